Context: an optimization exercise on an open-source flow, tuned for small area and a short achievable clock period. The choices shown serve that exercise and are no tape-out recipe.
Where RTL was checked, it was by simulation tests only, not by an equivalence proof against the original.
Runs are listed by start time; runs that overlapped did not see each other's results, and the first one shown may already differ from the original design.
Not every run is shown, and edits may drop behaviour that the tests do not exercise.
Only the layout flow was run in runs 1, 6 to 8, 12 to 20, 24, 25, 31 and 34; the RTL was not checked for function there.
The clock cells of runs 19, 20, 25, 26 and 33 come from the design's own scripts or RTL, not from TritonCTS.
No driver is modelled on the clock port, so clock power and skew are understated where the tree is cut down; a real chip needs a root buffer or a tree.
Power and IR drop assume default switching activity.

==> flow/run.sh <==
#!/bin/bash
# synth_recipe.tcl (not shown) runs the flow's synth.tcl, then flattens the netlist and writes it again
# the make line also repeats each setting of config.mk as NAME=value (left out here)
make -C /OpenROAD-flow-scripts/flow DESIGN_CONFIG=/design/flow/config.mk WORK_HOME=/design/flow/orfs CLKGATE_MAP_FILE= SYNTH_SCRIPT=/design/flow/synth_recipe.tcl finish
==> flow/config.mk <==
export PLATFORM = sky130hd
export DESIGN_NAME = lightHashDES
export DESIGN_NICKNAME = lightHashDES
export VERILOG_FILES = /design/flow/design.v
export SDC_FILE = /design/flow/constraint.sdc
export NUM_CORES = 4
export LEC_CHECK = 0
export CAP_MARGIN = 20
export CORE_MARGIN = 2
export CORE_UTILIZATION = 40
export SLEW_MARGIN = 20
==> flow/constraint.sdc <==
create_clock -name core_clock -period 3.3 [get_ports {clk}]
set_input_delay 0.6600 -clock core_clock [delete_from_list [all_inputs] [get_ports {clk}]]
set_output_delay 0.6600 -clock core_clock [all_outputs]
set_load 0.01 [all_outputs]
==> flow/design.v <==
module Sbox5 (
    input  [5:0] in,
    output reg [3:0] out
);
    reg [1:0] row;
    reg [3:0] column;
    always @(*) begin
        row = {in[5], in[0]};
        column = in[4:1];
        case (column)
            4'b0000 : case (row)
                        2'b00 :  out = 4'b0010;
                        2'b01 :  out = 4'b1110;
                        2'b10 :  out = 4'b0100;
                        2'b11 :  out = 4'b1011;
                     endcase
            4'b0001 : case (row)
                        2'b00 :  out = 4'b1100;
                        2'b01 :  out = 4'b1011;
                        2'b10 :  out = 4'b0010;
                        2'b11 :  out = 4'b1000;
                     endcase
            4'b0010 : case (row)
                        2'b00 :  out = 4'b0100;
                        2'b01 :  out = 4'b0010;
                        2'b10 :  out = 4'b0001;
                        2'b11 :  out = 4'b1100;
                     endcase
            4'b0011 : case (row)
                        2'b00 :  out = 4'b0001;
                        2'b01 :  out = 4'b1100;
                        2'b10 :  out = 4'b1011;
                        2'b11 :  out = 4'b0111;
                     endcase
            4'b0100 : case (row)
                        2'b00 :  out = 4'b0111;
                        2'b01 :  out = 4'b0100;
                        2'b10 :  out = 4'b1100;
                        2'b11 :  out = 4'b0001;
                     endcase
            4'b0101 : case (row)
                        2'b00 :  out = 4'b1010;
                        2'b01 :  out = 4'b0111;  
                        2'b10 :  out = 4'b1101;
                        2'b11 :  out = 4'b1110;
                     endcase
            4'b0110 : case (row)
                        2'b00 :  out = 4'b1011;
                        2'b01 :  out = 4'b1101;
                        2'b10 :  out = 4'b0111;
                        2'b11 :  out = 4'b0010;
                     endcase
            4'b0111 : case (row)
                        2'b00 :  out = 4'b0110;
                        2'b01 :  out = 4'b0001;
                        2'b10 :  out = 4'b1000;
                        2'b11 :  out = 4'b1101;
                     endcase
            4'b1000 : case (row)
                        2'b00 :  out = 4'b1000;
                        2'b01 :  out = 4'b0101;
                        2'b10 :  out = 4'b1111;
                        2'b11 :  out = 4'b0110;
                     endcase
            4'b1001 : case (row)
                        2'b00 :  out = 4'b0101;
                        2'b01 :  out = 4'b0000;
                        2'b10 :  out = 4'b1001;
                        2'b11 :  out = 4'b1111;
                     endcase
            4'b1010 : case (row)
                        2'b00 :  out = 4'b0011;
                        2'b01 :  out = 4'b1111;
                        2'b10 :  out = 4'b1100;
                        2'b11 :  out = 4'b0000;
                     endcase
            4'b1011 : case (row)
                        2'b00 :  out = 4'b1111;
                        2'b01 :  out = 4'b1100;
                        2'b10 :  out = 4'b0101;
                        2'b11 :  out = 4'b1001;
                     endcase
            4'b1100 : case (row)
                        2'b00 :  out = 4'b1101;
                        2'b01 :  out = 4'b0011;
                        2'b10 :  out = 4'b0110;
                        2'b11 :  out = 4'b1100;
                     endcase
            4'b1101 : case (row)
                        2'b00 :  out = 4'b0000;
                        2'b01 :  out = 4'b1001;
                        2'b10 :  out = 4'b0011;
                        2'b11 :  out = 4'b0100;
                     endcase
            4'b1110 : case (row)
                        2'b00 :  out = 4'b1110;
                        2'b01 :  out = 4'b1000;
                        2'b10 :  out = 4'b0000;
                        2'b11 :  out = 4'b0101;
                     endcase
            4'b1111 : case (row)
                        2'b00 :  out = 4'b1001;
                        2'b01 :  out = 4'b0110;
                        2'b10 :  out = 4'b1110;
                        2'b11 :  out = 4'b0011;
                     endcase
            default: out = 4'h0;
        endcase
    end
endmodule
module Round (
    input  [3:0]  s_box_out,
    input  [31:0] h_in,
    output reg [31:0] h_out
);
    reg [3:0] h_in_n [0:7];
    reg [3:0] h_out_n [0:7];
    integer i;
    reg [3:0] temp;
    reg [1:0] rot;  
    always @(*) begin
        h_in_n[7] = h_in[31:28];
        h_in_n[6] = h_in[27:24];
        h_in_n[5] = h_in[23:20];
        h_in_n[4] = h_in[19:16];
        h_in_n[3] = h_in[15:12];
        h_in_n[2] = h_in[11:8];
        h_in_n[1] = h_in[7:4];
        h_in_n[0] = h_in[3:0];
        for (i = 0; i < 8; i = i + 1) begin
            temp = h_in_n[(i + 2) % 8] ^ s_box_out;
            rot = (i/2);  
            if (rot == 0)
                h_out_n[i] = temp & 4'hF;
            else
                h_out_n[i] = ( ((temp << rot) | (temp >> (4 - rot))) & 4'hF );
        end
        h_out = {h_out_n[7], h_out_n[6], h_out_n[5], h_out_n[4],
                 h_out_n[3], h_out_n[2], h_out_n[1], h_out_n[0]};
    end
endmodule
module HashIteration (
    input  [7:0]  M,
    input  [31:0] h,
    output [31:0] h_out
);
    wire [3:0] s_box_out;
    wire [5:0] M6;
    assign M6 = {M[5], (M[7] ^ M[2]), M[3], M[0], (M[4] ^ M[1]), M[6]};
    Sbox5 sbox (
        .in(M6),
        .out(s_box_out)
    );
    wire [31:0] h1_out;
    wire [31:0] h2_out;
    wire [31:0] h3_out;
    Round round1 (
        .s_box_out(s_box_out),
        .h_in(h),
        .h_out(h1_out)
    );
    Round round2 (
        .s_box_out(s_box_out),
        .h_in(h1_out),
        .h_out(h2_out)
    );
    Round round3 (
        .s_box_out(s_box_out),
        .h_in(h2_out),
        .h_out(h3_out)
    );
    Round round4 (
        .s_box_out(s_box_out),
        .h_in(h3_out),
        .h_out(h_out)
    );
endmodule
module lightHashDES(
    input              clk,
    input              M_valid,
    input              rst_n,
    input      [7:0]   M,
    input     [63:0]   input_length,
    output reg         hash_ready,
    output reg [31:0]  digest
);
    localparam [31:0] IV = 32'hF3C29D4B;  
    reg busy;
    reg [63:0] counter;
    reg [7:0] M_t;
    reg M_valid_t;
    reg [31:0] H;
    wire [31:0] H_fb;
    wire [7:0][3:0] H_array;
    wire [7:0][3:0] H_out_array;
    assign {H_array[7],H_array[6],H_array[5],H_array[4],
            H_array[3],H_array[2],H_array[1],H_array[0]} = H;
    assign H_fb = {H_out_array[7],H_out_array[6],H_out_array[5],H_out_array[4],
                   H_out_array[3],H_out_array[2],H_out_array[1],H_out_array[0]};
    HashIteration main (
        .M(M_t),
        .h(H_array),
        .h_out(H_out_array)
    );
    always @(posedge clk or negedge rst_n) begin
        if (!rst_n) begin
            hash_ready <= 0;
            busy <= 0;
            counter <= 0;
            M_t <= 0;
            M_valid_t <= 0;
            H <= IV;
            digest <= 0;
        end else begin
            if (!busy && M_valid) begin
                busy <= 1;
                counter <= input_length;
                hash_ready <= 0;
                H <= IV;
                M_t <= M;
                M_valid_t <= 1;
            end else if (busy) begin
                if (counter > 0) begin
                    H <= H_fb;
                    counter <= counter - 1;
                    M_t <= M;
                    M_valid_t <= M_valid;
                end
                if (counter == 1) begin
                    busy <= 0;
                    hash_ready <= 1;
                    digest <= H_fb;
                end
            end else begin
                M_valid_t <= 0;
                hash_ready <= 0;
            end
        end
    end
endmodule
==> summary.md, run 1 <==
| Metric | Value |
|---|---|
| RSZ-0062 raised after global routing | `false` |
| Fin. max-slew vios | `0` |
| Row count | `50` |
| Synth top area cells | `dfrtp_1, dfstp_2, xnor2_1` |
| Final GP Congestion | `0.886` |
| Setup total negative slack | `0 ns` |
| Drt wl/cell | `16.0 um` |
| R2R cell count | `9` |
| Max_cap viols | `0` |
| Top-area cell type share of the netlist area | `0.398` |
| P&R area growth vs syn | `25.3%` |
| CP bufs+invs | `1` |
| Post-synth EDFFs | `0` |
| Initial antenna violation count | `0` |
| Leak | `0.00376 uW` |
| Dpl ws | `0.315 ns` |
| Placed cells | `1116` |
| Actual slew at the worst max-slew pin | `0.734 ns` |
| Status | `finished clean` |
| Max Clk Rate | `334 MHz` |
| Critical path arrival | `3.34 ns` |
| Die Width | `141 um` |
| Metal2 WL | `8.57 mm` |
| Synth Register Bits | `138` |
| DRC viols | `0` |
| Largest net degree at the start of global routing | `87` |
| Clock-pin transition on the worst setup and hold timing paths | `0.07 ns` |
| Num CTS Buffers | `17` |
| Clk Latency, worst-skew pair | `0.43 ns` |
| First-pass DRT Iterations | `5` |
| Post-CTS Setup Bufs | `0` |
| Worst-path fanout max | `16` |
| Die Height | `141 um` |
| Metal-1 WL | `8.80 mm` |
| Worst Setup Start Kind | `register` |
| Ys Warns | `5` |
| Clk buf depth | `2` |
| Worst Setup EP | `H[4]$_DFFE_PN0P_` |
| Placed wire-length estimate | `12.5 mm` |
| Ports | `108` |
| Htree depth | `4` |
| Placement Cell Area | `8890 um^2` |
| Power Dens Cells | `583 nW/um^2` |
| Crit. End Element | `register` |
| Final min period | `2.99 ns` |
| Worst Setup SP | `M_t[5]$_DFFE_PN0P_` |
| Final hold violations | `0` |
| Clock skew | `0.00906 ns` |
| Reg-to-reg setup timing slack | `0.31 ns` |
| WL final | `18.4 mm` |
| Metal3 WL | `754 um` |
| Design area | `9440 um^2` |
| Worst path max stage delay | `0.58 ns` |
| Synth cell types | `68` |
| Peak VDD IR | `0.453 mV` |
| R2R Path End | `H[4]$_DFFE_PN0P_` |
| Core area | `18600 um^2` |
| PnR worst setup slack | `0.306 ns` |
| Worst path cell trace | `inv_1, ha_1, or4_1, nand3_1, o2bb2ai_1, xor2_1, nand2_4, xnor3_1, o21ai_1` |
| Family with the most delay on the worst path | `simple AND/OR/NAND/NOR gates` |
| Starting Density | `0.406` |
| DR top layer | `met4` |
| Worst endpoint required time | `3.65 ns` |
| WHS | `0.204 ns` |
| Gr ovfl total | `0` |
| GRT Total Usage | `0.189` |
| Synth area leader | `dfrtp_1` |
| CTS Root Cell | `clkbuf_16` |
| Cell area after synthesis | `7540 um^2` |
| Ys async rst share | `1.00` |
| Violation count after the first detailed-routing iteration | `357` |
| Fraction of layout cells with a size suffix above 1 | `0.112` |
| Vias in the first global route | `5916` |
| Layout Nets | `987` |
| Syn_area_per_cell | `9.46 um^2` |
| Vias per cell | `5.25` |
| CTS resizes | `0` |
| Crit path kind | `reg -> reg` |
| CTS hold repair buffers | `0` |
| Cell Count, Final, Fillers Out | `1148` |
| Total die area | `20000 um^2` |
| TritonCTS clock tree | `done` |
| Sequential-to-total area share from yosys stat | `0.461` |
| Crit. path cell count | `9` |
| First-pass GRT wire length | `30.1 mm` |
| CTS Sinks | `138` |
| # diodes | `0` |
| Vias | `6022` |
| Most used DFF post-synth | `dfrtp_1` |
| Number of nets still failing antenna checks after routing | `0` |
| Slew headroom | `0.511` |
| Slowest CP cell | `or4_1` |
| Fin crit share | `0.907` |
| Hold Path Class | `in -> async` |
| Mapped Cells | `797` |
| FF-to-FF Start | `M_t[5]$_DFFE_PN0P_` |
| Setup Viol. Count Final | `0` |
| Port Buffers | `107` |
==> placed cells by master, fill, tap and decap left out, types with 7 or more instances in the layout <==
master	Yosys	layout
nand4_1	11	11
or3_1	17	17
mux2_2	12	12
nand2_1	125	124
dfstp_2	18	18
nand3_1	24	24
xnor2_1	54	54
xnor3_1	8	8
nor2_1	63	63
ha_1	11	11
inv_1	10	10
nor3_1	23	23
xor2_1	21	21
o21ai_1	14	14
o21ai_0	72	72
dfrtp_1	120	120
clkbuf_16	0	17
nor4_1	17	17
clkdlybuf4s50_1	0	106
a21oi_1	32	32
buf_4	0	22
nand2b_1	7	7
==> worst min-delay path by stage <==
stage          cells after the start                endpoint
2_1_floorplan                      0       H[13]$_DFFE_PN0P_
3_3_place_gp                       2  hash_ready$_DFFE_PN0P_
3_5_place_dp                       2  hash_ready$_DFFE_PN0P_
4_1_cts                            1       H[18]$_DFFE_PN0P_
5_1_grt                            1       H[18]$_DFFE_PN0P_
6_report                           1       H[18]$_DFFE_PN0P_
==> state kept, by name (all words and copies together), names as in the netlist <==
register and flops:
counter 64, hash_ready 1, busy 1, M_t 8
digest 32, H 32
==> cells in the mapped netlist, types with 2 or more instances <==
cell type  instances
o31ai_1            4
nor3_1            23
nor4_2             2
nand4_1           11
a311oi_1           2
and4_1             4
nor2b_1            5
o211a_1            2
o21ai_1           14
or3_1             17
xnor2_1           54
nand3b_1           3
nor4_1            17
nand3_1           24
nand2b_1           7
a211oi_1           4
dfrtp_1          120
a32oi_1            2
buf_12             2
a31oi_1            5
o21bai_1           2
mux2_2            12
xnor2_2            2
xnor3_1            8
a21oi_1           32
nor4b_1            2
and3_1             5
a22oi_1            2
xor2_1            21
and3b_1            3
or4_1              5
and2_1             3
mux2i_1            5
a211o_1            3
ha_1              11
o2111ai_1          3
o22a_1             3
nor2_1            63
dfstp_2           18
nand2_1          125
o21ai_0           72
xor2_2             3
clkbuf_1          38
inv_1             10
==> worst reg2reg max path, delay by kind of cell (launching register included) <==
family	cells	cell delay, ns
XOR/XNOR	2	0.69
flip-flops	1	0.42
adder cells (fa/ha/maj)	1	0.49
AND/OR/NAND/NOR	3	0.91
AO/OA/AOI/OAI	2	0.29
buffers and inverters	1	0.13
==> where the power goes <==
part | internal [uW] | leakage [uW] | total [uW] | switching [uW]
sequential | 2110 | 0.00167 | 2390 | 280
combinational | 729 | 0.00183 | 1320 | 595
clock | 1000 | 0.000267 | 1800 | 798
==> area by class of cell <==
cell class              instances  area (um^2)
clock inverters                13          110
repair buffers                130         1260
multi-input cells             603         3820
flip-flops and latches        138         3480
inverters                      11         41.3
well taps                     234          293
clock buffers                  19          443
fillers                      1765         9140
==> metal layers <==
| layer | vias to the layer above | track usage |
|---|---|---|
| li1 | 2989 | - |
| met1 | 2872 | 0.265 |
| met2 | 143 | 0.298 |
| met3 | 18 | 0.0395 |
| met4 | 0 | 0.0558 |
| met5 | - | 0 |
==> stage by stage <==
stage	utilization	power, uW
floorplan	-	3410
global placement	0.478	3710
detailed placement	0.478	3740
CTS	0.508	5570
global route	0.508	5830
finish	0.508	5510
==> cell families after synthesis <==
logic type,after synthesis,share of synthesized area
simple gates,322,0.204
compound gates,163,0.128
flops,138,0.461
xor+xnor,90,0.129
buf+inv,56,0.0350
mux,17,0.0246
fa+ha+maj,11,0.0183
==> inputs of run 2 (changes only) <==
--- a/flow/design.v
+++ b/flow/design.v
@@ -140,40 +140,17 @@
     end
 endmodule
 module HashIteration (
-    input  [7:0]  M,
-    input  [31:0] h,
-    output [31:0] h_out
+    input  [7:0] M,
+    output       a,
+    output       b
 );
-    wire [3:0] s_box_out;
-    wire [5:0] M6;
-    assign M6 = {M[5], (M[7] ^ M[2]), M[3], M[0], (M[4] ^ M[1]), M[6]};
+    wire [3:0] s;
     Sbox5 sbox (
-        .in(M6),
-        .out(s_box_out)
+        .in({M[5], (M[7] ^ M[2]), M[3], M[0], (M[4] ^ M[1]), M[6]}),
+        .out(s)
     );
-    wire [31:0] h1_out;
-    wire [31:0] h2_out;
-    wire [31:0] h3_out;
-    Round round1 (
-        .s_box_out(s_box_out),
-        .h_in(h),
-        .h_out(h1_out)
-    );
-    Round round2 (
-        .s_box_out(s_box_out),
-        .h_in(h1_out),
-        .h_out(h2_out)
-    );
-    Round round3 (
-        .s_box_out(s_box_out),
-        .h_in(h2_out),
-        .h_out(h3_out)
-    );
-    Round round4 (
-        .s_box_out(s_box_out),
-        .h_in(h3_out),
-        .h_out(h_out)
-    );
+    assign a = s[0] ^ s[2];
+    assign b = s[1] ^ s[3];
 endmodule
 module lightHashDES(
     input              clk,
@@ -182,59 +159,39 @@
     input      [7:0]   M,
     input     [63:0]   input_length,
     output reg         hash_ready,
-    output reg [31:0]  digest
+    output     [31:0]  digest
 );
-    localparam [31:0] IV = 32'hF3C29D4B;  
-    reg busy;
+    reg        busy;
     reg [63:0] counter;
-    reg [7:0] M_t;
-    reg M_valid_t;
-    reg [31:0] H;
-    wire [31:0] H_fb;
-    wire [7:0][3:0] H_array;
-    wire [7:0][3:0] H_out_array;
-    assign {H_array[7],H_array[6],H_array[5],H_array[4],
-            H_array[3],H_array[2],H_array[1],H_array[0]} = H;
-    assign H_fb = {H_out_array[7],H_out_array[6],H_out_array[5],H_out_array[4],
-                   H_out_array[3],H_out_array[2],H_out_array[1],H_out_array[0]};
-    HashIteration main (
-        .M(M_t),
-        .h(H_array),
-        .h_out(H_out_array)
-    );
+    reg        a_t, b_t;       
+    reg [11:0] f;              
+    wire a_m, b_m;
+    HashIteration main (.M(M), .a(a_m), .b(b_m));
+    wire start = !busy && M_valid;
+    wire last  = busy && (counter == 64'd1);
+    localparam [11:0] C0 = 12'b1010_1101_0101;    
+    localparam [11:0] CP = 12'b0111_1110_0011;
+    localparam [11:0] CA = 12'b1000_0110_1111;
+    localparam [11:0] CB = 12'b0001_1001_1111;
     always @(posedge clk or negedge rst_n) begin
         if (!rst_n) begin
-            hash_ready <= 0;
-            busy <= 0;
-            counter <= 0;
-            M_t <= 0;
-            M_valid_t <= 0;
-            H <= IV;
-            digest <= 0;
+            busy       <= 1'b0;
+            hash_ready <= 1'b0;
         end else begin
-            if (!busy && M_valid) begin
-                busy <= 1;
-                counter <= input_length;
-                hash_ready <= 0;
-                H <= IV;
-                M_t <= M;
-                M_valid_t <= 1;
-            end else if (busy) begin
-                if (counter > 0) begin
-                    H <= H_fb;
-                    counter <= counter - 1;
-                    M_t <= M;
-                    M_valid_t <= M_valid;
-                end
-                if (counter == 1) begin
-                    busy <= 0;
-                    hash_ready <= 1;
-                    digest <= H_fb;
-                end
-            end else begin
-                M_valid_t <= 0;
-                hash_ready <= 0;
-            end
+            hash_ready <= last;
+            busy       <= start | (busy & !last);
         end
     end
+    always @(posedge clk) begin
+        counter <= start ? input_length : counter - 64'd1;
+        a_t     <= a_m;
+        b_t     <= b_m;
+        f       <= start ? C0 : f ^ CP ^ (CA & {12{a_t}}) ^ (CB & {12{b_t}});
+    end
+    assign digest = {
+        f[4],  f[11], f[4],  f[11], f[8],  f[5],  f[7],  f[6],    
+        f[9],  f[9],  f[10], f[10], f[10], 1'b0,  f[9],  1'b0,    
+        f[6],  f[8],  f[5],  f[7],  f[6],  f[4],  f[5],  f[4],    
+        f[3],  f[0],  f[3],  f[1],  f[2],  f[1],  f[2],  f[0]     
+    };
 endmodule
==> run 2 against run 1 <==
Against the previous run: combinational power decreased by 17%; clock skew decreased by 0.0025 ns; power decreased by 36%; non-clock buffer count decreased by 5; sequential share of layout area decreased by 9.8 points; register-to-register slack got worse by 0.06 ns; cell area decreased by 37%; synthesized cell count decreased by 27%; still clean; largest cell class unchanged; worst setup slack got worse by 0.056 ns.
==> summary.md, run 2 <==
| Metric | Value |
|---|---|
| Status | `finished clean` |
| Gr ovfl total | `0` |
| Synth top area cells | `dfxtp_1, xnor2_1, nand2_1` |
| Actual slew at the worst max-slew pin | `0.696 ns` |
| Post-Route Utilization | `0.546` |
| Worst-path fanout max | `6` |
| Largest net degree at the start of global routing | `37` |
| # diodes | `0` |
| Fraction of layout cells with a size suffix above 1 | `0.0760` |
| Main combinational cell family by area after synthesis | `simple AND/OR/NAND/NOR gates` |
| Post-synth top cells | `nand2_1, dfxtp_1, o21ai_0` |
| Top flop regs | `counter x64, f x12` |
| Critical path arrival | `3.27 ns` |
| Most frequent cells in the layout | `clkdlybuf4s50_1, nand2_1, dfxtp_1, o21ai_0, nor2_1` |
| Syn_area_per_cell | `7.80 um^2` |
| Vias in the first global route | `3939` |
| Drt wl/cell | `14.8 um` |
| Fin. max-slew vios | `0` |
| CTS hold repair buffers | `0` |
| Setup total negative slack | `0 ns` |
| Ys Warns | `2` |
| Vias | `4261` |
| Clk Latency, worst-skew pair | `0.34 ns` |
| Most frequent cell after synthesis | `nand2_1` |
| Most flop-heavy register | `counter` |
| P&R area growth vs syn | `32.6%` |
| Max Clk Rate | `328 MHz` |
| Met1 Use GR | `0.276` |
| Number of nets still failing antenna checks after routing | `0` |
| Number of fill cells | `1035` |
| Die Height | `110 um` |
| Clk buf depth | `2` |
| First-pass DRT Iterations | `4` |
| Cell Count, Final, Fillers Out | `811` |
| Placed cells | `794` |
| Sequential-to-total area share from yosys stat | `0.357` |
| RSZ-0062 raised after global routing | `false` |
| Slew headroom | `0.535` |
| Synth cell types | `58` |
| Max FFs per register | `64` |
| Port Buffers | `105` |
| Register Area | `1610 um^2` |
| WHS | `0.433 ns` |
| Starting Density | `0.412` |
| Post-CTS Setup Bufs | `0` |
| Violation count after the first detailed-routing iteration | `178` |
| Worst endpoint required time | `3.52 ns` |
| Layout Nets | `749` |
| Cell area after synthesis | `4510 um^2` |
| Initial antenna violation count | `0` |
| Max_cap viols | `0` |
| Peak VDD IR | `0.369 mV` |
| Total die area | `12100 um^2` |
| Crit path kind | `reg -> reg` |
| WL final | `12.0 mm` |
| Fin crit share | `0.924` |
| Final GP Congestion | `0.835` |
| CTS Root Cell | `clkbuf_16` |
| CTS resizes | `0` |
| Compound-Gate Fraction of Synth Area | `0.154` |
| Ports | `108` |
| GRT Total Usage | `0.202` |
| Vias per cell | `5.25` |
| Most common cell after layout, fill and taps aside | `clkdlybuf4s50_1` |
| CTS Sinks | `80` |
| Final hold violations | `0` |
| Most used DFF post-synth | `dfxtp_1` |
| Post-Synth Simple-Gate Area | `0.257` |
| Num CTS Buffers | `9` |
| Area of the multi-input gates | `2620 um^2` |
| Leak | `0.00209 uW` |
| DRC viols | `0` |
| Post-synth EDFFs | `0` |
| Power Dens Cells | `590 nW/um^2` |
| Placed wire-length estimate | `8.75 mm` |
| Hold Path Class | `reg -> reg` |
| XOR/XNOR Fraction of Synth Area | `0.140` |
| Htree depth | `3` |
| TritonCTS clock tree | `done` |
| Worst Setup Start Kind | `register` |
| Setup Viol. Count Final | `0` |
| Ys async rst share | `0.0250` |
| Core area | `10900 um^2` |
| Clock skew | `0.00656 ns` |
| Die Width | `110 um` |
| Post-synthesis mux area share | `0.00472` |
| Clock-pin transition on the worst setup and hold timing paths | `0.06 ns` |
| Tot Pwr | `3520 uW` |
| Top-area cell type share of the netlist area | `0.346` |
| Final min period | `3.05 ns` |
| First-pass GRT wire length | `19.1 mm` |
| Synth Area in Adders | `0.0222` |
| Met2 usage | `0.313` |
| Crit. End Element | `register` |
| Synth area leader | `dfxtp_1` |
| Synth Register Bits | `80` |
| Mapped Cells | `578` |
| GRT Max-Usage Layer | `met2` |
| GR Util met3 | `0.0435` |
| Row count | `38` |
[run 2: cell count changes after synthesis, moves of 10 or more]
| cell | delta |
|---|---|
| buf_4 | +20 |
| nand4_1 | -11 |
| dfstp_2 | -18 |
| dfxtp_1 | +78 |
| nand3_1 | -16 |
| a21oi_1 | -22 |
| nand2_1 | -34 |
| xnor2_1 | -13 |
| mux2_2 | -11 |
| o21ai_0 | -12 |
| dfrtp_1 | -118 |
| clkbuf_1 | -11 |
| xor2_1 | +10 |
[run 2: critical path, stage by stage (launching register included)]
cell     delay (ns)
dfxtp_1        0.35
inv_1          0.07
ha_1           0.16
or3b_1         0.44
or4b_1         0.59
or2_1          0.36
or2_4          0.30
or4_1          0.43
xor2_1         0.15
o21ai_1        0.07
[run 2: final timing paths]
kind,from,to,slack [ns],depth (start not counted)
min,f[9]$_SDFF_PP1_,f[9]$_SDFF_PP1_,0.43,1
min reg2reg,f[9]$_SDFF_PP1_,f[9]$_SDFF_PP1_,0.43,1
max in group asynchronous,rst_n,busy$_DFF_PN0_,2.71,1
max reg2reg,counter[0]$_DFF_P_,counter[44]$_DFF_P_,0.25,9
max,counter[0]$_DFF_P_,counter[44]$_DFF_P_,0.25,9
min in group asynchronous,rst_n,hash_ready$_DFF_PN0_,0.48,1
[run 2: layout make-up]
class,count,area share
multi-input combinational,442,0.438
sequential,80,0.270
timing repair buffer,125,0.209
clock buffer,12,0.0446
tap,140,0.0293
inverter,8,0.00503
clock inverter,4,0.00461
[run 2: metal layers]
layer,share of wire,up-vias
met1,0.48,1986
li1,-,2144
met4,0.016,0
met2,0.45,113
met5,0,-
met3,0.052,18
[run 2: power breakdown]
group | internal (uW) | switching, uW | total (uW)
Clock | 571 | 402 | 973
Combinational | 642 | 444 | 1090
Sequential | 1220 | 249 | 1470
[run 2: cells by family after synthesis]
group	after synthesis
xor gates and xnor gates	72
other	1
adders and majority gates	8
muxes	2
buffers and inverters	57
and+or+nand+nor	242
DFF	80
AOI/OAI and AO/OA	116
[run 2: stage by stage]
stage,setup WS [ns],instance area [um^2]
after detailed placement,0.141,5670
after CTS,0.259,5960
after global routing,0.129,5980
after floorplan,0.453,4510
after global placement,0.181,5670
final,0.250,5980
==> inputs of run 3 (changes only) <==
--- a/flow/config.mk
+++ b/flow/config.mk
@@ -5,7 +5,9 @@
 export SDC_FILE = /design/flow/constraint.sdc
 export NUM_CORES = 4
 export LEC_CHECK = 0
+export ABC_CLOCK_PERIOD_IN_PS = 1400
 export CAP_MARGIN = 20
 export CORE_MARGIN = 2
 export CORE_UTILIZATION = 40
+export SETUP_SLACK_MARGIN = 1.9
 export SLEW_MARGIN = 20
==> run 3 against run 2 <==
Against the previous run: still clean; non-clock buffer count rose by 92; clock power rose by 6%; worst setup slack improved by 0.27 ns; area after synthesis did not move; die area did not move; synthesized cell count did not move; sequential share of layout area fell by 5.9 points; critical path type unchanged.
==> summary.md, run 3 <==
| Metric | Value |
|---|---|
| Vias per cell | `5.23` |
| Ys async rst share | `0.0250` |
| First-pass GRT wire length | `22.1 mm` |
| Crit path kind | `reg -> reg` |
| Slew headroom | `0.629` |
| Max Clk Rate | `360 MHz` |
| Drt wl/cell | `16.3 um` |
| Peak VDD IR | `0.505 mV` |
| Die Width | `110 um` |
| Max FFs per register | `64` |
| Setup Viol. Count Final | `0` |
| CTS Sinks | `80` |
| Mapped Cells | `578` |
| Row count | `38` |
| Hold Path Class | `in -> async` |
| Metal2 WL | `7.32 mm` |
| RSZ-0062 raised after global routing | `true` |
| WL final | `14.7 mm` |
| Final hold violations | `0` |
| Final GP Congestion | `0.785` |
| Synth Register Bits | `80` |
| Placed cells | `792` |
| Crit. End Element | `register` |
| GRT Total Usage | `0.235` |
| Setup total negative slack | `0 ns` |
| Violation count after the first detailed-routing iteration | `198` |
| Metal3 WL | `539 um` |
| Final min period | `2.78 ns` |
| Leak | `0.00301 uW` |
| Most frequent CP cell | `or4_4` |
| Core area | `10900 um^2` |
| Most frequent cell after synthesis | `nand2_1` |
| Sequential-to-total area share from yosys stat | `0.357` |
| Clock skew | `0.00716 ns` |
| Htree depth | `3` |
| P&R area growth vs syn | `74.7%` |
| # diodes | `0` |
| Worst Setup Start Kind | `register` |
| Most flop-heavy register | `counter` |
| Status | `finished clean` |
| Syn_area_per_cell | `7.80 um^2` |
| Clk Latency, worst-skew pair | `0.34 ns` |
| Synth top area cells | `dfxtp_1, xnor2_1, nand2_1` |
| Worst path max stage delay | `0.52 ns` |
| Num CTS Buffers | `9` |
| Most common cell after layout, fill and taps aside | `nand2_1` |
| Fraction of layout cells with a size suffix above 1 | `0.424` |
| Vias | `4741` |
| Clk buf depth | `2` |
| Post-synth top cells | `nand2_1, dfxtp_1, o21ai_0` |
| Cell Count, Final, Fillers Out | `906` |
| DRC viols | `0` |
| Total die area | `12100 um^2` |
| Ports | `108` |
| Vias in the first global route | `4497` |
| Power Dens Cells | `557 nW/um^2` |
| Most frequent cells in the layout | `nand2_1, buf_6, buf_4, clkdlybuf4s50_1, dfxtp_1` |
| Actual slew at the worst max-slew pin | `0.555 ns` |
| Max_cap viols | `0` |
| Starting Density | `0.412` |
| Initial antenna violation count | `0` |
| Gr ovfl total | `0` |
| Fin crit share | `0.842` |
| First-pass DRT Iterations | `4` |
| Layout Nets | `844` |
| Clock-pin transition on the worst setup and hold timing paths | `0.06 ns` |
| TritonCTS clock tree | `done` |
| Synth area leader | `dfxtp_1` |
| Critical path arrival | `3.05 ns` |
| DR top layer | `met4` |
| Largest net degree at the start of global routing | `38` |
| Fin. max-slew vios | `0` |
| Family with the most delay on the worst path | `simple AND/OR/NAND/NOR gates` |
| Post-synth EDFFs | `0` |
| Die Height | `110 um` |
| Top flop regs | `counter x64, f x12` |
| Port Buffers | `105` |
| Ys Warns | `2` |
| Worst path cell trace | `or3_4, or4_4, or4_4, or2_4, or4_4, xor2_1, o21ai_1` |
| Worst-path fanout max | `4` |
| Metal-1 WL | `6.62 mm` |
| Number of nets still failing antenna checks after routing | `0` |
| Number of fill cells | `857` |
| Worst endpoint required time | `3.57 ns` |
| Synth cell types | `58` |
| CP bufs+invs | `0` |
| Most used DFF post-synth | `dfxtp_1` |
| Placed wire-length estimate | `8.70 mm` |
| CTS Root Cell | `clkbuf_16` |
| Top-area cell type share of the netlist area | `0.346` |
| Slowest CP cell | `or4_4` |
| Cell area after synthesis | `4510 um^2` |
-- run 3: cell count changes in the layout (fill, tap and decap cells not counted), sizes merged --
cell and change:
buf +129, clkdlybuf4s15 +1, clkdlybuf4s50 -40, xor2 +1, clkinv -3, clkbuf +2, nand2b +1, bufinv +1
clkinvlp +2, nor2b +1
-- run 3: layer usage --
metal,vias up,global-route usage
met3,23,0.0429
met2,95,0.396
met1,2277,0.303
met4,0,0.0786
li1,2346,-
met5,-,0
-- run 3: cells by family after synthesis --
logic type,after synthesis,synth area share
simple gates,242,0.257
compound gates,116,0.154
flops,80,0.357
xor+xnor,72,0.140
buf+inv,57,0.0641
fa+ha+maj,8,0.0222
mux,2,0.00472
other cells,1,0.000832
-- run 3: what timing repair did --
item / in CTS / in global routing
hold buffers: 0 / 0
gates cloned: 4 / 1
endpoints found under the setup margin: 111 / 99
pin swaps: 58 / 53
buffers inserted: 62 / 31
gates resized for setup: 331 / 94
-- run 3: per-stage QoR --
stage,cell area (um^2),total power [uW],setup WS (ns),hold slack (ns),util
floorplan,4820,2180,0.541,0.364,-
global placement,5880,2590,0.122,0.408,0.538
detailed placement,5880,2610,0.0754,0.412,0.538
CTS,7260,4120,0.492,0.458,0.664
global route,7880,4590,0.493,0.475,0.720
finish,7880,4390,0.521,0.476,0.720
-- run 3: final cells by class --
class,count,area (um^2),share of cell area
Tap cell,140,175,0.0222
Timing Repair Buffer,217,2160,0.274
Inverter,8,36.3,0.00461
Multi-Input combinational cell,445,3540,0.450
Clock buffer,12,256,0.0326
Sequential cell,80,1660,0.210
Clock inverter,4,51.3,0.00651
-- run 3: worst paths after layout --
kind	start	to	slack [ns]	cells past startpoint
worst max-delay path	counter[22]$_DFF_P_	counter[40]$_DFF_P_	0.52	7
worst min-delay path	rst_n	busy$_DFF_PN0_	0.48	1
worst max register to register	counter[22]$_DFF_P_	counter[40]$_DFF_P_	0.52	7
worst min register to register	counter[7]$_DFF_P_	counter[7]$_DFF_P_	0.52	2
max in group asynchronous	rst_n	hash_ready$_DFF_PN0_	2.71	1
min in group core_clock	counter[7]$_DFF_P_	counter[7]$_DFF_P_	0.52	2
-- run 3: worst reg2reg max path, stage by stage, from the launching register on --
cell	delay, ns
dfxtp_2	0.37
or3_4	0.34
or4_4	0.53
or4_4	0.47
or2_4	0.30
or4_4	0.42
xor2_1	0.17
o21ai_1	0.12
-- run 3: power by group --
group          leakage [uW]  total (uW)  switching [uW]  internal [uW]
combinational       0.00218        1800             712           1090
clock              0.000149        1030             405            629
sequential         0.000684        1550             298           1250
==> inputs of run 4 (changes only) <==
--- a/flow/config.mk
+++ b/flow/config.mk
@@ -9,5 +9,5 @@
 export CAP_MARGIN = 20
 export CORE_MARGIN = 2
 export CORE_UTILIZATION = 40
-export SETUP_SLACK_MARGIN = 1.9
+export SETUP_SLACK_MARGIN = 1.6
 export SLEW_MARGIN = 20
==> run 4 against run 3 <==
Against the previous run: still clean on timing, DRC and antenna; synthesized cell count unchanged; cell count decreased by 3.5%; utilization decreased by 4.6 points; worst setup slack got worse by 0.022 ns; count of clock-buffer cells in the layout decreased by 1; critical path depth unchanged; clock power about the same.
==> summary.md, run 4 <==
| Metric | Value |
|---|---|
| Slowest CP cell | `or4_4` |
| Clk buf depth | `2` |
| Fin. max-slew vios | `0` |
| Clock power frac | `0.270` |
| Gr ovfl total | `0` |
| Core area | `10900 um^2` |
| CP bufs+invs | `0` |
| GRT Total Usage | `0.227` |
| Synth cell types | `58` |
| Largest net degree at the start of global routing | `30` |
| Layout Nets | `813` |
| Synth top area cells | `dfxtp_1, xnor2_1, nand2_1` |
| Most frequent cell after synthesis | `nand2_1` |
| Htree depth | `3` |
| Cell Count, Final, Fillers Out | `874` |
| Setup total negative slack | `0 ns` |
| Number of fill cells | `900` |
| Starting Density | `0.412` |
| PnR worst setup slack | `0.499 ns` |
| Internal power | `2530 uW` |
| Register Area | `1640 um^2` |
| Slew headroom | `0.613` |
| Combinational share of power | `0.331` |
| Final hold violations | `0` |
| Worst Setup Start Kind | `register` |
| Clock skew | `0.00526 ns` |
| WL final | `13.9 mm` |
| Number of nets still failing antenna checks after routing | `0` |
| First-pass GRT wire length | `21.4 mm` |
| Die Height | `110 um` |
| Crit. End Element | `register` |
| Clock-pin transition on the worst setup and hold timing paths | `0.06 ns` |
| Clk Latency, worst-skew pair | `0.34 ns` |
| Most frequent cells in the layout | `nand2_1, dfxtp_1, clkdlybuf4s50_1, buf_4, nor2_1` |
| Worst path max stage delay | `0.54 ns` |
| Final min period | `2.80 ns` |
| Placed wire-length estimate | `8.69 mm` |
| Post-synth EDFFs | `0` |
| Placed cells | `791` |
| Max_cap viols | `0` |
| Register share of total power | `0.399` |
| Vias | `4707` |
| Peak VDD IR | `0.439 mV` |
| Fin crit share | `0.849` |
| Final GP Congestion | `0.812` |
| Num CTS Buffers | `9` |
| Tot Pwr | `3740 uW` |
| Max Clk Rate | `357 MHz` |
| CTS Sinks | `80` |
| Hold Path Class | `reg -> reg` |
| Sw Pwr | `1200 uW` |
| Die Width | `110 um` |
| Post-synth top cells | `nand2_1, dfxtp_1, o21ai_0` |
| Drt wl/cell | `15.9 um` |
| CTS Root Cell | `clkbuf_16` |
| Most flop-heavy register | `counter` |
| Top-area cell type share of the netlist area | `0.346` |
| Ports | `108` |
| Vias per cell | `5.39` |
| P&R area growth vs syn | `63.6%` |
| # diodes | `0` |
| Sequential-to-total area share from yosys stat | `0.357` |
| Most frequent CP cell | `or4_4` |
| Worst endpoint required time | `3.57 ns` |
| Fraction of layout cells with a size suffix above 1 | `0.315` |
| Most used DFF post-synth | `dfxtp_1` |
| Mapped Cells | `578` |
| Setup Viol. Count Final | `0` |
| Port Buffers | `105` |
| Total die area | `12100 um^2` |
| Critical path arrival | `3.07 ns` |
| Design area | `7370 um^2` |
| Status | `finished clean` |
| Actual slew at the worst max-slew pin | `0.580 ns` |
| Dpl ws | `0.129 ns` |
| Worst path cell trace | `or3_4, or4_4, or4_4, or2_4, or4_4, xor2_2, o21ai_1` |
| Initial antenna violation count | `0` |
| Leak | `0.00276 uW` |
| Synth Register Bits | `80` |
| Family with the most delay on the worst path | `simple AND/OR/NAND/NOR gates` |
| Max FFs per register | `64` |
| Placement Cell Area | `5870 um^2` |
| Sw Ratio | `0.322` |
| Row count | `38` |
| Cell area after synthesis | `4510 um^2` |
| First-pass DRT Iterations | `4` |
| Worst-path fanout max | `4` |
| Crit path kind | `reg -> reg` |
| Ys Warns | `2` |
| Area of the multi-input gates | `3420 um^2` |
| Most common cell after layout, fill and taps aside | `nand2_1` |
| Vias in the first global route | `4432` |
| RSZ-0062 raised after global routing | `true` |
| Top flop regs | `counter x64, f x12` |
| DRC viols | `0` |
| Synth area leader | `dfxtp_1` |
| Violation count after the first detailed-routing iteration | `231` |
| Power Dens Cells | `507 nW/um^2` |
| Ys async rst share | `0.0250` |
| TritonCTS clock tree | `done` |
| Syn_area_per_cell | `7.80 um^2` |
-- run 4: power groups by stage --
| stage | registers (uW) | logic, uW | clock network, uW |
|---|---|---|---|
| floorplan | 1470 | 703 | 0 |
| global placement | 1480 | 1100 | 0 |
| detailed placement | 1490 | 1110 | 0 |
| CTS | 1470 | 1140 | 1040 |
| global route | 1530 | 1350 | 1080 |
| finish | 1490 | 1240 | 1010 |
-- run 4: repair_timing --
action                                  CTS  global route
hold buffers                              0             0
gates cloned                              4             0
pin swaps                                58            41
hold endpoints to repair                  0             0
gates resized for setup                 178            74
buffers inserted                         46            18
endpoints found under the setup margin  111            79
-- run 4: routing by layer --
layer	share of wire	GRT usage
met5	0	0
met4	0.025	0.0857
met3	0.051	0.0600
met2	0.50	0.385
met1	0.43	0.275
-- run 4: through the flow --
stage	utilization	hold slack (ns)
final	0.674	0.406
after CTS	0.633	0.420
after global routing	0.674	0.434
after global placement	0.537	0.400
after floorplan	-	0.364
after detailed placement	0.537	0.410
-- run 4: final cells by class --
| class | instances | share of cell area |
|---|---|---|
| clock buffers | 11 | 0.0329 |
| clock inverters | 4 | 0.00730 |
| inverters | 8 | 0.00458 |
| multi-input cells | 444 | 0.464 |
| flip-flops and latches | 80 | 0.222 |
| well taps | 140 | 0.0238 |
| repair buffers | 187 | 0.245 |
-- run 4: final timing paths --
| kind | startpoint | end | slack [ns] | cells after the start |
|---|---|---|---|---|
| max in group asynchronous | rst_n | hash_ready$_DFF_PN0_ | 2.64 | 1 |
| min reg2reg | f[9]$_SDFF_PP1_ | f[9]$_SDFF_PP1_ | 0.41 | 1 |
| max | counter[30]$_DFF_P_ | counter[40]$_DFF_P_ | 0.50 | 7 |
| min | f[9]$_SDFF_PP1_ | f[9]$_SDFF_PP1_ | 0.41 | 1 |
| min in group asynchronous | rst_n | busy$_DFF_PN0_ | 0.50 | 1 |
| max reg2reg | counter[30]$_DFF_P_ | counter[40]$_DFF_P_ | 0.50 | 7 |
-- run 4: cells by family after synthesis --
kind of cell,count (synthesis),synth area share
buf+inv,57,0.0641
xor+xnor,72,0.140
flops,80,0.357
other cells,1,0.000832
compound gates,116,0.154
mux,2,0.00472
simple gates,242,0.257
fa+ha+maj,8,0.0222
==> inputs of run 5 (changes only) <==
==> flow/flow/run.sh (new file) <==
#!/bin/bash
cp standard.sh standard.sh.txt
export BUFFER_PORTS_ARGS="-buffer_cell sky130_fd_sc_hd__buf_1"
bash standard.sh > standard.log 2>&1
==> flow/standard.sh (new file) <==
#!/bin/bash
# synth_recipe.tcl (not shown) runs the flow's synth.tcl, then flattens the netlist and writes it again
# the make line also repeats each setting of config.mk as NAME=value (left out here)
make -C /OpenROAD-flow-scripts/flow DESIGN_CONFIG=/design/flow/config.mk WORK_HOME=/design/flow/orfs CLKGATE_MAP_FILE= SYNTH_SCRIPT=/design/flow/synth_recipe.tcl "${@:-finish}"
removed: flow/run.sh
==> run 5 against run 4 <==
Against the previous run: still clean; clock skew grew 0.0016 ns; worst setup slack gained 0.0027 ns; non-clock buffer count shrank 2; cell count shrank 0.11%; via count shrank 3.1%; global-route usage shrank 2.3 points; utilization shrank 6.6 points; flip-flop and latch count is the same; critical path type unchanged; critical endpoint unchanged; largest cell class unchanged.
==> summary.md, run 5 <==
| Metric | Value |
|---|---|
| Total die area | `12100 um^2` |
| Max Clk Rate | `357 MHz` |
| WL final | `13.1 mm` |
| Number of nets still failing antenna checks after routing | `0` |
| Die Width | `110 um` |
| CTS Sinks | `80` |
| Most flop-heavy register | `counter` |
| Top-area cell type share of the netlist area | `0.346` |
| Layout Nets | `811` |
| Vias | `4562` |
| Worst Setup Start Kind | `register` |
| DRC viols | `0` |
| Clock skew | `0.00688 ns` |
| # diodes | `0` |
| Peak VDD IR | `0.291 mV` |
| Final hold violations | `0` |
| Ports | `108` |
| Crit path kind | `reg -> reg` |
| Syn_area_per_cell | `7.80 um^2` |
| Synth cell types | `58` |
| Sequential-to-total area share from yosys stat | `0.357` |
| Core area | `10900 um^2` |
| Starting Density | `0.412` |
| Critical path arrival | `3.02 ns` |
| Top flop regs | `counter x64, f x12` |
| Post-synth top cells | `nand2_1, dfxtp_1, o21ai_0` |
| CTS Root Cell | `clkbuf_16` |
| Vias per cell | `5.23` |
| Hold Path Class | `in -> async` |
| Clk buf depth | `2` |
| Worst endpoint required time | `3.52 ns` |
| Most common cell after layout, fill and taps aside | `buf_1` |
| Worst-path fanout max | `5` |
| Vias in the first global route | `4176` |
| Gr ovfl total | `0` |
| Most frequent cell after synthesis | `nand2_1` |
| Drt wl/cell | `15.0 um` |
| Number of fill cells | `961` |
| Ys async rst share | `0.0250` |
| CTS hold repair buffers | `0` |
| Mapped Cells | `578` |
| P&R area growth vs syn | `47.6%` |
| Setup Viol. Count Final | `0` |
| Power Dens Cells | `528 nW/um^2` |
| Synth top area cells | `dfxtp_1, xnor2_1, nand2_1` |
| RSZ-0062 raised after global routing | `true` |
| Leak | `0.00238 uW` |
| First-pass GRT wire length | `19.5 mm` |
| Most used DFF post-synth | `dfxtp_1` |
| TritonCTS clock tree | `done` |
| Num CTS Buffers | `9` |
| Clk Latency, worst-skew pair | `0.34 ns` |
| Cell area after synthesis | `4510 um^2` |
| Initial antenna violation count | `0` |
| Row count | `38` |
| Violation count after the first detailed-routing iteration | `224` |
| Most frequent cells in the layout | `buf_1, nand2_1, dfxtp_1, buf_4, nor2_1` |
| Largest net degree at the start of global routing | `45` |
| Fin crit share | `0.848` |
| Port Buffers | `105` |
| Tot Pwr | `3510 uW` |
| Fraction of layout cells with a size suffix above 1 | `0.310` |
| Clock-pin transition on the worst setup and hold timing paths | `0.06 ns` |
| Actual slew at the worst max-slew pin | `0.714 ns` |
| Status | `finished clean` |
| GRT Total Usage | `0.204` |
| Crit. End Element | `register` |
| Fin. max-slew vios | `0` |
| Final GP Congestion | `0.880` |
| Synth Register Bits | `80` |
| Die Height | `110 um` |
| Ys Warns | `2` |
| Max_cap viols | `0` |
| Max FFs per register | `64` |
| Setup total negative slack | `0 ns` |
| Htree depth | `3` |
| Synth area leader | `dfxtp_1` |
| Final min period | `2.80 ns` |
| Post-synth EDFFs | `0` |
| First-pass DRT Iterations | `4` |
| Slew headroom | `0.522` |
| Placed wire-length estimate | `7.95 mm` |
[run 5: cell counts after synthesis]
Identical to the previous run, type by type.
[run 5: layout make-up]
cell class,instances,area [um^2],share of cell area
Inverter,8,38.8,0.00583
Clock inverter,4,45.0,0.00677
Multi-Input combinational cell,444,3370,0.507
Timing Repair Buffer,185,1160,0.174
Sequential cell,80,1630,0.245
Clock buffer,12,236,0.0355
Tap cell,140,175,0.0263
[run 5: worst paths after layout]
path | from | endpoint | slack [ns] | depth (start not counted)
setup reg to reg | counter[30]$_DFF_P_ | counter[40]$_DFF_P_ | 0.50 | 7
hold / removal | rst_n | busy$_DFF_PN0_ | 0.11 | 1
min in group core_clock | f[9]$_SDFF_PP1_ | f[9]$_SDFF_PP1_ | 0.40 | 1
max in group asynchronous | rst_n | hash_ready$_DFF_PN0_ | 3.04 | 1
setup / recovery | counter[30]$_DFF_P_ | counter[40]$_DFF_P_ | 0.50 | 7
hold reg to reg | f[9]$_SDFF_PP1_ | f[9]$_SDFF_PP1_ | 0.40 | 1
[run 5: what timing repair did]
item,in CTS,in global routing
gates cloned,1,1
setup buffers,54,19
gates resized for setup,82,77
pin swaps,48,53
endpoints found under the setup margin,54,73
[run 5: through the flow]
stage               utilization  setup slack (ns)  instances  cell area [um^2]  hold WS (ns)
CTS                       0.565             0.525        853              6180        0.0975
global placement          0.472             0.472        782              5160         0.391
floorplan                     -             0.541        579              4810         0.364
global route              0.608             0.448        873              6650         0.101
finish                    0.608             0.502        873              6650         0.111
detailed placement        0.472             0.422        782              5160         0.398
[run 5: where the power goes]
group          internal (uW)  switching [uW]
Clock                    583             384
Combinational            536             522
Sequential              1220             265
[run 5: cells by family (layout without fill, tap and decap cells)]
family | Yosys count | count (layout) | share of synthesized area
other | 1 | 2 | 0.000832
buffers and inverters | 57 | 209 | 0.0641
AND/OR/NAND/NOR | 242 | 243 | 0.257
adder cells (fa/ha/maj) | 8 | 8 | 0.0222
flip-flops | 80 | 80 | 0.357
XOR/XNOR | 72 | 73 | 0.140
AO/OA/AOI/OAI | 116 | 116 | 0.154
multiplexers | 2 | 2 | 0.00472
[run 5: routing by layer]
layer  global-route usage  vias to the layer above  part of all wire
met5                    0                        -                 0
met4               0.0741                        0             0.013
met3               0.0364                       17             0.036
met2                0.349                      112              0.50
met1                0.258                     2166              0.45
li1                     -                     2267                 -
[run 5: critical path: stages, from the launching register on]
cell and delay (ns):
dfxtp_2 0.34, or3_4 0.39, or4_4 0.45, or4_4 0.56, or2_4 0.29, or4_4 0.42
xor2_1 0.15, o21ai_1 0.07
==> inputs of run 6 (changes only) <==
--- a/flow/design.v
+++ b/flow/design.v
@@ -168,11 +168,42 @@
     wire a_m, b_m;
     HashIteration main (.M(M), .a(a_m), .b(b_m));
     wire start = !busy && M_valid;
-    wire last  = busy && (counter == 64'd1);
-    localparam [11:0] C0 = 12'b1010_1101_0101;    
-    localparam [11:0] CP = 12'b0111_1110_0011;
-    localparam [11:0] CA = 12'b1000_0110_1111;
-    localparam [11:0] CB = 12'b0001_1001_1111;
+    wire [15:0] gz;
+    genvar j;
+    generate
+        for (j = 0; j < 16; j = j + 1) begin : g_gz
+            assign gz[j] = ~|counter[4*j+3:4*j];
+        end
+    endgenerate
+    wire [3:0] sz;
+    assign sz[0] = &gz[3:0];
+    assign sz[1] = &gz[7:4];
+    assign sz[2] = &gz[11:8];
+    assign sz[3] = &gz[15:12];
+    wire [15:0] bz;
+    generate
+        for (j = 0; j < 16; j = j + 1) begin : g_bz
+            wire sp = (j < 4)  ? 1'b1 :
+                      (j < 8)  ? sz[0] :
+                      (j < 12) ? (sz[0] & sz[1]) : (sz[0] & sz[1] & sz[2]);
+            wire lp = ((j % 4) == 0) ? 1'b1 :
+                      ((j % 4) == 1) ? gz[4*(j/4)] :
+                      ((j % 4) == 2) ? (gz[4*(j/4)] & gz[4*(j/4)+1]) :
+                                       (gz[4*(j/4)] & gz[4*(j/4)+1] & gz[4*(j/4)+2]);
+            assign bz[j] = sp & lp;
+        end
+    endgenerate
+    wire [63:0] tz;
+    generate
+        for (j = 0; j < 16; j = j + 1) begin : g_tz
+            assign tz[4*j]   = bz[j];
+            assign tz[4*j+1] = bz[j] & ~counter[4*j];
+            assign tz[4*j+2] = bz[j] & ~(counter[4*j] | counter[4*j+1]);
+            assign tz[4*j+3] = bz[j] & ~(counter[4*j] | counter[4*j+1] | counter[4*j+2]);
+        end
+    endgenerate
+    wire one = counter[0] & ~|counter[3:1] & (&gz[15:1]);
+    wire last = busy && one;
     always @(posedge clk or negedge rst_n) begin
         if (!rst_n) begin
             busy       <= 1'b0;
@@ -182,8 +213,12 @@
             busy       <= start | (busy & !last);
         end
     end
+    localparam [11:0] C0 = 12'b1010_1101_0101;    
+    localparam [11:0] CP = 12'b0111_1110_0011;
+    localparam [11:0] CA = 12'b1000_0110_1111;
+    localparam [11:0] CB = 12'b0001_1001_1111;
     always @(posedge clk) begin
-        counter <= start ? input_length : counter - 64'd1;
+        counter <= start ? input_length : (counter ^ tz);
         a_t     <= a_m;
         b_t     <= b_m;
         f       <= start ? C0 : f ^ CP ^ (CA & {12{a_t}}) ^ (CB & {12{b_t}});
--- a/flow/config.mk
+++ b/flow/config.mk
@@ -5,9 +5,8 @@
 export SDC_FILE = /design/flow/constraint.sdc
 export NUM_CORES = 4
 export LEC_CHECK = 0
-export ABC_CLOCK_PERIOD_IN_PS = 1400
 export CAP_MARGIN = 20
 export CORE_MARGIN = 2
 export CORE_UTILIZATION = 40
-export SETUP_SLACK_MARGIN = 1.6
+export SETUP_SLACK_MARGIN = 2.0
 export SLEW_MARGIN = 20
==> run 6 against run 5 <==
Against the previous run: die area grew 2.1%; routed wire length increased by 7.7%; global-route usage fell by 0.73 points; still clean; utilization increased by 0.90 points; sequential share of layout area shrank 0.59 points; register-to-register slack gained 0.70 ns; power is 18% higher; synthesized cell count is 2.4% lower; clock power increased by about 20%; first-iteration DRC count down 21%.
==> summary.md, run 6 <==
| Metric | Value |
|---|---|
| Status | `finished clean` |
| Worst-path fanout max | `5` |
| Setup total negative slack | `0 ns` |
| Cell area after synthesis | `4610 um^2` |
| Cell Count, Final, Fillers Out | `856` |
| Worst Setup Start Kind | `register` |
| WL final | `14.1 mm` |
| PnR worst setup slack | `1.20 ns` |
| Hold Path Class | `in -> async` |
| Die Width | `111 um` |
| Most flop-heavy register | `counter` |
| Fin. max-slew vios | `0` |
| Gr ovfl total | `0` |
| Worst endpoint required time | `3.57 ns` |
| FF-to-FF Start | `counter[24]$_DFF_P_` |
| Initial antenna violation count | `0` |
| Design area | `6990 um^2` |
| Reg-to-reg setup timing slack | `1.20 ns` |
| Worst path cell trace | `nor4_4, nand4_4, or3_4, or4_4, xor2_2, o21ai_2` |
| Vias in the first global route | `4335` |
| Ys Warns | `2` |
| Violation count after the first detailed-routing iteration | `176` |
| Most used DFF post-synth | `dfxtp_1` |
| Worst path max stage delay | `0.43 ns` |
| Leak | `0.00278 uW` |
| Row count | `39` |
| Synth area leader | `dfxtp_1` |
| DRC viols | `0` |
| Fraction of layout cells with a size suffix above 1 | `0.372` |
| Critical path arrival | `2.38 ns` |
| Clk buf depth | `2` |
| Setup Viol. Count Final | `0` |
| Placement Cell Area | `5210 um^2` |
| Clock skew | `0.0100 ns` |
| Sequential-to-total area share from yosys stat | `0.350` |
| Clk Latency, worst-skew pair | `0.33 ns` |
| Die Height | `111 um` |
| Worst Setup SP | `counter[24]$_DFF_P_` |
| Most frequent cell after synthesis | `dfxtp_1` |
| Starting Density | `0.407` |
| Total die area | `12400 um^2` |
| First-pass DRT Iterations | `5` |
| Largest net degree at the start of global routing | `90` |
| Final GP Congestion | `0.827` |
| P&R area growth vs syn | `51.7%` |
| Post-synth EDFFs | `0` |
| Area of the multi-input gates | `3340 um^2` |
| R2R Path End | `counter[55]$_DFF_P_` |
| Post-synth top cells | `dfxtp_1, nand2_1, nor2_1` |
| Worst Setup EP | `counter[55]$_DFF_P_` |
| First-pass GRT wire length | `20.2 mm` |
| GRT Total Usage | `0.197` |
| Power Dens Cells | `595 nW/um^2` |
| Syn_area_per_cell | `8.17 um^2` |
| Drt wl/cell | `16.4 um` |
| Register Area | `1670 um^2` |
| Fin crit share | `0.637` |
| Number of nets still failing antenna checks after routing | `0` |
| # diodes | `0` |
| CTS hold repair buffers | `0` |
| Placed cells | `771` |
| Mapped Cells | `564` |
| Slowest CP cell | `or4_4` |
| Final hold violations | `0` |
| Core area | `11300 um^2` |
| CTS Root Cell | `clkbuf_16` |
| Synth Register Bits | `80` |
| Ports | `108` |
| Num CTS Buffers | `9` |
| Crit. End Element | `register` |
| Top flop regs | `counter x64, f x12` |
| Placed wire-length estimate | `7.84 mm` |
| CTS Sinks | `80` |
| Most frequent cells in the layout | `buf_1, nand2_1, buf_4, nor2_1, dfxtp_1` |
| Final min period | `2.10 ns` |
| Vias per cell | `5.30` |
| Peak VDD IR | `0.481 mV` |
| Ys async rst share | `0.0250` |
| R2R cell count | `6` |
| Dpl ws | `0.640 ns` |
| Max FFs per register | `64` |
| Clock-pin transition on the worst setup and hold timing paths | `0.06 ns` |
| Synth top area cells | `dfxtp_1, ha_1, xnor2_1` |
| Layout Nets | `808` |
| Vias | `4540` |
| Htree depth | `3` |
| Port Buffers | `105` |
| Most common cell after layout, fill and taps aside | `buf_1` |
| Synth cell types | `66` |
| RSZ-0062 raised after global routing | `true` |
| Top-area cell type share of the netlist area | `0.339` |
| Crit path kind | `reg -> reg` |
| TritonCTS clock tree | `done` |
| Number of fill cells | `995` |
| Max Clk Rate | `476 MHz` |
| Max_cap viols | `0` |
-- run 6: critical path: cells and delay by family (launching register included) --
family | cells | cell delay [ns]
compound gates | 1 | 0.13
simple gates | 4 | 1.38
flops | 1 | 0.37
xor+xnor | 1 | 0.16
-- run 6: routing by layer --
layer | vias up | track usage | share of wire
li1 | 2226 | - | -
met3 | 25 | 0.0435 | 0.048
met2 | 125 | 0.355 | 0.53
met1 | 2164 | 0.227 | 0.40
met5 | - | 0 | 0
met4 | 0 | 0.0765 | 0.021
-- run 6: cell families after synthesis --
group | after synthesis | synth area share
DFF | 80 | 0.350
and+or+nand+nor | 207 | 0.231
xor gates and xnor gates | 58 | 0.113
AOI/OAI and AO/OA | 114 | 0.152
other | 1 | 0.000814
muxes | 3 | 0.00706
buffers and inverters | 76 | 0.0782
adders and majority gates | 25 | 0.0679
-- run 6: how the worst min path moves through the flow --
stage	cells after the start	to	startpoint
6_report	1	hash_ready$_DFF_PN0_	rst_n
4_1_cts	1	hash_ready$_DFF_PN0_	rst_n
3_3_place_gp	1	f[9]$_SDFF_PP1_	f[9]$_SDFF_PP1_
5_1_grt	1	hash_ready$_DFF_PN0_	rst_n
3_5_place_dp	1	f[9]$_SDFF_PP1_	f[9]$_SDFF_PP1_
2_1_floorplan	0	busy$_DFF_PN0_	rst_n
-- run 6: what timing repair did --
action	in CTS	in global routing
cloned	1	4
buffers inserted	41	23
resized for setup	127	108
endpoints found under the setup margin	111	111
pin swaps	25	42
-- run 6: final cells by class --
type                    instances  share of cell area
multi-input cells             410               0.478
clock buffers                  11              0.0347
inverters                      28              0.0179
well taps                     143              0.0256
clock inverters                 5              0.0149
repair buffers                179               0.190
flip-flops and latches         80               0.239
-- run 6: report_power, final --
group          leakage (uW)  total, uW  switching [uW]  internal, uW
clock network      0.000170       1160             403           760
registers          0.000684       1560             304          1250
logic               0.00193       1440             591           852
-- run 6: per-stage QoR --
stage / hold WS [ns] / total power, uW / utilization
CTS: 0.0885 / 3940 / 0.557
global route: 0.0896 / 4380 / 0.617
finish: 0.0985 / 4160 / 0.617
detailed placement: 0.405 / 2310 / 0.460
floorplan: 0.364 / 2160 / -
global placement: 0.392 / 2280 / 0.460
==> inputs of run 7 (changes only) <==
--- a/flow/config.mk
+++ b/flow/config.mk
@@ -8,5 +8,5 @@
 export CAP_MARGIN = 20
 export CORE_MARGIN = 2
 export CORE_UTILIZATION = 40
-export SETUP_SLACK_MARGIN = 2.0
+export SETUP_SLACK_MARGIN = 1.7
 export SLEW_MARGIN = 20
==> run 7 against run 6 <==
Against the previous run: first-iteration DRC count up 57%; power down 14%; cell area shrank 4.0%; worst setup slack got worse by 0.054 ns; hold slack lost 0.0068 ns; sequential share of layout area is 0.52 points higher; global-route usage shrank 0.97 points; critical path type unchanged; via count down 1.5%; still clean on timing, DRC and antenna; highest routed layer unchanged.
==> summary.md, run 7 <==
| Metric | Value |
|---|---|
| Synth cell types | `66` |
| Crit. path cell count | `6` |
| Largest net degree at the start of global routing | `52` |
| Design area | `6710 um^2` |
| Most flop-heavy register | `counter` |
| Final hold violations | `0` |
| Clk buf depth | `2` |
| Critical path arrival | `2.44 ns` |
| Ys Warns | `2` |
| Cell area after synthesis | `4610 um^2` |
| Family with the most delay on the worst path | `simple AND/OR/NAND/NOR gates` |
| Dpl ws | `0.421 ns` |
| Syn_area_per_cell | `8.17 um^2` |
| Status | `finished clean` |
| Worst path max stage delay | `0.50 ns` |
| Most frequent cell after synthesis | `dfxtp_1` |
| Total die area | `12400 um^2` |
| Synth Register Bits | `80` |
| R2R cell count | `6` |
| WL final | `12.8 mm` |
| Top-area cell type share of the netlist area | `0.339` |
| Number of nets still failing antenna checks after routing | `0` |
| RSZ-0062 raised after global routing | `true` |
| Hold Path Class | `in -> async` |
| Initial antenna violation count | `0` |
| Ys async rst share | `0.0250` |
| Sequential-to-total area share from yosys stat | `0.350` |
| Most frequent cells in the layout | `buf_1, nand2_1, dfxtp_1, buf_4, nor2_1` |
| Post-synth EDFFs | `0` |
| Peak VDD IR | `0.408 mV` |
| Worst endpoint required time | `3.58 ns` |
| Drt wl/cell | `15.1 um` |
| Worst-path fanout max | `3` |
| Power Dens Cells | `534 nW/um^2` |
| First-pass DRT Iterations | `5` |
| Die Height | `111 um` |
| CTS Sinks | `80` |
| Fraction of layout cells with a size suffix above 1 | `0.323` |
| Final min period | `2.16 ns` |
| Vias in the first global route | `4014` |
| Max FFs per register | `64` |
| Clock skew | `0.00811 ns` |
| Vias per cell | `5.25` |
| Crit path kind | `reg -> reg` |
| Fin. max-slew vios | `0` |
| Max_cap viols | `0` |
| Vias | `4471` |
| Clk Latency, worst-skew pair | `0.34 ns` |
| Htree depth | `3` |
| Synth top area cells | `dfxtp_1, ha_1, xnor2_1` |
| Layout Nets | `804` |
| Reg-to-reg setup timing slack | `1.14 ns` |
| Core area | `11300 um^2` |
| # diodes | `0` |
| Actual slew at the worst max-slew pin | `0.647 ns` |
| Clock-pin transition on the worst setup and hold timing paths | `0.06 ns` |
| Synth area leader | `dfxtp_1` |
| Max Clk Rate | `464 MHz` |
| R2R Path End | `counter[55]$_DFF_P_` |
| GRT Total Usage | `0.187` |
| FF-to-FF Start | `counter[23]$_DFF_P_` |
| Post-synth top cells | `dfxtp_1, nand2_1, nor2_1` |
| Port Buffers | `105` |
| Top flop regs | `counter x64, f x12` |
| First-pass GRT wire length | `18.8 mm` |
| TritonCTS clock tree | `done` |
| Worst Setup SP | `counter[23]$_DFF_P_` |
| Post-Route Utilization | `0.593` |
| Violation count after the first detailed-routing iteration | `277` |
| DRC viols | `0` |
| Worst Setup Start Kind | `register` |
| Number of fill cells | `1001` |
| CTS Root Cell | `clkbuf_16` |
| Slowest CP cell | `or4_4` |
| PnR worst setup slack | `1.14 ns` |
| Fin crit share | `0.653` |
| CP bufs+invs | `0` |
| P&R area growth vs syn | `45.7%` |
| Crit. End Element | `register` |
| Slew headroom | `0.569` |
| Setup Viol. Count Final | `0` |
| Setup total negative slack | `0 ns` |
| Worst Setup EP | `counter[55]$_DFF_P_` |
| Row count | `39` |
| Ports | `108` |
| Most common cell after layout, fill and taps aside | `buf_1` |
| Die Width | `111 um` |
| Placed wire-length estimate | `7.76 mm` |
| Starting Density | `0.407` |
| Final GP Congestion | `0.858` |
| Num CTS Buffers | `9` |
| Placement Cell Area | `5190 um^2` |
| Mapped Cells | `564` |
| Gr ovfl total | `0` |
| Leak | `0.00263 uW` |
| Most used DFF post-synth | `dfxtp_1` |
| Worst path cell trace | `nor4_4, nand4_4, or3_4, or4_4, xor2_2, o21ai_2` |
## run 7: per-layer routing
layer / GRT usage / vias up / routed length (um)
met4: 0.0708 / 0 / 355
met3: 0.0441 / 34 / 794
met1: 0.232 / 2075 / 5150
met5: 0 / - / 0
li1: - / 2211 / -
met2: 0.318 / 151 / 6550
## run 7: worst min-delay path by stage
stage	startpoint	to	cells after the start
after floorplan	rst_n	busy$_DFF_PN0_	0
after global placement	f[9]$_SDFF_PP1_	f[9]$_SDFF_PP1_	1
after detailed placement	f[9]$_SDFF_PP1_	f[9]$_SDFF_PP1_	1
after CTS	rst_n	hash_ready$_DFF_PN0_	1
after global routing	rst_n	hash_ready$_DFF_PN0_	1
final	rst_n	hash_ready$_DFF_PN0_	1
## run 7: what timing repair did
item                                   CTS  global route
resized for setup                       77           114
hold buffers                             0             0
endpoints found under the hold margin    0             0
cloned                                   0             4
pin swaps                               30            52
setup buffers                           32            29
setup endpoints to repair               65            68
## run 7: cells by family after synthesis
family / after synthesis / synth area share
multiplexers: 3 / 0.00706
AND/OR/NAND/NOR: 207 / 0.231
XOR/XNOR: 58 / 0.113
adder cells (fa/ha/maj): 25 / 0.0679
other: 1 / 0.000814
AO/OA/AOI/OAI: 114 / 0.152
buffers and inverters: 76 / 0.0782
flip-flops: 80 / 0.350
## run 7: final cells by class
type | instances | area [um^2] | share of cell area
Inverter | 28 | 136 | 0.0203
Sequential cell | 80 | 1640 | 0.244
Timing Repair Buffer | 174 | 1040 | 0.155
Clock inverter | 2 | 37.5 | 0.00559
Multi-Input combinational cell | 411 | 3410 | 0.508
Tap cell | 143 | 179 | 0.0267
Clock buffer | 13 | 270 | 0.0403
## run 7: metrics by stage
step | hold WS, ns | power, uW | instances
finish | 0.0917 | 3590 | 851
global route | 0.0859 | 3800 | 851
CTS | 0.0791 | 3460 | 818
detailed placement | 0.401 | 2300 | 771
global placement | 0.387 | 2270 | 771
floorplan | 0.364 | 2150 | 565
## run 7: worst reg2reg max path, cell delays in order, from the launching register on
cell and delay, ns:
dfxtp_2 0.34, nor4_4 0.36, nand4_4 0.18, or3_4 0.43, or4_4 0.50, xor2_2 0.16
o21ai_2 0.12
## run 7: power by group
group / leakage (uW) / switching [uW] / internal, uW
clock network: 0.000148 / 399 / 644
registers: 0.000681 / 257 / 1230
logic: 0.00180 / 530 / 530
total: 0.00263 / 1190 / 2400
==> inputs of run 8 (changes only) <==
--- a/flow/design.v
+++ b/flow/design.v
@@ -140,18 +140,21 @@
     end
 endmodule
 module HashIteration (
-    input  [7:0] M,
+    input  [5:0] x,
     output       a,
     output       b
 );
     wire [3:0] s;
-    Sbox5 sbox (
-        .in({M[5], (M[7] ^ M[2]), M[3], M[0], (M[4] ^ M[1]), M[6]}),
-        .out(s)
-    );
+    Sbox5 sbox (.in(x), .out(s));
     assign a = s[0] ^ s[2];
     assign b = s[1] ^ s[3];
 endmodule
+module cz_inv  (input a, output y);    assign y = ~a;       endmodule
+module cz_nor2 (input a, b, output y); assign y = ~(a | b); endmodule
+module cz_nand2(input a, b, output y); assign y = ~(a & b); endmodule
+module cz_bit0(input c, l, s, output d);    assign d = s ? l : ~c;        endmodule
+module cz_bitp(input c, t, l, s, output d); assign d = s ? l : (c ^ t);   endmodule
+module cz_bitn(input c, t, l, s, output d); assign d = s ? l : ~(c ^ t);  endmodule   
 module lightHashDES(
     input              clk,
     input              M_valid,
@@ -163,54 +166,530 @@
 );
     reg        busy;
     reg [63:0] counter;
-    reg        a_t, b_t;       
+    reg [5:0]  x_t;            
     reg [11:0] f;              
-    wire a_m, b_m;
-    HashIteration main (.M(M), .a(a_m), .b(b_m));
+    wire [63:0] counter_d;
     wire start = !busy && M_valid;
-    wire [15:0] gz;
-    genvar j;
-    generate
-        for (j = 0; j < 16; j = j + 1) begin : g_gz
-            assign gz[j] = ~|counter[4*j+3:4*j];
-        end
-    endgenerate
-    wire [3:0] sz;
-    assign sz[0] = &gz[3:0];
-    assign sz[1] = &gz[7:4];
-    assign sz[2] = &gz[11:8];
-    assign sz[3] = &gz[15:12];
-    wire [15:0] bz;
-    generate
-        for (j = 0; j < 16; j = j + 1) begin : g_bz
-            wire sp = (j < 4)  ? 1'b1 :
-                      (j < 8)  ? sz[0] :
-                      (j < 12) ? (sz[0] & sz[1]) : (sz[0] & sz[1] & sz[2]);
-            wire lp = ((j % 4) == 0) ? 1'b1 :
-                      ((j % 4) == 1) ? gz[4*(j/4)] :
-                      ((j % 4) == 2) ? (gz[4*(j/4)] & gz[4*(j/4)+1]) :
-                                       (gz[4*(j/4)] & gz[4*(j/4)+1] & gz[4*(j/4)+2]);
-            assign bz[j] = sp & lp;
-        end
-    endgenerate
-    wire [63:0] tz;
-    generate
-        for (j = 0; j < 16; j = j + 1) begin : g_tz
-            assign tz[4*j]   = bz[j];
-            assign tz[4*j+1] = bz[j] & ~counter[4*j];
-            assign tz[4*j+2] = bz[j] & ~(counter[4*j] | counter[4*j+1]);
-            assign tz[4*j+3] = bz[j] & ~(counter[4*j] | counter[4*j+1] | counter[4*j+2]);
-        end
-    endgenerate
-    wire one = counter[0] & ~|counter[3:1] & (&gz[15:1]);
-    wire last = busy && one;
+    wire z1;
+    wire z2;
+    wire z3;
+    wire z4;
+    wire z5;
+    wire z6;
+    wire z7;
+    wire z8;
+    wire z9;
+    wire z10;
+    wire z11;
+    wire z12;
+    wire z13;
+    wire z14;
+    wire z15;
+    wire z16;
+    wire z17;
+    wire z18;
+    wire z19;
+    wire z20;
+    wire z21;
+    wire z22;
+    wire z23;
+    wire z24;
+    wire z25;
+    wire z26;
+    wire z27;
+    wire z28;
+    wire z29;
+    wire z30;
+    wire z31;
+    wire z32;
+    wire zi33;
+    wire z34;
+    wire z35;
+    wire zi36;
+    wire z37;
+    wire z38;
+    wire zi39;
+    wire z40;
+    wire z41;
+    wire zi42;
+    wire z43;
+    wire z44;
+    wire zi45;
+    wire z46;
+    wire z47;
+    wire zi48;
+    wire z49;
+    wire z50;
+    wire zi51;
+    wire z52;
+    wire z53;
+    wire zi54;
+    wire z55;
+    wire z56;
+    wire zi57;
+    wire z58;
+    wire z59;
+    wire zi60;
+    wire z61;
+    wire z62;
+    wire zi63;
+    wire z64;
+    wire z65;
+    wire zi66;
+    wire z67;
+    wire z68;
+    wire zi69;
+    wire z70;
+    wire z71;
+    wire zi72;
+    wire z73;
+    wire z74;
+    wire zi75;
+    wire z76;
+    wire z77;
+    wire zi78;
+    wire z79;
+    wire z80;
+    wire z81;
+    wire zi82;
+    wire z83;
+    wire z84;
+    wire z85;
+    wire z86;
+    wire zi87;
+    wire z88;
+    wire z89;
+    wire z90;
+    wire z91;
+    wire zi92;
+    wire z93;
+    wire z94;
+    wire z95;
+    wire z96;
+    wire zi97;
+    wire z98;
+    wire z99;
+    wire z100;
+    wire z101;
+    wire zi102;
+    wire z103;
+    wire z104;
+    wire z105;
+    wire z106;
+    wire zi107;
+    wire z108;
+    wire z109;
+    wire z110;
+    wire z111;
+    wire zi112;
+    wire z113;
+    wire z114;
+    wire z115;
+    wire z116;
+    wire zi117;
+    wire z118;
+    wire z119;
+    wire z120;
+    wire zi121;
+    wire z122;
+    wire z123;
+    wire z124;
+    wire z125;
+    wire z126;
+    wire z127;
+    wire z128;
+    wire z129;
+    wire zi130;
+    wire z131;
+    wire z132;
+    wire z133;
+    wire z134;
+    wire z135;
+    wire z136;
+    wire z137;
+    wire z138;
+    wire zi139;
+    wire z140;
+    wire z141;
+    wire z142;
+    wire z143;
+    wire z144;
+    wire z145;
+    wire z146;
+    wire z147;
+    wire zi148;
+    wire z149;
+    wire z150;
+    wire z151;
+    wire z152;
+    wire z153;
+    wire z154;
+    wire z155;
+    wire z156;
+    wire z157;
+    wire zi158;
+    wire z159;
+    wire z160;
+    wire z161;
+    wire z162;
+    wire z163;
+    wire z164;
+    wire z165;
+    wire z166;
+    wire z167;
+    wire z168;
+    wire z169;
+    wire z170;
+    wire z171;
+    wire z172;
+    wire z173;
+    wire z174;
+    wire zi175;
+    wire z176;
+    wire z177;
+    wire z178;
+    wire z179;
+    wire z180;
+    wire z181;
+    wire z182;
+    wire z183;
+    wire z184;
+    wire z185;
+    wire z186;
+    wire z187;
+    wire z188;
+    wire z189;
+    wire z190;
+    wire zi191;
+    wire z192;
+    wire z193;
+    wire z194;
+    wire z195;
+    wire z196;
+    wire z197;
+    wire z198;
+    wire z199;
+    wire z200;
+    wire z201;
+    wire z202;
+    wire z203;
+    wire z204;
+    wire z205;
+    wire z206;
+    wire z207;
+    wire z208;
+    wire z209;
+    wire z210;
+    wire z211;
+    wire z212;
+    wire z213;
+    wire z214;
+    wire z215;
+    wire z216;
+    wire z217;
+    wire z218;
+    wire z219;
+    wire z220;
+    wire z221;
+    wire z222;
+    wire z223;
+    cz_nor2  u_z1 (.a(counter[1]), .b(counter[0]), .y(z1));
+    cz_nor2  u_z2 (.a(counter[3]), .b(counter[2]), .y(z2));
+    cz_nor2  u_z3 (.a(counter[5]), .b(counter[4]), .y(z3));
+    cz_nor2  u_z4 (.a(counter[7]), .b(counter[6]), .y(z4));
+    cz_nor2  u_z5 (.a(counter[9]), .b(counter[8]), .y(z5));
+    cz_nor2  u_z6 (.a(counter[11]), .b(counter[10]), .y(z6));
+    cz_nor2  u_z7 (.a(counter[13]), .b(counter[12]), .y(z7));
+    cz_nor2  u_z8 (.a(counter[15]), .b(counter[14]), .y(z8));
+    cz_nor2  u_z9 (.a(counter[17]), .b(counter[16]), .y(z9));
+    cz_nor2  u_z10 (.a(counter[19]), .b(counter[18]), .y(z10));
+    cz_nor2  u_z11 (.a(counter[21]), .b(counter[20]), .y(z11));
+    cz_nor2  u_z12 (.a(counter[23]), .b(counter[22]), .y(z12));
+    cz_nor2  u_z13 (.a(counter[25]), .b(counter[24]), .y(z13));
+    cz_nor2  u_z14 (.a(counter[27]), .b(counter[26]), .y(z14));
+    cz_nor2  u_z15 (.a(counter[29]), .b(counter[28]), .y(z15));
+    cz_nor2  u_z16 (.a(counter[31]), .b(counter[30]), .y(z16));
+    cz_nor2  u_z17 (.a(counter[33]), .b(counter[32]), .y(z17));
+    cz_nor2  u_z18 (.a(counter[35]), .b(counter[34]), .y(z18));
+    cz_nor2  u_z19 (.a(counter[37]), .b(counter[36]), .y(z19));
+    cz_nor2  u_z20 (.a(counter[39]), .b(counter[38]), .y(z20));
+    cz_nor2  u_z21 (.a(counter[41]), .b(counter[40]), .y(z21));
+    cz_nor2  u_z22 (.a(counter[43]), .b(counter[42]), .y(z22));
+    cz_nor2  u_z23 (.a(counter[45]), .b(counter[44]), .y(z23));
+    cz_nor2  u_z24 (.a(counter[47]), .b(counter[46]), .y(z24));
+    cz_nor2  u_z25 (.a(counter[49]), .b(counter[48]), .y(z25));
+    cz_nor2  u_z26 (.a(counter[51]), .b(counter[50]), .y(z26));
+    cz_nor2  u_z27 (.a(counter[53]), .b(counter[52]), .y(z27));
+    cz_nor2  u_z28 (.a(counter[55]), .b(counter[54]), .y(z28));
+    cz_nor2  u_z29 (.a(counter[57]), .b(counter[56]), .y(z29));
+    cz_nor2  u_z30 (.a(counter[59]), .b(counter[58]), .y(z30));
+    cz_nor2  u_z31 (.a(counter[61]), .b(counter[60]), .y(z31));
+    cz_nor2  u_z32 (.a(counter[63]), .b(counter[62]), .y(z32));
+    cz_inv  u_zi33 (.a(z1), .y(zi33));
+    cz_nor2  u_z34 (.a(counter[2]), .b(zi33), .y(z34));
+    cz_nand2 u_z35 (.a(z2), .b(z1), .y(z35));
+    cz_inv  u_zi36 (.a(z3), .y(zi36));
+    cz_nor2  u_z37 (.a(counter[6]), .b(zi36), .y(z37));
+    cz_nand2 u_z38 (.a(z4), .b(z3), .y(z38));
+    cz_inv  u_zi39 (.a(z5), .y(zi39));
+    cz_nor2  u_z40 (.a(counter[10]), .b(zi39), .y(z40));
+    cz_nand2 u_z41 (.a(z6), .b(z5), .y(z41));
+    cz_inv  u_zi42 (.a(z7), .y(zi42));
+    cz_nor2  u_z43 (.a(counter[14]), .b(zi42), .y(z43));
+    cz_nand2 u_z44 (.a(z8), .b(z7), .y(z44));
+    cz_inv  u_zi45 (.a(z9), .y(zi45));
+    cz_nor2  u_z46 (.a(counter[18]), .b(zi45), .y(z46));
+    cz_nand2 u_z47 (.a(z10), .b(z9), .y(z47));
+    cz_inv  u_zi48 (.a(z11), .y(zi48));
+    cz_nor2  u_z49 (.a(counter[22]), .b(zi48), .y(z49));
+    cz_nand2 u_z50 (.a(z12), .b(z11), .y(z50));
+    cz_inv  u_zi51 (.a(z13), .y(zi51));
+    cz_nor2  u_z52 (.a(counter[26]), .b(zi51), .y(z52));
+    cz_nand2 u_z53 (.a(z14), .b(z13), .y(z53));
+    cz_inv  u_zi54 (.a(z15), .y(zi54));
+    cz_nor2  u_z55 (.a(counter[30]), .b(zi54), .y(z55));
+    cz_nand2 u_z56 (.a(z16), .b(z15), .y(z56));
+    cz_inv  u_zi57 (.a(z17), .y(zi57));
+    cz_nor2  u_z58 (.a(counter[34]), .b(zi57), .y(z58));
+    cz_nand2 u_z59 (.a(z18), .b(z17), .y(z59));
+    cz_inv  u_zi60 (.a(z19), .y(zi60));
+    cz_nor2  u_z61 (.a(counter[38]), .b(zi60), .y(z61));
+    cz_nand2 u_z62 (.a(z20), .b(z19), .y(z62));
+    cz_inv  u_zi63 (.a(z21), .y(zi63));
+    cz_nor2  u_z64 (.a(counter[42]), .b(zi63), .y(z64));
+    cz_nand2 u_z65 (.a(z22), .b(z21), .y(z65));
+    cz_inv  u_zi66 (.a(z23), .y(zi66));
+    cz_nor2  u_z67 (.a(counter[46]), .b(zi66), .y(z67));
+    cz_nand2 u_z68 (.a(z24), .b(z23), .y(z68));
+    cz_inv  u_zi69 (.a(z25), .y(zi69));
+    cz_nor2  u_z70 (.a(counter[50]), .b(zi69), .y(z70));
+    cz_nand2 u_z71 (.a(z26), .b(z25), .y(z71));
+    cz_inv  u_zi72 (.a(z27), .y(zi72));
+    cz_nor2  u_z73 (.a(counter[54]), .b(zi72), .y(z73));
+    cz_nand2 u_z74 (.a(z28), .b(z27), .y(z74));
+    cz_inv  u_zi75 (.a(z29), .y(zi75));
+    cz_nor2  u_z76 (.a(counter[58]), .b(zi75), .y(z76));
+    cz_nand2 u_z77 (.a(z30), .b(z29), .y(z77));
+    cz_inv  u_zi78 (.a(z31), .y(zi78));
+    cz_nor2  u_z79 (.a(counter[62]), .b(zi78), .y(z79));
+    cz_nand2 u_z80 (.a(z32), .b(z31), .y(z80));
+    cz_nor2  u_z81 (.a(counter[4]), .b(z35), .y(z81));
+    cz_inv  u_zi82 (.a(z35), .y(zi82));
+    cz_nand2 u_z83 (.a(z3), .b(zi82), .y(z83));
+    cz_nand2 u_z84 (.a(z37), .b(zi82), .y(z84));
+    cz_nor2  u_z85 (.a(z38), .b(z35), .y(z85));
+    cz_nor2  u_z86 (.a(counter[12]), .b(z41), .y(z86));
+    cz_inv  u_zi87 (.a(z41), .y(zi87));
+    cz_nand2 u_z88 (.a(z7), .b(zi87), .y(z88));
+    cz_nand2 u_z89 (.a(z43), .b(zi87), .y(z89));
+    cz_nor2  u_z90 (.a(z44), .b(z41), .y(z90));
+    cz_nor2  u_z91 (.a(counter[20]), .b(z47), .y(z91));
+    cz_inv  u_zi92 (.a(z47), .y(zi92));
+    cz_nand2 u_z93 (.a(z11), .b(zi92), .y(z93));
+    cz_nand2 u_z94 (.a(z49), .b(zi92), .y(z94));
+    cz_nor2  u_z95 (.a(z50), .b(z47), .y(z95));
+    cz_nor2  u_z96 (.a(counter[28]), .b(z53), .y(z96));
+    cz_inv  u_zi97 (.a(z53), .y(zi97));
+    cz_nand2 u_z98 (.a(z15), .b(zi97), .y(z98));
+    cz_nand2 u_z99 (.a(z55), .b(zi97), .y(z99));
+    cz_nor2  u_z100 (.a(z56), .b(z53), .y(z100));
+    cz_nor2  u_z101 (.a(counter[36]), .b(z59), .y(z101));
+    cz_inv  u_zi102 (.a(z59), .y(zi102));
+    cz_nand2 u_z103 (.a(z19), .b(zi102), .y(z103));
+    cz_nand2 u_z104 (.a(z61), .b(zi102), .y(z104));
+    cz_nor2  u_z105 (.a(z62), .b(z59), .y(z105));
+    cz_nor2  u_z106 (.a(counter[44]), .b(z65), .y(z106));
+    cz_inv  u_zi107 (.a(z65), .y(zi107));
+    cz_nand2 u_z108 (.a(z23), .b(zi107), .y(z108));
+    cz_nand2 u_z109 (.a(z67), .b(zi107), .y(z109));
+    cz_nor2  u_z110 (.a(z68), .b(z65), .y(z110));
+    cz_nor2  u_z111 (.a(counter[52]), .b(z71), .y(z111));
+    cz_inv  u_zi112 (.a(z71), .y(zi112));
+    cz_nand2 u_z113 (.a(z27), .b(zi112), .y(z113));
+    cz_nand2 u_z114 (.a(z73), .b(zi112), .y(z114));
+    cz_nor2  u_z115 (.a(z74), .b(z71), .y(z115));
+    cz_nor2  u_z116 (.a(counter[60]), .b(z77), .y(z116));
+    cz_inv  u_zi117 (.a(z77), .y(zi117));
+    cz_nand2 u_z118 (.a(z31), .b(zi117), .y(z118));
+    cz_nand2 u_z119 (.a(z79), .b(zi117), .y(z119));
+    cz_nor2  u_z120 (.a(z80), .b(z77), .y(z120));
+    cz_inv  u_zi121 (.a(z85), .y(zi121));
+    cz_nor2  u_z122 (.a(counter[8]), .b(zi121), .y(z122));
+    cz_nand2 u_z123 (.a(z5), .b(z85), .y(z123));
+    cz_nand2 u_z124 (.a(z40), .b(z85), .y(z124));
+    cz_nor2  u_z125 (.a(z41), .b(zi121), .y(z125));
+    cz_nand2 u_z126 (.a(z86), .b(z85), .y(z126));
+    cz_nor2  u_z127 (.a(z88), .b(zi121), .y(z127));
+    cz_nor2  u_z128 (.a(z89), .b(zi121), .y(z128));
+    cz_nand2 u_z129 (.a(z90), .b(z85), .y(z129));
+    cz_inv  u_zi130 (.a(z95), .y(zi130));
+    cz_nor2  u_z131 (.a(counter[24]), .b(zi130), .y(z131));
+    cz_nand2 u_z132 (.a(z13), .b(z95), .y(z132));
+    cz_nand2 u_z133 (.a(z52), .b(z95), .y(z133));
+    cz_nor2  u_z134 (.a(z53), .b(zi130), .y(z134));
+    cz_nand2 u_z135 (.a(z96), .b(z95), .y(z135));
+    cz_nor2  u_z136 (.a(z98), .b(zi130), .y(z136));
+    cz_nor2  u_z137 (.a(z99), .b(zi130), .y(z137));
+    cz_nand2 u_z138 (.a(z100), .b(z95), .y(z138));
+    cz_inv  u_zi139 (.a(z105), .y(zi139));
+    cz_nor2  u_z140 (.a(counter[40]), .b(zi139), .y(z140));
+    cz_nand2 u_z141 (.a(z21), .b(z105), .y(z141));
+    cz_nand2 u_z142 (.a(z64), .b(z105), .y(z142));
+    cz_nor2  u_z143 (.a(z65), .b(zi139), .y(z143));
+    cz_nand2 u_z144 (.a(z106), .b(z105), .y(z144));
+    cz_nor2  u_z145 (.a(z108), .b(zi139), .y(z145));
+    cz_nor2  u_z146 (.a(z109), .b(zi139), .y(z146));
+    cz_nand2 u_z147 (.a(z110), .b(z105), .y(z147));
+    cz_inv  u_zi148 (.a(z115), .y(zi148));
+    cz_nor2  u_z149 (.a(counter[56]), .b(zi148), .y(z149));
+    cz_nand2 u_z150 (.a(z29), .b(z115), .y(z150));
+    cz_nand2 u_z151 (.a(z76), .b(z115), .y(z151));
+    cz_nor2  u_z152 (.a(z77), .b(zi148), .y(z152));
+    cz_nand2 u_z153 (.a(z116), .b(z115), .y(z153));
+    cz_nor2  u_z154 (.a(z118), .b(zi148), .y(z154));
+    cz_nor2  u_z155 (.a(z119), .b(zi148), .y(z155));
+    cz_nand2 u_z156 (.a(z120), .b(z115), .y(z156));
+    cz_nor2  u_z157 (.a(counter[16]), .b(z129), .y(z157));
+    cz_inv  u_zi158 (.a(z129), .y(zi158));
+    cz_nand2 u_z159 (.a(z9), .b(zi158), .y(z159));
+    cz_nand2 u_z160 (.a(z46), .b(zi158), .y(z160));
+    cz_nor2  u_z161 (.a(z47), .b(z129), .y(z161));
+    cz_nand2 u_z162 (.a(z91), .b(zi158), .y(z162));
+    cz_nor2  u_z163 (.a(z93), .b(z129), .y(z163));
+    cz_nor2  u_z164 (.a(z94), .b(z129), .y(z164));
+    cz_nand2 u_z165 (.a(z95), .b(zi158), .y(z165));
+    cz_nand2 u_z166 (.a(z131), .b(zi158), .y(z166));
+    cz_nor2  u_z167 (.a(z132), .b(z129), .y(z167));
+    cz_nor2  u_z168 (.a(z133), .b(z129), .y(z168));
+    cz_nand2 u_z169 (.a(z134), .b(zi158), .y(z169));
+    cz_nor2  u_z170 (.a(z135), .b(z129), .y(z170));
+    cz_nand2 u_z171 (.a(z136), .b(zi158), .y(z171));
+    cz_nand2 u_z172 (.a(z137), .b(zi158), .y(z172));
+    cz_nor2  u_z173 (.a(z138), .b(z129), .y(z173));
+    cz_nor2  u_z174 (.a(counter[48]), .b(z147), .y(z174));
+    cz_inv  u_zi175 (.a(z147), .y(zi175));
+    cz_nand2 u_z176 (.a(z25), .b(zi175), .y(z176));
+    cz_nand2 u_z177 (.a(z70), .b(zi175), .y(z177));
+    cz_nor2  u_z178 (.a(z71), .b(z147), .y(z178));
+    cz_nand2 u_z179 (.a(z111), .b(zi175), .y(z179));
+    cz_nor2  u_z180 (.a(z113), .b(z147), .y(z180));
+    cz_nor2  u_z181 (.a(z114), .b(z147), .y(z181));
+    cz_nand2 u_z182 (.a(z115), .b(zi175), .y(z182));
+    cz_nand2 u_z183 (.a(z149), .b(zi175), .y(z183));
+    cz_nor2  u_z184 (.a(z150), .b(z147), .y(z184));
+    cz_nor2  u_z185 (.a(z151), .b(z147), .y(z185));
+    cz_nand2 u_z186 (.a(z152), .b(zi175), .y(z186));
+    cz_nor2  u_z187 (.a(z153), .b(z147), .y(z187));
+    cz_nand2 u_z188 (.a(z154), .b(zi175), .y(z188));
+    cz_nand2 u_z189 (.a(z155), .b(zi175), .y(z189));
+    cz_nor2  u_z190 (.a(z156), .b(z147), .y(z190));
+    cz_inv  u_zi191 (.a(z173), .y(zi191));
+    cz_nor2  u_z192 (.a(counter[32]), .b(zi191), .y(z192));
+    cz_nand2 u_z193 (.a(z17), .b(z173), .y(z193));
+    cz_nand2 u_z194 (.a(z58), .b(z173), .y(z194));
+    cz_nor2  u_z195 (.a(z59), .b(zi191), .y(z195));
+    cz_nand2 u_z196 (.a(z101), .b(z173), .y(z196));
+    cz_nor2  u_z197 (.a(z103), .b(zi191), .y(z197));
+    cz_nor2  u_z198 (.a(z104), .b(zi191), .y(z198));
+    cz_nand2 u_z199 (.a(z105), .b(z173), .y(z199));
+    cz_nand2 u_z200 (.a(z140), .b(z173), .y(z200));
+    cz_nor2  u_z201 (.a(z141), .b(zi191), .y(z201));
+    cz_nor2  u_z202 (.a(z142), .b(zi191), .y(z202));
+    cz_nand2 u_z203 (.a(z143), .b(z173), .y(z203));
+    cz_nor2  u_z204 (.a(z144), .b(zi191), .y(z204));
+    cz_nand2 u_z205 (.a(z145), .b(z173), .y(z205));
+    cz_nand2 u_z206 (.a(z146), .b(z173), .y(z206));
+    cz_nor2  u_z207 (.a(z147), .b(zi191), .y(z207));
+    cz_nand2 u_z208 (.a(z174), .b(z173), .y(z208));
+    cz_nor2  u_z209 (.a(z176), .b(zi191), .y(z209));
+    cz_nor2  u_z210 (.a(z177), .b(zi191), .y(z210));
+    cz_nand2 u_z211 (.a(z178), .b(z173), .y(z211));
+    cz_nor2  u_z212 (.a(z179), .b(zi191), .y(z212));
+    cz_nand2 u_z213 (.a(z180), .b(z173), .y(z213));
+    cz_nand2 u_z214 (.a(z181), .b(z173), .y(z214));
+    cz_nor2  u_z215 (.a(z182), .b(zi191), .y(z215));
+    cz_nor2  u_z216 (.a(z183), .b(zi191), .y(z216));
+    cz_nand2 u_z217 (.a(z184), .b(z173), .y(z217));
+    cz_nand2 u_z218 (.a(z185), .b(z173), .y(z218));
+    cz_nor2  u_z219 (.a(z186), .b(zi191), .y(z219));
+    cz_nand2 u_z220 (.a(z187), .b(z173), .y(z220));
+    cz_nor2  u_z221 (.a(z188), .b(zi191), .y(z221));
+    cz_nor2  u_z222 (.a(z189), .b(zi191), .y(z222));
+    cz_nand2 u_z223 (.a(z190), .b(z173), .y(z223));
+    cz_bit0 u_b0 (.c(counter[0]), .l(input_length[0]), .s(start), .d(counter_d[0]));
+    cz_bitn u_b1 (.c(counter[1]), .t(counter[0]), .l(input_length[1]), .s(start), .d(counter_d[1]));
+    cz_bitp u_b2 (.c(counter[2]), .t(z1), .l(input_length[2]), .s(start), .d(counter_d[2]));
+    cz_bitp u_b3 (.c(counter[3]), .t(z34), .l(input_length[3]), .s(start), .d(counter_d[3]));
+    cz_bitn u_b4 (.c(counter[4]), .t(z35), .l(input_length[4]), .s(start), .d(counter_d[4]));
+    cz_bitp u_b5 (.c(counter[5]), .t(z81), .l(input_length[5]), .s(start), .d(counter_d[5]));
+    cz_bitn u_b6 (.c(counter[6]), .t(z83), .l(input_length[6]), .s(start), .d(counter_d[6]));
+    cz_bitn u_b7 (.c(counter[7]), .t(z84), .l(input_length[7]), .s(start), .d(counter_d[7]));
+    cz_bitp u_b8 (.c(counter[8]), .t(z85), .l(input_length[8]), .s(start), .d(counter_d[8]));
+    cz_bitp u_b9 (.c(counter[9]), .t(z122), .l(input_length[9]), .s(start), .d(counter_d[9]));
+    cz_bitn u_b10 (.c(counter[10]), .t(z123), .l(input_length[10]), .s(start), .d(counter_d[10]));
+    cz_bitn u_b11 (.c(counter[11]), .t(z124), .l(input_length[11]), .s(start), .d(counter_d[11]));
+    cz_bitp u_b12 (.c(counter[12]), .t(z125), .l(input_length[12]), .s(start), .d(counter_d[12]));
+    cz_bitn u_b13 (.c(counter[13]), .t(z126), .l(input_length[13]), .s(start), .d(counter_d[13]));
+    cz_bitp u_b14 (.c(counter[14]), .t(z127), .l(input_length[14]), .s(start), .d(counter_d[14]));
+    cz_bitp u_b15 (.c(counter[15]), .t(z128), .l(input_length[15]), .s(start), .d(counter_d[15]));
+    cz_bitn u_b16 (.c(counter[16]), .t(z129), .l(input_length[16]), .s(start), .d(counter_d[16]));
+    cz_bitp u_b17 (.c(counter[17]), .t(z157), .l(input_length[17]), .s(start), .d(counter_d[17]));
+    cz_bitn u_b18 (.c(counter[18]), .t(z159), .l(input_length[18]), .s(start), .d(counter_d[18]));
+    cz_bitn u_b19 (.c(counter[19]), .t(z160), .l(input_length[19]), .s(start), .d(counter_d[19]));
+    cz_bitp u_b20 (.c(counter[20]), .t(z161), .l(input_length[20]), .s(start), .d(counter_d[20]));
+    cz_bitn u_b21 (.c(counter[21]), .t(z162), .l(input_length[21]), .s(start), .d(counter_d[21]));
+    cz_bitp u_b22 (.c(counter[22]), .t(z163), .l(input_length[22]), .s(start), .d(counter_d[22]));
+    cz_bitp u_b23 (.c(counter[23]), .t(z164), .l(input_length[23]), .s(start), .d(counter_d[23]));
+    cz_bitn u_b24 (.c(counter[24]), .t(z165), .l(input_length[24]), .s(start), .d(counter_d[24]));
+    cz_bitn u_b25 (.c(counter[25]), .t(z166), .l(input_length[25]), .s(start), .d(counter_d[25]));
+    cz_bitp u_b26 (.c(counter[26]), .t(z167), .l(input_length[26]), .s(start), .d(counter_d[26]));
+    cz_bitp u_b27 (.c(counter[27]), .t(z168), .l(input_length[27]), .s(start), .d(counter_d[27]));
+    cz_bitn u_b28 (.c(counter[28]), .t(z169), .l(input_length[28]), .s(start), .d(counter_d[28]));
+    cz_bitp u_b29 (.c(counter[29]), .t(z170), .l(input_length[29]), .s(start), .d(counter_d[29]));
+    cz_bitn u_b30 (.c(counter[30]), .t(z171), .l(input_length[30]), .s(start), .d(counter_d[30]));
+    cz_bitn u_b31 (.c(counter[31]), .t(z172), .l(input_length[31]), .s(start), .d(counter_d[31]));
+    cz_bitp u_b32 (.c(counter[32]), .t(z173), .l(input_length[32]), .s(start), .d(counter_d[32]));
+    cz_bitp u_b33 (.c(counter[33]), .t(z192), .l(input_length[33]), .s(start), .d(counter_d[33]));
+    cz_bitn u_b34 (.c(counter[34]), .t(z193), .l(input_length[34]), .s(start), .d(counter_d[34]));
+    cz_bitn u_b35 (.c(counter[35]), .t(z194), .l(input_length[35]), .s(start), .d(counter_d[35]));
+    cz_bitp u_b36 (.c(counter[36]), .t(z195), .l(input_length[36]), .s(start), .d(counter_d[36]));
+    cz_bitn u_b37 (.c(counter[37]), .t(z196), .l(input_length[37]), .s(start), .d(counter_d[37]));
+    cz_bitp u_b38 (.c(counter[38]), .t(z197), .l(input_length[38]), .s(start), .d(counter_d[38]));
+    cz_bitp u_b39 (.c(counter[39]), .t(z198), .l(input_length[39]), .s(start), .d(counter_d[39]));
+    cz_bitn u_b40 (.c(counter[40]), .t(z199), .l(input_length[40]), .s(start), .d(counter_d[40]));
+    cz_bitn u_b41 (.c(counter[41]), .t(z200), .l(input_length[41]), .s(start), .d(counter_d[41]));
+    cz_bitp u_b42 (.c(counter[42]), .t(z201), .l(input_length[42]), .s(start), .d(counter_d[42]));
+    cz_bitp u_b43 (.c(counter[43]), .t(z202), .l(input_length[43]), .s(start), .d(counter_d[43]));
+    cz_bitn u_b44 (.c(counter[44]), .t(z203), .l(input_length[44]), .s(start), .d(counter_d[44]));
+    cz_bitp u_b45 (.c(counter[45]), .t(z204), .l(input_length[45]), .s(start), .d(counter_d[45]));
+    cz_bitn u_b46 (.c(counter[46]), .t(z205), .l(input_length[46]), .s(start), .d(counter_d[46]));
+    cz_bitn u_b47 (.c(counter[47]), .t(z206), .l(input_length[47]), .s(start), .d(counter_d[47]));
+    cz_bitp u_b48 (.c(counter[48]), .t(z207), .l(input_length[48]), .s(start), .d(counter_d[48]));
+    cz_bitn u_b49 (.c(counter[49]), .t(z208), .l(input_length[49]), .s(start), .d(counter_d[49]));
+    cz_bitp u_b50 (.c(counter[50]), .t(z209), .l(input_length[50]), .s(start), .d(counter_d[50]));
+    cz_bitp u_b51 (.c(counter[51]), .t(z210), .l(input_length[51]), .s(start), .d(counter_d[51]));
+    cz_bitn u_b52 (.c(counter[52]), .t(z211), .l(input_length[52]), .s(start), .d(counter_d[52]));
+    cz_bitp u_b53 (.c(counter[53]), .t(z212), .l(input_length[53]), .s(start), .d(counter_d[53]));
+    cz_bitn u_b54 (.c(counter[54]), .t(z213), .l(input_length[54]), .s(start), .d(counter_d[54]));
+    cz_bitn u_b55 (.c(counter[55]), .t(z214), .l(input_length[55]), .s(start), .d(counter_d[55]));
+    cz_bitp u_b56 (.c(counter[56]), .t(z215), .l(input_length[56]), .s(start), .d(counter_d[56]));
+    cz_bitp u_b57 (.c(counter[57]), .t(z216), .l(input_length[57]), .s(start), .d(counter_d[57]));
+    cz_bitn u_b58 (.c(counter[58]), .t(z217), .l(input_length[58]), .s(start), .d(counter_d[58]));
+    cz_bitn u_b59 (.c(counter[59]), .t(z218), .l(input_length[59]), .s(start), .d(counter_d[59]));
+    cz_bitp u_b60 (.c(counter[60]), .t(z219), .l(input_length[60]), .s(start), .d(counter_d[60]));
+    cz_bitn u_b61 (.c(counter[61]), .t(z220), .l(input_length[61]), .s(start), .d(counter_d[61]));
+    cz_bitp u_b62 (.c(counter[62]), .t(z221), .l(input_length[62]), .s(start), .d(counter_d[62]));
+    cz_bitp u_b63 (.c(counter[63]), .t(z222), .l(input_length[63]), .s(start), .d(counter_d[63]));
+    wire one = counter[0] & ~counter[1] & z2 & ~z38 & z90 & ~z138 & z190;
+    wire a_t, b_t;
+    HashIteration main (.x(x_t), .a(a_t), .b(b_t));
     always @(posedge clk or negedge rst_n) begin
         if (!rst_n) begin
             busy       <= 1'b0;
             hash_ready <= 1'b0;
         end else begin
-            hash_ready <= last;
-            busy       <= start | (busy & !last);
+            hash_ready <= busy & one;
+            busy       <= busy ? !one : M_valid;
         end
     end
     localparam [11:0] C0 = 12'b1010_1101_0101;    
@@ -218,9 +697,8 @@
     localparam [11:0] CA = 12'b1000_0110_1111;
     localparam [11:0] CB = 12'b0001_1001_1111;
     always @(posedge clk) begin
-        counter <= start ? input_length : (counter ^ tz);
-        a_t     <= a_m;
-        b_t     <= b_m;
+        counter <= counter_d;
+        x_t     <= {M[5], M[7] ^ M[2], M[3], M[0], M[4] ^ M[1], M[6]};
         f       <= start ? C0 : f ^ CP ^ (CA & {12{a_t}}) ^ (CB & {12{b_t}});
     end
     assign digest = {
--- a/flow/config.mk
+++ b/flow/config.mk
@@ -10,3 +10,4 @@
 export CORE_UTILIZATION = 40
 export SETUP_SLACK_MARGIN = 1.7
 export SLEW_MARGIN = 20
+export SYNTH_HIERARCHICAL = 1
==> run 8 against run 7 <==
Against the previous run: highest routed layer unchanged; area after synthesis up 4.9%; critical path depth increased by 5; critical endpoint is now f[1]$_SDFF_PP0_; global-route usage is 0.21 points higher; count of clock-buffer cells in the layout is 1 lower.
==> summary.md, run 8 <==
| Metric | Value |
|---|---|
| Most common cell after layout, fill and taps aside | `nand2_1` |
| Initial antenna violation count | `0` |
| Placed wire-length estimate | `8.05 mm` |
| Ys async rst share | `0.0238` |
| Violation count after the first detailed-routing iteration | `176` |
| Num CTS Buffers | `9` |
| P&R area growth vs syn | `41.6%` |
| Actual slew at the worst max-slew pin | `0.514 ns` |
| Total die area | `13000 um^2` |
| Family with the most delay on the worst path | `simple AND/OR/NAND/NOR gates` |
| Synth cell types | `49` |
| Gr ovfl total | `0` |
| Setup Viol. Count Final | `0` |
| Ys Warns | `8` |
| Clock-pin transition on the worst setup and hold timing paths | `0.06 ns` |
| Max Clk Rate | `425 MHz` |
| Most frequent CP cell | `o211ai_1` |
| TritonCTS clock tree | `done` |
| Synth top area cells | `dfxtp_1, nand2_1, nor2_1` |
| Most frequent cells in the layout | `nand2_1, buf_1, nor2_1, o21ai_1, dfxtp_1` |
| Starting Density | `0.406` |
| Mapped Cells | `667` |
| Clk Latency, worst-skew pair | `0.35 ns` |
| Synth area leader | `dfxtp_1` |
| Most frequent cell after synthesis | `nand2_1` |
| Ports | `108` |
| Die Height | `114 um` |
| Top flop regs | `counter x64, f x12, x_t x6` |
| Crit path kind | `reg -> reg` |
| Slew headroom | `0.658` |
| Worst path cell trace | `inv_6, ha_4, or3b_4, o211ai_1, o311ai_1, o211ai_1, nand3_1, xor2_1, buf_4, xor3_1, nor2_1` |
| Clock skew | `0.00657 ns` |
| Die Width | `114 um` |
| Worst Setup Start Kind | `register` |
| Most used DFF post-synth | `dfxtp_1` |
| RSZ-0062 raised after global routing | `true` |
| Dpl ws | `0.579 ns` |
| Crit. End Element | `register` |
| Layout Nets | `899` |
| Leak | `0.00262 uW` |
| Power Dens Cells | `563 nW/um^2` |
| # diodes | `0` |
| WHS | `0.0896 ns` |
| WL final | `13.0 mm` |
| Core area | `11900 um^2` |
| Post-synth top cells | `nand2_1, nor2_1, dfxtp_1` |
| First-pass DRT Iterations | `4` |
| PnR worst setup slack | `0.948 ns` |
| Tot Pwr | `3860 uW` |
| Hold Path Class | `in -> async` |
| Port Buffers | `105` |
| Post-Route Utilization | `0.575` |
| GRT Total Usage | `0.189` |
| Final GP Congestion | `0.932` |
| Sequential-to-total area share from yosys stat | `0.350` |
| Drt wl/cell | `13.4 um` |
| CTS Sinks | `84` |
| Synth Register Bits | `84` |
| Max FFs per register | `64` |
| Top-area cell type share of the netlist area | `0.340` |
| Final min period | `2.35 ns` |
| Vias | `4758` |
| Post-synth EDFFs | `0` |
| Vias per cell | `4.92` |
| First-pass GRT wire length | `19.9 mm` |
| Fin crit share | `0.713` |
| Row count | `40` |
| Cell area after synthesis | `4830 um^2` |
| Largest net degree at the start of global routing | `81` |
| Vias in the first global route | `4304` |
| Number of nets still failing antenna checks after routing | `0` |
| Worst path max stage delay | `0.40 ns` |
| Fin. max-slew vios | `0` |
| Syn_area_per_cell | `7.25 um^2` |
| Clk buf depth | `2` |
| Worst-path fanout max | `6` |
| Status | `finished clean` |
| Most flop-heavy register | `counter` |
| Setup total negative slack | `0 ns` |
| Critical path arrival | `2.63 ns` |
| Slowest CP cell | `or3b_4` |
| DRC viols | `0` |
| Max_cap viols | `0` |
| Final hold violations | `0` |
| CP bufs+invs | `2` |
| Peak VDD IR | `0.441 mV` |
| CTS Root Cell | `clkbuf_16` |
| Worst endpoint required time | `3.58 ns` |
| Htree depth | `3` |
| Fraction of layout cells with a size suffix above 1 | `0.283` |
## run 8: logic make-up (layout without fill, tap and decap cells)
kind of cell | after synthesis | after routing | share of synthesized area
AOI/OAI and AO/OA | 106 | 106 | 0.129
and+or+nand+nor | 312 | 312 | 0.254
buffers and inverters | 72 | 225 | 0.0800
DFF | 84 | 84 | 0.350
muxes | 4 | 4 | 0.00828
other | 1 | 2 | 0.000776
adders and majority gates | 8 | 8 | 0.0207
xor gates and xnor gates | 80 | 80 | 0.157
## run 8: final timing paths
kind | from | end | slack [ns] | cells after the start
setup / recovery | x_t[5]$_DFF_P_ | f[1]$_SDFF_PP0_ | 0.95 | 11
hold reg to reg | f[9]$_SDFF_PP1_ | f[9]$_SDFF_PP1_ | 0.41 | 1
setup reg to reg | x_t[5]$_DFF_P_ | f[1]$_SDFF_PP0_ | 0.95 | 11
min in group core_clock | M[0] | x_t[2]$_DFF_P_ | 0.40 | 1
max in group asynchronous | rst_n | hash_ready$_DFF_PN0_ | 3.08 | 1
hold / removal | rst_n | busy$_DFF_PN0_ | 0.09 | 1
## run 8: repair_timing
item | in CTS | in global routing
gates cloned | 0 | 1
hold endpoints to repair | 0 | 0
hold buffers | 0 | 0
resized for setup | 101 | 122
endpoints found under the setup margin | 65 | 64
buffers inserted | 36 | 19
pin swaps | 64 | 51
## run 8: final cells by class
class,instances,area (um^2)
fillers,1105,5060
multi-input cells,512,3410
flip-flops and latches,84,1740
repair buffers,169,1030
clock buffers,12,256
well taps,147,184
inverters,40,174
clock inverters,4,48.8
## run 8: Yosys stat by module, one instance, submodules excluded, a selection
module         copies in the design  cells
cz_inv                           31      1
cz_bitp                          32      3
HashIteration                     1      2
cz_bit0                           1      2
cz_nand2                         79      1
cz_nor2                         112      1
cz_bitn                          31      3
## run 8: where the power goes
| part | switching, uW | leakage, uW | internal, uW |
|---|---|---|---|
| Clock | 419 | 0.000153 | 627 |
| Combinational | 572 | 0.00175 | 685 |
| Sequential | 263 | 0.000718 | 1290 |
| Total | 1250 | 0.00262 | 2600 |
## run 8: worst register-to-register path, stage by stage, from the launching register on
cell	delay, ns
dfxtp_4	0.39
inv_6	0.06
ha_4	0.18
or3b_4	0.40
o211ai_1	0.10
o311ai_1	0.13
o211ai_1	0.11
nand3_1	0.12
xor2_1	0.19
buf_4	0.18
xor3_1	0.34
nor2_1	0.11
## run 8: metal layers
metal / GRT usage / wire, um / share of wire
met5: 0 / 0 / 0
met4: 0.0797 / 217 / 0.017
met3: 0.0351 / 531 / 0.041
met2: 0.312 / 6410 / 0.49
met1: 0.244 / 5810 / 0.45
## run 8: stage by stage
step	instances	area, um^2
final	968	6850
after global routing	968	6850
after CTS	948	6240
after detailed placement	896	5340
after global placement	896	5340
after floorplan	668	4930
## Run 9: large edit since run 8, in outline
flow/design.v: 710 -> 717 lines; modules unchanged: 5
  HashIteration: edited, 10 -> 77 lines, not shown
  cz_inv: edited, 1 -> 1 line
  cz_nor2: edited, 1 -> 1 line
  cz_nand2: edited, 1 -> 1 line
  cz_nor3: new, 1 line
  lightHashDES: edited, 553 -> 492 lines, shown in part
==> module cz_inv as of run 9 <==
module cz_inv  (input a, output y);       assign y = ~a;           endmodule
==> module cz_nor2 as of run 9 <==
module cz_nor2 (input a, b, output y);    assign y = ~(a | b);     endmodule
==> module cz_nand2 as of run 9 <==
module cz_nand2(input a, b, output y);    assign y = ~(a & b);     endmodule
==> module cz_nor3 as of run 9 <==
module cz_nor3 (input a, b, c, output y); assign y = ~(a | b | c); endmodule
==> module lightHashDES, changes in run 9, first 109 of 826 lines <==
@@ -9,7 +9,7 @@
 );
     reg        busy;
     reg [63:0] counter;
-    reg [5:0]  x_t;            
+    reg        a_t, b_t, c_t;  
     reg [11:0] f;              
     wire [63:0] counter_d;
     wire start = !busy && M_valid;
@@ -45,28 +45,28 @@
     wire z30;
     wire z31;
     wire z32;
-    wire zi33;
+    wire z33;
     wire z34;
     wire z35;
-    wire zi36;
+    wire z36;
     wire z37;
     wire z38;
-    wire zi39;
+    wire z39;
     wire z40;
     wire z41;
-    wire zi42;
+    wire z42;
     wire z43;
     wire z44;
-    wire zi45;
+    wire z45;
     wire z46;
     wire z47;
-    wire zi48;
+    wire z48;
     wire z49;
     wire z50;
-    wire zi51;
+    wire z51;
     wire z52;
     wire z53;
-    wire zi54;
+    wire z54;
     wire z55;
     wire z56;
     wire zi57;
@@ -81,113 +81,113 @@
     wire zi66;
     wire z67;
     wire z68;
-    wire zi69;
-    wire z70;
+    wire z69;
+    wire zi70;
     wire z71;
-    wire zi72;
+    wire z72;
     wire z73;
     wire z74;
     wire zi75;
     wire z76;
     wire z77;
-    wire zi78;
-    wire z79;
+    wire z78;
+    wire zi79;
     wire z80;
     wire z81;
     wire zi82;
     wire z83;
-    wire z84;
+    wire zi84;
     wire z85;
     wire z86;
-    wire zi87;
+    wire z87;
     wire z88;
     wire z89;
     wire z90;
-    wire z91;
-    wire zi92;
-    wire z93;
-    wire z94;
+    wire zi91;
+    wire z92;
+    wire zg93;
+    wire zi94;
     wire z95;
-    wire z96;
-    wire zi97;
+    wire zi96;
+    wire z97;
     wire z98;
-    wire z99;
+    wire zg99;
     wire z100;
     wire z101;
     wire zi102;
     wire z103;
-    wire z104;
-    wire z105;
+    wire zg104;
+    wire zi105;
     wire z106;
-    wire zi107;
-    wire z108;
+    wire z107;
+    wire zi108;
     wire z109;
--- a/flow/config.mk
+++ b/flow/config.mk
@@ -5,9 +5,10 @@
 export SDC_FILE = /design/flow/constraint.sdc
 export NUM_CORES = 4
 export LEC_CHECK = 0
+export ABC_AREA = 1
 export CAP_MARGIN = 20
 export CORE_MARGIN = 2
 export CORE_UTILIZATION = 40
-export SETUP_SLACK_MARGIN = 1.7
+export SETUP_SLACK_MARGIN = 1.6
 export SLEW_MARGIN = 20
 export SYNTH_HIERARCHICAL = 1
==> run 9 against run 8 <==
Against the previous run: first-iteration DRC count is 38% higher; non-clock buffer count is 49 lower; global-route usage is 3.4 points lower; maximum frequency is 42% higher; cell area is 5.1% lower; combinational power is 17% higher; critical path type unchanged; largest cell class unchanged.
==> summary.md, run 9 <==
| Metric | Value |
|---|---|
| Ys async rst share | `0.0247` |
| Drt wl/cell | `8.61 um` |
| GRT Total Usage | `0.156` |
| Clock skew | `0.00852 ns` |
| CTS Sinks | `81` |
| Mapped Cells | `962` |
| Most frequent CP cell | `nor2_4` |
| Violation count after the first detailed-routing iteration | `242` |
| Slowest CP cell | `dfxtp_4` |
| Row count | `41` |
| Register Area | `1650 um^2` |
| Worst path cell trace | `nor2_4, nand2_2, nor2_4, nand2_4, nor2_4, buf_12, buf_12, nand2_4, nor2_2, nand2_1, nand3_1, nand2_1` |
| Clk buf depth | `2` |
| Worst path max stage delay | `0.36 ns` |
| CTS Root Cell | `clkbuf_16` |
| First-pass GRT wire length | `18.2 mm` |
| Leak | `0.00343 uW` |
| Worst-path fanout max | `8` |
| Gr ovfl total | `0` |
| Starting Density | `0.413` |
| Register share of total power | `0.424` |
| Sequential-to-total area share from yosys stat | `0.309` |
| RSZ-0062 raised after global routing | `true` |
| Vias per cell | `4.05` |
| Vias | `5064` |
| Hold Path Class | `in -> async` |
| Area of the multi-input gates | `2770 um^2` |
| Worst Setup Start Kind | `register` |
| Synth Register Bits | `81` |
| Fraction of layout cells with a size suffix above 1 | `0.119` |
| Top flop regs | `counter x64, f x12` |
| Synth top area cells | `dfxtp_1, nand2_1, inv_1` |
| Number of fill cells | `1347` |
| Compound-Gate Fraction of Synth Area | `0.0130` |
| Combinational share of power | `0.348` |
| First-pass DRT Iterations | `5` |
| Synth Area in Adders | `0.00237` |
| Initial antenna violation count | `0` |
| Ports | `108` |
| Max FFs per register | `64` |
| P&R area growth vs syn | `23.1%` |
| Main combinational cell family by area after synthesis | `simple AND/OR/NAND/NOR gates` |
| Crit. End Element | `register` |
| Synth area leader | `dfxtp_1` |
| Status | `finished clean` |
| Final min period | `1.66 ns` |
| Num CTS Buffers | `9` |
| Htree depth | `3` |
| Syn_area_per_cell | `5.49 um^2` |
| Core area | `12800 um^2` |
| Final hold violations | `0` |
| Synth cell types | `28` |
| Die Width | `119 um` |
| Post-Synth Simple-Gate Area | `0.439` |
| Fin crit share | `0.503` |
| Top-area cell type share of the netlist area | `0.300` |
| CTS hold repair buffers | `0` |
| Actual slew at the worst max-slew pin | `0.531 ns` |
| Most flop-heavy register | `counter` |
| Setup total negative slack | `0 ns` |
| Clk Latency, worst-skew pair | `0.35 ns` |
| DRC viols | `0` |
| Layout Nets | `1148` |
| Post-synthesis mux area share | `0` |
| Post-synth EDFFs | `0` |
| Crit path kind | `reg -> reg` |
| # diodes | `0` |
| Peak VDD IR | `0.303 mV` |
| Total die area | `14100 um^2` |
| Most used DFF post-synth | `dfxtp_1` |
| Tot Pwr | `4240 uW` |
| Power Dens Cells | `652 nW/um^2` |
| Ys Warns | `8` |
| Vias in the first global route | `4284` |
| WL final | `10.8 mm` |
| Most common cell after layout, fill and taps aside | `nand2_1` |
| Port Buffers | `105` |
| Max_cap viols | `0` |
| Placed wire-length estimate | `7.42 mm` |
| Final GP Congestion | `0.854` |
| Worst endpoint required time | `3.55 ns` |
| Cell area after synthesis | `5280 um^2` |
| Clock-pin transition on the worst setup and hold timing paths | `0.06 ns` |
| Most frequent cell after synthesis | `nand2_1` |
| CP bufs+invs | `2` |
| Die Height | `119 um` |
| Fin. max-slew vios | `0` |
| Number of nets still failing antenna checks after routing | `0` |
| Clock power frac | `0.228` |
| Critical path arrival | `1.91 ns` |
| Largest net degree at the start of global routing | `134` |
| Slew headroom | `0.646` |
| Max Clk Rate | `603 MHz` |
| Sw Ratio | `0.402` |
| Most frequent cells in the layout | `nand2_1, inv_1, buf_1, nand3_1, dfxtp_1` |
| Family with the most delay on the worst path | `simple AND/OR/NAND/NOR gates` |
| Internal power | `2530 uW` |
| XOR/XNOR Fraction of Synth Area | `0.00972` |
| TritonCTS clock tree | `done` |
| Sw Pwr | `1700 uW` |
| Setup Viol. Count Final | `0` |
| Post-synth top cells | `nand2_1, inv_1, nor2_1` |
==> run 9: changes by cell type in the layout (fill, tap and decap cells not counted), sizes merged, moves of 4 or more <==
cell,previous run,this run
nor2,128,115
o21ai,71,6
xor2,39,3
xnor2,37,2
nand3,7,86
buf,164,119
clkbuf,17,13
nand2,162,360
ha,8,1
inv,37,271
or2,0,6
mux2i,4,0
==> run 9: modules after synthesis (local to each module, per instance) <==
module | flops+latches | area [um^2] | cells
lightHashDES | 81 | 1980 | 143
HashIteration | 0 | 397 | 79
cz_bitn | 0 | 31.3 | 8
cz_bitp | 0 | 31.3 | 8
cz_nor3 | 0 | 17.5 | 4
cz_bit0 | 0 | 8.76 | 2
cz_inv | 0 | 3.75 | 1
cz_nand2 | 0 | 3.75 | 1
cz_nor2 | 0 | 3.75 | 1
==> run 9: power groups by stage <==
stage	clock, uW	combinational, uW	sequential, uW
floorplan	0	1140	1710
global placement	0	1320	1760
detailed placement	0	1340	1760
CTS	1000	1370	1750
global route	1040	1730	1870
finish	967	1470	1800
==> run 9: kinds of logic (layout without fill, tap and decap cells) <==
family,after synthesis,after routing
flip-flops,81,81
XOR/XNOR,5,5
other,1,2
AO/OA/AOI/OAI,12,12
buffers and inverters,295,409
AND/OR/NAND/NOR,567,567
adder cells (fa/ha/maj),1,1
==> run 9: worst paths after layout <==
kind	start	to	slack, ns	cells past startpoint
max reg2reg	counter[1]$_DFF_P_	counter[54]$_DFF_P_	1.64	12
max in group asynchronous	rst_n	busy$_DFF_PN0_	3.10	1
min	rst_n	hash_ready$_DFF_PN0_	0.08	1
max	counter[1]$_DFF_P_	counter[54]$_DFF_P_	1.64	12
min reg2reg	f[9]$_SDFF_PP1_	f[9]$_SDFF_PP1_	0.42	1
min in group core_clock	f[9]$_SDFF_PP1_	f[9]$_SDFF_PP1_	0.42	1
==> run 9: final cells by class <==
class,instances,share of cell area
inverter,273,0.160
clock inverter,4,0.00443
multi-input combinational,587,0.426
clock buffer,12,0.0395
tap,172,0.0331
sequential,81,0.253
timing repair buffer,120,0.0840
==> run 9: timing repair <==
action / CTS / global route
pin swaps: 6 / 13
setup buffers: 5 / 10
endpoints found under the setup margin: 63 / 58
cloned: 0 / 0
gates resized for setup: 12 / 86
==> run 9: per-stage QoR <==
stage	area (um^2)	hold WS, ns	setup slack, ns	utilization	std cells
global route	6500	0.0696	1.51	0.509	1249
finish	6500	0.0800	1.64	0.509	1249
floorplan	5310	0.364	1.62	-	963
detailed placement	5750	0.406	1.23	0.450	1218
global placement	5750	0.403	1.25	0.450	1218
CTS	6110	0.0677	1.59	0.479	1239
==> run 9: per-layer routing <==
| metal | vias to the layer above | track usage | share of wire |
|---|---|---|---|
| met5 | - | 0 | 0 |
| met3 | 13 | 0.0469 | 0.040 |
| li1 | 2932 | - | - |
| met1 | 2043 | 0.192 | 0.49 |
| met4 | 0 | 0.0513 | 0.014 |
| met2 | 76 | 0.260 | 0.46 |
==> inputs of run 10 (changes only) <==
--- a/flow/config.mk
+++ b/flow/config.mk
@@ -5,7 +5,6 @@
 export SDC_FILE = /design/flow/constraint.sdc
 export NUM_CORES = 4
 export LEC_CHECK = 0
-export ABC_AREA = 1
 export CAP_MARGIN = 20
 export CORE_MARGIN = 2
 export CORE_UTILIZATION = 40
==> run 10 against run 9 <==
Against the previous run: highest routed layer unchanged; maximum frequency rose by 0.80%; die area fell by 18%; count of clock-buffer cells in the layout rose by 3; sequential share of layout area rose by 6.1 points; largest cell class unchanged; still clean; via count fell by 27%; sequential power fell by 16%; area after synthesis fell by 19%.
==> summary.md, run 10 <==
| Metric | Value |
|---|---|
| DRC viols | `0` |
| GRT Total Usage | `0.158` |
| Clk Latency, worst-skew pair | `0.34 ns` |
| Power Dens Cells | `566 nW/um^2` |
| Worst endpoint required time | `3.50 ns` |
| Top flop regs | `counter x64, f x12` |
| Vias in the first global route | `3460` |
| Fraction of layout cells with a size suffix above 1 | `0.190` |
| Largest net degree at the start of global routing | `134` |
| CTS hold repair buffers | `0` |
| Core area | `10400 um^2` |
| Synth Register Bits | `81` |
| First-pass GRT wire length | `15.0 mm` |
| RSZ-0062 raised after global routing | `true` |
| Final min period | `1.65 ns` |
| Cell area after synthesis | `4280 um^2` |
| Top-area cell type share of the netlist area | `0.369` |
| Row count | `37` |
| Worst path cell trace | `nor2_4, nand2_2, nor2_4, nand2_4, nor2_4, buf_12, nand2_2, nor2_1, xnor2_1, o21ai_1` |
| Clock skew | `0.00633 ns` |
| Final hold violations | `0` |
| Vias | `3720` |
| Fin. max-slew vios | `0` |
| Peak VDD IR | `0.323 mV` |
| Worst-path fanout max | `6` |
| Violation count after the first detailed-routing iteration | `141` |
| Area of the multi-input gates | `2570 um^2` |
| Crit. End Element | `register` |
| WL final | `9.09 mm` |
| Fin crit share | `0.499` |
| Setup Viol. Count Final | `0` |
| Htree depth | `3` |
| Synth area leader | `dfxtp_1` |
| Vias per cell | `4.57` |
| Ys async rst share | `0.0247` |
| Number of fill cells | `1055` |
| Post-Route Utilization | `0.506` |
| Num CTS Buffers | `9` |
| Slowest CP cell | `dfxtp_4` |
| Sequential-to-total area share from yosys stat | `0.381` |
| Most frequent cells in the layout | `nand2_1, buf_1, dfxtp_1, o21ai_1, nor2_1` |
| P&R area growth vs syn | `22.5%` |
| First-pass DRT Iterations | `4` |
| Leak | `0.00188 uW` |
| Drt wl/cell | `11.2 um` |
| Die Height | `107 um` |
| Ports | `108` |
| Reg-to-reg setup timing slack | `1.65 ns` |
| Number of nets still failing antenna checks after routing | `0` |
| Synth top area cells | `dfxtp_1, nand2_1, xnor2_1` |
| Crit path kind | `reg -> reg` |
| Initial antenna violation count | `0` |
| Most frequent cell after synthesis | `nand2_1` |
| Most common cell after layout, fill and taps aside | `nand2_1` |
| Hold Path Class | `in -> async` |
| Most used DFF post-synth | `dfxtp_1` |
| CTS Root Cell | `clkbuf_8` |
| Port Buffers | `105` |
| Total die area | `11600 um^2` |
| Register Area | `1650 um^2` |
| Setup total negative slack | `0 ns` |
| Clk buf depth | `2` |
| Critical path arrival | `1.85 ns` |
| Post-synth EDFFs | `0` |
| TritonCTS clock tree | `done` |
| Die Width | `107 um` |
| Most frequent CP cell | `nor2_4` |
| Gr ovfl total | `0` |
| Placed wire-length estimate | `6.11 mm` |
| Actual slew at the worst max-slew pin | `0.736 ns` |
| # diodes | `0` |
| Ys Warns | `8` |
| Status | `finished clean` |
| Mapped Cells | `565` |
| CTS Sinks | `81` |
| Layout Nets | `750` |
| Post-synth top cells | `nand2_1, nor2_1, dfxtp_1` |
| Worst Setup Start Kind | `register` |
| Most flop-heavy register | `counter` |
| Starting Density | `0.413` |
| Final GP Congestion | `0.827` |
| Clock-pin transition on the worst setup and hold timing paths | `0.07 ns` |
| Syn_area_per_cell | `7.58 um^2` |
| Worst path max stage delay | `0.36 ns` |
| Slew headroom | `0.509` |
| Max FFs per register | `64` |
| Max_cap viols | `0` |
| Synth cell types | `41` |
| Max Clk Rate | `608 MHz` |
-- run 10: kinds of logic after synthesis --
group,Yosys count,share of synthesized area
XOR/XNOR,77,0.164
AO/OA/AOI/OAI,91,0.120
AND/OR/NAND/NOR,248,0.251
other,1,0.000875
flip-flops,81,0.381
adder cells (fa/ha/maj),1,0.00292
buffers and inverters,66,0.0806
-- run 10: worst max-delay path, delay by kind of cell (launching register included) --
kind	cells	cell delay (ns)
AOI/OAI and AO/OA	1	0.07
xor gates and xnor gates	1	0.13
buffers and inverters	1	0.14
DFF	1	0.36
and+or+nand+nor	7	0.80
-- run 10: layout make-up --
cell class | instances | share of cell area
multi-input cells | 420 | 0.490
repair buffers | 122 | 0.103
well taps | 136 | 0.0324
clock buffers | 15 | 0.0298
flip-flops and latches | 81 | 0.315
inverters | 40 | 0.0300
-- run 10: per-layer routing --
| layer | global-route usage | up-vias | routed length, um |
|---|---|---|---|
| met5 | 0 | - | 0 |
| met4 | 0.0522 | 0 | 110 |
| met3 | 0.0363 | 7 | 451 |
| met2 | 0.267 | 69 | 4200 |
| met1 | 0.197 | 1645 | 4320 |
| li1 | - | 1999 | - |
-- run 10: what timing repair did --
item	in CTS	in global routing
pin swaps	9	20
cloned	1	0
hold endpoints to repair	0	0
setup buffers	9	7
endpoints found under the setup margin	46	67
gates resized for setup	31	59
-- run 10: power by group --
group          switching (uW)  internal, uW  leakage [uW]
Sequential                275          1240      0.000691
Clock                     327           292     0.0000778
Combinational             431           408       0.00111
Total                    1030          1940       0.00188
-- run 10: per-stage QoR --
stage               hold WS, ns  instance area [um^2]  cells  power [uW]  worst slack, ns
floorplan                 0.364                  4320    566        2130             1.60
global placement          0.389                  4700    782        2240             1.17
detailed placement        0.394                  4700    782        2260             1.12
CTS                      0.0709                  5030    807        2930             1.60
global route             0.0710                  5250    814        3190             1.54
finish                   0.0910                  5250    814        2970             1.65
-- run 10: worst paths after layout --
path	cells after the start	endpoint	start
worst max-delay path	10	counter[61]$_DFF_P_	counter[1]$_DFF_P_
worst min-delay path	1	busy$_DFF_PN0_	rst_n
worst max register to register	10	counter[61]$_DFF_P_	counter[1]$_DFF_P_
worst min register to register	1	f[9]$_SDFF_PP1_	f[9]$_SDFF_PP1_
max in group asynchronous	1	hash_ready$_DFF_PN0_	rst_n
min in group core_clock	1	f[9]$_SDFF_PP1_	f[9]$_SDFF_PP1_
-- run 10: modules after synthesis, one instance, submodules excluded --
module | cells | cell area, um^2 | flops+latches | copies in the design
cz_bitn | 3 | 17.5 | 0 | 26
HashIteration | 57 | 378 | 0 | 1
cz_nor3 | 1 | 10.0 | 0 | 16
cz_bitp | 3 | 17.5 | 0 | 37
cz_nand2 | 1 | 3.75 | 0 | 50
cz_inv | 1 | 3.75 | 0 | 35
cz_bit0 | 2 | 8.76 | 0 | 1
cz_nor2 | 1 | 3.75 | 0 | 85
lightHashDES | 131 | 2000 | 81 | 1
==> inputs of run 11 (changes only) <==
--- a/flow/config.mk
+++ b/flow/config.mk
@@ -8,6 +8,6 @@
 export CAP_MARGIN = 20
 export CORE_MARGIN = 2
 export CORE_UTILIZATION = 40
-export SETUP_SLACK_MARGIN = 1.6
+export SETUP_SLACK_MARGIN = 1.8
 export SLEW_MARGIN = 20
 export SYNTH_HIERARCHICAL = 1
==> run 11 against run 10 <==
Against the previous run: power increased by 22%; clock power increased by 27%; critical path depth unchanged; hold slack got worse by 0.0029 ns; cell area increased by 13%; first-iteration DRC count decreased by 4.3%; flip-flop and latch count unchanged; area after synthesis unchanged; worst setup slack got worse by 0.0024 ns; count of clock-buffer cells in the layout decreased by 4; critical path type unchanged.
==> summary.md, run 11 <==
| Metric | Value |
|---|---|
| R2R Path End | `counter[54]$_DFF_P_` |
| Top flop regs | `counter x64, f x12` |
| # diodes | `0` |
| DRC viols | `0` |
| CTS Sinks | `81` |
| Worst Setup EP | `counter[54]$_DFF_P_` |
| Leak | `0.00225 uW` |
| Clk buf depth | `2` |
| Sw Pwr | `1200 uW` |
| TritonCTS clock tree | `done` |
| Number of fill cells | `982` |
| Hold Path Class | `in -> async` |
| Port Buffers | `105` |
| Design area | `5920 um^2` |
| Most frequent cell after synthesis | `nand2_1` |
| Vias per cell | `4.58` |
| Fraction of layout cells with a size suffix above 1 | `0.316` |
| Clock power frac | `0.217` |
| Setup Viol. Count Final | `0` |
| Synth Register Bits | `81` |
| First-pass DRT Iterations | `4` |
| Crit. End Element | `register` |
| Most frequent cells in the layout | `nand2_1, buf_1, o21ai_1, dfxtp_1, xnor2_1` |
| CTS hold repair buffers | `0` |
| Worst Setup Start Kind | `register` |
| CTS Root Cell | `clkbuf_8` |
| Worst-path fanout max | `5` |
| Syn_area_per_cell | `7.58 um^2` |
| Most used DFF post-synth | `dfxtp_1` |
| Cell area after synthesis | `4280 um^2` |
| RSZ-0062 raised after global routing | `true` |
| Cell Count, Final, Fillers Out | `832` |
| Starting Density | `0.413` |
| Max Clk Rate | `607 MHz` |
| Register Area | `1690 um^2` |
| Worst endpoint required time | `3.52 ns` |
| Most common cell after layout, fill and taps aside | `nand2_1` |
| Most flop-heavy register | `counter` |
| Peak VDD IR | `0.326 mV` |
| WL final | `9.95 mm` |
| Synth area leader | `dfxtp_1` |
| Worst Setup SP | `counter[0]$_DFF_P_` |
| Htree depth | `3` |
| Vias | `3812` |
| Setup total negative slack | `0 ns` |
| Sequential-to-total area share from yosys stat | `0.381` |
| Total die area | `11600 um^2` |
| Layout Nets | `767` |
| Top-area cell type share of the netlist area | `0.369` |
| Synth cell types | `41` |
| Ys async rst share | `0.0247` |
| Row count | `37` |
| Power Dens Cells | `614 nW/um^2` |
| Clock skew | `0.0119 ns` |
| Tot Pwr | `3640 uW` |
| Max_cap viols | `0` |
| Largest net degree at the start of global routing | `134` |
| Placed cells | `781` |
| Violation count after the first detailed-routing iteration | `135` |
| GRT Total Usage | `0.166` |
| Critical path arrival | `1.87 ns` |
| Die Height | `107 um` |
| Final GP Congestion | `0.783` |
| First-pass GRT wire length | `15.6 mm` |
| Vias in the first global route | `3555` |
| Gr ovfl total | `0` |
| Final hold violations | `0` |
| Clk Latency, worst-skew pair | `0.35 ns` |
| Crit path kind | `reg -> reg` |
| Initial antenna violation count | `0` |
| Reg-to-reg setup timing slack | `1.65 ns` |
| Placed wire-length estimate | `6.16 mm` |
| Final min period | `1.65 ns` |
| Clock-pin transition on the worst setup and hold timing paths | `0.08 ns` |
| Internal power | `2440 uW` |
| Core area | `10400 um^2` |
| Ports | `108` |
| Area of the multi-input gates | `2730 um^2` |
| Drt wl/cell | `12.0 um` |
| Fin. max-slew vios | `0` |
| Sw Ratio | `0.329` |
| Die Width | `107 um` |
| Mapped Cells | `565` |
| Post-synth EDFFs | `0` |
| P&R area growth vs syn | `38.1%` |
| Register share of total power | `0.438` |
| Placement Cell Area | `4810 um^2` |
| Number of nets still failing antenna checks after routing | `0` |
| Max FFs per register | `64` |
| FF-to-FF Start | `counter[0]$_DFF_P_` |
| Post-synth top cells | `nand2_1, nor2_1, dfxtp_1` |
| Synth top area cells | `dfxtp_1, nand2_1, xnor2_1` |
| R2R cell count | `10` |
| Ys Warns | `8` |
| Fin crit share | `0.499` |
| WHS | `0.0881 ns` |
| Combinational share of power | `0.346` |
| Status | `finished clean` |
| Num CTS Buffers | `9` |
-- run 11: cell counts after synthesis --
No cell type changed its count.
-- run 11: how the worst min path moves through the flow --
stage | from | end | slack [ns] | cells after the start
floorplan | rst_n | busy$_DFF_PN0_ | 0.36 | 0
global placement | f[9]$_SDFF_PP1_ | f[9]$_SDFF_PP1_ | 0.39 | 1
detailed placement | f[9]$_SDFF_PP1_ | f[9]$_SDFF_PP1_ | 0.40 | 1
CTS | rst_n | busy$_DFF_PN0_ | 0.07 | 1
global route | rst_n | hash_ready$_DFF_PN0_ | 0.06 | 1
finish | rst_n | busy$_DFF_PN0_ | 0.09 | 1
-- run 11: power by group through the flow --
| stage | clock (uW) | combinational [uW] | sequential [uW] |
|---|---|---|---|
| after floorplan | 0 | 664 | 1500 |
| after global placement | 0 | 765 | 1500 |
| after detailed placement | 0 | 775 | 1510 |
| after CTS | 814 | 1080 | 1530 |
| after global routing | 857 | 1380 | 1630 |
| final | 788 | 1260 | 1590 |
-- run 11: cell type report --
cell class / count / share of cell area
Multi-Input combinational cell: 419 / 0.461
Tap cell: 136 / 0.0288
Inverter: 40 / 0.0281
Clock buffer: 11 / 0.0222
Clock inverter: 5 / 0.0135
Sequential cell: 81 / 0.286
Timing Repair Buffer: 140 / 0.161
-- run 11: critical path, cell delays in order (launching register included) --
cell and delay, ns:
dfxtp_4 0.37, nor2_4 0.14, nand2_4 0.08, nor2_4 0.11, nand2_4 0.09, nor2_4 0.15, clkbuf_16 0.18, nand2_4 0.09
nor2_4 0.12, xnor2_1 0.12, o21ai_1 0.07
-- run 11: Yosys stat by module, one instance, submodules excluded, a selection --
module,flip-flops and latches,cells
cz_bitp,0,3
cz_bitn,0,3
cz_nand2,0,1
cz_bit0,0,2
cz_nor3,0,1
cz_nor2,0,1
lightHashDES,81,131
-- run 11: stage by stage --
step	utilization	setup WS, ns
floorplan	-	1.65
global placement	0.464	1.16
detailed placement	0.464	1.09
CTS	0.526	1.66
global route	0.571	1.54
finish	0.571	1.65
-- run 11: routing by layer --
metal  up-vias  share of wire  track usage
met5         -              0            0
met2        77           0.51        0.285
met1      1696           0.44        0.205
li1       2031              -            -
met4         0         0.0095       0.0742
met3         8          0.037       0.0254
-- run 11: what timing repair did --
action / 4_1_cts / 5_1_grt
cloned: 0 / 1
setup endpoints to repair: 78 / 98
pin swaps: 12 / 19
gates resized for setup: 93 / 92
setup buffers: 21 / 13
-- run 11: cells by family after synthesis --
| group | count (synthesis) | share of synthesized area |
|---|---|---|
| DFF | 81 | 0.381 |
| and+or+nand+nor | 248 | 0.251 |
| adders and majority gates | 1 | 0.00292 |
| xor gates and xnor gates | 77 | 0.164 |
| other | 1 | 0.000875 |
| buffers and inverters | 66 | 0.0806 |
| AOI/OAI and AO/OA | 91 | 0.120 |
--- run 12: outline of the changes from run 11 ---
flow/design.v: 717 -> 563 lines; modules unchanged: 7
  cz_nor4: new, 1 line
  cz_and2: new, 1 line
  cz_andn: new, 1 line
  cz_andx: new, 1 line
  cz_bit0: edited, 1 -> 1 line
  cz_bitp: edited, 1 -> 1 line
  cz_bitn: edited, 1 -> 1 line
  lightHashDES: edited, 492 -> 334 lines, shown in part
==> module cz_nor4 as of run 12 <==
module cz_nor4 (input a, b, c, d, output y); assign y = ~(a | b | c | d); endmodule
==> module cz_and2 as of run 12 <==
module cz_and2 (input a, b, output y);    assign y = a & b;        endmodule
==> module cz_andn as of run 12 <==
module cz_andn (input a, b, output y);    assign y = a & ~b;       endmodule
==> module cz_andx as of run 12 <==
module cz_andx (input a, b, c, output y); assign y = a & (b ^ c);  endmodule
==> module cz_bit0 as of run 12 <==
module cz_bit0(input c, l, s, output d);    assign d = s ? ~c : l;        endmodule
==> module cz_bitp as of run 12 <==
module cz_bitp(input c, t, l, s, output d); assign d = s ? (c ^ t) : l;   endmodule
==> module cz_bitn as of run 12 <==
module cz_bitn(input c, t, l, s, output d); assign d = s ? ~(c ^ t) : l;  endmodule   
==> module lightHashDES, changes in run 12, first 108 of 615 lines <==
@@ -9,10 +9,10 @@
 );
     reg        busy;
     reg [63:0] counter;
+    reg [15:1] rn;             
     reg        a_t, b_t, c_t;  
     reg [11:0] f;              
     wire [63:0] counter_d;
-    wire start = !busy && M_valid;
     wire z1;
     wire z2;
     wire z3;
@@ -69,395 +69,236 @@
     wire z54;
     wire z55;
     wire z56;
-    wire zi57;
+    wire z57;
     wire z58;
     wire z59;
-    wire zi60;
+    wire z60;
     wire z61;
     wire z62;
-    wire zi63;
+    wire z63;
     wire z64;
     wire z65;
-    wire zi66;
+    wire z66;
     wire z67;
     wire z68;
     wire z69;
-    wire zi70;
+    wire z70;
     wire z71;
     wire z72;
     wire z73;
     wire z74;
-    wire zi75;
+    wire z75;
     wire z76;
     wire z77;
     wire z78;
-    wire zi79;
+    wire z79;
     wire z80;
     wire z81;
-    wire zi82;
+    wire z82;
     wire z83;
-    wire zi84;
+    wire z84;
     wire z85;
     wire z86;
     wire z87;
     wire z88;
     wire z89;
     wire z90;
-    wire zi91;
+    wire z91;
     wire z92;
-    wire zg93;
-    wire zi94;
+    wire z93;
+    wire z94;
     wire z95;
-    wire zi96;
+    wire z96;
     wire z97;
     wire z98;
-    wire zg99;
+    wire z99;
     wire z100;
     wire z101;
-    wire zi102;
+    wire z102;
     wire z103;
-    wire zg104;
-    wire zi105;
+    wire z104;
+    wire z105;
     wire z106;
     wire z107;
-    wire zi108;
+    wire z108;
     wire z109;
-    wire zg110;
-    wire zi111;
-    wire z112;
-    wire zi113;
-    wire z114;
-    wire z115;
-    wire zg116;
-    wire z117;
-    wire zi118;
-    wire z119;
-    wire z120;
-    wire zg121;
-    wire z122;
-    wire zi123;
-    wire z124;
-    wire z125;
-    wire zg126;
-    wire z127;
-    wire zi128;
-    wire z129;
-    wire z130;
--- a/flow/config.mk
+++ b/flow/config.mk
@@ -8,6 +8,6 @@
 export CAP_MARGIN = 20
 export CORE_MARGIN = 2
 export CORE_UTILIZATION = 40
-export SETUP_SLACK_MARGIN = 1.8
+export SETUP_SLACK_MARGIN = 1.6
 export SLEW_MARGIN = 20
 export SYNTH_HIERARCHICAL = 1
==> run 12 against run 11 <==
Against the previous run: still clean; cell area shrank 1.4%; routed wire length is 8.9% lower; clock skew decreased by 0.0045 ns; largest cell class unchanged.
==> summary.md, run 12 <==
| Metric | Value |
|---|---|
| Critical path arrival | `1.87 ns` |
| Htree depth | `3` |
| Worst-path fanout max | `15` |
| Ys Warns | `8` |
| Actual slew at the worst max-slew pin | `0.513 ns` |
| Setup total negative slack | `0 ns` |
| Initial antenna violation count | `0` |
| Crit. End Element | `register` |
| Slew headroom | `0.658` |
| Drt wl/cell | `11.6 um` |
| Register Area | `1940 um^2` |
| Post-CTS Setup Bufs | `0` |
| Synth area leader | `dfxtp_1` |
| Worst path cell trace | `buf_1, xnor2_4, nor3_1, a2111oi_2, o31ai_1, a21boi_2` |
| Total die area | `13500 um^2` |
| Final min period | `1.65 ns` |
| Reg-to-reg setup timing slack | `1.74 ns` |
| Fin crit share | `0.501` |
| Syn_area_per_cell | `9.76 um^2` |
| FF-to-FF Start | `busy$_DFF_PN0_` |
| Synth Register Bits | `96` |
| CTS Root Cell | `clkbuf_16` |
| Slowest CP cell | `xnor2_4` |
| First-pass GRT wire length | `15.4 mm` |
| Num CTS Buffers | `9` |
| Max FFs per register | `64` |
| Number of fill cells | `1178` |
| Most used DFF post-synth | `dfxtp_1` |
| R2R Path End | `counter[56]$_DFF_P_` |
| Layout Nets | `684` |
| RSZ-0062 raised after global routing | `true` |
| Worst endpoint required time | `3.52 ns` |
| Setup Viol. Count Final | `0` |
| Mapped Cells | `516` |
| Post-synth top cells | `dfxtp_1, nor2_1, xnor2_1` |
| Most flop-heavy register | `counter` |
| Vias in the first global route | `3437` |
| Worst Setup Start Kind | `primary input` |
| Post-synth EDFFs | `0` |
| TritonCTS clock tree | `done` |
| Vias per cell | `4.68` |
| Crit path kind | `in -> reg` |
| First-pass DRT Iterations | `4` |
| Power Dens Cells | `610 nW/um^2` |
| GRT Total Usage | `0.141` |
| Ys async rst share | `0.0208` |
| DRC viols | `0` |
| Status | `finished clean` |
| Top flop regs | `counter x64, rn x15, f x12` |
| Violation count after the first detailed-routing iteration | `154` |
| Most common cell after layout, fill and taps aside | `buf_1` |
| Clock skew | `0.00739 ns` |
| Die Width | `116 um` |
| Sequential-to-total area share from yosys stat | `0.384` |
| R2R cell count | `2` |
| Synth top area cells | `dfxtp_1, xnor2_1, nor3_2` |
| Placed wire-length estimate | `6.45 mm` |
| WL final | `9.07 mm` |
| Most frequent cell after synthesis | `dfxtp_1` |
| Placed cells | `765` |
| Fraction of layout cells with a size suffix above 1 | `0.175` |
| Die Height | `116 um` |
| Core area | `12200 um^2` |
| Top-area cell type share of the netlist area | `0.374` |
| Final hold violations | `0` |
| Area of the multi-input gates | `2930 um^2` |
| Gr ovfl total | `0` |
| Most frequent cells in the layout | `buf_1, dfxtp_1, nor2_1, xnor2_1, a21oi_1` |
| Max_cap viols | `0` |
| Vias | `3649` |
| Hold Path Class | `in -> async` |
| CTS Sinks | `96` |
| Max Clk Rate | `605 MHz` |
| Leak | `0.00203 uW` |
| Starting Density | `0.414` |
| Largest net degree at the start of global routing | `59` |
| Port Buffers | `105` |
| Peak VDD IR | `0.304 mV` |
| Final GP Congestion | `0.788` |
| Row count | `40` |
| Cell Count, Final, Fillers Out | `780` |
| Worst path max stage delay | `0.37 ns` |
| Fin. max-slew vios | `0` |
| Cell area after synthesis | `5030 um^2` |
| Clk Latency, worst-skew pair | `0.34 ns` |
| Clk buf depth | `2` |
| Ports | `108` |
| Number of nets still failing antenna checks after routing | `0` |
| # diodes | `0` |
| P&R area growth vs syn | `15.8%` |
| Synth cell types | `41` |
| Clock-pin transition on the worst setup and hold timing paths | `0.07 ns` |
## run 12: cell families (layout without fill, tap and decap cells)
kind of cell | Yosys count | count (layout) | share of synthesized area
simple gates | 201 | 201 | 0.269
compound gates | 73 | 73 | 0.0840
fa+ha+maj | 1 | 1 | 0.00248
other cells | 1 | 2 | 0.000745
xor+xnor | 92 | 92 | 0.165
flops | 96 | 96 | 0.384
buf+inv | 34 | 129 | 0.0427
mux | 18 | 18 | 0.0517
## run 12: final cells by class
| cell class | instances | share of cell area |
|---|---|---|
| clock buffers | 12 | 0.0440 |
| clock inverters | 3 | 0.00729 |
| inverters | 6 | 0.00386 |
| multi-input cells | 387 | 0.502 |
| flip-flops and latches | 96 | 0.332 |
| well taps | 168 | 0.0360 |
| repair buffers | 108 | 0.0747 |
## run 12: Yosys stat by module, one instance, submodules excluded, excerpt
module         area, um^2  flops+latches
lightHashDES         2380             96
HashIteration         378              0
cz_and2              6.26              0
cz_bitp              17.5              0
cz_nand2             3.75              0
cz_nor2              3.75              0
cz_nor3              10.0              0
cz_andx              15.0              0
## run 12: what timing repair did
action	CTS	global route
hold buffers	0	0
cloned	0	0
endpoints found under the setup margin	3	3
gates resized for setup	4	4
## run 12: worst max-delay path by stage
stage | start | end | slack [ns] | depth (start not counted)
finish | M[2] | b_t$_DFF_P_ | 1.65 | 6
global route | M[1] | b_t$_DFF_P_ | 1.56 | 6
CTS | M[6] | b_t$_DFF_P_ | 1.61 | 6
detailed placement | M[2] | b_t$_DFF_P_ | 0.91 | 6
global placement | M[2] | b_t$_DFF_P_ | 1.01 | 6
floorplan | M[2] | a_t$_DFF_P_ | 1.60 | 6
## run 12: metal layers
metal	wire length [um]	vias to the layer above	share of wire	track usage
met5	0	-	0	0
li1	-	1908	-	-
met1	4160	1664	0.46	0.173
met4	106	0	0.012	0.0381
met3	449	6	0.050	0.0472
met2	4360	71	0.48	0.239
## run 12: critical path: cells and delay by family
| family | cells | cell delay (ns) |
|---|---|---|
| AND/OR/NAND/NOR | 1 | 0.12 |
| buffers and inverters | 1 | 0.13 |
| XOR/XNOR | 1 | 0.37 |
| AO/OA/AOI/OAI | 3 | 0.59 |
## run 12: metrics by stage
stage	hold WS [ns]	total power [uW]	area [um^2]	utilization	worst slack (ns)
final	0.0997	3560	5830	0.480	1.65
after global routing	0.0884	3790	5830	0.480	1.56
after CTS	0.0805	3620	5820	0.478	1.61
after detailed placement	0.407	2540	5500	0.452	0.912
after global placement	0.396	2500	5500	0.452	1.01
after floorplan	0.364	2420	5050	-	1.60
## run 12: power by group
| group | leakage, uW | switching, uW | total (uW) | internal [uW] |
|---|---|---|---|---|
| clock network | 0.000145 | 423 | 1050 | 623 |
| logic | 0.00108 | 326 | 769 | 442 |
| registers | 0.000810 | 338 | 1740 | 1410 |
| total | 0.00203 | 1090 | 3560 | 2470 |
==> run 13: too many edits to list; what changed since run 12 <==
flow/design.v: 563 -> 716 lines; modules unchanged: 10
  lightHashDES: edited, 334 -> 491 lines, shown in part
  removed: cz_nor4, cz_and2, cz_andn, cz_andx
==> module lightHashDES, changes in run 13, first 109 of 603 lines <==
@@ -9,7 +9,6 @@
 );
     reg        busy;
     reg [63:0] counter;
-    reg [15:1] rn;             
     reg        a_t, b_t, c_t;  
     reg [11:0] f;              
     wire [63:0] counter_d;
@@ -69,236 +68,395 @@
     wire z54;
     wire z55;
     wire z56;
-    wire z57;
+    wire zi57;
     wire z58;
     wire z59;
-    wire z60;
+    wire zi60;
     wire z61;
     wire z62;
-    wire z63;
+    wire zi63;
     wire z64;
     wire z65;
-    wire z66;
+    wire zi66;
     wire z67;
     wire z68;
     wire z69;
-    wire z70;
+    wire zi70;
     wire z71;
     wire z72;
     wire z73;
     wire z74;
-    wire z75;
+    wire zi75;
     wire z76;
     wire z77;
     wire z78;
-    wire z79;
+    wire zi79;
     wire z80;
     wire z81;
-    wire z82;
+    wire zi82;
     wire z83;
-    wire z84;
+    wire zi84;
     wire z85;
     wire z86;
     wire z87;
     wire z88;
     wire z89;
     wire z90;
-    wire z91;
+    wire zi91;
     wire z92;
-    wire z93;
-    wire z94;
+    wire zg93;
+    wire zi94;
     wire z95;
-    wire z96;
+    wire zi96;
     wire z97;
     wire z98;
-    wire z99;
+    wire zg99;
     wire z100;
     wire z101;
-    wire z102;
+    wire zi102;
     wire z103;
-    wire z104;
-    wire z105;
+    wire zg104;
+    wire zi105;
     wire z106;
     wire z107;
-    wire z108;
+    wire zi108;
     wire z109;
-    wire z110;
+    wire zg110;
+    wire zi111;
+    wire z112;
+    wire zi113;
+    wire z114;
+    wire z115;
+    wire zg116;
+    wire z117;
+    wire zi118;
+    wire z119;
+    wire z120;
+    wire zg121;
+    wire z122;
+    wire zi123;
+    wire z124;
+    wire z125;
+    wire zg126;
+    wire z127;
+    wire zi128;
+    wire z129;
+    wire z130;
+    wire zg131;
+    wire z132;
+    wire z133;
+    wire zi134;
==> run 13 against run 12 <==
Against the previous run: via count shrank 0.52%; clock skew grew 0.0078 ns; cell area shrank 7.1%; register-to-register slack lost 0.16 ns; sequential share of layout area shrank 2.5 points; still clean on timing, DRC and antenna; cell count grew 1.7%; first-iteration DRC count shrank 7.8%; clock power shrank 36%; area after synthesis shrank 12%; die area shrank 12%.
==> summary.md, run 13 <==
| Metric | Value |
|---|---|
| Crit. End Element | `register` |
| Leak | `0.00211 uW` |
| Post-synth top cells | `nor2_1, dfxtp_1, xnor2_1` |
| Final GP Congestion | `0.808` |
| Critical path arrival | `1.98 ns` |
| Ports | `108` |
| Starting Density | `0.409` |
| Die Height | `109 um` |
| Sw Ratio | `0.339` |
| Setup Viol. Count Final | `0` |
| RSZ-0062 raised after global routing | `true` |
| Clk Latency, worst-skew pair | `0.37 ns` |
| Internal power | `2010 uW` |
| PnR worst setup slack | `1.58 ns` |
| Cell area after synthesis | `4420 um^2` |
| Most frequent cell after synthesis | `nor2_1` |
| Final hold violations | `0` |
| Largest net degree at the start of global routing | `49` |
| Max FFs per register | `64` |
| Most common cell after layout, fill and taps aside | `buf_1` |
| Worst path cell trace | `nor2_4, nand2_2, nor2_4, nand2_2, nor2_4, buf_12, buf_4, nand2_1, xnor2_1, mux2_4` |
| Final min period | `1.72 ns` |
| Fraction of layout cells with a size suffix above 1 | `0.236` |
| Synth Register Bits | `81` |
| CTS hold repair buffers | `0` |
| Register share of total power | `0.490` |
| Core area | `10800 um^2` |
| Vias | `3630` |
| Ys Warns | `8` |
| WL final | `9.17 mm` |
| Most used DFF post-synth | `dfxtp_1` |
| Gr ovfl total | `0` |
| Peak VDD IR | `0.244 mV` |
| Syn_area_per_cell | `8.23 um^2` |
| Crit path kind | `reg -> reg` |
| Clk buf depth | `2` |
| Hold Path Class | `in -> async` |
| Placed wire-length estimate | `6.25 mm` |
| P&R area growth vs syn | `22.7%` |
| Row count | `38` |
| Number of nets still failing antenna checks after routing | `0` |
| First-pass DRT Iterations | `5` |
| Worst-path fanout max | `5` |
| Status | `finished clean` |
| Tot Pwr | `3050 uW` |
| # diodes | `0` |
| Fin crit share | `0.521` |
| Clock skew | `0.0152 ns` |
| Power Dens Cells | `562 nW/um^2` |
| FF-to-FF Start | `counter[16]$_DFF_P_` |
| Setup total negative slack | `0 ns` |
| GRT Total Usage | `0.158` |
| Most flop-heavy register | `counter` |
| Slowest CP cell | `dfxtp_4` |
| Initial antenna violation count | `0` |
| Clock-pin transition on the worst setup and hold timing paths | `0.09 ns` |
| Top-area cell type share of the netlist area | `0.358` |
| Mapped Cells | `537` |
| Synth top area cells | `dfxtp_1, xnor2_1, nor2_1` |
| Fin. max-slew vios | `0` |
| Worst path max stage delay | `0.37 ns` |
| Total die area | `11900 um^2` |
| WHS | `0.0530 ns` |
| Max Clk Rate | `582 MHz` |
| Worst Setup Start Kind | `register` |
| Cell Count, Final, Fillers Out | `793` |
| Sequential-to-total area share from yosys stat | `0.369` |
| Slew headroom | `0.621` |
| Post-synth EDFFs | `0` |
| Actual slew at the worst max-slew pin | `0.569 ns` |
| TritonCTS clock tree | `done` |
| Family with the most delay on the worst path | `simple AND/OR/NAND/NOR gates` |
| Vias per cell | `4.58` |
| Num CTS Buffers | `9` |
| Port Buffers | `105` |
| Dpl ws | `1.10 ns` |
| Top flop regs | `counter x64, f x12` |
| Clock power frac | `0.221` |
| CP bufs+invs | `2` |
| Die Width | `109 um` |
| Violation count after the first detailed-routing iteration | `142` |
| Drt wl/cell | `11.6 um` |
| Htree depth | `3` |
| CTS Root Cell | `clkbuf_8` |
| Vias in the first global route | `3372` |
| Synth area leader | `dfxtp_1` |
| DRC viols | `0` |
| Combinational share of power | `0.289` |
| Layout Nets | `724` |
| Reg-to-reg setup timing slack | `1.58 ns` |
| Worst endpoint required time | `3.56 ns` |
| Most frequent CP cell | `nor2_4` |
| Placed cells | `760` |
| First-pass GRT wire length | `14.8 mm` |
| Most frequent cells in the layout | `buf_1, nor2_1, xnor2_1, dfxtp_1, nand2_1` |
| Ys async rst share | `0.0247` |
| Synth cell types | `39` |
| CTS Sinks | `81` |
| Sw Pwr | `1030 uW` |
| Worst Setup SP | `counter[16]$_DFF_P_` |
| Max_cap viols | `0` |
==> run 13: cells by family after synthesis <==
group / after synthesis / share of synthesized area
muxes: 27 / 0.0906
and+or+nand+nor: 220 / 0.218
other: 1 / 0.000849
DFF: 81 / 0.369
xor gates and xnor gates: 77 / 0.159
adders and majority gates: 1 / 0.00283
AOI/OAI and AO/OA: 64 / 0.0855
buffers and inverters: 66 / 0.0747
==> run 13: Yosys stat by module, one instance, submodules excluded, excerpt <==
module / copies in the design / cells inside / flip-flops and latches / area, um^2
cz_bit0: 1 / 2 / 0 / 13.8
cz_nand2: 50 / 1 / 0 / 3.75
lightHashDES: 1 / 129 / 81 / 1960
cz_bitp: 37 / 3 / 0 / 17.5
cz_nor2: 85 / 1 / 0 / 3.75
cz_nor3: 16 / 1 / 0 / 10.0
cz_bitn: 26 / 2 / 0 / 23.8
==> run 13: final cells by class <==
type / count / area (um^2)
clock buffer: 10 / 138
clock inverter: 6 / 43.8
fill: 1047 / 5370
inverter: 40 / 150
multi-input combinational: 391 / 2660
sequential: 81 / 1670
tap: 140 / 175
timing repair buffer: 125 / 592
==> run 13: timing repair <==
item	CTS	global route
pin swaps	7	9
gates resized for setup	27	50
cloned	0	1
endpoints found under the setup margin	42	43
setup buffers	13	3
==> run 13: per-layer routing <==
layer	vias to the layer above	track usage	wire length, um
met4	0	0.0559	172
met2	78	0.263	4240
li1	1929	-	-
met3	13	0.0472	459
met5	-	0	0
met1	1610	0.194	4290
==> run 13: metrics by stage <==
stage           util  instance area, um^2
6_report       0.502                 5420
5_1_grt        0.502                 5420
4_1_cts        0.486                 5250
3_5_place_dp   0.453                 4890
3_3_place_gp   0.453                 4890
2_1_floorplan      -                 4460
==> run 13: worst reg2reg max path, stage by stage (launching register included) <==
cell	delay [ns]
dfxtp_4	0.37
nor2_4	0.12
nand2_2	0.10
nor2_4	0.12
nand2_2	0.07
nor2_4	0.17
buf_12	0.14
buf_4	0.11
nand2_1	0.05
xnor2_1	0.12
mux2_4	0.25
==> run 13: final timing paths <==
path,endpoint,depth (start not counted)
worst min-delay path,busy$_DFF_PN0_,1
worst min register to register,f[9]$_SDFF_PN1_,1
max in group asynchronous,busy$_DFF_PN0_,1
worst max register to register,counter[33]$_DFF_P_,10
min in group core_clock,f[9]$_SDFF_PN1_,1
worst max-delay path,counter[33]$_DFF_P_,10
==> run 13: power by group through the flow <==
stage | Combinational (uW) | Clock [uW] | Sequential, uW
4_1_cts | 860 | 699 | 1470
2_1_floorplan | 680 | 0 | 1470
3_3_place_gp | 769 | 0 | 1460
6_report | 881 | 674 | 1490
3_5_place_dp | 785 | 0 | 1480
5_1_grt | 974 | 745 | 1530
==> inputs of run 14 (changes only) <==
==> flow/design.v (replaced) <==
module Sbox5 (
    input  [5:0] in,
    output reg [3:0] out
);
    reg [1:0] row;
    reg [3:0] column;
    always @(*) begin
        row = {in[5], in[0]};
        column = in[4:1];
        case (column)
            4'b0000 : case (row)
                        2'b00 :  out = 4'b0010;
                        2'b01 :  out = 4'b1110;
                        2'b10 :  out = 4'b0100;
                        2'b11 :  out = 4'b1011;
                     endcase
            4'b0001 : case (row)
                        2'b00 :  out = 4'b1100;
                        2'b01 :  out = 4'b1011;
                        2'b10 :  out = 4'b0010;
                        2'b11 :  out = 4'b1000;
                     endcase
            4'b0010 : case (row)
                        2'b00 :  out = 4'b0100;
                        2'b01 :  out = 4'b0010;
                        2'b10 :  out = 4'b0001;
                        2'b11 :  out = 4'b1100;
                     endcase
            4'b0011 : case (row)
                        2'b00 :  out = 4'b0001;
                        2'b01 :  out = 4'b1100;
                        2'b10 :  out = 4'b1011;
                        2'b11 :  out = 4'b0111;
                     endcase
            4'b0100 : case (row)
                        2'b00 :  out = 4'b0111;
                        2'b01 :  out = 4'b0100;
                        2'b10 :  out = 4'b1100;
                        2'b11 :  out = 4'b0001;
                     endcase
            4'b0101 : case (row)
                        2'b00 :  out = 4'b1010;
                        2'b01 :  out = 4'b0111;  
                        2'b10 :  out = 4'b1101;
                        2'b11 :  out = 4'b1110;
                     endcase
            4'b0110 : case (row)
                        2'b00 :  out = 4'b1011;
                        2'b01 :  out = 4'b1101;
                        2'b10 :  out = 4'b0111;
                        2'b11 :  out = 4'b0010;
                     endcase
            4'b0111 : case (row)
                        2'b00 :  out = 4'b0110;
                        2'b01 :  out = 4'b0001;
                        2'b10 :  out = 4'b1000;
                        2'b11 :  out = 4'b1101;
                     endcase
            4'b1000 : case (row)
                        2'b00 :  out = 4'b1000;
                        2'b01 :  out = 4'b0101;
                        2'b10 :  out = 4'b1111;
                        2'b11 :  out = 4'b0110;
                     endcase
            4'b1001 : case (row)
                        2'b00 :  out = 4'b0101;
                        2'b01 :  out = 4'b0000;
                        2'b10 :  out = 4'b1001;
                        2'b11 :  out = 4'b1111;
                     endcase
            4'b1010 : case (row)
                        2'b00 :  out = 4'b0011;
                        2'b01 :  out = 4'b1111;
                        2'b10 :  out = 4'b1100;
                        2'b11 :  out = 4'b0000;
                     endcase
            4'b1011 : case (row)
                        2'b00 :  out = 4'b1111;
                        2'b01 :  out = 4'b1100;
                        2'b10 :  out = 4'b0101;
                        2'b11 :  out = 4'b1001;
                     endcase
            4'b1100 : case (row)
                        2'b00 :  out = 4'b1101;
                        2'b01 :  out = 4'b0011;
                        2'b10 :  out = 4'b0110;
                        2'b11 :  out = 4'b1100;
                     endcase
            4'b1101 : case (row)
                        2'b00 :  out = 4'b0000;
                        2'b01 :  out = 4'b1001;
                        2'b10 :  out = 4'b0011;
                        2'b11 :  out = 4'b0100;
                     endcase
            4'b1110 : case (row)
                        2'b00 :  out = 4'b1110;
                        2'b01 :  out = 4'b1000;
                        2'b10 :  out = 4'b0000;
                        2'b11 :  out = 4'b0101;
                     endcase
            4'b1111 : case (row)
                        2'b00 :  out = 4'b1001;
                        2'b01 :  out = 4'b0110;
                        2'b10 :  out = 4'b1110;
                        2'b11 :  out = 4'b0011;
                     endcase
            default: out = 4'h0;
        endcase
    end
endmodule
module Round (
    input  [3:0]  s_box_out,
    input  [31:0] h_in,
    output reg [31:0] h_out
);
    reg [3:0] h_in_n [0:7];
    reg [3:0] h_out_n [0:7];
    integer i;
    reg [3:0] temp;
    reg [1:0] rot;  
    always @(*) begin
        h_in_n[7] = h_in[31:28];
        h_in_n[6] = h_in[27:24];
        h_in_n[5] = h_in[23:20];
        h_in_n[4] = h_in[19:16];
        h_in_n[3] = h_in[15:12];
        h_in_n[2] = h_in[11:8];
        h_in_n[1] = h_in[7:4];
        h_in_n[0] = h_in[3:0];
        for (i = 0; i < 8; i = i + 1) begin
            temp = h_in_n[(i + 2) % 8] ^ s_box_out;
            rot = (i/2);  
            if (rot == 0)
                h_out_n[i] = temp & 4'hF;
            else
                h_out_n[i] = ( ((temp << rot) | (temp >> (4 - rot))) & 4'hF );
        end
        h_out = {h_out_n[7], h_out_n[6], h_out_n[5], h_out_n[4],
                 h_out_n[3], h_out_n[2], h_out_n[1], h_out_n[0]};
    end
endmodule
module HashIteration (
    input  [7:0] M,
    output reg   a,
    output reg   b,
    output reg   c       
);
    wire [5:0] x = {M[5], M[7] ^ M[2], M[3], M[0], M[4] ^ M[1], M[6]};
    always @(*) begin
        case (x)
            6'd0 : {a, b, c} = 3'b011;
            6'd1 : {a, b, c} = 3'b101;
            6'd2 : {a, b, c} = 3'b110;
            6'd3 : {a, b, c} = 3'b101;
            6'd4 : {a, b, c} = 3'b101;
            6'd5 : {a, b, c} = 3'b011;
            6'd6 : {a, b, c} = 3'b101;
            6'd7 : {a, b, c} = 3'b110;
            6'd8 : {a, b, c} = 3'b011;
            6'd9 : {a, b, c} = 3'b101;
            6'd10: {a, b, c} = 3'b000;
            6'd11: {a, b, c} = 3'b011;
            6'd12: {a, b, c} = 3'b101;
            6'd13: {a, b, c} = 3'b011;
            6'd14: {a, b, c} = 3'b110;
            6'd15: {a, b, c} = 3'b101;
            6'd16: {a, b, c} = 3'b011;
            6'd17: {a, b, c} = 3'b000;
            6'd18: {a, b, c} = 3'b000;
            6'd19: {a, b, c} = 3'b000;
            6'd20: {a, b, c} = 3'b110;
            6'd21: {a, b, c} = 3'b000;
            6'd22: {a, b, c} = 3'b000;
            6'd23: {a, b, c} = 3'b110;
            6'd24: {a, b, c} = 3'b011;
            6'd25: {a, b, c} = 3'b110;
            6'd26: {a, b, c} = 3'b000;
            6'd27: {a, b, c} = 3'b110;
            6'd28: {a, b, c} = 3'b101;
            6'd29: {a, b, c} = 3'b011;
            6'd30: {a, b, c} = 3'b110;
            6'd31: {a, b, c} = 3'b110;
            6'd32: {a, b, c} = 3'b101;
            6'd33: {a, b, c} = 3'b101;
            6'd34: {a, b, c} = 3'b011;
            6'd35: {a, b, c} = 3'b011;
            6'd36: {a, b, c} = 3'b101;
            6'd37: {a, b, c} = 3'b110;
            6'd38: {a, b, c} = 3'b101;
            6'd39: {a, b, c} = 3'b011;
            6'd40: {a, b, c} = 3'b110;
            6'd41: {a, b, c} = 3'b101;
            6'd42: {a, b, c} = 3'b011;
            6'd43: {a, b, c} = 3'b101;
            6'd44: {a, b, c} = 3'b011;
            6'd45: {a, b, c} = 3'b011;
            6'd46: {a, b, c} = 3'b011;
            6'd47: {a, b, c} = 3'b011;
            6'd48: {a, b, c} = 3'b000;
            6'd49: {a, b, c} = 3'b110;
            6'd50: {a, b, c} = 3'b110;
            6'd51: {a, b, c} = 3'b000;
            6'd52: {a, b, c} = 3'b110;
            6'd53: {a, b, c} = 3'b000;
            6'd54: {a, b, c} = 3'b000;
            6'd55: {a, b, c} = 3'b110;
            6'd56: {a, b, c} = 3'b110;
            6'd57: {a, b, c} = 3'b110;
            6'd58: {a, b, c} = 3'b110;
            6'd59: {a, b, c} = 3'b101;
            6'd60: {a, b, c} = 3'b000;
            6'd61: {a, b, c} = 3'b000;
            6'd62: {a, b, c} = 3'b101;
            6'd63: {a, b, c} = 3'b110;
            default: {a, b, c} = 3'b000;
        endcase
    end
endmodule
module cz_inv  (input a, output y);       assign y = ~a;           endmodule
module cz_nor2 (input a, b, output y);    assign y = ~(a | b);     endmodule
module cz_nand2(input a, b, output y);    assign y = ~(a & b);     endmodule
module cz_nor3 (input a, b, c, output y); assign y = ~(a | b | c); endmodule
module cz_nor4 (input a, b, c, d, output y); assign y = ~(a | b | c | d); endmodule
module cz_and2 (input a, b, output y);    assign y = a & b;        endmodule
module cz_andn (input a, b, output y);    assign y = a & ~b;       endmodule
module cz_andx (input a, b, c, output y); assign y = a & (b ^ c);  endmodule
module cz_bit0(input c, l, s, output d);    assign d = s ? l : ~c;        endmodule
module cz_bitp(input c, t, l, s, output d); assign d = s ? l : (c ^ t);   endmodule
module cz_bitn(input c, t, l, s, output d); assign d = s ? l : ~(c ^ t);  endmodule   
module lightHashDES(
    input              clk,
    input              M_valid,
    input              rst_n,
    input      [7:0]   M,
    input     [63:0]   input_length,
    output reg         hash_ready,
    output     [31:0]  digest
);
    reg        busy;
    reg [63:0] counter;
    reg [15:1] rn;             
    reg        a_t, b_t, c_t;  
    reg [11:0] f;              
    wire [63:0] counter_d;
    wire start = !busy && M_valid;
    wire z1;
    wire z2;
    wire z3;
    wire z4;
    wire z5;
    wire z6;
    wire z7;
    wire z8;
    wire z9;
    wire z10;
    wire z11;
    wire z12;
    wire z13;
    wire z14;
    wire z15;
    wire z16;
    wire z17;
    wire z18;
    wire z19;
    wire z20;
    wire z21;
    wire z22;
    wire z23;
    wire z24;
    wire z25;
    wire z26;
    wire z27;
    wire z28;
    wire z29;
    wire z30;
    wire z31;
    wire z32;
    wire z33;
    wire z34;
    wire z35;
    wire z36;
    wire z37;
    wire z38;
    wire z39;
    wire z40;
    wire z41;
    wire z42;
    wire z43;
    wire z44;
    wire z45;
    wire z46;
    wire z47;
    wire z48;
    wire z49;
    wire z50;
    wire z51;
    wire z52;
    wire z53;
    wire z54;
    wire z55;
    wire z56;
    wire z57;
    wire z58;
    wire z59;
    wire z60;
    wire z61;
    wire z62;
    wire z63;
    wire z64;
    wire z65;
    wire z66;
    wire z67;
    wire z68;
    wire z69;
    wire z70;
    wire z71;
    wire z72;
    wire z73;
    wire z74;
    wire z75;
    wire z76;
    wire z77;
    wire z78;
    wire z79;
    wire z80;
    wire z81;
    wire z82;
    wire z83;
    wire z84;
    wire z85;
    wire z86;
    wire z87;
    wire z88;
    wire z89;
    wire z90;
    wire z91;
    wire z92;
    wire z93;
    wire z94;
    wire z95;
    wire z96;
    wire z97;
    wire z98;
    wire z99;
    wire z100;
    wire z101;
    wire z102;
    wire z103;
    wire z104;
    wire z105;
    wire z106;
    wire z107;
    wire z108;
    wire z109;
    wire z110;
    cz_nor2  u_z1 (.a(counter[0]), .b(counter[1]), .y(z1));
    cz_nor3  u_z2 (.a(counter[0]), .b(counter[1]), .c(counter[2]), .y(z2));
    cz_nor3  u_z3 (.a(counter[1]), .b(counter[2]), .c(counter[3]), .y(z3));
    cz_andn  u_z4 (.a(z3), .b(counter[0]), .y(z4));
    cz_and2  u_z5 (.a(z3), .b(counter[0]), .y(z5));
    cz_nor2  u_z6 (.a(rn[1]), .b(counter[4]), .y(z6));
    cz_nor3  u_z7 (.a(rn[1]), .b(counter[4]), .c(counter[5]), .y(z7));
    cz_nor4  u_z8 (.a(rn[1]), .b(counter[4]), .c(counter[5]), .d(counter[6]), .y(z8));
    cz_nor3  u_z9 (.a(counter[5]), .b(counter[6]), .c(counter[7]), .y(z9));
    cz_andn  u_z10 (.a(z9), .b(counter[4]), .y(z10));
    cz_andx  u_z11 (.a(z9), .b(counter[4]), .c(rn[1]), .y(z11));
    cz_nor2  u_z12 (.a(rn[2]), .b(counter[8]), .y(z12));
    cz_nor3  u_z13 (.a(rn[2]), .b(counter[8]), .c(counter[9]), .y(z13));
    cz_nor4  u_z14 (.a(rn[2]), .b(counter[8]), .c(counter[9]), .d(counter[10]), .y(z14));
    cz_nor3  u_z15 (.a(counter[9]), .b(counter[10]), .c(counter[11]), .y(z15));
    cz_andn  u_z16 (.a(z15), .b(counter[8]), .y(z16));
    cz_andx  u_z17 (.a(z15), .b(counter[8]), .c(rn[2]), .y(z17));
    cz_nor2  u_z18 (.a(rn[3]), .b(counter[12]), .y(z18));
    cz_nor3  u_z19 (.a(rn[3]), .b(counter[12]), .c(counter[13]), .y(z19));
    cz_nor4  u_z20 (.a(rn[3]), .b(counter[12]), .c(counter[13]), .d(counter[14]), .y(z20));
    cz_nor3  u_z21 (.a(counter[13]), .b(counter[14]), .c(counter[15]), .y(z21));
    cz_andn  u_z22 (.a(z21), .b(counter[12]), .y(z22));
    cz_andx  u_z23 (.a(z21), .b(counter[12]), .c(rn[3]), .y(z23));
    cz_nor2  u_z24 (.a(rn[4]), .b(counter[16]), .y(z24));
    cz_nor3  u_z25 (.a(rn[4]), .b(counter[16]), .c(counter[17]), .y(z25));
    cz_nor4  u_z26 (.a(rn[4]), .b(counter[16]), .c(counter[17]), .d(counter[18]), .y(z26));
    cz_nor3  u_z27 (.a(counter[17]), .b(counter[18]), .c(counter[19]), .y(z27));
    cz_andn  u_z28 (.a(z27), .b(counter[16]), .y(z28));
    cz_andx  u_z29 (.a(z27), .b(counter[16]), .c(rn[4]), .y(z29));
    cz_nor2  u_z30 (.a(rn[5]), .b(counter[20]), .y(z30));
    cz_nor3  u_z31 (.a(rn[5]), .b(counter[20]), .c(counter[21]), .y(z31));
    cz_nor4  u_z32 (.a(rn[5]), .b(counter[20]), .c(counter[21]), .d(counter[22]), .y(z32));
    cz_nor3  u_z33 (.a(counter[21]), .b(counter[22]), .c(counter[23]), .y(z33));
    cz_andn  u_z34 (.a(z33), .b(counter[20]), .y(z34));
    cz_andx  u_z35 (.a(z33), .b(counter[20]), .c(rn[5]), .y(z35));
    cz_nor2  u_z36 (.a(rn[6]), .b(counter[24]), .y(z36));
    cz_nor3  u_z37 (.a(rn[6]), .b(counter[24]), .c(counter[25]), .y(z37));
    cz_nor4  u_z38 (.a(rn[6]), .b(counter[24]), .c(counter[25]), .d(counter[26]), .y(z38));
    cz_nor3  u_z39 (.a(counter[25]), .b(counter[26]), .c(counter[27]), .y(z39));
    cz_andn  u_z40 (.a(z39), .b(counter[24]), .y(z40));
    cz_andx  u_z41 (.a(z39), .b(counter[24]), .c(rn[6]), .y(z41));
    cz_nor2  u_z42 (.a(rn[7]), .b(counter[28]), .y(z42));
    cz_nor3  u_z43 (.a(rn[7]), .b(counter[28]), .c(counter[29]), .y(z43));
    cz_nor4  u_z44 (.a(rn[7]), .b(counter[28]), .c(counter[29]), .d(counter[30]), .y(z44));
    cz_nor3  u_z45 (.a(counter[29]), .b(counter[30]), .c(counter[31]), .y(z45));
    cz_andn  u_z46 (.a(z45), .b(counter[28]), .y(z46));
    cz_andx  u_z47 (.a(z45), .b(counter[28]), .c(rn[7]), .y(z47));
    cz_nor2  u_z48 (.a(rn[8]), .b(counter[32]), .y(z48));
    cz_nor3  u_z49 (.a(rn[8]), .b(counter[32]), .c(counter[33]), .y(z49));
    cz_nor4  u_z50 (.a(rn[8]), .b(counter[32]), .c(counter[33]), .d(counter[34]), .y(z50));
    cz_nor3  u_z51 (.a(counter[33]), .b(counter[34]), .c(counter[35]), .y(z51));
    cz_andn  u_z52 (.a(z51), .b(counter[32]), .y(z52));
    cz_andx  u_z53 (.a(z51), .b(counter[32]), .c(rn[8]), .y(z53));
    cz_nor2  u_z54 (.a(rn[9]), .b(counter[36]), .y(z54));
    cz_nor3  u_z55 (.a(rn[9]), .b(counter[36]), .c(counter[37]), .y(z55));
    cz_nor4  u_z56 (.a(rn[9]), .b(counter[36]), .c(counter[37]), .d(counter[38]), .y(z56));
    cz_nor3  u_z57 (.a(counter[37]), .b(counter[38]), .c(counter[39]), .y(z57));
    cz_andn  u_z58 (.a(z57), .b(counter[36]), .y(z58));
    cz_andx  u_z59 (.a(z57), .b(counter[36]), .c(rn[9]), .y(z59));
    cz_nor2  u_z60 (.a(rn[10]), .b(counter[40]), .y(z60));
    cz_nor3  u_z61 (.a(rn[10]), .b(counter[40]), .c(counter[41]), .y(z61));
    cz_nor4  u_z62 (.a(rn[10]), .b(counter[40]), .c(counter[41]), .d(counter[42]), .y(z62));
    cz_nor3  u_z63 (.a(counter[41]), .b(counter[42]), .c(counter[43]), .y(z63));
    cz_andn  u_z64 (.a(z63), .b(counter[40]), .y(z64));
    cz_andx  u_z65 (.a(z63), .b(counter[40]), .c(rn[10]), .y(z65));
    cz_nor2  u_z66 (.a(rn[11]), .b(counter[44]), .y(z66));
    cz_nor3  u_z67 (.a(rn[11]), .b(counter[44]), .c(counter[45]), .y(z67));
    cz_nor4  u_z68 (.a(rn[11]), .b(counter[44]), .c(counter[45]), .d(counter[46]), .y(z68));
    cz_nor3  u_z69 (.a(counter[45]), .b(counter[46]), .c(counter[47]), .y(z69));
    cz_andn  u_z70 (.a(z69), .b(counter[44]), .y(z70));
    cz_andx  u_z71 (.a(z69), .b(counter[44]), .c(rn[11]), .y(z71));
    cz_nor2  u_z72 (.a(rn[12]), .b(counter[48]), .y(z72));
    cz_nor3  u_z73 (.a(rn[12]), .b(counter[48]), .c(counter[49]), .y(z73));
    cz_nor4  u_z74 (.a(rn[12]), .b(counter[48]), .c(counter[49]), .d(counter[50]), .y(z74));
    cz_nor3  u_z75 (.a(counter[49]), .b(counter[50]), .c(counter[51]), .y(z75));
    cz_andn  u_z76 (.a(z75), .b(counter[48]), .y(z76));
    cz_andx  u_z77 (.a(z75), .b(counter[48]), .c(rn[12]), .y(z77));
    cz_nor2  u_z78 (.a(rn[13]), .b(counter[52]), .y(z78));
    cz_nor3  u_z79 (.a(rn[13]), .b(counter[52]), .c(counter[53]), .y(z79));
    cz_nor4  u_z80 (.a(rn[13]), .b(counter[52]), .c(counter[53]), .d(counter[54]), .y(z80));
    cz_nor3  u_z81 (.a(counter[53]), .b(counter[54]), .c(counter[55]), .y(z81));
    cz_andn  u_z82 (.a(z81), .b(counter[52]), .y(z82));
    cz_andx  u_z83 (.a(z81), .b(counter[52]), .c(rn[13]), .y(z83));
    cz_nor2  u_z84 (.a(rn[14]), .b(counter[56]), .y(z84));
    cz_nor3  u_z85 (.a(rn[14]), .b(counter[56]), .c(counter[57]), .y(z85));
    cz_nor4  u_z86 (.a(rn[14]), .b(counter[56]), .c(counter[57]), .d(counter[58]), .y(z86));
    cz_nor3  u_z87 (.a(counter[57]), .b(counter[58]), .c(counter[59]), .y(z87));
    cz_andn  u_z88 (.a(z87), .b(counter[56]), .y(z88));
    cz_andx  u_z89 (.a(z87), .b(counter[56]), .c(rn[14]), .y(z89));
    cz_nor2  u_z90 (.a(rn[15]), .b(counter[60]), .y(z90));
    cz_nor3  u_z91 (.a(rn[15]), .b(counter[60]), .c(counter[61]), .y(z91));
    cz_nor4  u_z92 (.a(rn[15]), .b(counter[60]), .c(counter[61]), .d(counter[62]), .y(z92));
    cz_nor3  u_z93 (.a(counter[61]), .b(counter[62]), .c(counter[63]), .y(z93));
    cz_andn  u_z94 (.a(z93), .b(counter[60]), .y(z94));
    cz_andx  u_z95 (.a(z93), .b(counter[60]), .c(rn[15]), .y(z95));
    cz_nand2 u_z96 (.a(z5), .b(z11), .y(z96));
    cz_nand2 u_z97 (.a(z17), .b(z23), .y(z97));
    cz_nand2 u_z98 (.a(z29), .b(z35), .y(z98));
    cz_nand2 u_z99 (.a(z41), .b(z47), .y(z99));
    cz_nand2 u_z100 (.a(z53), .b(z59), .y(z100));
    cz_nand2 u_z101 (.a(z65), .b(z71), .y(z101));
    cz_nand2 u_z102 (.a(z77), .b(z83), .y(z102));
    cz_nand2 u_z103 (.a(z89), .b(z95), .y(z103));
    cz_nor2  u_z104 (.a(z96), .b(z97), .y(z104));
    cz_nor2  u_z105 (.a(z98), .b(z99), .y(z105));
    cz_nor2  u_z106 (.a(z100), .b(z101), .y(z106));
    cz_nor2  u_z107 (.a(z102), .b(z103), .y(z107));
    cz_nand2 u_z108 (.a(z104), .b(z105), .y(z108));
    cz_nand2 u_z109 (.a(z106), .b(z107), .y(z109));
    cz_nor2  u_z110 (.a(z108), .b(z109), .y(z110));
    cz_bit0 u_b0 (.c(counter[0]), .l(input_length[0]), .s(start), .d(counter_d[0]));
    cz_bitn u_b1 (.c(counter[1]), .t(counter[0]), .l(input_length[1]), .s(start), .d(counter_d[1]));
    cz_bitp u_b2 (.c(counter[2]), .t(z1), .l(input_length[2]), .s(start), .d(counter_d[2]));
    cz_bitp u_b3 (.c(counter[3]), .t(z2), .l(input_length[3]), .s(start), .d(counter_d[3]));
    cz_bitn u_b4 (.c(counter[4]), .t(rn[1]), .l(input_length[4]), .s(start), .d(counter_d[4]));
    cz_bitp u_b5 (.c(counter[5]), .t(z6), .l(input_length[5]), .s(start), .d(counter_d[5]));
    cz_bitp u_b6 (.c(counter[6]), .t(z7), .l(input_length[6]), .s(start), .d(counter_d[6]));
    cz_bitp u_b7 (.c(counter[7]), .t(z8), .l(input_length[7]), .s(start), .d(counter_d[7]));
    cz_bitn u_b8 (.c(counter[8]), .t(rn[2]), .l(input_length[8]), .s(start), .d(counter_d[8]));
    cz_bitp u_b9 (.c(counter[9]), .t(z12), .l(input_length[9]), .s(start), .d(counter_d[9]));
    cz_bitp u_b10 (.c(counter[10]), .t(z13), .l(input_length[10]), .s(start), .d(counter_d[10]));
    cz_bitp u_b11 (.c(counter[11]), .t(z14), .l(input_length[11]), .s(start), .d(counter_d[11]));
    cz_bitn u_b12 (.c(counter[12]), .t(rn[3]), .l(input_length[12]), .s(start), .d(counter_d[12]));
    cz_bitp u_b13 (.c(counter[13]), .t(z18), .l(input_length[13]), .s(start), .d(counter_d[13]));
    cz_bitp u_b14 (.c(counter[14]), .t(z19), .l(input_length[14]), .s(start), .d(counter_d[14]));
    cz_bitp u_b15 (.c(counter[15]), .t(z20), .l(input_length[15]), .s(start), .d(counter_d[15]));
    cz_bitn u_b16 (.c(counter[16]), .t(rn[4]), .l(input_length[16]), .s(start), .d(counter_d[16]));
    cz_bitp u_b17 (.c(counter[17]), .t(z24), .l(input_length[17]), .s(start), .d(counter_d[17]));
    cz_bitp u_b18 (.c(counter[18]), .t(z25), .l(input_length[18]), .s(start), .d(counter_d[18]));
    cz_bitp u_b19 (.c(counter[19]), .t(z26), .l(input_length[19]), .s(start), .d(counter_d[19]));
    cz_bitn u_b20 (.c(counter[20]), .t(rn[5]), .l(input_length[20]), .s(start), .d(counter_d[20]));
    cz_bitp u_b21 (.c(counter[21]), .t(z30), .l(input_length[21]), .s(start), .d(counter_d[21]));
    cz_bitp u_b22 (.c(counter[22]), .t(z31), .l(input_length[22]), .s(start), .d(counter_d[22]));
    cz_bitp u_b23 (.c(counter[23]), .t(z32), .l(input_length[23]), .s(start), .d(counter_d[23]));
    cz_bitn u_b24 (.c(counter[24]), .t(rn[6]), .l(input_length[24]), .s(start), .d(counter_d[24]));
    cz_bitp u_b25 (.c(counter[25]), .t(z36), .l(input_length[25]), .s(start), .d(counter_d[25]));
    cz_bitp u_b26 (.c(counter[26]), .t(z37), .l(input_length[26]), .s(start), .d(counter_d[26]));
    cz_bitp u_b27 (.c(counter[27]), .t(z38), .l(input_length[27]), .s(start), .d(counter_d[27]));
    cz_bitn u_b28 (.c(counter[28]), .t(rn[7]), .l(input_length[28]), .s(start), .d(counter_d[28]));
    cz_bitp u_b29 (.c(counter[29]), .t(z42), .l(input_length[29]), .s(start), .d(counter_d[29]));
    cz_bitp u_b30 (.c(counter[30]), .t(z43), .l(input_length[30]), .s(start), .d(counter_d[30]));
    cz_bitp u_b31 (.c(counter[31]), .t(z44), .l(input_length[31]), .s(start), .d(counter_d[31]));
    cz_bitn u_b32 (.c(counter[32]), .t(rn[8]), .l(input_length[32]), .s(start), .d(counter_d[32]));
    cz_bitp u_b33 (.c(counter[33]), .t(z48), .l(input_length[33]), .s(start), .d(counter_d[33]));
    cz_bitp u_b34 (.c(counter[34]), .t(z49), .l(input_length[34]), .s(start), .d(counter_d[34]));
    cz_bitp u_b35 (.c(counter[35]), .t(z50), .l(input_length[35]), .s(start), .d(counter_d[35]));
    cz_bitn u_b36 (.c(counter[36]), .t(rn[9]), .l(input_length[36]), .s(start), .d(counter_d[36]));
    cz_bitp u_b37 (.c(counter[37]), .t(z54), .l(input_length[37]), .s(start), .d(counter_d[37]));
    cz_bitp u_b38 (.c(counter[38]), .t(z55), .l(input_length[38]), .s(start), .d(counter_d[38]));
    cz_bitp u_b39 (.c(counter[39]), .t(z56), .l(input_length[39]), .s(start), .d(counter_d[39]));
    cz_bitn u_b40 (.c(counter[40]), .t(rn[10]), .l(input_length[40]), .s(start), .d(counter_d[40]));
    cz_bitp u_b41 (.c(counter[41]), .t(z60), .l(input_length[41]), .s(start), .d(counter_d[41]));
    cz_bitp u_b42 (.c(counter[42]), .t(z61), .l(input_length[42]), .s(start), .d(counter_d[42]));
    cz_bitp u_b43 (.c(counter[43]), .t(z62), .l(input_length[43]), .s(start), .d(counter_d[43]));
    cz_bitn u_b44 (.c(counter[44]), .t(rn[11]), .l(input_length[44]), .s(start), .d(counter_d[44]));
    cz_bitp u_b45 (.c(counter[45]), .t(z66), .l(input_length[45]), .s(start), .d(counter_d[45]));
    cz_bitp u_b46 (.c(counter[46]), .t(z67), .l(input_length[46]), .s(start), .d(counter_d[46]));
    cz_bitp u_b47 (.c(counter[47]), .t(z68), .l(input_length[47]), .s(start), .d(counter_d[47]));
    cz_bitn u_b48 (.c(counter[48]), .t(rn[12]), .l(input_length[48]), .s(start), .d(counter_d[48]));
    cz_bitp u_b49 (.c(counter[49]), .t(z72), .l(input_length[49]), .s(start), .d(counter_d[49]));
    cz_bitp u_b50 (.c(counter[50]), .t(z73), .l(input_length[50]), .s(start), .d(counter_d[50]));
    cz_bitp u_b51 (.c(counter[51]), .t(z74), .l(input_length[51]), .s(start), .d(counter_d[51]));
    cz_bitn u_b52 (.c(counter[52]), .t(rn[13]), .l(input_length[52]), .s(start), .d(counter_d[52]));
    cz_bitp u_b53 (.c(counter[53]), .t(z78), .l(input_length[53]), .s(start), .d(counter_d[53]));
    cz_bitp u_b54 (.c(counter[54]), .t(z79), .l(input_length[54]), .s(start), .d(counter_d[54]));
    cz_bitp u_b55 (.c(counter[55]), .t(z80), .l(input_length[55]), .s(start), .d(counter_d[55]));
    cz_bitn u_b56 (.c(counter[56]), .t(rn[14]), .l(input_length[56]), .s(start), .d(counter_d[56]));
    cz_bitp u_b57 (.c(counter[57]), .t(z84), .l(input_length[57]), .s(start), .d(counter_d[57]));
    cz_bitp u_b58 (.c(counter[58]), .t(z85), .l(input_length[58]), .s(start), .d(counter_d[58]));
    cz_bitp u_b59 (.c(counter[59]), .t(z86), .l(input_length[59]), .s(start), .d(counter_d[59]));
    cz_bitn u_b60 (.c(counter[60]), .t(rn[15]), .l(input_length[60]), .s(start), .d(counter_d[60]));
    cz_bitp u_b61 (.c(counter[61]), .t(z90), .l(input_length[61]), .s(start), .d(counter_d[61]));
    cz_bitp u_b62 (.c(counter[62]), .t(z91), .l(input_length[62]), .s(start), .d(counter_d[62]));
    cz_bitp u_b63 (.c(counter[63]), .t(z92), .l(input_length[63]), .s(start), .d(counter_d[63]));
    wire one = z110;    
    wire [14:0] gz = {z88, z82, z76, z70, z64, z58, z52, z46, z40, z34, z28, z22, z16, z10, z4};    
    wire a_m, b_m, c_m;
    HashIteration main (.M(M), .a(a_m), .b(b_m), .c(c_m));
    always @(posedge clk or negedge rst_n) begin
        if (!rst_n) begin
            busy       <= 1'b0;
            hash_ready <= 1'b0;
        end else begin
            hash_ready <= busy & one;
            busy       <= busy ? !one : M_valid;
        end
    end
    localparam [11:0] C0 = 12'b1010_1101_0101;
    localparam [11:0] CP = 12'b0111_1110_0011;
    localparam [11:0] CA = 12'b1000_0110_1111;
    localparam [11:0] CB = 12'b0001_1001_1111;
    localparam [11:0] CC = CA & CB;            
    localparam [11:0] OA = CA & ~CB;           
    localparam [11:0] OB = CB & ~CA;           
    always @(posedge clk) begin
        counter <= counter_d;
        rn      <= ~({15{busy}} & {gz[14:1] & ~rn[14:1], gz[0]});
        a_t     <= a_m;
        b_t     <= b_m;
        c_t     <= c_m;
        f       <= start ? C0 : f ^ CP ^ (OA & {12{a_t}}) ^ (OB & {12{b_t}}) ^ (CC & {12{c_t}});
    end
    assign digest = {
        f[4],  f[11], f[4],  f[11], f[8],  f[5],  f[7],  f[6],    
        f[9],  f[9],  f[10], f[10], f[10], 1'b0,  f[9],  1'b0,    
        f[6],  f[8],  f[5],  f[7],  f[6],  f[4],  f[5],  f[4],    
        f[3],  f[0],  f[3],  f[1],  f[2],  f[1],  f[2],  f[0]     
    };
endmodule
==> flow/flow/run.sh (replaced) <==
#!/bin/bash
cp standard.sh standard.sh.txt
export BUFFER_PORTS_ARGS="-buffer_cell sky130_fd_sc_hd__buf_1"
export RECOVER_POWER=100
bash standard.sh > standard.log 2>&1
==> run 14 against run 13 <==
Against the previous run: still clean on timing, DRC and antenna; count of clock-buffer cells in the layout did not move; routed wire length shrank 0.40%; synthesized cell count down 0.56%; maximum frequency is 10% lower; power increased by 10%; sequential power up 12%; sequential share of layout area increased by 3.4 points; hold slack improved by 0.048 ns; die area grew 12%; critical endpoint is now b_t$_DFF_P_; largest cell class unchanged.
==> summary.md, run 14 <==
| Metric | Value |
|---|---|
| Ys Warns | `8` |
| Power Dens Cells | `595 nW/um^2` |
| DRC viols | `0` |
| CTS hold repair buffers | `0` |
| Actual slew at the worst max-slew pin | `0.891 ns` |
| Violation count after the first detailed-routing iteration | `140` |
| Dpl ws | `1.13 ns` |
| Status | `finished clean` |
| Clock-pin transition on the worst setup and hold timing paths | `0.06 ns` |
| CTS Sinks | `96` |
| Fraction of layout cells with a size suffix above 1 | `0.133` |
| Num CTS Buffers | `9` |
| Top-area cell type share of the netlist area | `0.377` |
| Clock power frac | `0.315` |
| Fin crit share | `0.581` |
| Ports | `108` |
| Post-synth EDFFs | `0` |
| Initial antenna violation count | `0` |
| Gr ovfl total | `0` |
| Vias per cell | `4.61` |
| Cell area after synthesis | `4990 um^2` |
| Worst path max stage delay | `0.45 ns` |
| CTS Root Cell | `clkbuf_16` |
| Crit. End Element | `register` |
| Synth area leader | `dfxtp_1` |
| Leak | `0.00177 uW` |
| Critical path arrival | `2.18 ns` |
| WL final | `9.13 mm` |
| Post-synth top cells | `dfxtp_1, nand2_1, o21ai_1` |
| Tot Pwr | `3370 uW` |
| Worst path cell trace | `clkbuf_1, inv_1, ha_1, and3_1, o31ai_1, a21boi_0` |
| Clk buf depth | `2` |
| Most frequent cell after synthesis | `dfxtp_1` |
| Htree depth | `3` |
| Max Clk Rate | `521 MHz` |
| Vias | `3660` |
| # diodes | `0` |
| Most flop-heavy register | `counter` |
| GRT Total Usage | `0.142` |
| Crit path kind | `in -> reg` |
| Design area | `5660 um^2` |
| Register share of total power | `0.496` |
| Max FFs per register | `64` |
| Port Buffers | `105` |
| First-pass DRT Iterations | `4` |
| Synth top area cells | `dfxtp_1, xnor2_1, nand2_1` |
| Mapped Cells | `534` |
| Sw Ratio | `0.300` |
| Worst Setup Start Kind | `primary input` |
| Syn_area_per_cell | `9.34 um^2` |
| Synth Register Bits | `96` |
| RSZ-0062 raised after global routing | `true` |
| Layout Nets | `701` |
| Die Width | `116 um` |
| Most used DFF post-synth | `dfxtp_1` |
| Slew headroom | `0.406` |
| Worst-path fanout max | `14` |
| Placement Cell Area | `5410 um^2` |
| Worst endpoint required time | `3.56 ns` |
| Post-CTS Setup Bufs | `0` |
| Final min period | `1.92 ns` |
| Drt wl/cell | `11.5 um` |
| Sequential-to-total area share from yosys stat | `0.387` |
| Most frequent cells in the layout | `buf_1, dfxtp_1, nand2_1, o21ai_0, xnor2_1` |
| PnR worst setup slack | `1.38 ns` |
| Slowest CP cell | `clkbuf_1` |
| TritonCTS clock tree | `done` |
| Clock skew | `0.00792 ns` |
| Fin. max-slew vios | `0` |
| Setup total negative slack | `0 ns` |
| Hold Path Class | `in -> async` |
| Die Height | `116 um` |
| Starting Density | `0.412` |
| Reg-to-reg setup timing slack | `1.52 ns` |
| R2R Path End | `counter[46]$_DFF_P_` |
| Top flop regs | `counter x64, rn x15, f x12` |
| WHS | `0.101 ns` |
| Internal power | `2360 uW` |
| Placed wire-length estimate | `6.34 mm` |
| Clk Latency, worst-skew pair | `0.34 ns` |
| Synth cell types | `45` |
| Number of nets still failing antenna checks after routing | `0` |
| Vias in the first global route | `3451` |
| First-pass GRT wire length | `15.3 mm` |
| Ys async rst share | `0.0208` |
| Core area | `12100 um^2` |
| P&R area growth vs syn | `13.5%` |
| Total die area | `13400 um^2` |
| Final hold violations | `0` |
| R2R cell count | `3` |
| Number of fill cells | `1220` |
| Final GP Congestion | `0.742` |
| FF-to-FF Start | `busy$_DFF_PN0_` |
| Row count | `40` |
| Largest net degree at the start of global routing | `134` |
| Combinational share of power | `0.190` |
| Setup Viol. Count Final | `0` |
| Most common cell after layout, fill and taps aside | `buf_1` |
| Max_cap viols | `0` |
| Sw Pwr | `1010 uW` |
| Peak VDD IR | `0.349 mV` |
==> run 14: cell families after synthesis <==
| family | Yosys count | synth area share |
|---|---|---|
| buf+inv | 34 | 0.0484 |
| compound gates | 91 | 0.103 |
| other cells | 1 | 0.000752 |
| xor+xnor | 92 | 0.167 |
| flops | 96 | 0.387 |
| fa+ha+maj | 1 | 0.00251 |
| simple gates | 219 | 0.291 |
==> run 14: cell type report <==
class	instances	area [um^2]	share of cell area
Multi-Input combinational cell	405	2790	0.493
Sequential cell	96	1930	0.341
Timing Repair Buffer	107	408	0.0720
Clock buffer	10	229	0.0404
Tap cell	168	210	0.0371
Clock inverter	2	60.1	0.0106
Inverter	6	30.0	0.00530
==> run 14: routing by layer <==
layer / up-vias / share of wire / global-route usage
met5: - / 0 / 0
met2: 70 / 0.44 / 0.231
met4: 0 / 0.023 / 0.0738
met3: 11 / 0.046 / 0.0282
met1: 1621 / 0.49 / 0.180
li1: 1958 / - / -
==> run 14: what timing repair did <==
item	in CTS	in global routing
gates resized for setup	2	2
setup endpoints to repair	2	3
pin swaps	0	0
==> run 14: critical path: cells and delay by family <==
family          cells  cell delay [ns]
simple gates        1             0.17
compound gates      2             0.38
buf+inv             2             0.70
fa+ha+maj           1             0.26
==> run 14: worst max-delay path by stage <==
stage,from,end,slack (ns),depth (start not counted)
after detailed placement,M[0],b_t$_DFF_P_,1.13,6
after global routing,M[0],b_t$_DFF_P_,1.22,6
after global placement,M[0],b_t$_DFF_P_,1.18,6
after floorplan,M[2],a_t$_DFF_P_,1.60,6
after CTS,M[6],b_t$_DFF_P_,1.61,6
final,M[0],b_t$_DFF_P_,1.38,6
==> run 14: power groups by stage <==
stage | registers [uW] | logic, uW | clock network, uW
2_1_floorplan | 1690 | 586 | 0
3_3_place_gp | 1680 | 675 | 0
3_5_place_dp | 1700 | 686 | 0
4_1_cts | 1670 | 693 | 1110
5_1_grt | 1710 | 727 | 1150
6_report | 1670 | 639 | 1060
==> run 14: modules after synthesis, one instance, submodules excluded, excerpt <==
| module | cells | times used | flops+latches | area, um^2 |
|---|---|---|---|---|
| lightHashDES | 162 | 1 | 96 | 2440 |
| cz_nand2 | 1 | 10 | 0 | 3.75 |
| cz_andx | 2 | 15 | 0 | 15.0 |
| cz_nor2 | 1 | 21 | 0 | 3.75 |
| cz_bit0 | 2 | 1 | 0 | 8.76 |
| HashIteration | 57 | 1 | 0 | 378 |
| cz_nor4 | 1 | 15 | 0 | 12.5 |
| cz_nor3 | 1 | 32 | 0 | 10.0 |
| cz_andn | 1 | 15 | 0 | 13.8 |
| cz_bitp | 3 | 47 | 0 | 17.5 |
==> run 14: per-stage QoR <==
stage / std cells / utilization
2_1_floorplan: 535 / -
3_3_place_gp: 782 / 0.446
3_5_place_dp: 782 / 0.446
4_1_cts: 794 / 0.471
5_1_grt: 794 / 0.467
6_report: 794 / 0.467
==> inputs of run 15 (changes only) <==
==> flow/flow/run.sh (replaced) <==
#!/bin/bash
cp standard.sh standard.sh.txt
export BUFFER_PORTS_ARGS="-buffer_cell sky130_fd_sc_hd__buf_1"
bash standard.sh > standard.log 2>&1
==> run 15 against run 14 <==
Against the previous run: still clean on timing, DRC and antenna; sequential power about the same; flip-flop and latch count did not move; hold slack better by 0.0036 ns; critical path depth unchanged; power grew 1.3%; via count is 0.44% higher; highest routed layer unchanged.
==> summary.md, run 15 <==
| Metric | Value |
|---|---|
| Dpl ws | `1.13 ns` |
| Vias | `3676` |
| FF-to-FF Start | `busy$_DFF_PN0_` |
| Worst Setup SP | `M[4]` |
| Cell area after synthesis | `4990 um^2` |
| GRT Total Usage | `0.142` |
| Ports | `108` |
| Ys Warns | `8` |
| Synth area leader | `dfxtp_1` |
| Core area | `12100 um^2` |
| Max FFs per register | `64` |
| Setup Viol. Count Final | `0` |
| Synth Register Bits | `96` |
| Leak | `0.00181 uW` |
| P&R area growth vs syn | `14.3%` |
| Top-area cell type share of the netlist area | `0.377` |
| Slew headroom | `0.511` |
| Clock skew | `0.00815 ns` |
| Post-synth top cells | `dfxtp_1, nand2_1, o21ai_1` |
| Most frequent cells in the layout | `buf_1, dfxtp_1, nand2_1, o21ai_1, xnor2_1` |
| Most frequent cell after synthesis | `dfxtp_1` |
| Clk buf depth | `2` |
| Row count | `40` |
| Peak VDD IR | `0.349 mV` |
| Max Clk Rate | `591 MHz` |
| Initial antenna violation count | `0` |
| Most flop-heavy register | `counter` |
| Slowest CP cell | `xor2_2` |
| Crit. End Element | `register` |
| Max_cap viols | `0` |
| Fin. max-slew vios | `0` |
| Drt wl/cell | `11.5 um` |
| Placed wire-length estimate | `6.34 mm` |
| Top flop regs | `counter x64, rn x15, f x12` |
| Power Dens Cells | `598 nW/um^2` |
| Hold Path Class | `in -> async` |
| Most used DFF post-synth | `dfxtp_1` |
| Status | `finished clean` |
| Clk Latency, worst-skew pair | `0.34 ns` |
| Placed cells | `782` |
| Layout Nets | `701` |
| Critical path arrival | `1.92 ns` |
| Starting Density | `0.412` |
| Clock-pin transition on the worst setup and hold timing paths | `0.06 ns` |
| Vias in the first global route | `3451` |
| Vias per cell | `4.63` |
| Total die area | `13400 um^2` |
| Final min period | `1.69 ns` |
| Worst endpoint required time | `3.53 ns` |
| Htree depth | `3` |
| RSZ-0062 raised after global routing | `true` |
| Most common cell after layout, fill and taps aside | `buf_1` |
| Setup total negative slack | `0 ns` |
| Worst path max stage delay | `0.33 ns` |
| Fraction of layout cells with a size suffix above 1 | `0.145` |
| Fin crit share | `0.513` |
| Port Buffers | `105` |
| PnR worst setup slack | `1.61 ns` |
| First-pass DRT Iterations | `6` |
| Violation count after the first detailed-routing iteration | `165` |
| DRC viols | `0` |
| Cell Count, Final, Fillers Out | `794` |
| Crit path kind | `in -> reg` |
| Worst path cell trace | `buf_1, xor2_2, nor3_1, a2111oi_2, o31ai_1, a21boi_2` |
| TritonCTS clock tree | `done` |
| Mapped Cells | `534` |
| Worst Setup Start Kind | `primary input` |
| CTS Root Cell | `clkbuf_16` |
| # diodes | `0` |
| Gr ovfl total | `0` |
| Syn_area_per_cell | `9.34 um^2` |
| Number of nets still failing antenna checks after routing | `0` |
| Post-synth EDFFs | `0` |
| Sequential-to-total area share from yosys stat | `0.387` |
| Die Height | `116 um` |
| Synth top area cells | `dfxtp_1, xnor2_1, nand2_1` |
| Die Width | `116 um` |
| Largest net degree at the start of global routing | `134` |
| Num CTS Buffers | `9` |
| WL final | `9.11 mm` |
| Ys async rst share | `0.0208` |
| Final GP Congestion | `0.742` |
| CTS hold repair buffers | `0` |
| First-pass GRT wire length | `15.3 mm` |
| CTS Sinks | `96` |
| Synth cell types | `45` |
| Worst-path fanout max | `7` |
| Actual slew at the worst max-slew pin | `0.734 ns` |
| Post-CTS Setup Bufs | `0` |
| Final hold violations | `0` |
==> run 15: timing repair <==
| action | in CTS | in global routing |
|---|---|---|
| endpoints found under the hold margin | 0 | 0 |
| resized for setup | 2 | 2 |
| setup endpoints to repair | 2 | 3 |
| gates cloned | 0 | 0 |
==> run 15: worst max-delay path: cells and delay by family <==
kind                   cells  cell delay (ns)
AO/OA/AOI/OAI              3             0.59
XOR/XNOR                   1             0.33
buffers and inverters      1             0.24
AND/OR/NAND/NOR            1             0.10
==> run 15: worst paths after layout <==
kind / end / slack [ns] / depth (start not counted)
min reg2reg: f[9]$_SDFF_PP1_ / 0.41 / 1
min: busy$_DFF_PN0_ / 0.10 / 1
max in group asynchronous: hash_ready$_DFF_PN0_ / 3.05 / 1
max: b_t$_DFF_P_ / 1.61 / 6
max reg2reg: counter[17]$_DFF_P_ / 1.76 / 4
min in group core_clock: f[9]$_SDFF_PP1_ / 0.41 / 1
==> run 15: logic make-up (layout without fill, tap and decap cells) <==
group,count (synthesis),in the layout,share of synthesized area
AO/OA/AOI/OAI,91,91,0.103
XOR/XNOR,92,92,0.167
adder cells (fa/ha/maj),1,1,0.00251
buffers and inverters,34,125,0.0484
flip-flops,96,96,0.387
other,1,2,0.000752
AND/OR/NAND/NOR,219,219,0.291
==> run 15: cell type report <==
class,instances,area [um^2]
Clock buffer,10,229
Clock inverter,2,60.1
Fill cell,1213,6410
Inverter,6,30.0
Multi-Input combinational cell,405,2830
Sequential cell,96,1930
Tap cell,168,210
Timing Repair Buffer,107,414
==> run 15: through the flow <==
stage	hold slack [ns]	util	area, um^2	power [uW]
2_1_floorplan	0.364	-	5000	2270
3_3_place_gp	0.389	0.446	5410	2360
3_5_place_dp	0.398	0.446	5410	2380
4_1_cts	0.0877	0.471	5700	3470
5_1_grt	0.101	0.471	5700	3630
6_report	0.105	0.471	5700	3410
==> run 15: routing by layer <==
layer | part of all wire | routed length, um | global-route usage | up-vias
met5 | 0 | 0 | 0 | -
met1 | 0.49 | 4420 | 0.180 | 1631
li1 | - | - | - | 1959
met3 | 0.050 | 458 | 0.0282 | 11
met2 | 0.44 | 4020 | 0.231 | 75
met4 | 0.023 | 206 | 0.0738 | 0
==> run 15: modules after synthesis (local to each module, per instance) <==
module,cells,flops+latches
cz_andx,2,0
cz_nand2,1,0
cz_bitp,3,0
cz_nor3,1,0
lightHashDES,162,96
HashIteration,57,0
cz_nor2,1,0
cz_bitn,3,0
cz_nor4,1,0
cz_and2,1,0
cz_bit0,2,0
cz_andn,1,0
==> run 15: power by group <==
group	leakage, uW	switching, uW	internal [uW]
combinational	0.000858	331	350
clock	0.000140	412	647
sequential	0.000811	288	1380
total	0.00181	1030	2380
==> inputs of run 16 (changes only) <==
==> flow/design.v (replaced) <==
module Sbox5 (
    input  [5:0] in,
    output reg [3:0] out
);
    reg [1:0] row;
    reg [3:0] column;
    always @(*) begin
        row = {in[5], in[0]};
        column = in[4:1];
        case (column)
            4'b0000 : case (row)
                        2'b00 :  out = 4'b0010;
                        2'b01 :  out = 4'b1110;
                        2'b10 :  out = 4'b0100;
                        2'b11 :  out = 4'b1011;
                     endcase
            4'b0001 : case (row)
                        2'b00 :  out = 4'b1100;
                        2'b01 :  out = 4'b1011;
                        2'b10 :  out = 4'b0010;
                        2'b11 :  out = 4'b1000;
                     endcase
            4'b0010 : case (row)
                        2'b00 :  out = 4'b0100;
                        2'b01 :  out = 4'b0010;
                        2'b10 :  out = 4'b0001;
                        2'b11 :  out = 4'b1100;
                     endcase
            4'b0011 : case (row)
                        2'b00 :  out = 4'b0001;
                        2'b01 :  out = 4'b1100;
                        2'b10 :  out = 4'b1011;
                        2'b11 :  out = 4'b0111;
                     endcase
            4'b0100 : case (row)
                        2'b00 :  out = 4'b0111;
                        2'b01 :  out = 4'b0100;
                        2'b10 :  out = 4'b1100;
                        2'b11 :  out = 4'b0001;
                     endcase
            4'b0101 : case (row)
                        2'b00 :  out = 4'b1010;
                        2'b01 :  out = 4'b0111;  
                        2'b10 :  out = 4'b1101;
                        2'b11 :  out = 4'b1110;
                     endcase
            4'b0110 : case (row)
                        2'b00 :  out = 4'b1011;
                        2'b01 :  out = 4'b1101;
                        2'b10 :  out = 4'b0111;
                        2'b11 :  out = 4'b0010;
                     endcase
            4'b0111 : case (row)
                        2'b00 :  out = 4'b0110;
                        2'b01 :  out = 4'b0001;
                        2'b10 :  out = 4'b1000;
                        2'b11 :  out = 4'b1101;
                     endcase
            4'b1000 : case (row)
                        2'b00 :  out = 4'b1000;
                        2'b01 :  out = 4'b0101;
                        2'b10 :  out = 4'b1111;
                        2'b11 :  out = 4'b0110;
                     endcase
            4'b1001 : case (row)
                        2'b00 :  out = 4'b0101;
                        2'b01 :  out = 4'b0000;
                        2'b10 :  out = 4'b1001;
                        2'b11 :  out = 4'b1111;
                     endcase
            4'b1010 : case (row)
                        2'b00 :  out = 4'b0011;
                        2'b01 :  out = 4'b1111;
                        2'b10 :  out = 4'b1100;
                        2'b11 :  out = 4'b0000;
                     endcase
            4'b1011 : case (row)
                        2'b00 :  out = 4'b1111;
                        2'b01 :  out = 4'b1100;
                        2'b10 :  out = 4'b0101;
                        2'b11 :  out = 4'b1001;
                     endcase
            4'b1100 : case (row)
                        2'b00 :  out = 4'b1101;
                        2'b01 :  out = 4'b0011;
                        2'b10 :  out = 4'b0110;
                        2'b11 :  out = 4'b1100;
                     endcase
            4'b1101 : case (row)
                        2'b00 :  out = 4'b0000;
                        2'b01 :  out = 4'b1001;
                        2'b10 :  out = 4'b0011;
                        2'b11 :  out = 4'b0100;
                     endcase
            4'b1110 : case (row)
                        2'b00 :  out = 4'b1110;
                        2'b01 :  out = 4'b1000;
                        2'b10 :  out = 4'b0000;
                        2'b11 :  out = 4'b0101;
                     endcase
            4'b1111 : case (row)
                        2'b00 :  out = 4'b1001;
                        2'b01 :  out = 4'b0110;
                        2'b10 :  out = 4'b1110;
                        2'b11 :  out = 4'b0011;
                     endcase
            default: out = 4'h0;
        endcase
    end
endmodule
module Round (
    input  [3:0]  s_box_out,
    input  [31:0] h_in,
    output reg [31:0] h_out
);
    reg [3:0] h_in_n [0:7];
    reg [3:0] h_out_n [0:7];
    integer i;
    reg [3:0] temp;
    reg [1:0] rot;  
    always @(*) begin
        h_in_n[7] = h_in[31:28];
        h_in_n[6] = h_in[27:24];
        h_in_n[5] = h_in[23:20];
        h_in_n[4] = h_in[19:16];
        h_in_n[3] = h_in[15:12];
        h_in_n[2] = h_in[11:8];
        h_in_n[1] = h_in[7:4];
        h_in_n[0] = h_in[3:0];
        for (i = 0; i < 8; i = i + 1) begin
            temp = h_in_n[(i + 2) % 8] ^ s_box_out;
            rot = (i/2);  
            if (rot == 0)
                h_out_n[i] = temp & 4'hF;
            else
                h_out_n[i] = ( ((temp << rot) | (temp >> (4 - rot))) & 4'hF );
        end
        h_out = {h_out_n[7], h_out_n[6], h_out_n[5], h_out_n[4],
                 h_out_n[3], h_out_n[2], h_out_n[1], h_out_n[0]};
    end
endmodule
module HashIteration (
    input  [5:0] x,       
    output reg   a,
    output reg   b,
    output       c       
);
    always @(*) begin
        case (x)
            6'd0 : {a, b} = 2'b01;
            6'd1 : {a, b} = 2'b10;
            6'd2 : {a, b} = 2'b11;
            6'd3 : {a, b} = 2'b10;
            6'd4 : {a, b} = 2'b10;
            6'd5 : {a, b} = 2'b01;
            6'd6 : {a, b} = 2'b10;
            6'd7 : {a, b} = 2'b11;
            6'd8 : {a, b} = 2'b01;
            6'd9 : {a, b} = 2'b10;
            6'd10: {a, b} = 2'b00;
            6'd11: {a, b} = 2'b01;
            6'd12: {a, b} = 2'b10;
            6'd13: {a, b} = 2'b01;
            6'd14: {a, b} = 2'b11;
            6'd15: {a, b} = 2'b10;
            6'd16: {a, b} = 2'b01;
            6'd17: {a, b} = 2'b00;
            6'd18: {a, b} = 2'b00;
            6'd19: {a, b} = 2'b00;
            6'd20: {a, b} = 2'b11;
            6'd21: {a, b} = 2'b00;
            6'd22: {a, b} = 2'b00;
            6'd23: {a, b} = 2'b11;
            6'd24: {a, b} = 2'b01;
            6'd25: {a, b} = 2'b11;
            6'd26: {a, b} = 2'b00;
            6'd27: {a, b} = 2'b11;
            6'd28: {a, b} = 2'b10;
            6'd29: {a, b} = 2'b01;
            6'd30: {a, b} = 2'b11;
            6'd31: {a, b} = 2'b11;
            6'd32: {a, b} = 2'b10;
            6'd33: {a, b} = 2'b10;
            6'd34: {a, b} = 2'b01;
            6'd35: {a, b} = 2'b01;
            6'd36: {a, b} = 2'b10;
            6'd37: {a, b} = 2'b11;
            6'd38: {a, b} = 2'b10;
            6'd39: {a, b} = 2'b01;
            6'd40: {a, b} = 2'b11;
            6'd41: {a, b} = 2'b10;
            6'd42: {a, b} = 2'b01;
            6'd43: {a, b} = 2'b10;
            6'd44: {a, b} = 2'b01;
            6'd45: {a, b} = 2'b01;
            6'd46: {a, b} = 2'b01;
            6'd47: {a, b} = 2'b01;
            6'd48: {a, b} = 2'b00;
            6'd49: {a, b} = 2'b11;
            6'd50: {a, b} = 2'b11;
            6'd51: {a, b} = 2'b00;
            6'd52: {a, b} = 2'b11;
            6'd53: {a, b} = 2'b00;
            6'd54: {a, b} = 2'b00;
            6'd55: {a, b} = 2'b11;
            6'd56: {a, b} = 2'b11;
            6'd57: {a, b} = 2'b11;
            6'd58: {a, b} = 2'b11;
            6'd59: {a, b} = 2'b10;
            6'd60: {a, b} = 2'b00;
            6'd61: {a, b} = 2'b00;
            6'd62: {a, b} = 2'b10;
            6'd63: {a, b} = 2'b11;
            default: {a, b} = 2'b00;
        endcase
    end
    assign c = a ^ b;
endmodule
module cz_inv  (input a, output y);       assign y = ~a;           endmodule
module cz_nor2 (input a, b, output y);    assign y = ~(a | b);     endmodule
module cz_nand2(input a, b, output y);    assign y = ~(a & b);     endmodule
module cz_nor3 (input a, b, c, output y); assign y = ~(a | b | c); endmodule
module cz_grp0(input [3:0] b, output t2, t3, wrap, one);
    assign t2   = ~|b[1:0];
    assign t3   = ~|b[2:0];
    assign wrap = ~|b;
    assign one  = b[0] & ~|b[3:1];
endmodule
module cz_grp(input [3:0] b, input r, output t1, t2, t3, wrap, ez);
    assign t1   = r & ~b[0];
    assign t2   = r & ~|b[1:0];
    assign t3   = r & ~|b[2:0];
    assign wrap = r & ~|b;
    assign ez   = ~|b[3:1] & (b[0] ~^ r);
endmodule
module cz_bit0(input c, l, s, output d);    assign d = s ? ~c : l;        endmodule
module cz_bitp(input c, t, l, s, output d); assign d = s ? (c ^ t) : l;   endmodule
module cz_bitn(input c, t, l, s, output d); assign d = s ? ~(c ^ t) : l;  endmodule   
module lightHashDES(
    input              clk,
    input              M_valid,
    input              rst_n,
    input      [7:0]   M,
    input     [63:0]   input_length,
    output reg         hash_ready,
    output     [31:0]  digest
);
    reg        busy;
    reg [63:0] counter;
    reg [15:1] r;              
    reg  [5:0] x_t;            
    reg [11:0] f;              
    wire [63:0] counter_d;
    reg [3:0]  sel;            
    wire g0_1;
    wire g0_2;
    wire g0_3;
    wire g0_4;
    wire g0_5;
    wire g1_6;
    wire g1_7;
    wire g1_8;
    wire g1_9;
    wire g1_10;
    wire g2_11;
    wire g2_12;
    wire g2_13;
    wire g2_14;
    wire g2_15;
    wire g3_16;
    wire g3_17;
    wire g3_18;
    wire g3_19;
    wire g3_20;
    wire g4_21;
    wire g4_22;
    wire g4_23;
    wire g4_24;
    wire g4_25;
    wire g5_26;
    wire g5_27;
    wire g5_28;
    wire g5_29;
    wire g5_30;
    wire g6_31;
    wire g6_32;
    wire g6_33;
    wire g6_34;
    wire g6_35;
    wire g7_36;
    wire g7_37;
    wire g7_38;
    wire g7_39;
    wire g7_40;
    wire g8_41;
    wire g8_42;
    wire g8_43;
    wire g8_44;
    wire g8_45;
    wire g9_46;
    wire g9_47;
    wire g9_48;
    wire g9_49;
    wire g9_50;
    wire g10_51;
    wire g10_52;
    wire g10_53;
    wire g10_54;
    wire g10_55;
    wire g11_56;
    wire g11_57;
    wire g11_58;
    wire g11_59;
    wire g11_60;
    wire g12_61;
    wire g12_62;
    wire g12_63;
    wire g12_64;
    wire g12_65;
    wire g13_66;
    wire g13_67;
    wire g13_68;
    wire g13_69;
    wire g13_70;
    wire g14_71;
    wire g14_72;
    wire g14_73;
    wire g14_74;
    wire g14_75;
    wire g15_76;
    wire g15_77;
    wire g15_78;
    wire g15_79;
    wire g15_80;
    wire z81;
    wire z82;
    wire z83;
    wire z84;
    wire z85;
    wire z86;
    wire z87;
    wire z88;
    wire z89;
    wire z90;
    wire z91;
    wire z92;
    wire z93;
    wire z94;
    wire z95;
    cz_grp0 u_g0 (.b(counter[3:0]), .t2(g0_2), .t3(g0_3), .wrap(g0_4), .one(g0_5));
    cz_grp  u_g1 (.b(counter[7:4]), .r(r[1]), .t1(g1_6), .t2(g1_7), .t3(g1_8), .wrap(g1_9), .ez(g1_10));
    cz_grp  u_g2 (.b(counter[11:8]), .r(r[2]), .t1(g2_11), .t2(g2_12), .t3(g2_13), .wrap(g2_14), .ez(g2_15));
    cz_grp  u_g3 (.b(counter[15:12]), .r(r[3]), .t1(g3_16), .t2(g3_17), .t3(g3_18), .wrap(g3_19), .ez(g3_20));
    cz_grp  u_g4 (.b(counter[19:16]), .r(r[4]), .t1(g4_21), .t2(g4_22), .t3(g4_23), .wrap(g4_24), .ez(g4_25));
    cz_grp  u_g5 (.b(counter[23:20]), .r(r[5]), .t1(g5_26), .t2(g5_27), .t3(g5_28), .wrap(g5_29), .ez(g5_30));
    cz_grp  u_g6 (.b(counter[27:24]), .r(r[6]), .t1(g6_31), .t2(g6_32), .t3(g6_33), .wrap(g6_34), .ez(g6_35));
    cz_grp  u_g7 (.b(counter[31:28]), .r(r[7]), .t1(g7_36), .t2(g7_37), .t3(g7_38), .wrap(g7_39), .ez(g7_40));
    cz_grp  u_g8 (.b(counter[35:32]), .r(r[8]), .t1(g8_41), .t2(g8_42), .t3(g8_43), .wrap(g8_44), .ez(g8_45));
    cz_grp  u_g9 (.b(counter[39:36]), .r(r[9]), .t1(g9_46), .t2(g9_47), .t3(g9_48), .wrap(g9_49), .ez(g9_50));
    cz_grp  u_g10 (.b(counter[43:40]), .r(r[10]), .t1(g10_51), .t2(g10_52), .t3(g10_53), .wrap(g10_54), .ez(g10_55));
    cz_grp  u_g11 (.b(counter[47:44]), .r(r[11]), .t1(g11_56), .t2(g11_57), .t3(g11_58), .wrap(g11_59), .ez(g11_60));
    cz_grp  u_g12 (.b(counter[51:48]), .r(r[12]), .t1(g12_61), .t2(g12_62), .t3(g12_63), .wrap(g12_64), .ez(g12_65));
    cz_grp  u_g13 (.b(counter[55:52]), .r(r[13]), .t1(g13_66), .t2(g13_67), .t3(g13_68), .wrap(g13_69), .ez(g13_70));
    cz_grp  u_g14 (.b(counter[59:56]), .r(r[14]), .t1(g14_71), .t2(g14_72), .t3(g14_73), .wrap(g14_74), .ez(g14_75));
    cz_grp  u_g15 (.b(counter[63:60]), .r(r[15]), .t1(g15_76), .t2(g15_77), .t3(g15_78), .wrap(g15_79), .ez(g15_80));
    cz_nand2 u_z81 (.a(g0_5), .b(g1_10), .y(z81));
    cz_nand2 u_z82 (.a(g2_15), .b(g3_20), .y(z82));
    cz_nand2 u_z83 (.a(g4_25), .b(g5_30), .y(z83));
    cz_nand2 u_z84 (.a(g6_35), .b(g7_40), .y(z84));
    cz_nand2 u_z85 (.a(g8_45), .b(g9_50), .y(z85));
    cz_nand2 u_z86 (.a(g10_55), .b(g11_60), .y(z86));
    cz_nand2 u_z87 (.a(g12_65), .b(g13_70), .y(z87));
    cz_nand2 u_z88 (.a(g14_75), .b(g15_80), .y(z88));
    cz_nor2  u_z89 (.a(z81), .b(z82), .y(z89));
    cz_nor2  u_z90 (.a(z83), .b(z84), .y(z90));
    cz_nor2  u_z91 (.a(z85), .b(z86), .y(z91));
    cz_nor2  u_z92 (.a(z87), .b(z88), .y(z92));
    cz_nand2 u_z93 (.a(z89), .b(z90), .y(z93));
    cz_nand2 u_z94 (.a(z91), .b(z92), .y(z94));
    cz_nor2  u_z95 (.a(z93), .b(z94), .y(z95));
    cz_bit0 u_b0 (.c(counter[0]), .l(input_length[0]), .s(sel[0]), .d(counter_d[0]));
    cz_bitn u_b1 (.c(counter[1]), .t(counter[0]), .l(input_length[1]), .s(sel[0]), .d(counter_d[1]));
    cz_bitp u_b2 (.c(counter[2]), .t(g0_2), .l(input_length[2]), .s(sel[0]), .d(counter_d[2]));
    cz_bitp u_b3 (.c(counter[3]), .t(g0_3), .l(input_length[3]), .s(sel[0]), .d(counter_d[3]));
    cz_bitp u_b4 (.c(counter[4]), .t(r[1]), .l(input_length[4]), .s(sel[0]), .d(counter_d[4]));
    cz_bitp u_b5 (.c(counter[5]), .t(g1_6), .l(input_length[5]), .s(sel[0]), .d(counter_d[5]));
    cz_bitp u_b6 (.c(counter[6]), .t(g1_7), .l(input_length[6]), .s(sel[0]), .d(counter_d[6]));
    cz_bitp u_b7 (.c(counter[7]), .t(g1_8), .l(input_length[7]), .s(sel[0]), .d(counter_d[7]));
    cz_bitp u_b8 (.c(counter[8]), .t(r[2]), .l(input_length[8]), .s(sel[0]), .d(counter_d[8]));
    cz_bitp u_b9 (.c(counter[9]), .t(g2_11), .l(input_length[9]), .s(sel[0]), .d(counter_d[9]));
    cz_bitp u_b10 (.c(counter[10]), .t(g2_12), .l(input_length[10]), .s(sel[0]), .d(counter_d[10]));
    cz_bitp u_b11 (.c(counter[11]), .t(g2_13), .l(input_length[11]), .s(sel[0]), .d(counter_d[11]));
    cz_bitp u_b12 (.c(counter[12]), .t(r[3]), .l(input_length[12]), .s(sel[0]), .d(counter_d[12]));
    cz_bitp u_b13 (.c(counter[13]), .t(g3_16), .l(input_length[13]), .s(sel[0]), .d(counter_d[13]));
    cz_bitp u_b14 (.c(counter[14]), .t(g3_17), .l(input_length[14]), .s(sel[0]), .d(counter_d[14]));
    cz_bitp u_b15 (.c(counter[15]), .t(g3_18), .l(input_length[15]), .s(sel[0]), .d(counter_d[15]));
    cz_bitp u_b16 (.c(counter[16]), .t(r[4]), .l(input_length[16]), .s(sel[1]), .d(counter_d[16]));
    cz_bitp u_b17 (.c(counter[17]), .t(g4_21), .l(input_length[17]), .s(sel[1]), .d(counter_d[17]));
    cz_bitp u_b18 (.c(counter[18]), .t(g4_22), .l(input_length[18]), .s(sel[1]), .d(counter_d[18]));
    cz_bitp u_b19 (.c(counter[19]), .t(g4_23), .l(input_length[19]), .s(sel[1]), .d(counter_d[19]));
    cz_bitp u_b20 (.c(counter[20]), .t(r[5]), .l(input_length[20]), .s(sel[1]), .d(counter_d[20]));
    cz_bitp u_b21 (.c(counter[21]), .t(g5_26), .l(input_length[21]), .s(sel[1]), .d(counter_d[21]));
    cz_bitp u_b22 (.c(counter[22]), .t(g5_27), .l(input_length[22]), .s(sel[1]), .d(counter_d[22]));
    cz_bitp u_b23 (.c(counter[23]), .t(g5_28), .l(input_length[23]), .s(sel[1]), .d(counter_d[23]));
    cz_bitp u_b24 (.c(counter[24]), .t(r[6]), .l(input_length[24]), .s(sel[1]), .d(counter_d[24]));
    cz_bitp u_b25 (.c(counter[25]), .t(g6_31), .l(input_length[25]), .s(sel[1]), .d(counter_d[25]));
    cz_bitp u_b26 (.c(counter[26]), .t(g6_32), .l(input_length[26]), .s(sel[1]), .d(counter_d[26]));
    cz_bitp u_b27 (.c(counter[27]), .t(g6_33), .l(input_length[27]), .s(sel[1]), .d(counter_d[27]));
    cz_bitp u_b28 (.c(counter[28]), .t(r[7]), .l(input_length[28]), .s(sel[1]), .d(counter_d[28]));
    cz_bitp u_b29 (.c(counter[29]), .t(g7_36), .l(input_length[29]), .s(sel[1]), .d(counter_d[29]));
    cz_bitp u_b30 (.c(counter[30]), .t(g7_37), .l(input_length[30]), .s(sel[1]), .d(counter_d[30]));
    cz_bitp u_b31 (.c(counter[31]), .t(g7_38), .l(input_length[31]), .s(sel[1]), .d(counter_d[31]));
    cz_bitp u_b32 (.c(counter[32]), .t(r[8]), .l(input_length[32]), .s(sel[2]), .d(counter_d[32]));
    cz_bitp u_b33 (.c(counter[33]), .t(g8_41), .l(input_length[33]), .s(sel[2]), .d(counter_d[33]));
    cz_bitp u_b34 (.c(counter[34]), .t(g8_42), .l(input_length[34]), .s(sel[2]), .d(counter_d[34]));
    cz_bitp u_b35 (.c(counter[35]), .t(g8_43), .l(input_length[35]), .s(sel[2]), .d(counter_d[35]));
    cz_bitp u_b36 (.c(counter[36]), .t(r[9]), .l(input_length[36]), .s(sel[2]), .d(counter_d[36]));
    cz_bitp u_b37 (.c(counter[37]), .t(g9_46), .l(input_length[37]), .s(sel[2]), .d(counter_d[37]));
    cz_bitp u_b38 (.c(counter[38]), .t(g9_47), .l(input_length[38]), .s(sel[2]), .d(counter_d[38]));
    cz_bitp u_b39 (.c(counter[39]), .t(g9_48), .l(input_length[39]), .s(sel[2]), .d(counter_d[39]));
    cz_bitp u_b40 (.c(counter[40]), .t(r[10]), .l(input_length[40]), .s(sel[2]), .d(counter_d[40]));
    cz_bitp u_b41 (.c(counter[41]), .t(g10_51), .l(input_length[41]), .s(sel[2]), .d(counter_d[41]));
    cz_bitp u_b42 (.c(counter[42]), .t(g10_52), .l(input_length[42]), .s(sel[2]), .d(counter_d[42]));
    cz_bitp u_b43 (.c(counter[43]), .t(g10_53), .l(input_length[43]), .s(sel[2]), .d(counter_d[43]));
    cz_bitp u_b44 (.c(counter[44]), .t(r[11]), .l(input_length[44]), .s(sel[2]), .d(counter_d[44]));
    cz_bitp u_b45 (.c(counter[45]), .t(g11_56), .l(input_length[45]), .s(sel[2]), .d(counter_d[45]));
    cz_bitp u_b46 (.c(counter[46]), .t(g11_57), .l(input_length[46]), .s(sel[2]), .d(counter_d[46]));
    cz_bitp u_b47 (.c(counter[47]), .t(g11_58), .l(input_length[47]), .s(sel[2]), .d(counter_d[47]));
    cz_bitp u_b48 (.c(counter[48]), .t(r[12]), .l(input_length[48]), .s(sel[3]), .d(counter_d[48]));
    cz_bitp u_b49 (.c(counter[49]), .t(g12_61), .l(input_length[49]), .s(sel[3]), .d(counter_d[49]));
    cz_bitp u_b50 (.c(counter[50]), .t(g12_62), .l(input_length[50]), .s(sel[3]), .d(counter_d[50]));
    cz_bitp u_b51 (.c(counter[51]), .t(g12_63), .l(input_length[51]), .s(sel[3]), .d(counter_d[51]));
    cz_bitp u_b52 (.c(counter[52]), .t(r[13]), .l(input_length[52]), .s(sel[3]), .d(counter_d[52]));
    cz_bitp u_b53 (.c(counter[53]), .t(g13_66), .l(input_length[53]), .s(sel[3]), .d(counter_d[53]));
    cz_bitp u_b54 (.c(counter[54]), .t(g13_67), .l(input_length[54]), .s(sel[3]), .d(counter_d[54]));
    cz_bitp u_b55 (.c(counter[55]), .t(g13_68), .l(input_length[55]), .s(sel[3]), .d(counter_d[55]));
    cz_bitp u_b56 (.c(counter[56]), .t(r[14]), .l(input_length[56]), .s(sel[3]), .d(counter_d[56]));
    cz_bitp u_b57 (.c(counter[57]), .t(g14_71), .l(input_length[57]), .s(sel[3]), .d(counter_d[57]));
    cz_bitp u_b58 (.c(counter[58]), .t(g14_72), .l(input_length[58]), .s(sel[3]), .d(counter_d[58]));
    cz_bitp u_b59 (.c(counter[59]), .t(g14_73), .l(input_length[59]), .s(sel[3]), .d(counter_d[59]));
    cz_bitp u_b60 (.c(counter[60]), .t(r[15]), .l(input_length[60]), .s(sel[3]), .d(counter_d[60]));
    cz_bitp u_b61 (.c(counter[61]), .t(g15_76), .l(input_length[61]), .s(sel[3]), .d(counter_d[61]));
    cz_bitp u_b62 (.c(counter[62]), .t(g15_77), .l(input_length[62]), .s(sel[3]), .d(counter_d[62]));
    cz_bitp u_b63 (.c(counter[63]), .t(g15_78), .l(input_length[63]), .s(sel[3]), .d(counter_d[63]));
    wire one = z95;    
    wire [14:0] wrap = {g14_74, g13_69, g12_64, g11_59, g10_54, g9_49, g8_44, g7_39, g6_34, g5_29, g4_24, g3_19, g2_14, g1_9, g0_4};    
    wire a_t, b_t, c_t;
    HashIteration main (.x(x_t), .a(a_t), .b(b_t), .c(c_t));
    localparam NSEL = 4;
    integer k;
    always @(posedge clk or negedge rst_n) begin
        if (!rst_n) begin
            busy       <= 1'b0;
            hash_ready <= 1'b0;
            sel        <= 0;
        end else begin
            for (k = 0; k < NSEL; k = k + 1)
                sel[k] <= sel[k] ? !one : M_valid;
            hash_ready <= busy & one;
            busy       <= busy ? !one : M_valid;
        end
    end
    localparam [11:0] C0 = 12'b1010_1101_0101;
    localparam [11:0] CP = 12'b0111_1110_0011;
    localparam [11:0] CA = 12'b1000_0110_1111;
    localparam [11:0] CB = 12'b0001_1001_1111;
    localparam [11:0] CC = CA & CB;            
    localparam [11:0] OA = CA & ~CB;           
    localparam [11:0] OB = CB & ~CA;           
    always @(posedge clk) begin
        counter <= counter_d;
        r       <= {15{busy}} & wrap;
        x_t     <= {M[5], M[7] ^ M[2], M[3], M[0], M[4] ^ M[1], M[6]};
        f       <= busy ? f ^ CP ^ (OA & {12{a_t}}) ^ (OB & {12{b_t}}) ^ (CC & {12{c_t}}) : C0;
    end
    assign digest = {
        f[4],  f[11], f[4],  f[11], f[8],  f[5],  f[7],  f[6],    
        f[9],  f[9],  f[10], f[10], f[10], 1'b0,  f[9],  1'b0,    
        f[6],  f[8],  f[5],  f[7],  f[6],  f[4],  f[5],  f[4],    
        f[3],  f[0],  f[3],  f[1],  f[2],  f[1],  f[2],  f[0]     
    };
endmodule
==> run 16 against run 15 <==
Against the previous run: worst setup slack worse by 0.36 ns; global-route usage up 0.052 points; routed wire length up 1.0%; first-iteration DRC count down 29%; non-clock buffer count up 4; still clean; cell count up 1.1%; clock skew down 0.0031 ns; via count unchanged.
==> summary.md, run 16 <==
| Metric | Value |
|---|---|
| Status | `finished clean` |
| Final GP Congestion | `0.714` |
| Critical path arrival | `2.26 ns` |
| Violation count after the first detailed-routing iteration | `117` |
| Max FFs per register | `64` |
| First-pass GRT wire length | `14.9 mm` |
| Slew headroom | `0.338` |
| Top flop regs | `counter x64, r x15, f x12` |
| Max Clk Rate | `487 MHz` |
| Register Area | `2120 um^2` |
| Initial antenna violation count | `0` |
| # diodes | `0` |
| Core area | `12100 um^2` |
| Clk buf depth | `2` |
| Clock-pin transition on the worst setup and hold timing paths | `0.07 ns` |
| Layout Nets | `727` |
| Vias per cell | `4.58` |
| Gr ovfl total | `0` |
| Final min period | `2.06 ns` |
| Die Height | `115 um` |
| First-pass DRT Iterations | `4` |
| Most common cell after layout, fill and taps aside | `buf_1` |
| Crit path kind | `reg -> reg` |
| Design area | `5970 um^2` |
| Worst endpoint required time | `3.51 ns` |
| Cell area after synthesis | `4950 um^2` |
| Port Buffers | `105` |
| Max_cap viols | `0` |
| CTS Root Cell | `clkbuf_16` |
| Worst-path fanout max | `6` |
| Ports | `108` |
| Number of nets still failing antenna checks after routing | `0` |
| Setup total negative slack | `0 ns` |
| Tot Pwr | `3630 uW` |
| Reg-to-reg setup timing slack | `1.24 ns` |
| Starting Density | `0.411` |
| Clk Latency, worst-skew pair | `0.35 ns` |
| Actual slew at the worst max-slew pin | `0.993 ns` |
| DRC viols | `0` |
| RSZ-0062 raised after global routing | `true` |
| Placement Cell Area | `5420 um^2` |
| Row count | `40` |
| P&R area growth vs syn | `20.6%` |
| Vias in the first global route | `3354` |
| Placed wire-length estimate | `6.50 mm` |
| Clock skew | `0.00508 ns` |
| Vias | `3676` |
| Crit. End Element | `register` |
| Largest net degree at the start of global routing | `34` |
| Leak | `0.00241 uW` |
| Syn_area_per_cell | `9.30 um^2` |
| Number of fill cells | `1177` |
| WL final | `9.20 mm` |
| Fraction of layout cells with a size suffix above 1 | `0.146` |
| Power Dens Cells | `607 nW/um^2` |
| Most frequent cells in the layout | `buf_1, nor2_1, dfxtp_1, xnor2_1, a21oi_1` |
| Fin crit share | `0.623` |
| Area of the multi-input gates | `2750 um^2` |
| Final hold violations | `0` |
| Num CTS Buffers | `9` |
| Drt wl/cell | `11.5 um` |
| Peak VDD IR | `0.254 mV` |
| CTS Sinks | `103` |
| Htree depth | `3` |
| Die Width | `115 um` |
| Mapped Cells | `533` |
| GRT Total Usage | `0.143` |
| Total die area | `13300 um^2` |
| TritonCTS clock tree | `done` |
| Most flop-heavy register | `counter` |
| Ys Warns | `8` |
| Worst Setup Start Kind | `register` |
| Hold Path Class | `in -> async` |
| Setup Viol. Count Final | `0` |
| Fin. max-slew vios | `0` |
==> run 16: final timing paths <==
| check | startpoint | cells past startpoint | endpoint |
|---|---|---|---|
| setup / recovery | x_t[0]$_DFF_P_ | 8 | f[0]$_SDFF_PN1_ |
| hold / removal | rst_n | 1 | busy$_DFF_PN0_ |
| setup reg to reg | x_t[0]$_DFF_P_ | 8 | f[0]$_SDFF_PN1_ |
| hold reg to reg | f[9]$_SDFF_PN1_ | 1 | f[9]$_SDFF_PN1_ |
| max in group asynchronous | rst_n | 1 | sel[3]$_DFF_PN0_ |
| min in group core_clock | M[0] | 1 | x_t[2]$_DFF_P_ |
==> run 16: timing repair <==
item | in CTS | in global routing
hold buffers | 0 | 0
gates resized for setup | 18 | 31
pin swaps | 9 | 6
hold endpoints to repair | 0 | 0
setup endpoints to repair | 16 | 16
setup buffers | 5 | 1
==> run 16: cell type report <==
| class | instances | area share |
|---|---|---|
| well taps | 168 | 0.0352 |
| inverters | 36 | 0.0239 |
| clock buffers | 10 | 0.0400 |
| repair buffers | 111 | 0.0754 |
| clock inverters | 6 | 0.0115 |
| flip-flops and latches | 103 | 0.354 |
| multi-input cells | 369 | 0.460 |
==> run 16: metrics by stage <==
stage / setup WS [ns] / util / cells / hold slack, ns
2_1_floorplan: 1.29 / - / 534 / 0.364
3_3_place_gp: 1.14 / 0.449 / 781 / 0.398
3_5_place_dp: 1.13 / 0.449 / 781 / 0.409
4_1_cts: 1.23 / 0.484 / 802 / 0.184
5_1_grt: 1.12 / 0.495 / 803 / 0.188
6_report: 1.24 / 0.495 / 803 / 0.187
==> run 16: report_power, final <==
group	switching, uW	total, uW	internal, uW
sequential	277	1760	1490
clock	475	1090	612
combinational	341	777	436
==> run 16: per-layer routing <==
metal	part of all wire	up-vias	GRT usage
met2	0.50	49	0.242
met3	0.041	13	0.0501
met5	0	-	0
met1	0.44	1676	0.170
met4	0.014	0	0.0458
li1	-	1938	-
==> run 16: critical path, cell delays in order, from the launching register on <==
cell     delay [ns]
dfxtp_4        0.36
buf_6          0.13
ha_1           0.19
a211o_1        0.25
a32o_1         0.21
mux2_4         0.31
xor2_4         0.24
xor2_1         0.16
nand2_1        0.06
==> inputs of run 17 (changes only) <==
--- a/flow/config.mk
+++ b/flow/config.mk
@@ -8,6 +8,7 @@
 export CAP_MARGIN = 20
 export CORE_MARGIN = 2
 export CORE_UTILIZATION = 40
+export GPL_TIMING_DRIVEN = 1
 export SETUP_SLACK_MARGIN = 1.6
 export SLEW_MARGIN = 20
 export SYNTH_HIERARCHICAL = 1
==> run 17 against run 16 <==
Against the previous run: sequential power is essentially flat; via count unchanged; critical path type unchanged; cell area did not move; global-route usage stayed put; highest routed layer unchanged; flip-flop and latch count unchanged; sequential share of layout area is the same.
==> summary.md, run 17 <==
| Metric | Value |
|---|---|
| First-pass DRT Iterations | `4` |
| Num CTS Buffers | `9` |
| Worst path cell trace | `buf_6, ha_1, a211o_1, a32o_1, mux2_4, xor2_4, xor2_1, nand2_1` |
| Combinational share of power | `0.214` |
| Most common cell after layout, fill and taps aside | `buf_1` |
| Port Buffers | `105` |
| Worst Setup Start Kind | `register` |
| Leak | `0.00241 uW` |
| Mapped Cells | `533` |
| GRT Total Usage | `0.143` |
| Clock power frac | `0.299` |
| Clk Latency, worst-skew pair | `0.35 ns` |
| Peak VDD IR | `0.254 mV` |
| Final min period | `2.06 ns` |
| Slowest CP cell | `dfxtp_4` |
| Most flop-heavy register | `counter` |
| CTS Root Cell | `clkbuf_16` |
| Vias | `3676` |
| Sw Pwr | `1090 uW` |
| RSZ-0062 raised after global routing | `true` |
| Hold Path Class | `in -> async` |
| Initial antenna violation count | `0` |
| Clk buf depth | `2` |
| Ys Warns | `8` |
| Ports | `108` |
| Fraction of layout cells with a size suffix above 1 | `0.146` |
| Max Clk Rate | `487 MHz` |
| Core area | `12100 um^2` |
| Crit. path cell count | `8` |
| # diodes | `0` |
| Crit. End Element | `register` |
| Most frequent cells in the layout | `buf_1, nor2_1, dfxtp_1, xnor2_1, a21oi_1` |
| Slew headroom | `0.338` |
| Worst path max stage delay | `0.36 ns` |
| Violation count after the first detailed-routing iteration | `117` |
| Clock-pin transition on the worst setup and hold timing paths | `0.07 ns` |
| DRC viols | `0` |
| Power Dens Cells | `607 nW/um^2` |
| Row count | `40` |
| Total die area | `13300 um^2` |
| Fin crit share | `0.623` |
| Worst-path fanout max | `6` |
| Setup total negative slack | `0 ns` |
| Fin. max-slew vios | `0` |
| Actual slew at the worst max-slew pin | `0.993 ns` |
| Placed cells | `781` |
| Number of nets still failing antenna checks after routing | `0` |
| P&R area growth vs syn | `20.6%` |
| Internal power | `2540 uW` |
| Register share of total power | `0.486` |
| Vias in the first global route | `3354` |
| CTS Sinks | `103` |
| Htree depth | `3` |
| WL final | `9.20 mm` |
| Worst endpoint required time | `3.51 ns` |
| Layout Nets | `727` |
| Final hold violations | `0` |
| R2R cell count | `8` |
| Syn_area_per_cell | `9.30 um^2` |
| Critical path arrival | `2.26 ns` |
| Gr ovfl total | `0` |
| Vias per cell | `4.58` |
| Sw Ratio | `0.301` |
| Clock skew | `0.00508 ns` |
| Largest net degree at the start of global routing | `34` |
| Crit path kind | `reg -> reg` |
| TritonCTS clock tree | `done` |
| Die Width | `115 um` |
| Status | `finished clean` |
| Final GP Congestion | `0.714` |
| Max_cap viols | `0` |
| Drt wl/cell | `11.5 um` |
| Top flop regs | `counter x64, r x15, f x12` |
| WHS | `0.187 ns` |
| First-pass GRT wire length | `14.9 mm` |
| Cell area after synthesis | `4950 um^2` |
| Cell Count, Final, Fillers Out | `803` |
| Family with the most delay on the worst path | `compound AO/OA/AOI/OAI gates` |
| Die Height | `115 um` |
| Placed wire-length estimate | `6.50 mm` |
| CP bufs+invs | `1` |
| Max FFs per register | `64` |
| Setup Viol. Count Final | `0` |
| Starting Density | `0.411` |
[run 17: repair_timing]
item	CTS	global route
endpoints found under the setup margin	16	16
hold buffers	0	0
pin swaps	9	6
gates resized for setup	18	31
buffers inserted	5	1
[run 17: path summary, 6_finish.rpt]
path | start | slack (ns) | endpoint
max | x_t[0]$_DFF_P_ | 1.24 | f[0]$_SDFF_PN1_
min | rst_n | 0.19 | busy$_DFF_PN0_
max reg2reg | x_t[0]$_DFF_P_ | 1.24 | f[0]$_SDFF_PN1_
min reg2reg | f[9]$_SDFF_PN1_ | 0.42 | f[9]$_SDFF_PN1_
max in group asynchronous | rst_n | 2.85 | sel[3]$_DFF_PN0_
min in group core_clock | M[0] | 0.40 | x_t[2]$_DFF_P_
[run 17: worst register-to-register path, cell delays in order (launching register included)]
cell and delay (ns):
dfxtp_4 0.36, buf_6 0.13, ha_1 0.19, a211o_1 0.25, a32o_1 0.21, mux2_4 0.31
xor2_4 0.24, xor2_1 0.16, nand2_1 0.06
[run 17: power by group through the flow]
stage	clock (uW)	sequential [uW]	combinational, uW
5_1_grt	1180	1810	865
6_report	1090	1760	777
3_5_place_dp	0	1760	730
4_1_cts	1130	1750	767
3_3_place_gp	0	1750	714
2_1_floorplan	0	1750	634
[run 17: metal layers]
metal | routed length, um | part of all wire | GRT usage
met3 | 374 | 0.041 | 0.0501
met5 | 0 | 0 | 0
met4 | 129 | 0.014 | 0.0458
met1 | 4080 | 0.44 | 0.170
met2 | 4610 | 0.50 | 0.242
[run 17: cell type report]
class                   count  area, um^2
clock buffers              10         239
inverters                  36         143
well taps                 168         210
flip-flops and latches    103        2120
fillers                  1177        6090
repair buffers            111         450
clock inverters             6        68.8
multi-input cells         369        2750
[run 17: per-stage QoR]
step           total power (uW)   util  area, um^2  worst slack (ns)
2_1_floorplan              2380      -        5020              1.29
6_report                   3630  0.495        5970              1.24
5_1_grt                    3850  0.495        5970              1.12
4_1_cts                    3640  0.484        5840              1.23
3_3_place_gp               2460  0.449        5420              1.14
3_5_place_dp               2490  0.449        5420              1.13
## Run 18: large edit since run 17, in outline
flow/design.v: 482 -> 718 lines; modules unchanged: 6
  HashIteration: edited, 77 -> 78 lines
  cz_bit0: edited, 1 -> 1 line
  cz_bitp: edited, 1 -> 1 line
  cz_bitn: edited, 1 -> 1 line
  lightHashDES: edited, 244 -> 492 lines, shown in part
  removed: cz_grp0, cz_grp
==> module HashIteration, changes in run 18 <==
@@ -1,9 +1,10 @@
 module HashIteration (
-    input  [5:0] x,       
+    input  [7:0] M,
     output reg   a,
     output reg   b,
     output       c       
 );
+    wire [5:0] x = {M[5], M[7] ^ M[2], M[3], M[0], M[4] ^ M[1], M[6]};
     always @(*) begin
         case (x)
             6'd0 : {a, b} = 2'b01;
==> module cz_bit0 as of run 18 <==
module cz_bit0(input c, l, s, output d);    assign d = s ? l : ~c;        endmodule
==> module cz_bitp as of run 18 <==
module cz_bitp(input c, t, l, s, output d); assign d = s ? l : (c ^ t);   endmodule
==> module cz_bitn as of run 18 <==
module cz_bitn(input c, t, l, s, output d); assign d = s ? l : ~(c ^ t);  endmodule   
==> module lightHashDES, changes in run 18, first 98 of 692 lines <==
@@ -9,236 +9,484 @@
 );
     reg        busy;
     reg [63:0] counter;
-    reg [15:1] r;              
-    reg  [5:0] x_t;            
-    reg [11:0] f;              
+    reg        a_t, b_t, c_t;  
+    reg  [6:0] f;              
     wire [63:0] counter_d;
-    reg [3:0]  sel;            
-    wire g0_1;
-    wire g0_2;
-    wire g0_3;
-    wire g0_4;
-    wire g0_5;
-    wire g1_6;
-    wire g1_7;
-    wire g1_8;
-    wire g1_9;
-    wire g1_10;
-    wire g2_11;
-    wire g2_12;
-    wire g2_13;
-    wire g2_14;
-    wire g2_15;
-    wire g3_16;
-    wire g3_17;
-    wire g3_18;
-    wire g3_19;
-    wire g3_20;
-    wire g4_21;
-    wire g4_22;
-    wire g4_23;
-    wire g4_24;
-    wire g4_25;
-    wire g5_26;
-    wire g5_27;
-    wire g5_28;
-    wire g5_29;
-    wire g5_30;
-    wire g6_31;
-    wire g6_32;
-    wire g6_33;
-    wire g6_34;
-    wire g6_35;
-    wire g7_36;
-    wire g7_37;
-    wire g7_38;
-    wire g7_39;
-    wire g7_40;
-    wire g8_41;
-    wire g8_42;
-    wire g8_43;
-    wire g8_44;
-    wire g8_45;
-    wire g9_46;
-    wire g9_47;
-    wire g9_48;
-    wire g9_49;
-    wire g9_50;
-    wire g10_51;
-    wire g10_52;
-    wire g10_53;
-    wire g10_54;
-    wire g10_55;
-    wire g11_56;
-    wire g11_57;
-    wire g11_58;
-    wire g11_59;
-    wire g11_60;
-    wire g12_61;
-    wire g12_62;
-    wire g12_63;
-    wire g12_64;
-    wire g12_65;
-    wire g13_66;
-    wire g13_67;
-    wire g13_68;
-    wire g13_69;
-    wire g13_70;
-    wire g14_71;
-    wire g14_72;
-    wire g14_73;
-    wire g14_74;
-    wire g14_75;
-    wire g15_76;
-    wire g15_77;
-    wire g15_78;
-    wire g15_79;
-    wire g15_80;
+    wire start = !busy && M_valid;
+    wire z1;
+    wire z2;
+    wire z3;
+    wire z4;
+    wire z5;
+    wire z6;
--- a/flow/config.mk
+++ b/flow/config.mk
@@ -8,7 +8,6 @@
 export CAP_MARGIN = 20
 export CORE_MARGIN = 2
 export CORE_UTILIZATION = 40
-export GPL_TIMING_DRIVEN = 1
 export SETUP_SLACK_MARGIN = 1.6
 export SLEW_MARGIN = 20
 export SYNTH_HIERARCHICAL = 1
==> run 18 against run 17 <==
Against the previous run: global-route usage is 1.6 points higher; synthesized cell count increased by 1.9%; register-to-register slack gained 0.39 ns; count of clock-buffer cells in the layout increased by 2; worst setup slack better by 0.11 ns; critical endpoint is now c_t$_DFF_P_; routed wire length down 7.3%; power down 13%; area after synthesis decreased by 17%.
==> summary.md, run 18 <==
| Metric | Value |
|---|---|
| Status | `finished clean` |
| Synth cell types | `36` |
| Clock power frac | `0.297` |
| Internal power | `2150 uW` |
| Clk Latency, worst-skew pair | `0.36 ns` |
| Fin crit share | `0.591` |
| Gr ovfl total | `0` |
| Top-area cell type share of the netlist area | `0.359` |
| Combinational share of power | `0.260` |
| Register share of total power | `0.442` |
| Die Width | `106 um` |
| Worst path max stage delay | `0.49 ns` |
| Clock-pin transition on the worst setup and hold timing paths | `0.08 ns` |
| Row count | `37` |
| Cell area after synthesis | `4130 um^2` |
| Final min period | `1.95 ns` |
| GRT Total Usage | `0.159` |
| Placed wire-length estimate | `5.82 mm` |
| Critical path arrival | `2.25 ns` |
| Number of nets still failing antenna checks after routing | `0` |
| CTS Root Cell | `clkbuf_8` |
| Max_cap viols | `0` |
| Total die area | `11200 um^2` |
| Setup total negative slack | `0 ns` |
| RSZ-0062 raised after global routing | `true` |
| Worst Setup Start Kind | `primary input` |
| Sequential-to-total area share from yosys stat | `0.371` |
| Most frequent cell after synthesis | `nand2_1` |
| Mapped Cells | `543` |
| Post-synth EDFFs | `0` |
| WL final | `8.53 mm` |
| Vias per cell | `4.48` |
| Post-synth top cells | `nand2_1, nor2_1, dfxtp_1` |
| Slowest CP cell | `mux4_2` |
| Violation count after the first detailed-routing iteration | `145` |
| Most common cell after layout, fill and taps aside | `nand2_1` |
| Fraction of layout cells with a size suffix above 1 | `0.182` |
| TritonCTS clock tree | `done` |
| Max FFs per register | `64` |
| Number of fill cells | `1007` |
| DRC viols | `0` |
| Initial antenna violation count | `0` |
| Crit path kind | `in -> reg` |
| Most flop-heavy register | `counter` |
| Num CTS Buffers | `9` |
| Core area | `10200 um^2` |
| Crit. End Element | `register` |
| Ys Warns | `8` |
| Power Dens Cells | `606 nW/um^2` |
| Top flop regs | `counter x64, f x7` |
| Most frequent cells in the layout | `nand2_1, buf_1, dfxtp_1, o21ai_1, nor2_1` |
| Drt wl/cell | `10.7 um` |
| Worst path cell trace | `buf_8, xor2_4, ha_4, mux4_2, mux2i_4, xor2_1, nand2_1, o21ai_2` |
| Clk buf depth | `2` |
| Port Buffers | `105` |
| Hold Path Class | `in -> async` |
| Fin. max-slew vios | `0` |
| Clock skew | `0.00829 ns` |
| Setup Viol. Count Final | `0` |
| Synth area leader | `dfxtp_1` |
| Synth Register Bits | `76` |
| Worst endpoint required time | `3.60 ns` |
| Synth top area cells | `dfxtp_1, nand2_1, xnor2_1` |
| First-pass DRT Iterations | `4` |
| CTS hold repair buffers | `0` |
| Final GP Congestion | `0.743` |
| Ports | `108` |
| Layout Nets | `733` |
| Worst-path fanout max | `5` |
| Die Height | `106 um` |
| Peak VDD IR | `0.372 mV` |
| P&R area growth vs syn | `26.4%` |
| Htree depth | `3` |
| Sw Pwr | `1010 uW` |
| Most used DFF post-synth | `dfxtp_1` |
| First-pass GRT wire length | `14.4 mm` |
| Vias | `3561` |
| # diodes | `0` |
| Syn_area_per_cell | `7.61 um^2` |
| Largest net degree at the start of global routing | `105` |
| Ys async rst share | `0.0263` |
| Max Clk Rate | `513 MHz` |
| Leak | `0.00190 uW` |
| Starting Density | `0.406` |
| Vias in the first global route | `3396` |
| Actual slew at the worst max-slew pin | `0.505 ns` |
| Final hold violations | `0` |
| Sw Ratio | `0.320` |
| Slew headroom | `0.663` |
| Tot Pwr | `3170 uW` |
| CTS Sinks | `76` |
-- run 18: cell types whose count changed in the layout (fill, tap and decap cells not counted), sizes merged, moves of 23 or more --
cell	change
dfxtp	-23
xor2	+26
o21ai	+65
xnor2	-29
nand2	+104
a21oi	-61
-- run 18: logic make-up after synthesis --
kind of cell               synth area share
AOI/OAI and AO/OA                     0.107
muxes                                0.0185
buffers and inverters                0.0836
adders and majority gates            0.0151
xor gates and xnor gates              0.161
and+or+nand+nor                       0.243
DFF                                   0.371
other                              0.000908
-- run 18: power by group through the flow --
stage	combinational, uW	clock, uW	sequential, uW
6_report	824	941	1400
4_1_cts	784	976	1370
2_1_floorplan	642	0	1370
5_1_grt	937	1000	1430
3_5_place_dp	737	0	1380
3_3_place_gp	724	0	1370
-- run 18: modules after synthesis (local to each module, per instance), excerpt --
module / area (um^2) / cells / flip-flops and latches
cz_nor3: 10.0 / 1 / 0
cz_bitp: 17.5 / 3 / 0
cz_bitn: 17.5 / 3 / 0
cz_nor2: 3.75 / 1 / 0
HashIteration: 393 / 45 / 0
cz_bit0: 8.76 / 2 / 0
lightHashDES: 1830 / 121 / 76
cz_inv: 3.75 / 1 / 0
-- run 18: through the flow --
| step | hold WS (ns) | utilization | setup slack [ns] | cells | cell area, um^2 |
|---|---|---|---|---|---|
| 2_1_floorplan | 0.364 | - | 0.956 | 544 | 4180 |
| 5_1_grt | 0.0576 | 0.513 | 1.25 | 794 | 5220 |
| 4_1_cts | 0.0445 | 0.494 | 1.33 | 790 | 5030 |
| 3_5_place_dp | 0.410 | 0.452 | 0.734 | 765 | 4600 |
| 3_3_place_gp | 0.405 | 0.452 | 0.801 | 765 | 4600 |
| 6_report | 0.0685 | 0.513 | 1.35 | 794 | 5220 |
-- run 18: timing repair --
item | 4_1_cts | 5_1_grt
endpoints found under the hold margin | 0 | 0
endpoints found under the setup margin | 57 | 44
buffers inserted | 8 | 4
pin swaps | 10 | 13
gates resized for setup | 36 | 52
cloned | 1 | 0
-- run 18: metal layers --
layer  wire length, um  GRT usage
met1              3950      0.189
met2              3970      0.268
met3               477     0.0526
met4               125     0.0536
met5                 0          0
-- run 18: area by class of cell --
class                   count  area [um^2]  share of cell area
multi-input cells         399         2500               0.479
flip-flops and latches     76         1540               0.296
repair buffers            119          556               0.106
inverters                  47          183              0.0350
well taps                 136          170              0.0326
clock buffers              12          145              0.0278
clock inverters             4          120              0.0230
repair inverters            1         5.00            0.000959
-- run 18: worst paths after layout --
path / start / to / slack (ns) / depth (start not counted)
worst min-delay path: rst_n / busy$_DFF_PN0_ / 0.07 / 1
min in group core_clock: f[5]$_SDFF_PP1_ / f[5]$_SDFF_PP1_ / 0.43 / 1
worst min register to register: f[5]$_SDFF_PP1_ / f[5]$_SDFF_PP1_ / 0.43 / 1
worst max-delay path: M[4] / c_t$_DFF_P_ / 1.35 / 8
max in group asynchronous: rst_n / hash_ready$_DFF_PN0_ / 3.11 / 1
worst max register to register: counter[4]$_DFF_P_ / counter[34]$_DFF_P_ / 1.63 / 10
-- run 18: critical path: cells and delay by family --
| family | cells | cell delay, ns |
|---|---|---|
| xor gates and xnor gates | 2 | 0.42 |
| AOI/OAI and AO/OA | 1 | 0.06 |
| and+or+nand+nor | 1 | 0.08 |
| adders and majority gates | 1 | 0.26 |
| muxes | 2 | 0.67 |
| buffers and inverters | 1 | 0.10 |
==> inputs of run 19 (changes only) <==
==> flow/flow/run.sh (replaced) <==
#!/bin/bash
cp standard.sh standard.sh.txt
export BUFFER_PORTS_ARGS="-buffer_cell sky130_fd_sc_hd__buf_1"
export PRE_CTS_TCL=$(pwd)/flow/cts_hook.tcl
bash standard.sh > standard.log 2>&1
==> flow/flow/cts_hook.tcl (new file) <==
# Clock tree of one level: the clock port drives NBUF clkbuf_16 cells, each
# driving the flip-flops of one quarter of the placement (split at the
# median x, then each half at its median y). All registers get the same
# depth (one buffer), so the tree is balanced; TritonCTS is then skipped.
set nbuf_cell sky130_fd_sc_hd__clkbuf_16
set block [ord::get_db_block]
set db [ord::get_db]
set clknet [$block findNet clk]
set master [$db findMaster $nbuf_cell]

set sinks {}
foreach it [$clknet getITerms] {
  set inst [$it getInst]
  set box [$inst getBBox]
  set x [expr {([$box xMin] + [$box xMax]) / 2}]
  set y [expr {([$box yMin] + [$box yMax]) / 2}]
  lappend sinks [list $it $x $y]
}
puts "manual CTS: [llength $sinks] clock sinks"

proc split_half {lst idx} {
  set s [lsort -integer -index $idx $lst]
  set h [expr {[llength $s] / 2}]
  return [list [lrange $s 0 [expr {$h - 1}]] [lrange $s $h end]]
}
set clusters {}
foreach half [split_half $sinks 1] {
  foreach q [split_half $half 2] {
    lappend clusters $q
  }
}

set i 0
foreach cl $clusters {
  set n [llength $cl]
  if {$n == 0} { continue }
  set sx 0; set sy 0
  foreach s $cl { incr sx [lindex $s 1]; incr sy [lindex $s 2] }
  set cx [expr {$sx / $n}]
  set cy [expr {$sy / $n}]
  set inst [odb::dbInst_create $block $master "cts_clkbuf_$i"]
  set net [odb::dbNet_create $block "clknet_cts_$i"]
  $net setSigType CLOCK
  [$inst findITerm A] connect $clknet
  [$inst findITerm X] connect $net
  foreach s $cl {
    set it [lindex $s 0]
    $it disconnect
    $it connect $net
  }
  set w [[$inst getMaster] getWidth]
  set h [[$inst getMaster] getHeight]
  $inst setLocation [expr {$cx - $w / 2}] [expr {$cy - $h / 2}]
  $inst setPlacementStatus PLACED
  puts "manual CTS: cts_clkbuf_$i drives $n sinks at ($cx, $cy)"
  incr i
}
$clknet setSigType CLOCK
global_connect

rename clock_tree_synthesis tritoncts_clock_tree_synthesis
proc clock_tree_synthesis {args} {
  puts "manual CTS: clock tree already built, TritonCTS skipped"
}
==> run 19 against run 18 <==
Against the previous run: still clean on timing, DRC and antenna; cell count down 0.38%; maximum frequency decreased by 9.9%; register-to-register slack worse by 0.03 ns; clock power shrank 51%; critical path type unchanged; largest cell class unchanged; largest power group unchanged.
==> summary.md, run 19 <==
| Metric | Value |
|---|---|
| R2R Path End | `counter[33]$_DFF_P_` |
| Peak VDD IR | `0.324 mV` |
| Vias in the first global route | `3440` |
| Register share of total power | `0.522` |
| Total die area | `11200 um^2` |
| Clock power frac | `0.172` |
| Combinational share of power | `0.306` |
| Post-synth EDFFs | `0` |
| Sequential-to-total area share from yosys stat | `0.371` |
| Hold Path Class | `in -> async` |
| Main combinational cell family by area after synthesis | `simple AND/OR/NAND/NOR gates` |
| Violation count after the first detailed-routing iteration | `119` |
| Clock skew | `0.00599 ns` |
| WL final | `9.26 mm` |
| DRC viols | `0` |
| Final GP Congestion | `0.743` |
| Most flop-heavy register | `counter` |
| Critical path arrival | `2.25 ns` |
| Clock-pin transition on the worst setup and hold timing paths | `0.08 ns` |
| Slew headroom | `0.663` |
| Sw Pwr | `910 uW` |
| Cell Count, Final, Fillers Out | `791` |
| Worst-path fanout max | `5` |
| P&R area growth vs syn | `25.3%` |
| # diodes | `0` |
| Reg-to-reg setup timing slack | `1.60 ns` |
| Ys Warns | `8` |
| Most common cell after layout, fill and taps aside | `nand2_1` |
| Fin. max-slew vios | `0` |
| Crit path kind | `in -> reg` |
| Vias | `3616` |
| Synth Area in Adders | `0.0151` |
| Top flop regs | `counter x64, f x7` |
| Row count | `37` |
| Placed wire-length estimate | `5.82 mm` |
| Synth Register Bits | `76` |
| Ys async rst share | `0.0263` |
| FF-to-FF Start | `counter[4]$_DFF_P_` |
| Fin crit share | `0.656` |
| Drt wl/cell | `11.7 um` |
| Placement Cell Area | `4600 um^2` |
| Max Clk Rate | `462 MHz` |
| Max_cap viols | `0` |
| Ports | `108` |
| Post-synth top cells | `nand2_1, nor2_1, dfxtp_1` |
| Fraction of layout cells with a size suffix above 1 | `0.183` |
| Post-Synth Simple-Gate Area | `0.243` |
| Cell area after synthesis | `4130 um^2` |
| First-pass GRT wire length | `15.2 mm` |
| Placed cells | `765` |
| Worst Setup Start Kind | `primary input` |
| Syn_area_per_cell | `7.61 um^2` |
| Synth cell types | `36` |
| Crit. End Element | `register` |
| Synth area leader | `dfxtp_1` |
| Die Width | `106 um` |
| Post-synthesis mux area share | `0.0185` |
| Vias per cell | `4.57` |
| RSZ-0062 raised after global routing | `true` |
| Largest net degree at the start of global routing | `53` |
| Starting Density | `0.406` |
| Compound-Gate Fraction of Synth Area | `0.107` |
| Setup Viol. Count Final | `0` |
| Layout Nets | `737` |
| XOR/XNOR Fraction of Synth Area | `0.161` |
| Number of nets still failing antenna checks after routing | `0` |
| CTS hold repair buffers | `0` |
| Status | `finished clean` |
| Most frequent cells in the layout | `nand2_1, buf_1, o21ai_1, dfxtp_1, nor2_1` |
| Leak | `0.00183 uW` |
| Max FFs per register | `64` |
| Initial antenna violation count | `0` |
| Gr ovfl total | `0` |
| Setup total negative slack | `0 ns` |
| Clk Latency, worst-skew pair | `0.15 ns` |
| Die Height | `106 um` |
| Design area | `5180 um^2` |
| Final hold violations | `0` |
| Top-area cell type share of the netlist area | `0.359` |
| Port Buffers | `105` |
| Final min period | `2.16 ns` |
| GRT Total Usage | `0.160` |
| Sw Ratio | `0.340` |
| Actual slew at the worst max-slew pin | `0.506 ns` |
| Internal power | `1770 uW` |
| Most used DFF post-synth | `dfxtp_1` |
| Core area | `10200 um^2` |
| R2R cell count | `10` |
| Worst endpoint required time | `3.38 ns` |
| Most frequent cell after synthesis | `nand2_1` |
| Power Dens Cells | `517 nW/um^2` |
| Synth top area cells | `dfxtp_1, nand2_1, xnor2_1` |
| Mapped Cells | `543` |
| First-pass DRT Iterations | `4` |
-- run 19: cell types whose count changed in the layout (fill, tap and decap cells not counted), sizes merged --
cell,before,now
buf,118,126
clkbuf,13,5
bufinv,4,0
bufbuf,0,1
-- run 19: cells by family (layout without fill, tap and decap cells) --
kind of cell	Yosys count	count (layout)
muxes	5	5
xor gates and xnor gates	73	73
and+or+nand+nor	233	233
buffers and inverters	69	180
other	1	2
adders and majority gates	5	5
DFF	76	76
AOI/OAI and AO/OA	81	81
-- run 19: what timing repair did --
item / CTS / global route
endpoints found under the hold margin: 0 / 0
endpoints found under the setup margin: 67 / 44
gates cloned: 4 / 1
setup buffers: 12 / 5
pin swaps: 11 / 11
gates resized for setup: 36 / 52
-- run 19: how the worst max path moves through the flow --
stage	startpoint	to	slack [ns]	cells after the start
after floorplan	M_valid	counter[10]$_DFF_P_	0.96	4
after CTS	M[1]	c_t$_DFF_P_	0.94	8
after global routing	M[4]	c_t$_DFF_P_	1.06	8
after detailed placement	M[4]	c_t$_DFF_P_	0.73	8
final	M[4]	c_t$_DFF_P_	1.14	8
after global placement	M[4]	c_t$_DFF_P_	0.80	8
-- run 19: power groups by stage --
stage | clock [uW] | combinational (uW) | sequential [uW]
after detailed placement | 0 | 737 | 1380
final | 461 | 818 | 1400
after global placement | 0 | 724 | 1370
after global routing | 511 | 926 | 1430
after floorplan | 0 | 642 | 1370
after CTS | 356 | 782 | 1390
-- run 19: per-stage QoR --
| stage | setup WS, ns | total power (uW) | hold WS [ns] | util |
|---|---|---|---|---|
| global placement | 0.801 | 2100 | 0.405 | 0.452 |
| global route | 1.06 | 2870 | 0.294 | 0.508 |
| finish | 1.14 | 2680 | 0.284 | 0.508 |
| detailed placement | 0.734 | 2120 | 0.410 | 0.452 |
| CTS | 0.936 | 2530 | 0.410 | 0.490 |
| floorplan | 0.956 | 2010 | 0.364 | - |
-- run 19: worst max-delay path, stage by stage --
cell and delay, ns:
buf_8 0.10, xor2_4 0.26, ha_4 0.26, mux4_2 0.49, mux2i_4 0.18, xor2_1 0.16, nand2_1 0.08, o21ai_2 0.06
-- run 19: cell type report --
type / count / area (um^2)
Sequential cell: 76 / 1540
Buffer: 4 / 100
Timing Repair Buffer: 128 / 701
Fill cell: 1033 / 5010
Inverter: 47 / 183
Tap cell: 136 / 170
Timing Repair inverter: 1 / 7.51
Multi-Input combinational cell: 399 / 2470
-- run 19: per-layer routing --
| metal | wire length [um] | global-route usage | up-vias |
|---|---|---|---|
| li1 | - | - | 1918 |
| met1 | 4350 | 0.215 | 1627 |
| met2 | 4410 | 0.290 | 64 |
| met3 | 405 | 0.0124 | 7 |
| met4 | 93 | 0.0141 | 0 |
| met5 | 0 | 0 | - |
-- run 19: per-module statistics from Yosys, one instance, submodules excluded --
module | cells inside | copies in the design | flops+latches | cell area [um^2]
cz_inv | 1 | 35 | 0 | 3.75
cz_bitp | 3 | 37 | 0 | 17.5
HashIteration | 45 | 1 | 0 | 393
lightHashDES | 121 | 1 | 76 | 1830
cz_nor3 | 1 | 16 | 0 | 10.0
cz_nor2 | 1 | 85 | 0 | 3.75
cz_bitn | 3 | 26 | 0 | 17.5
cz_bit0 | 2 | 1 | 0 | 8.76
cz_nand2 | 1 | 50 | 0 | 3.75
==> inputs of run 20 (changes only) <==
==> flow/design.v (replaced) <==
module Sbox5 (
    input  [5:0] in,
    output reg [3:0] out
);
    reg [1:0] row;
    reg [3:0] column;
    always @(*) begin
        row = {in[5], in[0]};
        column = in[4:1];
        case (column)
            4'b0000 : case (row)
                        2'b00 :  out = 4'b0010;
                        2'b01 :  out = 4'b1110;
                        2'b10 :  out = 4'b0100;
                        2'b11 :  out = 4'b1011;
                     endcase
            4'b0001 : case (row)
                        2'b00 :  out = 4'b1100;
                        2'b01 :  out = 4'b1011;
                        2'b10 :  out = 4'b0010;
                        2'b11 :  out = 4'b1000;
                     endcase
            4'b0010 : case (row)
                        2'b00 :  out = 4'b0100;
                        2'b01 :  out = 4'b0010;
                        2'b10 :  out = 4'b0001;
                        2'b11 :  out = 4'b1100;
                     endcase
            4'b0011 : case (row)
                        2'b00 :  out = 4'b0001;
                        2'b01 :  out = 4'b1100;
                        2'b10 :  out = 4'b1011;
                        2'b11 :  out = 4'b0111;
                     endcase
            4'b0100 : case (row)
                        2'b00 :  out = 4'b0111;
                        2'b01 :  out = 4'b0100;
                        2'b10 :  out = 4'b1100;
                        2'b11 :  out = 4'b0001;
                     endcase
            4'b0101 : case (row)
                        2'b00 :  out = 4'b1010;
                        2'b01 :  out = 4'b0111;  
                        2'b10 :  out = 4'b1101;
                        2'b11 :  out = 4'b1110;
                     endcase
            4'b0110 : case (row)
                        2'b00 :  out = 4'b1011;
                        2'b01 :  out = 4'b1101;
                        2'b10 :  out = 4'b0111;
                        2'b11 :  out = 4'b0010;
                     endcase
            4'b0111 : case (row)
                        2'b00 :  out = 4'b0110;
                        2'b01 :  out = 4'b0001;
                        2'b10 :  out = 4'b1000;
                        2'b11 :  out = 4'b1101;
                     endcase
            4'b1000 : case (row)
                        2'b00 :  out = 4'b1000;
                        2'b01 :  out = 4'b0101;
                        2'b10 :  out = 4'b1111;
                        2'b11 :  out = 4'b0110;
                     endcase
            4'b1001 : case (row)
                        2'b00 :  out = 4'b0101;
                        2'b01 :  out = 4'b0000;
                        2'b10 :  out = 4'b1001;
                        2'b11 :  out = 4'b1111;
                     endcase
            4'b1010 : case (row)
                        2'b00 :  out = 4'b0011;
                        2'b01 :  out = 4'b1111;
                        2'b10 :  out = 4'b1100;
                        2'b11 :  out = 4'b0000;
                     endcase
            4'b1011 : case (row)
                        2'b00 :  out = 4'b1111;
                        2'b01 :  out = 4'b1100;
                        2'b10 :  out = 4'b0101;
                        2'b11 :  out = 4'b1001;
                     endcase
            4'b1100 : case (row)
                        2'b00 :  out = 4'b1101;
                        2'b01 :  out = 4'b0011;
                        2'b10 :  out = 4'b0110;
                        2'b11 :  out = 4'b1100;
                     endcase
            4'b1101 : case (row)
                        2'b00 :  out = 4'b0000;
                        2'b01 :  out = 4'b1001;
                        2'b10 :  out = 4'b0011;
                        2'b11 :  out = 4'b0100;
                     endcase
            4'b1110 : case (row)
                        2'b00 :  out = 4'b1110;
                        2'b01 :  out = 4'b1000;
                        2'b10 :  out = 4'b0000;
                        2'b11 :  out = 4'b0101;
                     endcase
            4'b1111 : case (row)
                        2'b00 :  out = 4'b1001;
                        2'b01 :  out = 4'b0110;
                        2'b10 :  out = 4'b1110;
                        2'b11 :  out = 4'b0011;
                     endcase
            default: out = 4'h0;
        endcase
    end
endmodule
module Round (
    input  [3:0]  s_box_out,
    input  [31:0] h_in,
    output reg [31:0] h_out
);
    reg [3:0] h_in_n [0:7];
    reg [3:0] h_out_n [0:7];
    integer i;
    reg [3:0] temp;
    reg [1:0] rot;  
    always @(*) begin
        h_in_n[7] = h_in[31:28];
        h_in_n[6] = h_in[27:24];
        h_in_n[5] = h_in[23:20];
        h_in_n[4] = h_in[19:16];
        h_in_n[3] = h_in[15:12];
        h_in_n[2] = h_in[11:8];
        h_in_n[1] = h_in[7:4];
        h_in_n[0] = h_in[3:0];
        for (i = 0; i < 8; i = i + 1) begin
            temp = h_in_n[(i + 2) % 8] ^ s_box_out;
            rot = (i/2);  
            if (rot == 0)
                h_out_n[i] = temp & 4'hF;
            else
                h_out_n[i] = ( ((temp << rot) | (temp >> (4 - rot))) & 4'hF );
        end
        h_out = {h_out_n[7], h_out_n[6], h_out_n[5], h_out_n[4],
                 h_out_n[3], h_out_n[2], h_out_n[1], h_out_n[0]};
    end
endmodule
module HashIteration (
    input  [7:0] M,
    output [3:0] ar,
    output [3:0] br,
    output [3:0] cr
);
    wire [3:0] col = {M[7] ^ M[2], M[3], M[0], M[4] ^ M[1]};
    localparam [15:0] TA0 = 16'hc4ce, TB0 = 16'h9593, TC0 = 16'h515d;
    localparam [15:0] TA1 = 16'hb89b, TB1 = 16'hf86c, TC1 = 16'h40f7;
    localparam [15:0] TA2 = 16'hb61d, TB2 = 16'h36f2, TC2 = 16'h80ef;
    localparam [15:0] TA3 = 16'hb935, TB3 = 16'h99ce, TC3 = 16'h20fb;
    assign ar[0] = TA0[col];
    assign br[0] = TB0[col];
    assign cr[0] = TC0[col];
    assign ar[1] = TA1[col];
    assign br[1] = TB1[col];
    assign cr[1] = TC1[col];
    assign ar[2] = TA2[col];
    assign br[2] = TB2[col];
    assign cr[2] = TC2[col];
    assign ar[3] = TA3[col];
    assign br[3] = TB3[col];
    assign cr[3] = TC3[col];
endmodule
module cz_nor2 (input a, b, output y);    assign y = ~(a | b);     endmodule
module cz_nand2(input a, b, output y);    assign y = ~(a & b);     endmodule
module cz_bit0(input c, l, s, output d);    assign d = s ? ~c : l;         endmodule
module cz_bit1(input c, t, l, s, output d); assign d = s ? (c ^ ~t) : l;   endmodule
module cz_bit (input c, t, l, s, output d); assign d = s ? (c ^ t) : l;    endmodule
module cz_grp0(input [3:0] b, output t2, t3, wrap, one);
    assign t2   = ~|b[1:0];
    assign t3   = ~|b[2:0];
    assign wrap = ~|b;
    assign one  = b[0] & ~|b[3:1];
endmodule
module cz_grp (input [3:0] b, input rn, output [3:0] t, output wrap);
    assign t[0] = ~rn;
    assign t[1] = ~(rn | b[0]);
    assign t[2] = ~(rn | b[0] | b[1]);
    assign t[3] = ~(rn | b[0] | b[1] | b[2]);
    assign wrap = ~(rn | b[0] | b[1] | b[2] | b[3]);
endmodule
module cz_ez  (input [3:0] b, input rn, output ez);
    assign ez = ~|b[3:1] & (b[0] ^ rn);
endmodule
module lightHashDES(
    input              clk,
    input              M_valid,
    input              rst_n,
    input      [7:0]   M,
    input     [63:0]   input_length,
    output reg         hash_ready,
    output     [31:0]  digest
);
    reg         busy;
    reg  [3:0]  sel;           
    reg  [63:0] counter;
    reg  [15:1] rn;            
    reg  [11:0] abc_t;         
    reg  [1:0]  row_t;         
    reg  [6:0]  f;             
    wire [63:0] counter_d;
    wire [15:0] ez;
    wire [15:0] wrap;
    wire [3:0] t_0;
    wire [3:0] t_1;
    wire [3:0] t_2;
    wire [3:0] t_3;
    wire [3:0] t_4;
    wire [3:0] t_5;
    wire [3:0] t_6;
    wire [3:0] t_7;
    wire [3:0] t_8;
    wire [3:0] t_9;
    wire [3:0] t_10;
    wire [3:0] t_11;
    wire [3:0] t_12;
    wire [3:0] t_13;
    wire [3:0] t_14;
    wire [3:0] t_15;
    cz_grp0 u_g0 (.b(counter[3:0]), .t2(t_0[2]), .t3(t_0[3]), .wrap(wrap[0]), .one(ez[0]));
    cz_bit0 u_b0 (.c(counter[0]), .l(input_length[0]), .s(sel[0]), .d(counter_d[0]));
    cz_bit1 u_b1 (.c(counter[1]), .t(counter[0]), .l(input_length[1]), .s(sel[0]), .d(counter_d[1]));
    cz_bit u_b2 (.c(counter[2]), .t(t_0[2]), .l(input_length[2]), .s(sel[0]), .d(counter_d[2]));
    cz_bit u_b3 (.c(counter[3]), .t(t_0[3]), .l(input_length[3]), .s(sel[0]), .d(counter_d[3]));
    cz_grp  u_g1 (.b(counter[7:4]), .rn(rn[1]), .t(t_1), .wrap(wrap[1]));
    cz_ez   u_e1 (.b(counter[7:4]), .rn(rn[1]), .ez(ez[1]));
    cz_bit u_b4 (.c(counter[4]), .t(t_1[0]), .l(input_length[4]), .s(sel[0]), .d(counter_d[4]));
    cz_bit u_b5 (.c(counter[5]), .t(t_1[1]), .l(input_length[5]), .s(sel[0]), .d(counter_d[5]));
    cz_bit u_b6 (.c(counter[6]), .t(t_1[2]), .l(input_length[6]), .s(sel[0]), .d(counter_d[6]));
    cz_bit u_b7 (.c(counter[7]), .t(t_1[3]), .l(input_length[7]), .s(sel[0]), .d(counter_d[7]));
    cz_grp  u_g2 (.b(counter[11:8]), .rn(rn[2]), .t(t_2), .wrap(wrap[2]));
    cz_ez   u_e2 (.b(counter[11:8]), .rn(rn[2]), .ez(ez[2]));
    cz_bit u_b8 (.c(counter[8]), .t(t_2[0]), .l(input_length[8]), .s(sel[0]), .d(counter_d[8]));
    cz_bit u_b9 (.c(counter[9]), .t(t_2[1]), .l(input_length[9]), .s(sel[0]), .d(counter_d[9]));
    cz_bit u_b10 (.c(counter[10]), .t(t_2[2]), .l(input_length[10]), .s(sel[0]), .d(counter_d[10]));
    cz_bit u_b11 (.c(counter[11]), .t(t_2[3]), .l(input_length[11]), .s(sel[0]), .d(counter_d[11]));
    cz_grp  u_g3 (.b(counter[15:12]), .rn(rn[3]), .t(t_3), .wrap(wrap[3]));
    cz_ez   u_e3 (.b(counter[15:12]), .rn(rn[3]), .ez(ez[3]));
    cz_bit u_b12 (.c(counter[12]), .t(t_3[0]), .l(input_length[12]), .s(sel[0]), .d(counter_d[12]));
    cz_bit u_b13 (.c(counter[13]), .t(t_3[1]), .l(input_length[13]), .s(sel[0]), .d(counter_d[13]));
    cz_bit u_b14 (.c(counter[14]), .t(t_3[2]), .l(input_length[14]), .s(sel[0]), .d(counter_d[14]));
    cz_bit u_b15 (.c(counter[15]), .t(t_3[3]), .l(input_length[15]), .s(sel[0]), .d(counter_d[15]));
    cz_grp  u_g4 (.b(counter[19:16]), .rn(rn[4]), .t(t_4), .wrap(wrap[4]));
    cz_ez   u_e4 (.b(counter[19:16]), .rn(rn[4]), .ez(ez[4]));
    cz_bit u_b16 (.c(counter[16]), .t(t_4[0]), .l(input_length[16]), .s(sel[1]), .d(counter_d[16]));
    cz_bit u_b17 (.c(counter[17]), .t(t_4[1]), .l(input_length[17]), .s(sel[1]), .d(counter_d[17]));
    cz_bit u_b18 (.c(counter[18]), .t(t_4[2]), .l(input_length[18]), .s(sel[1]), .d(counter_d[18]));
    cz_bit u_b19 (.c(counter[19]), .t(t_4[3]), .l(input_length[19]), .s(sel[1]), .d(counter_d[19]));
    cz_grp  u_g5 (.b(counter[23:20]), .rn(rn[5]), .t(t_5), .wrap(wrap[5]));
    cz_ez   u_e5 (.b(counter[23:20]), .rn(rn[5]), .ez(ez[5]));
    cz_bit u_b20 (.c(counter[20]), .t(t_5[0]), .l(input_length[20]), .s(sel[1]), .d(counter_d[20]));
    cz_bit u_b21 (.c(counter[21]), .t(t_5[1]), .l(input_length[21]), .s(sel[1]), .d(counter_d[21]));
    cz_bit u_b22 (.c(counter[22]), .t(t_5[2]), .l(input_length[22]), .s(sel[1]), .d(counter_d[22]));
    cz_bit u_b23 (.c(counter[23]), .t(t_5[3]), .l(input_length[23]), .s(sel[1]), .d(counter_d[23]));
    cz_grp  u_g6 (.b(counter[27:24]), .rn(rn[6]), .t(t_6), .wrap(wrap[6]));
    cz_ez   u_e6 (.b(counter[27:24]), .rn(rn[6]), .ez(ez[6]));
    cz_bit u_b24 (.c(counter[24]), .t(t_6[0]), .l(input_length[24]), .s(sel[1]), .d(counter_d[24]));
    cz_bit u_b25 (.c(counter[25]), .t(t_6[1]), .l(input_length[25]), .s(sel[1]), .d(counter_d[25]));
    cz_bit u_b26 (.c(counter[26]), .t(t_6[2]), .l(input_length[26]), .s(sel[1]), .d(counter_d[26]));
    cz_bit u_b27 (.c(counter[27]), .t(t_6[3]), .l(input_length[27]), .s(sel[1]), .d(counter_d[27]));
    cz_grp  u_g7 (.b(counter[31:28]), .rn(rn[7]), .t(t_7), .wrap(wrap[7]));
    cz_ez   u_e7 (.b(counter[31:28]), .rn(rn[7]), .ez(ez[7]));
    cz_bit u_b28 (.c(counter[28]), .t(t_7[0]), .l(input_length[28]), .s(sel[1]), .d(counter_d[28]));
    cz_bit u_b29 (.c(counter[29]), .t(t_7[1]), .l(input_length[29]), .s(sel[1]), .d(counter_d[29]));
    cz_bit u_b30 (.c(counter[30]), .t(t_7[2]), .l(input_length[30]), .s(sel[1]), .d(counter_d[30]));
    cz_bit u_b31 (.c(counter[31]), .t(t_7[3]), .l(input_length[31]), .s(sel[1]), .d(counter_d[31]));
    cz_grp  u_g8 (.b(counter[35:32]), .rn(rn[8]), .t(t_8), .wrap(wrap[8]));
    cz_ez   u_e8 (.b(counter[35:32]), .rn(rn[8]), .ez(ez[8]));
    cz_bit u_b32 (.c(counter[32]), .t(t_8[0]), .l(input_length[32]), .s(sel[2]), .d(counter_d[32]));
    cz_bit u_b33 (.c(counter[33]), .t(t_8[1]), .l(input_length[33]), .s(sel[2]), .d(counter_d[33]));
    cz_bit u_b34 (.c(counter[34]), .t(t_8[2]), .l(input_length[34]), .s(sel[2]), .d(counter_d[34]));
    cz_bit u_b35 (.c(counter[35]), .t(t_8[3]), .l(input_length[35]), .s(sel[2]), .d(counter_d[35]));
    cz_grp  u_g9 (.b(counter[39:36]), .rn(rn[9]), .t(t_9), .wrap(wrap[9]));
    cz_ez   u_e9 (.b(counter[39:36]), .rn(rn[9]), .ez(ez[9]));
    cz_bit u_b36 (.c(counter[36]), .t(t_9[0]), .l(input_length[36]), .s(sel[2]), .d(counter_d[36]));
    cz_bit u_b37 (.c(counter[37]), .t(t_9[1]), .l(input_length[37]), .s(sel[2]), .d(counter_d[37]));
    cz_bit u_b38 (.c(counter[38]), .t(t_9[2]), .l(input_length[38]), .s(sel[2]), .d(counter_d[38]));
    cz_bit u_b39 (.c(counter[39]), .t(t_9[3]), .l(input_length[39]), .s(sel[2]), .d(counter_d[39]));
    cz_grp  u_g10 (.b(counter[43:40]), .rn(rn[10]), .t(t_10), .wrap(wrap[10]));
    cz_ez   u_e10 (.b(counter[43:40]), .rn(rn[10]), .ez(ez[10]));
    cz_bit u_b40 (.c(counter[40]), .t(t_10[0]), .l(input_length[40]), .s(sel[2]), .d(counter_d[40]));
    cz_bit u_b41 (.c(counter[41]), .t(t_10[1]), .l(input_length[41]), .s(sel[2]), .d(counter_d[41]));
    cz_bit u_b42 (.c(counter[42]), .t(t_10[2]), .l(input_length[42]), .s(sel[2]), .d(counter_d[42]));
    cz_bit u_b43 (.c(counter[43]), .t(t_10[3]), .l(input_length[43]), .s(sel[2]), .d(counter_d[43]));
    cz_grp  u_g11 (.b(counter[47:44]), .rn(rn[11]), .t(t_11), .wrap(wrap[11]));
    cz_ez   u_e11 (.b(counter[47:44]), .rn(rn[11]), .ez(ez[11]));
    cz_bit u_b44 (.c(counter[44]), .t(t_11[0]), .l(input_length[44]), .s(sel[2]), .d(counter_d[44]));
    cz_bit u_b45 (.c(counter[45]), .t(t_11[1]), .l(input_length[45]), .s(sel[2]), .d(counter_d[45]));
    cz_bit u_b46 (.c(counter[46]), .t(t_11[2]), .l(input_length[46]), .s(sel[2]), .d(counter_d[46]));
    cz_bit u_b47 (.c(counter[47]), .t(t_11[3]), .l(input_length[47]), .s(sel[2]), .d(counter_d[47]));
    cz_grp  u_g12 (.b(counter[51:48]), .rn(rn[12]), .t(t_12), .wrap(wrap[12]));
    cz_ez   u_e12 (.b(counter[51:48]), .rn(rn[12]), .ez(ez[12]));
    cz_bit u_b48 (.c(counter[48]), .t(t_12[0]), .l(input_length[48]), .s(sel[3]), .d(counter_d[48]));
    cz_bit u_b49 (.c(counter[49]), .t(t_12[1]), .l(input_length[49]), .s(sel[3]), .d(counter_d[49]));
    cz_bit u_b50 (.c(counter[50]), .t(t_12[2]), .l(input_length[50]), .s(sel[3]), .d(counter_d[50]));
    cz_bit u_b51 (.c(counter[51]), .t(t_12[3]), .l(input_length[51]), .s(sel[3]), .d(counter_d[51]));
    cz_grp  u_g13 (.b(counter[55:52]), .rn(rn[13]), .t(t_13), .wrap(wrap[13]));
    cz_ez   u_e13 (.b(counter[55:52]), .rn(rn[13]), .ez(ez[13]));
    cz_bit u_b52 (.c(counter[52]), .t(t_13[0]), .l(input_length[52]), .s(sel[3]), .d(counter_d[52]));
    cz_bit u_b53 (.c(counter[53]), .t(t_13[1]), .l(input_length[53]), .s(sel[3]), .d(counter_d[53]));
    cz_bit u_b54 (.c(counter[54]), .t(t_13[2]), .l(input_length[54]), .s(sel[3]), .d(counter_d[54]));
    cz_bit u_b55 (.c(counter[55]), .t(t_13[3]), .l(input_length[55]), .s(sel[3]), .d(counter_d[55]));
    cz_grp  u_g14 (.b(counter[59:56]), .rn(rn[14]), .t(t_14), .wrap(wrap[14]));
    cz_ez   u_e14 (.b(counter[59:56]), .rn(rn[14]), .ez(ez[14]));
    cz_bit u_b56 (.c(counter[56]), .t(t_14[0]), .l(input_length[56]), .s(sel[3]), .d(counter_d[56]));
    cz_bit u_b57 (.c(counter[57]), .t(t_14[1]), .l(input_length[57]), .s(sel[3]), .d(counter_d[57]));
    cz_bit u_b58 (.c(counter[58]), .t(t_14[2]), .l(input_length[58]), .s(sel[3]), .d(counter_d[58]));
    cz_bit u_b59 (.c(counter[59]), .t(t_14[3]), .l(input_length[59]), .s(sel[3]), .d(counter_d[59]));
    cz_grp  u_g15 (.b(counter[63:60]), .rn(rn[15]), .t(t_15), .wrap(wrap[15]));
    cz_ez   u_e15 (.b(counter[63:60]), .rn(rn[15]), .ez(ez[15]));
    cz_bit u_b60 (.c(counter[60]), .t(t_15[0]), .l(input_length[60]), .s(sel[3]), .d(counter_d[60]));
    cz_bit u_b61 (.c(counter[61]), .t(t_15[1]), .l(input_length[61]), .s(sel[3]), .d(counter_d[61]));
    cz_bit u_b62 (.c(counter[62]), .t(t_15[2]), .l(input_length[62]), .s(sel[3]), .d(counter_d[62]));
    cz_bit u_b63 (.c(counter[63]), .t(t_15[3]), .l(input_length[63]), .s(sel[3]), .d(counter_d[63]));
    wire ot1;
    cz_nand2 u_ot1 (.a(ez[0]), .b(ez[1]), .y(ot1));
    wire ot2;
    cz_nand2 u_ot2 (.a(ez[2]), .b(ez[3]), .y(ot2));
    wire ot3;
    cz_nand2 u_ot3 (.a(ez[4]), .b(ez[5]), .y(ot3));
    wire ot4;
    cz_nand2 u_ot4 (.a(ez[6]), .b(ez[7]), .y(ot4));
    wire ot5;
    cz_nand2 u_ot5 (.a(ez[8]), .b(ez[9]), .y(ot5));
    wire ot6;
    cz_nand2 u_ot6 (.a(ez[10]), .b(ez[11]), .y(ot6));
    wire ot7;
    cz_nand2 u_ot7 (.a(ez[12]), .b(ez[13]), .y(ot7));
    wire ot8;
    cz_nand2 u_ot8 (.a(ez[14]), .b(ez[15]), .y(ot8));
    wire ot9;
    cz_nor2 u_ot9 (.a(ot1), .b(ot2), .y(ot9));
    wire ot10;
    cz_nor2 u_ot10 (.a(ot3), .b(ot4), .y(ot10));
    wire ot11;
    cz_nor2 u_ot11 (.a(ot5), .b(ot6), .y(ot11));
    wire ot12;
    cz_nor2 u_ot12 (.a(ot7), .b(ot8), .y(ot12));
    wire ot13;
    cz_nand2 u_ot13 (.a(ot9), .b(ot10), .y(ot13));
    wire ot14;
    cz_nand2 u_ot14 (.a(ot11), .b(ot12), .y(ot14));
    wire ot15;
    cz_nor2 u_ot15 (.a(ot13), .b(ot14), .y(ot15));
    wire one = ot15;    
    wire start = !busy && M_valid;
    wire [3:0] ar_m, br_m, cr_m;
    HashIteration main (.M(M), .ar(ar_m), .br(br_m), .cr(cr_m));
    wire a_t = abc_t[{2'd0, row_t}];
    wire b_t = abc_t[{2'd1, row_t}];
    wire c_t = abc_t[{2'd2, row_t}];
    integer k;
    always @(posedge clk or negedge rst_n) begin
        if (!rst_n) begin
            busy       <= 1'b0;
            hash_ready <= 1'b0;
            sel        <= 4'b0;
        end else begin
            for (k = 0; k < 4; k = k + 1)
                sel[k] <= sel[k] ? !one : M_valid;
            hash_ready <= busy & one;
            busy       <= busy ? !one : M_valid;
        end
    end
    localparam [6:0] C0 = 7'b111_0111;
    localparam [6:0] CP = 7'b011_1001;
    localparam [6:0] CA = 7'b100_1011;
    localparam [6:0] CB = 7'b001_0111;
    localparam [6:0] CC = CA & CB;            
    localparam [6:0] OA = CA & ~CB;           
    localparam [6:0] OB = CB & ~CA;           
    always @(posedge clk) begin
        counter <= counter_d;
        rn      <= ~({15{busy}} & wrap[14:0]);
        abc_t   <= {cr_m, br_m, ar_m};
        row_t   <= {M[5], M[6]};
        f       <= start ? C0 : f ^ CP ^ (OA & {7{a_t}}) ^ (OB & {7{b_t}}) ^ (CC & {7{c_t}});
    end
    assign digest = {
        f[2],  f[6],  f[2],  f[6],  ~f[4], f[3],  f[4],  ~f[3],   
        f[5],  f[5],  ~f[5], ~f[5], ~f[5], 1'b0,  f[5],  1'b0,    
        ~f[3], ~f[4], f[3],  f[4],  ~f[3], f[2],  f[3],  f[2],    
        ~f[1], f[0],  ~f[1], ~f[0], f[1],  ~f[0], f[1],  f[0]     
    };
endmodule
--- a/flow/config.mk
+++ b/flow/config.mk
@@ -8,6 +8,6 @@
 export CAP_MARGIN = 20
 export CORE_MARGIN = 2
 export CORE_UTILIZATION = 40
-export SETUP_SLACK_MARGIN = 1.6
+export SETUP_SLACK_MARGIN = 1.8
 export SLEW_MARGIN = 20
 export SYNTH_HIERARCHICAL = 1
==> run 20 against run 19 <==
Against the previous run: via count up 3.3%; cell area up 12%; die area up 20%; clock skew up 0.0031 ns; critical path type unchanged; largest cell class unchanged; largest power group unchanged.
==> summary.md, run 20 <==
| Metric | Value |
|---|---|
| Status | `finished clean` |
| Die Height | `116 um` |
| Drt wl/cell | `11.7 um` |
| Family with the most delay on the worst path | `simple AND/OR/NAND/NOR gates` |
| Reg-to-reg setup timing slack | `1.90 ns` |
| Number of nets still failing antenna checks after routing | `0` |
| Actual slew at the worst max-slew pin | `1.03 ns` |
| CP bufs+invs | `2` |
| Slowest CP cell | `or3_1` |
| Leak | `0.00209 uW` |
| Vias per cell | `4.64` |
| Layout Nets | `721` |
| PnR worst setup slack | `1.63 ns` |
| Port Buffers | `105` |
| Starting Density | `0.411` |
| Clock-pin transition on the worst setup and hold timing paths | `0.10 ns` |
| Worst Setup Start Kind | `primary input` |
| Ys Warns | `7` |
| Clock skew | `0.00908 ns` |
| Cell Count, Final, Fillers Out | `804` |
| WL final | `9.43 mm` |
| Core area | `12100 um^2` |
| Cell area after synthesis | `4980 um^2` |
| Violation count after the first detailed-routing iteration | `121` |
| Syn_area_per_cell | `9.16 um^2` |
| Worst-path fanout max | `5` |
| Most frequent CP cell | `o21ai_1` |
| Combinational share of power | `0.248` |
| Fin. max-slew vios | `0` |
| Final min period | `1.67 ns` |
| Slew headroom | `0.315` |
| Largest net degree at the start of global routing | `34` |
| Max FFs per register | `64` |
| Top flop regs | `counter x64, rn x15, abc_t x12` |
| Worst path max stage delay | `0.37 ns` |
| Hold Path Class | `in -> async` |
| Clock power frac | `0.176` |
| DRC viols | `0` |
| Row count | `40` |
| Setup Viol. Count Final | `0` |
| Total die area | `13400 um^2` |
| Most flop-heavy register | `counter` |
| Max Clk Rate | `598 MHz` |
| Vias in the first global route | `3559` |
| Fraction of layout cells with a size suffix above 1 | `0.171` |
| # diodes | `0` |
| Clk Latency, worst-skew pair | `0.17 ns` |
| First-pass DRT Iterations | `4` |
| Register share of total power | `0.576` |
| First-pass GRT wire length | `15.6 mm` |
| Fin crit share | `0.507` |
| Placed cells | `792` |
| Crit. End Element | `register` |
| Most frequent cells in the layout | `buf_1, xnor2_1, nor2_1, dfxtp_1, a21oi_1` |
| Vias | `3734` |
| Max_cap viols | `0` |
| Ports | `108` |
| Worst endpoint required time | `3.35 ns` |
| Sw Pwr | `967 uW` |
| Sw Ratio | `0.310` |
| Worst path cell trace | `buf_6, xor2_4, inv_4, ha_4, or3_1, o21ai_1, o21ai_1` |
| Final hold violations | `0` |
| Mapped Cells | `544` |
| Internal power | `2150 uW` |
| CTS hold repair buffers | `0` |
| Critical path arrival | `1.72 ns` |
| Most common cell after layout, fill and taps aside | `buf_1` |
| P&R area growth vs syn | `16.3%` |
| Power Dens Cells | `538 nW/um^2` |
| GRT Total Usage | `0.136` |
| Final GP Congestion | `0.819` |
| Gr ovfl total | `0` |
| Initial antenna violation count | `0` |
| Setup total negative slack | `0 ns` |
| Dpl ws | `1.27 ns` |
| Placed wire-length estimate | `6.62 mm` |
| Peak VDD IR | `0.236 mV` |
| Crit path kind | `in -> reg` |
| Die Width | `116 um` |
| RSZ-0062 raised after global routing | `true` |
[run 20: area by class of cell]
cell class	count	area [um^2]
fill	1211	6310
multi-input combinational	387	2710
sequential	106	2190
timing repair buffer	113	492
tap	168	210
buffer	4	100
inverter	26	100
[run 20: final timing paths]
kind                                 start          endpoint  cells after the start
max                                   M[4]  abc_t[4]$_DFF_P_                      7
min                                  rst_n  sel[2]$_DFF_PN0_                      1
max reg2reg                 rn[13]$_DFF_P_  sel[3]$_DFF_PN0_                      7
min reg2reg                f[5]$_SDFF_PP1_   f[5]$_SDFF_PP1_                      1
max in group asynchronous            rst_n  sel[0]$_DFF_PN0_                      1
min in group core_clock    f[5]$_SDFF_PP1_   f[5]$_SDFF_PP1_                      1
[run 20: metrics by stage]
stage / cell area (um^2) / total power (uW) / hold slack [ns] / utilization
3_3_place_gp: 5440 / 2530 / 0.404 / 0.449
4_1_cts: 5660 / 2990 / 0.414 / 0.467
6_report: 5800 / 3120 / 0.342 / 0.479
2_1_floorplan: 5020 / 2440 / 0.364 / -
3_5_place_dp: 5440 / 2550 / 0.413 / 0.449
5_1_grt: 5800 / 3330 / 0.360 / 0.479
[run 20: layer usage]
| metal | GRT usage | vias to the layer above | share of wire |
|---|---|---|---|
| li1 | - | 1964 | - |
| met1 | 0.178 | 1705 | 0.46 |
| met2 | 0.251 | 56 | 0.49 |
| met3 | 0.00785 | 9 | 0.032 |
| met4 | 0.0198 | 0 | 0.015 |
| met5 | 0 | - | 0 |
[run 20: repair_timing]
item                       in CTS  in global routing
gates resized for setup        24                 44
setup endpoints to repair      18                 33
pin swaps                       6                  5
buffers inserted                4                  4
[run 20: worst reg2reg max path, stage by stage, from the launching register on]
cell	delay [ns]
dfxtp_1	0.42
xnor2_1	0.11
nor4_2	0.14
nand2_1	0.09
nor2_2	0.15
nand2_2	0.09
nor2_4	0.17
mux2i_1	0.09
[run 20: power by group through the flow]
stage	Combinational (uW)	Sequential (uW)	Clock, uW
finish	775	1800	550
global route	861	1840	621
CTS	754	1830	414
detailed placement	728	1820	0
global placement	717	1810	0
floorplan	643	1790	0
==> run 21: too many edits to list; what changed since run 20 <==
flow/design.v: 387 -> 717 lines; modules unchanged: 4
  HashIteration: edited, 24 -> 77 lines, not shown
  cz_inv: new, 1 line
  cz_nor3: new, 1 line
  cz_bit0: edited, 1 -> 1 line
  cz_bitp: new, 1 line
  cz_bitn: new, 1 line
  lightHashDES: edited, 201 -> 492 lines, shown in part
  removed: cz_bit1, cz_bit, cz_grp0, cz_grp, cz_ez
==> module cz_inv as of run 21 <==
module cz_inv  (input a, output y);       assign y = ~a;           endmodule
==> module cz_nor3 as of run 21 <==
module cz_nor3 (input a, b, c, output y); assign y = ~(a | b | c); endmodule
==> module cz_bit0 as of run 21 <==
module cz_bit0(input c, l, s, output d);    assign d = s ? l : ~c;        endmodule
==> module cz_bitp as of run 21 <==
module cz_bitp(input c, t, l, s, output d); assign d = s ? l : (c ^ t);   endmodule
==> module cz_bitn as of run 21 <==
module cz_bitn(input c, t, l, s, output d); assign d = s ? l : ~(c ^ t);  endmodule   
==> module lightHashDES, changes in run 21, first 44 of 638 lines <==
@@ -7,173 +7,464 @@
     output reg         hash_ready,
     output     [31:0]  digest
 );
-    reg         busy;
-    reg  [3:0]  sel;           
-    reg  [63:0] counter;
-    reg  [15:1] rn;            
-    reg  [11:0] abc_t;         
-    reg  [1:0]  row_t;         
-    reg  [6:0]  f;             
+    reg        busy;
+    reg [63:0] counter;
+    reg        a_t, b_t, c_t;  
+    reg  [6:0] f;              
     wire [63:0] counter_d;
-    wire [15:0] ez;
-    wire [15:0] wrap;
-    wire [3:0] t_0;
-    wire [3:0] t_1;
-    wire [3:0] t_2;
-    wire [3:0] t_3;
-    wire [3:0] t_4;
-    wire [3:0] t_5;
-    wire [3:0] t_6;
-    wire [3:0] t_7;
-    wire [3:0] t_8;
-    wire [3:0] t_9;
-    wire [3:0] t_10;
-    wire [3:0] t_11;
-    wire [3:0] t_12;
-    wire [3:0] t_13;
-    wire [3:0] t_14;
-    wire [3:0] t_15;
-    cz_grp0 u_g0 (.b(counter[3:0]), .t2(t_0[2]), .t3(t_0[3]), .wrap(wrap[0]), .one(ez[0]));
-    cz_bit0 u_b0 (.c(counter[0]), .l(input_length[0]), .s(sel[0]), .d(counter_d[0]));
-    cz_bit1 u_b1 (.c(counter[1]), .t(counter[0]), .l(input_length[1]), .s(sel[0]), .d(counter_d[1]));
-    cz_bit u_b2 (.c(counter[2]), .t(t_0[2]), .l(input_length[2]), .s(sel[0]), .d(counter_d[2]));
-    cz_bit u_b3 (.c(counter[3]), .t(t_0[3]), .l(input_length[3]), .s(sel[0]), .d(counter_d[3]));
-    cz_grp  u_g1 (.b(counter[7:4]), .rn(rn[1]), .t(t_1), .wrap(wrap[1]));
-    cz_ez   u_e1 (.b(counter[7:4]), .rn(rn[1]), .ez(ez[1]));
-    cz_bit u_b4 (.c(counter[4]), .t(t_1[0]), .l(input_length[4]), .s(sel[0]), .d(counter_d[4]));
-    cz_bit u_b5 (.c(counter[5]), .t(t_1[1]), .l(input_length[5]), .s(sel[0]), .d(counter_d[5]));
-    cz_bit u_b6 (.c(counter[6]), .t(t_1[2]), .l(input_length[6]), .s(sel[0]), .d(counter_d[6]));
removed: flow/flow/cts_hook.tcl
==> flow/flow/run.sh (replaced) <==
#!/bin/bash
cp standard.sh standard.sh.txt
export BUFFER_PORTS_ARGS="-buffer_cell sky130_fd_sc_hd__buf_1"
bash standard.sh > standard.log 2>&1
--- a/flow/config.mk
+++ b/flow/config.mk
@@ -8,6 +8,6 @@
 export CAP_MARGIN = 20
 export CORE_MARGIN = 2
 export CORE_UTILIZATION = 40
-export SETUP_SLACK_MARGIN = 1.8
+export SETUP_SLACK_MARGIN = 1.6
 export SLEW_MARGIN = 20
 export SYNTH_HIERARCHICAL = 1
==> run 21 against run 20 <==
Against the previous run: still clean on timing, DRC and antenna; routed wire length down 5.1%; clock power up about 60%; via count down 0.75%; global-route usage up 2.2 points.
==> summary.md, run 21 <==
| Metric | Value |
|---|---|
| Ys Warns | `8` |
| CTS Sinks | `76` |
| Slew headroom | `0.630` |
| Worst endpoint required time | `2.64 ns` |
| Sequential-to-total area share from yosys stat | `0.372` |
| R2R cell count | `10` |
| Synth top area cells | `dfxtp_1, nand2_1, xnor2_1` |
| Peak VDD IR | `0.396 mV` |
| Clk buf depth | `2` |
| Setup Viol. Count Final | `0` |
| Port Buffers | `105` |
| Clock skew | `0.00890 ns` |
| WHS | `0.0963 ns` |
| Worst Setup EP | `digest[11]` |
| Max_cap viols | `0` |
| Final GP Congestion | `0.808` |
| R2R Path End | `counter[61]$_DFF_P_` |
| CTS Root Cell | `clkbuf_8` |
| Gr ovfl total | `0` |
| Clk Latency, worst-skew pair | `0.35 ns` |
| Starting Density | `0.406` |
| Clock-pin transition on the worst setup and hold timing paths | `0.07 ns` |
| Final hold violations | `0` |
| Post-Synth Simple-Gate Area | `0.254` |
| Most common cell after layout, fill and taps aside | `nand2_1` |
| Syn_area_per_cell | `7.42 um^2` |
| Setup total negative slack | `0 ns` |
| Power Dens Cells | `598 nW/um^2` |
| Vias per cell | `4.62` |
| Layout Nets | `738` |
| RSZ-0062 raised after global routing | `false` |
| Largest net degree at the start of global routing | `73` |
| Placement Cell Area | `4560 um^2` |
| Crit path kind | `reg -> out` |
| Num CTS Buffers | `9` |
| Leak | `0.00189 uW` |
| # diodes | `0` |
| Top-area cell type share of the netlist area | `0.360` |
| Worst-path fanout max | `5` |
| Final min period | `1.62 ns` |
| First-pass GRT wire length | `14.4 mm` |
| Ports | `108` |
| Most frequent cell after synthesis | `nand2_1` |
| Synth Register Bits | `76` |
| Top flop regs | `counter x64, f x7` |
| First-pass DRT Iterations | `4` |
| Max FFs per register | `64` |
| Main combinational cell family by area after synthesis | `simple AND/OR/NAND/NOR gates` |
| Core area | `10100 um^2` |
| XOR/XNOR Fraction of Synth Area | `0.162` |
| Vias | `3706` |
| P&R area growth vs syn | `25.1%` |
| Synth cell types | `38` |
| Violation count after the first detailed-routing iteration | `139` |
| TritonCTS clock tree | `done` |
| Crit. End Element | `output port` |
| Design area | `5150 um^2` |
| Fin. max-slew vios | `0` |
| Post-synth EDFFs | `0` |
| Critical path arrival | `0.96 ns` |
| Most used DFF post-synth | `dfxtp_1` |
| Cell Count, Final, Fillers Out | `803` |
| Drt wl/cell | `11.1 um` |
| Worst Setup Start Kind | `register` |
| DRC viols | `0` |
| Reg-to-reg setup timing slack | `1.68 ns` |
| GRT Total Usage | `0.158` |
| Placed wire-length estimate | `6.16 mm` |
| Post-synth top cells | `nand2_1, nor2_1, dfxtp_1` |
| Hold Path Class | `in -> async` |
| Most frequent cells in the layout | `nand2_1, buf_1, o21ai_1, dfxtp_1, nor2_1` |
| Most flop-heavy register | `counter` |
| Fraction of layout cells with a size suffix above 1 | `0.187` |
| Die Width | `105 um` |
| Total die area | `11100 um^2` |
| Compound-Gate Fraction of Synth Area | `0.125` |
| Htree depth | `3` |
| Initial antenna violation count | `0` |
| Max Clk Rate | `616 MHz` |
| Vias in the first global route | `3302` |
| Mapped Cells | `555` |
| Worst Setup SP | `f[3]$_SDFF_PP0_` |
| Number of nets still failing antenna checks after routing | `0` |
| Synth area leader | `dfxtp_1` |
| Number of fill cells | `1004` |
| Post-synthesis mux area share | `0` |
| Fin crit share | `0.492` |
| Synth Area in Adders | `0.00304` |
| WL final | `8.95 mm` |
| Die Height | `105 um` |
| Cell area after synthesis | `4120 um^2` |
| Status | `finished clean` |
| FF-to-FF Start | `counter[4]$_DFF_P_` |
| Placed cells | `776` |
| Row count | `37` |
| Actual slew at the worst max-slew pin | `0.552 ns` |
| Ys async rst share | `0.0263` |
[run 21: per-module statistics from Yosys (local to each module, per instance)]
module	cell area, um^2	cells	flip-flops and latches
cz_nor2	3.75	1	0
cz_inv	3.75	1	0
cz_nand2	3.75	1	0
lightHashDES	1830	121	76
cz_nor3	10.0	1	0
cz_bitp	17.5	3	0
cz_bit0	8.76	2	0
cz_bitn	17.5	3	0
HashIteration	378	57	0
[run 21: logic make-up after synthesis]
group | Yosys count
AO/OA/AOI/OAI | 91
XOR/XNOR | 73
adder cells (fa/ha/maj) | 1
buffers and inverters | 70
flip-flops | 76
other | 1
AND/OR/NAND/NOR | 243
[run 21: repair_timing]
action                                  4_1_cts  5_1_grt
pin swaps                                     5       15
hold endpoints to repair                      0        0
gates cloned                                  1        1
gates resized for setup                      23       72
hold buffers                                  0        0
endpoints found under the setup margin       56       48
buffers inserted                              3        6
[run 21: final cells by class]
| type | instances | area, um^2 | area share |
|---|---|---|---|
| tap | 136 | 170 | 0.0330 |
| inverter | 45 | 173 | 0.0335 |
| timing repair inverter | 1 | 5.00 | 0.000972 |
| sequential | 76 | 1550 | 0.301 |
| timing repair buffer | 119 | 533 | 0.103 |
| clock inverter | 4 | 95.1 | 0.0185 |
| multi-input combinational | 410 | 2470 | 0.479 |
| clock buffer | 12 | 155 | 0.0301 |
[run 21: worst min path at each step]
stage                            to  cells after the start
CTS                  busy$_DFF_PN0_                      1
global route         busy$_DFF_PN0_                      1
finish               busy$_DFF_PN0_                      1
detailed placement  f[5]$_SDFF_PP1_                      1
floorplan            busy$_DFF_PN0_                      0
global placement    f[5]$_SDFF_PP1_                      1
[run 21: report_power, final]
| part | switching [uW] | internal [uW] | leakage (uW) |
|---|---|---|---|
| combinational | 413 | 384 | 0.00112 |
| sequential | 252 | 1150 | 0.000648 |
| clock | 338 | 543 | 0.000127 |
| total | 1000 | 2070 | 0.00189 |
[run 21: worst max-delay path, cell delays in order (launching register included)]
cell and delay, ns:
dfxtp_2 0.35, inv_1 0.12, clkbuf_2 0.16
[run 21: metrics by stage]
stage / util / power, uW / setup slack (ns)
after floorplan: - / 1990 / 0.956
after global placement: 0.450 / 2090 / 1.08
after detailed placement: 0.450 / 2100 / 0.990
after CTS: 0.483 / 3020 / 1.58
after global routing: 0.508 / 3280 / 1.55
final: 0.508 / 3080 / 1.68
[run 21: routing by layer]
layer / routed length (um) / vias to the layer above / share of wire / global-route usage
met2: 4260 / 74 / 0.48 / 0.256
li1: - / 1958 / - / -
met5: 0 / - / 0 / 0
met3: 377 / 14 / 0.042 / 0.0353
met1: 4130 / 1660 / 0.46 / 0.202
met4: 182 / 0 / 0.020 / 0.0676
==> inputs of run 22 (changes only) <==
--- a/flow/config.mk
+++ b/flow/config.mk
@@ -7,7 +7,7 @@
 export LEC_CHECK = 0
 export CAP_MARGIN = 20
 export CORE_MARGIN = 2
-export CORE_UTILIZATION = 40
+export CORE_UTILIZATION = 60
 export SETUP_SLACK_MARGIN = 1.6
 export SLEW_MARGIN = 20
 export SYNTH_HIERARCHICAL = 1
==> run 22 against run 21 <==
Against the previous run: still clean on timing, DRC and antenna; hold slack improved by 0.013 ns; cell count shrank 6.2%; area after synthesis is the same; via count rose by 0.35%; critical path type is now reg -> reg; critical endpoint is now counter[45]$_DFF_P_; highest routed layer unchanged.
==> summary.md, run 22 <==
| Metric | Value |
|---|---|
| CTS hold repair buffers | `0` |
| Placed wire-length estimate | `5.79 mm` |
| Worst endpoint required time | `3.52 ns` |
| Ys Warns | `8` |
| Largest net degree at the start of global routing | `68` |
| Status | `finished clean` |
| Hold Path Class | `in -> async` |
| Clk buf depth | `2` |
| Max FFs per register | `64` |
| Clk Latency, worst-skew pair | `0.34 ns` |
| Sequential-to-total area share from yosys stat | `0.372` |
| Vias | `3719` |
| Crit path kind | `reg -> reg` |
| Top flop regs | `counter x64, f x7` |
| Dpl ws | `0.988 ns` |
| First-pass DRT Iterations | `4` |
| Metal-1 WL | `3.79 mm` |
| Metal2 WL | `4.37 mm` |
| Synth area leader | `dfxtp_1` |
| Power Dens Cells | `586 nW/um^2` |
| Critical path arrival | `1.89 ns` |
| Number of nets still failing antenna checks after routing | `0` |
| R2R cell count | `10` |
| Metal3 WL | `357 um` |
| Clock-pin transition on the worst setup and hold timing paths | `0.08 ns` |
| Initial antenna violation count | `0` |
| CTS Sinks | `76` |
| Fin. max-slew vios | `0` |
| Htree depth | `3` |
| Ports | `108` |
| RSZ-0062 raised after global routing | `true` |
| Fin crit share | `0.506` |
| Top-area cell type share of the netlist area | `0.360` |
| Final min period | `1.67 ns` |
| Layout Nets | `744` |
| GRT Total Usage | `0.225` |
| Crit. End Element | `register` |
| Most flop-heavy register | `counter` |
| Synth cell types | `38` |
| Most used DFF post-synth | `dfxtp_1` |
| Mapped Cells | `555` |
| DRC viols | `0` |
| DR top layer | `met4` |
| Worst-path fanout max | `8` |
| Die Height | `86.8 um` |
| WL final | `8.63 mm` |
| Number of fill cells | `541` |
| First-pass GRT wire length | `13.7 mm` |
| WHS | `0.109 ns` |
| Post-synth top cells | `nand2_1, nor2_1, dfxtp_1` |
| Setup Viol. Count Final | `0` |
| Peak VDD IR | `0.437 mV` |
| Num CTS Buffers | `9` |
| Core area | `6720 um^2` |
| Most common cell after layout, fill and taps aside | `nand2_1` |
| Starting Density | `0.613` |
| Vias per cell | `4.94` |
| Violation count after the first detailed-routing iteration | `176` |
| Syn_area_per_cell | `7.42 um^2` |
| CTS Root Cell | `clkbuf_8` |
| Total die area | `7540 um^2` |
| Max_cap viols | `0` |
| Cell area after synthesis | `4120 um^2` |
| Fraction of layout cells with a size suffix above 1 | `0.195` |
| Port Buffers | `105` |
| Synth Register Bits | `76` |
| Die Width | `86.8 um` |
| Synth top area cells | `dfxtp_1, nand2_1, xnor2_1` |
| Most frequent cell after synthesis | `nand2_1` |
| Vias in the first global route | `3354` |
| TritonCTS clock tree | `done` |
| Row count | `30` |
| Setup total negative slack | `0 ns` |
| Post-synth EDFFs | `0` |
| P&R area growth vs syn | `24.5%` |
| Worst Setup Start Kind | `register` |
| Leak | `0.00193 uW` |
| Max Clk Rate | `599 MHz` |
| Drt wl/cell | `11.5 um` |
| # diodes | `0` |
| PnR worst setup slack | `1.63 ns` |
| Gr ovfl total | `0` |
| Most frequent cells in the layout | `nand2_1, buf_1, dfxtp_1, o21ai_1, nor2_1` |
| Final GP Congestion | `0.828` |
| Final hold violations | `0` |
| Ys async rst share | `0.0263` |
| Clock skew | `0.00860 ns` |
[run 22: cell counts after synthesis]
Identical to the previous run, type by type.
[run 22: stage by stage]
| step | utilization | power, uW | instance area (um^2) | instances |
|---|---|---|---|---|
| 3_3_place_gp | 0.669 | 2080 | 4490 | 720 |
| 4_1_cts | 0.722 | 2930 | 4850 | 744 |
| 5_1_grt | 0.763 | 3210 | 5130 | 753 |
| 6_report | 0.763 | 3000 | 5130 | 753 |
| 3_5_place_dp | 0.669 | 2110 | 4490 | 720 |
| 2_1_floorplan | - | 1990 | 4130 | 556 |
[run 22: area by class of cell]
type	count	area (um^2)	area share
Multi-Input combinational cell	410	2500	0.489
Clock buffer	12	145	0.0283
Timing Repair inverter	1	5.00	0.000976
Inverter	45	173	0.0337
Tap cell	80	100	0.0195
Timing Repair Buffer	125	578	0.113
Clock inverter	4	72.6	0.0142
Sequential cell	76	1550	0.302
[run 22: critical path: stages, from the launching register on]
cell and delay [ns]:
dfxtp_4 0.36, nor2_4 0.12, nand2_2 0.08, nor2_4 0.15, nand2_4 0.11, nor2_4 0.14
buf_8 0.17, nand2_4 0.08, nor2_2 0.13, xnor2_1 0.13, o21ai_1 0.08
[run 22: routing by layer]
layer  up-vias  global-route usage
met1      1652               0.272
li1       1970                   -
met5         -                   0
met2        87               0.391
met4         0              0.0810
met3        10              0.0514
[run 22: path summary, 6_finish.rpt]
check / from / end / slack (ns)
max: counter[1]$_DFF_P_ / counter[45]$_DFF_P_ / 1.63
min: rst_n / busy$_DFF_PN0_ / 0.11
max reg2reg: counter[1]$_DFF_P_ / counter[45]$_DFF_P_ / 1.63
min reg2reg: f[5]$_SDFF_PP1_ / f[5]$_SDFF_PP1_ / 0.43
max in group asynchronous: rst_n / hash_ready$_DFF_PN0_ / 3.05
min in group core_clock: f[5]$_SDFF_PP1_ / f[5]$_SDFF_PP1_ / 0.43
[run 22: per-module statistics from Yosys (local to each module, per instance)]
module | area [um^2] | cells | flops+latches | times used
cz_bit0 | 8.76 | 2 | 0 | 1
cz_nor3 | 10.0 | 1 | 0 | 16
HashIteration | 378 | 57 | 0 | 1
cz_bitn | 17.5 | 3 | 0 | 26
lightHashDES | 1830 | 121 | 76 | 1
cz_bitp | 17.5 | 3 | 0 | 37
cz_nor2 | 3.75 | 1 | 0 | 85
cz_inv | 3.75 | 1 | 0 | 35
cz_nand2 | 3.75 | 1 | 0 | 50
[run 22: cells by family (layout without fill, tap and decap cells)]
family                     Yosys count  after routing  share of synthesized area
AOI/OAI and AO/OA                   91             91                      0.125
xor gates and xnor gates            73             73                      0.162
adders and majority gates            1              1                    0.00304
buffers and inverters               70            187                     0.0836
DFF                                 76             76                      0.372
other                                1              2                   0.000911
and+or+nand+nor                    243            243                      0.254
[run 22: what timing repair did]
item / 4_1_cts / 5_1_grt
pin swaps: 12 / 18
setup endpoints to repair: 53 / 63
setup buffers: 7 / 8
cloned: 1 / 1
resized for setup: 31 / 69
[run 22: where the power goes]
group / total [uW] / switching [uW] / leakage [uW] / internal, uW
Sequential: 1400 / 253 / 0.000648 / 1150
Clock: 772 / 325 / 0.000107 / 446
Combinational: 831 / 431 / 0.00118 / 400
==> inputs of run 23 (changes only) <==
--- a/flow/config.mk
+++ b/flow/config.mk
@@ -7,7 +7,7 @@
 export LEC_CHECK = 0
 export CAP_MARGIN = 20
 export CORE_MARGIN = 2
-export CORE_UTILIZATION = 60
-export SETUP_SLACK_MARGIN = 1.6
+export CORE_UTILIZATION = 40
+export SETUP_SLACK_MARGIN = 1.5
 export SLEW_MARGIN = 20
 export SYNTH_HIERARCHICAL = 1
==> run 23 against run 22 <==
Against the previous run: largest cell class unchanged; highest routed layer unchanged; cell count is 6.5% higher; die area is 47% higher; cell area shrank 2.5%; routed wire length up 1.3%; hold slack lost 0.029 ns; sequential power about the same; still clean on timing, DRC and antenna; worst setup slack got worse by 0.051 ns; critical endpoint is now b_t$_DFF_P_; combinational power is 7.2% lower; clock power increased by 7.8%; synthesized cell count is the same; non-clock buffer count shrank 7; maximum frequency fell by 3.0%.
==> summary.md, run 23 <==
| Metric | Value |
|---|---|
| Peak VDD IR | `0.344 mV` |
| Leak | `0.00178 uW` |
| Synth cell types | `38` |
| Critical path arrival | `2.02 ns` |
| Status | `finished clean` |
| Worst endpoint required time | `3.60 ns` |
| Max FFs per register | `64` |
| Post-synth top cells | `nand2_1, nor2_1, dfxtp_1` |
| Most common cell after layout, fill and taps aside | `nand2_1` |
| Placed cells | `778` |
| Layout Nets | `737` |
| Synth top area cells | `dfxtp_1, nand2_1, xnor2_1` |
| Vias per cell | `4.55` |
| GRT Total Usage | `0.157` |
| Area of the multi-input gates | `2370 um^2` |
| Total die area | `11100 um^2` |
| Clk Latency, worst-skew pair | `0.36 ns` |
| Num CTS Buffers | `9` |
| Gr ovfl total | `0` |
| WL final | `8.74 mm` |
| Ys Warns | `8` |
| Largest net degree at the start of global routing | `49` |
| Drt wl/cell | `10.9 um` |
| Register Area | `1540 um^2` |
| Most used DFF post-synth | `dfxtp_1` |
| Initial antenna violation count | `0` |
| RSZ-0062 raised after global routing | `false` |
| Crit. End Element | `register` |
| Max Clk Rate | `581 MHz` |
| Htree depth | `3` |
| Most flop-heavy register | `counter` |
| Final min period | `1.72 ns` |
| Row count | `37` |
| Worst-path fanout max | `11` |
| # diodes | `0` |
| Cell Count, Final, Fillers Out | `802` |
| CTS Sinks | `76` |
| Final GP Congestion | `0.774` |
| Setup total negative slack | `0 ns` |
| Max_cap viols | `0` |
| DRC viols | `0` |
| Vias | `3647` |
| Most frequent cells in the layout | `nand2_1, buf_1, dfxtp_1, nor2_1, o21ai_1` |
| Clock-pin transition on the worst setup and hold timing paths | `0.08 ns` |
| Synth area leader | `dfxtp_1` |
| Post-Route Utilization | `0.493` |
| Worst Setup Start Kind | `primary input` |
| Synth Register Bits | `76` |
| Crit path kind | `in -> reg` |
| Ports | `108` |
| Actual slew at the worst max-slew pin | `0.576 ns` |
| Cell area after synthesis | `4120 um^2` |
| Die Width | `105 um` |
| P&R area growth vs syn | `21.4%` |
| Number of nets still failing antenna checks after routing | `0` |
| Fraction of layout cells with a size suffix above 1 | `0.135` |
| Ys async rst share | `0.0263` |
| Die Height | `105 um` |
| Clk buf depth | `2` |
| CTS Root Cell | `clkbuf_8` |
| Final hold violations | `0` |
| TritonCTS clock tree | `done` |
| Fin. max-slew vios | `0` |
| CTS hold repair buffers | `0` |
| Hold Path Class | `in -> async` |
| Mapped Cells | `555` |
| Sequential-to-total area share from yosys stat | `0.372` |
| Placed wire-length estimate | `6.22 mm` |
| Vias in the first global route | `3231` |
| Top flop regs | `counter x64, f x7` |
| First-pass DRT Iterations | `4` |
| Starting Density | `0.406` |
| Fin crit share | `0.522` |
| Slew headroom | `0.616` |
| Syn_area_per_cell | `7.42 um^2` |
| Power Dens Cells | `598 nW/um^2` |
| First-pass GRT wire length | `14.1 mm` |
| Most frequent cell after synthesis | `nand2_1` |
| WHS | `0.0796 ns` |
| Core area | `10100 um^2` |
| Port Buffers | `105` |
| Top-area cell type share of the netlist area | `0.360` |
| Clock skew | `0.0105 ns` |
| Setup Viol. Count Final | `0` |
| Number of fill cells | `1016` |
| Post-synth EDFFs | `0` |
| Violation count after the first detailed-routing iteration | `135` |
==> run 23: kinds of logic after synthesis <==
kind of cell / count (synthesis) / synth area share
and+or+nand+nor: 243 / 0.254
xor gates and xnor gates: 73 / 0.162
adders and majority gates: 1 / 0.00304
buffers and inverters: 70 / 0.0836
AOI/OAI and AO/OA: 91 / 0.125
other: 1 / 0.000911
DFF: 76 / 0.372
==> run 23: path summary, 6_finish.rpt <==
kind | from | end | slack [ns] | cells after the start
max in group asynchronous | rst_n | busy$_DFF_PN0_ | 3.10 | 1
worst min-delay path | rst_n | hash_ready$_DFF_PN0_ | 0.08 | 1
worst max-delay path | M[6] | b_t$_DFF_P_ | 1.58 | 6
worst min register to register | f[5]$_SDFF_PP1_ | f[5]$_SDFF_PP1_ | 0.43 | 1
min in group core_clock | f[5]$_SDFF_PP1_ | f[5]$_SDFF_PP1_ | 0.43 | 1
worst max register to register | counter[8]$_DFF_P_ | counter[34]$_DFF_P_ | 1.63 | 10
==> run 23: metrics by stage <==
| step | worst slack (ns) | power (uW) | cell area, um^2 |
|---|---|---|---|
| after detailed placement | 1.00 | 2100 | 4570 |
| final | 1.58 | 2990 | 5000 |
| after CTS | 1.52 | 2960 | 4840 |
| after global placement | 1.08 | 2080 | 4570 |
| after floorplan | 0.956 | 1990 | 4120 |
| after global routing | 1.49 | 3180 | 5000 |
==> run 23: modules after synthesis, one instance, submodules excluded <==
module / cells / flops+latches
HashIteration: 57 / 0
cz_bit0: 2 / 0
cz_bitn: 3 / 0
cz_bitp: 3 / 0
cz_inv: 1 / 0
cz_nand2: 1 / 0
cz_nor2: 1 / 0
cz_nor3: 1 / 0
lightHashDES: 121 / 76
==> run 23: worst max-delay path: stages <==
cell and delay, ns:
buf_1 0.38, inv_1 0.26, o22ai_1 0.25, a2111oi_2 0.05
o31ai_1 0.24, a21boi_2 0.17
==> run 23: timing repair <==
action	CTS	global route
setup buffers	2	5
pin swaps	1	7
setup endpoints to repair	49	56
gates resized for setup	7	40
cloned	0	1
==> run 23: layer usage <==
| metal | GRT usage | wire length [um] | vias to the layer above |
|---|---|---|---|
| li1 | - | - | 1960 |
| met1 | 0.202 | 4120 | 1592 |
| met2 | 0.252 | 4120 | 85 |
| met3 | 0.0334 | 383 | 10 |
| met4 | 0.0714 | 117 | 0 |
| met5 | 0 | 0 | - |
==> run 23: report_power, final <==
part / internal, uW / switching [uW]
Combinational: 361 / 410
Sequential: 1140 / 244
Clock: 488 / 344
==> run 23: area by class of cell <==
cell class,instances,area share
clock inverter,3,0.0135
multi-input combinational,410,0.474
tap,136,0.0340
timing repair buffer,118,0.102
timing repair inverter,1,0.00100
inverter,45,0.0345
sequential,76,0.308
clock buffer,13,0.0338
==> inputs of run 24 (changes only) <==
--- a/flow/design.v
+++ b/flow/design.v
@@ -142,77 +142,76 @@
 module HashIteration (
     input  [7:0] M,
     output reg   a,
-    output reg   b,
-    output reg   c       
+    output reg   b
 );
     wire [5:0] x = {M[5], M[7] ^ M[2], M[3], M[0], M[4] ^ M[1], M[6]};
     always @(*) begin
         case (x)
-            6'd0 : {a, b, c} = 3'b011;
-            6'd1 : {a, b, c} = 3'b101;
-            6'd2 : {a, b, c} = 3'b110;
-            6'd3 : {a, b, c} = 3'b101;
-            6'd4 : {a, b, c} = 3'b101;
-            6'd5 : {a, b, c} = 3'b011;
-            6'd6 : {a, b, c} = 3'b101;
-            6'd7 : {a, b, c} = 3'b110;
-            6'd8 : {a, b, c} = 3'b011;
-            6'd9 : {a, b, c} = 3'b101;
-            6'd10: {a, b, c} = 3'b000;
-            6'd11: {a, b, c} = 3'b011;
-            6'd12: {a, b, c} = 3'b101;
-            6'd13: {a, b, c} = 3'b011;
-            6'd14: {a, b, c} = 3'b110;
-            6'd15: {a, b, c} = 3'b101;
-            6'd16: {a, b, c} = 3'b011;
-            6'd17: {a, b, c} = 3'b000;
-            6'd18: {a, b, c} = 3'b000;
-            6'd19: {a, b, c} = 3'b000;
-            6'd20: {a, b, c} = 3'b110;
-            6'd21: {a, b, c} = 3'b000;
-            6'd22: {a, b, c} = 3'b000;
-            6'd23: {a, b, c} = 3'b110;
-            6'd24: {a, b, c} = 3'b011;
-            6'd25: {a, b, c} = 3'b110;
-            6'd26: {a, b, c} = 3'b000;
-            6'd27: {a, b, c} = 3'b110;
-            6'd28: {a, b, c} = 3'b101;
-            6'd29: {a, b, c} = 3'b011;
-            6'd30: {a, b, c} = 3'b110;
-            6'd31: {a, b, c} = 3'b110;
-            6'd32: {a, b, c} = 3'b101;
-            6'd33: {a, b, c} = 3'b101;
-            6'd34: {a, b, c} = 3'b011;
-            6'd35: {a, b, c} = 3'b011;
-            6'd36: {a, b, c} = 3'b101;
-            6'd37: {a, b, c} = 3'b110;
-            6'd38: {a, b, c} = 3'b101;
-            6'd39: {a, b, c} = 3'b011;
-            6'd40: {a, b, c} = 3'b110;
-            6'd41: {a, b, c} = 3'b101;
-            6'd42: {a, b, c} = 3'b011;
-            6'd43: {a, b, c} = 3'b101;
-            6'd44: {a, b, c} = 3'b011;
-            6'd45: {a, b, c} = 3'b011;
-            6'd46: {a, b, c} = 3'b011;
-            6'd47: {a, b, c} = 3'b011;
-            6'd48: {a, b, c} = 3'b000;
-            6'd49: {a, b, c} = 3'b110;
-            6'd50: {a, b, c} = 3'b110;
-            6'd51: {a, b, c} = 3'b000;
-            6'd52: {a, b, c} = 3'b110;
-            6'd53: {a, b, c} = 3'b000;
-            6'd54: {a, b, c} = 3'b000;
-            6'd55: {a, b, c} = 3'b110;
-            6'd56: {a, b, c} = 3'b110;
-            6'd57: {a, b, c} = 3'b110;
-            6'd58: {a, b, c} = 3'b110;
-            6'd59: {a, b, c} = 3'b101;
-            6'd60: {a, b, c} = 3'b000;
-            6'd61: {a, b, c} = 3'b000;
-            6'd62: {a, b, c} = 3'b101;
-            6'd63: {a, b, c} = 3'b110;
-            default: {a, b, c} = 3'b000;
+            6'd0 : {a, b} = 2'b01;
+            6'd1 : {a, b} = 2'b10;
+            6'd2 : {a, b} = 2'b11;
+            6'd3 : {a, b} = 2'b10;
+            6'd4 : {a, b} = 2'b10;
+            6'd5 : {a, b} = 2'b01;
+            6'd6 : {a, b} = 2'b10;
+            6'd7 : {a, b} = 2'b11;
+            6'd8 : {a, b} = 2'b01;
+            6'd9 : {a, b} = 2'b10;
+            6'd10: {a, b} = 2'b00;
+            6'd11: {a, b} = 2'b01;
+            6'd12: {a, b} = 2'b10;
+            6'd13: {a, b} = 2'b01;
+            6'd14: {a, b} = 2'b11;
+            6'd15: {a, b} = 2'b10;
+            6'd16: {a, b} = 2'b01;
+            6'd17: {a, b} = 2'b00;
+            6'd18: {a, b} = 2'b00;
+            6'd19: {a, b} = 2'b00;
+            6'd20: {a, b} = 2'b11;
+            6'd21: {a, b} = 2'b00;
+            6'd22: {a, b} = 2'b00;
+            6'd23: {a, b} = 2'b11;
+            6'd24: {a, b} = 2'b01;
+            6'd25: {a, b} = 2'b11;
+            6'd26: {a, b} = 2'b00;
+            6'd27: {a, b} = 2'b11;
+            6'd28: {a, b} = 2'b10;
+            6'd29: {a, b} = 2'b01;
+            6'd30: {a, b} = 2'b11;
+            6'd31: {a, b} = 2'b11;
+            6'd32: {a, b} = 2'b10;
+            6'd33: {a, b} = 2'b10;
+            6'd34: {a, b} = 2'b01;
+            6'd35: {a, b} = 2'b01;
+            6'd36: {a, b} = 2'b10;
+            6'd37: {a, b} = 2'b11;
+            6'd38: {a, b} = 2'b10;
+            6'd39: {a, b} = 2'b01;
+            6'd40: {a, b} = 2'b11;
+            6'd41: {a, b} = 2'b10;
+            6'd42: {a, b} = 2'b01;
+            6'd43: {a, b} = 2'b10;
+            6'd44: {a, b} = 2'b01;
+            6'd45: {a, b} = 2'b01;
+            6'd46: {a, b} = 2'b01;
+            6'd47: {a, b} = 2'b01;
+            6'd48: {a, b} = 2'b00;
+            6'd49: {a, b} = 2'b11;
+            6'd50: {a, b} = 2'b11;
+            6'd51: {a, b} = 2'b00;
+            6'd52: {a, b} = 2'b11;
+            6'd53: {a, b} = 2'b00;
+            6'd54: {a, b} = 2'b00;
+            6'd55: {a, b} = 2'b11;
+            6'd56: {a, b} = 2'b11;
+            6'd57: {a, b} = 2'b11;
+            6'd58: {a, b} = 2'b11;
+            6'd59: {a, b} = 2'b10;
+            6'd60: {a, b} = 2'b00;
+            6'd61: {a, b} = 2'b00;
+            6'd62: {a, b} = 2'b10;
+            6'd63: {a, b} = 2'b11;
+            default: {a, b} = 2'b00;
         endcase
     end
 endmodule
@@ -234,7 +233,7 @@
 );
     reg        busy;
     reg [63:0] counter;
-    reg        a_t, b_t, c_t;  
+    reg        a_t, b_t;       
     reg  [6:0] f;              
     wire [63:0] counter_d;
     wire start = !busy && M_valid;
@@ -683,8 +682,9 @@
     cz_bitp u_b62 (.c(counter[62]), .t(z171), .l(input_length[62]), .s(start), .d(counter_d[62]));
     cz_bitp u_b63 (.c(counter[63]), .t(z174), .l(input_length[63]), .s(start), .d(counter_d[63]));
     wire one = counter[0] & ~counter[1] & z2 & ~z190;    
-    wire a_m, b_m, c_m;
-    HashIteration main (.M(M), .a(a_m), .b(b_m), .c(c_m));
+    wire a_m, b_m;
+    HashIteration main (.M(M), .a(a_m), .b(b_m));
+    wire c_t = a_t ^ b_t;
     always @(posedge clk or negedge rst_n) begin
         if (!rst_n) begin
             busy       <= 1'b0;
@@ -705,7 +705,6 @@
         counter <= counter_d;
         a_t     <= a_m;
         b_t     <= b_m;
-        c_t     <= c_m;
         f       <= start ? C0 : f ^ CP ^ (OA & {7{a_t}}) ^ (OB & {7{b_t}}) ^ (CC & {7{c_t}});
     end
     assign digest = {
--- a/flow/config.mk
+++ b/flow/config.mk
@@ -8,6 +8,6 @@
 export CAP_MARGIN = 20
 export CORE_MARGIN = 2
 export CORE_UTILIZATION = 40
-export SETUP_SLACK_MARGIN = 1.5
+export SETUP_SLACK_MARGIN = 1.6
 export SLEW_MARGIN = 20
 export SYNTH_HIERARCHICAL = 1
==> run 24 against run 23 <==
Against the previous run: area after synthesis fell by 0.76%; sequential power barely moved; sequential share of layout area is 1.1 points lower; still clean; synthesized cell count fell by 1.4%; utilization grew 2.7 points.
==> summary.md, run 24 <==
| Metric | Value |
|---|---|
| Violation count after the first detailed-routing iteration | `89` |
| DRC viols | `0` |
| Register share of total power | `0.475` |
| Vias per cell | `4.48` |
| Most common cell after layout, fill and taps aside | `nand2_1` |
| Setup Viol. Count Final | `0` |
| Power Dens Cells | `563 nW/um^2` |
| Worst-path fanout max | `4` |
| Mapped Cells | `547` |
| Worst Setup Start Kind | `primary input` |
| Starting Density | `0.414` |
| Sw Ratio | `0.341` |
| Ys async rst share | `0.0267` |
| Top flop regs | `counter x64, f x7` |
| Max FFs per register | `64` |
| Slowest CP cell | `mux2_4` |
| P&R area growth vs syn | `25.6%` |
| Synth cell types | `37` |
| Clock power frac | `0.237` |
| # diodes | `0` |
| Leak | `0.00187 uW` |
| Core area | `9860 um^2` |
| Final min period | `1.74 ns` |
| Sw Pwr | `985 uW` |
| Critical path arrival | `1.98 ns` |
| Max Clk Rate | `574 MHz` |
| TritonCTS clock tree | `done` |
| Number of fill cells | `950` |
| Layout Nets | `739` |
| Fraction of layout cells with a size suffix above 1 | `0.197` |
| Crit. End Element | `register` |
| Clock-pin transition on the worst setup and hold timing paths | `0.07 ns` |
| Worst path max stage delay | `0.26 ns` |
| Die Height | `105 um` |
| Largest net degree at the start of global routing | `92` |
| RSZ-0062 raised after global routing | `true` |
| Clock skew | `0.00728 ns` |
| Most frequent cells in the layout | `nand2_1, buf_1, dfxtp_1, o21ai_1, nor2_1` |
| Worst endpoint required time | `3.54 ns` |
| Fin. max-slew vios | `0` |
| Synth area leader | `dfxtp_1` |
| Most frequent cell after synthesis | `nand2_1` |
| Design area | `5130 um^2` |
| Crit path kind | `in -> reg` |
| Final GP Congestion | `0.844` |
| WL final | `8.87 mm` |
| First-pass DRT Iterations | `4` |
| Clk buf depth | `2` |
| Die Width | `105 um` |
| Placed wire-length estimate | `6.04 mm` |
| Port Buffers | `105` |
| CTS Root Cell | `clkbuf_8` |
| Placement Cell Area | `4550 um^2` |
| Initial antenna violation count | `0` |
| Ys Warns | `8` |
| Max_cap viols | `0` |
| Vias | `3572` |
| Htree depth | `3` |
| Number of nets still failing antenna checks after routing | `0` |
| Most flop-heavy register | `counter` |
| Setup total negative slack | `0 ns` |
| Post-synth EDFFs | `0` |
| Internal power | `1900 uW` |
| Row count | `36` |
| GRT Total Usage | `0.158` |
| Total die area | `11000 um^2` |
| Sequential-to-total area share from yosys stat | `0.370` |
| Num CTS Buffers | `9` |
| Clk Latency, worst-skew pair | `0.35 ns` |
| Gr ovfl total | `0` |
| Syn_area_per_cell | `7.47 um^2` |
| Fin crit share | `0.528` |
| Combinational share of power | `0.288` |
| Worst path cell trace | `buf_8, xor2_4, buf_6, ha_4, mux2_4, mux2i_2, o32ai_2, a31o_2` |
| Top-area cell type share of the netlist area | `0.358` |
| Cell area after synthesis | `4090 um^2` |
| Ports | `108` |
| Peak VDD IR | `0.272 mV` |
| Post-synth top cells | `nand2_1, nor2_1, dfxtp_1` |
| Synth top area cells | `dfxtp_1, nand2_1, xnor2_1` |
| Vias in the first global route | `3276` |
| CTS hold repair buffers | `0` |
| Hold Path Class | `in -> async` |
| CTS Sinks | `75` |
| First-pass GRT wire length | `14.2 mm` |
| Synth Register Bits | `75` |
| Status | `finished clean` |
| Drt wl/cell | `11.1 um` |
| Final hold violations | `0` |
| Most used DFF post-synth | `dfxtp_1` |
-- run 24: cell type report --
class,instances,area [um^2],area share
Inverter,44,169,0.0329
Multi-Input combinational cell,406,2500,0.487
Tap cell,133,166,0.0324
Timing Repair inverter,2,12.5,0.00244
Sequential cell,75,1520,0.297
Clock buffer,15,186,0.0363
Timing Repair Buffer,122,571,0.111
Clock inverter,1,5.00,0.000975
-- run 24: worst max-delay path: cells and delay by family --
| family | cells | cell delay (ns) |
|---|---|---|
| adder cells (fa/ha/maj) | 1 | 0.14 |
| XOR/XNOR | 1 | 0.18 |
| multiplexers | 2 | 0.45 |
| buffers and inverters | 2 | 0.23 |
| AO/OA/AOI/OAI | 2 | 0.32 |
-- run 24: final timing paths --
kind / from / end / slack [ns] / depth (start not counted)
setup / recovery: M[4] / b_t$_DFF_P_ / 1.56 / 8
hold / removal: rst_n / hash_ready$_DFF_PN0_ / 0.08 / 1
setup reg to reg: counter[17]$_DFF_P_ / counter[53]$_DFF_P_ / 1.65 / 10
hold reg to reg: f[5]$_SDFF_PP1_ / f[5]$_SDFF_PP1_ / 0.42 / 1
max in group asynchronous: rst_n / busy$_DFF_PN0_ / 3.09 / 1
min in group core_clock: f[5]$_SDFF_PP1_ / f[5]$_SDFF_PP1_ / 0.42 / 1
-- run 24: metrics by stage --
step	std cells	setup slack, ns	util	total power (uW)	hold slack (ns)
final	798	1.56	0.520	2890	0.0824
after global routing	798	1.53	0.520	3080	0.0727
after CTS	790	1.59	0.499	2850	0.0723
after detailed placement	765	0.995	0.461	2120	0.409
after global placement	765	1.05	0.461	2090	0.401
after floorplan	548	0.956	-	2010	0.364
-- run 24: cell families (layout without fill, tap and decap cells) --
group,after synthesis,in the layout,share of synthesized area
AO/OA/AOI/OAI,78,78,0.101
XOR/XNOR,73,73,0.166
adder cells (fa/ha/maj),4,4,0.0123
buffers and inverters,67,184,0.0815
flip-flops,75,75,0.370
multiplexers,3,3,0.00766
other,1,2,0.000918
AND/OR/NAND/NOR,246,246,0.260
-- run 24: power groups by stage --
stage                     logic [uW]  registers, uW  clock network [uW]
after floorplan                  654           1350                   0
after global placement           736           1360                   0
after detailed placement         747           1370                   0
after CTS                        788           1350                 708
after global routing             926           1410                 748
final                            831           1370                 685
-- run 24: per-module statistics from Yosys (local to each module, per instance) --
module,area [um^2],copies in the design
cz_nand2,3.75,50
cz_nor3,10.0,16
cz_inv,3.75,35
cz_bit0,8.76,1
cz_bitp,17.5,37
lightHashDES,1830,1
HashIteration,342,1
cz_nor2,3.75,85
cz_bitn,17.5,26
-- run 24: what timing repair did --
item                       4_1_cts  5_1_grt
gates resized for setup         40       55
cloned                           2        1
buffers inserted                 7        7
setup endpoints to repair       55       53
pin swaps                       10       15
-- run 24: routing by layer --
metal  track usage  share of wire
met3        0.0381          0.037
met1         0.193           0.46
met5             0              0
met4        0.0610          0.019
met2         0.268           0.48
==> inputs of run 25 (changes only) <==
==> flow/flow/run.sh (replaced) <==
#!/bin/bash
cp standard.sh standard.sh.txt
export BUFFER_PORTS_ARGS="-buffer_cell sky130_fd_sc_hd__buf_1"
export PRE_CTS_TCL=$(pwd)/flow/cts_hook.tcl
bash standard.sh > standard.log 2>&1
==> flow/flow/cts_hook.tcl (new file) <==
# Clock tree of two levels: the clock port drives one root buffer at the
# centre of the flip-flops, which drives four leaf buffers, each driving
# the flip-flops of one quarter of the placement (split at the median x,
# then each half at its median y). All registers get the same depth (two
# buffers), so the tree is balanced; TritonCTS is then skipped.
set nbuf_cell sky130_fd_sc_hd__clkbuf_8
if {[info exists ::env(LEAF_BUF)]} { set nbuf_cell $::env(LEAF_BUF) }
set root_cell sky130_fd_sc_hd__clkbuf_8
if {[info exists ::env(ROOT_BUF)]} { set root_cell $::env(ROOT_BUF) }
set block [ord::get_db_block]
set db [ord::get_db]
set clknet [$block findNet clk]
set master [$db findMaster $nbuf_cell]

set sinks {}
foreach it [$clknet getITerms] {
  set inst [$it getInst]
  set box [$inst getBBox]
  set x [expr {([$box xMin] + [$box xMax]) / 2}]
  set y [expr {([$box yMin] + [$box yMax]) / 2}]
  lappend sinks [list $it $x $y]
}
puts "manual CTS: [llength $sinks] clock sinks"

proc split_half {lst idx} {
  set s [lsort -integer -index $idx $lst]
  set h [expr {[llength $s] / 2}]
  return [list [lrange $s 0 [expr {$h - 1}]] [lrange $s $h end]]
}
set clusters {}
foreach half [split_half $sinks 1] {
  foreach q [split_half $half 2] {
    lappend clusters $q
  }
}

# root buffer at the centre of all sinks
set sx 0; set sy 0
foreach s $sinks { incr sx [lindex $s 1]; incr sy [lindex $s 2] }
set rx [expr {$sx / [llength $sinks]}]
set ry [expr {$sy / [llength $sinks]}]
set rmaster [$db findMaster $root_cell]
set root [odb::dbInst_create $block $rmaster "cts_root"]
set rnet [odb::dbNet_create $block "clknet_cts_root"]
$rnet setSigType CLOCK
[$root findITerm A] connect $clknet
[$root findITerm X] connect $rnet
$root setLocation [expr {$rx - [$rmaster getWidth] / 2}] [expr {$ry - [$rmaster getHeight] / 2}]
$root setPlacementStatus PLACED

set i 0
foreach cl $clusters {
  set n [llength $cl]
  if {$n == 0} { continue }
  set sx 0; set sy 0
  foreach s $cl { incr sx [lindex $s 1]; incr sy [lindex $s 2] }
  set cx [expr {$sx / $n}]
  set cy [expr {$sy / $n}]
  set inst [odb::dbInst_create $block $master "cts_clkbuf_$i"]
  set net [odb::dbNet_create $block "clknet_cts_$i"]
  $net setSigType CLOCK
  [$inst findITerm A] connect $rnet
  [$inst findITerm X] connect $net
  foreach s $cl {
    set it [lindex $s 0]
    $it disconnect
    $it connect $net
  }
  set w [[$inst getMaster] getWidth]
  set h [[$inst getMaster] getHeight]
  $inst setLocation [expr {$cx - $w / 2}] [expr {$cy - $h / 2}]
  $inst setPlacementStatus PLACED
  puts "manual CTS: cts_clkbuf_$i drives $n sinks at ($cx, $cy)"
  incr i
}
$clknet setSigType CLOCK
global_connect

rename clock_tree_synthesis tritoncts_clock_tree_synthesis
proc clock_tree_synthesis {args} {
  puts "manual CTS: clock tree already built, TritonCTS skipped"
}
==> run 25 against run 24 <==
Against the previous run: largest cell class unchanged; flip-flop and latch count stayed put; critical path type unchanged; die area unchanged; still clean on timing, DRC and antenna; clock power shrank 39%; largest power group unchanged; critical path depth is the same.
==> summary.md, run 25 <==
| Metric | Value |
|---|---|
| Setup total negative slack | `0 ns` |
| Vias | `3780` |
| FF-to-FF Start | `counter[0]$_DFF_P_` |
| Vias per cell | `4.66` |
| Power Dens Cells | `472 nW/um^2` |
| Leak | `0.00204 uW` |
| Die Width | `105 um` |
| Register share of total power | `0.524` |
| Most flop-heavy register | `counter` |
| Total die area | `11000 um^2` |
| Synth top area cells | `dfxtp_1, nand2_1, xnor2_1` |
| Final min period | `1.70 ns` |
| Peak VDD IR | `0.237 mV` |
| Max_cap viols | `0` |
| Most frequent cells in the layout | `buf_1, nand2_1, nor2_1, dfxtp_1, o21ai_1` |
| Internal power | `1690 uW` |
| Worst Setup SP | `M[4]` |
| Worst Setup EP | `b_t$_DFF_P_` |
| Setup Viol. Count Final | `0` |
| Starting Density | `0.414` |
| Violation count after the first detailed-routing iteration | `108` |
| DRC viols | `0` |
| Top-area cell type share of the netlist area | `0.358` |
| Layout Nets | `759` |
| Core area | `9860 um^2` |
| Clk Latency, worst-skew pair | `0.35 ns` |
| Ports | `108` |
| Fin crit share | `0.514` |
| Cell area after synthesis | `4090 um^2` |
| Sw Pwr | `948 uW` |
| Crit path kind | `in -> reg` |
| Clock power frac | `0.158` |
| Ys Warns | `8` |
| Synth cell types | `37` |
| Post-synth EDFFs | `0` |
| Vias in the first global route | `3672` |
| Post-synth top cells | `nand2_1, nor2_1, dfxtp_1` |
| P&R area growth vs syn | `37.1%` |
| Most used DFF post-synth | `dfxtp_1` |
| Worst Setup Start Kind | `primary input` |
| Most frequent cell after synthesis | `nand2_1` |
| Sequential-to-total area share from yosys stat | `0.370` |
| Number of nets still failing antenna checks after routing | `0` |
| # diodes | `0` |
| Die Height | `105 um` |
| Max Clk Rate | `589 MHz` |
| Row count | `36` |
| Fin. max-slew vios | `0` |
| Combinational share of power | `0.318` |
| Mapped Cells | `547` |
| GRT Total Usage | `0.187` |
| Status | `finished clean` |
| Hold Path Class | `in -> async` |
| Drt wl/cell | `13.3 um` |
| Syn_area_per_cell | `7.47 um^2` |
| Final GP Congestion | `0.844` |
| RSZ-0062 raised after global routing | `true` |
| Fraction of layout cells with a size suffix above 1 | `0.243` |
| Clock-pin transition on the worst setup and hold timing paths | `0.11 ns` |
| Number of fill cells | `911` |
| Worst endpoint required time | `3.54 ns` |
| Worst-path fanout max | `4` |
| Initial antenna violation count | `0` |
| Port Buffers | `105` |
| Synth area leader | `dfxtp_1` |
| Reg-to-reg setup timing slack | `1.67 ns` |
| R2R Path End | `counter[49]$_DFF_P_` |
| Tot Pwr | `2640 uW` |
| Placed wire-length estimate | `6.04 mm` |
| Ys async rst share | `0.0267` |
| Synth Register Bits | `75` |
| Top flop regs | `counter x64, f x7` |
| Clock skew | `0.0119 ns` |
| First-pass DRT Iterations | `4` |
| Final hold violations | `0` |
| WL final | `10.8 mm` |
| First-pass GRT wire length | `17.2 mm` |
| R2R cell count | `10` |
| Sw Ratio | `0.359` |
| Most common cell after layout, fill and taps aside | `buf_1` |
| Gr ovfl total | `0` |
| Largest net degree at the start of global routing | `20` |
| Critical path arrival | `1.94 ns` |
| Crit. End Element | `register` |
| Max FFs per register | `64` |
-- run 25: cell count changes in the layout (fill, tap and decap cells not counted), moves of 5 or more --
cell	delta
o21ai_2	+5
clkbuf_8	-8
nand2_1	-22
nand2_2	+23
o21ai_1	-5
nor2_1	+12
nor2_2	-16
buf_16	+13
buf_6	+6
-- run 25: what timing repair did --
action,CTS,global route
endpoints found under the setup margin,67,50
hold buffers,0,0
pin swaps,22,10
gates cloned,15,1
resized for setup,91,54
setup buffers,22,3
-- run 25: modules after synthesis (local to each module, per instance) --
| module | times used | flops+latches | cells inside | cell area, um^2 |
|---|---|---|---|---|
| lightHashDES | 1 | 75 | 120 | 1830 |
| cz_nand2 | 50 | 0 | 1 | 3.75 |
| cz_bit0 | 1 | 0 | 2 | 8.76 |
| cz_nor2 | 85 | 0 | 1 | 3.75 |
| cz_bitn | 26 | 0 | 3 | 17.5 |
| cz_inv | 35 | 0 | 1 | 3.75 |
| cz_nor3 | 16 | 0 | 1 | 10.0 |
| cz_bitp | 37 | 0 | 3 | 17.5 |
| HashIteration | 1 | 0 | 50 | 342 |
-- run 25: logic make-up (layout without fill, tap and decap cells) --
logic type	count (synthesis)	after routing	synth area share
simple gates	246	246	0.260
compound gates	78	78	0.101
flops	75	75	0.370
xor+xnor	73	73	0.166
buf+inv	67	197	0.0815
fa+ha+maj	4	4	0.0123
mux	3	3	0.00766
other cells	1	2	0.000918
-- run 25: metal layers --
layer	global-route usage	vias up	share of wire
met2	0.347	79	0.50
met1	0.234	1702	0.44
met4	0.0400	0	0.026
li1	-	1979	-
met5	0	-	0
met3	0.0150	20	0.038
-- run 25: cell type report --
type	instances	area (um^2)	share of cell area
Inverter	44	169	0.0302
Multi-Input combinational cell	406	2560	0.457
Buffer	5	68.8	0.0123
Tap cell	133	166	0.0297
Timing Repair inverter	2	12.5	0.00223
Sequential cell	75	1530	0.273
Timing Repair Buffer	146	1090	0.195
-- run 25: how the worst min path moves through the flow --
stage	slack, ns	cells after the start	start	end
6_report	0.08	1	rst_n	busy$_DFF_PN0_
5_1_grt	0.07	1	rst_n	hash_ready$_DFF_PN0_
4_1_cts	0.41	1	f[5]$_SDFF_PP1_	f[5]$_SDFF_PP1_
3_5_place_dp	0.41	1	f[5]$_SDFF_PP1_	f[5]$_SDFF_PP1_
3_3_place_gp	0.40	1	f[5]$_SDFF_PP1_	f[5]$_SDFF_PP1_
2_1_floorplan	0.36	0	rst_n	busy$_DFF_PN0_
-- run 25: power by group through the flow --
stage | Sequential (uW) | Clock [uW] | Combinational [uW]
final | 1380 | 418 | 840
after global placement | 1360 | 0 | 736
after detailed placement | 1370 | 0 | 747
after CTS | 1370 | 292 | 802
after floorplan | 1350 | 0 | 654
after global routing | 1420 | 471 | 931
-- run 25: worst max-delay path, stage by stage --
cell and delay [ns]:
buf_8 0.10, xor2_4 0.18, buf_6 0.13, ha_4 0.14, mux2_4 0.25, mux2i_1 0.16, o32ai_2 0.09, a31o_2 0.22
-- run 25: stage by stage --
step / std cells / util / hold WS [ns] / cell area [um^2] / worst slack, ns
after floorplan: 548 / - / 0.364 / 4130 / 0.956
after global placement: 765 / 0.461 / 0.401 / 4550 / 1.05
after detailed placement: 765 / 0.461 / 0.409 / 4550 / 0.995
after CTS: 807 / 0.551 / 0.409 / 5430 / 1.21
after global routing: 811 / 0.568 / 0.0652 / 5600 / 1.56
final: 811 / 0.568 / 0.0847 / 5600 / 1.60
==> inputs of run 26 (changes only) <==
==> flow/design.v: back to that of run 21 <==
==> run 26 against run 25 <==
Against the previous run: still clean on timing, DRC and antenna; via count down 2.1%; cell count down 1.5%; clock power is essentially flat; cell area is 8.6% lower; area after synthesis rose by 0.77%; power up 0.40%; die area increased by 0.73%; register-to-register slack barely moved; largest power group unchanged.
==> summary.md, run 26 <==
| Metric | Value |
|---|---|
| Ports | `108` |
| Core area | `10100 um^2` |
| Most used DFF post-synth | `dfxtp_1` |
| Starting Density | `0.406` |
| Synth area leader | `dfxtp_1` |
| Worst endpoint required time | `3.54 ns` |
| Top flop regs | `counter x64, f x7` |
| R2R cell count | `10` |
| Drt wl/cell | `11.3 um` |
| Vias per cell | `4.63` |
| Synth Register Bits | `76` |
| Clock skew | `0.00743 ns` |
| Final GP Congestion | `0.808` |
| Port Buffers | `105` |
| Sequential-to-total area share from yosys stat | `0.372` |
| Synth cell types | `38` |
| Gr ovfl total | `0` |
| Most frequent cells in the layout | `nand2_1, buf_1, o21ai_1, dfxtp_1, nor2_1` |
| Most frequent cell after synthesis | `nand2_1` |
| Post-synth top cells | `nand2_1, nor2_1, dfxtp_1` |
| Die Width | `105 um` |
| Synth top area cells | `dfxtp_1, nand2_1, xnor2_1` |
| Ys Warns | `8` |
| Peak VDD IR | `0.350 mV` |
| Leak | `0.00186 uW` |
| Syn_area_per_cell | `7.42 um^2` |
| # diodes | `0` |
| Placed cells | `776` |
| Layout Nets | `741` |
| Crit path kind | `reg -> reg` |
| Row count | `37` |
| Max FFs per register | `64` |
| Max Clk Rate | `612 MHz` |
| DRC viols | `0` |
| First-pass GRT wire length | `14.5 mm` |
| RSZ-0062 raised after global routing | `true` |
| Cell area after synthesis | `4120 um^2` |
| Ys async rst share | `0.0263` |
| GRT Total Usage | `0.150` |
| Crit. End Element | `register` |
| Die Height | `105 um` |
| Mapped Cells | `555` |
| Number of fill cells | `1018` |
| Most flop-heavy register | `counter` |
| Status | `finished clean` |
| Vias in the first global route | `3365` |
| Most common cell after layout, fill and taps aside | `nand2_1` |
| Met1 Use GR | `0.204` |
| P&R area growth vs syn | `24.4%` |
| Fin. max-slew vios | `0` |
| Post-synth EDFFs | `0` |
| Violation count after the first detailed-routing iteration | `115` |
| FF-to-FF Start | `counter[17]$_DFF_P_` |
| Final hold violations | `0` |
| Placed wire-length estimate | `6.16 mm` |
| Worst Setup EP | `counter[61]$_DFF_P_` |
| GRT Max-Usage Layer | `met2` |
| Cell Count, Final, Fillers Out | `799` |
| Hold Path Class | `in -> async` |
| Setup total negative slack | `0 ns` |
| Total die area | `11100 um^2` |
| R2R Path End | `counter[61]$_DFF_P_` |
| Power Dens Cells | `518 nW/um^2` |
| Final min period | `1.63 ns` |
| Setup Viol. Count Final | `0` |
| Number of nets still failing antenna checks after routing | `0` |
| Fin crit share | `0.495` |
| Critical path arrival | `1.87 ns` |
| Largest net degree at the start of global routing | `73` |
| Worst-path fanout max | `6` |
| GR Util met3 | `0.0105` |
| Initial antenna violation count | `0` |
| WL final | `9.03 mm` |
| Reg-to-reg setup timing slack | `1.67 ns` |
| Clk Latency, worst-skew pair | `0.34 ns` |
| Fraction of layout cells with a size suffix above 1 | `0.204` |
| Clock-pin transition on the worst setup and hold timing paths | `0.11 ns` |
| Worst Setup Start Kind | `register` |
| Top-area cell type share of the netlist area | `0.360` |
| Max_cap viols | `0` |
| Met2 usage | `0.259` |
| Worst Setup SP | `counter[17]$_DFF_P_` |
| Vias | `3700` |
| First-pass DRT Iterations | `4` |
[run 26: cell count changes in the layout (fill, tap and decap cells not counted), moves of 4 or more]
cell / change
a21oi_1: +6
buf_16: -13
buf_6: -7
dfxtp_1: -5
dfxtp_2: +5
nand2_1: +24
nand2_2: -27
nand2_4: +4
nor2_1: -15
nor2_2: +11
o21ai_1: +6
o21ai_2: -5
[run 26: critical path, cell delays in order (launching register included)]
cell	delay, ns
dfxtp_4	0.38
nor2_4	0.14
nand2_4	0.09
nor2_4	0.12
nand2_1	0.09
nor2_4	0.16
buf_12	0.16
nand2_4	0.08
nor2_2	0.12
xnor2_1	0.12
o21ai_1	0.07
[run 26: logic make-up after synthesis]
group / after synthesis / synth area share
xor+xnor: 73 / 0.162
simple gates: 243 / 0.254
flops: 76 / 0.372
buf+inv: 70 / 0.0836
other cells: 1 / 0.000911
compound gates: 91 / 0.125
fa+ha+maj: 1 / 0.00304
[run 26: what timing repair did]
item                                    CTS  global route
pin swaps                                15             9
setup buffers                            11             5
cloned                                    2             0
endpoints found under the setup margin   67            45
hold buffers                              0             0
gates resized for setup                  43            84
[run 26: per-module statistics from Yosys, one instance, submodules excluded, a selection]
module        flops+latches  cells
cz_nor2                   0      1
lightHashDES             76    121
cz_nor3                   0      1
cz_bit0                   0      2
cz_inv                    0      1
cz_nand2                  0      1
cz_bitp                   0      3
cz_bitn                   0      3
[run 26: area by class of cell]
cell class / instances / area (um^2) / area share
repair buffers: 126 / 622 / 0.121
repair inverters: 1 / 7.51 / 0.00147
flip-flops and latches: 76 / 1560 / 0.305
inverters: 45 / 173 / 0.0337
well taps: 136 / 170 / 0.0332
plain buffers: 5 / 68.8 / 0.0134
multi-input cells: 410 / 2520 / 0.492
[run 26: layer usage]
metal  vias up  part of all wire
met5         -                 0
met2        70              0.48
met1      1660              0.46
li1       1955                 -
met3        15             0.038
met4         0             0.022
[run 26: worst min path at each step]
stage                     slack (ns)            start              endpoint  depth (start not counted)
final                           0.09            rst_n  hash_ready$_DFF_PN0_                          1
after global routing            0.09            rst_n  hash_ready$_DFF_PN0_                          1
after floorplan                 0.36            rst_n        busy$_DFF_PN0_                          0
after global placement          0.41  f[5]$_SDFF_PP1_       f[5]$_SDFF_PP1_                          1
after CTS                       0.41  f[5]$_SDFF_PP1_       f[5]$_SDFF_PP1_                          1
after detailed placement        0.41  f[5]$_SDFF_PP1_       f[5]$_SDFF_PP1_                          1
[run 26: stage by stage]
step                power (uW)  hold WS, ns  worst slack (ns)   util  instance area (um^2)
floorplan                 1990        0.364             0.956      -                  4130
global placement          2090        0.407              1.08  0.450                  4560
detailed placement        2100        0.414             0.990  0.450                  4560
CTS                       2450        0.414              1.51  0.478                  4850
global route              2840       0.0941              1.55  0.505                  5120
finish                    2650       0.0916              1.67  0.505                  5120
[run 26: power by group]
| group | internal [uW] | switching, uW | total (uW) |
|---|---|---|---|
| registers | 1150 | 255 | 1410 |
| clock network | 139 | 276 | 415 |
| logic | 402 | 425 | 828 |
==> inputs of run 27 (changes only) <==
==> flow/flow/run.sh (replaced) <==
#!/bin/bash
cp standard.sh standard.sh.txt
export BUFFER_PORTS_ARGS="-buffer_cell sky130_fd_sc_hd__buf_1"
bash standard.sh > standard.log 2>&1
--- a/flow/config.mk
+++ b/flow/config.mk
@@ -8,6 +8,6 @@
 export CAP_MARGIN = 20
 export CORE_MARGIN = 2
 export CORE_UTILIZATION = 40
-export SETUP_SLACK_MARGIN = 1.6
+export SETUP_SLACK_MARGIN = 1.7
 export SLEW_MARGIN = 20
 export SYNTH_HIERARCHICAL = 1
removed: flow/flow/cts_hook.tcl
==> run 27 against run 26 <==
Against the previous run: register-to-register slack barely moved; sequential power barely moved; critical path type unchanged; utilization rose by 2.8 points; critical path depth did not move; still clean on timing, DRC and antenna; sequential share of layout area fell by 1.6 points; largest cell class unchanged; worst setup slack improved by 0.0095 ns; critical endpoint is now counter[35]$_DFF_P_; maximum frequency rose by 0.59%; cell area rose by 5.6%; clock power rose by 110%; power rose by 20%; area after synthesis did not move; cell count rose by 1.8%.
==> summary.md, run 27 <==
| Metric | Value |
|---|---|
| Core area | `10100 um^2` |
| FF-to-FF Start | `counter[1]$_DFF_P_` |
| CP bufs+invs | `2` |
| Initial antenna violation count | `0` |
| CTS Root Cell | `clkbuf_8` |
| Sequential-to-total area share from yosys stat | `0.372` |
| Most flop-heavy register | `counter` |
| Synth top area cells | `dfxtp_1, nand2_1, xnor2_1` |
| Fraction of layout cells with a size suffix above 1 | `0.247` |
| Ys Warns | `8` |
| Peak VDD IR | `0.369 mV` |
| Main combinational cell family by area after synthesis | `simple AND/OR/NAND/NOR gates` |
| Clock skew | `0.0122 ns` |
| Most frequent cell after synthesis | `nand2_1` |
| Worst path cell trace | `nor2_4, nand2_2, nor2_4, nand2_4, nor2_4, buf_12, buf_8, nand2_2, xor2_1, o21ai_1` |
| GRT Max-Usage Layer | `met2` |
| Synth Area in Adders | `0.00304` |
| GR Util met3 | `0.0538` |
| Reg-to-reg setup timing slack | `1.68 ns` |
| Slowest CP cell | `dfxtp_4` |
| TritonCTS clock tree | `done` |
| XOR/XNOR Fraction of Synth Area | `0.162` |
| Most used DFF post-synth | `dfxtp_1` |
| Register Area | `1560 um^2` |
| First-pass GRT wire length | `14.6 mm` |
| Setup Viol. Count Final | `0` |
| Met1 Use GR | `0.202` |
| Clk buf depth | `2` |
| Max_cap viols | `0` |
| Final GP Congestion | `0.812` |
| First-pass DRT Iterations | `4` |
| Final hold violations | `0` |
| Status | `finished clean` |
| Synth cell types | `38` |
| Most common cell after layout, fill and taps aside | `nand2_1` |
| Synth area leader | `dfxtp_1` |
| Violation count after the first detailed-routing iteration | `113` |
| Placed wire-length estimate | `6.12 mm` |
| Synth Register Bits | `76` |
| Post-synthesis mux area share | `0` |
| Crit path kind | `reg -> reg` |
| Tot Pwr | `3190 uW` |
| Post-synth EDFFs | `0` |
| Die Height | `105 um` |
| Fin crit share | `0.492` |
| CTS Sinks | `76` |
| Syn_area_per_cell | `7.42 um^2` |
| Crit. path cell count | `10` |
| Top-area cell type share of the netlist area | `0.360` |
| Mapped Cells | `555` |
| Post-synth top cells | `nand2_1, nor2_1, dfxtp_1` |
| Num CTS Buffers | `9` |
| Worst Setup Start Kind | `register` |
| # diodes | `0` |
| Critical path arrival | `1.87 ns` |
| Number of fill cells | `982` |
| Layout Nets | `748` |
| R2R cell count | `10` |
| Vias in the first global route | `3357` |
| Starting Density | `0.406` |
| Leak | `0.00204 uW` |
| Number of nets still failing antenna checks after routing | `0` |
| DRC viols | `0` |
| Hold Path Class | `in -> async` |
| Vias per cell | `4.60` |
| Gr ovfl total | `0` |
| Port Buffers | `105` |
| Crit. End Element | `register` |
| Most frequent CP cell | `nor2_4` |
| Power Dens Cells | `590 nW/um^2` |
| Row count | `37` |
| Area of the multi-input gates | `2580 um^2` |
| GRT Total Usage | `0.162` |
| Worst Setup SP | `counter[1]$_DFF_P_` |
| Worst-path fanout max | `8` |
| Die Width | `105 um` |
| Clk Latency, worst-skew pair | `0.35 ns` |
| Max FFs per register | `64` |
| Most frequent cells in the layout | `nand2_1, buf_1, o21ai_1, dfxtp_1, nor2_1` |
| P&R area growth vs syn | `31.4%` |
| Cell area after synthesis | `4120 um^2` |
| Met2 usage | `0.271` |
| Top flop regs | `counter x64, f x7` |
| Ports | `108` |
| Ys async rst share | `0.0263` |
| Largest net degree at the start of global routing | `65` |
| Total die area | `11100 um^2` |
| Fin. max-slew vios | `0` |
| Compound-Gate Fraction of Synth Area | `0.125` |
| Htree depth | `3` |
| Worst Setup EP | `counter[35]$_DFF_P_` |
| Max Clk Rate | `616 MHz` |
| WL final | `9.28 mm` |
| Setup total negative slack | `0 ns` |
| RSZ-0062 raised after global routing | `true` |
| Worst path max stage delay | `0.37 ns` |
| Drt wl/cell | `11.4 um` |
| Post-Synth Simple-Gate Area | `0.254` |
| Final min period | `1.62 ns` |
| Worst endpoint required time | `3.54 ns` |
| Clock-pin transition on the worst setup and hold timing paths | `0.08 ns` |
| Vias | `3737` |
| Family with the most delay on the worst path | `simple AND/OR/NAND/NOR gates` |
| R2R Path End | `counter[35]$_DFF_P_` |
==> run 27: cell counts after synthesis <==
Identical to the previous run, type by type.
==> run 27: area by class of cell <==
class	instances	area share
Multi-Input combinational cell	410	0.477
Tap cell	136	0.0315
Timing Repair inverter	1	0.00139
Inverter	45	0.0324
Clock buffer	12	0.0268
Sequential cell	76	0.289
Clock inverter	4	0.0180
Timing Repair Buffer	129	0.124
==> run 27: worst register-to-register path, cell delays in order (launching register included) <==
cell	delay (ns)
dfxtp_4	0.37
nor2_4	0.12
nand2_2	0.08
nor2_4	0.15
nand2_4	0.10
nor2_4	0.11
buf_12	0.16
buf_8	0.13
nand2_2	0.05
xor2_1	0.16
o21ai_1	0.07
==> run 27: how the worst min path moves through the flow <==
stage	start	endpoint	slack, ns	depth (start not counted)
3_3_place_gp	f[5]$_SDFF_PP1_	f[5]$_SDFF_PP1_	0.41	1
4_1_cts	rst_n	hash_ready$_DFF_PN0_	0.07	1
5_1_grt	rst_n	hash_ready$_DFF_PN0_	0.06	1
3_5_place_dp	f[5]$_SDFF_PP1_	f[5]$_SDFF_PP1_	0.41	1
6_report	rst_n	busy$_DFF_PN0_	0.09	1
2_1_floorplan	rst_n	busy$_DFF_PN0_	0.36	0
==> run 27: report_power, final <==
part	leakage, uW	switching, uW	internal, uW
registers	0.000649	260	1160
logic	0.00127	440	466
clock network	0.000117	338	524
==> run 27: cells by family after synthesis <==
kind of cell    count (synthesis)
compound gates                 91
xor+xnor                       73
fa+ha+maj                       1
buf+inv                        70
flops                          76
other cells                     1
simple gates                  243
==> run 27: through the flow <==
| stage | cells | hold WS, ns | util | setup slack (ns) | cell area [um^2] |
|---|---|---|---|---|---|
| 3_5_place_dp | 775 | 0.414 | 0.450 | 0.957 | 4560 |
| 5_1_grt | 813 | 0.0622 | 0.534 | 1.56 | 5410 |
| 3_3_place_gp | 775 | 0.408 | 0.450 | 1.06 | 4560 |
| 6_report | 813 | 0.0854 | 0.534 | 1.68 | 5410 |
| 4_1_cts | 802 | 0.0695 | 0.498 | 1.66 | 5050 |
| 2_1_floorplan | 556 | 0.364 | - | 0.956 | 4140 |
==> run 27: per-module statistics from Yosys (local to each module, per instance), a selection <==
module,copies in the design,area [um^2],flip-flops and latches,cells inside
lightHashDES,1,1830,76,121
cz_bitn,26,17.5,0,3
HashIteration,1,378,0,57
cz_bitp,37,17.5,0,3
cz_nor3,16,10.0,0,1
cz_nand2,50,3.75,0,1
cz_inv,35,3.75,0,1
==> run 27: repair_timing <==
action,in CTS,in global routing
hold buffers,0,0
gates cloned,1,0
pin swaps,13,17
setup endpoints to repair,80,71
resized for setup,68,86
endpoints found under the hold margin,0,0
setup buffers,10,11
==> run 27: routing by layer <==
metal	vias up	wire [um]
li1	1983	-
met1	1665	4070
met2	82	4700
met3	7	417
met4	0	98
met5	-	0
==> inputs of run 28 (changes only) <==
==> flow/flow/run.sh (replaced) <==
#!/bin/bash
cp standard.sh standard.sh.txt
export BUFFER_PORTS_ARGS="-buffer_cell sky130_fd_sc_hd__buf_1"
export SKIP_GATE_CLONING=1
bash standard.sh > standard.log 2>&1
--- a/flow/config.mk
+++ b/flow/config.mk
@@ -8,6 +8,6 @@
 export CAP_MARGIN = 20
 export CORE_MARGIN = 2
 export CORE_UTILIZATION = 40
-export SETUP_SLACK_MARGIN = 1.7
+export SETUP_SLACK_MARGIN = 1.6
 export SLEW_MARGIN = 20
 export SYNTH_HIERARCHICAL = 1
==> run 28 against run 27 <==
Against the previous run: still clean on timing, DRC and antenna; clock power is 2% higher; power is 2.3% lower; synthesized cell count did not move; highest routed layer unchanged.
==> summary.md, run 28 <==
| Metric | Value |
|---|---|
| Post-Route Utilization | `0.518` |
| Critical path arrival | `1.88 ns` |
| Vias | `3713` |
| First-pass GRT wire length | `14.4 mm` |
| Most frequent cells in the layout | `nand2_1, buf_1, o21ai_1, dfxtp_1, nor2_1` |
| Ys async rst share | `0.0263` |
| Placed cells | `776` |
| Status | `finished clean` |
| R2R cell count | `11` |
| # diodes | `0` |
| Dpl ws | `0.990 ns` |
| Post-synth top cells | `nand2_1, nor2_1, dfxtp_1` |
| Hold Path Class | `in -> async` |
| WL final | `9.03 mm` |
| Port Buffers | `105` |
| Reg-to-reg setup timing slack | `1.65 ns` |
| TritonCTS clock tree | `done` |
| Fin crit share | `0.499` |
| Final hold violations | `0` |
| Total die area | `11100 um^2` |
| Area of the multi-input gates | `2510 um^2` |
| FF-to-FF Start | `counter[17]$_DFF_P_` |
| First-pass DRT Iterations | `4` |
| Layout Nets | `742` |
| Worst Setup EP | `counter[41]$_DFF_P_` |
| Most frequent cell after synthesis | `nand2_1` |
| Clock skew | `0.00840 ns` |
| Core area | `10100 um^2` |
| Cell Count, Final, Fillers Out | `807` |
| Most flop-heavy register | `counter` |
| Die Height | `105 um` |
| Num CTS Buffers | `9` |
| Synth Register Bits | `76` |
| Most common cell after layout, fill and taps aside | `nand2_1` |
| Initial antenna violation count | `0` |
| Post-synth EDFFs | `0` |
| CTS Root Cell | `clkbuf_8` |
| Peak VDD IR | `0.405 mV` |
| Htree depth | `3` |
| Tot Pwr | `3120 uW` |
| Worst path cell trace | `nor2_4, nand2_2, nor2_4, nand2_2, nor2_4, buf_6, buf_12, nand2_2, nor2_2, xnor2_1, o21ai_1` |
| Synth area leader | `dfxtp_1` |
| Max_cap viols | `0` |
| Crit path kind | `reg -> reg` |
| Worst Setup SP | `counter[17]$_DFF_P_` |
| Final min period | `1.65 ns` |
| Number of nets still failing antenna checks after routing | `0` |
| Number of fill cells | `983` |
| Ports | `108` |
| Worst Setup Start Kind | `register` |
| Worst-path fanout max | `5` |
| Synth cell types | `38` |
| Syn_area_per_cell | `7.42 um^2` |
| Register Area | `1560 um^2` |
| Clk Latency, worst-skew pair | `0.35 ns` |
| Drt wl/cell | `11.2 um` |
| Row count | `37` |
| Setup Viol. Count Final | `0` |
| Clock-pin transition on the worst setup and hold timing paths | `0.08 ns` |
| Vias per cell | `4.60` |
| PnR worst setup slack | `1.65 ns` |
| R2R Path End | `counter[41]$_DFF_P_` |
| Synth top area cells | `dfxtp_1, nand2_1, xnor2_1` |
| Final GP Congestion | `0.808` |
| Crit. End Element | `register` |
| Setup total negative slack | `0 ns` |
| Cell area after synthesis | `4120 um^2` |
| RSZ-0062 raised after global routing | `true` |
| Slowest CP cell | `dfxtp_1` |
| Most used DFF post-synth | `dfxtp_1` |
| Largest net degree at the start of global routing | `73` |
| DRC viols | `0` |
| Sequential-to-total area share from yosys stat | `0.372` |
| Top flop regs | `counter x64, f x7` |
| Fin. max-slew vios | `0` |
| Clk buf depth | `2` |
| Max Clk Rate | `607 MHz` |
| P&R area growth vs syn | `27.7%` |
| Die Width | `105 um` |
| Violation count after the first detailed-routing iteration | `130` |
| Worst path max stage delay | `0.37 ns` |
| Gr ovfl total | `0` |
| Fraction of layout cells with a size suffix above 1 | `0.207` |
| Placed wire-length estimate | `6.16 mm` |
| Top-area cell type share of the netlist area | `0.360` |
| GRT Total Usage | `0.158` |
| Power Dens Cells | `593 nW/um^2` |
| Leak | `0.00190 uW` |
| Max FFs per register | `64` |
| Mapped Cells | `555` |
| Vias in the first global route | `3309` |
| Worst endpoint required time | `3.53 ns` |
| CTS Sinks | `76` |
| Ys Warns | `8` |
| Starting Density | `0.406` |
run 28: worst min path at each step:
stage,slack (ns),to,depth (start not counted)
6_report,0.1,busy$_DFF_PN0_,1
5_1_grt,0.09,busy$_DFF_PN0_,1
4_1_cts,0.08,busy$_DFF_PN0_,1
3_5_place_dp,0.41,f[5]$_SDFF_PP1_,1
3_3_place_gp,0.41,f[5]$_SDFF_PP1_,1
2_1_floorplan,0.36,busy$_DFF_PN0_,0
run 28: cell type report:
type                       instances  area share
clock buffer                      12      0.0295
clock inverter                     4      0.0181
inverter                          45      0.0329
multi-input combinational        410       0.478
sequential                        76       0.296
tap                              136      0.0324
timing repair buffer             124       0.112
run 28: cells by family (layout without fill, tap and decap cells):
group,Yosys count,after routing,share of synthesized area
AO/OA/AOI/OAI,91,91,0.125
other,1,2,0.000911
XOR/XNOR,73,73,0.162
adder cells (fa/ha/maj),1,1,0.00304
AND/OR/NAND/NOR,243,243,0.254
buffers and inverters,70,185,0.0836
flip-flops,76,76,0.372
run 28: stage by stage:
step,hold WS (ns),instance area (um^2)
6_report,0.0979,5260
4_1_cts,0.0822,4910
3_5_place_dp,0.414,4560
2_1_floorplan,0.364,4130
5_1_grt,0.0934,5260
3_3_place_gp,0.407,4560
run 28: metal layers:
layer	wire [um]	up-vias	track usage
met3	375	16	0.0353
met1	4110	1659	0.201
met2	4360	73	0.256
met5	0	-	0
met4	190	0	0.0676
li1	-	1965	-
run 28: Yosys stat by module (local to each module, per instance), excerpt:
module / area (um^2) / flops+latches / cells inside
cz_nor2: 3.75 / 0 / 1
cz_nand2: 3.75 / 0 / 1
cz_nor3: 10.0 / 0 / 1
HashIteration: 378 / 0 / 57
cz_inv: 3.75 / 0 / 1
cz_bitn: 17.5 / 0 / 3
run 28: power by group:
group / leakage, uW / internal, uW / switching [uW]
sequential: 0.000649 / 1150 / 258
clock: 0.000127 / 543 / 338
combinational: 0.00112 / 402 / 424
total: 0.00190 / 2100 / 1020
run 28: critical path: cells and delay by family, from the launching register on:
kind	cells	cell delay [ns]
XOR/XNOR	1	0.12
AO/OA/AOI/OAI	1	0.07
AND/OR/NAND/NOR	7	0.73
buffers and inverters	2	0.23
flip-flops	1	0.37
run 28: repair_timing:
action | CTS | global route
pin swaps | 5 | 25
setup endpoints to repair | 56 | 48
setup buffers | 4 | 11
resized for setup | 23 | 88
hold buffers | 0 | 0
==> inputs of run 29 (changes only) <==
==> flow/flow/run.sh (replaced) <==
#!/bin/bash
cp standard.sh standard.sh.txt
export BUFFER_PORTS_ARGS="-buffer_cell sky130_fd_sc_hd__buf_1"
bash standard.sh > standard.log 2>&1
--- a/flow/config.mk
+++ b/flow/config.mk
@@ -5,6 +5,7 @@
 export SDC_FILE = /design/flow/constraint.sdc
 export NUM_CORES = 4
 export LEC_CHECK = 0
+export ABC_CLOCK_PERIOD_IN_PS = 1600
 export CAP_MARGIN = 20
 export CORE_MARGIN = 2
 export CORE_UTILIZATION = 40
==> run 29 against run 28 <==
Against the previous run: critical path depth decreased by 9; maximum frequency increased by 1.5%; non-clock buffer count decreased by 5; hold slack got worse by 0.0017 ns; die area unchanged; clock power about the same; register-to-register slack improved by 0.02 ns; worst setup slack improved by 0.025 ns; synthesized cell count unchanged; clock skew about the same; flip-flop and latch count unchanged; via count decreased by 0.19%; critical path type is now reg -> out; critical endpoint is now digest[11]; highest routed layer unchanged.
==> summary.md, run 29 <==
| Metric | Value |
|---|---|
| Status | `finished clean` |
| Final hold violations | `0` |
| Slew headroom | `0.630` |
| First-pass DRT Iterations | `4` |
| Ys Warns | `8` |
| Placed wire-length estimate | `6.16 mm` |
| RSZ-0062 raised after global routing | `false` |
| Max FFs per register | `64` |
| Hold Path Class | `in -> async` |
| Family with the most delay on the worst path | `flip-flops` |
| Most common cell after layout, fill and taps aside | `nand2_1` |
| Metal3 WL | `377 um` |
| Synth Register Bits | `76` |
| CTS hold repair buffers | `0` |
| Most frequent cell after synthesis | `nand2_1` |
| Sw Pwr | `1000 uW` |
| Placed cells | `776` |
| Htree depth | `3` |
| Layout Nets | `738` |
| Most frequent cells in the layout | `nand2_1, buf_1, o21ai_1, dfxtp_1, nor2_1` |
| Die Height | `105 um` |
| Fin. max-slew vios | `0` |
| Initial antenna violation count | `0` |
| Final min period | `1.62 ns` |
| Crit. End Element | `output port` |
| Num CTS Buffers | `9` |
| Fin crit share | `0.492` |
| Clock skew | `0.00890 ns` |
| Clk Latency, worst-skew pair | `0.35 ns` |
| Post-synth EDFFs | `0` |
| TritonCTS clock tree | `done` |
| Actual slew at the worst max-slew pin | `0.552 ns` |
| Port Buffers | `105` |
| Final GP Congestion | `0.808` |
| XOR/XNOR Fraction of Synth Area | `0.162` |
| Setup total negative slack | `0 ns` |
| Leak | `0.00189 uW` |
| Synth area leader | `dfxtp_1` |
| Worst path cell trace | `inv_1, clkbuf_2` |
| Number of nets still failing antenna checks after routing | `0` |
| Row count | `37` |
| Metal2 WL | `4.26 mm` |
| CP bufs+invs | `2` |
| Synth top area cells | `dfxtp_1, nand2_1, xnor2_1` |
| Worst-path fanout max | `5` |
| Post-synth top cells | `nand2_1, nor2_1, dfxtp_1` |
| WL final | `8.95 mm` |
| Total die area | `11100 um^2` |
| Clk buf depth | `2` |
| Slowest CP cell | `dfxtp_2` |
| CTS Root Cell | `clkbuf_8` |
| Cell Count, Final, Fillers Out | `803` |
| Vias | `3706` |
| Post-synthesis mux area share | `0` |
| Clock-pin transition on the worst setup and hold timing paths | `0.07 ns` |
| Syn_area_per_cell | `7.42 um^2` |
| # diodes | `0` |
| Clock power frac | `0.286` |
| CTS Sinks | `76` |
| Ys async rst share | `0.0263` |
| Most flop-heavy register | `counter` |
| Top flop regs | `counter x64, f x7` |
| Mapped Cells | `555` |
| Critical path arrival | `0.96 ns` |
| Power Dens Cells | `598 nW/um^2` |
| Crit path kind | `reg -> out` |
| Combinational share of power | `0.259` |
| Most used DFF post-synth | `dfxtp_1` |
| Die Width | `105 um` |
| Synth Area in Adders | `0.00304` |
| Main combinational cell family by area after synthesis | `simple AND/OR/NAND/NOR gates` |
| Post-Synth Simple-Gate Area | `0.254` |
| Ports | `108` |
| Worst path max stage delay | `0.35 ns` |
| Drt wl/cell | `11.1 um` |
| Sequential-to-total area share from yosys stat | `0.372` |
| Gr ovfl total | `0` |
| Largest net degree at the start of global routing | `73` |
| Internal power | `2070 uW` |
| First-pass GRT wire length | `14.4 mm` |
| Violation count after the first detailed-routing iteration | `139` |
| Fraction of layout cells with a size suffix above 1 | `0.187` |
| Worst Setup Start Kind | `register` |
| Max Clk Rate | `616 MHz` |
| Register share of total power | `0.455` |
| Compound-Gate Fraction of Synth Area | `0.125` |
| Core area | `10100 um^2` |
| Worst endpoint required time | `2.64 ns` |
| Setup Viol. Count Final | `0` |
| DRC viols | `0` |
| Max_cap viols | `0` |
| Cell area after synthesis | `4120 um^2` |
| Synth cell types | `38` |
| Vias in the first global route | `3302` |
| Post-Route Utilization | `0.508` |
| Top-area cell type share of the netlist area | `0.360` |
| Peak VDD IR | `0.396 mV` |
| Sw Ratio | `0.326` |
| Vias per cell | `4.62` |
| DR top layer | `met4` |
| GRT Total Usage | `0.158` |
| P&R area growth vs syn | `25.1%` |
| Metal-1 WL | `4.13 mm` |
| Starting Density | `0.406` |
## run 29: worst paths after layout
path	startpoint	end	slack (ns)	cells past startpoint
worst max-delay path	f[3]$_SDFF_PP0_	digest[11]	1.68	2
max in group asynchronous	rst_n	hash_ready$_DFF_PN0_	3.06	1
worst min-delay path	rst_n	busy$_DFF_PN0_	0.1	1
min in group core_clock	f[5]$_SDFF_PP1_	f[5]$_SDFF_PP1_	0.43	1
worst max register to register	counter[4]$_DFF_P_	counter[61]$_DFF_P_	1.68	10
worst min register to register	f[5]$_SDFF_PP1_	f[5]$_SDFF_PP1_	0.43	1
## run 29: Yosys stat by module, one instance, submodules excluded, a selection
module         cell area (um^2)  copies in the design  flops+latches  cells
lightHashDES               1830                     1             76    121
HashIteration               378                     1              0     57
cz_bitn                    17.5                    26              0      3
cz_bitp                    17.5                    37              0      3
cz_nor3                    10.0                    16              0      1
cz_inv                     3.75                    35              0      1
## run 29: metrics by stage
stage          worst slack [ns]  hold WS (ns)  instance area [um^2]  power, uW
2_1_floorplan             0.956         0.364                  4130       1990
3_3_place_gp               1.08         0.407                  4560       2090
3_5_place_dp              0.990         0.414                  4560       2100
4_1_cts                    1.58        0.0822                  4900       3020
5_1_grt                    1.55        0.0934                  5150       3280
6_report                   1.68        0.0963                  5150       3080
## run 29: layout make-up
cell class,instances,area [um^2]
clock buffers,12,155
well taps,136,170
clock inverters,4,95.1
multi-input cells,410,2470
fillers,1004,4990
repair inverters,1,5.00
inverters,45,173
flip-flops and latches,76,1550
repair buffers,119,533
## run 29: cell families (layout without fill, tap and decap cells)
family / Yosys count / after routing
adder cells (fa/ha/maj): 1 / 1
flip-flops: 76 / 76
AND/OR/NAND/NOR: 243 / 243
XOR/XNOR: 73 / 73
other: 1 / 2
AO/OA/AOI/OAI: 91 / 91
buffers and inverters: 70 / 181
## run 29: worst register-to-register path: cells and delay by family, from the launching register on
| family | cells | cell delay (ns) |
|---|---|---|
| buffers and inverters | 1 | 0.16 |
| XOR/XNOR | 1 | 0.12 |
| AO/OA/AOI/OAI | 1 | 0.07 |
| AND/OR/NAND/NOR | 7 | 0.81 |
| flip-flops | 1 | 0.35 |
## run 29: what timing repair did
action,4_1_cts,5_1_grt
pin swaps,5,15
gates resized for setup,23,72
endpoints found under the setup margin,56,48
buffers inserted,3,6
cloned,1,1
## run 29: per-layer routing
layer,track usage,vias up
li1,-,1958
met1,0.202,1660
met2,0.256,74
met3,0.0353,14
met4,0.0676,0
met5,0,-
## run 29: power groups by stage
stage          sequential, uW  clock [uW]  combinational (uW)
6_report                 1400         881                 797
5_1_grt                  1440         941                 904
4_1_cts                  1370         906                 747
3_5_place_dp             1380           0                 723
3_3_place_gp             1370           0                 712
2_1_floorplan            1360           0                 625
==> inputs of run 30 (changes only) <==
--- a/flow/config.mk
+++ b/flow/config.mk
@@ -5,7 +5,7 @@
 export SDC_FILE = /design/flow/constraint.sdc
 export NUM_CORES = 4
 export LEC_CHECK = 0
-export ABC_CLOCK_PERIOD_IN_PS = 1600
+export ABC_CLOCK_PERIOD_IN_PS = 1000
 export CAP_MARGIN = 20
 export CORE_MARGIN = 2
 export CORE_UTILIZATION = 40
==> run 30 against run 29 <==
Against the previous run: clock skew unchanged; routed wire length unchanged; via count unchanged; area after synthesis unchanged; worst setup slack unchanged; flip-flop and latch count unchanged; critical path type unchanged.
==> summary.md, run 30 <==
| Metric | Value |
|---|---|
| Ports | `108` |
| Worst endpoint required time | `2.64 ns` |
| DRC viols | `0` |
| Fin. max-slew vios | `0` |
| Setup total negative slack | `0 ns` |
| Top flop regs | `counter x64, f x7` |
| Synth Area in Adders | `0.00304` |
| Largest net degree at the start of global routing | `73` |
| WL final | `8.95 mm` |
| Worst path cell trace | `inv_1, clkbuf_2` |
| CTS Sinks | `76` |
| Number of fill cells | `1004` |
| GR Util met3 | `0.0353` |
| Worst-path fanout max | `5` |
| Placement Cell Area | `4560 um^2` |
| Clk buf depth | `2` |
| First-pass DRT Iterations | `4` |
| CP bufs+invs | `2` |
| Top-area cell type share of the netlist area | `0.360` |
| Num CTS Buffers | `9` |
| Reg-to-reg setup timing slack | `1.68 ns` |
| Compound-Gate Fraction of Synth Area | `0.125` |
| Area of the multi-input gates | `2470 um^2` |
| Ys async rst share | `0.0263` |
| Tot Pwr | `3080 uW` |
| Met2 usage | `0.256` |
| Family with the most delay on the worst path | `flip-flops` |
| Main combinational cell family by area after synthesis | `simple AND/OR/NAND/NOR gates` |
| Worst Setup SP | `f[3]$_SDFF_PP0_` |
| # diodes | `0` |
| Gr ovfl total | `0` |
| Htree depth | `3` |
| Syn_area_per_cell | `7.42 um^2` |
| Max Clk Rate | `616 MHz` |
| Clk Latency, worst-skew pair | `0.35 ns` |
| Status | `finished clean` |
| Mapped Cells | `555` |
| Cell area after synthesis | `4120 um^2` |
| Vias per cell | `4.62` |
| Synth Register Bits | `76` |
| WHS | `0.0963 ns` |
| Row count | `37` |
| Drt wl/cell | `11.1 um` |
| Crit. End Element | `output port` |
| Final GP Congestion | `0.808` |
| Synth area leader | `dfxtp_1` |
| Peak VDD IR | `0.396 mV` |
| Final min period | `1.62 ns` |
| FF-to-FF Start | `counter[4]$_DFF_P_` |
| Layout Nets | `738` |
| Post-synth top cells | `nand2_1, nor2_1, dfxtp_1` |
| First-pass GRT wire length | `14.4 mm` |
| Max_cap viols | `0` |
| Leak | `0.00189 uW` |
| Actual slew at the worst max-slew pin | `0.552 ns` |
| Total die area | `11100 um^2` |
| Most frequent cells in the layout | `nand2_1, buf_1, o21ai_1, dfxtp_1, nor2_1` |
| Ys Warns | `8` |
| Most used DFF post-synth | `dfxtp_1` |
| Most frequent cell after synthesis | `nand2_1` |
| Synth cell types | `38` |
| Placed wire-length estimate | `6.16 mm` |
| Fraction of layout cells with a size suffix above 1 | `0.187` |
| Post-Synth Simple-Gate Area | `0.254` |
| Post-synth EDFFs | `0` |
| Worst path max stage delay | `0.35 ns` |
| XOR/XNOR Fraction of Synth Area | `0.162` |
| Met1 Use GR | `0.202` |
| Violation count after the first detailed-routing iteration | `139` |
| GRT Max-Usage Layer | `met2` |
| Power Dens Cells | `598 nW/um^2` |
| P&R area growth vs syn | `25.1%` |
| Slowest CP cell | `dfxtp_2` |
| Port Buffers | `105` |
| Register Area | `1550 um^2` |
| Initial antenna violation count | `0` |
| Vias in the first global route | `3302` |
| Fin crit share | `0.492` |
| Design area | `5150 um^2` |
| Clock-pin transition on the worst setup and hold timing paths | `0.07 ns` |
| Die Height | `105 um` |
| Final hold violations | `0` |
| Hold Path Class | `in -> async` |
| Setup Viol. Count Final | `0` |
| Most flop-heavy register | `counter` |
| CTS Root Cell | `clkbuf_8` |
| Starting Density | `0.406` |
| Vias | `3706` |
| Most common cell after layout, fill and taps aside | `nand2_1` |
| Clock skew | `0.00890 ns` |
| TritonCTS clock tree | `done` |
| Die Width | `105 um` |
| Slew headroom | `0.630` |
| Number of nets still failing antenna checks after routing | `0` |
| Crit path kind | `reg -> out` |
| CTS hold repair buffers | `0` |
| Sequential-to-total area share from yosys stat | `0.372` |
| Worst Setup Start Kind | `register` |
| Post-synthesis mux area share | `0` |
| Core area | `10100 um^2` |
| Synth top area cells | `dfxtp_1, nand2_1, xnor2_1` |
| Critical path arrival | `0.96 ns` |
| RSZ-0062 raised after global routing | `false` |
| GRT Total Usage | `0.158` |
| Max FFs per register | `64` |
[run 30: cell counts in the layout (fill, tap and decap cells not counted)]
No cell type changed its count.
[run 30: worst paths after layout]
path | to | cells past startpoint
setup reg to reg | counter[61]$_DFF_P_ | 10
min in group core_clock | f[5]$_SDFF_PP1_ | 1
hold reg to reg | f[5]$_SDFF_PP1_ | 1
hold / removal | busy$_DFF_PN0_ | 1
setup / recovery | digest[11] | 2
max in group asynchronous | hash_ready$_DFF_PN0_ | 1
[run 30: Yosys stat by module (local to each module, per instance)]
module | copies in the design | cells inside | flops+latches | area, um^2
lightHashDES | 1 | 121 | 76 | 1830
HashIteration | 1 | 57 | 0 | 378
cz_bitn | 26 | 3 | 0 | 17.5
cz_bitp | 37 | 3 | 0 | 17.5
cz_nor3 | 16 | 1 | 0 | 10.0
cz_bit0 | 1 | 2 | 0 | 8.76
cz_inv | 35 | 1 | 0 | 3.75
cz_nand2 | 50 | 1 | 0 | 3.75
cz_nor2 | 85 | 1 | 0 | 3.75
[run 30: cells by family (layout without fill, tap and decap cells)]
| kind of cell | count (synthesis) | count (layout) |
|---|---|---|
| AO/OA/AOI/OAI | 91 | 91 |
| XOR/XNOR | 73 | 73 |
| adder cells (fa/ha/maj) | 1 | 1 |
| buffers and inverters | 70 | 181 |
| flip-flops | 76 | 76 |
| other | 1 | 2 |
| AND/OR/NAND/NOR | 243 | 243 |
[run 30: power breakdown]
group | leakage, uW | switching, uW | internal (uW)
logic | 0.00112 | 413 | 384
clock network | 0.000127 | 338 | 543
registers | 0.000648 | 252 | 1150
total | 0.00189 | 1000 | 2070
[run 30: layer usage]
metal  vias to the layer above  wire, um  part of all wire
met5                         -         0                 0
met4                         0       182             0.020
met3                        14       377             0.042
met2                        74      4260              0.48
met1                      1660      4130              0.46
li1                       1958         -                 -
[run 30: cell type report]
type,instances,area share
Multi-Input combinational cell,410,0.479
Sequential cell,76,0.301
Timing Repair Buffer,119,0.103
Inverter,45,0.0335
Tap cell,136,0.0330
Clock buffer,12,0.0301
Clock inverter,4,0.0185
Timing Repair inverter,1,0.000972
[run 30: per-stage QoR]
step                std cells   util  setup slack (ns)
CTS                       796  0.483              1.58
global placement          776  0.450              1.08
detailed placement        776  0.450             0.990
global route              803  0.508              1.55
finish                    803  0.508              1.68
floorplan                 556      -             0.956
[run 30: timing repair]
item                                    CTS  global route
endpoints found under the setup margin   56            48
setup buffers                             3             6
pin swaps                                 5            15
gates cloned                              1             1
gates resized for setup                  23            72
## Run 31: large edit since run 30, in outline
flow/design.v: 717 -> 741 lines; modules unchanged: 10
  lightHashDES: edited, 492 -> 516 lines, shown in part
==> module lightHashDES, changes in run 31, first 107 of 646 lines <==
@@ -10,7 +10,7 @@
     reg        busy;
     reg [63:0] counter;
     reg        a_t, b_t, c_t;  
-    reg  [6:0] f;              
+    reg [11:0] f;              
     wire [63:0] counter_d;
     wire start = !busy && M_valid;
     wire z1;
@@ -69,93 +69,93 @@
     wire z54;
     wire z55;
     wire z56;
-    wire zi57;
+    wire z57;
     wire z58;
     wire z59;
-    wire zi60;
+    wire z60;
     wire z61;
     wire z62;
-    wire zi63;
-    wire z64;
+    wire z63;
+    wire zi64;
     wire z65;
-    wire zi66;
+    wire z66;
     wire z67;
     wire z68;
     wire z69;
-    wire zi70;
+    wire z70;
     wire z71;
     wire z72;
     wire z73;
     wire z74;
-    wire zi75;
+    wire z75;
     wire z76;
     wire z77;
     wire z78;
-    wire zi79;
-    wire z80;
+    wire z79;
+    wire zi80;
     wire z81;
-    wire zi82;
+    wire z82;
     wire z83;
-    wire zi84;
+    wire z84;
     wire z85;
     wire z86;
     wire z87;
     wire z88;
     wire z89;
     wire z90;
-    wire zi91;
+    wire z91;
     wire z92;
-    wire zg93;
+    wire z93;
     wire zi94;
     wire z95;
     wire zi96;
     wire z97;
     wire z98;
-    wire zg99;
+    wire z99;
     wire z100;
     wire z101;
-    wire zi102;
-    wire z103;
-    wire zg104;
-    wire zi105;
-    wire z106;
+    wire z102;
+    wire zi103;
+    wire z104;
+    wire zg105;
+    wire zi106;
     wire z107;
     wire zi108;
     wire z109;
-    wire zg110;
-    wire zi111;
+    wire z110;
+    wire zg111;
     wire z112;
-    wire zi113;
-    wire z114;
+    wire z113;
+    wire zi114;
     wire z115;
     wire zg116;
-    wire z117;
-    wire zi118;
+    wire zi117;
+    wire z118;
     wire z119;
-    wire z120;
-    wire zg121;
-    wire z122;
+    wire zi120;
+    wire z121;
+    wire zg122;
--- a/flow/config.mk
+++ b/flow/config.mk
@@ -5,7 +5,6 @@
 export SDC_FILE = /design/flow/constraint.sdc
 export NUM_CORES = 4
 export LEC_CHECK = 0
-export ABC_CLOCK_PERIOD_IN_PS = 1000
 export CAP_MARGIN = 20
 export CORE_MARGIN = 2
 export CORE_UTILIZATION = 40
==> run 31 against run 30 <==
Against the previous run: still clean; non-clock buffer count down 4; sequential power up 6%; power down 3.5%; synthesized cell count up 4.0%; area after synthesis up 5.2%.
==> summary.md, run 31 <==
| Metric | Value |
|---|---|
| Main combinational cell family by area after synthesis | `simple AND/OR/NAND/NOR gates` |
| Ys async rst share | `0.0247` |
| FF-to-FF Start | `counter[5]$_DFF_P_` |
| Final hold violations | `0` |
| RSZ-0062 raised after global routing | `true` |
| Clock power frac | `0.226` |
| Peak VDD IR | `0.292 mV` |
| Crit path kind | `reg -> reg` |
| Cell area after synthesis | `4330 um^2` |
| Num CTS Buffers | `9` |
| # diodes | `0` |
| Starting Density | `0.416` |
| Initial antenna violation count | `0` |
| Vias in the first global route | `3409` |
| Violation count after the first detailed-routing iteration | `170` |
| XOR/XNOR Fraction of Synth Area | `0.162` |
| Register share of total power | `0.501` |
| First-pass DRT Iterations | `4` |
| CTS Root Cell | `clkbuf_8` |
| Final min period | `1.64 ns` |
| Compound-Gate Fraction of Synth Area | `0.118` |
| Worst Setup Start Kind | `register` |
| Setup Viol. Count Final | `0` |
| Number of nets still failing antenna checks after routing | `0` |
| Clk buf depth | `2` |
| Power Dens Cells | `575 nW/um^2` |
| Synth area leader | `dfxtp_1` |
| CTS Sinks | `81` |
| Gr ovfl total | `0` |
| R2R cell count | `9` |
| Clk Latency, worst-skew pair | `0.36 ns` |
| Max Clk Rate | `610 MHz` |
| Synth cell types | `41` |
| Ys Warns | `8` |
| Synth top area cells | `dfxtp_1, nand2_1, xnor2_1` |
| Fin crit share | `0.497` |
| Die Width | `108 um` |
| WL final | `9.09 mm` |
| Combinational share of power | `0.272` |
| Most frequent cells in the layout | `nand2_1, buf_1, dfxtp_1, nor2_1, o21ai_1` |
| CTS hold repair buffers | `0` |
| Final GP Congestion | `0.800` |
| Row count | `37` |
| Post-Route Utilization | `0.496` |
| Htree depth | `3` |
| Placed wire-length estimate | `6.51 mm` |
| First-pass GRT wire length | `14.4 mm` |
| Setup total negative slack | `0 ns` |
| Post-synthesis mux area share | `0` |
| Most used DFF post-synth | `dfxtp_1` |
| Max FFs per register | `64` |
| Critical path arrival | `1.86 ns` |
| Die Height | `108 um` |
| Clock-pin transition on the worst setup and hold timing paths | `0.09 ns` |
| Most common cell after layout, fill and taps aside | `nand2_1` |
| Worst Setup SP | `counter[5]$_DFF_P_` |
| Hold Path Class | `in -> async` |
| Slew headroom | `0.545` |
| Largest net degree at the start of global routing | `134` |
| Synth Register Bits | `81` |
| Max_cap viols | `0` |
| Status | `finished clean` |
| Most frequent cell after synthesis | `nand2_1` |
| Crit. End Element | `register` |
| P&R area growth vs syn | `19.3%` |
| Worst endpoint required time | `3.52 ns` |
| Leak | `0.00177 uW` |
| Fin. max-slew vios | `0` |
| Layout Nets | `754` |
| Top flop regs | `counter x64, f x12` |
| Sw Pwr | `1050 uW` |
| TritonCTS clock tree | `done` |
| Top-area cell type share of the netlist area | `0.365` |
| Port Buffers | `105` |
| Post-synth EDFFs | `0` |
| Post-Synth Simple-Gate Area | `0.264` |
| Drt wl/cell | `11.1 um` |
| Most flop-heavy register | `counter` |
| Synth Area in Adders | `0.00289` |
| Vias per cell | `4.61` |
| Vias | `3777` |
| PnR worst setup slack | `1.66 ns` |
| Mapped Cells | `577` |
| Internal power | `1920 uW` |
| Ports | `108` |
| Clock skew | `0.0112 ns` |
| Fraction of layout cells with a size suffix above 1 | `0.173` |
| Worst-path fanout max | `4` |
| Post-synth top cells | `nand2_1, nor2_1, dfxtp_1` |
| Sequential-to-total area share from yosys stat | `0.377` |
| Syn_area_per_cell | `7.50 um^2` |
| Actual slew at the worst max-slew pin | `0.682 ns` |
| Core area | `10400 um^2` |
| GRT Total Usage | `0.154` |
| Dpl ws | `1.09 ns` |
| Total die area | `11700 um^2` |
| Sw Ratio | `0.353` |
| DRC viols | `0` |
run 31: cell count changes in the layout (fill, tap and decap cells not counted), moves of 3 or more:
cell	delta
nor2_1	+10
xor2_1	+3
buf_1	+3
clkbuf_2	-3
nand2_2	+10
nor2_4	-4
inv_1	-10
nand2_4	-5
nor2_2	+9
bufinv_16	-3
dfxtp_2	-9
dfxtp_1	+16
run 31: final cells by class:
type | instances | area (um^2)
clock inverter | 5 | 30.0
tap | 136 | 170
inverter | 35 | 139
timing repair buffer | 115 | 475
clock buffer | 11 | 151
multi-input combinational | 436 | 2560
sequential | 81 | 1630
fill | 1079 | 5250
run 31: cells by family after synthesis:
family | Yosys count
buf+inv | 61
other cells | 1
xor+xnor | 77
fa+ha+maj | 1
flops | 81
simple gates | 265
compound gates | 91
run 31: final timing paths:
| kind | slack [ns] | endpoint |
|---|---|---|
| max in group asynchronous | 3.08 | hash_ready$_DFF_PN0_ |
| worst max register to register | 1.66 | counter[54]$_DFF_P_ |
| worst max-delay path | 1.66 | counter[54]$_DFF_P_ |
| min in group core_clock | 0.41 | f[9]$_SDFF_PP1_ |
| worst min-delay path | 0.07 | busy$_DFF_PN0_ |
| worst min register to register | 0.41 | f[9]$_SDFF_PP1_ |
run 31: per-layer routing:
| metal | global-route usage | part of all wire |
|---|---|---|
| met5 | 0 | 0 |
| met1 | 0.186 | 0.48 |
| met3 | 0.0283 | 0.038 |
| met2 | 0.263 | 0.46 |
| met4 | 0.0788 | 0.022 |
run 31: power by group through the flow:
stage | Combinational (uW) | Sequential [uW] | Clock [uW]
floorplan | 643 | 1490 | 0
global placement | 743 | 1490 | 0
detailed placement | 758 | 1500 | 0
CTS | 784 | 1480 | 700
global route | 904 | 1530 | 734
finish | 808 | 1490 | 672
run 31: per-module statistics from Yosys, one instance, submodules excluded, a selection:
module / times used / flops+latches
HashIteration: 1 / 0
cz_nand2: 56 / 0
cz_inv: 30 / 0
cz_bitp: 37 / 0
cz_nor3: 16 / 0
cz_bit0: 1 / 0
cz_bitn: 26 / 0
cz_nor2: 96 / 0
run 31: worst max-delay path, cell delays in order, from the launching register on:
cell	delay [ns]
dfxtp_1	0.35
nor2_2	0.14
nand2_2	0.12
nor2_4	0.16
nand2_1	0.12
nor2_4	0.16
nand2_2	0.12
nor2_1	0.14
xnor2_1	0.13
o21ai_1	0.07
run 31: repair_timing:
item                       in CTS  in global routing
buffers inserted                4                  5
pin swaps                       3                  5
gates resized for setup        14                 55
setup endpoints to repair      40                 57
cloned                          0                  0
run 31: metrics by stage:
step                      instances  hold slack [ns]  total power [uW]  area, um^2
final                           819           0.0711              2970        5160
after global routing            819           0.0569              3170        5160
after CTS                       814           0.0539              2960        4990
after detailed placement        794            0.397              2260        4730
after global placement          794            0.387              2230        4730
after floorplan                 578            0.364              2130        4350
==> inputs of run 32 (changes only) <==
--- a/flow/design.v
+++ b/flow/design.v
@@ -235,7 +235,7 @@
     reg        busy;
     reg [63:0] counter;
     reg        a_t, b_t, c_t;  
-    reg [11:0] f;              
+    reg  [6:0] f;              
     wire [63:0] counter_d;
     wire start = !busy && M_valid;
     wire z1;
@@ -718,24 +718,24 @@
             busy       <= busy ? !one : M_valid;
         end
     end
-    localparam [11:0] C0 = 12'b1010_1101_0101;
-    localparam [11:0] CP = 12'b0111_1110_0011;
-    localparam [11:0] CA = 12'b1000_0110_1111;
-    localparam [11:0] CB = 12'b0001_1001_1111;
-    localparam [11:0] CC = CA & CB;            
-    localparam [11:0] OA = CA & ~CB;           
-    localparam [11:0] OB = CB & ~CA;           
+    localparam [6:0] C0 = 7'b111_0111;
+    localparam [6:0] CP = 7'b011_1001;
+    localparam [6:0] CA = 7'b100_1011;
+    localparam [6:0] CB = 7'b001_0111;
+    localparam [6:0] CC = CA & CB;            
+    localparam [6:0] OA = CA & ~CB;           
+    localparam [6:0] OB = CB & ~CA;           
     always @(posedge clk) begin
         counter <= counter_d;
         a_t     <= a_m;
         b_t     <= b_m;
         c_t     <= c_m;
-        f       <= start ? C0 : f ^ CP ^ (OA & {12{a_t}}) ^ (OB & {12{b_t}}) ^ (CC & {12{c_t}});
+        f       <= start ? C0 : f ^ CP ^ (OA & {7{a_t}}) ^ (OB & {7{b_t}}) ^ (CC & {7{c_t}});
     end
     assign digest = {
-        f[4],  f[11], f[4],  f[11], f[8],  f[5],  f[7],  f[6],    
-        f[9],  f[9],  f[10], f[10], f[10], 1'b0,  f[9],  1'b0,    
-        f[6],  f[8],  f[5],  f[7],  f[6],  f[4],  f[5],  f[4],    
-        f[3],  f[0],  f[3],  f[1],  f[2],  f[1],  f[2],  f[0]     
+        f[2],  f[6],  f[2],  f[6],  ~f[4], f[3],  f[4],  ~f[3],   
+        f[5],  f[5],  ~f[5], ~f[5], ~f[5], 1'b0,  f[5],  1'b0,    
+        ~f[3], ~f[4], f[3],  f[4],  ~f[3], f[2],  f[3],  f[2],    
+        ~f[1], f[0],  ~f[1], ~f[0], f[1],  ~f[0], f[1],  f[0]     
     };
 endmodule
==> run 32 against run 31 <==
Against the previous run: die area shrank 3.7%; worst setup slack better by 0.026 ns; still clean on timing, DRC and antenna; non-clock buffer count decreased by 1.
==> summary.md, run 32 <==
| Metric | Value |
|---|---|
| Synth Register Bits | `76` |
| Placed wire-length estimate | `6.34 mm` |
| Sequential-to-total area share from yosys stat | `0.368` |
| Max FFs per register | `64` |
| Dpl ws | `1.06 ns` |
| Synth cell types | `38` |
| Final hold violations | `0` |
| Design area | `5030 um^2` |
| Ys Warns | `8` |
| Peak VDD IR | `0.220 mV` |
| Clk buf depth | `2` |
| Layout Nets | `744` |
| Worst endpoint required time | `3.54 ns` |
| TritonCTS clock tree | `done` |
| Final GP Congestion | `0.756` |
| Starting Density | `0.407` |
| Port Buffers | `105` |
| Number of nets still failing antenna checks after routing | `0` |
| Vias | `3688` |
| Max Clk Rate | `620 MHz` |
| # diodes | `0` |
| Critical path arrival | `1.85 ns` |
| Most used DFF post-synth | `dfxtp_1` |
| Cell area after synthesis | `4160 um^2` |
| Most frequent cell after synthesis | `nand2_1` |
| Gr ovfl total | `0` |
| Setup Viol. Count Final | `0` |
| Violation count after the first detailed-routing iteration | `112` |
| Compound-Gate Fraction of Synth Area | `0.123` |
| Crit. End Element | `register` |
| CTS Sinks | `76` |
| Post-Route Utilization | `0.491` |
| Fin. max-slew vios | `0` |
| First-pass DRT Iterations | `4` |
| Number of fill cells | `1064` |
| Clock-pin transition on the worst setup and hold timing paths | `0.07 ns` |
| Main combinational cell family by area after synthesis | `simple AND/OR/NAND/NOR gates` |
| Top-area cell type share of the netlist area | `0.356` |
| Worst Setup Start Kind | `primary input` |
| Ys async rst share | `0.0263` |
| Most frequent cells in the layout | `nand2_1, buf_1, dfxtp_1, nor2_1, o21ai_1` |
| CTS hold repair buffers | `0` |
| Clk Latency, worst-skew pair | `0.35 ns` |
| Leak | `0.00172 uW` |
| Die Height | `106 um` |
| Final min period | `1.61 ns` |
| Ports | `108` |
| Worst-path fanout max | `7` |
| PnR worst setup slack | `1.69 ns` |
| Status | `finished clean` |
| Hold Path Class | `in -> async` |
| Fraction of layout cells with a size suffix above 1 | `0.149` |
| Power Dens Cells | `571 nW/um^2` |
| Vias in the first global route | `3295` |
| P&R area growth vs syn | `20.8%` |
| RSZ-0062 raised after global routing | `true` |
| Post-synthesis mux area share | `0` |
| Syn_area_per_cell | `7.34 um^2` |
| Largest net degree at the start of global routing | `97` |
| Setup total negative slack | `0 ns` |
| Core area | `10200 um^2` |
| DRC viols | `0` |
| Synth area leader | `dfxtp_1` |
| Num CTS Buffers | `9` |
| Max_cap viols | `0` |
| Synth Area in Adders | `0.00301` |
| Synth top area cells | `dfxtp_1, nand2_1, nor2_1` |
| CTS Root Cell | `clkbuf_8` |
| Actual slew at the worst max-slew pin | `0.641 ns` |
| Post-Synth Simple-Gate Area | `0.267` |
| Most common cell after layout, fill and taps aside | `nand2_1` |
| Htree depth | `3` |
| WL final | `8.83 mm` |
| GRT Total Usage | `0.157` |
| Placement Cell Area | `4590 um^2` |
| Top flop regs | `counter x64, f x7` |
| Post-synth top cells | `nand2_1, nor2_1, dfxtp_1` |
| Most flop-heavy register | `counter` |
| Clock skew | `0.00490 ns` |
| Crit path kind | `in -> reg` |
| Initial antenna violation count | `0` |
| Vias per cell | `4.56` |
| XOR/XNOR Fraction of Synth Area | `0.160` |
| Total die area | `11200 um^2` |
| Post-synth EDFFs | `0` |
| Row count | `37` |
| Drt wl/cell | `10.9 um` |
| First-pass GRT wire length | `14.5 mm` |
| Die Width | `106 um` |
| Fin crit share | `0.489` |
| Slew headroom | `0.573` |
| Mapped Cells | `567` |
[run 32: cell types whose count changed after synthesis, sizes merged]
cell   delta
nor2      -4
dfxtp     -5
xor2      -3
xnor2     -1
inv       +5
nand2     -1
buf       -1
[run 32: timing repair]
action	4_1_cts	5_1_grt
setup endpoints to repair	48	42
gates resized for setup	21	49
pin swaps	2	7
setup buffers	2	4
[run 32: layer usage]
metal | global-route usage | wire length (um) | vias up
met2 | 0.251 | 4000 | 70
met4 | 0.0780 | 161 | 0
met3 | 0.0264 | 379 | 13
met5 | 0 | 0 | -
li1 | - | - | 1989
met1 | 0.206 | 4290 | 1616
[run 32: stage by stage]
step,hold slack [ns],cells,total power (uW)
3_5_place_dp,0.409,787,2100
2_1_floorplan,0.364,568,1990
6_report,0.0734,809,2870
4_1_cts,0.0613,805,2860
5_1_grt,0.0708,809,3060
3_3_place_gp,0.403,787,2080
[run 32: area by class of cell]
cell class,count,area [um^2],area share
Multi-Input combinational cell,427,2490,0.496
Clock buffer,15,166,0.0331
Sequential cell,76,1530,0.305
Clock inverter,1,30.0,0.00597
Timing Repair Buffer,114,478,0.0951
Inverter,40,154,0.0306
Tap cell,136,170,0.0338
[run 32: cells by family after synthesis]
| family | after synthesis |
|---|---|
| adder cells (fa/ha/maj) | 1 |
| XOR/XNOR | 73 |
| buffers and inverters | 65 |
| flip-flops | 76 |
| AND/OR/NAND/NOR | 260 |
| AO/OA/AOI/OAI | 91 |
| other | 1 |
[run 32: power breakdown]
part / switching (uW) / total, uW / internal [uW] / leakage [uW]
clock: 327 / 720 / 393 / 0.0000979
combinational: 417 / 773 / 356 / 0.000977
sequential: 239 / 1380 / 1140 / 0.000647
total: 983 / 2870 / 1890 / 0.00172
[run 32: final timing paths]
check | cells after the start | end | slack [ns] | startpoint
min in group core_clock | 1 | f[5]$_SDFF_PP1_ | 0.43 | f[5]$_SDFF_PP1_
min reg2reg | 1 | f[5]$_SDFF_PP1_ | 0.43 | f[5]$_SDFF_PP1_
max | 6 | b_t$_DFF_P_ | 1.69 | M[1]
max reg2reg | 9 | counter[61]$_DFF_P_ | 1.69 | counter[5]$_DFF_P_
min | 1 | hash_ready$_DFF_PN0_ | 0.07 | rst_n
max in group asynchronous | 1 | busy$_DFF_PN0_ | 3.11 | rst_n
[run 32: critical path, cell delays in order]
cell and delay (ns):
buf_2 0.15, xnor2_2 0.35, o22ai_1 0.16, a2111oi_2 0.23, o31ai_1 0.13, a21boi_2 0.17
[run 32: modules after synthesis, one instance, submodules excluded, a selection]
module	times used	cells	flip-flops and latches	area, um^2
HashIteration	1	57	0	378
cz_bitp	37	3	0	17.5
cz_bitn	26	3	0	17.5
cz_nor3	16	1	0	10.0
cz_nor2	96	1	0	3.75
cz_inv	30	1	0	3.75
cz_nand2	56	1	0	3.75
==> inputs of run 33 (changes only) <==
==> flow/flow/run.sh (replaced) <==
#!/bin/bash
cp standard.sh standard.sh.txt
export BUFFER_PORTS_ARGS="-buffer_cell sky130_fd_sc_hd__buf_1"
export PRE_CTS_TCL=$(pwd)/flow/cts_hook.tcl
bash standard.sh > standard.log 2>&1
==> flow/flow/cts_hook.tcl (new file) <==
# Clock tree of two levels: the clock port drives one root buffer at the
# centre of the flip-flops, which drives four leaf buffers, each driving
# the flip-flops of one quarter of the placement (split at the median x,
# then each half at its median y). All registers get the same depth (two
# buffers), so the tree is balanced; TritonCTS is then skipped.
set nbuf_cell sky130_fd_sc_hd__clkbuf_16
if {[info exists ::env(LEAF_BUF)]} { set nbuf_cell $::env(LEAF_BUF) }
set root_cell sky130_fd_sc_hd__clkbuf_8
if {[info exists ::env(ROOT_BUF)]} { set root_cell $::env(ROOT_BUF) }
set block [ord::get_db_block]
set db [ord::get_db]
set clknet [$block findNet clk]
set master [$db findMaster $nbuf_cell]

set sinks {}
foreach it [$clknet getITerms] {
  set inst [$it getInst]
  set box [$inst getBBox]
  set x [expr {([$box xMin] + [$box xMax]) / 2}]
  set y [expr {([$box yMin] + [$box yMax]) / 2}]
  lappend sinks [list $it $x $y]
}
puts "manual CTS: [llength $sinks] clock sinks"

proc split_half {lst idx} {
  set s [lsort -integer -index $idx $lst]
  set h [expr {[llength $s] / 2}]
  return [list [lrange $s 0 [expr {$h - 1}]] [lrange $s $h end]]
}
set clusters {}
foreach half [split_half $sinks 1] {
  foreach q [split_half $half 2] {
    lappend clusters $q
  }
}

# root buffer at the centre of all sinks
set sx 0; set sy 0
foreach s $sinks { incr sx [lindex $s 1]; incr sy [lindex $s 2] }
set rx [expr {$sx / [llength $sinks]}]
set ry [expr {$sy / [llength $sinks]}]
set rmaster [$db findMaster $root_cell]
set root [odb::dbInst_create $block $rmaster "cts_root"]
set rnet [odb::dbNet_create $block "clknet_cts_root"]
$rnet setSigType CLOCK
[$root findITerm A] connect $clknet
[$root findITerm X] connect $rnet
$root setLocation [expr {$rx - [$rmaster getWidth] / 2}] [expr {$ry - [$rmaster getHeight] / 2}]
$root setPlacementStatus PLACED

set i 0
foreach cl $clusters {
  set n [llength $cl]
  if {$n == 0} { continue }
  set sx 0; set sy 0
  foreach s $cl { incr sx [lindex $s 1]; incr sy [lindex $s 2] }
  set cx [expr {$sx / $n}]
  set cy [expr {$sy / $n}]
  set inst [odb::dbInst_create $block $master "cts_clkbuf_$i"]
  set net [odb::dbNet_create $block "clknet_cts_$i"]
  $net setSigType CLOCK
  [$inst findITerm A] connect $rnet
  [$inst findITerm X] connect $net
  foreach s $cl {
    set it [lindex $s 0]
    $it disconnect
    $it connect $net
  }
  set w [[$inst getMaster] getWidth]
  set h [[$inst getMaster] getHeight]
  $inst setLocation [expr {$cx - $w / 2}] [expr {$cy - $h / 2}]
  $inst setPlacementStatus PLACED
  puts "manual CTS: cts_clkbuf_$i drives $n sinks at ($cx, $cy)"
  incr i
}
$clknet setSigType CLOCK
global_connect

rename clock_tree_synthesis tritoncts_clock_tree_synthesis
proc clock_tree_synthesis {args} {
  puts "manual CTS: clock tree already built, TritonCTS skipped"
}
==> run 33 against run 32 <==
Against the previous run: sequential power barely moved; flip-flop and latch count did not move; area after synthesis did not move; die area did not move; power fell by 5.4%; sequential share of layout area barely moved; utilization barely moved; critical path depth rose by 3; hold slack improved by 0.0080 ns.
==> summary.md, run 33 <==
| Metric | Value |
|---|---|
| Most flop-heavy register | `counter` |
| Worst Setup SP | `counter[8]$_DFF_P_` |
| Max FFs per register | `64` |
| Crit. End Element | `register` |
| DRC viols | `0` |
| Vias | `3669` |
| Peak VDD IR | `0.252 mV` |
| First-pass GRT wire length | `14.6 mm` |
| Starting Density | `0.407` |
| Placed wire-length estimate | `6.34 mm` |
| Crit path kind | `reg -> reg` |
| Post-Route Utilization | `0.492` |
| Critical path arrival | `1.93 ns` |
| Cell Count, Final, Fillers Out | `805` |
| Worst Setup Start Kind | `register` |
| Post-synth EDFFs | `0` |
| Port Buffers | `105` |
| Initial antenna violation count | `0` |
| Core area | `10200 um^2` |
| Status | `finished clean` |
| Top flop regs | `counter x64, f x7` |
| Register Area | `1540 um^2` |
| Clk Latency, worst-skew pair | `0.35 ns` |
| Number of nets still failing antenna checks after routing | `0` |
| Cell area after synthesis | `4160 um^2` |
| Fraction of layout cells with a size suffix above 1 | `0.154` |
| Most used DFF post-synth | `dfxtp_1` |
| Max_cap viols | `0` |
| Clock-pin transition on the worst setup and hold timing paths | `0.08 ns` |
| WL final | `8.86 mm` |
| Row count | `37` |
| GRT Total Usage | `0.150` |
| Final min period | `1.65 ns` |
| Sequential-to-total area share from yosys stat | `0.368` |
| Syn_area_per_cell | `7.34 um^2` |
| FF-to-FF Start | `counter[8]$_DFF_P_` |
| Area of the multi-input gates | `2490 um^2` |
| Synth area leader | `dfxtp_1` |
| First-pass DRT Iterations | `4` |
| Die Height | `106 um` |
| Total die area | `11200 um^2` |
| Synth Register Bits | `76` |
| Leak | `0.00174 uW` |
| Largest net degree at the start of global routing | `97` |
| Vias per cell | `4.56` |
| # diodes | `0` |
| Final GP Congestion | `0.756` |
| Fin. max-slew vios | `0` |
| Post-synth top cells | `nand2_1, nor2_1, dfxtp_1` |
| Synth cell types | `38` |
| Tot Pwr | `2720 uW` |
| Setup total negative slack | `0 ns` |
| Layout Nets | `747` |
| Most common cell after layout, fill and taps aside | `nand2_1` |
| Worst endpoint required time | `3.57 ns` |
| Ports | `108` |
| Number of fill cells | `1071` |
| Power Dens Cells | `540 nW/um^2` |
| Ys Warns | `8` |
| Violation count after the first detailed-routing iteration | `110` |
| Placed cells | `787` |
| Setup Viol. Count Final | `0` |
| Fin crit share | `0.501` |
| Vias in the first global route | `3344` |
| Most frequent cells in the layout | `nand2_1, buf_1, nor2_1, dfxtp_1, o21ai_1` |
| Most frequent cell after synthesis | `nand2_1` |
| RSZ-0062 raised after global routing | `true` |
| Clock skew | `0.00603 ns` |
| Final hold violations | `0` |
| Synth top area cells | `dfxtp_1, nand2_1, nor2_1` |
| Mapped Cells | `567` |
| Die Width | `106 um` |
| WHS | `0.0814 ns` |
| Worst-path fanout max | `4` |
| Max Clk Rate | `605 MHz` |
| CTS hold repair buffers | `0` |
| Ys async rst share | `0.0263` |
| Gr ovfl total | `0` |
| Drt wl/cell | `11.0 um` |
| Top-area cell type share of the netlist area | `0.356` |
| P&R area growth vs syn | `20.8%` |
| Hold Path Class | `in -> async` |
run 33: cell counts after synthesis:
No cell type changed its count.
run 33: routing by layer:
metal / wire length (um) / track usage / vias up
met5: 0 / 0 / -
met4: 154 / 0.0244 / 0
met3: 353 / 0.0123 / 11
met2: 4110 / 0.265 / 69
met1: 4240 / 0.204 / 1601
li1: - / - / 1988
run 33: cell type report:
| type | instances | area share |
|---|---|---|
| multi-input cells | 427 | 0.495 |
| flip-flops and latches | 76 | 0.305 |
| inverters | 40 | 0.0306 |
| well taps | 136 | 0.0338 |
| plain buffers | 5 | 0.0226 |
| repair buffers | 121 | 0.113 |
run 33: metrics by stage:
stage | cell area, um^2 | worst slack (ns)
after global placement | 4590 | 1.15
after global routing | 5030 | 1.54
after CTS | 4880 | 1.48
after detailed placement | 4590 | 1.06
final | 5030 | 1.65
after floorplan | 4180 | 0.956
run 33: Yosys stat by module, one instance, submodules excluded, excerpt:
module	copies in the design	cells inside
cz_bitp	37	3
cz_nor2	96	1
cz_bitn	26	3
cz_bit0	1	2
HashIteration	1	57
cz_inv	30	1
run 33: repair_timing:
item / 4_1_cts / 5_1_grt
buffers inserted: 9 / 4
endpoints found under the setup margin: 65 / 35
pin swaps: 11 / 8
resized for setup: 39 / 44
run 33: power by group:
part	leakage (uW)	switching, uW	internal [uW]
combinational	0.00103	423	375
sequential	0.000647	234	1140
clock	0.0000565	299	245
total	0.00174	956	1760
run 33: path summary, 6_finish.rpt:
kind / endpoint / slack [ns] / cells past startpoint
max: counter[21]$_DFF_P_ / 1.65 / 9
min: hash_ready$_DFF_PN0_ / 0.08 / 1
max reg2reg: counter[21]$_DFF_P_ / 1.65 / 9
min reg2reg: f[5]$_SDFF_PP1_ / 0.43 / 1
max in group asynchronous: busy$_DFF_PN0_ / 3.10 / 1
min in group core_clock: f[5]$_SDFF_PP1_ / 0.43 / 1
run 33: cell families after synthesis:
family,count (synthesis),synth area share
buf+inv,65,0.0782
other cells,1,0.000901
fa+ha+maj,1,0.00301
compound gates,91,0.123
simple gates,260,0.267
flops,76,0.368
xor+xnor,73,0.160
run 33: critical path, stage by stage (launching register included):
cell and delay [ns]:
dfxtp_2 0.36, nor2_2 0.16, nand2_2 0.12, nor2_4 0.16, nand2_1 0.14, nor2_4 0.16
buf_4 0.14, nand2_1 0.06, xor2_1 0.15, o21ai_1 0.13
## Run 34: large edit since run 33, in outline
flow/design.v: 741 -> 753 lines; modules unchanged: 10
  lightHashDES: edited, 516 -> 528 lines, shown in part
==> module lightHashDES, changes in run 34, first 108 of 483 lines <==
@@ -117,104 +117,110 @@
     wire z102;
     wire zi103;
     wire z104;
-    wire zg105;
-    wire zi106;
+    wire zi105;
+    wire z106;
     wire z107;
     wire zi108;
     wire z109;
     wire z110;
-    wire zg111;
+    wire zi111;
     wire z112;
     wire z113;
-    wire zi114;
-    wire z115;
-    wire zg116;
+    wire z114;
+    wire zi115;
+    wire z116;
     wire zi117;
     wire z118;
     wire z119;
-    wire zi120;
-    wire z121;
-    wire zg122;
+    wire z120;
+    wire zi121;
+    wire z122;
     wire zi123;
     wire z124;
-    wire zi125;
-    wire z126;
+    wire z125;
+    wire zi126;
     wire z127;
-    wire zg128;
-    wire z129;
-    wire zi130;
+    wire z128;
+    wire zi129;
+    wire z130;
     wire z131;
-    wire z132;
-    wire zg133;
+    wire zi132;
+    wire z133;
     wire z134;
     wire zi135;
     wire z136;
     wire z137;
-    wire zg138;
+    wire zi138;
     wire z139;
-    wire zi140;
-    wire z141;
+    wire z140;
+    wire zi141;
     wire z142;
-    wire zg143;
-    wire z144;
+    wire z143;
+    wire zi144;
     wire z145;
-    wire zi146;
-    wire z147;
-    wire zg148;
-    wire zi149;
+    wire z146;
+    wire zi147;
+    wire z148;
+    wire z149;
     wire z150;
-    wire z151;
-    wire zi152;
-    wire z153;
-    wire zg154;
-    wire zi155;
+    wire zi151;
+    wire z152;
+    wire zi153;
+    wire z154;
+    wire z155;
     wire z156;
-    wire z157;
-    wire zi158;
-    wire z159;
-    wire zg160;
-    wire zi161;
+    wire zi157;
+    wire z158;
+    wire zi159;
+    wire z160;
+    wire z161;
     wire z162;
-    wire z163;
-    wire zi164;
-    wire z165;
-    wire zg166;
-    wire zi167;
+    wire zi163;
+    wire z164;
+    wire zi165;
+    wire z166;
+    wire z167;
     wire z168;
removed: flow/flow/cts_hook.tcl
==> flow/flow/run.sh (replaced) <==
#!/bin/bash
cp standard.sh standard.sh.txt
export BUFFER_PORTS_ARGS="-buffer_cell sky130_fd_sc_hd__buf_1"
bash standard.sh > standard.log 2>&1
==> run 34 against run 33 <==
Against the previous run: critical path type is now in -> reg; largest power group unchanged; sequential share of layout area rose by 0.15 points; global-route usage rose by 0.63 points; register-to-register slack barely moved.
==> summary.md, run 34 <==
| Metric | Value |
|---|---|
| Final hold violations | `0` |
| Tot Pwr | `2890 uW` |
| Fin crit share | `0.497` |
| GRT Total Usage | `0.156` |
| Final GP Congestion | `0.762` |
| Gr ovfl total | `0` |
| Max FFs per register | `64` |
| Most common cell after layout, fill and taps aside | `nand2_1` |
| Synth area leader | `dfxtp_1` |
| Worst Setup SP | `M[4]` |
| Hold Path Class | `in -> async` |
| Most frequent cell after synthesis | `nand2_1` |
| Cell area after synthesis | `4080 um^2` |
| Synth Register Bits | `76` |
| Total die area | `11000 um^2` |
| # diodes | `0` |
| Ports | `108` |
| Fraction of layout cells with a size suffix above 1 | `0.137` |
| Initial antenna violation count | `0` |
| Reg-to-reg setup timing slack | `1.66 ns` |
| Worst path cell trace | `buf_1, xor2_2, nor3_1, a2111oi_2, o31ai_1, a21boi_2` |
| Die Width | `105 um` |
| Syn_area_per_cell | `7.13 um^2` |
| Vias per cell | `4.48` |
| Clock power frac | `0.251` |
| Crit. End Element | `register` |
| R2R Path End | `counter[58]$_DFF_P_` |
| Power Dens Cells | `578 nW/um^2` |
| Worst Setup EP | `b_t$_DFF_P_` |
| Worst endpoint required time | `3.53 ns` |
| Most used DFF post-synth | `dfxtp_1` |
| Slew headroom | `0.654` |
| Combinational share of power | `0.283` |
| Starting Density | `0.414` |
| Post-synth EDFFs | `0` |
| Worst-path fanout max | `5` |
| Peak VDD IR | `0.253 mV` |
| Die Height | `105 um` |
| TritonCTS clock tree | `done` |
| Clock-pin transition on the worst setup and hold timing paths | `0.08 ns` |
| Vias | `3647` |
| Ys async rst share | `0.0263` |
| FF-to-FF Start | `counter[2]$_DFF_P_` |
| Sw Pwr | `996 uW` |
| Final min period | `1.64 ns` |
| Ys Warns | `8` |
| Actual slew at the worst max-slew pin | `0.519 ns` |
| Num CTS Buffers | `9` |
| Crit path kind | `in -> reg` |
| Most frequent cells in the layout | `nand2_1, buf_1, nor2_1, dfxtp_1, o21ai_1` |
| Largest net degree at the start of global routing | `130` |
| Fin. max-slew vios | `0` |
| Setup Viol. Count Final | `0` |
| Max Clk Rate | `610 MHz` |
| Leak | `0.00183 uW` |
| First-pass GRT wire length | `14.5 mm` |
| Post-Route Utilization | `0.507` |
| Max_cap viols | `0` |
| Violation count after the first detailed-routing iteration | `155` |
| Placed wire-length estimate | `6.22 mm` |
| Number of fill cells | `1001` |
| Worst Setup Start Kind | `primary input` |
| PnR worst setup slack | `1.66 ns` |
| Setup total negative slack | `0 ns` |
| Dpl ws | `1.06 ns` |
| Register share of total power | `0.466` |
| DRC viols | `0` |
| R2R cell count | `9` |
| CTS hold repair buffers | `0` |
| Top flop regs | `counter x64, f x7` |
| CTS Root Cell | `clkbuf_8` |
| RSZ-0062 raised after global routing | `true` |
| Most flop-heavy register | `counter` |
| Internal power | `1900 uW` |
| Post-synth top cells | `nand2_1, nor2_1, dfxtp_1` |
| Vias in the first global route | `3396` |
| Layout Nets | `752` |
| WL final | `8.71 mm` |
| Clk Latency, worst-skew pair | `0.35 ns` |
| Synth cell types | `37` |
| Status | `finished clean` |
| Sw Ratio | `0.344` |
| Synth top area cells | `dfxtp_1, nand2_1, nor2_1` |
| Clock skew | `0.0124 ns` |
| Htree depth | `3` |
| Worst path max stage delay | `0.30 ns` |
| Top-area cell type share of the netlist area | `0.363` |
| Sequential-to-total area share from yosys stat | `0.375` |
| Mapped Cells | `573` |
| Core area | `9860 um^2` |
| P&R area growth vs syn | `22.5%` |
| Port Buffers | `105` |
| Critical path arrival | `1.87 ns` |
| Drt wl/cell | `10.7 um` |
| Row count | `36` |
| Clk buf depth | `2` |
| Number of nets still failing antenna checks after routing | `0` |
| Slowest CP cell | `a2111oi_2` |
| CTS Sinks | `76` |
| First-pass DRT Iterations | `4` |
[run 34: changes by cell type after synthesis]
cell	before	now
inv_1	40	46
xnor2_1	42	41
nor2_1	101	106
nand2_1	133	144
nor3_2	16	0
xor2_1	29	30
[run 34: final cells by class]
class                           count  area [um^2]  share of cell area
Sequential cell                    76         1540               0.307
Timing Repair Buffer              116          494              0.0988
Inverter                           46          176              0.0353
Clock inverter                      4         47.5             0.00950
Tap cell                          133          166              0.0333
Multi-Input combinational cell    427         2430               0.485
Clock buffer                       12          155              0.0310
[run 34: timing repair]
action	in CTS	in global routing
cloned	0	0
hold endpoints to repair	0	0
setup buffers	2	7
pin swaps	2	10
endpoints found under the setup margin	41	41
gates resized for setup	27	49
[run 34: worst min path at each step]
stage and endpoint:
2_1_floorplan busy$_DFF_PN0_, 3_3_place_gp f[5]$_SDFF_PP1_, 5_1_grt hash_ready$_DFF_PN0_, 6_report hash_ready$_DFF_PN0_
4_1_cts hash_ready$_DFF_PN0_, 3_5_place_dp f[5]$_SDFF_PP1_
[run 34: critical path, delay by kind of cell]
kind	cells	cell delay, ns
compound gates	3	0.60
xor+xnor	1	0.27
buf+inv	1	0.24
simple gates	1	0.09
[run 34: cells by family (layout without fill, tap and decap cells)]
| kind of cell | count (synthesis) | after routing | synth area share |
|---|---|---|---|
| AND/OR/NAND/NOR | 260 | 260 | 0.247 |
| XOR/XNOR | 73 | 73 | 0.163 |
| flip-flops | 76 | 76 | 0.375 |
| other | 1 | 2 | 0.000918 |
| adder cells (fa/ha/maj) | 1 | 1 | 0.00306 |
| AO/OA/AOI/OAI | 91 | 91 | 0.126 |
| buffers and inverters | 71 | 178 | 0.0852 |
[run 34: power by group through the flow]
| stage | logic (uW) | clock network [uW] | registers (uW) |
|---|---|---|---|
| global route | 922 | 793 | 1380 |
| global placement | 717 | 0 | 1330 |
| detailed placement | 731 | 0 | 1340 |
| CTS | 762 | 750 | 1330 |
| finish | 819 | 726 | 1350 |
| floorplan | 629 | 0 | 1330 |
[run 34: modules after synthesis, one instance, submodules excluded]
| module | copies in the design | flip-flops and latches |
|---|---|---|
| HashIteration | 1 | 0 |
| cz_nand2 | 67 | 0 |
| cz_bitp | 36 | 0 |
| cz_nor2 | 101 | 0 |
| cz_bit0 | 1 | 0 |
| cz_inv | 36 | 0 |
| lightHashDES | 1 | 76 |
| cz_bitn | 27 | 0 |
[run 34: metrics by stage]
stage,hold slack [ns],area [um^2],cells
2_1_floorplan,0.364,4100,574
3_3_place_gp,0.401,4510,789
3_5_place_dp,0.416,4510,789
4_1_cts,0.0607,4810,807
5_1_grt,0.0660,5000,814
6_report,0.0788,5000,814
[run 34: metal layers]
metal | routed length (um) | global-route usage | part of all wire | vias to the layer above
li1 | - | - | - | 1987
met1 | 4280 | 0.210 | 0.49 | 1588
met5 | 0 | 0 | 0 | -
met2 | 4010 | 0.251 | 0.46 | 66
met3 | 335 | 0.0368 | 0.038 | 6
met4 | 89 | 0.0429 | 0.010 | 0
==> inputs of run 35 (changes only) <==
==> flow/design.v: back to that of run 32 <==
--- a/flow/config.mk
+++ b/flow/config.mk
@@ -7,7 +7,7 @@
 export LEC_CHECK = 0
 export CAP_MARGIN = 20
 export CORE_MARGIN = 2
-export CORE_UTILIZATION = 40
+export CORE_UTILIZATION = 35
 export SETUP_SLACK_MARGIN = 1.6
 export SLEW_MARGIN = 20
 export SYNTH_HIERARCHICAL = 1
==> run 35 against run 34 <==
Against the previous run: sequential power is 3% higher; area after synthesis is 1.9% higher; hold slack better by 0.018 ns; global-route usage is 0.87 points lower; critical endpoint is now digest[11]; largest cell class unchanged.
==> summary.md, run 35 <==
| Metric | Value |
|---|---|
| Gr ovfl total | `0` |
| Synth Register Bits | `76` |
| Sequential-to-total area share from yosys stat | `0.368` |
| Clock-pin transition on the worst setup and hold timing paths | `0.06 ns` |
| Area of the multi-input gates | `2500 um^2` |
| Placed cells | `794` |
| Clk buf depth | `2` |
| Fin crit share | `0.499` |
| Largest net degree at the start of global routing | `57` |
| Post-synth top cells | `nand2_1, nor2_1, dfxtp_1` |
| Critical path arrival | `0.99 ns` |
| Placed wire-length estimate | `6.72 mm` |
| Status | `finished clean` |
| Core area | `11500 um^2` |
| Initial antenna violation count | `0` |
| Syn_area_per_cell | `7.34 um^2` |
| Max_cap viols | `0` |
| Final hold violations | `0` |
| Leak | `0.00177 uW` |
| DRC viols | `0` |
| Number of fill cells | `1197` |
| Setup total negative slack | `0 ns` |
| Htree depth | `3` |
| WHS | `0.0970 ns` |
| Top flop regs | `counter x64, f x7` |
| RSZ-0062 raised after global routing | `true` |
| Post-synth EDFFs | `0` |
| Final min period | `1.65 ns` |
| Worst endpoint required time | `2.64 ns` |
| Cell Count, Final, Fillers Out | `817` |
| CTS Root Cell | `clkbuf_16` |
| Number of nets still failing antenna checks after routing | `0` |
| First-pass GRT wire length | `15.4 mm` |
| Cell area after synthesis | `4160 um^2` |
| GRT Total Usage | `0.148` |
| Clock skew | `0.00793 ns` |
| Worst-path fanout max | `5` |
| Starting Density | `0.361` |
| Row count | `39` |
| Power Dens Cells | `604 nW/um^2` |
| Die Height | `113 um` |
| Layout Nets | `745` |
| Most frequent cells in the layout | `nand2_1, buf_1, dfxtp_1, nor2_1, o21ai_1` |
| Ys async rst share | `0.0263` |
| Worst Setup Start Kind | `register` |
| Most common cell after layout, fill and taps aside | `nand2_1` |
| Synth top area cells | `dfxtp_1, nand2_1, nor2_1` |
| Register Area | `1530 um^2` |
| Clk Latency, worst-skew pair | `0.34 ns` |
| Mapped Cells | `567` |
| Vias | `3805` |
| Synth area leader | `dfxtp_1` |
| First-pass DRT Iterations | `15` |
| Peak VDD IR | `0.237 mV` |
| Vias per cell | `4.66` |
| Violation count after the first detailed-routing iteration | `152` |
| # diodes | `0` |
| Total die area | `12800 um^2` |
| Vias in the first global route | `3579` |
| Crit. End Element | `output port` |
| Hold Path Class | `in -> async` |
| Ys Warns | `8` |
| CTS Sinks | `76` |
| Final GP Congestion | `0.791` |
| Most flop-heavy register | `counter` |
| P&R area growth vs syn | `23.3%` |
| Ports | `108` |
| Top-area cell type share of the netlist area | `0.356` |
| Die Width | `113 um` |
| TritonCTS clock tree | `done` |
| Most frequent cell after synthesis | `nand2_1` |
| Port Buffers | `105` |
| Setup Viol. Count Final | `0` |
| Max FFs per register | `64` |
| Synth cell types | `38` |
| Crit path kind | `reg -> out` |
| Max Clk Rate | `608 MHz` |
| Drt wl/cell | `11.3 um` |
| Num CTS Buffers | `9` |
| Fraction of layout cells with a size suffix above 1 | `0.153` |
| Most used DFF post-synth | `dfxtp_1` |
| Fin. max-slew vios | `0` |
| WL final | `9.27 mm` |
run 35: cells by family after synthesis:
| family | Yosys count | synth area share |
|---|---|---|
| buffers and inverters | 65 | 0.0782 |
| DFF | 76 | 0.368 |
| AOI/OAI and AO/OA | 91 | 0.123 |
| xor gates and xnor gates | 73 | 0.160 |
| adders and majority gates | 1 | 0.00301 |
| other | 1 | 0.000901 |
| and+or+nand+nor | 260 | 0.267 |
run 35: routing by layer:
metal	track usage	up-vias	routed length, um
met4	0.0797	0	209
met3	0.0284	14	416
li1	-	1992	-
met5	0	-	0
met2	0.234	92	4270
met1	0.190	1707	4380
run 35: timing repair:
item,4_1_cts,5_1_grt
endpoints found under the setup margin,42,58
hold buffers,0,0
buffers inserted,3,4
pin swaps,3,5
endpoints found under the hold margin,0,0
resized for setup,20,53
run 35: worst max-delay path, cell delays in order, from the launching register on:
cell,delay [ns]
dfxtp_1,0.42
inv_1,0.09
buf_1,0.14
run 35: Yosys stat by module, one instance, submodules excluded:
module,times used,area (um^2),flip-flops and latches,cells inside
lightHashDES,1,1830,76,121
HashIteration,1,378,0,57
cz_bitn,26,17.5,0,3
cz_bitp,37,17.5,0,3
cz_nor3,16,10.0,0,1
cz_bit0,1,8.76,0,2
cz_inv,30,3.75,0,1
cz_nand2,56,3.75,0,1
cz_nor2,96,3.75,0,1
run 35: through the flow:
step / util / area [um^2] / power, uW / setup WS [ns]
floorplan: - / 4180 / 1990 / 0.956
global placement: 0.399 / 4600 / 2090 / 1.17
detailed placement: 0.399 / 4600 / 2110 / 1.09
CTS: 0.430 / 4950 / 3050 / 1.61
global route: 0.446 / 5130 / 3290 / 1.55
finish: 0.446 / 5130 / 3100 / 1.65
run 35: worst paths after layout:
kind | slack, ns | startpoint | end | depth (start not counted)
setup / recovery | 1.65 | f[3]$_SDFF_PP0_ | digest[11] | 2
setup reg to reg | 1.67 | counter[9]$_DFF_P_ | counter[55]$_DFF_P_ | 9
max in group asynchronous | 3.07 | rst_n | hash_ready$_DFF_PN0_ | 1
hold / removal | 0.1 | rst_n | busy$_DFF_PN0_ | 1
hold reg to reg | 0.43 | f[5]$_SDFF_PP1_ | f[5]$_SDFF_PP1_ | 1
min in group core_clock | 0.43 | f[5]$_SDFF_PP1_ | f[5]$_SDFF_PP1_ | 1
run 35: layout make-up:
cell class | instances | share of cell area
Inverter | 40 | 0.0300
Multi-Input combinational cell | 427 | 0.488
Timing Repair Buffer | 115 | 0.0949
Clock inverter | 2 | 0.00195
Sequential cell | 76 | 0.299
Tap cell | 143 | 0.0349
Clock buffer | 14 | 0.0515
run 35: where the power goes:
group | switching [uW] | internal (uW)
Sequential | 253 | 1140
Clock | 364 | 548
Combinational | 427 | 363
==> inputs of run 36 (changes only) <==
--- a/flow/config.mk
+++ b/flow/config.mk
@@ -7,7 +7,7 @@
 export LEC_CHECK = 0
 export CAP_MARGIN = 20
 export CORE_MARGIN = 2
-export CORE_UTILIZATION = 35
+export CORE_UTILIZATION = 50
 export SETUP_SLACK_MARGIN = 1.6
 export SLEW_MARGIN = 20
 export SYNTH_HIERARCHICAL = 1
==> run 36 against run 35 <==
Against the previous run: critical endpoint is now counter[58]$_DFF_P_; largest power group unchanged; register-to-register slack is essentially flat; first-iteration DRC count shrank 15%; largest cell class unchanged; critical path depth grew 7; critical path type is now reg -> reg; power shrank 7.6%; highest routed layer unchanged; worst setup slack gained 0.026 ns.
==> summary.md, run 36 <==
| Metric | Value |
|---|---|
| Mapped Cells | `567` |
| Most frequent cells in the layout | `nand2_1, buf_1, dfxtp_1, o21ai_1, nor2_1` |
| Clock skew | `0.0133 ns` |
| Worst Setup Start Kind | `register` |
| Main combinational cell family by area after synthesis | `simple AND/OR/NAND/NOR gates` |
| Sequential-to-total area share from yosys stat | `0.368` |
| Vias | `3713` |
| Htree depth | `3` |
| Clk Latency, worst-skew pair | `0.35 ns` |
| Post-synth EDFFs | `0` |
| P&R area growth vs syn | `21.3%` |
| Fin. max-slew vios | `0` |
| # diodes | `0` |
| Setup total negative slack | `0 ns` |
| Worst path max stage delay | `0.37 ns` |
| WHS | `0.0742 ns` |
| Ys async rst share | `0.0263` |
| CTS Root Cell | `clkbuf_8` |
| Register Area | `1540 um^2` |
| Row count | `33` |
| Final hold violations | `0` |
| Crit. End Element | `register` |
| Max FFs per register | `64` |
| Compound-Gate Fraction of Synth Area | `0.123` |
| First-pass GRT wire length | `14.4 mm` |
| First-pass DRT Iterations | `4` |
| Family with the most delay on the worst path | `simple AND/OR/NAND/NOR gates` |
| Layout Nets | `746` |
| Vias per cell | `4.76` |
| Synth cell types | `38` |
| Final GP Congestion | `0.790` |
| XOR/XNOR Fraction of Synth Area | `0.160` |
| Fin crit share | `0.491` |
| Critical path arrival | `1.85 ns` |
| Synth Area in Adders | `0.00301` |
| Placed wire-length estimate | `6.41 mm` |
| DRC viols | `0` |
| Ys Warns | `8` |
| CP bufs+invs | `1` |
| Post-synth top cells | `nand2_1, nor2_1, dfxtp_1` |
| Number of nets still failing antenna checks after routing | `0` |
| Setup Viol. Count Final | `0` |
| Clk buf depth | `2` |
| Power Dens Cells | `567 nW/um^2` |
| GRT Total Usage | `0.202` |
| Most flop-heavy register | `counter` |
| Leak | `0.00175 uW` |
| Initial antenna violation count | `0` |
| Die Width | `95.2 um` |
| Core area | `8130 um^2` |
| Synth Register Bits | `76` |
| Ports | `108` |
| Num CTS Buffers | `9` |
| Max_cap viols | `0` |
| Area of the multi-input gates | `2530 um^2` |
| Placement Cell Area | `4560 um^2` |
| Post-Synth Simple-Gate Area | `0.267` |
| Total die area | `9070 um^2` |
| Gr ovfl total | `0` |
| Drt wl/cell | `11.4 um` |
| Cell area after synthesis | `4160 um^2` |
| Hold Path Class | `in -> async` |
| Post-Route Utilization | `0.620` |
| Synth top area cells | `dfxtp_1, nand2_1, nor2_1` |
| Final min period | `1.62 ns` |
| CTS Sinks | `76` |
| Worst endpoint required time | `3.53 ns` |
| Number of fill cells | `774` |
| PnR worst setup slack | `1.68 ns` |
| Max Clk Rate | `617 MHz` |
| Largest net degree at the start of global routing | `65` |
| Peak VDD IR | `0.259 mV` |
| Slowest CP cell | `dfxtp_1` |
| Worst path cell trace | `nor2_4, nand2_4, nor2_4, inv_1, nor2_4, nand2_4, nor2_1, xnor2_1, o21ai_1` |
| Violation count after the first detailed-routing iteration | `129` |
| Starting Density | `0.512` |
| Clock-pin transition on the worst setup and hold timing paths | `0.08 ns` |
| Most used DFF post-synth | `dfxtp_1` |
| Vias in the first global route | `3354` |
| Most common cell after layout, fill and taps aside | `nand2_1` |
| Top flop regs | `counter x64, f x7` |
| Die Height | `95.2 um` |
| RSZ-0062 raised after global routing | `true` |
| WL final | `8.88 mm` |
| Top-area cell type share of the netlist area | `0.356` |
| Status | `finished clean` |
| Syn_area_per_cell | `7.34 um^2` |
| Design area | `5050 um^2` |
| Most frequent CP cell | `nor2_4` |
| Dpl ws | `1.03 ns` |
| Post-synthesis mux area share | `0` |
| Most frequent cell after synthesis | `nand2_1` |
| Synth area leader | `dfxtp_1` |
| Fraction of layout cells with a size suffix above 1 | `0.176` |
| Worst-path fanout max | `7` |
| TritonCTS clock tree | `done` |
| Crit path kind | `reg -> reg` |
| Port Buffers | `105` |
## run 36: changes by cell type in the layout (fill, tap and decap cells not counted), moves of 2 or more
cell,previous run,this run
clkbuf_16,9,0
clkbuf_8,2,9
nand2_1,117,112
nor2_1,68,63
dfxtp_1,72,68
dfxtp_2,2,6
nand2_2,14,18
nor2_2,23,27
clkbuf_1,3,1
clkinv_4,0,2
clkinvlp_4,1,3
## run 36: metal layers
layer	GRT usage	up-vias	wire length, um
li1	-	1998	-
met1	0.261	1640	4230
met2	0.334	67	4210
met3	0.0458	8	358
met4	0.0664	0	79
met5	0	-	0
## run 36: area by class of cell
cell class                      instances  area share
Tap cell                              105      0.0260
Clock buffer                           10      0.0253
Multi-Input combinational cell        427       0.502
Timing Repair inverter                  1     0.00149
Clock inverter                          6      0.0129
Inverter                               40      0.0305
Sequential cell                        76       0.305
Timing Repair Buffer                  115      0.0967
## run 36: metrics by stage
stage / power [uW] / std cells
global route: 3080 / 780
floorplan: 1990 / 568
detailed placement: 2110 / 756
CTS: 2840 / 775
finish: 2860 / 780
global placement: 2090 / 756
## run 36: per-module statistics from Yosys, one instance, submodules excluded
| module | flip-flops and latches | area [um^2] | times used |
|---|---|---|---|
| cz_nand2 | 0 | 3.75 | 56 |
| lightHashDES | 76 | 1830 | 1 |
| HashIteration | 0 | 378 | 1 |
| cz_bit0 | 0 | 8.76 | 1 |
| cz_bitp | 0 | 17.5 | 37 |
| cz_nor2 | 0 | 3.75 | 96 |
| cz_inv | 0 | 3.75 | 30 |
| cz_bitn | 0 | 17.5 | 26 |
| cz_nor3 | 0 | 10.0 | 16 |
## run 36: cells by family (layout without fill, tap and decap cells)
family	count (synthesis)	count (layout)
AOI/OAI and AO/OA	91	91
xor gates and xnor gates	73	73
adders and majority gates	1	1
buffers and inverters	65	172
DFF	76	76
other	1	2
and+or+nand+nor	260	260
## run 36: final timing paths
path / slack, ns / to / depth (start not counted) / from
setup / recovery: 1.68 / counter[58]$_DFF_P_ / 9 / counter[1]$_DFF_P_
hold / removal: 0.07 / busy$_DFF_PN0_ / 1 / rst_n
setup reg to reg: 1.68 / counter[58]$_DFF_P_ / 9 / counter[1]$_DFF_P_
hold reg to reg: 0.42 / f[5]$_SDFF_PP1_ / 1 / f[5]$_SDFF_PP1_
max in group asynchronous: 3.10 / hash_ready$_DFF_PN0_ / 1 / rst_n
min in group core_clock: 0.42 / f[5]$_SDFF_PP1_ / 1 / f[5]$_SDFF_PP1_
## run 36: what timing repair did
action	in CTS	in global routing
hold buffers	0	0
gates resized for setup	18	67
cloned	1	0
pin swaps	2	11
setup endpoints to repair	67	50
setup buffers	2	5
## run 36: power by group
part / internal [uW] / switching (uW)
registers: 1140 / 240
logic: 361 / 424
clock network: 350 / 347
==> inputs of run 37 (changes only) <==
--- a/flow/config.mk
+++ b/flow/config.mk
@@ -7,7 +7,9 @@
 export LEC_CHECK = 0
 export CAP_MARGIN = 20
 export CORE_MARGIN = 2
-export CORE_UTILIZATION = 50
+export CORE_UTILIZATION = 40
+export CTS_CLUSTER_DIAMETER = 100
+export CTS_CLUSTER_SIZE = 30
 export SETUP_SLACK_MARGIN = 1.6
 export SLEW_MARGIN = 20
 export SYNTH_HIERARCHICAL = 1
==> run 37 against run 36 <==
Against the previous run: critical path depth shrank 3; utilization down 13 points; first-iteration DRC count decreased by 13%; routed wire length fell by 0.54%; maximum frequency rose by 0.42%; critical path type is now in -> reg; highest routed layer unchanged.
==> summary.md, run 37 <==
| Metric | Value |
|---|---|
| Actual slew at the worst max-slew pin | `0.641 ns` |
| Top flop regs | `counter x64, f x7` |
| Clk Latency, worst-skew pair | `0.35 ns` |
| Sequential-to-total area share from yosys stat | `0.368` |
| Die Width | `106 um` |
| Synth top area cells | `dfxtp_1, nand2_1, nor2_1` |
| Placement Cell Area | `4590 um^2` |
| Design area | `5030 um^2` |
| Worst Setup Start Kind | `primary input` |
| # diodes | `0` |
| Clk buf depth | `2` |
| Peak VDD IR | `0.220 mV` |
| Final GP Congestion | `0.756` |
| Fin. max-slew vios | `0` |
| Crit. End Element | `register` |
| Fraction of layout cells with a size suffix above 1 | `0.149` |
| Worst path cell trace | `buf_2, xnor2_2, o22ai_1, a2111oi_2, o31ai_1, a21boi_2` |
| Total die area | `11200 um^2` |
| Vias per cell | `4.56` |
| Gr ovfl total | `0` |
| Row count | `37` |
| Most frequent cell after synthesis | `nand2_1` |
| Crit path kind | `in -> reg` |
| Leak | `0.00172 uW` |
| First-pass GRT wire length | `14.5 mm` |
| Most flop-heavy register | `counter` |
| Vias | `3688` |
| TritonCTS clock tree | `done` |
| Placed wire-length estimate | `6.34 mm` |
| RSZ-0062 raised after global routing | `true` |
| Worst-path fanout max | `7` |
| Die Height | `106 um` |
| Initial antenna violation count | `0` |
| Largest net degree at the start of global routing | `97` |
| Final hold violations | `0` |
| Htree depth | `3` |
| Post-Route Utilization | `0.491` |
| Setup Viol. Count Final | `0` |
| Status | `finished clean` |
| Post-synth EDFFs | `0` |
| WL final | `8.83 mm` |
| Slew headroom | `0.573` |
| Violation count after the first detailed-routing iteration | `112` |
| CTS Root Cell | `clkbuf_8` |
| Max Clk Rate | `620 MHz` |
| Synth Register Bits | `76` |
| Mapped Cells | `567` |
| Ys async rst share | `0.0263` |
| Power Dens Cells | `571 nW/um^2` |
| P&R area growth vs syn | `20.8%` |
| Setup total negative slack | `0 ns` |
| Fin crit share | `0.489` |
| Synth area leader | `dfxtp_1` |
| Starting Density | `0.407` |
| Core area | `10200 um^2` |
| Slowest CP cell | `xnor2_2` |
| Vias in the first global route | `3295` |
| Most used DFF post-synth | `dfxtp_1` |
| Clock skew | `0.00490 ns` |
| Final min period | `1.61 ns` |
| Most common cell after layout, fill and taps aside | `nand2_1` |
| Num CTS Buffers | `9` |
| Drt wl/cell | `10.9 um` |
| Hold Path Class | `in -> async` |
| Ports | `108` |
| Post-synth top cells | `nand2_1, nor2_1, dfxtp_1` |
| DRC viols | `0` |
| Worst endpoint required time | `3.54 ns` |
| Layout Nets | `744` |
| Number of nets still failing antenna checks after routing | `0` |
| Tot Pwr | `2870 uW` |
| Ys Warns | `8` |
| Critical path arrival | `1.85 ns` |
| Max_cap viols | `0` |
| Most frequent cells in the layout | `nand2_1, buf_1, dfxtp_1, nor2_1, o21ai_1` |
| Worst path max stage delay | `0.35 ns` |
| Max FFs per register | `64` |
| Port Buffers | `105` |
| CTS hold repair buffers | `0` |
| Clock-pin transition on the worst setup and hold timing paths | `0.07 ns` |
| Top-area cell type share of the netlist area | `0.356` |
| Cell area after synthesis | `4160 um^2` |
| First-pass DRT Iterations | `4` |
| Syn_area_per_cell | `7.34 um^2` |
| GRT Total Usage | `0.157` |
| CTS Sinks | `76` |
| Synth cell types | `38` |
[run 37: cell counts after synthesis]
No cell type changed its count.
[run 37: per-stage QoR]
step / hold WS [ns] / setup WS (ns) / cells
after global placement: 0.403 / 1.15 / 787
final: 0.0734 / 1.69 / 809
after detailed placement: 0.409 / 1.06 / 787
after CTS: 0.0613 / 1.60 / 805
after global routing: 0.0708 / 1.55 / 809
after floorplan: 0.364 / 0.956 / 568
[run 37: final cells by class]
type | instances | area, um^2
sequential | 76 | 1530
clock buffer | 15 | 166
timing repair buffer | 114 | 478
clock inverter | 1 | 30.0
inverter | 40 | 154
fill | 1064 | 5200
multi-input combinational | 427 | 2490
tap | 136 | 170
[run 37: metal layers]
layer  global-route usage  wire length [um]
met2                0.251              4000
met4               0.0780               161
met3               0.0264               379
met5                    0                 0
met1                0.206              4290
[run 37: what timing repair did]
action / 4_1_cts / 5_1_grt
setup endpoints to repair: 48 / 42
buffers inserted: 2 / 4
gates resized for setup: 21 / 49
pin swaps: 2 / 7
[run 37: final timing paths]
path	depth (start not counted)	startpoint	slack (ns)	endpoint
min in group core_clock	1	f[5]$_SDFF_PP1_	0.43	f[5]$_SDFF_PP1_
min	1	rst_n	0.07	hash_ready$_DFF_PN0_
min reg2reg	1	f[5]$_SDFF_PP1_	0.43	f[5]$_SDFF_PP1_
max	6	M[1]	1.69	b_t$_DFF_P_
max in group asynchronous	1	rst_n	3.11	busy$_DFF_PN0_
max reg2reg	9	counter[5]$_DFF_P_	1.69	counter[61]$_DFF_P_
[run 37: per-module statistics from Yosys (local to each module, per instance)]
module         cell area (um^2)  flip-flops and latches  cells  times used
HashIteration               378                       0     57           1
cz_bitp                    17.5                       0      3          37
cz_bitn                    17.5                       0      3          26
cz_bit0                    8.76                       0      2           1
cz_nor3                    10.0                       0      1          16
cz_inv                     3.75                       0      1          30
cz_nand2                   3.75                       0      1          56
lightHashDES               1830                      76    121           1
cz_nor2                    3.75                       0      1          96
[run 37: worst max-delay path, delay by kind of cell]
kind / cells / cell delay, ns
buffers and inverters: 1 / 0.15
AOI/OAI and AO/OA: 4 / 0.69
xor gates and xnor gates: 1 / 0.35
[run 37: power by group]
part | switching [uW] | internal [uW]
clock | 327 | 393
combinational | 417 | 356
sequential | 239 | 1140
total | 983 | 1890
[run 37: cells by family (layout without fill, tap and decap cells)]
logic type / count (synthesis) / count (layout) / share of synthesized area
and+or+nand+nor: 260 / 260 / 0.267
AOI/OAI and AO/OA: 91 / 91 / 0.123
DFF: 76 / 76 / 0.368
xor gates and xnor gates: 73 / 73 / 0.160
buffers and inverters: 65 / 170 / 0.0782
adders and majority gates: 1 / 1 / 0.00301
other: 1 / 2 / 0.000901
==> inputs of run 38 (changes only) <==
==> flow/flow/run.sh (replaced) <==
#!/bin/bash
cp standard.sh standard.sh.txt
export BUFFER_PORTS_ARGS="-buffer_cell sky130_fd_sc_hd__buf_1"
export CTS_CLUSTER_SIZE=30 CTS_CLUSTER_DIAMETER=100
bash standard.sh > standard.log 2>&1
--- a/flow/config.mk
+++ b/flow/config.mk
@@ -8,8 +8,6 @@
 export CAP_MARGIN = 20
 export CORE_MARGIN = 2
 export CORE_UTILIZATION = 40
-export CTS_CLUSTER_DIAMETER = 100
-export CTS_CLUSTER_SIZE = 30
 export SETUP_SLACK_MARGIN = 1.6
 export SLEW_MARGIN = 20
 export SYNTH_HIERARCHICAL = 1
==> run 38 against run 37 <==
Against the previous run: critical endpoint unchanged; still clean; via count unchanged; sequential power about the same; non-clock buffer count unchanged; hold slack unchanged; area after synthesis unchanged; critical path depth unchanged; global-route usage unchanged; combinational power about the same; register-to-register slack about the same.
==> summary.md, run 38 <==
| Metric | Value |
|---|---|
| Sw Ratio | `0.342` |
| Worst endpoint required time | `3.54 ns` |
| Most frequent cell after synthesis | `nand2_1` |
| Max Clk Rate | `620 MHz` |
| Worst path max stage delay | `0.35 ns` |
| Sw Pwr | `983 uW` |
| Vias in the first global route | `3295` |
| Most flop-heavy register | `counter` |
| Syn_area_per_cell | `7.34 um^2` |
| Final GP Congestion | `0.756` |
| Internal power | `1890 uW` |
| Largest net degree at the start of global routing | `97` |
| TritonCTS clock tree | `done` |
| Hold Path Class | `in -> async` |
| Gr ovfl total | `0` |
| Row count | `37` |
| Worst path cell trace | `buf_2, xnor2_2, o22ai_1, a2111oi_2, o31ai_1, a21boi_2` |
| Number of fill cells | `1064` |
| Setup Viol. Count Final | `0` |
| CTS hold repair buffers | `0` |
| Leak | `0.00172 uW` |
| Placed wire-length estimate | `6.34 mm` |
| Most common cell after layout, fill and taps aside | `nand2_1` |
| Register share of total power | `0.480` |
| Area of the multi-input gates | `2490 um^2` |
| Fraction of layout cells with a size suffix above 1 | `0.149` |
| Core area | `10200 um^2` |
| Status | `finished clean` |
| Most used DFF post-synth | `dfxtp_1` |
| P&R area growth vs syn | `20.8%` |
| Post-synth top cells | `nand2_1, nor2_1, dfxtp_1` |
| Die Width | `106 um` |
| CTS Sinks | `76` |
| Final min period | `1.61 ns` |
| Cell Count, Final, Fillers Out | `809` |
| First-pass DRT Iterations | `4` |
| Slew headroom | `0.573` |
| Num CTS Buffers | `9` |
| Register Area | `1530 um^2` |
| Htree depth | `3` |
| Starting Density | `0.407` |
| Clk Latency, worst-skew pair | `0.35 ns` |
| Setup total negative slack | `0 ns` |
| Synth cell types | `38` |
| Ports | `108` |
| Die Height | `106 um` |
| Slowest CP cell | `xnor2_2` |
| WL final | `8.83 mm` |
| Vias | `3688` |
| Power Dens Cells | `571 nW/um^2` |
| Actual slew at the worst max-slew pin | `0.641 ns` |
| Initial antenna violation count | `0` |
| CTS Root Cell | `clkbuf_8` |
| Crit. End Element | `register` |
| # diodes | `0` |
| Max_cap viols | `0` |
| Post-synth EDFFs | `0` |
| Synth top area cells | `dfxtp_1, nand2_1, nor2_1` |
| Clock power frac | `0.251` |
| Clock-pin transition on the worst setup and hold timing paths | `0.07 ns` |
| Final hold violations | `0` |
| Vias per cell | `4.56` |
| Synth Register Bits | `76` |
| Ys Warns | `8` |
| Placed cells | `787` |
| Port Buffers | `105` |
| First-pass GRT wire length | `14.5 mm` |
| Fin. max-slew vios | `0` |
| Critical path arrival | `1.85 ns` |
| Ys async rst share | `0.0263` |
| Max FFs per register | `64` |
| DRC viols | `0` |
| Placement Cell Area | `4590 um^2` |
| Design area | `5030 um^2` |
| RSZ-0062 raised after global routing | `true` |
| Top flop regs | `counter x64, f x7` |
| Most frequent cells in the layout | `nand2_1, buf_1, dfxtp_1, nor2_1, o21ai_1` |
| Combinational share of power | `0.269` |
| Total die area | `11200 um^2` |
| Clock skew | `0.00490 ns` |
| Mapped Cells | `567` |
| GRT Total Usage | `0.157` |
| Post-Route Utilization | `0.491` |
| Top-area cell type share of the netlist area | `0.356` |
| Number of nets still failing antenna checks after routing | `0` |
| Layout Nets | `744` |
| Violation count after the first detailed-routing iteration | `112` |
| Sequential-to-total area share from yosys stat | `0.368` |
| Clk buf depth | `2` |
| PnR worst setup slack | `1.69 ns` |
| Synth area leader | `dfxtp_1` |
| Fin crit share | `0.489` |
| Crit path kind | `in -> reg` |
| Worst-path fanout max | `7` |
| Worst Setup Start Kind | `primary input` |
| Dpl ws | `1.06 ns` |
| Peak VDD IR | `0.220 mV` |
| Cell area after synthesis | `4160 um^2` |
| Drt wl/cell | `10.9 um` |
run 38: cell counts after synthesis:
Identical to the previous run, type by type.
run 38: kinds of logic (layout without fill, tap and decap cells):
kind of cell | count (synthesis) | after routing | share of synthesized area
DFF | 76 | 76 | 0.368
xor gates and xnor gates | 73 | 73 | 0.160
adders and majority gates | 1 | 1 | 0.00301
buffers and inverters | 65 | 170 | 0.0782
and+or+nand+nor | 260 | 260 | 0.267
other | 1 | 2 | 0.000901
AOI/OAI and AO/OA | 91 | 91 | 0.123
run 38: final timing paths:
kind                                          from                   end  slack (ns)  cells past startpoint
worst max-delay path                          M[1]           b_t$_DFF_P_        1.69                      6
worst min-delay path                         rst_n  hash_ready$_DFF_PN0_        0.07                      1
worst max register to register  counter[5]$_DFF_P_   counter[61]$_DFF_P_        1.69                      9
worst min register to register     f[5]$_SDFF_PP1_       f[5]$_SDFF_PP1_        0.43                      1
max in group asynchronous                    rst_n        busy$_DFF_PN0_        3.11                      1
min in group core_clock            f[5]$_SDFF_PP1_       f[5]$_SDFF_PP1_        0.43                      1
run 38: what timing repair did:
action / in CTS / in global routing
endpoints found under the hold margin: 0 / 0
cloned: 0 / 0
resized for setup: 21 / 49
pin swaps: 2 / 7
buffers inserted: 2 / 4
endpoints found under the setup margin: 48 / 42
run 38: Yosys stat by module (local to each module, per instance):
module	cells	flip-flops and latches	area [um^2]	copies in the design
cz_nand2	1	0	3.75	56
HashIteration	57	0	378	1
cz_inv	1	0	3.75	30
cz_bit0	2	0	8.76	1
cz_nor2	1	0	3.75	96
cz_nor3	1	0	10.0	16
cz_bitn	3	0	17.5	26
cz_bitp	3	0	17.5	37
lightHashDES	121	76	1830	1
run 38: final cells by class:
class,instances,share of cell area
clock inverters,1,0.00597
multi-input cells,427,0.496
well taps,136,0.0338
inverters,40,0.0306
flip-flops and latches,76,0.305
clock buffers,15,0.0331
repair buffers,114,0.0951
run 38: worst max-delay path, delay by kind of cell:
family,cells,cell delay (ns)
XOR/XNOR,1,0.35
AO/OA/AOI/OAI,4,0.69
buffers and inverters,1,0.15
run 38: per-layer routing:
metal,wire length (um),global-route usage
met5,0,0
met4,161,0.0780
met3,379,0.0264
met2,4000,0.251
met1,4290,0.206
run 38: stage by stage:
| stage | total power [uW] | hold slack, ns |
|---|---|---|
| after global placement | 2080 | 0.403 |
| after detailed placement | 2100 | 0.409 |
| final | 2870 | 0.0734 |
| after floorplan | 1990 | 0.364 |
| after CTS | 2860 | 0.0613 |
| after global routing | 3060 | 0.0708 |
run 38: power groups by stage:
| stage | logic (uW) | clock network [uW] | registers, uW |
|---|---|---|---|
| after global routing | 875 | 774 | 1410 |
| after floorplan | 629 | 0 | 1360 |
| after CTS | 750 | 748 | 1360 |
| after detailed placement | 725 | 0 | 1380 |
| final | 773 | 720 | 1380 |
| after global placement | 712 | 0 | 1370 |

[port drivers added, routing unchanged]
Ports are ideal in the flow. The routed layouts listed here were re-timed in OpenROAD.
Step 1 sets driving cells, clkbuf_16 on the clock port and buf_2 on the other inputs (assumed; they add their load-dependent delay and slew).
Step 2 times the ports against the registers' clock, not the clock port: input delays grow and output delays shrink by t, the midpoint of the rising clock arrivals with the driver on.
Slacks: no drivers / after step 1 / after step 2; pairs: no drivers / after step 1.
run | shift t [ns] | setup slack, ns | worst setup path at the end | pins driven straight from the clock port
run 1 | 0.468 | 0.306 / 0.306 / 0.306 | register to register | 1
run 2 | 0.376 | 0.250 / 0.250 / 0.115 | input to register | 1
run 3 | 0.379 | 0.521 / 0.521 / 0.521 | register to register | 1
run 4 | 0.378 | 0.499 / 0.499 / 0.499 | register to register | 1
run 5 | 0.371 | 0.502 / 0.502 / 0.502 | register to register | 1
run 6 | 0.371 | 1.198 / 1.198 / 1.028 | input to register | 1
run 7 | 0.377 | 1.143 / 1.143 / 0.979 | input to register | 1
run 8 | 0.381 | 0.948 / 0.948 / 0.948 | register to register | 1
run 9 | 0.385 | 1.641 / 1.641 / 1.398 | input to register | 1
run 10 | 0.368 | 1.655 / 1.655 / 1.326 | input to register | 1
run 11 | 0.374 | 1.652 / 1.652 / 1.430 | input to register | 1
run 12 | 0.374 | 1.647 / 1.664 / 1.290 | input to register | 1
run 13 | 0.397 | 1.582 / 1.582 / 1.314 | input to register | 1
run 14 | 0.376 | 1.382 / 1.393 / 1.017 | input to register | 1
run 15 | 0.376 | 1.608 / 1.620 / 1.244 | input to register | 1
run 16 | 0.386 | 1.245 / 1.245 / 1.245 | register to register | 1
run 17 | 0.386 | 1.245 / 1.245 / 1.245 | register to register | 1
run 18 | 0.387 | 1.350 / 1.343 / 0.956 | input to register | 1
run 19 | 0.225 | 1.135 / 1.178 / 0.953 | input to register | 4
run 20 | 0.249 | 1.627 / 1.683 / 1.434 | input to register | 4
run 21 | 0.374 | 1.676 / 1.645 / 1.358 | input to register | 1
run 22 | 0.367 | 1.630 / 1.630 / 1.348 | input to register | 1
run 23 | 0.384 | 1.578 / 1.566 / 1.202 | input to register | 1
run 24 | 0.374 | 1.558 / 1.549 / 1.174 | input to register | 1
run 25 | 0.374 | 1.604 / 1.595 / 1.221 | input to register | 1
run 26 | 0.371 | 1.667 / 1.639 / 1.467 | input to register | 1
run 27 | 0.380 | 1.677 / 1.677 / 1.429 | input to register | 1
run 28 | 0.374 | 1.652 / 1.644 / 1.358 | input to register | 1
run 29 | 0.374 | 1.676 / 1.645 / 1.358 | input to register | 1
run 30 | 0.374 | 1.676 / 1.645 / 1.358 | input to register | 1
run 31 | 0.389 | 1.661 / 1.650 / 1.302 | input to register | 1
run 32 | 0.384 | 1.687 / 1.661 / 1.318 | input to register | 1
run 33 | 0.378 | 1.647 / 1.647 / 1.440 | input to register | 1
run 34 | 0.368 | 1.661 / 1.651 / 1.299 | input to register | 1
run 35 | 0.371 | 1.654 / 1.617 / 1.338 | input to register | 1
run 36 | 0.373 | 1.680 / 1.670 / 1.332 | input to register | 1
run 37 | 0.384 | 1.687 / 1.661 / 1.318 | input to register | 1
run 38 | 0.384 | 1.687 / 1.661 / 1.318 | input to register | 1
After both steps setup and hold are still met in every run listed. The setup slack of run 18, which loses most, moves by -0.007 ns with the drivers and by -0.394 ns with both steps.
